Source: an optimization exercise on an open RTL-to-GDS flow (aim: small area, a short achievable clock period and few clock cycles per item). Production flows keep margins and buffers that such runs may drop.
Where RTL was checked, it was by simulation tests only, not by an equivalence proof against the original.
The runs stand in the order in which they began. Some may have run side by side, so a run need not build on the results above it, and the first need not be the original design.
Some runs may be left out. An edit can pass the tests and still lose a function that they never use.
Only the layout flow was run in runs 2 to 6, 12, 15, 17, 23, 28, 31, 32, 35, 38, 41 and 46 to 48; the RTL was not checked for function there.
No activity file was given, so power comes from the tool's default toggle rates.

--- flow/config.mk ---
export PLATFORM = sky130hd
export DESIGN_NAME = dot_product
export DESIGN_NICKNAME = dot_product
export VERILOG_FILES = /design/flow/design.v
export SDC_FILE = /design/flow/constraint.sdc
export NUM_CORES = 4
export LEC_CHECK = 0
export CAP_MARGIN = 20
export CORE_MARGIN = 2
export CORE_UTILIZATION = 30
export PLACE_DENSITY = 0.5
export SLEW_MARGIN = 20
--- flow/constraint.sdc ---
create_clock -name core_clock -period 10.0 [get_ports {clk}]
set_input_delay 2.0000 -clock core_clock [delete_from_list [all_inputs] [get_ports {clk}]]
set_output_delay 2.0000 -clock core_clock [all_outputs]
set_load 0.01 [all_outputs]
--- flow/design.v ---
module sram22_64x32m4w8 (
  input clk,
  input we,
  input [3:0] wmask,
  input [5:0] addr,
  input [31:0] din,
  output reg [31:0] dout
);
reg [31:0] mem [0:63];
always @(posedge clk) begin
  if (we) begin
    if (wmask[0]) mem[addr][7:0]   <= din[7:0];
    if (wmask[1]) mem[addr][15:8]  <= din[15:8];
    if (wmask[2]) mem[addr][23:16] <= din[23:16];
    if (wmask[3]) mem[addr][31:24] <= din[31:24];
  end else begin
    dout <= mem[addr];
  end
end
endmodule
module dot_product #(
  parameter ADDR_WIDTH = 5,
  parameter WIDTH = 32
) (
  input clk,
  input rst,
  input [ADDR_WIDTH:0] len,
  input [WIDTH-1:0] a_data,
  input a_valid,
  output reg a_ready,
  input [WIDTH-1:0] b_data,
  input b_valid,
  output reg b_ready,
  output [WIDTH-1:0] c_data,
  output reg c_valid,
  input c_ready
);
reg [WIDTH-1:0] a_r, b_r;
reg a_full, b_full;
reg [ADDR_WIDTH:0] len_r;
reg [ADDR_WIDTH:0] n;
reg [WIDTH-1:0] p_r;
reg p_v, p_last;
reg [WIDTH-1:0] acc;
wire a_fire = a_valid && a_ready;
wire b_fire = b_valid && b_ready;
wire pair = a_full && b_full;
wire last = pair && (n == len_r - 1'b1);
wire a_full_nx = a_fire || (a_full && !pair);
wire b_full_nx = b_fire || (b_full && !pair);
assign c_data = acc;
always @(posedge clk) begin
  len_r <= len;
  if (a_ready) a_r <= a_data;
  if (b_ready) b_r <= b_data;
  p_r <= a_r * b_r;
  if (rst) begin
    a_full <= 1'b0;
    b_full <= 1'b0;
    a_ready <= 1'b1;
    b_ready <= 1'b1;
    n <= 0;
    p_v <= 1'b0;
    p_last <= 1'b0;
    acc <= 0;
    c_valid <= 1'b0;
  end else begin
    a_full <= a_full_nx;
    b_full <= b_full_nx;
    a_ready <= !a_full_nx || b_full_nx;
    b_ready <= !b_full_nx || a_full_nx;
    if (pair) n <= last ? 0 : n + 1'b1;
    p_v <= pair;
    p_last <= last;
    if (c_valid && c_ready) begin
      c_valid <= 1'b0;
      acc <= 0;
    end else begin
      if (p_v) acc <= acc + p_r;
      if (p_last) c_valid <= 1'b1;
    end
  end
end
endmodule
--- flow/run.sh ---
#!/bin/bash
# synth_recipe.tcl (not shown) runs the flow's synth.tcl, then flattens the netlist and writes it again
# the make line also repeats each setting of config.mk as NAME=value (left out here)
make -C /OpenROAD-flow-scripts/flow DESIGN_CONFIG=/design/flow/config.mk WORK_HOME=/design/flow/orfs CLKGATE_MAP_FILE= SYNTH_SCRIPT=/design/flow/synth_recipe.tcl finish
==> results of run 1 <==
-- sequential cells by signal, indices dropped and copies added, names as in the netlist --
| register | flops |
|---|---|
| a_r | 32 |
| acc | 32 |
| b_r | 32 |
| p_r | 32 |
| len_r | 6 |
| n | 6 |
| a_full | 1 |
| a_ready | 1 |
| b_full | 1 |
| b_ready | 1 |
| c_valid | 1 |
| p_last | 1 |
| p_v | 1 |
-- path summary, 6_finish.rpt --
| kind | start | end | depth (start not counted) |
|---|---|---|---|
| max | b_r[5] | p_r[31] | 22 |
| min | p_last | c_valid | 2 |
| max reg2reg | b_r[5] | p_r[31] | 22 |
| min reg2reg | p_last | c_valid | 2 |
-- placed cells by master, fill, tap and decap left out, drive strengths merged, types with 3 or more instances in the layout --
master | Yosys | routed
a211oi | 11 | 11
a21o | 23 | 23
a21oi | 59 | 59
a31oi | 4 | 4
and2 | 288 | 288
and3 | 4 | 4
buf | 1 | 20
clkbuf | 97 | 18
clkdlybuf4s50 | 0 | 109
clkinv | 0 | 4
dfxtp | 83 | 83
edfxtp | 64 | 64
fa | 409 | 409
ha | 156 | 156
inv | 399 | 408
mux2i | 14 | 14
nand2 | 273 | 273
nand2b | 13 | 13
nand3 | 15 | 15
nand4 | 8 | 8
nor2 | 72 | 72
nor2b | 3 | 3
nor3 | 5 | 5
o21a | 15 | 15
o21ai | 35 | 35
o21bai | 7 | 7
o22ai | 3 | 3
xnor2 | 93 | 93
xor2 | 30 | 30
-- area by class of cell --
class / instances / area, um^2 / area share (%)
repair buffers: 129 / 1241 / 5.164
multi-input cells: 1568 / 15930 / 66.28
well taps: 940 / 1176 / 4.894
clock inverters: 14 / 153.9 / 0.6403
clock buffers: 18 / 450.4 / 1.874
inverters: 399 / 1498 / 6.231
flip-flops and latches: 147 / 3586 / 14.92
-- worst max-delay path: cells and delay by family, from the launching register on --
| kind | cells | cell delay, ps |
|---|---|---|
| simple gates | 5 | 870 |
| buf+inv | 4 | 200 |
| flops | 1 | 1000 |
| compound gates | 3 | 1130 |
| xor+xnor | 1 | 110 |
| fa+ha+maj | 9 | 4240 |
-- metrics by stage --
step           hold slack [ps]  utilization [%]
2_1_floorplan            411.4                -
4_1_cts                  454.4            34.20
5_1_grt                  472.2            34.20
6_report                 446.7            34.20
3_3_place_gp             426.7            33.34
3_5_place_dp             431.0            33.34
-- kinds of logic after synthesis --
family                     Yosys count  share of synthesized area, %
AOI/OAI and AO/OA                  177                         5.302
buffers and inverters              497                         8.732
xor gates and xnor gates           123                         5.039
adders and majority gates          565                         47.43
DFF                                147                         16.76
and+or+nand+nor                    688                         16.03
muxes                               15                        0.7081
-- routing by layer --
layer	track usage (%)	up-vias	wire (um)
li1	-	6797	-
met1	20.63	7608	24790
met3	2.388	70	1543
met4	5.176	0	1562
met2	31.25	249	31930
met5	0	-	0
==> impl_metrics.tcl, run 1 <==
set metrics [dict create \
    status "finished clean" \
    crit_required_ps 10370 \
    hpwl_um 48370 \
    rsz0062_at_grt "false" \
    async_flop_share_pct 0 \
    wl_per_cell_um 18.61 \
    worstPathArrival_ps 8060 \
    grt_pass1_wl_um 95320 \
    synthesis.area_um2 21380 \
    cts-buffers-inserted 17 \
    place_congestion 0.8390 \
    grt_usage_pct 17.08 \
    port_buffers 109 \
    clock_latency_ps 500 \
    rows 97 \
    ys_seq_area_share_pct 16.76 \
    ys_ff_latch 147 \
    dp_cells 3183 \
    r2r_slack_ps 2310 \
    fin_worst_skew_ps 25.75 \
    period_minus_slack_ps 7695 \
    crit_slowest_cell "edfxtp_1" \
    cts_htree_levels 4 \
    syn_to_final_growth_pct 12.42 \
    period_share_pct 76.95 \
    drv_slew 0 \
    final_cell_area_um2 24030 \
    ys_warn_count 1 \
    routed_wl_um 59830 \
    drt_first_pass_iters 6 \
    start_kind "flip-flop" \
    cts.repair.resized 0 \
    start_util_pct 30.42 \
    cpMostUsedCell "fa_1" \
    layout-drive-gt1-share_pct 2.813 \
    ctsHoldBuffers 0 \
    synth_edf_count 64 \
    grt_max_degree 34 \
    yosys.area.top_type_share_pct 38.30 \
    vias_per_cell 4.580 \
    cts_setup_buffers 0 \
    drt_iter0_drc 602 \
    dieWidth_um 271.0 \
    antenna_cells 0 \
    ys_types 52 \
    fillers 7228 \
    setup_ws_ps 2305 \
    synth_ff_type "dfxtp_1" \
    antenna_found_initial 0 \
    hold_class "reg2reg" \
    cts_root_buf "clkbuf_16" \
    fp.coreArea_um2 70270 \
    clkTransAtPathRegs_ps 70 \
    fin_setup_tns_ps 0 \
    slowest_delay_ps 1000 \
    dpl_worst_slack_ps 2249 \
    final-setup-viol-count 0 \
    antenna_left 0 \
    synth.most_common_cell "fa_1" \
    end_kind "flip-flop" \
    path_cells "and2_1, fa_1, fa_1, fa_1, inv_1, fa_1, inv_1, fa_1, fa_1, fa_1, inv_1, fa_1, inv_1, ha_1, and3_1, nand4_1, o21ai_0, nand4_1, a41oi_1, o21a_1, nor2_1, xnor2_1" \
    path_class "reg2reg" \
    synth_commonest_cells "fa_1 (409), inv_1 (399), and2_1 (288)" \
    clkSinkCount 147 \
    cp_max_fo 27 \
    synthCells 2212 \
    io_pins 110 \
    worstMarginPinSlew_ps 1073 \
    synth.avg_cell_area_um2 9.665 \
    nets 2902 \
    hold_viol_final 0 \
    max_freq_mhz 130.0 \
    yosysTopAreaCell "fa_1" \
    cap_viol_max_count 0 \
    grt_pass1_vias 16240 \
    cts_buffer_depth 2 \
    layout.cells.non_filler 3215 \
    vias 14720 \
    slew_headroom_pct 28.43 \
    die-area_um2 73420 \
    grt_overflow 0 \
    drcViolationCount 0 \
    die_y_um 271.0 \
    placed_area_um2 23430 \
    cts_tree "yes" \
    syn_nets 2852 \
    synth.area.top_cells "fa_1 (38%), ha_1 (9.1%), edfxtp_1 (9.0%)" \
]
Testbench counts, summed over its fixed seeds: cycles 10,109, items 512.
Power of run 1 is not shown: default switching activity piles up to over one toggle a cycle in this logic, so the estimate is an artifact.
--- run 2: outline of the changes from run 1 ---
flow/design.v: 84 -> 1700 lines; modules unchanged: 1
  dot_product: edited, 64 -> 1680 lines, shown in part
==> module dot_product, changes in run 2, first 21 of 1686 lines <==
@@ -15,34 +15,1653 @@
   output reg c_valid,
   input c_ready
 );
-reg [WIDTH-1:0] a_r, b_r;
+reg [WIDTH-1:0] a_r;
 reg a_full, b_full;
 reg [ADDR_WIDTH:0] len_r;
 reg [ADDR_WIDTH:0] n;
-reg [WIDTH-1:0] p_r;
-reg p_v, p_last;
+reg m_v, m_first, m_last;
 reg [WIDTH-1:0] acc;
 wire a_fire = a_valid && a_ready;
 wire b_fire = b_valid && b_ready;
 wire pair = a_full && b_full;
-wire last = pair && (n == len_r - 1'b1);
+wire last = n == len_r - 1'b1;
 wire a_full_nx = a_fire || (a_full && !pair);
 wire b_full_nx = b_fire || (b_full && !pair);
 assign c_data = acc;
--- a/flow/config.mk
+++ b/flow/config.mk
@@ -7,6 +7,7 @@
 export LEC_CHECK = 0
 export CAP_MARGIN = 20
 export CORE_MARGIN = 2
-export CORE_UTILIZATION = 30
-export PLACE_DENSITY = 0.5
+export CORE_UTILIZATION = 40
+export PLACE_DENSITY = 0.6
+export SETUP_SLACK_MARGIN = 5
 export SLEW_MARGIN = 20
==> run 2 against run 1 <==
Register-to-register slack gained 3100 ps. Count of clock-buffer cells in the layout grew 22. Synthesized cell count grew 58%. Area after synthesis grew 24%. Cell count grew 31%. Sequential share of layout area grew 4.8 points. Maximum frequency grew 66%. Via count grew 53%. Critical path type unchanged. Critical endpoint is now m_31_3.
==> impl_metrics.tcl, run 2 <==
set metrics [dict create \
    antenna_left 0 \
    syn_nets 3848 \
    final_common_cell "nand2_1" \
    synth.area.top_cells "fa_1 (17%), edfxtp_1 (11%), dfxtp_1 (10%)" \
    place_congestion 0.8646 \
    grt_usage_pct 21.27 \
    period_share_pct 46.45 \
    end_kind "flip-flop" \
    ys_warn_count 1 \
    rsz0062_at_grt "false" \
    start_kind "flip-flop" \
    fin_worst_skew_ps 25.24 \
    hold_class "reg2reg" \
    top_regs "a_r: 32 flops, acc: 32 flops, b_r: 32 flops" \
    cts_tree "yes" \
    yosysTopAreaCell "fa_1" \
    cts_root_buf "clkbuf_16" \
    hold_viol_final 0 \
    drcViolationCount 0 \
    clock_latency_ps 600 \
    max_freq_mhz 215.3 \
    antenna_cells 0 \
    wl_per_cell_um 17.34 \
    cts_htree_levels 1 \
    clkTransAtPathRegs_ps 60 \
    async_flop_share_pct 0 \
    synth_commonest_cells "nand2_1 (479), inv_1 (315), o21ai_0 (313)" \
    ys_types 61 \
    routed_wl_um 72800 \
    ys_seq_area_share_pct 21.37 \
    yosys.area.top_type_share_pct 16.54 \
    nets 3671 \
    worstPathArrival_ps 5120 \
    grt_pass1_wl_um 115700 \
    synth.avg_cell_area_um2 7.598 \
    die_y_um 261.4 \
    cts-buffers-inserted 29 \
    min_path_cells 2 \
    drv_slew 0 \
    worstMarginPinSlew_ps 1073 \
    final-setup-viol-count 0 \
    grt_overflow 0 \
    drt_iter0_drc 1884 \
    cap_viol_max_count 0 \
    start_util_pct 40.39 \
    die-area_um2 68350 \
    cp_max_fo 70 \
    grt_max_degree 108 \
    io_pins 110 \
    status "finished clean" \
    rows 94 \
    synth_ff_type "dfxtp_1" \
    clkSinkCount 235 \
    ys_ff_latch 235 \
    layout.cells.non_filler 4198 \
    dp_cells 4143 \
    hpwl_um 51020 \
    fp.coreArea_um2 65630 \
    vias_per_cell 5.381 \
    slew_headroom_pct 28.44 \
    ctsHoldBuffers 0 \
    syn_to_final_growth_pct 8.260 \
    synthesis.area_um2 26510 \
    port_buffers 109 \
    drt_first_pass_iters 5 \
    period_minus_slack_ps 4645 \
    grt_pass1_vias 20190 \
    crit_required_ps 10480 \
    synth_edf_count 96 \
    fillers 6648 \
    r2r_slack_ps 5360 \
    ff2ff_path_depth 14 \
    vias 22590 \
    fin_setup_tns_ps 0 \
    cts_buffer_depth 3 \
    antenna_found_initial 0 \
    layout-drive-gt1-share_pct 3.599 \
    synth.most_common_cell "nand2_1" \
    layout_common_cells "nand2_1 (479), inv_1 (315), o21ai_0 (313)" \
    synthCells 3489 \
    path_class "reg2reg" \
    dieWidth_um 261.4 \
]
==> run 2: cell types whose count changed in the layout (fill, tap and decap cells not counted), moves of 55 or more <==
cell | before | now
a21oi_1 | 58 | 256
and2_1 | 288 | 3
dfxtp_1 | 81 | 136
fa_1 | 409 | 219
ha_1 | 156 | 65
inv_1 | 399 | 315
maj3_1 | 0 | 170
nand2_1 | 273 | 479
nor2_1 | 72 | 298
nor2b_1 | 3 | 93
o211ai_1 | 1 | 70
o21ai_0 | 34 | 313
o22ai_1 | 3 | 106
==> run 2: kinds of logic after synthesis <==
kind of cell             synth area share (%)
AND/OR/NAND/NOR                         16.56
AO/OA/AOI/OAI                           21.39
buffers and inverters                   9.784
XOR/XNOR                                3.833
flip-flops                              21.37
adder cells (fa/ha/maj)                 26.03
multiplexers                            1.043
==> run 2: area by class of cell <==
cell class	instances	area [um^2]	area share, %
clock buffer	40	819.5	2.856
clock inverter	13	156.4	0.5450
inverter	318	1197	4.172
multi-input combinational	2563	18250	63.60
sequential	235	5669	19.75
tap	864	1081	3.767
timing repair buffer	165	1523	5.306
==> run 2: repair_timing <==
item	4_1_cts	5_1_grt
buffers inserted	0	1
resized for setup	1	2
hold endpoints to repair	0	0
endpoints found under the setup margin	1	1
==> run 2: final timing paths <==
kind / end / from
hold reg to reg: n[1] / n[1]
setup reg to reg: m_31_3 / b_r[4]
hold / removal: n[1] / n[1]
setup / recovery: m_31_3 / b_r[4]
==> run 2: critical path, cell delays in order (launching register included) <==
cell and delay [ps]:
edfxtp_1 320, buf_4 430, buf_4 620, xor2_1 210, a31oi_1 230, o21ai_0 150, fa_1 650, fa_1 500
fa_1 460, xnor2_1 150, xnor2_1 210, xnor2_1 160, xnor2_1 150, xnor2_1 160, xnor2_1 100
==> run 2: metrics by stage <==
stage          util [%]  worst slack (ps)  hold slack, ps  cell area, um^2
4_1_cts           43.68              5083           534.9            28670
2_1_floorplan         -              5861           346.2            26510
5_1_grt           43.73              5002           572.1            28700
6_report          43.73              5355           531.6            28700
3_5_place_dp      42.19              4893           526.2            27690
3_3_place_gp      42.19              4949           524.3            27690
==> run 2: layer usage <==
| layer | GRT usage, % | wire, um | part of all wire [%] |
|---|---|---|---|
| met4 | 5.997 | 2148 | 3.0 |
| met2 | 32.38 | 31860 | 44 |
| met5 | 0 | 0 | 0 |
| met3 | 2.884 | 4267 | 5.9 |
| met1 | 31.39 | 34530 | 47 |
Power of run 2 is not shown: the default activity estimate is doubtful for this run.
==> run 3: too many edits to list; what changed since run 2 <==
flow/design.v: 1700 -> 1646 lines; modules unchanged: 1
  dot_product: edited, 1680 -> 1626 lines, not shown
==> run 3 against run 2 <==
Still clean. Utilization is 0.44 points higher. Non-clock buffer count increased by 2. Via count decreased by 10%. Critical path type unchanged.
==> impl_metrics.tcl, run 3 <==
set metrics [dict create \
    synth_ff_type "dfxtp_1" \
    die-area_um2 59580 \
    fillers 5498 \
    synth_top_family_by_area "adder cells" \
    final_common_cell "nand2_1" \
    cts_buffer_depth 3 \
    period_minus_slack_ps 4756 \
    end_kind "flip-flop" \
    placed_area_um2 24300 \
    nets 3092 \
    synth_commonest_cells "nand2_1 (414), clkbuf_1 (280), a21oi_1 (258)" \
    clkPwrFrac_pct 10.3 \
    cts_htree_levels 1 \
    crit_start "b_r[1]" \
    grt_pass1_vias 19280 \
    cap_viol_max_count 0 \
    synth.avg_cell_area_um2 8.073 \
    final_cell_area_um2 25340 \
    clkTransAtPathRegs_ps 60 \
    ys_seq_area_share_pct 22.23 \
    cts_root_buf "clkbuf_16" \
    yosys.area_share.simple_pct 15.76 \
    p_seq_share_pct 16.9 \
    routed_wl_um 70290 \
    max_freq_mhz 210.3 \
    fin_worst_skew_ps 12.42 \
    grt_usage_pct 23.22 \
    reg2reg_to "m_31_2" \
    async_flop_share_pct 0 \
    start_kind "flip-flop" \
    cts_tree "yes" \
    ys_types 61 \
    worstMarginPinSlew_ps 860.2 \
    p_sw_share_pct 47.49 \
    cp_max_fo 51 \
    endpoint "m_31_2" \
    dieWidth_um 244.1 \
    clock_latency_ps 570 \
    antenna_left 0 \
    syn_to_final_growth_pct 9.904 \
    ctsHoldBuffers 0 \
    hold_viol_final 0 \
    fin_setup_tns_ps 0 \
    antenna_found_initial 0 \
    synth.area.top_cells "fa_1 (19%), edfxtp_1 (13%), dfxtp_1 (9.7%)" \
    grt_pass1_wl_um 110200 \
    vias_per_cell 5.748 \
    power_switching_mw 4.364 \
    hold_class "reg2reg" \
    cts-buffers-inserted 25 \
    rows 88 \
    place_congestion 0.8895 \
    drt_first_pass_iters 6 \
    port_buffers 109 \
    grt_overflow 0 \
    die_y_um 244.1 \
    status "finished clean" \
    p_comb_share_pct 72.9 \
    ys_warn_count 1 \
    synth.most_common_cell "nand2_1" \
    clkSinkCount 208 \
    start_util_pct 40.19 \
    post-route-util_pct 44.17 \
    fp.coreArea_um2 57370 \
    worstReg2RegStart "b_r[1]" \
    internal_power_mw 4.826 \
    synth_edf_count 96 \
    synth_fa_ha_area_share_pct 26.75 \
    rsz0062_at_grt "true" \
    synthXorXnorAreaFrac_pct 4.407 \
    hpwl_um 49500 \
    ys_ff_latch 208 \
    final-setup-viol-count 0 \
    io_pins 110 \
    path_class "reg2reg" \
    synth_compound_area_share_pct 22.40 \
    wl_per_cell_um 19.98 \
    layout-drive-gt1-share_pct 4.504 \
    synthCells 2856 \
    ff2ff_path_depth 17 \
    p_leak_nw 9.706 \
    synthesis.area_um2 23060 \
    drcViolationCount 0 \
    r2r_slack_ps 5240 \
    synthMuxAreaShare_pct 0.3690 \
    crit_required_ps 10450 \
    ir_drop_uv 294.4 \
    period_share_pct 47.56 \
    vias 20220 \
    layout_common_cells "nand2_1 (411), a21oi_1 (258), fa_1 (218)" \
    power.density_nw_per_um2 362.7 \
    worstPathArrival_ps 5210 \
    top_regs "a_r: 32 flops, acc: 32 flops, b_r: 32 flops" \
    yosys.area.top_type_share_pct 18.93 \
    antenna_cells 0 \
    grt_max_degree 110 \
    drv_slew 0 \
    drt_iter0_drc 2215 \
    syn_nets 3214 \
    slew_headroom_pct 42.65 \
    yosysTopAreaCell "fa_1" \
]
==> run 3: cell count changes after synthesis, moves of 39 or more <==
cell and delta:
nor2_1 -143, inv_1 -138, o21ai_0 -119, maj3_1 -71
a22oi_1 +69, nand2_1 -65, a221oi_1 +55, o211ai_1 -55
buf_1 -52, o22ai_1 -39
==> run 3: final cells by class <==
cell class | count | area (um^2) | share of cell area [%]
tap | 765 | 957.2 | 3.777
multi-input combinational | 2153 | 16100 | 63.54
inverter | 179 | 671.9 | 2.652
clock inverter | 10 | 97.59 | 0.3851
sequential | 208 | 5126 | 20.23
timing repair buffer | 167 | 1637 | 6.459
clock buffer | 36 | 748.2 | 2.953
==> run 3: how the worst min path moves through the flow <==
| stage | from | endpoint | slack [ps] | cells after the start |
|---|---|---|---|---|
| global placement | a_ready | b_ready | 460 | 2 |
| detailed placement | n[5] | m_first | 480 | 1 |
| finish | n[5] | m_first | 480 | 1 |
| floorplan | b_r[3] | m_2_2 | 350 | 0 |
| CTS | n[5] | m_first | 490 | 1 |
| global route | n[5] | m_first | 520 | 1 |
==> run 3: critical path, cell delays in order (launching register included) <==
cell	delay [ps]
edfxtp_1	420
clkbuf_16	240
and2_1	200
buf_6	180
a21oi_1	160
o22ai_1	90
a21oi_1	200
fa_1	530
fa_1	560
inv_1	50
fa_1	440
fa_1	440
fa_1	390
xnor2_1	180
xnor2_1	150
xnor2_1	150
xnor2_1	150
xnor2_1	90
==> run 3: logic make-up (layout without fill, tap and decap cells) <==
kind of cell | Yosys count | after routing
AOI/OAI and AO/OA | 829 | 829
and+or+nand+nor | 818 | 818
buffers and inverters | 495 | 392
adders and majority gates | 382 | 382
DFF | 208 | 208
xor gates and xnor gates | 116 | 116
muxes | 8 | 8
==> run 3: power groups by stage <==
stage / clock (mW) / sequential [mW] / combinational, mW
detailed placement: 0 / 1.58 / 6.67
finish: 0.943 / 1.55 / 6.70
global placement: 0 / 1.57 / 6.54
floorplan: 0 / 1.54 / 4.91
CTS: 0.970 / 1.56 / 6.72
global route: 1.00 / 1.58 / 7.53
==> run 3: per-layer routing <==
layer / track usage, % / routed length [um]
met1: 30.73 / 29560
met2: 38.20 / 32620
met3: 2.513 / 4668
met5: 0 / 0
met4: 10.63 / 3448
==> run 3: repair_timing <==
action,in CTS,in global routing
buffers inserted,1,5
endpoints found under the setup margin,1,4
resized for setup,6,21
gates cloned,1,2
==> run 3: metrics by stage <==
| stage | hold slack (ps) | instances | setup slack [ps] | power, mW |
|---|---|---|---|---|
| final | 481.6 | 3518 | 5244 | 9.190 |
| after floorplan | 346.2 | 2856 | 5038 | 6.452 |
| after CTS | 488.9 | 3511 | 5006 | 9.248 |
| after global routing | 521.4 | 3518 | 4990 | 10.11 |
| after global placement | 460.9 | 3463 | 4632 | 8.104 |
| after detailed placement | 480.4 | 3463 | 4677 | 8.247 |
--- run 4: outline of the changes from run 3 ---
flow/design.v: 1646 -> 1694 lines; modules unchanged: 1
  dot_product: edited, 1626 -> 1674 lines, not shown
removed: flow/run.sh
==> flow/flow/run.sh (new file) <==
#!/bin/bash
# Own layout flow: the standard layout (standard synthesis, floorplan,
# placement, CTS, routing) with the timing repair steps aiming at a setup
# slack margin below the clock period, so that repair keeps shortening the
# critical paths instead of stopping once the 10 ns clock is met.
# The design's clock and I/O constraints are used unchanged.
set -euo pipefail
cd "$(dirname "$0")/.."
MARGIN=$(cat flow/margin.txt)
bash standard.sh SETUP_SLACK_MARGIN="$MARGIN" finish > flow_make.log 2>&1
==> flow/flow/margin.txt (new file) <==
6.6
==> flow/standard.sh (new file) <==
#!/bin/bash
# synth_recipe.tcl (not shown) runs the flow's synth.tcl, then flattens the netlist and writes it again
# the make line also repeats each setting of config.mk as NAME=value (left out here)
make -C /OpenROAD-flow-scripts/flow DESIGN_CONFIG=/design/flow/config.mk WORK_HOME=/design/flow/orfs CLKGATE_MAP_FILE= SYNTH_SCRIPT=/design/flow/synth_recipe.tcl "${@:-finish}"
--- a/flow/config.mk
+++ b/flow/config.mk
@@ -9,5 +9,4 @@
 export CORE_MARGIN = 2
 export CORE_UTILIZATION = 40
 export PLACE_DENSITY = 0.6
-export SETUP_SLACK_MARGIN = 5
 export SLEW_MARGIN = 20
==> run 4 against run 3 <==
Highest routed layer unchanged. First-iteration DRC count decreased by 46%. Count of clock-buffer cells in the layout increased by 6. Hold slack improved by 49 ps. Global-route usage decreased by 1.5 points. Non-clock buffer count increased by 113. Still clean on timing, DRC and antenna.
==> impl_metrics.tcl, run 4 <==
set metrics [dict create \
    port_buffers 109 \
    grt_max_degree 50 \
    reg2reg_to "acc[29]" \
    die-area_um2 51350 \
    worstMarginPinSlew_ps 701.0 \
    ys_types 57 \
    clkTransAtPathRegs_ps 60 \
    die_y_um 226.6 \
    crit_family "adder cells" \
    vias_per_cell 5.237 \
    cap_viol_max_count 0 \
    synth_ff_type "dfxtp_1" \
    drt_iter0_drc 1186 \
    r2r_slack_ps 6140 \
    syn_to_final_growth_pct 23.54 \
    start_kind "flip-flop" \
    antenna_found_initial 0 \
    fp.coreArea_um2 48950 \
    path_depth 14 \
    antenna_left 0 \
    cts_buffer_depth 3 \
    synthCells 1885 \
    start_util_pct 40.49 \
    crit_buf_inv 2 \
    ys_ff_latch 251 \
    worstPathArrival_ps 4190 \
    dpl_worst_slack_ps 5878 \
    drcViolationCount 0 \
    syn_nets 2244 \
    path_class "reg2reg" \
    io_pins 110 \
    rows 81 \
    max_freq_mhz 259.2 \
    crit_start "m_6_0" \
    final-setup-viol-count 0 \
    cp_max_fo 5 \
    timing.hold.ws_ps 530.5 \
    top_regs "a_r: 32 flops, acc: 32 flops" \
    clkSinkCount 251 \
    grt_usage_pct 21.69 \
    synth.avg_cell_area_um2 10.51 \
    grt_overflow 0 \
    synth_commonest_cells "inv_1 (297), a22oi_1 (256), fa_1 (219)" \
    synth.most_common_cell "inv_1" \
    place_congestion 0.9118 \
    status "finished clean" \
    fin_worst_skew_ps 38.39 \
    async_flop_share_pct 0 \
    layout-drive-gt1-share_pct 17.33 \
    ys_seq_area_share_pct 31.01 \
    dp_cells 2544 \
    grt_pass1_vias 14910 \
    endpoint "acc[29]" \
    synthesis.area_um2 19820 \
    clock_latency_ps 600 \
    cts-buffers-inserted 30 \
    antenna_cells 0 \
    yosys.area.top_type_share_pct 22.12 \
    setup_ws_ps 6142 \
    end_kind "flip-flop" \
    rsz0062_at_grt "true" \
    drt_first_pass_iters 6 \
    ff2ff_path_depth 14 \
    layout.cells.non_filler 2747 \
    dieWidth_um 226.6 \
    ys_warn_count 1 \
    period_minus_slack_ps 3858 \
    grt_pass1_wl_um 85580 \
    cts_root_buf "clkbuf_16" \
    synth_edf_count 112 \
    cts_htree_levels 1 \
    drv_slew 0 \
    cts_tree "yes" \
    synth.area.top_cells "fa_1 (22%), edfxtp_1 (17%), dfxtp_1 (14%)" \
    wl_per_cell_um 20.27 \
    crit_slowest_cell "fa_1" \
    slew_headroom_pct 53.27 \
    slowest_delay_ps 540 \
    layout_common_cells "inv_1 (284), a22oi_1 (252), fa_1 (199)" \
    routed_wl_um 55670 \
    hold_viol_final 0 \
    nets 2418 \
    yosysTopAreaCell "fa_1" \
    vias 14390 \
    crit_required_ps 10330 \
    worstReg2RegStart "m_6_0" \
    fin_setup_tns_ps 0 \
    hpwl_um 38280 \
    hold_class "reg2reg" \
    period_share_pct 38.58 \
    final_common_cell "inv_1" \
    path_cells "inv_2, fa_2, fa_1, inv_2, fa_1, ha_4, o21ai_2, a21oi_2, o21a_1, a221o_1, a221oi_4, or4_1, o211ai_1, xnor2_1" \
]
-- run 4: what timing repair did --
item                       CTS  global route
pin swaps                   29            27
setup endpoints to repair   71            28
buffers inserted            82            62
gates resized for setup    103            68
cloned                       0             3
hold buffers                 0             0
-- run 4: per-layer routing --
layer / share of wire (%) / vias up / GRT usage, %
li1: - / 6517 / -
met1: 43 / 7181 / 28.79
met2: 47 / 557 / 35.69
met3: 5.5 / 132 / 2.488
met4: 4.7 / 0 / 9.826
met5: 0 / - / 0
-- run 4: kinds of logic (layout without fill, tap and decap cells) --
family                     Yosys count  in the layout  synth area share [%]
buffers and inverters              437            635                 8.289
AOI/OAI and AO/OA                  372            372                 13.51
xor gates and xnor gates           359            359                 15.86
adders and majority gates          284            284                 26.22
DFF                                251            251                 31.01
and+or+nand+nor                    177            177                 4.836
muxes                                5              5                0.2714
-- run 4: per-stage QoR --
step / instance area, um^2 / utilization (%)
2_1_floorplan: 20250 / -
3_3_place_gp: 21800 / 44.53
3_5_place_dp: 21800 / 44.53
4_1_cts: 23700 / 48.41
5_1_grt: 24490 / 50.02
6_report: 24490 / 50.02
-- run 4: worst min-delay path, stage by stage, from the launching register on --
cell,delay (ps)
dfxtp_1,360
nand2_1,80
a21oi_1,50
-- run 4: how the worst min path moves through the flow --
stage / start / endpoint / cells after the start / slack [ps]
2_1_floorplan: b_neg[0] / m_0_1 / 0 / 350
3_3_place_gp: n[1] / n[1] / 2 / 510
3_5_place_dp: n[1] / n[1] / 2 / 520
4_1_cts: n[1] / n[1] / 2 / 530
5_1_grt: n[1] / n[1] / 2 / 570
6_report: n[1] / n[1] / 2 / 530
-- run 4: area by class of cell --
cell class	instances	area [um^2]
Clock buffer	42	883.3
Inverter	299	1125
Multi-Input combinational cell	1197	12740
Timing Repair Buffer	280	2626
Fill cell	4376	24460
Sequential cell	251	6160
Clock inverter	14	122.6
Tap cell	664	830.8
Power of run 4 is not shown: default switching activity piles up to over one toggle a cycle in this logic, so the estimate is an artifact.
## Run 5: large edit since run 4, in outline
flow/design.v: 1694 -> 1640 lines; modules unchanged: 1
  dot_product: edited, 1674 -> 1620 lines, not shown
==> run 5 against run 4 <==
Still clean. Design area is 2.6% lower. Critical path depth is 1 higher. Routed wire length is 2.9% lower. Worst setup slack better by 210 ps. Global-route usage is 0.45 points lower. Count of clock-buffer cells in the layout is 6 lower.
==> impl_metrics.tcl, run 5 <==
set metrics [dict create \
    worstReg2RegStart "b_one[2]" \
    fp.coreArea_um2 46560 \
    cts-buffers-inserted 27 \
    io_pins 110 \
    routed_wl_um 54050 \
    cts_buffer_depth 3 \
    vias_per_cell 5.493 \
    fillers 4065 \
    grt_pass1_wl_um 82200 \
    final-setup-viol-count 0 \
    grt_pass1_vias 14430 \
    antenna_left 0 \
    period_minus_slack_ps 3645 \
    drcViolationCount 0 \
    synthesis.area_um2 18880 \
    cts_tree "yes" \
    max_freq_mhz 274.3 \
    placed_area_um2 20520 \
    ys_warn_count 1 \
    rows 79 \
    nets 2306 \
    grt_usage_pct 21.24 \
    synth_edf_count 112 \
    async_flop_share_pct 0 \
    crit_required_ps 10460 \
    synth.avg_cell_area_um2 10.75 \
    antenna_cells 0 \
    worstMarginPinSlew_ps 622.1 \
    holdCritStartpoint "n[5]" \
    slowest_delay_ps 570 \
    antenna_found_initial 0 \
    start_util_pct 40.56 \
    hpwl_um 36100 \
    status "finished clean" \
    path_cells "buf_12, a22oi_2, xor2_1, fa_1, inv_2, fa_1, fa_2, inv_2, fa_2, xnor2_2, xnor2_1, xnor2_1, xnor2_1, xnor2_1, xnor2_1" \
    top_regs "a_r: 32 flops, acc: 32 flops" \
    die_y_um 221.3 \
    cap_viol_max_count 0 \
    wl_per_cell_um 20.98 \
    final_cell_area_um2 23850 \
    cts_root_buf "clkbuf_16" \
    final_common_cell "a22oi_1" \
    ys_seq_area_share_pct 29.69 \
    hold_viol_final 0 \
    grt_max_degree 49 \
    ys_types 58 \
    cp_max_fo 5 \
    path_class "reg2reg" \
    crit_buf_inv 3 \
    vias 14150 \
    ys_ff_latch 224 \
    layout-drive-gt1-share_pct 22.04 \
    clkTransAtPathRegs_ps 70 \
    cts_htree_levels 1 \
    synth.area.top_cells "fa_1 (23%), edfxtp_1 (18%), dfxtp_1 (12%)" \
    clock_latency_ps 570 \
    crit_slowest_cell "fa_1" \
    place_congestion 0.8893 \
    yosysTopAreaCell "fa_1" \
    drt_first_pass_iters 6 \
    period_share_pct 36.45 \
    fin_worst_skew_ps 12.99 \
    timing.hold.ws_ps 462.2 \
    synthCells 1756 \
    dieWidth_um 221.3 \
    end_kind "flip-flop" \
    rsz0062_at_grt "true" \
    yosys.area.top_type_share_pct 23.11 \
    start_kind "flip-flop" \
    layout_common_cells "a22oi_1 (206), xnor2_1 (202), fa_1 (173)" \
    worstPathArrival_ps 4110 \
    drv_slew 0 \
    hold_class "reg2reg" \
    syn_nets 2113 \
    syn_to_final_growth_pct 26.33 \
    clkSinkCount 224 \
    fin_setup_tns_ps 0 \
    crit_start "b_one[2]" \
    synth_ff_type "edfxtp_1" \
    die-area_um2 48960 \
    crit_family "adder cells" \
    ctsHoldBuffers 0 \
    slew_headroom_pct 58.53 \
    cpMostUsedCell "xnor2_1" \
    port_buffers 109 \
    synth.most_common_cell "a22oi_1" \
    drt_iter0_drc 1176 \
    synth_commonest_cells "a22oi_1 (256), fa_1 (218), xnor2_1 (209)" \
    grt_overflow 0 \
]
run 5: kinds of logic (layout without fill, tap and decap cells):
kind of cell / count (synthesis) / count (layout) / share of synthesized area, %
compound gates: 382 / 382 / 14.43
xor+xnor: 356 / 356 / 16.51
fa+ha+maj: 282 / 282 / 27.35
buf+inv: 322 / 535 / 6.467
flops: 224 / 224 / 29.69
mux: 6 / 6 / 0.3446
simple gates: 184 / 184 / 5.202
run 5: worst paths after layout:
path | cells after the start | slack [ps] | end
worst max register to register | 15 | 6350 | m_31_0
worst min-delay path | 1 | 460 | m_first
worst min register to register | 1 | 460 | m_first
worst max-delay path | 15 | 6350 | m_31_0
run 5: final cells by class:
type | count | area [um^2] | area share, %
Multi-Input combinational cell | 1210 | 12920 | 54.17
Tap cell | 607 | 759.5 | 3.184
Inverter | 179 | 680.7 | 2.853
Clock buffer | 36 | 752.0 | 3.152
Timing Repair Buffer | 307 | 2985 | 12.52
Sequential cell | 224 | 5610 | 23.52
Clock inverter | 13 | 145.1 | 0.6084
run 5: routing by layer:
layer | wire length [um] | GRT usage, % | part of all wire, %
met1 | 22940 | 28.43 | 42
met2 | 25270 | 34.43 | 47
met3 | 3513 | 2.589 | 6.5
met4 | 2326 | 9.829 | 4.3
met5 | 0 | 0 | 0
run 5: timing repair:
| action | 4_1_cts | 5_1_grt |
|---|---|---|
| pin swaps | 19 | 59 |
| setup endpoints to repair | 107 | 42 |
| gates resized for setup | 86 | 162 |
| buffers inserted | 117 | 51 |
| cloned | 2 | 3 |
run 5: per-stage QoR:
stage          util (%)  std cells  setup slack (ps)
6_report          51.24       2576              6355
3_5_place_dp      44.07       2354              5488
4_1_cts           48.73       2522              6345
2_1_floorplan         -       1756              6506
3_3_place_gp      44.07       2354              5616
5_1_grt           51.24       2576              6194
Power of run 5 is not shown: the default activity estimate is doubtful for this run.
==> run 6: too many edits to list; what changed since run 5 <==
flow/design.v: 1640 -> 1714 lines; modules unchanged: 1
  dot_product: edited, 1620 -> 1694 lines, not shown
==> run 6 against run 5 <==
Clock skew grew 2.0 ps. Maximum frequency grew 1.2%. Count of clock-buffer cells in the layout is the same.
==> impl_metrics.tcl, run 6 <==
set metrics [dict create \
    status "finished clean" \
    final-setup-viol-count 0 \
    dieWidth_um 227.8 \
    yosys.area.top_type_share_pct 21.89 \
    final_common_cell "inv_1" \
    drcViolationCount 0 \
    syn_nets 2252 \
    layout_common_cells "inv_1 (280), a22oi_1 (255), fa_1 (197)" \
    fillers 4453 \
    synth_ff_type "dfxtp_1" \
    hold_viol_final 0 \
    io_pins 110 \
    max_freq_mhz 277.6 \
    grt_overflow 0 \
    place_congestion 0.9084 \
    layout-drive-gt1-share_pct 14.12 \
    drt_iter0_drc 1199 \
    die_y_um 227.8 \
    rsz0062_at_grt "true" \
    multi_input_area_um2 12680 \
    cts_htree_levels 1 \
    port_buffers 109 \
    ys_seq_area_share_pct 31.69 \
    cts_buffer_depth 3 \
    synth.most_common_cell "inv_1" \
    fin_setup_tns_ps 0 \
    clock_latency_ps 590 \
    ys_ff_latch 261 \
    grt_max_degree 50 \
    start_util_pct 40.74 \
    synth.avg_cell_area_um2 10.58 \
    routed_wl_um 55190 \
    hpwl_um 38080 \
    fp.coreArea_um2 49150 \
    slew_headroom_pct 39.80 \
    synth.area.top_cells "fa_1 (22%), edfxtp_1 (17%), dfxtp_1 (15%)" \
    period_share_pct 36.02 \
    ys_warn_count 1 \
    async_flop_share_pct 0 \
    antenna_left 0 \
    cp_max_fo 5 \
    cap_viol_max_count 0 \
    seq_area_um2 6357 \
    syn_to_final_growth_pct 19.61 \
    clkTransAtPathRegs_ps 60 \
    clkSinkCount 261 \
    path_class "reg2reg" \
    hold_class "reg2reg" \
    grt_pass1_wl_um 86480 \
    nets 2362 \
    ys_types 64 \
    grt_pass1_vias 14880 \
    vias 14140 \
    crit_required_ps 10350 \
    drv_slew 0 \
    vias_per_cell 5.260 \
    cts_root_buf "clkbuf_16" \
    wl_per_cell_um 20.52 \
    yosysTopAreaCell "fa_1" \
    synthesis.area_um2 20030 \
    worstMarginPinSlew_ps 903.0 \
    rows 81 \
    cts_tree "yes" \
    worstPathArrival_ps 3950 \
    period_minus_slack_ps 3602 \
    top_regs "a_r: 32 flops, acc: 32 flops" \
    cts-buffers-inserted 29 \
    fin_worst_skew_ps 14.98 \
    drt_first_pass_iters 6 \
    synth_commonest_cells "inv_1 (289), a22oi_1 (256), fa_1 (219)" \
    synthCells 1893 \
    antenna_cells 0 \
    synth_edf_count 112 \
    grt_usage_pct 21.04 \
    antenna_found_initial 0 \
    start_kind "flip-flop" \
    die-area_um2 51870 \
    end_kind "flip-flop" \
]
-- run 6: path summary, 6_finish.rpt --
| kind | start | to | slack [ps] | cells past startpoint |
|---|---|---|---|---|
| max | m_7_2 | acc[27] | 6400 | 13 |
| min | m_last | c_valid | 540 | 3 |
| max reg2reg | m_7_2 | acc[27] | 6400 | 13 |
| min reg2reg | m_last | c_valid | 540 | 3 |
-- run 6: worst max-delay path, stage by stage, from the launching register on --
cell and delay, ps:
dfxtp_2 320, inv_2 30, fa_2 390, fa_1 490
inv_1 50, fa_1 480, ha_4 340, nand2_2 70
o21ai_2 190, a31oi_4 150, o211ai_4 290, a31oi_4 160
o31a_1 280, xnor2_1 120
-- run 6: cell families (layout without fill, tap and decap cells) --
family          Yosys count  after routing  synth area share [%]
xor+xnor                360            360                 15.74
buf+inv                 429            561                 8.209
compound gates          364            364                 13.06
fa+ha+maj               284            284                 25.95
mux                       6              6                0.3186
simple gates            189            189                 5.030
flops                   261            261                 31.69
-- run 6: through the flow --
stage	util [%]	worst slack [ps]	std cells	hold slack [ps]	instance area, um^2
global placement	44.18	5909	2553	523.4	21710
global route	48.73	6305	2689	581.6	23950
CTS	47.87	6441	2655	548.3	23530
floorplan	-	6584	1893	342.7	20150
finish	48.73	6398	2689	544.2	23950
detailed placement	44.26	5742	2555	540.2	21760
-- run 6: what timing repair did --
item                       in CTS  in global routing
hold buffers                    0                  0
resized for setup             150                 18
pin swaps                      69                 13
setup endpoints to repair      92                 33
buffers inserted               47                 34
-- run 6: final cells by class --
class,count,share of cell area (%)
Clock buffer,36,3.317
Sequential cell,261,26.54
Inverter,290,4.565
Timing Repair Buffer,218,8.561
Multi-Input combinational cell,1203,52.95
Tap cell,664,3.468
Clock inverter,17,0.5955
-- run 6: per-layer routing --
layer	routed length, um	track usage (%)	vias to the layer above
met5	0	0	-
met4	2351	8.512	0
met3	3824	3.209	131
met2	24880	33.55	633
met1	24130	28.73	6977
li1	-	-	6402
Power of run 6 is not shown: default switching activity piles up to over one toggle a cycle in this logic, so the estimate is an artifact.
==> run 7: too many edits to list; what changed since run 6 <==
flow/design.v: 1714 -> 1664 lines; modules unchanged: 1
  dot_product: edited, 1694 -> 1644 lines, not shown
==> run 7 against run 6 <==
Maximum frequency increased by 3.0%. Synthesized cell count down 5.4%. Highest routed layer unchanged. Still clean. Design area up 1.9%.
==> impl_metrics.tcl, run 7 <==
set metrics [dict create \
    status "finished clean" \
    start_util_pct 40.42 \
    crit_buf_inv 4 \
    vias_per_cell 5.495 \
    syn_to_final_growth_pct 26.98 \
    layout_common_cells "a22oi_1 (210), xnor2_1 (206), inv_1 (175)" \
    vias 14570 \
    syn_nets 2147 \
    cts_buffer_depth 3 \
    synth.most_common_cell "a22oi_1" \
    rows 80 \
    rsz0062_at_grt "true" \
    grt_pass1_vias 15110 \
    clkSinkCount 236 \
    post-route-util_pct 51.33 \
    synthesis.area_um2 19220 \
    grt_pass1_wl_um 88450 \
    drt_iter0_drc 1215 \
    synth_edf_count 112 \
    synthXorXnorAreaFrac_pct 16.18 \
    worstPathArrival_ps 3940 \
    nets 2372 \
    place_congestion 0.8721 \
    drcViolationCount 0 \
    final-setup-viol-count 0 \
    final_cell_area_um2 24400 \
    ff2ff_path_depth 11 \
    io_pins 110 \
    crit_required_ps 10440 \
    path_depth 11 \
    crit_start "a_r[26]" \
    worstMarginPinSlew_ps 903.6 \
    hpwl_um 37740 \
    fin_setup_tns_ps 0 \
    async_flop_share_pct 0 \
    die_y_um 223.2 \
    path_cells "buf_4, buf_6, a22oi_2, xnor2_2, fa_2, fa_1, inv_2, fa_2, fa_2, inv_2, fa_1" \
    cts_root_buf "clkbuf_16" \
    grt_overflow 0 \
    placed_area_um2 20780 \
    clock_latency_ps 580 \
    dieWidth_um 223.2 \
    drv_slew 0 \
    synth_ff_type "dfxtp_1" \
    path_class "reg2reg" \
    synthCells 1790 \
    synthMuxAreaShare_pct 0.2865 \
    fp.coreArea_um2 47550 \
    drt_first_pass_iters 5 \
    ys_types 58 \
    synth.avg_cell_area_um2 10.74 \
    slew_headroom_pct 38.21 \
    antenna_found_initial 0 \
    cap_viol_max_count 0 \
    holdCritStartpoint "b_neg[15]" \
    crit_family "adder cells" \
    ctsHoldBuffers 0 \
    layout-drive-gt1-share_pct 22.26 \
    cts-buffers-inserted 27 \
    worstReg2RegStart "a_r[26]" \
    synth_commonest_cells "a22oi_1 (256), fa_1 (218), xnor2_1 (213)" \
    min_path_cells 2 \
    cpMostUsedCell "fa_2" \
    hold_class "reg2reg" \
    synth.area.top_cells "fa_1 (23%), edfxtp_1 (18%), dfxtp_1 (13%)" \
    port_buffers 109 \
    yosysTopAreaCell "fa_1" \
    die-area_um2 49820 \
    end_kind "flip-flop" \
    ys_warn_count 1 \
    synth_fa_ha_area_share_pct 26.88 \
    fin_worst_skew_ps 20.41 \
    cts_htree_levels 1 \
    routed_wl_um 56940 \
    setup_ws_ps 6501 \
    grt_usage_pct 22.94 \
    synth_compound_area_share_pct 14.32 \
    period_minus_slack_ps 3499 \
    dpl_worst_slack_ps 5723 \
    antenna_left 0 \
    ys_ff_latch 236 \
    crit_slowest_cell "fa_1" \
    hold_viol_final 0 \
    yosys.area.top_type_share_pct 22.71 \
    cts_tree "yes" \
    cp_max_fo 3 \
    yosys.area_share.simple_pct 5.495 \
    synth_top_family_by_area "adder cells" \
    ys_seq_area_share_pct 30.42 \
    wl_per_cell_um 21.48 \
    max_freq_mhz 285.8 \
    final_common_cell "a22oi_1" \
    top_regs "a_r: 32 flops, acc: 32 flops" \
    start_kind "flip-flop" \
    period_share_pct 34.99 \
    grt_max_degree 49 \
    slowest_delay_ps 540 \
    clkTransAtPathRegs_ps 60 \
]
[run 7: cells by family after synthesis]
family                   Yosys count
AO/OA/AOI/OAI                    383
XOR/XNOR                         355
adder cells (fa/ha/maj)          282
buffers and inverters            328
flip-flops                       236
multiplexers                       5
AND/OR/NAND/NOR                  201
[run 7: area by class of cell]
type	instances	area, um^2
Antenna cell	1	2.502
Sequential cell	236	5853
Fill cell	4094	23140
Clock inverter	9	96.34
Timing Repair Buffer	337	3241
Tap cell	615	769.5
Multi-Input combinational cell	1226	12900
Inverter	187	718.2
Clock buffer	40	823.3
[run 7: stage by stage]
stage | instances | hold WS, ps
after floorplan | 1790 | 346.2
after global placement | 2398 | 497.9
after detailed placement | 2398 | 503.7
after CTS | 2617 | 518.4
after global routing | 2650 | 562.3
final | 2651 | 518.3
[run 7: metal layers]
metal,GRT usage [%],share of wire [%],wire length (um)
met1,30.15,42,23750
met2,36.94,45,25710
met3,4.293,7.9,4518
met4,10.26,5.2,2951
met5,0,0,0
[run 7: worst paths after layout]
path             to  slack (ps)
max          m_30_1        6500
min          m_31_6         520
min reg2reg  m_31_6         520
max reg2reg  m_30_1        6500
[run 7: worst reg2reg max path: cells and delay by family (launching register included)]
kind | cells | cell delay [ps]
compound gates | 1 | 210
xor+xnor | 1 | 150
fa+ha+maj | 5 | 2190
flops | 1 | 450
buf+inv | 4 | 380
[run 7: repair_timing]
action	CTS	global route
setup endpoints to repair	94	39
gates resized for setup	134	117
pin swaps	48	87
cloned	6	0
setup buffers	164	32
Testbench counts for the RTL of run 7, summed over its fixed seeds: cycles 10,109, items 512.
Power of run 7 is not shown: the default activity estimate is doubtful for this run.
==> run 8, diff against run 7 <==
==> flow/flow/margin.txt (replaced) <==
7.0
--- a/flow/config.mk
+++ b/flow/config.mk
@@ -8,5 +8,7 @@
 export CAP_MARGIN = 20
 export CORE_MARGIN = 2
 export CORE_UTILIZATION = 40
+export CTS_CLUSTER_DIAMETER = 100
+export CTS_CLUSTER_SIZE = 30
 export PLACE_DENSITY = 0.6
 export SLEW_MARGIN = 20
==> run 8 against run 7 <==
Register-to-register slack gained 30 ps. Sequential share of layout area shrank 0.80 points. Worst setup slack gained 27 ps. Global-route usage grew 0.49 points. Count of clock-buffer cells in the layout shrank 24. Area after synthesis is the same. Hold slack gained 18 ps. Critical path type unchanged. Maximum frequency grew 0.78%. Routed wire length grew 3.6%. Die area is the same. Clock skew grew 9.3 ps.
==> impl_metrics.tcl, run 8 <==
set metrics [dict create \
    synthMuxAreaShare_pct 0.2865 \
    max_freq_mhz 288.0 \
    crit_family "adder cells" \
    fp.coreArea_um2 47550 \
    slew_headroom_pct 53.48 \
    clkTransAtPathRegs_ps 120 \
    routed_wl_um 58970 \
    r2r_slack_ps 6530 \
    period_share_pct 34.72 \
    vias_per_cell 5.525 \
    ys_warn_count 1 \
    period_minus_slack_ps 3472 \
    yosys.area.top_type_share_pct 22.71 \
    grt_usage_pct 23.43 \
    antenna_found_initial 1 \
    clkSinkCount 236 \
    reg2reg_to "acc[19]" \
    synthesis.area_um2 19220 \
    ys_types 58 \
    io_pins 110 \
    crit_slowest_cell "fa_1" \
    start_util_pct 40.42 \
    syn_to_final_growth_pct 31.51 \
    grt_pass1_wl_um 89670 \
    path_cells "fa_1, fa_1, ha_4, a21oi_2, and2b_2, nor3_2, a221o_2, o31ai_4, buf_6, a2111oi_4, a311o_1" \
    synth_ff_type "dfxtp_1" \
    layout-drive-gt1-share_pct 32.50 \
    worstMarginPinSlew_ps 696.1 \
    cts_buffer_depth 3 \
    cts_root_buf "clkbuf_16" \
    antenna_left 0 \
    synth_commonest_cells "a22oi_1 (256), fa_1 (218), xnor2_1 (213)" \
    hold_class "reg2reg" \
    synth.area.top_cells "fa_1 (23%), edfxtp_1 (18%), dfxtp_1 (13%)" \
    ys_ff_latch 236 \
    grt_pass1_vias 15210 \
    worstPathArrival_ps 3740 \
    grt_max_degree 49 \
    rows 80 \
    clock_latency_ps 520 \
    async_flop_share_pct 0 \
    die_y_um 223.2 \
    final-setup-viol-count 0 \
    synthXorXnorAreaFrac_pct 16.18 \
    synth_compound_area_share_pct 14.32 \
    rsz0062_at_grt "true" \
    fin_setup_tns_ps 0 \
    ys_seq_area_share_pct 30.42 \
    cts-buffers-inserted 13 \
    crit_required_ps 10260 \
    synthCells 1790 \
    cpMostUsedCell "fa_1" \
    crit_start "m_6_1" \
    endpoint "acc[19]" \
    layout_common_cells "xnor2_1 (190), a22oi_1 (180), buf_4 (159)" \
    ff2ff_path_depth 11 \
    start_kind "flip-flop" \
    crit_buf_inv 1 \
    cts_htree_levels 1 \
    synth.most_common_cell "a22oi_1" \
    path_depth 11 \
    nets 2403 \
    cts_tree "yes" \
    drt_iter0_drc 1225 \
    slowest_delay_ps 560 \
    cp_max_fo 4 \
    antenna_cells 0 \
    drcViolationCount 0 \
    synth_top_family_by_area "adder cells" \
    top_regs "a_r: 32 flops, acc: 32 flops" \
    drt_first_pass_iters 5 \
    die-area_um2 49820 \
    end_kind "flip-flop" \
    syn_nets 2147 \
    synth.avg_cell_area_um2 10.74 \
    path_class "reg2reg" \
    wl_per_cell_um 22.11 \
    status "finished clean" \
    place_congestion 0.8709 \
    cap_viol_max_count 0 \
    port_buffers 109 \
    yosys.area_share.simple_pct 5.495 \
    dieWidth_um 223.2 \
    synth_fa_ha_area_share_pct 26.88 \
    synth_edf_count 112 \
    yosysTopAreaCell "fa_1" \
    grt_overflow 0 \
    fin_worst_skew_ps 29.74 \
    worstReg2RegStart "m_6_1" \
    drv_slew 0 \
    final_common_cell "xnor2_1" \
    hold_viol_final 0 \
    post-route-util_pct 53.16 \
    ctsHoldBuffers 0 \
    hpwl_um 37860 \
    vias 14740 \
]
-- run 8: changes by cell type in the layout (fill, tap and decap cells not counted), sizes merged --
cell	previous run	this run
clkbuf	40	16
diode	1	0
clkinv	4	3
bufinv	1	0
buf	222	302
dlygate4sd2	34	0
inv	190	188
clkdlybuf4s15	1	0
-- run 8: metal layers --
layer | track usage [%] | wire (um)
met1 | 31.25 | 24050
met2 | 38.57 | 27570
met3 | 3.227 | 4421
met4 | 9.461 | 2917
met5 | 0 | 17
-- run 8: repair_timing --
action	4_1_cts	5_1_grt
pin swaps	115	93
setup buffers	210	29
endpoints found under the setup margin	119	103
gates cloned	9	0
resized for setup	397	138
-- run 8: worst min-delay path: cells and delay by family (launching register included) --
family | cells | cell delay [ps]
AOI/OAI and AO/OA | 1 | 90
and+or+nand+nor | 1 | 50
DFF | 1 | 370
-- run 8: metrics by stage --
step / hold slack [ps] / area [um^2] / std cells / setup WS (ps)
floorplan: 346.2 / 19960 / 1790 / 6714
global placement: 513.4 / 21080 / 2398 / 5904
detailed placement: 522.5 / 21080 / 2398 / 5852
CTS: 541.3 / 24460 / 2638 / 6407
global route: 567.7 / 25270 / 2667 / 6389
finish: 536.0 / 25270 / 2667 / 6528
-- run 8: cell type report --
class                           count  area, um^2
Fill cell                        4026       22270
Multi-Input combinational cell   1226       13550
Sequential cell                   236        5859
Timing Repair Buffer              382        3958
Tap cell                          615       769.5
Inverter                          187       710.7
Clock buffer                       16       357.8
Clock inverter                      5       70.07
-- run 8: cells by family (layout without fill, tap and decap cells) --
group / after synthesis / count (layout)
XOR/XNOR: 355 / 355
buffers and inverters: 328 / 590
AO/OA/AOI/OAI: 383 / 383
AND/OR/NAND/NOR: 201 / 201
adder cells (fa/ha/maj): 282 / 282
multiplexers: 5 / 5
flip-flops: 236 / 236
-- run 8: worst min path at each step --
stage	from	end	slack [ps]	depth (start not counted)
floorplan	b_neg[0]	m_0_1	350	0
finish	a_full	b_ready	540	2
CTS	n[0]	n[0]	540	2
global route	b_neg[15]	m_31_6	570	2
global placement	b_neg[15]	m_31_6	510	2
detailed placement	a_full	b_ready	520	2
Power of run 8 is not shown: the default activity estimate is doubtful for this run.
==> run 9, diff against run 8 <==
--- a/flow/config.mk
+++ b/flow/config.mk
@@ -8,7 +8,5 @@
 export CAP_MARGIN = 20
 export CORE_MARGIN = 2
 export CORE_UTILIZATION = 40
-export CTS_CLUSTER_DIAMETER = 100
-export CTS_CLUSTER_SIZE = 30
 export PLACE_DENSITY = 0.6
 export SLEW_MARGIN = 20
==> run 9 against run 8 <==
Still clean. Maximum frequency fell by 0.65%. Critical path depth unchanged. Area after synthesis unchanged. Design area rose by 1.7%. Clock skew is 7.4 ps lower. Register-to-register slack worse by 20 ps. Sequential share of layout area decreased by 0.40 points. Die area did not move. Worst setup slack got worse by 23 ps. Routed wire length increased by 0.11%. Cell count rose by 1.0%. Hold slack got worse by 8.3 ps. Critical endpoint is now acc[28].
==> impl_metrics.tcl, run 9 <==
set metrics [dict create \
    hpwl_um 37860 \
    wl_per_cell_um 21.91 \
    synth_commonest_cells "a22oi_1 (256), fa_1 (218), xnor2_1 (213)" \
    die_y_um 223.2 \
    syn_to_final_growth_pct 33.76 \
    crit_buf_inv 1 \
    clkTransAtPathRegs_ps 60 \
    async_flop_share_pct 0 \
    cp_max_fo 4 \
    grt_usage_pct 23.37 \
    slowest_delay_ps 590 \
    cts_tree "yes" \
    max_freq_mhz 286.2 \
    antenna_found_initial 1 \
    synth.most_common_cell "a22oi_1" \
    synthCells 1790 \
    place_congestion 0.8709 \
    start_util_pct 40.42 \
    hold_class "reg2reg" \
    clock_latency_ps 580 \
    yosys.area_share.simple_pct 5.495 \
    grt_overflow 0 \
    rows 80 \
    worstMarginPinSlew_ps 697.0 \
    synth_fa_ha_area_share_pct 26.88 \
    drt_iter0_drc 1348 \
    antenna_cells 0 \
    dieWidth_um 223.2 \
    vias 14830 \
    fin_worst_skew_ps 22.35 \
    synthXorXnorAreaFrac_pct 16.18 \
    synth_compound_area_share_pct 14.32 \
    path_cells "fa_2, fa_1, ha_4, nand3_4, buf_4, or4_4, nand3_4, o41ai_4, o31ai_4, a21oi_2, xnor2_1" \
    grt_pass1_vias 15240 \
    yosysTopAreaCell "fa_1" \
    final_common_cell "xnor2_1" \
    dr_wl_met2_um 27680 \
    crit_slowest_cell "fa_2" \
    period_minus_slack_ps 3494 \
    cts-buffers-inserted 28 \
    cts_root_buf "clkbuf_16" \
    synth.area.top_cells "fa_1 (23%), edfxtp_1 (18%), dfxtp_1 (13%)" \
    synth.avg_cell_area_um2 10.74 \
    layout-drive-gt1-share_pct 33.32 \
    rsz0062_at_grt "true" \
    status "finished clean" \
    clkSinkCount 236 \
    die-area_um2 49820 \
    ys_seq_area_share_pct 30.42 \
    cts_htree_levels 1 \
    synthesis.area_um2 19220 \
    end_kind "flip-flop" \
    crit_required_ps 10320 \
    start_kind "flip-flop" \
    crit_family "adder cells" \
    nets 2416 \
    routed_wl_um 59040 \
    final-setup-viol-count 0 \
    grt_max_degree 49 \
    synth_top_family_by_area "adder cells" \
    fin_setup_tns_ps 0 \
    cap_viol_max_count 0 \
    cpMostUsedCell "nand3_4" \
    vias_per_cell 5.504 \
    yosys.area.top_type_share_pct 22.71 \
    syn_nets 2147 \
    synth_edf_count 112 \
    drt_first_pass_iters 5 \
    ys_warn_count 1 \
    antenna_left 0 \
    ys_types 58 \
    period_share_pct 34.94 \
    hold_viol_final 0 \
    drv_slew 0 \
    fp.coreArea_um2 47550 \
    grt_pass1_wl_um 89610 \
    worstPathArrival_ps 3810 \
    wirelength_met1_um 23970 \
    port_buffers 109 \
    slew_headroom_pct 53.41 \
    cts_buffer_depth 3 \
    dr.max_layer_used "met5" \
    drcViolationCount 0 \
    ctsHoldBuffers 0 \
    synth_ff_type "dfxtp_1" \
    path_class "reg2reg" \
    layout_common_cells "xnor2_1 (186), buf_4 (173), a22oi_1 (168)" \
    top_regs "a_r: 32 flops, acc: 32 flops" \
    ys_ff_latch 236 \
    wl_met3_um 4220 \
    synthMuxAreaShare_pct 0.2865 \
    io_pins 110 \
]
-- run 9: cell counts after synthesis --
Identical to the previous run, type by type.
-- run 9: worst register-to-register path, stage by stage (launching register included) --
cell	delay (ps)
dfxtp_2	320
fa_2	590
fa_1	470
ha_4	320
nand3_4	70
buf_4	150
or4_4	500
nand3_4	100
o41ai_4	80
o31ai_4	390
a21oi_2	110
xnor2_1	140
-- run 9: worst paths after layout --
check,startpoint,end,slack [ps],cells after the start
worst max-delay path,m_5_0,acc[28],6510,11
worst min-delay path,a_full,b_ready,530,2
worst max register to register,m_5_0,acc[28],6510,11
worst min register to register,a_full,b_ready,530,2
-- run 9: kinds of logic (layout without fill, tap and decap cells) --
| family | Yosys count | in the layout |
|---|---|---|
| AO/OA/AOI/OAI | 383 | 383 |
| buffers and inverters | 328 | 618 |
| flip-flops | 236 | 236 |
| XOR/XNOR | 355 | 355 |
| multiplexers | 5 | 5 |
| adder cells (fa/ha/maj) | 282 | 282 |
| AND/OR/NAND/NOR | 201 | 201 |
-- run 9: area by class of cell --
cell class                      instances  area (um^2)
Sequential cell                       236         5857
Tap cell                              615        769.5
Multi-Input combinational cell       1226        13560
Fill cell                            3994        21840
Inverter                              187        710.7
Clock buffer                           32        715.7
Clock inverter                         19        221.5
Timing Repair Buffer                  380         3872
-- run 9: routing by layer --
metal	up-vias	global-route usage, %
met5	-	0
met4	2	10.37
met3	166	3.358
met2	679	38.00
met1	7409	31.11
li1	6577	-
-- run 9: stage by stage --
| step | utilization, % | area [um^2] | std cells | hold slack [ps] | worst slack, ps |
|---|---|---|---|---|---|
| 6_report | 54.07 | 25710 | 2695 | 527.6 | 6506 |
| 5_1_grt | 54.07 | 25710 | 2695 | 549.9 | 6392 |
| 3_3_place_gp | 44.34 | 21080 | 2398 | 513.4 | 5904 |
| 4_1_cts | 52.33 | 24880 | 2667 | 533.2 | 6430 |
| 2_1_floorplan | - | 19960 | 1790 | 346.2 | 6714 |
| 3_5_place_dp | 44.34 | 21080 | 2398 | 522.5 | 5852 |
-- run 9: repair_timing --
item | CTS | global route
gates resized for setup | 368 | 142
endpoints found under the setup margin | 119 | 102
endpoints found under the hold margin | 0 | 0
cloned | 8 | 0
pin swaps | 104 | 135
buffers inserted | 210 | 28
Power of run 9 is not shown: the default activity estimate is doubtful for this run.
==> run 10, diff against run 9 <==
==> flow/flow/run.sh (replaced) <==
#!/bin/bash
# Own layout flow: the standard layout (standard synthesis, floorplan,
# placement, CTS, routing) run through standard.sh, with extra make settings
# read from flow/make_args.txt (one VAR=value per line). They set how hard
# timing repair works (a setup slack margin, so that repair keeps shortening
# the critical paths after the 10 ns clock is met) and which buffer cell
# buffers the ports. The design's clock and I/O constraints are unchanged.
# make's full output goes to flow_make.log here; each ORFS step also keeps
# its own log under orfs/logs/.
set -euo pipefail
cd "$(dirname "$0")/.."
args=()
while IFS= read -r line || [[ -n "$line" ]]; do
  [[ -z "$line" || "$line" == \#* ]] && continue
  args+=("$line")
done < flow/make_args.txt
bash standard.sh "${args[@]}" finish > flow_make.log 2>&1
==> flow/flow/make_args.txt (new file) <==
SETUP_SLACK_MARGIN=6.8
BUFFER_PORTS_ARGS=-buffer_cell sky130_fd_sc_hd__buf_2
removed: flow/flow/margin.txt
==> run 10 against run 9 <==
Still clean. Area after synthesis did not move. Critical path depth stayed put. Utilization decreased by 2.3 points. Design area shrank 4.3%. Synthesized cell count did not move. Non-clock buffer count shrank 44. Sequential share of layout area grew 1.0 points. Hold slack got worse by 4.8 ps. Worst setup slack gained 14 ps. Die area unchanged.
==> impl_metrics.tcl, run 10 <==
set metrics [dict create \
    wirelength_met1_um 23910 \
    slowest_delay_ps 610 \
    synthesis.area_um2 19220 \
    crit_required_ps 10310 \
    ys_warn_count 1 \
    ctsHoldBuffers 0 \
    layout-drive-gt1-share_pct 33.78 \
    drt_first_pass_iters 5 \
    wl_met3_um 4072 \
    syn_nets 2147 \
    dieWidth_um 223.2 \
    place_congestion 0.8856 \
    grt_overflow 0 \
    syn_to_final_growth_pct 27.99 \
    hold_end "m_31_6" \
    path_depth 11 \
    dr.max_layer_used "met4" \
    yosys.area.top_type_share_pct 22.71 \
    status "finished clean" \
    crit_family "adder cells" \
    synth.avg_cell_area_um2 10.74 \
    antenna_found_initial 0 \
    cts-buffers-inserted 28 \
    start_util_pct 40.42 \
    clock_latency_ps 570 \
    hold_class "reg2reg" \
    drv_slew 0 \
    max_freq_mhz 287.4 \
    clkSinkCount 236 \
    cp_max_fo 4 \
    worstMarginPinSlew_ps 900.6 \
    die-area_um2 49820 \
    slew_headroom_pct 38.40 \
    cts_buffer_depth 3 \
    routed_wl_um 57880 \
    yosysTopAreaCell "fa_1" \
    synth_ff_type "dfxtp_1" \
    ys_seq_area_share_pct 30.42 \
    top_regs "a_r: 32 flops, acc: 32 flops" \
    cpMostUsedCell "fa_2" \
    r2r_slack_ps 6520 \
    synth_commonest_cells "a22oi_1 (256), fa_1 (218), xnor2_1 (213)" \
    fin_setup_tns_ps 0 \
    crit_buf_inv 1 \
    final-setup-viol-count 0 \
    hold_viol_final 0 \
    clkTransAtPathRegs_ps 60 \
    final_common_cell "xnor2_1" \
    rows 80 \
    io_pins 110 \
    fp.coreArea_um2 47550 \
    crit_slowest_cell "fa_2" \
    reg2reg_to "acc[31]" \
    period_minus_slack_ps 3480 \
    worstPathArrival_ps 3790 \
    synth_edf_count 112 \
    drt_iter0_drc 1175 \
    worstReg2RegStart "m_5_1" \
    die_y_um 223.2 \
    cts_htree_levels 1 \
    antenna_cells 0 \
    ff2ff_path_depth 11 \
    holdCritStartpoint "b_neg[15]" \
    cts_tree "yes" \
    hpwl_um 37930 \
    path_class "reg2reg" \
    end_kind "flip-flop" \
    grt_usage_pct 23.04 \
    start_kind "flip-flop" \
    path_cells "fa_2, fa_2, ha_4, nand3_4, nor2_4, o31ai_2, a221o_2, buf_4, a311oi_4, nor3_4, xnor2_1" \
    dr_wl_met2_um 26750 \
    antenna_left 0 \
    port_buffers 109 \
    period_share_pct 34.80 \
    fin_worst_skew_ps 14.30 \
    synth.most_common_cell "a22oi_1" \
    vias 14460 \
    grt_pass1_wl_um 88840 \
    ys_ff_latch 236 \
    rsz0062_at_grt "true" \
    layout_common_cells "xnor2_1 (193), a22oi_1 (181), buf_4 (147)" \
    synthCells 1790 \
    async_flop_share_pct 0 \
    cap_viol_max_count 0 \
    min_path_cells 2 \
    grt_max_degree 49 \
    vias_per_cell 5.452 \
    grt_pass1_vias 15240 \
    wl_per_cell_um 21.82 \
    synth.area.top_cells "fa_1 (23%), edfxtp_1 (18%), dfxtp_1 (13%)" \
    drcViolationCount 0 \
    cts_root_buf "clkbuf_16" \
    nets 2372 \
    ys_types 58 \
]
run 10: cell count changes in the layout (fill, tap and decap cells not counted), sizes merged:
cell	previous run	this run
clkbuf	32	35
bufinv	4	2
buf	301	329
clkinv	11	8
inv	186	191
clkdlybuf4s50	74	0
bufbuf	5	7
clkinvlp	5	3
run 10: how the worst max path moves through the flow:
stage,endpoint,slack [ps],start
floorplan,acc[28],6710,m_first
finish,acc[31],6520,m_5_1
CTS,acc[19],6480,m_7_2
detailed placement,acc[31],5960,m_first
global route,acc[19],6440,m_5_1
global placement,acc[25],6000,m_first
run 10: timing repair:
item / CTS / global route
hold endpoints to repair: 0 / 0
endpoints found under the setup margin: 73 / 60
pin swaps: 69 / 103
buffers inserted: 160 / 33
cloned: 7 / 0
resized for setup: 141 / 197
run 10: cell type report:
class / instances / area [um^2]
inverter: 187 / 713.2
multi-input combinational: 1226 / 13380
clock inverter: 17 / 168.9
sequential: 236 / 5857
clock buffer: 35 / 790.8
fill: 4076 / 22950
tap: 615 / 769.5
timing repair buffer: 336 / 2918
run 10: per-stage QoR:
step / area [um^2] / setup WS, ps / std cells / util, % / hold WS (ps)
3_5_place_dp: 20440 / 5962 / 2400 / 43.00 / 526.5
4_1_cts: 23580 / 6479 / 2619 / 49.58 / 538.5
6_report: 24600 / 6520 / 2652 / 51.73 / 522.9
5_1_grt: 24600 / 6440 / 2652 / 51.73 / 561.0
3_3_place_gp: 20440 / 6000 / 2400 / 43.00 / 520.3
2_1_floorplan: 19770 / 6714 / 1790 / - / 346.2
run 10: worst reg2reg max path: stages, from the launching register on:
cell and delay, ps:
dfxtp_2 320, fa_2 610, fa_2 470, ha_4 310, nand3_4 90, nor2_4 110, o31ai_2 90, a221o_2 510
buf_4 180, a311oi_4 280, nor3_4 90, xnor2_1 150
run 10: layer usage:
layer  GRT usage [%]  vias to the layer above
met5               0                        -
li1                -                     6475
met2           36.73                      596
met4           11.43                        0
met3           3.819                      157
met1           30.48                     7230
run 10: cells by family (layout without fill, tap and decap cells):
family | count (synthesis) | after routing | share of synthesized area (%)
fa+ha+maj | 282 | 282 | 26.88
compound gates | 383 | 383 | 14.32
simple gates | 201 | 201 | 5.495
buf+inv | 328 | 575 | 6.426
flops | 236 | 236 | 30.42
mux | 5 | 5 | 0.2864
xor+xnor | 355 | 355 | 16.18
Power of run 10 is not shown: default switching activity piles up to over one toggle a cycle in this logic, so the estimate is an artifact.
==> run 11, diff against run 10 <==
==> flow/flow/make_args.txt (replaced) <==
SETUP_SLACK_MARGIN=6.6
BUFFER_PORTS_ARGS=-buffer_cell sky130_fd_sc_hd__buf_2
==> run 11 against run 10 <==
Die area unchanged. Largest cell class unchanged. Routed wire length decreased by 3.8%. Cell count decreased by 0.83%. Clock skew increased by 22 ps. Critical path depth decreased by 1. Hold slack got worse by 4.2 ps. Synthesized cell count unchanged. Via count decreased by 0.29%. Sequential cell count unchanged.
==> impl_metrics.tcl, run 11 <==
set metrics [dict create \
    status "finished clean" \
    port_buffers 109 \
    cts_root_buf "clkbuf_16" \
    r2r_slack_ps 6470 \
    clkSinkCount 236 \
    ys_warn_count 1 \
    worstPathArrival_ps 3850 \
    clkTransAtPathRegs_ps 70 \
    holdCritStartpoint "b_neg[15]" \
    wl_per_cell_um 21.17 \
    drcViolationCount 0 \
    min_path_cells 2 \
    hpwl_um 37710 \
    ff2ff_path_depth 10 \
    ys_types 58 \
    drt_first_pass_iters 6 \
    grt_usage_pct 22.28 \
    vias 14420 \
    async_flop_share_pct 0 \
    ys_ff_latch 236 \
    period_share_pct 35.34 \
    top_regs "a_r: 32 flops, acc: 32 flops" \
    worstReg2RegStart "m_6_2" \
    setup_ws_ps 6466 \
    end_kind "flip-flop" \
    fp.coreArea_um2 47550 \
    die-area_um2 49820 \
    slew_headroom_pct 32.49 \
    synth.area.top_cells "fa_1 (23%), edfxtp_1 (18%), dfxtp_1 (13%)" \
    start_util_pct 40.42 \
    cts_tree "yes" \
    final-setup-viol-count 0 \
    die_y_um 223.2 \
    crit_required_ps 10320 \
    start_kind "flip-flop" \
    grt_pass1_wl_um 86440 \
    final_common_cell "a22oi_1" \
    synthesis.area_um2 19220 \
    dpl_worst_slack_ps 5747 \
    syn_nets 2147 \
    cts_buffer_depth 3 \
    drt_iter0_drc 1282 \
    period_minus_slack_ps 3534 \
    grt_pass1_vias 14920 \
    synth.avg_cell_area_um2 10.74 \
    reg2reg_to "acc[19]" \
    io_pins 110 \
    routed_wl_um 55680 \
    fin_worst_skew_ps 36.71 \
    antenna_cells 0 \
    synth_commonest_cells "a22oi_1 (256), fa_1 (218), xnor2_1 (213)" \
    rsz0062_at_grt "true" \
    path_class "reg2reg" \
    synth.most_common_cell "a22oi_1" \
    yosysTopAreaCell "fa_1" \
    hold_end "m_31_6" \
    antenna_found_initial 0 \
    rows 80 \
    synth_ff_type "dfxtp_1" \
    path_cells "fa_2, fa_1, ha_4, a21oi_2, and2b_2, nor3_2, a221o_2, o31ai_4, a2111oi_2, a311o_1" \
    ys_seq_area_share_pct 30.42 \
    syn_to_final_growth_pct 22.04 \
    yosys.area.top_type_share_pct 22.71 \
    crit_slowest_cell "fa_2" \
    grt_max_degree 49 \
    layout_common_cells "a22oi_1 (223), xnor2_1 (205), fa_1 (172)" \
    cp_max_fo 7 \
    cts_htree_levels 1 \
    vias_per_cell 5.481 \
    fin_setup_tns_ps 0 \
    slowest_delay_ps 600 \
    hold_class "reg2reg" \
    synth_edf_count 112 \
    grt_overflow 0 \
    fillers 4144 \
    cts-buffers-inserted 26 \
    synthCells 1790 \
    nets 2352 \
    cap_viol_max_count 0 \
    dieWidth_um 223.2 \
    clock_latency_ps 580 \
    antenna_left 0 \
    worstMarginPinSlew_ps 987.1 \
    layout-drive-gt1-share_pct 26.05 \
    place_congestion 0.9150 \
    drv_slew 0 \
    hold_viol_final 0 \
    max_freq_mhz 283.0 \
]
run 11: cell counts after synthesis:
Identical to the previous run, type by type.
run 11: worst max-delay path by stage:
stage	to	slack, ps	from	cells past startpoint
finish	acc[19]	6470	m_6_2	10
global route	acc[21]	6370	m_6_2	11
CTS	acc[19]	6460	m_6_1	10
detailed placement	acc[19]	5750	m_first	12
global placement	acc[19]	5820	m_first	12
floorplan	m_30_2	6580	a_r[4]	11
run 11: through the flow:
step	util, %	cells	hold slack (ps)	instance area [um^2]
CTS	47.93	2599	528.6	22790
floorplan	-	1790	346.2	19420
global route	49.33	2630	560.4	23460
finish	49.33	2630	518.7	23460
detailed placement	42.58	2399	501.8	20250
global placement	42.58	2399	507.8	20250
run 11: cell families (layout without fill, tap and decap cells):
kind of cell,count (synthesis),in the layout,share of synthesized area (%)
xor+xnor,355,355,16.18
simple gates,201,201,5.495
fa+ha+maj,282,282,26.88
flops,236,236,30.42
mux,5,5,0.2864
compound gates,383,383,14.32
buf+inv,328,553,6.426
run 11: layout make-up:
| type | count | area [um^2] | share of cell area [%] |
|---|---|---|---|
| Timing Repair Buffer | 318 | 2491 | 10.62 |
| Tap cell | 615 | 769.5 | 3.281 |
| Inverter | 187 | 718.2 | 3.062 |
| Sequential cell | 236 | 5854 | 24.96 |
| Clock buffer | 33 | 686.9 | 2.929 |
| Multi-Input combinational cell | 1226 | 12790 | 54.54 |
| Clock inverter | 15 | 141.4 | 0.6028 |
run 11: routing by layer:
metal / wire length, um / GRT usage [%] / share of wire, %
met1: 23730 / 30.52 / 43
met2: 25480 / 35.45 / 46
met4: 2291 / 8.963 / 4.1
met5: 0 / 0 / 0
met3: 4176 / 3.437 / 7.5
run 11: repair_timing:
action,CTS,global route
hold buffers,0,0
pin swaps,57,68
cloned,4,0
buffers inserted,148,31
endpoints found under the setup margin,52,37
resized for setup,92,106
run 11: critical path, delay by kind of cell, from the launching register on:
family	cells	cell delay [ps]
DFF	1	340
and+or+nand+nor	2	270
adders and majority gates	3	1390
AOI/OAI and AO/OA	5	1260
Power of run 11 is not shown: the default activity estimate is doubtful for this run.
## Run 12: large edit since run 11, in outline
flow/design.v: 1664 -> 1826 lines; modules unchanged: 1
  dot_product: edited, 1644 -> 1806 lines, not shown
==> flow/flow/make_args.txt (replaced) <==
SETUP_SLACK_MARGIN=7.0
BUFFER_PORTS_ARGS=-buffer_cell sky130_fd_sc_hd__buf_2
==> run 12 against run 11 <==
Synthesized cell count rose by 17%. Hold slack got worse by 110 ps. Die area is 19% higher. Non-clock buffer count decreased by 50. Critical path depth unchanged. Highest routed layer unchanged. Sequential share of layout area up 4.3 points. Design area grew 16%. Still clean. Area after synthesis grew 20%. Clock skew down 15 ps. First-iteration DRC count grew 3.4%. Routed wire length grew 8.0%. Via count increased by 9.1%.
==> impl_metrics.tcl, run 12 <==
set metrics [dict create \
    cts-buffers-inserted 39 \
    yosys.area.top_type_share_pct 21.70 \
    final-setup-viol-count 0 \
    layout-drive-gt1-share_pct 20.29 \
    crit_start "b_two[0]" \
    die_y_um 243.6 \
    antenna_found_initial 0 \
    drcViolationCount 0 \
    ctsHoldBuffers 0 \
    vias_per_cell 5.196 \
    synth.most_common_cell "inv_1" \
    syn_to_final_growth_pct 18.82 \
    grt_usage_pct 20.36 \
    cts_buffer_depth 3 \
    fin_setup_tns_ps 0 \
    clkSinkCount 326 \
    fin_worst_skew_ps 21.94 \
    synth.area.top_cells "fa_1 (22%), edfxtp_1 (19%), dfxtp_1 (16%)" \
    period_minus_slack_ps 3017 \
    ys_types 81 \
    dieWidth_um 243.6 \
    drt_first_pass_iters 6 \
    power.density_nw_per_um2 282.3 \
    layout_common_cells "inv_1 (279), fa_1 (229), a22oi_1 (225)" \
    drv_slew 0 \
    fillers 5139 \
    ys_warn_count 1 \
    async_flop_share_pct 0 \
    drt_iter0_drc 1325 \
    routed_wl_um 60120 \
    cap_viol_max_count 0 \
    cts_tree "yes" \
    reg2reg_to "m_29_3" \
    grt_max_degree 65 \
    antenna_left 0 \
    place_congestion 0.8970 \
    finalPower_mw 7.704 \
    grt_pass1_wl_um 94470 \
    synth_commonest_cells "inv_1 (291), a22oi_1 (256), fa_1 (249)" \
    synth_ff_type "dfxtp_1" \
    final_common_cell "inv_1" \
    yosysTopAreaCell "fa_1" \
    vias 15740 \
    setup_ws_ps 6983 \
    synth.avg_cell_area_um2 11.00 \
    end_kind "flip-flop" \
    slew_headroom_pct 42.27 \
    cts_root_buf "clkbuf_16" \
    final_cell_area_um2 27290 \
    endpoint "m_29_3" \
    worstPathArrival_ps 3450 \
    clock_latency_ps 560 \
    period_share_pct 30.17 \
    die-area_um2 59350 \
    fp.coreArea_um2 56600 \
    synthCells 2088 \
    dpl_worst_slack_ps 6333 \
    cp_max_fo 7 \
    start_util_pct 40.58 \
    placed_area_um2 24000 \
    io_pins 110 \
    rsz0062_at_grt "true" \
    clkTransAtPathRegs_ps 60 \
    synthesis.area_um2 22970 \
    grt_pass1_vias 16770 \
    start_kind "flip-flop" \
    ir_drop_uv 163.3 \
    ff2ff_path_depth 10 \
    port_buffers 109 \
    rows 87 \
    hpwl_um 41380 \
    grt_overflow 0 \
    ys_ff_latch 326 \
    wl_per_cell_um 19.85 \
    nets 2625 \
    hold_class "reg2reg" \
    path_class "reg2reg" \
    worstReg2RegStart "b_two[0]" \
    status "finished clean" \
    hold_viol_final 0 \
    syn_nets 2472 \
    r2r_slack_ps 6980 \
    p_leak_nw 11.44 \
    max_freq_mhz 331.4 \
    worstMarginPinSlew_ps 865.9 \
    cts_htree_levels 2 \
    crit_required_ps 10440 \
    antenna_cells 0 \
    ys_seq_area_share_pct 34.69 \
    synth_edf_count 144 \
]
[run 12: cell types whose count changed in the layout (fill, tap and decap cells not counted), moves of 32 or more]
cell / change
edfxtp_1: +32
fa_1: +57
buf_4: -51
dfxtp_1: +44
nand2b_1: +56
inv_1: +113
[run 12: kinds of logic after synthesis]
group	synth area share [%]
buffers and inverters	7.697
AO/OA/AOI/OAI	12.87
adder cells (fa/ha/maj)	24.97
flip-flops	34.69
multiplexers	0.3214
AND/OR/NAND/NOR	5.987
XOR/XNOR	13.46
[run 12: critical path, stage by stage (launching register included)]
cell	delay, ps
edfxtp_1	420
buf_12	170
buf_6	110
a22oi_2	230
xnor2_2	110
fa_2	590
inv_2	60
fa_2	390
fa_2	370
inv_2	60
fa_1	390
[run 12: power breakdown]
| part | leakage [nW] | internal (mW) | switching (mW) |
|---|---|---|---|
| logic | 7.85 | 1.79 | 2.27 |
| clock network | 0.648 | 0.849 | 0.574 |
| registers | 2.94 | 2.03 | 0.188 |
| total | 11.4 | 4.67 | 3.03 |
[run 12: cell type report]
type / count / area, um^2 / area share [%]
Tap cell: 756 / 945.9 / 3.466
Timing Repair Buffer: 268 / 2354 / 8.624
Sequential cell: 326 / 7991 / 29.28
Clock inverter: 17 / 135.1 / 0.4951
Inverter: 292 / 1096 / 4.016
Multi-Input combinational cell: 1314 / 13600 / 49.83
Clock buffer: 55 / 1171 / 4.291
[run 12: how the worst min path moves through the flow]
stage,startpoint,to,slack [ps],cells after the start
2_1_floorplan,b_neg[2],m_4_3,340,0
3_3_place_gp,m_last,s_last,410,2
3_5_place_dp,m_last,s_last,400,2
4_1_cts,m_last,s_last,410,2
5_1_grt,m_last,s_last,470,2
6_report,m_last,s_last,410,2
[run 12: layer usage]
metal	up-vias	global-route usage [%]	routed length [um]
met2	637	32.72	27580
met5	-	0	0
met3	170	3.272	3925
met4	0	9.164	2754
li1	7192	-	-
met1	7736	27.11	25860
[run 12: stage by stage]
stage	util, %	instances	hold WS, ps
5_1_grt	48.21	3028	467.1
6_report	48.21	3028	408.6
3_3_place_gp	42.40	2824	407.8
3_5_place_dp	42.40	2824	404.0
4_1_cts	47.27	3012	413.6
2_1_floorplan	-	2088	342.7
[run 12: repair_timing]
item	in CTS	in global routing
setup buffers	112	15
gates resized for setup	71	91
pin swaps	22	37
gates cloned	4	1
endpoints found under the setup margin	87	56
==> run 13, diff against run 12 <==
==> flow/design.v: back to that of run 7 <==
==> flow/flow/make_args.txt (replaced) <==
SETUP_SLACK_MARGIN=6.3
BUFFER_PORTS_ARGS=-buffer_cell sky130_fd_sc_hd__buf_2
==> run 13 against run 12 <==
Still clean. Utilization decreased by 1.6 points. Sequential cell count decreased by 90. Sequential share of layout area decreased by 2.9 points. Clock skew decreased by 7.4 ps. Cell count decreased by 16%. Global-route usage increased by 0.68 points. Count of clock-buffer cells in the layout decreased by 20. Routed wire length decreased by 12%. First-iteration DRC count decreased by 17%. Design area decreased by 19%. Largest cell class unchanged.
==> impl_metrics.tcl, run 13 <==
set metrics [dict create \
    crit_family "adder cells" \
    antenna_left 0 \
    crit_buf_inv 1 \
    vias 13920 \
    multi_input_area_um2 12310 \
    grt_overflow 0 \
    cap_viol_max_count 0 \
    async_flop_share_pct 0 \
    syn_nets 2147 \
    start_kind "flip-flop" \
    setup_ws_ps 6326 \
    drv_slew 0 \
    layout_common_cells "a22oi_1 (247), xnor2_1 (212), fa_1 (212)" \
    start_util_pct 40.42 \
    slowest_delay_ps 610 \
    synth.area.top_cells "fa_1 (23%), edfxtp_1 (18%), dfxtp_1 (13%)" \
    clkTransAtPathRegs_ps 60 \
    slew_headroom_pct 42.86 \
    clkSinkCount 236 \
    status "finished clean" \
    place_congestion 0.9063 \
    min_path_cells 2 \
    path_cells "fa_1, fa_1, ha_4, a21o_1, a21o_2, nor3_1, a221o_2, buf_4, a21oi_1, or4_1, o211ai_1" \
    grt_use_met2_pct 32.63 \
    hold_class "reg2reg" \
    vias_per_cell 5.458 \
    syn_to_final_growth_pct 15.40 \
    nets 2272 \
    fp.coreArea_um2 47550 \
    grt_max_degree 49 \
    antenna_cells 0 \
    ff2ff_path_depth 11 \
    cts_root_buf "clkbuf_16" \
    die-area_um2 49820 \
    cpMostUsedCell "fa_1" \
    cts-buffers-inserted 27 \
    drt_iter0_drc 1100 \
    fin_worst_skew_ps 14.52 \
    synth_commonest_cells "a22oi_1 (256), fa_1 (218), xnor2_1 (213)" \
    io_pins 110 \
    yosysTopAreaCell "fa_1" \
    end_kind "flip-flop" \
    port_buffers 109 \
    period_share_pct 36.74 \
    ys_warn_count 1 \
    met1_usage_pct 29.07 \
    synth.avg_cell_area_um2 10.74 \
    hold_end "m_31_6" \
    max_freq_mhz 272.2 \
    cts_tree "yes" \
    ys_types 58 \
    synth_edf_count 112 \
    ys_ff_latch 236 \
    path_class "reg2reg" \
    synthCells 1790 \
    dp_cells 2403 \
    r2r_slack_ps 6330 \
    layout.cells.non_filler 2551 \
    use_met3_pct 3.121 \
    grt_pass1_wl_um 82100 \
    reg2reg_to "acc[29]" \
    seq_area_um2 5849 \
    ys_seq_area_share_pct 30.42 \
    dpl_worst_slack_ps 5652 \
    yosys.area.top_type_share_pct 22.71 \
    hold_viol_final 0 \
    antenna_found_initial 0 \
    fillers 4357 \
    cp_max_fo 6 \
    hpwl_um 37220 \
    final-setup-viol-count 0 \
    drt_first_pass_iters 5 \
    period_minus_slack_ps 3674 \
    timing.hold.ws_ps 507.3 \
    synth_ff_type "dfxtp_1" \
    worstPathArrival_ps 4070 \
    dieWidth_um 223.2 \
    crit_required_ps 10400 \
    rows 80 \
    fin_setup_tns_ps 0 \
    cts_htree_levels 1 \
    crit_slowest_cell "fa_1" \
    final_common_cell "a22oi_1" \
    cts_buffer_depth 3 \
    grt_usage_pct 21.04 \
    layout-drive-gt1-share_pct 16.94 \
    routed_wl_um 53200 \
    clock_latency_ps 570 \
    busiest_layer "met2" \
    worstReg2RegStart "m_8_0" \
    wl_per_cell_um 20.85 \
    synthesis.area_um2 19220 \
    worstMarginPinSlew_ps 855.0 \
    grt_pass1_vias 14170 \
    synth.most_common_cell "a22oi_1" \
    holdCritStartpoint "b_neg[15]" \
    drcViolationCount 0 \
    top_regs "a_r: 32 flops, acc: 32 flops" \
    rsz0062_at_grt "true" \
    die_y_um 223.2 \
]
==> run 13: changes by cell type after synthesis, sizes merged, moves of 14 or more <==
cell,change
dfxtp,-58
buf,-29
edfxtp,-32
inv,-106
fa,-31
nor2b,+24
nand2b,-57
clkbuf,+14
==> run 13: cell families (layout without fill, tap and decap cells) <==
group | Yosys count | in the layout | share of synthesized area [%]
AOI/OAI and AO/OA | 383 | 383 | 14.32
xor gates and xnor gates | 355 | 355 | 16.18
adders and majority gates | 282 | 282 | 26.88
buffers and inverters | 328 | 474 | 6.426
DFF | 236 | 236 | 30.42
muxes | 5 | 5 | 0.2864
and+or+nand+nor | 201 | 201 | 5.495
==> run 13: how the worst max path moves through the flow <==
stage	start	depth (start not counted)	to
floorplan	a_r[5]	11	m_30_2
global placement	b_neg[5]	9	m_30_2
detailed placement	b_neg[5]	9	m_30_2
CTS	a_r[8]	9	m_30_2
global route	m_7_2	10	acc[19]
finish	m_8_0	11	acc[29]
==> run 13: area by class of cell <==
cell class                      count  area share, %
Clock buffer                       35          3.323
Clock inverter                     15         0.7334
Inverter                          187          3.187
Multi-Input combinational cell   1226          55.52
Sequential cell                   236          26.37
Tap cell                          615          3.469
Timing Repair Buffer              237          7.390
==> run 13: per-stage QoR <==
step / utilization (%) / instance area (um^2)
6_report: 46.65 / 22180
5_1_grt: 46.65 / 22180
4_1_cts: 45.20 / 21490
3_5_place_dp: 42.55 / 20230
3_3_place_gp: 42.54 / 20230
2_1_floorplan: - / 19240
==> run 13: worst register-to-register path, stage by stage (launching register included) <==
cell	delay, ps
dfxtp_1	310
fa_1	520
fa_1	610
ha_4	230
a21o_1	190
a21o_2	240
nor3_1	200
a221o_2	340
buf_4	160
a21oi_1	90
or4_1	510
o211ai_1	110
==> run 13: per-layer routing <==
layer	part of all wire (%)	vias to the layer above
li1	-	6276
met1	44	6905
met2	44	601
met3	6.8	141
met4	4.9	0
met5	0	-
==> run 13: repair_timing <==
action	4_1_cts	5_1_grt
pin swaps	2	13
gates cloned	0	2
hold endpoints to repair	0	0
hold buffers	0	0
gates resized for setup	11	42
setup buffers	40	56
endpoints found under the setup margin	36	17
Testbench counts for the RTL of run 13, summed over its fixed seeds: cycles 10,109, items 512.
Power of run 13 is not shown: the default activity estimate is doubtful for this run.
==> run 14, diff against run 13 <==
==> flow/flow/make_args.txt (replaced) <==
SETUP_SLACK_MARGIN=6.6
BUFFER_PORTS_ARGS=-buffer_cell sky130_fd_sc_hd__buf_2
--- a/flow/config.mk
+++ b/flow/config.mk
@@ -7,6 +7,6 @@
 export LEC_CHECK = 0
 export CAP_MARGIN = 20
 export CORE_MARGIN = 2
-export CORE_UTILIZATION = 40
-export PLACE_DENSITY = 0.6
+export CORE_UTILIZATION = 55
+export PLACE_DENSITY = 0.7
 export SLEW_MARGIN = 20
==> run 14 against run 13 <==
Largest cell class unchanged. Clock skew rose by 15 ps. Non-clock buffer count rose by 108. Still clean on timing, DRC and antenna. Sequential share of layout area fell by 1.6 points. Maximum frequency rose by 4.2%. Hold slack improved by 7.1 ps. Via count rose by 7.7%. Count of clock-buffer cells in the layout rose by 2. Worst setup slack improved by 150 ps. Critical path type unchanged. Global-route usage rose by 10 points. Die area fell by 27%.
==> impl_metrics.tcl, run 14 <==
set metrics [dict create \
    fin_worst_skew_ps 29.09 \
    grt_max_degree 49 \
    rows 68 \
    cts_htree_levels 1 \
    start_kind "flip-flop" \
    die_y_um 190.9 \
    cts_buffer_depth 3 \
    layout-drive-gt1-share_pct 27.13 \
    grt_pass1_vias 15410 \
    fin_setup_tns_ps 0 \
    ctsHoldBuffers 0 \
    clkSinkCount 236 \
    rsz0062_at_grt "true" \
    crit_start "b_one[5]" \
    max_freq_mhz 283.5 \
    crit_slowest_cell "fa_2" \
    place_congestion 0.9404 \
    synth_ff_type "dfxtp_1" \
    slew_headroom_pct 24.42 \
    io_pins 110 \
    cts_root_buf "clkbuf_16" \
    hpwl_um 35450 \
    drcViolationCount 0 \
    final-setup-viol-count 0 \
    crit_required_ps 10460 \
    period_minus_slack_ps 3527 \
    yosysTopAreaCell "fa_1" \
    synthCells 1790 \
    cts_tree "yes" \
    period_share_pct 35.27 \
    drt_iter0_drc 1831 \
    syn_nets 2147 \
    antenna_cells 0 \
    cap_viol_max_count 0 \
    grt_usage_pct 31.17 \
    cts-buffers-inserted 26 \
    drv_slew 0 \
    fp.coreArea_um2 34460 \
    synthesis.area_um2 19220 \
    clock_latency_ps 560 \
    grt_overflow 0 \
    wl_per_cell_um 23.21 \
    reg2reg_to "m_29_2" \
    worstMarginPinSlew_ps 1105 \
    ys_types 58 \
    synth.most_common_cell "a22oi_1" \
    hold_viol_final 0 \
    final_common_cell "a22oi_1" \
    die-area_um2 36450 \
    synth_edf_count 112 \
    routed_wl_um 57950 \
    antenna_left 0 \
    layout_common_cells "a22oi_1 (210), xnor2_1 (207), fa_1 (184)" \
    status "finished clean" \
    synth.avg_cell_area_um2 10.74 \
    vias_per_cell 6.006 \
    drt_first_pass_iters 7 \
    worstReg2RegStart "b_one[5]" \
    async_flop_share_pct 0 \
    ys_seq_area_share_pct 30.42 \
    ff2ff_path_depth 10 \
    end_kind "flip-flop" \
    grt_pass1_wl_um 87180 \
    path_cells "buf_4, a22oi_1, xnor2_1, fa_1, fa_2, fa_2, fa_2, inv_1, ha_2, ha_4" \
    synth_commonest_cells "a22oi_1 (256), fa_1 (218), xnor2_1 (213)" \
    top_regs "a_r: 32 flops, acc: 32 flops" \
    worstPathArrival_ps 3980 \
    syn_to_final_growth_pct 22.84 \
    port_buffers 109 \
    hold_class "reg2reg" \
    dieWidth_um 190.9 \
    path_class "reg2reg" \
    r2r_slack_ps 6470 \
    nets 2379 \
    antenna_found_initial 0 \
    slowest_delay_ps 540 \
    ys_warn_count 1 \
    synth.area.top_cells "fa_1 (23%), edfxtp_1 (18%), dfxtp_1 (13%)" \
    ys_ff_latch 236 \
    start_util_pct 55.77 \
    cp_max_fo 8 \
    clkTransAtPathRegs_ps 60 \
    vias 15000 \
    endpoint "m_29_2" \
    cpMostUsedCell "fa_2" \
    yosys.area.top_type_share_pct 22.71 \
]
## run 14: worst max-delay path, delay by kind of cell, from the launching register on
family	cells	cell delay, ps
adder cells (fa/ha/maj)	6	2200
XOR/XNOR	1	160
AO/OA/AOI/OAI	1	400
buffers and inverters	2	260
flip-flops	1	410
## run 14: cells by family (layout without fill, tap and decap cells)
family | Yosys count | count (layout) | share of synthesized area (%)
AOI/OAI and AO/OA | 383 | 383 | 14.32
adders and majority gates | 282 | 282 | 26.88
DFF | 236 | 236 | 30.42
xor gates and xnor gates | 355 | 355 | 16.18
buffers and inverters | 328 | 580 | 6.426
and+or+nand+nor | 201 | 201 | 5.495
muxes | 5 | 5 | 0.2864
## run 14: routing by layer
layer,up-vias,track usage [%],wire (um)
met4,0,16.64,3654
met3,240,6.224,5628
met2,959,48.20,25920
li1,6488,-,-
met1,7311,41.50,22740
met5,-,0,0
## run 14: area by class of cell
cell class	count	area (um^2)
multi-input cells	1226	12810
fillers	2474	10850
flip-flops and latches	236	5854
repair buffers	345	2806
clock buffers	37	755.7
inverters	187	710.7
well taps	455	569.3
clock inverters	11	96.34
## run 14: worst min path at each step
stage | from | cells past startpoint | endpoint
global placement | b_neg[15] | 2 | m_31_6
detailed placement | b_neg[15] | 2 | m_31_6
floorplan | b_neg[0] | 0 | m_0_1
CTS | b_neg[15] | 2 | m_31_6
finish | b_neg[15] | 2 | m_31_6
global route | b_neg[15] | 2 | m_31_6
## run 14: stage by stage
step | cells | worst slack (ps) | hold WS (ps) | util (%) | cell area [um^2]
2_1_floorplan | 1790 | 6576 | 346.2 | - | 19420
3_3_place_gp | 2234 | 5849 | 506.4 | 58.07 | 20010
3_5_place_dp | 2235 | 5754 | 507.3 | 58.15 | 20040
4_1_cts | 2457 | 6482 | 522.7 | 66.18 | 22800
5_1_grt | 2497 | 6404 | 560.7 | 68.51 | 23610
6_report | 2497 | 6473 | 514.5 | 68.51 | 23610
## run 14: timing repair
item	in CTS	in global routing
cloned	5	1
endpoints found under the setup margin	60	34
resized for setup	89	113
endpoints found under the hold margin	0	0
pin swaps	60	76
buffers inserted	169	39
Power of run 14 is not shown: the default activity estimate is doubtful for this run.
==> run 15: too many edits to list; what changed since run 14 <==
flow/design.v: 1664 -> 1559 lines; modules unchanged: 1
  dot_product: edited, 1644 -> 1539 lines, not shown
--- a/flow/config.mk
+++ b/flow/config.mk
@@ -7,6 +7,6 @@
 export LEC_CHECK = 0
 export CAP_MARGIN = 20
 export CORE_MARGIN = 2
-export CORE_UTILIZATION = 55
-export PLACE_DENSITY = 0.7
+export CORE_UTILIZATION = 40
+export PLACE_DENSITY = 0.6
 export SLEW_MARGIN = 20
==> run 15 against run 14 <==
Sequential cell count is the same. First-iteration DRC count shrank 34%. Count of clock-buffer cells in the layout shrank 7.
==> impl_metrics.tcl, run 15 <==
set metrics [dict create \
    ctsHoldBuffers 0 \
    hold_class "reg2reg" \
    clkTransAtPathRegs_ps 60 \
    grt_max_degree 44 \
    grt_pass1_wl_um 85430 \
    cts-buffers-inserted 28 \
    fillers 4730 \
    layout-drive-gt1-share_pct 18.62 \
    io_pins 110 \
    worstMarginPinSlew_ps 889.5 \
    synth.most_common_cell "xnor2_1" \
    dieWidth_um 228.9 \
    drv_slew 0 \
    hold_viol_final 0 \
    antenna_cells 0 \
    vias_per_cell 5.375 \
    drcViolationCount 0 \
    max_freq_mhz 285.5 \
    antenna_found_initial 0 \
    cts_htree_levels 1 \
    worstPathArrival_ps 3800 \
    cts_root_buf "clkbuf_16" \
    yosys.area.top_type_share_pct 26.75 \
    yosysTopAreaCell "xnor2_1" \
    async_flop_share_pct 0 \
    grt_pass1_vias 15540 \
    rows 82 \
    cp_max_fo 7 \
    layout.cells.non_filler 2928 \
    syn_nets 2243 \
    status "finished clean" \
    fp.coreArea_um2 50070 \
    drt_iter0_drc 1209 \
    dp_cells 2758 \
    ys_ff_latch 236 \
    synth.area.top_cells "xnor2_1 (27%), edfxtp_1 (17%), dfxtp_1 (12%)" \
    antenna_left 0 \
    synth_commonest_cells "xnor2_1 (618), a22oi_1 (254), maj3_1 (133)" \
    cap_viol_max_count 0 \
    port_buffers 109 \
    grt_usage_pct 20.24 \
    slew_headroom_pct 40.70 \
    cts_buffer_depth 3 \
    clock_latency_ps 570 \
    ys_warn_count 1 \
    start_kind "flip-flop" \
    synth_edf_count 112 \
    cts_tree "yes" \
    place_congestion 0.9043 \
    die_y_um 228.9 \
    grt_overflow 0 \
    period_share_pct 35.02 \
    vias 15740 \
    synthCells 2087 \
    synthesis.area_um2 20230 \
    end_kind "flip-flop" \
    fin_worst_skew_ps 10.50 \
    synth_ff_type "dfxtp_1" \
    final_common_cell "xnor2_1" \
    syn_to_final_growth_pct 17.57 \
    period_minus_slack_ps 3502 \
    synth.avg_cell_area_um2 9.694 \
    wl_per_cell_um 18.82 \
    fin_setup_tns_ps 0 \
    die-area_um2 52390 \
    ys_types 57 \
    nets 2390 \
    layout_common_cells "xnor2_1 (604), a22oi_1 (253), xor2_1 (127)" \
    final-setup-viol-count 0 \
    ys_seq_area_share_pct 28.89 \
    path_class "reg2reg" \
    drt_first_pass_iters 6 \
    hpwl_um 37250 \
    start_util_pct 40.41 \
    crit_required_ps 10300 \
    rsz0062_at_grt "true" \
    clkSinkCount 236 \
    top_regs "a_r: 32 flops, acc: 32 flops" \
    routed_wl_um 55100 \
]
-- run 15: changes by cell type after synthesis, moves of 51 or more --
cell / previous run / this run
xnor2_1: 213 / 618
clkbuf_1: 103 / 44
maj3_1: 0 / 133
buf_2: 3 / 54
fa_1: 218 / 15
inv_1: 186 / 21
-- run 15: worst max-delay path, stage by stage (launching register included) --
cell	delay, ps
dfxtp_4	370
buf_12	150
nand2b_4	140
fa_2	360
nor2_2	110
a21oi_1	40
inv_1	100
ha_4	160
o21ai_2	60
nand2b_1	130
nand3_1	160
o21ai_4	230
o21ai_4	100
a31o_4	270
buf_4	140
o211ai_1	240
a31oi_2	170
buf_4	170
xnor2_1	130
-- run 15: final cells by class --
cell class                 count  area (um^2)  area share, %
inverter                      21        78.83         0.3314
multi-input combinational   1692        14150          59.51
tap                          672        840.8          3.535
sequential                   236         5852          24.60
clock inverter                22        190.2         0.7996
timing repair buffer         255         1962          8.248
clock buffer                  30        708.2          2.977
-- run 15: cell families after synthesis --
family	after synthesis	synth area share [%]
mux	15	0.8226
simple gates	282	6.778
xor+xnor	753	33.00
fa+ha+maj	218	12.37
compound gates	424	14.50
buf+inv	159	3.643
flops	236	28.89
-- run 15: path summary, 6_finish.rpt --
path	depth (start not counted)	end	startpoint	slack (ps)
max	18	acc[27]	m_first	6500
min	2	n[0]	n[0]	530
max reg2reg	18	acc[27]	m_first	6500
min reg2reg	2	n[0]	n[0]	530
-- run 15: what timing repair did --
item | CTS | global route
hold endpoints to repair | 0 | 0
setup endpoints to repair | 36 | 31
pin swaps | 23 | 46
resized for setup | 51 | 72
gates cloned | 2 | 0
buffers inserted | 54 | 62
-- run 15: layer usage --
metal | up-vias | GRT usage, % | part of all wire, %
met5 | - | 0 | 0
met4 | 0 | 8.442 | 3.7
met3 | 130 | 1.809 | 5.1
met2 | 483 | 34.32 | 48
met1 | 7566 | 26.45 | 43
li1 | 7559 | - | -
-- run 15: per-stage QoR --
step	hold WS, ps	area, um^2	worst slack, ps	utilization [%]
floorplan	342.7	20270	6617	-
global placement	510.9	21200	5711	42.34
detailed placement	517.1	21200	5687	42.34
CTS	526.0	22910	6522	45.76
global route	553.6	23790	6331	47.51
finish	527.5	23790	6498	47.51
Power of run 15 is not shown: the default activity estimate is doubtful for this run.
==> run 16, diff against run 15 <==
==> flow/design.v: back to that of run 7 <==
==> flow/flow/make_args.txt (replaced) <==
SETUP_SLACK_MARGIN=6.0
BUFFER_PORTS_ARGS=-buffer_cell sky130_fd_sc_hd__buf_2
==> run 16 against run 15 <==
Still clean on timing, DRC and antenna. Critical endpoint is now m_30_2. First-iteration DRC count shrank 5.4%. Sequential share of layout area rose by 2.4 points. Highest routed layer is now met5. Register-to-register slack got worse by 330 ps. Maximum frequency is 8.6% lower. Via count fell by 13%. Hold slack worse by 13 ps. Worst setup slack worse by 330 ps. Non-clock buffer count decreased by 66. Global-route usage up 0.58 points. Critical path depth decreased by 9. Count of clock-buffer cells in the layout up 7. Area after synthesis shrank 5.0%.
==> impl_metrics.tcl, run 16 <==
set metrics [dict create \
    period_minus_slack_ps 3833 \
    clock_latency_ps 580 \
    synth.most_common_cell "a22oi_1" \
    cts_root_buf "clkbuf_16" \
    syn_to_final_growth_pct 12.90 \
    setup_ws_ps 6167 \
    yosysTopAreaCell "fa_1" \
    ff2ff_path_depth 9 \
    hold_viol_final 0 \
    worstPathArrival_ps 4290 \
    reg2reg_to "m_30_2" \
    cts_htree_levels 1 \
    port_buffers 109 \
    fillers 4375 \
    drv_slew 0 \
    cap_viol_max_count 0 \
    cts_tree "yes" \
    ys_ff_latch 236 \
    cts_buffer_depth 3 \
    worstReg2RegStart "b_one[9]" \
    wl_per_cell_um 20.64 \
    ys_types 58 \
    synth_ff_type "dfxtp_1" \
    layout-drive-gt1-share_pct 13.51 \
    ys_seq_area_share_pct 30.42 \
    start_util_pct 40.42 \
    met1_usage_pct 28.31 \
    grt_overflow 0 \
    synth.area.top_cells "fa_1 (23%), edfxtp_1 (18%), dfxtp_1 (13%)" \
    placed_area_um2 20220 \
    worstMarginPinSlew_ps 881.1 \
    cp_max_fo 14 \
    dpl_worst_slack_ps 5635 \
    grt_usage_pct 20.83 \
    path_class "reg2reg" \
    fin_setup_tns_ps 0 \
    die_y_um 223.2 \
    final_cell_area_um2 21700 \
    top_regs "a_r: 32 flops, acc: 32 flops" \
    synth_edf_count 112 \
    synthesis.area_um2 19220 \
    max_freq_mhz 260.9 \
    hold_class "reg2reg" \
    io_pins 110 \
    busiest_layer "met2" \
    synthCells 1790 \
    crit_start "b_one[9]" \
    fin_worst_skew_ps 26.76 \
    syn_nets 2147 \
    crit_required_ps 10450 \
    clkTransAtPathRegs_ps 60 \
    routed_wl_um 51660 \
    die-area_um2 49820 \
    async_flop_share_pct 0 \
    synth.avg_cell_area_um2 10.74 \
    grt_pass1_wl_um 81360 \
    endpoint "m_30_2" \
    ys_warn_count 1 \
    vias 13660 \
    vias_per_cell 5.456 \
    drcViolationCount 0 \
    place_congestion 0.9248 \
    grt_max_degree 49 \
    antenna_cells 0 \
    grt_pass1_vias 14120 \
    yosys.area.top_type_share_pct 22.71 \
    use_met3_pct 2.871 \
    drt_first_pass_iters 6 \
    fp.coreArea_um2 47550 \
    grt_use_met2_pct 33.44 \
    rows 80 \
    nets 2224 \
    antenna_left 0 \
    layout_common_cells "a22oi_1 (255), fa_1 (218), xnor2_1 (213)" \
    final-setup-viol-count 0 \
    period_share_pct 38.33 \
    cts-buffers-inserted 27 \
    synth_commonest_cells "a22oi_1 (256), fa_1 (218), xnor2_1 (213)" \
    final_common_cell "a22oi_1" \
    rsz0062_at_grt "false" \
    status "finished clean" \
    drt_iter0_drc 1144 \
    hpwl_um 37550 \
    end_kind "flip-flop" \
    dieWidth_um 223.2 \
    slew_headroom_pct 41.26 \
    clkSinkCount 236 \
    r2r_slack_ps 6170 \
    antenna_found_initial 1 \
    start_kind "flip-flop" \
]
run 16: cell type report:
cell class / count / area (um^2) / area share (%)
multi-input cells: 1226 / 12160 / 56.05
repair buffers: 189 / 1220 / 5.622
flip-flops and latches: 236 / 5849 / 26.96
clock buffers: 37 / 809.5 / 3.731
well taps: 615 / 769.5 / 3.546
clock inverters: 13 / 180.2 / 0.8304
inverters: 187 / 706.9 / 3.258
run 16: stage by stage:
| step | std cells | util, % | hold WS (ps) |
|---|---|---|---|
| floorplan | 1790 | - | 346.2 |
| global placement | 2402 | 42.53 | 491.9 |
| detailed placement | 2402 | 42.53 | 502.1 |
| CTS | 2459 | 44.75 | 521.1 |
| global route | 2503 | 45.64 | 537.8 |
| finish | 2503 | 45.64 | 514.8 |
run 16: timing repair:
action,CTS,global route
hold buffers,0,0
pin swaps,0,1
cloned,0,0
buffers inserted,7,44
resized for setup,2,5
endpoints found under the setup margin,11,7
run 16: logic make-up after synthesis:
family | after synthesis | share of synthesized area [%]
flip-flops | 236 | 30.42
buffers and inverters | 328 | 6.426
AND/OR/NAND/NOR | 201 | 5.495
XOR/XNOR | 355 | 16.18
adder cells (fa/ha/maj) | 282 | 26.88
AO/OA/AOI/OAI | 383 | 14.32
multiplexers | 5 | 0.2864
run 16: metal layers:
| metal | vias up | part of all wire, % | wire length [um] |
|---|---|---|---|
| met5 | - | 0.017 | 9 |
| met4 | 2 | 4.3 | 2215 |
| met3 | 126 | 6.9 | 3577 |
| met2 | 566 | 46 | 23730 |
| met1 | 6789 | 43 | 22130 |
| li1 | 6173 | - | - |
run 16: how the worst min path moves through the flow:
stage                   start      to  slack (ps)  depth (start not counted)
floorplan            b_neg[0]   m_0_1         350                          0
global placement    b_neg[15]  m_31_6         490                          2
detailed placement  b_neg[15]  m_31_6         500                          2
CTS                 b_neg[15]  m_31_6         520                          2
global route        b_neg[15]  m_31_6         540                          2
finish              b_neg[15]  m_31_6         510                          2
run 16: worst max-delay path, cell delays in order (launching register included):
cell and delay, ps:
edfxtp_1 780, a22oi_1 210, xor2_1 220, fa_1 480
fa_1 430, fa_1 430, fa_1 460, fa_1 430
inv_1 60, ha_1 220
Testbench counts for the RTL of run 16, summed over its fixed seeds: cycles 10,109, items 512.
Power of run 16 is not shown: the default activity estimate is doubtful for this run.
--- run 17: outline of the changes from run 16 ---
flow/design.v: 1664 -> 1520 lines; modules unchanged: 1
  dot_product: edited, 1644 -> 1500 lines, not shown
==> flow/flow/make_args.txt (replaced) <==
SETUP_SLACK_MARGIN=6.6
BUFFER_PORTS_ARGS=-buffer_cell sky130_fd_sc_hd__buf_2
==> run 17 against run 16 <==
Maximum frequency is 0.87% higher. Hold slack worse by 29 ps. Sequential share of layout area is 6.3 points lower. First-iteration DRC count is 4.4% lower. Non-clock buffer count is 149 higher. Count of clock-buffer cells in the layout is 4 higher. Sequential cell count is 28 lower. Via count is 17% higher. Clock skew is 12 ps lower. Critical endpoint is now m_29_1.
==> impl_metrics.tcl, run 17 <==
set metrics [dict create \
    timing.hold.ws_ps 485.6 \
    ys_types 53 \
    start_kind "flip-flop" \
    dieWidth_um 223.1 \
    synth.area.top_cells "xnor2_1 (24%), dfxtp_1 (13%), edfxtp_1 (13%)" \
    fin_worst_skew_ps 14.39 \
    hold_viol_final 0 \
    period_minus_slack_ps 3800 \
    grt_overflow 0 \
    worstMarginPinSlew_ps 993.6 \
    yosysTopAreaCell "xnor2_1" \
    drv_slew 0 \
    max_freq_mhz 263.1 \
    grt_use_met2_pct 36.24 \
    layout-drive-gt1-share_pct 25.71 \
    syn_to_final_growth_pct 25.61 \
    layout_common_cells "xnor2_1 (467), a22oi_1 (224), buf_4 (187)" \
    die-area_um2 49780 \
    final_cell_area_um2 24120 \
    vias 16030 \
    synth.most_common_cell "xnor2_1" \
    status "finished clean" \
    grt_pass1_wl_um 88100 \
    nets 2488 \
    ys_warn_count 1 \
    rows 80 \
    cts_htree_levels 1 \
    worstPathArrival_ps 4240 \
    antenna_left 0 \
    top_regs "a_r: 32 flops, acc: 32 flops" \
    hpwl_um 38670 \
    busiest_layer "met2" \
    antenna_cells 0 \
    cp_max_fo 6 \
    synth_ff_type "dfxtp_1" \
    syn_nets 2262 \
    clkSinkCount 208 \
    grt_pass1_vias 15860 \
    drcViolationCount 0 \
    cap_viol_max_count 0 \
    final-setup-viol-count 0 \
    ys_seq_area_share_pct 25.85 \
    wl_per_cell_um 19.29 \
    die_y_um 223.1 \
    fp.coreArea_um2 47550 \
    async_flop_share_pct 0 \
    routed_wl_um 56510 \
    synth_commonest_cells "xnor2_1 (533), a22oi_1 (256), xor2_1 (140)" \
    synth.avg_cell_area_um2 9.287 \
    io_pins 110 \
    grt_max_degree 49 \
    met1_usage_pct 28.96 \
    yosys.area.top_type_share_pct 24.31 \
    place_congestion 0.8791 \
    synthCells 2068 \
    end_kind "flip-flop" \
    clock_latency_ps 560 \
    rsz0062_at_grt "true" \
    vias_per_cell 5.472 \
    slew_headroom_pct 33.76 \
    path_class "reg2reg" \
    placed_area_um2 20220 \
    start_util_pct 40.39 \
    clkTransAtPathRegs_ps 70 \
    period_share_pct 38.00 \
    cts_buffer_depth 3 \
    antenna_found_initial 0 \
    synth_edf_count 80 \
    ys_ff_latch 208 \
    hold_class "reg2reg" \
    post-route-util_pct 50.74 \
    drt_iter0_drc 1094 \
    crit_required_ps 10440 \
    synthesis.area_um2 19200 \
    grt_usage_pct 22.34 \
    cts_root_buf "clkbuf_16" \
    cts_tree "yes" \
    use_met3_pct 3.582 \
    cts-buffers-inserted 27 \
    final_common_cell "xnor2_1" \
    port_buffers 109 \
    drt_first_pass_iters 7 \
    fin_setup_tns_ps 0 \
]
[run 17: path summary, 6_finish.rpt]
kind | endpoint | start | depth (start not counted) | slack [ps]
max | m_29_1 | b_one[5] | 15 | 6200
min | c_valid | m_last | 2 | 490
max reg2reg | m_29_1 | b_one[5] | 15 | 6200
min reg2reg | c_valid | m_last | 2 | 490
[run 17: kinds of logic after synthesis]
| kind of cell | share of synthesized area [%] |
|---|---|
| compound gates | 16.18 |
| mux | 1.642 |
| flops | 25.85 |
| xor+xnor | 30.82 |
| fa+ha+maj | 14.03 |
| simple gates | 7.408 |
| buf+inv | 4.065 |
[run 17: per-stage QoR]
stage          worst slack, ps  instances
6_report                  6200       2929
5_1_grt                   6051       2929
4_1_cts                   6238       2875
3_5_place_dp              5642       2677
3_3_place_gp              5657       2676
2_1_floorplan             6348       2068
[run 17: worst max-delay path, cell delays in order (launching register included)]
cell	delay [ps]
edfxtp_1	510
buf_4	190
a22oi_1	200
xnor2_1	130
maj3_1	410
ha_4	280
xnor2_4	140
xnor2_2	160
xnor2_2	230
xnor2_2	160
xnor2_2	150
xor2_1	200
xnor2_1	110
fa_1	500
inv_1	50
ha_1	270
[run 17: routing by layer]
layer	wire (um)	vias to the layer above	share of wire, %
li1	-	7618	-
met1	24020	7713	43
met2	25900	572	46
met3	3649	125	6.5
met4	2932	0	5.2
met5	0	-	0
[run 17: repair_timing]
| action | CTS | global route |
|---|---|---|
| pin swaps | 65 | 87 |
| setup endpoints to repair | 49 | 46 |
| cloned | 3 | 1 |
| buffers inserted | 146 | 53 |
| hold buffers | 0 | 0 |
| gates resized for setup | 119 | 124 |
[run 17: layout make-up]
type | count | area, um^2
clock buffers | 41 | 830.8
clock inverters | 8 | 122.6
fillers | 4266 | 23420
inverters | 37 | 138.9
multi-input cells | 1682 | 14700
flip-flops and latches | 208 | 4972
well taps | 615 | 769.5
repair buffers | 338 | 2594
Power of run 17 is not shown: the default activity estimate is doubtful for this run.
## Run 18: large edit since run 17, in outline
flow/design.v: 1520 -> 1560 lines; modules unchanged: 1
  dot_product: edited, 1500 -> 1540 lines, not shown
==> flow/flow/make_args.txt (replaced) <==
SETUP_SLACK_MARGIN=6.9
BUFFER_PORTS_ARGS=-buffer_cell sky130_fd_sc_hd__buf_2
==> run 18 against run 17 <==
Via count grew 3.6%. Non-clock buffer count grew 27. Design area grew 7.0%. Routed wire length grew 4.7%. First-iteration DRC count grew 15%. Die area grew 4.3%. Largest cell class unchanged. Sequential cell count grew 27. Synthesized cell count grew 2.2%. Area after synthesis grew 4.4%.
==> impl_metrics.tcl, run 18 <==
set metrics [dict create \
    vias 16600 \
    place_congestion 0.8309 \
    wirelength_met1_um 24930 \
    yosys.area.top_type_share_pct 27.04 \
    fin_worst_skew_ps 35.35 \
    crit_buf_inv 0 \
    synth.most_common_cell "xnor2_1" \
    period_share_pct 34.21 \
    crit_family "compound AO/OA/AOI/OAI gates" \
    max_freq_mhz 292.3 \
    synth_edf_count 80 \
    drt_iter0_drc 1263 \
    hold_viol_final 0 \
    path_cells "fa_2, xnor2_2, xnor2_1, ha_1, nand2_2, o21ai_4, a311oi_4, o32a_1, o221ai_4, a21o_1, a21oi_2, or4b_4, nand3_2" \
    r2r_slack_ps 6580 \
    async_flop_share_pct 0 \
    grt_pass1_vias 16310 \
    cts-buffers-inserted 27 \
    path_class "reg2reg" \
    crit_slowest_cell "or4b_4" \
    timing.hold.ws_ps 468.1 \
    synth_commonest_cells "xnor2_1 (619), a22oi_1 (255), dfxtp_1 (155)" \
    end_kind "flip-flop" \
    drv_slew 0 \
    synthesis.area_um2 20050 \
    ys_types 59 \
    post-route-util_pct 51.77 \
    antenna_found_initial 0 \
    start_kind "flip-flop" \
    rsz0062_at_grt "true" \
    routed_wl_um 59150 \
    rows 82 \
    wl_met3_um 3100 \
    wl_per_cell_um 19.37 \
    vias_per_cell 5.435 \
    die_y_um 227.9 \
    grt_pass1_wl_um 88880 \
    hold_class "reg2reg" \
    fin_setup_tns_ps 0 \
    cp_max_fo 4 \
    cts_root_buf "clkbuf_16" \
    port_buffers 109 \
    crit_required_ps 10490 \
    worstPathArrival_ps 3910 \
    fillers 4485 \
    drt_first_pass_iters 5 \
    synth.area.top_cells "xnor2_1 (27%), dfxtp_1 (15%), edfxtp_1 (12%)" \
    drcViolationCount 0 \
    dr_wl_met2_um 28380 \
    ys_seq_area_share_pct 27.46 \
    grt_usage_pct 21.19 \
    synthCells 2113 \
    final-setup-viol-count 0 \
    final_common_cell "xnor2_1" \
    hpwl_um 37900 \
    antenna_cells 0 \
    start_util_pct 40.20 \
    clock_latency_ps 570 \
    clkSinkCount 235 \
    period_minus_slack_ps 3421 \
    nets 2518 \
    antenna_left 0 \
    clkTransAtPathRegs_ps 60 \
    syn_to_final_growth_pct 28.78 \
    die-area_um2 51920 \
    cts_tree "yes" \
    grt_max_degree 54 \
    fp.coreArea_um2 49860 \
    io_pins 110 \
    status "finished clean" \
    syn_nets 2270 \
    layout_common_cells "xnor2_1 (541), a22oi_1 (219), buf_4 (183)" \
    top_regs "a_r: 32 flops, acc: 32 flops" \
    cap_viol_max_count 0 \
    ys_warn_count 1 \
    ys_ff_latch 235 \
    cts_buffer_depth 3 \
    grt_overflow 0 \
    cts_htree_levels 1 \
    synth_ff_type "dfxtp_1" \
    yosysTopAreaCell "xnor2_1" \
    ctsHoldBuffers 0 \
    slowest_delay_ps 480 \
    worstMarginPinSlew_ps 1061 \
    dieWidth_um 227.9 \
    slew_headroom_pct 29.28 \
    synth.avg_cell_area_um2 9.487 \
    dr.max_layer_used "met4" \
    layout-drive-gt1-share_pct 29.39 \
]
==> run 18: cell types whose count changed after synthesis, moves of 16 or more <==
| cell | before | now |
|---|---|---|
| clkbuf_1 | 34 | 50 |
| xnor2_1 | 533 | 619 |
| nand2_1 | 109 | 85 |
| nor2_1 | 108 | 82 |
| fa_1 | 44 | 15 |
| a21oi_1 | 88 | 72 |
| dfxtp_1 | 128 | 155 |
| maj3_1 | 83 | 143 |
==> run 18: metal layers <==
layer / track usage, % / vias up
met5: 0 / -
met4: 9.355 / 0
met3: 3.863 / 163
met2: 35.82 / 535
met1: 26.35 / 8036
li1: - / 7865
==> run 18: final timing paths <==
check / to / start / depth (start not counted)
max: acc[23] / acc[3] / 13
min: c_valid / m_last / 2
max reg2reg: acc[23] / acc[3] / 13
min reg2reg: c_valid / m_last / 2
==> run 18: repair_timing <==
action / in CTS / in global routing
setup endpoints to repair: 87 / 68
setup buffers: 145 / 76
pin swaps: 64 / 172
gates cloned: 2 / 5
gates resized for setup: 165 / 203
hold endpoints to repair: 0 / 0
==> run 18: cell type report <==
type / count / area (um^2) / area share (%)
Multi-Input combinational cell: 1710 / 15240 / 59.03
Clock buffer: 41 / 788.3 / 3.053
Clock inverter: 9 / 86.33 / 0.3344
Tap cell: 672 / 840.8 / 3.257
Sequential cell: 235 / 5585 / 21.64
Timing Repair Buffer: 365 / 3193 / 12.37
Inverter: 22 / 82.58 / 0.3199
==> run 18: metrics by stage <==
stage / area (um^2) / setup WS [ps] / cells
floorplan: 20120 / 6878 / 2113
global placement: 21040 / 6157 / 2776
detailed placement: 21040 / 6109 / 2776
CTS: 24020 / 6565 / 2973
global route: 25820 / 6473 / 3054
finish: 25820 / 6579 / 3054
==> run 18: worst reg2reg max path, delay by kind of cell (launching register included) <==
family / cells / cell delay (ps)
XOR/XNOR: 2 / 300
AO/OA/AOI/OAI: 6 / 1240
AND/OR/NAND/NOR: 3 / 640
adder cells (fa/ha/maj): 2 / 820
flip-flops: 1 / 340
==> run 18: logic make-up (layout without fill, tap and decap cells) <==
family          count (synthesis)  in the layout  share of synthesized area (%)
compound gates                429            429                          14.70
flops                         235            235                          27.46
xor+xnor                      749            749                          32.91
simple gates                  273            273                          6.647
buf+inv                       168            437                          3.682
fa+ha+maj                     229            229                          13.04
mux                            30             30                          1.554
Testbench counts for the RTL of run 18, summed over its fixed seeds: cycles 10,109, items 512.
Power of run 18 is not shown: the default activity estimate is doubtful for this run.
==> run 19, diff against run 18 <==
==> flow/flow/make_args.txt (replaced) <==
SETUP_SLACK_MARGIN=7.2
BUFFER_PORTS_ARGS=-buffer_cell sky130_fd_sc_hd__buf_2
==> run 19 against run 18 <==
Still clean on timing, DRC and antenna. Area after synthesis stayed put. Utilization is 2.5 points higher. Non-clock buffer count is 64 higher. Die area stayed put. Sequential cell count stayed put. Maximum frequency is 3.1% higher. First-iteration DRC count is 7.3% lower. Routed wire length is 0.31% higher. Critical path depth stayed put. Hold slack worse by 3.2 ps.
==> impl_metrics.tcl, run 19 <==
set metrics [dict create \
    synth_ff_type "dfxtp_1" \
    yosys.area.top_type_share_pct 27.04 \
    final_common_cell "xnor2_1" \
    crit_required_ps 10490 \
    setup_ws_ps 6680 \
    nets 2582 \
    timing.hold.ws_ps 464.9 \
    synth_commonest_cells "xnor2_1 (619), a22oi_1 (255), dfxtp_1 (155)" \
    synthesis.area_um2 20050 \
    worstPathArrival_ps 3810 \
    vias_per_cell 5.462 \
    start_kind "flip-flop" \
    layout-drive-gt1-share_pct 36.35 \
    fin_setup_tns_ps 0 \
    yosysTopAreaCell "xnor2_1" \
    ys_warn_count 1 \
    clkSinkCount 235 \
    cts-buffers-inserted 27 \
    min_path_cells 2 \
    hold_end "c_valid" \
    synth.most_common_cell "xnor2_1" \
    dpl_worst_slack_ps 6461 \
    cts_buffer_depth 3 \
    hpwl_um 38340 \
    start_util_pct 40.20 \
    hold_viol_final 0 \
    antenna_left 0 \
    grt_max_degree 50 \
    grt_pass1_wl_um 90850 \
    drt_first_pass_iters 6 \
    synth.avg_cell_area_um2 9.487 \
    clkTransAtPathRegs_ps 60 \
    cts_tree "yes" \
    holdCritStartpoint "m_last" \
    slew_headroom_pct 39.11 \
    fin_worst_skew_ps 21.51 \
    status "finished clean" \
    period_share_pct 33.20 \
    final-setup-viol-count 0 \
    cts_htree_levels 1 \
    cp_max_fo 4 \
    die_y_um 227.9 \
    reg2reg_to "acc[23]" \
    fp.coreArea_um2 49860 \
    r2r_slack_ps 6680 \
    antenna_cells 0 \
    ctsHoldBuffers 0 \
    drv_slew 0 \
    clock_latency_ps 570 \
    path_class "reg2reg" \
    synthCells 2113 \
    rsz0062_at_grt "true" \
    routed_wl_um 59330 \
    period_minus_slack_ps 3320 \
    wl_per_cell_um 19.03 \
    drcViolationCount 0 \
    fillers 4321 \
    antenna_found_initial 0 \
    ys_types 59 \
    grt_pass1_vias 16750 \
    ff2ff_path_depth 13 \
    syn_to_final_growth_pct 35.09 \
    hold_class "reg2reg" \
    vias 17030 \
    ys_seq_area_share_pct 27.46 \
    dieWidth_um 227.9 \
    layout_common_cells "xnor2_1 (500), buf_4 (235), a22oi_1 (197)" \
    drt_iter0_drc 1171 \
    worstMarginPinSlew_ps 913.3 \
    rows 82 \
    syn_nets 2270 \
    io_pins 110 \
    grt_usage_pct 21.54 \
    post-route-util_pct 54.31 \
    port_buffers 109 \
    place_congestion 0.8701 \
    cap_viol_max_count 0 \
    die-area_um2 51920 \
    top_regs "a_r: 32 flops, acc: 32 flops" \
    async_flop_share_pct 0 \
    ys_ff_latch 235 \
    end_kind "flip-flop" \
    max_freq_mhz 301.2 \
    cts_root_buf "clkbuf_16" \
    synth.area.top_cells "xnor2_1 (27%), dfxtp_1 (15%), edfxtp_1 (12%)" \
    worstReg2RegStart "m_3_0" \
    grt_overflow 0 \
    synth_edf_count 80 \
]
run 19: cell counts after synthesis:
Identical to the previous run, type by type.
run 19: layer usage:
metal,wire length (um),vias up,GRT usage (%)
met5,0,-,0
met4,2965,0,10.27
met3,3316,170,2.850
met2,28430,599,36.60
met1,24620,8273,27.03
li1,-,7988,-
run 19: how the worst max path moves through the flow:
stage / endpoint / cells past startpoint / from
CTS: acc[23] / 13 / m_3_0
finish: acc[23] / 13 / m_3_0
global placement: acc[31] / 6 / rst
global route: acc[28] / 14 / m_3_0
floorplan: acc[31] / 5 / rst
detailed placement: acc[31] / 6 / rst
run 19: critical path, cell delays in order (launching register included):
cell      delay (ps)
dfxtp_2          320
fa_2             410
xnor2_2          150
xnor2_1          140
ha_1             350
nand2_2           80
o21ai_4          200
a311oi_4         150
o32a_1           390
o221ai_4         250
a21o_1           180
a21oi_2           60
or4b_4           480
nand3_2           80
run 19: layout make-up:
cell class              count  area [um^2]  area share, %
repair buffers            429         3731          13.78
flip-flops and latches    235         5610          20.72
inverters                  22        82.58         0.3049
clock inverters            21        209.0         0.7716
clock buffers              29        683.2          2.523
multi-input cells        1710        15920          58.80
well taps                 672        840.8          3.105
run 19: timing repair:
action | CTS | global route
gates resized for setup | 324 | 193
cloned | 4 | 1
setup endpoints to repair | 108 | 109
buffers inserted | 219 | 63
pin swaps | 178 | 203
run 19: per-stage QoR:
step	cell area, um^2	std cells
2_1_floorplan	20530	2113
3_3_place_gp	21360	2781
3_5_place_dp	21360	2781
4_1_cts	25560	3054
5_1_grt	27080	3118
6_report	27080	3118
run 19: logic make-up after synthesis:
kind of cell	share of synthesized area (%)
AOI/OAI and AO/OA	14.70
xor gates and xnor gates	32.91
adders and majority gates	13.04
buffers and inverters	3.682
DFF	27.46
muxes	1.554
and+or+nand+nor	6.647
Power of run 19 is not shown: the default activity estimate is doubtful for this run.
==> run 20, diff against run 19 <==
==> flow/flow/make_args.txt (replaced) <==
SETUP_SLACK_MARGIN=6.3
BUFFER_PORTS_ARGS=-buffer_cell sky130_fd_sc_hd__buf_2
==> run 20 against run 19 <==
Still clean on timing, DRC and antenna. Cell count is 8.2% lower. Sequential share of layout area is 3.9 points higher. Area after synthesis stayed put. Critical path depth stayed put. Via count is 8.8% lower. Sequential cell count stayed put. Routed wire length is 11% lower. Maximum frequency is 7.0% lower. Die area stayed put. Non-clock buffer count is 257 lower. Design area is 17% lower. Register-to-register slack worse by 250 ps. Largest cell class unchanged.
==> impl_metrics.tcl, run 20 <==
set metrics [dict create \
    status "finished clean" \
    cts_tree "yes" \
    start_kind "flip-flop" \
    fp.coreArea_um2 49860 \
    placed_area_um2 21020 \
    cap_viol_max_count 0 \
    cp_max_fo 4 \
    max_freq_mhz 280.1 \
    grt_pass1_wl_um 83080 \
    synthCells 2113 \
    ys_ff_latch 235 \
    vias 15540 \
    yosysTopAreaCell "xnor2_1" \
    top_regs "a_r: 32 flops, acc: 32 flops" \
    end_kind "flip-flop" \
    syn_nets 2270 \
    r2r_slack_ps 6430 \
    synthesis.area_um2 20050 \
    io_pins 110 \
    timing.hold.ws_ps 477.7 \
    antenna_left 0 \
    die-area_um2 51920 \
    layout-drive-gt1-share_pct 11.79 \
    cts-buffers-inserted 27 \
    grt_usage_pct 19.63 \
    holdCritStartpoint "m_last" \
    clock_latency_ps 590 \
    ys_types 59 \
    die_y_um 227.9 \
    fillers 4758 \
    grt_max_degree 54 \
    cts_root_buf "clkbuf_16" \
    synth_edf_count 80 \
    vias_per_cell 5.430 \
    worstReg2RegStart "acc[3]" \
    routed_wl_um 53010 \
    ff2ff_path_depth 13 \
    hold_viol_final 0 \
    rows 82 \
    synth.avg_cell_area_um2 9.487 \
    nets 2325 \
    async_flop_share_pct 0 \
    worstPathArrival_ps 4090 \
    drv_slew 0 \
    grt_pass1_vias 15150 \
    min_path_cells 2 \
    rsz0062_at_grt "false" \
    synth.most_common_cell "xnor2_1" \
    path_class "reg2reg" \
    fin_worst_skew_ps 25.97 \
    drt_first_pass_iters 7 \
    reg2reg_to "acc[23]" \
    ys_warn_count 1 \
    drt_iter0_drc 1037 \
    syn_to_final_growth_pct 11.81 \
    post-route-util_pct 44.95 \
    slew_headroom_pct 31.53 \
    hold_class "reg2reg" \
    grt_overflow 0 \
    synth_ff_type "dfxtp_1" \
    yosys.area.top_type_share_pct 27.04 \
    synth.area.top_cells "xnor2_1 (27%), dfxtp_1 (15%), edfxtp_1 (12%)" \
    port_buffers 109 \
    drcViolationCount 0 \
    final_cell_area_um2 22410 \
    final-setup-viol-count 0 \
    clkTransAtPathRegs_ps 60 \
    worstMarginPinSlew_ps 1027 \
    antenna_found_initial 0 \
    antenna_cells 0 \
    cts_buffer_depth 3 \
    hpwl_um 37690 \
    place_congestion 0.8658 \
    clkSinkCount 235 \
    fin_setup_tns_ps 0 \
    ys_seq_area_share_pct 27.46 \
    crit_required_ps 10520 \
    synth_commonest_cells "xnor2_1 (619), a22oi_1 (255), dfxtp_1 (155)" \
    hold_end "c_valid" \
    period_share_pct 35.70 \
    final_common_cell "xnor2_1" \
    period_minus_slack_ps 3570 \
    cts_htree_levels 1 \
    wl_per_cell_um 18.53 \
    start_util_pct 40.20 \
    dieWidth_um 227.9 \
    layout_common_cells "xnor2_1 (618), a22oi_1 (255), dfxtp_1 (154)" \
]
## run 20: cell counts after synthesis
Identical to the previous run, type by type.
## run 20: timing repair
action	in CTS	in global routing
gates resized for setup	5	10
endpoints found under the setup margin	8	20
pin swaps	0	9
hold buffers	0	0
setup buffers	0	33
## run 20: cell families (layout without fill, tap and decap cells)
group	count (synthesis)	count (layout)	share of synthesized area, %
flops	235	235	27.46
fa+ha+maj	229	229	13.04
xor+xnor	749	749	32.91
mux	30	30	1.554
simple gates	273	273	6.647
buf+inv	168	244	3.682
compound gates	429	429	14.70
## run 20: worst max-delay path by stage
stage / cells after the start / start / end
2_1_floorplan: 13 / acc[3] / acc[29]
3_3_place_gp: 13 / acc[3] / acc[29]
4_1_cts: 13 / acc[3] / acc[29]
3_5_place_dp: 13 / acc[3] / acc[29]
5_1_grt: 13 / acc[3] / acc[23]
6_report: 13 / acc[3] / acc[23]
## run 20: worst max-delay path, stage by stage, from the launching register on
cell      delay (ps)
dfxtp_1          340
fa_2             420
xnor2_2          150
xnor2_1          130
ha_1             360
nand2_1          110
o21ai_4          180
a311oi_2         160
o32a_1           450
o221ai_4         260
a21o_1           160
a21oi_1           70
or4b_2           630
nand3_1           90
## run 20: metal layers
layer | up-vias | part of all wire (%) | global-route usage [%]
met4 | 0 | 4.1 | 8.435
met2 | 462 | 47 | 32.74
met1 | 7471 | 44 | 25.74
met3 | 122 | 4.9 | 2.188
li1 | 7481 | - | -
met5 | - | 0 | 0
## run 20: area by class of cell
type                            count  area, um^2  area share, %
Multi-Input combinational cell   1710       13880          61.91
Sequential cell                   235        5507          24.57
Timing Repair Buffer              172        1122          5.007
Tap cell                          672       840.8          3.751
Clock buffer                       34       763.2          3.405
Clock inverter                     16       221.5         0.9881
Inverter                           22       82.58         0.3684
## run 20: stage by stage
stage | instances | setup slack (ps)
global placement | 2777 | 6004
finish | 2861 | 6430
floorplan | 2113 | 6615
detailed placement | 2778 | 5962
global route | 2861 | 6284
CTS | 2828 | 6227
Power of run 20 is not shown: the default activity estimate is doubtful for this run.
==> run 21, diff against run 20 <==
==> flow/flow/make_args.txt (replaced) <==
SETUP_SLACK_MARGIN=6.45
BUFFER_PORTS_ARGS=-buffer_cell sky130_fd_sc_hd__buf_2
==> run 21 against run 20 <==
Routed wire length grew 1.0%. Die area is the same. Cell count grew 1.0%. Worst setup slack gained 140 ps. Count of clock-buffer cells in the layout is the same. Critical path type unchanged. Clock skew shrank 6.2 ps. First-iteration DRC count is the same. Via count grew 0.57%. Sequential share of layout area shrank 0.40 points. Register-to-register slack gained 140 ps. Hold slack is essentially flat.
==> impl_metrics.tcl, run 21 <==
set metrics [dict create \
    die_y_um 227.9 \
    fin_setup_tns_ps 0 \
    synth_edf_count 80 \
    syn_to_final_growth_pct 13.64 \
    start_util_pct 40.20 \
    wl_per_cell_um 18.52 \
    drv_slew 0 \
    synthCells 2113 \
    antenna_cells 0 \
    port_buffers 109 \
    yosysTopAreaCell "xnor2_1" \
    cts_htree_levels 1 \
    clock_latency_ps 580 \
    top_regs "a_r: 32 flops, acc: 32 flops" \
    grt_overflow 0 \
    synth_commonest_cells "xnor2_1 (619), a22oi_1 (255), dfxtp_1 (155)" \
    start_kind "flip-flop" \
    cts_root_buf "clkbuf_16" \
    cts_tree "yes" \
    synthesis.area_um2 20050 \
    drt_first_pass_iters 6 \
    layout-drive-gt1-share_pct 13.56 \
    die-area_um2 51920 \
    hpwl_um 37690 \
    place_congestion 0.8658 \
    crit_slowest_cell "fa_2" \
    path_cells "fa_2, maj3_1, ha_1, a21o_1, a21oi_1, nor2b_1, a311oi_2, o32a_1, o221ai_4, a21oi_2, o21ai_1, or3_1, o311ai_1" \
    synth.area.top_cells "xnor2_1 (27%), dfxtp_1 (15%), edfxtp_1 (12%)" \
    final-setup-viol-count 0 \
    period_share_pct 34.31 \
    r2r_slack_ps 6570 \
    synth.avg_cell_area_um2 9.487 \
    rsz0062_at_grt "true" \
    routed_wl_um 53550 \
    grt_usage_pct 20.06 \
    slew_headroom_pct 38.12 \
    vias_per_cell 5.405 \
    antenna_left 0 \
    layout_common_cells "xnor2_1 (614), a22oi_1 (255), dfxtp_1 (154)" \
    drt_iter0_drc 1037 \
    path_class "reg2reg" \
    grt_pass1_vias 15390 \
    grt_max_degree 54 \
    cts_buffer_depth 3 \
    ys_ff_latch 235 \
    hold_class "reg2reg" \
    clkTransAtPathRegs_ps 70 \
    antenna_found_initial 0 \
    status "finished clean" \
    nets 2355 \
    period_minus_slack_ps 3431 \
    max_freq_mhz 291.4 \
    synth.most_common_cell "xnor2_1" \
    synth_ff_type "dfxtp_1" \
    rows 82 \
    hold_viol_final 0 \
    worstMarginPinSlew_ps 928.2 \
    end_kind "flip-flop" \
    yosys.area.top_type_share_pct 27.04 \
    syn_nets 2270 \
    crit_required_ps 10480 \
    dieWidth_um 227.9 \
    ys_warn_count 1 \
    async_flop_share_pct 0 \
    vias 15630 \
    grt_pass1_wl_um 84590 \
    io_pins 110 \
    clkSinkCount 235 \
    drcViolationCount 0 \
    cap_viol_max_count 0 \
    final_common_cell "xnor2_1" \
    cts-buffers-inserted 27 \
    ys_types 59 \
    worstPathArrival_ps 3910 \
    fp.coreArea_um2 49860 \
    slowest_delay_ps 410 \
    cp_max_fo 4 \
    fin_worst_skew_ps 19.76 \
    ys_seq_area_share_pct 27.46 \
]
-- run 21: logic make-up (layout without fill, tap and decap cells) --
family	Yosys count	count (layout)	synth area share, %
buffers and inverters	168	274	3.682
AND/OR/NAND/NOR	273	273	6.647
XOR/XNOR	749	749	32.91
adder cells (fa/ha/maj)	229	229	13.04
flip-flops	235	235	27.46
multiplexers	30	30	1.554
AO/OA/AOI/OAI	429	429	14.70
-- run 21: layout make-up --
class | count | area (um^2)
Sequential cell | 235 | 5507
Timing Repair Buffer | 202 | 1389
Tap cell | 672 | 840.8
Inverter | 22 | 82.58
Multi-Input combinational cell | 1710 | 13980
Clock inverter | 16 | 221.5
Clock buffer | 34 | 763.2
Fill cell | 4727 | 27080
-- run 21: stage by stage --
stage / setup WS (ps) / cells / util, % / instance area [um^2] / hold WS [ps]
after floorplan: 6615 / 2113 / - / 20050 / 342.7
after global placement: 6004 / 2777 / 42.13 / 21010 / 442.0
after detailed placement: 5962 / 2778 / 42.16 / 21020 / 469.5
after CTS: 6424 / 2856 / 44.82 / 22350 / 483.6
after global routing: 6376 / 2891 / 45.69 / 22780 / 489.5
final: 6569 / 2891 / 45.69 / 22780 / 477.8
-- run 21: metal layers --
layer / share of wire, % / wire, um / global-route usage [%]
met2: 47 / 25010 / 33.42
met1: 44 / 23560 / 25.89
met5: 0 / 0 / 0
met4: 4.2 / 2237 / 9.048
met3: 5.1 / 2749 / 2.637
-- run 21: critical path: cells and delay by family (launching register included) --
kind	cells	cell delay, ps
and+or+nand+nor	2	440
DFF	1	320
adders and majority gates	3	1040
AOI/OAI and AO/OA	8	1550
-- run 21: worst paths after layout --
| check | from | to | cells after the start |
|---|---|---|---|
| worst max-delay path | m_3_1 | acc[29] | 13 |
| worst min-delay path | m_last | c_valid | 2 |
| worst min register to register | m_last | c_valid | 2 |
| worst max register to register | m_3_1 | acc[29] | 13 |
-- run 21: what timing repair did --
item | 4_1_cts | 5_1_grt
hold buffers | 0 | 0
buffers inserted | 28 | 35
resized for setup | 11 | 20
endpoints found under the hold margin | 0 | 0
endpoints found under the setup margin | 17 | 25
pin swaps | 7 | 9
Power of run 21 is not shown: the default activity estimate is doubtful for this run.
==> run 22, diff against run 21 <==
==> flow/flow/make_args.txt (replaced) <==
SETUP_SLACK_MARGIN=6.6
BUFFER_PORTS_ARGS=-buffer_cell sky130_fd_sc_hd__buf_2
==> run 22 against run 21 <==
Critical path depth is the same. Count of clock-buffer cells in the layout is the same. Non-clock buffer count grew 39. Maximum frequency grew 2.2%. Die area is the same. First-iteration DRC count grew 6.9%. Routed wire length grew 2.0%. Utilization grew 1.1 points. Sequential cell count is the same. Synthesized cell count is the same. Critical endpoint is now acc[23].
==> impl_metrics.tcl, run 22 <==
set metrics [dict create \
    ctsHoldBuffers 0 \
    routed_wl_um 54620 \
    placed_area_um2 21020 \
    drcViolationCount 0 \
    clkTransAtPathRegs_ps 60 \
    final_common_cell "xnor2_1" \
    io_pins 110 \
    start_kind "flip-flop" \
    ys_types 59 \
    dieWidth_um 227.9 \
    cts_tree "yes" \
    vias 15860 \
    worstMarginPinSlew_ps 937.3 \
    fin_setup_tns_ps 0 \
    top_regs "a_r: 32 flops, acc: 32 flops" \
    fin_worst_skew_ps 22.42 \
    status "finished clean" \
    crit_start "m_3_0" \
    antenna_left 0 \
    grt_max_degree 54 \
    die-area_um2 51920 \
    end_kind "flip-flop" \
    synthCells 2113 \
    hold_viol_final 0 \
    ys_ff_latch 235 \
    cp_max_fo 4 \
    grt_pass1_wl_um 85790 \
    drv_slew 0 \
    hold_class "reg2reg" \
    cts-buffers-inserted 27 \
    drt_iter0_drc 1109 \
    r2r_slack_ps 6640 \
    ys_warn_count 1 \
    ys_seq_area_share_pct 27.46 \
    slew_headroom_pct 37.51 \
    synth_ff_type "dfxtp_1" \
    path_class "reg2reg" \
    port_buffers 109 \
    hold_end "c_valid" \
    cts_root_buf "clkbuf_16" \
    min_path_cells 2 \
    synth.avg_cell_area_um2 9.487 \
    async_flop_share_pct 0 \
    syn_to_final_growth_pct 16.37 \
    synth.area.top_cells "xnor2_1 (27%), dfxtp_1 (15%), edfxtp_1 (12%)" \
    antenna_found_initial 0 \
    layout-drive-gt1-share_pct 16.30 \
    clock_latency_ps 580 \
    synth_commonest_cells "xnor2_1 (619), a22oi_1 (255), dfxtp_1 (155)" \
    worstReg2RegStart "m_3_0" \
    crit_required_ps 10520 \
    place_congestion 0.8658 \
    cts_buffer_depth 3 \
    grt_pass1_vias 15600 \
    layout_common_cells "xnor2_1 (607), a22oi_1 (255), dfxtp_1 (152)" \
    drt_first_pass_iters 7 \
    max_freq_mhz 297.8 \
    grt_usage_pct 20.38 \
    hpwl_um 37690 \
    syn_nets 2270 \
    period_share_pct 33.58 \
    synthesis.area_um2 20050 \
    yosysTopAreaCell "xnor2_1" \
    antenna_cells 0 \
    ff2ff_path_depth 13 \
    grt_overflow 0 \
    yosys.area.top_type_share_pct 27.04 \
    rows 82 \
    rsz0062_at_grt "true" \
    synth.most_common_cell "xnor2_1" \
    period_minus_slack_ps 3358 \
    clkSinkCount 235 \
    die_y_um 227.9 \
    final_cell_area_um2 23330 \
    vias_per_cell 5.411 \
    start_util_pct 40.20 \
    nets 2394 \
    cap_viol_max_count 0 \
    synth_edf_count 80 \
    holdCritStartpoint "m_last" \
    worstPathArrival_ps 3870 \
    wl_per_cell_um 18.64 \
    reg2reg_to "acc[23]" \
    fp.coreArea_um2 49860 \
    final-setup-viol-count 0 \
    cts_htree_levels 1 \
]
==> run 22: timing repair <==
action	CTS	global route
gates resized for setup	25	53
setup buffers	63	39
pin swaps	12	25
endpoints found under the hold margin	0	0
endpoints found under the setup margin	32	26
==> run 22: how the worst max path moves through the flow <==
stage                     endpoint  slack, ps  depth (start not counted)
after detailed placement   acc[29]       5960                         13
after global routing       acc[29]       6520                         14
final                      acc[23]       6640                         13
after global placement     acc[29]       6000                         13
after floorplan            acc[29]       6620                         13
after CTS                  acc[29]       6520                         13
==> run 22: stage by stage <==
| step | hold slack [ps] | worst slack [ps] | instances | util, % |
|---|---|---|---|---|
| 6_report | 477.8 | 6642 | 2930 | 46.78 |
| 5_1_grt | 489.5 | 6523 | 2930 | 46.78 |
| 4_1_cts | 483.6 | 6515 | 2891 | 45.55 |
| 3_5_place_dp | 469.5 | 5962 | 2778 | 42.16 |
| 3_3_place_gp | 442.0 | 6004 | 2777 | 42.13 |
| 2_1_floorplan | 342.7 | 6615 | 2113 | - |
==> run 22: critical path: stages, from the launching register on <==
cell and delay, ps:
dfxtp_2 320, fa_2 410, xnor2_2 160, xnor2_1 120, ha_1 350, nand2_1 90
o21ai_2 180, a311oi_2 160, o32a_1 390, o221ai_4 290, a21o_1 170, a21oi_1 80
or4b_4 500, nand3_2 80
==> run 22: area by class of cell <==
type,count,area (um^2)
Clock buffer,34,763.2
Clock inverter,16,221.5
Fill cell,4675,26540
Inverter,22,82.58
Multi-Input combinational cell,1710,14190
Sequential cell,235,5509
Tap cell,672,840.8
Timing Repair Buffer,241,1724
==> run 22: cells by family after synthesis <==
family | Yosys count | synth area share, %
multiplexers | 30 | 1.554
buffers and inverters | 168 | 3.682
XOR/XNOR | 749 | 32.91
AO/OA/AOI/OAI | 429 | 14.70
adder cells (fa/ha/maj) | 229 | 13.04
flip-flops | 235 | 27.46
AND/OR/NAND/NOR | 273 | 6.647
==> run 22: routing by layer <==
metal | track usage, % | up-vias | share of wire [%]
li1 | - | 7620 | -
met1 | 26.48 | 7628 | 44
met2 | 33.87 | 476 | 47
met3 | 2.450 | 131 | 5.2
met4 | 9.314 | 0 | 4.2
met5 | 0 | - | 0
Power of run 22 is not shown: the default activity estimate is doubtful for this run.
==> run 23, diff against run 22 <==
--- a/flow/design.v
+++ b/flow/design.v
@@ -1070,7 +1070,31 @@
 wire xs562;
 assign xs562 = xs559 ^ xs560;
 wire xs563;
-assign xs563 = xs561 ^ xs562;
+assign xs563 = xo511 ^ xo517;
+wire xs564;
+assign xs564 = xo523 ^ xs561;
+wire xs565;
+assign xs565 = xs562 ^ xc510;
+wire xs566;
+assign xs566 = xc516 ^ xc522;
+wire xs567;
+assign xs567 = xs563 ^ xs564;
+wire xs568;
+assign xs568 = xs565 ^ xs566;
+wire xs569;
+assign xs569 = xo529 ^ xs567;
+wire xs570;
+assign xs570 = xs568 ^ xo535;
+wire xs571;
+assign xs571 = xc528 ^ xs569;
+wire xs572;
+assign xs572 = xs570 ^ xc534;
+wire xs573;
+assign xs573 = xs571 ^ xs572;
+wire xs574;
+assign xs574 = xo541 ^ xs573;
+wire xs575;
+assign xs575 = xc540 ^ xs574;
 reg m_0_0;
 reg m_0_1;
 reg m_1_0;
@@ -1163,18 +1187,6 @@
 reg m_31_0;
 reg m_31_1;
 reg m_31_2;
-reg m_31_3;
-reg m_31_4;
-reg m_31_5;
-reg m_31_6;
-reg m_31_7;
-reg m_31_8;
-reg m_31_9;
-reg m_31_10;
-reg m_31_11;
-reg m_31_12;
-reg m_31_13;
-reg m_31_14;
 always @(posedge clk) begin
   m_0_0 <= pp0_0;
   m_0_1 <= b_neg[0];
@@ -1265,270 +1277,234 @@
   m_30_0 <= xc508;
   m_30_1 <= xs545;
   m_30_2 <= xs547;
-  m_31_0 <= xs563;
-  m_31_1 <= xc510;
-  m_31_2 <= xo511;
-  m_31_3 <= xc516;
-  m_31_4 <= xo517;
-  m_31_5 <= xc522;
-  m_31_6 <= xo523;
-  m_31_7 <= xc528;
-  m_31_8 <= xo529;
-  m_31_9 <= xc534;
-  m_31_10 <= xo535;
-  m_31_11 <= xc540;
-  m_31_12 <= xo541;
-  m_31_13 <= xc546;
-  m_31_14 <= xc548;
+  m_31_0 <= xc546;
+  m_31_1 <= xs575;
+  m_31_2 <= xc548;
 end
 wire [WIDTH-1:0] accg = acc;
-wire ys564;
-wire yc565;
-assign ys564 = m_0_0 ^ m_0_1;
-assign yc565 = m_0_0 & m_0_1;
-wire ys566;
-wire yc567;
-assign ys566 = m_1_0 ^ accg[1];
-assign yc567 = m_1_0 & accg[1];
-wire ys568;
-wire yc569;
-assign ys568 = m_2_0 ^ m_2_1 ^ m_2_2;
-assign yc569 = (m_2_0 & m_2_1) | (m_2_0 & m_2_2) | (m_2_1 & m_2_2);
-wire ys570;
-wire yc571;
-assign ys570 = accg[2] ^ yc567;
-assign yc571 = accg[2] & yc567;
-wire ys572;
-wire yc573;
-assign ys572 = m_3_0 ^ m_3_1 ^ accg[3];
-assign yc573 = (m_3_0 & m_3_1) | (m_3_0 & accg[3]) | (m_3_1 & accg[3]);
-wire ys574;
-wire yc575;
-assign ys574 = yc569 ^ yc571;
-assign yc575 = yc569 & yc571;
-wire ys576, yc577, yo578, yp579, yp580, yt581;
-assign yp579 = m_4_0 ^ m_4_1;
-assign yp580 = m_4_2 ^ accg[4];
-assign yt581 = yp579 ^ yp580;
-assign ys576 = yt581 ^ yc573;
-assign yc577 = yt581 ? yc573 : accg[4];
-assign yo578 = yp579 ? m_4_2 : m_4_0;
-wire ys582, yc583, yo584, yp585, yp586, yt587;
-assign yp585 = m_5_0 ^ m_5_1;
-assign yp586 = m_5_2 ^ accg[5];
-assign yt587 = yp585 ^ yp586;
-assign ys582 = yt587 ^ yo578;
-assign yc583 = yt587 ? yo578 : accg[5];
-assign yo584 = yp585 ? m_5_2 : m_5_0;
+wire ys576;
+wire yc577;
+assign ys576 = m_0_0 ^ m_0_1;
+assign yc577 = m_0_0 & m_0_1;
+wire ys578;
+wire yc579;
+assign ys578 = m_1_0 ^ accg[1];
+assign yc579 = m_1_0 & accg[1];
+wire ys580;
+wire yc581;
+assign ys580 = m_2_0 ^ m_2_1 ^ m_2_2;
+assign yc581 = (m_2_0 & m_2_1) | (m_2_0 & m_2_2) | (m_2_1 & m_2_2);
+wire ys582;
+wire yc583;
+assign ys582 = accg[2] ^ yc579;
+assign yc583 = accg[2] & yc579;
+wire ys584;
+wire yc585;
+assign ys584 = m_3_0 ^ m_3_1 ^ accg[3];
+assign yc585 = (m_3_0 & m_3_1) | (m_3_0 & accg[3]) | (m_3_1 & accg[3]);
+wire ys586;
+wire yc587;
+assign ys586 = yc581 ^ yc583;
+assign yc587 = yc581 & yc583;
 wire ys588, yc589, yo590, yp591, yp592, yt593;
-assign yp591 = m_6_0 ^ m_6_1;
-assign yp592 = m_6_2 ^ accg[6];
+assign yp591 = m_4_0 ^ m_4_1;
+assign yp592 = m_4_2 ^ accg[4];
 assign yt593 = yp591 ^ yp592;
-assign ys588 = yt593 ^ yo584;
-assign yc589 = yt593 ? yo584 : accg[6];
-assign yo590 = yp591 ? m_6_2 : m_6_0;
+assign ys588 = yt593 ^ yc585;
+assign yc589 = yt593 ? yc585 : accg[4];
+assign yo590 = yp591 ? m_4_2 : m_4_0;
 wire ys594, yc595, yo596, yp597, yp598, yt599;
-assign yp597 = m_7_0 ^ m_7_1;
-assign yp598 = m_7_2 ^ accg[7];
+assign yp597 = m_5_0 ^ m_5_1;
+assign yp598 = m_5_2 ^ accg[5];
 assign yt599 = yp597 ^ yp598;
 assign ys594 = yt599 ^ yo590;
-assign yc595 = yt599 ? yo590 : accg[7];
-assign yo596 = yp597 ? m_7_2 : m_7_0;
+assign yc595 = yt599 ? yo590 : accg[5];
+assign yo596 = yp597 ? m_5_2 : m_5_0;
 wire ys600, yc601, yo602, yp603, yp604, yt605;
-assign yp603 = m_8_0 ^ m_8_1;
-assign yp604 = m_8_2 ^ accg[8];
+assign yp603 = m_6_0 ^ m_6_1;
+assign yp604 = m_6_2 ^ accg[6];
 assign yt605 = yp603 ^ yp604;
 assign ys600 = yt605 ^ yo596;
-assign yc601 = yt605 ? yo596 : accg[8];
-assign yo602 = yp603 ? m_8_2 : m_8_0;
+assign yc601 = yt605 ? yo596 : accg[6];
+assign yo602 = yp603 ? m_6_2 : m_6_0;
 wire ys606, yc607, yo608, yp609, yp610, yt611;
-assign yp609 = m_9_0 ^ m_9_1;
-assign yp610 = m_9_2 ^ accg[9];
+assign yp609 = m_7_0 ^ m_7_1;
+assign yp610 = m_7_2 ^ accg[7];
 assign yt611 = yp609 ^ yp610;
 assign ys606 = yt611 ^ yo602;
-assign yc607 = yt611 ? yo602 : accg[9];
-assign yo608 = yp609 ? m_9_2 : m_9_0;
+assign yc607 = yt611 ? yo602 : accg[7];
+assign yo608 = yp609 ? m_7_2 : m_7_0;
 wire ys612, yc613, yo614, yp615, yp616, yt617;
-assign yp615 = m_10_0 ^ m_10_1;
-assign yp616 = m_10_2 ^ accg[10];
+assign yp615 = m_8_0 ^ m_8_1;
+assign yp616 = m_8_2 ^ accg[8];
 assign yt617 = yp615 ^ yp616;
 assign ys612 = yt617 ^ yo608;
-assign yc613 = yt617 ? yo608 : accg[10];
-assign yo614 = yp615 ? m_10_2 : m_10_0;
+assign yc613 = yt617 ? yo608 : accg[8];
+assign yo614 = yp615 ? m_8_2 : m_8_0;
 wire ys618, yc619, yo620, yp621, yp622, yt623;
-assign yp621 = m_11_0 ^ m_11_1;
-assign yp622 = m_11_2 ^ accg[11];
+assign yp621 = m_9_0 ^ m_9_1;
+assign yp622 = m_9_2 ^ accg[9];
 assign yt623 = yp621 ^ yp622;
 assign ys618 = yt623 ^ yo614;
-assign yc619 = yt623 ? yo614 : accg[11];
-assign yo620 = yp621 ? m_11_2 : m_11_0;
+assign yc619 = yt623 ? yo614 : accg[9];
+assign yo620 = yp621 ? m_9_2 : m_9_0;
 wire ys624, yc625, yo626, yp627, yp628, yt629;
-assign yp627 = m_12_0 ^ m_12_1;
-assign yp628 = m_12_2 ^ accg[12];
+assign yp627 = m_10_0 ^ m_10_1;
+assign yp628 = m_10_2 ^ accg[10];
 assign yt629 = yp627 ^ yp628;
 assign ys624 = yt629 ^ yo620;
-assign yc625 = yt629 ? yo620 : accg[12];
-assign yo626 = yp627 ? m_12_2 : m_12_0;
+assign yc625 = yt629 ? yo620 : accg[10];
+assign yo626 = yp627 ? m_10_2 : m_10_0;
 wire ys630, yc631, yo632, yp633, yp634, yt635;
-assign yp633 = m_13_0 ^ m_13_1;
-assign yp634 = m_13_2 ^ accg[13];
+assign yp633 = m_11_0 ^ m_11_1;
+assign yp634 = m_11_2 ^ accg[11];
 assign yt635 = yp633 ^ yp634;
 assign ys630 = yt635 ^ yo626;
-assign yc631 = yt635 ? yo626 : accg[13];
-assign yo632 = yp633 ? m_13_2 : m_13_0;
+assign yc631 = yt635 ? yo626 : accg[11];
+assign yo632 = yp633 ? m_11_2 : m_11_0;
 wire ys636, yc637, yo638, yp639, yp640, yt641;
-assign yp639 = m_14_0 ^ m_14_1;
-assign yp640 = m_14_2 ^ accg[14];
+assign yp639 = m_12_0 ^ m_12_1;
+assign yp640 = m_12_2 ^ accg[12];
 assign yt641 = yp639 ^ yp640;
 assign ys636 = yt641 ^ yo632;
-assign yc637 = yt641 ? yo632 : accg[14];
-assign yo638 = yp639 ? m_14_2 : m_14_0;
+assign yc637 = yt641 ? yo632 : accg[12];
+assign yo638 = yp639 ? m_12_2 : m_12_0;
 wire ys642, yc643, yo644, yp645, yp646, yt647;
-assign yp645 = m_15_0 ^ m_15_1;
-assign yp646 = m_15_2 ^ accg[15];
+assign yp645 = m_13_0 ^ m_13_1;
+assign yp646 = m_13_2 ^ accg[13];
 assign yt647 = yp645 ^ yp646;
 assign ys642 = yt647 ^ yo638;
-assign yc643 = yt647 ? yo638 : accg[15];
-assign yo644 = yp645 ? m_15_2 : m_15_0;
+assign yc643 = yt647 ? yo638 : accg[13];
+assign yo644 = yp645 ? m_13_2 : m_13_0;
 wire ys648, yc649, yo650, yp651, yp652, yt653;
-assign yp651 = m_16_0 ^ m_16_1;
-assign yp652 = m_16_2 ^ accg[16];
+assign yp651 = m_14_0 ^ m_14_1;
+assign yp652 = m_14_2 ^ accg[14];
 assign yt653 = yp651 ^ yp652;
 assign ys648 = yt653 ^ yo644;
-assign yc649 = yt653 ? yo644 : accg[16];
-assign yo650 = yp651 ? m_16_2 : m_16_0;
+assign yc649 = yt653 ? yo644 : accg[14];
+assign yo650 = yp651 ? m_14_2 : m_14_0;
 wire ys654, yc655, yo656, yp657, yp658, yt659;
-assign yp657 = m_17_0 ^ m_17_1;
-assign yp658 = m_17_2 ^ accg[17];
+assign yp657 = m_15_0 ^ m_15_1;
+assign yp658 = m_15_2 ^ accg[15];
 assign yt659 = yp657 ^ yp658;
 assign ys654 = yt659 ^ yo650;
-assign yc655 = yt659 ? yo650 : accg[17];
-assign yo656 = yp657 ? m_17_2 : m_17_0;
+assign yc655 = yt659 ? yo650 : accg[15];
+assign yo656 = yp657 ? m_15_2 : m_15_0;
 wire ys660, yc661, yo662, yp663, yp664, yt665;
-assign yp663 = m_18_0 ^ m_18_1;
-assign yp664 = m_18_2 ^ accg[18];
+assign yp663 = m_16_0 ^ m_16_1;
+assign yp664 = m_16_2 ^ accg[16];
 assign yt665 = yp663 ^ yp664;
 assign ys660 = yt665 ^ yo656;
-assign yc661 = yt665 ? yo656 : accg[18];
-assign yo662 = yp663 ? m_18_2 : m_18_0;
+assign yc661 = yt665 ? yo656 : accg[16];
+assign yo662 = yp663 ? m_16_2 : m_16_0;
 wire ys666, yc667, yo668, yp669, yp670, yt671;
-assign yp669 = m_19_0 ^ m_19_1;
-assign yp670 = m_19_2 ^ accg[19];
+assign yp669 = m_17_0 ^ m_17_1;
+assign yp670 = m_17_2 ^ accg[17];
 assign yt671 = yp669 ^ yp670;
 assign ys666 = yt671 ^ yo662;
-assign yc667 = yt671 ? yo662 : accg[19];
-assign yo668 = yp669 ? m_19_2 : m_19_0;
+assign yc667 = yt671 ? yo662 : accg[17];
+assign yo668 = yp669 ? m_17_2 : m_17_0;
 wire ys672, yc673, yo674, yp675, yp676, yt677;
-assign yp675 = m_20_0 ^ m_20_1;
-assign yp676 = m_20_2 ^ accg[20];
+assign yp675 = m_18_0 ^ m_18_1;
+assign yp676 = m_18_2 ^ accg[18];
 assign yt677 = yp675 ^ yp676;
 assign ys672 = yt677 ^ yo668;
-assign yc673 = yt677 ? yo668 : accg[20];
-assign yo674 = yp675 ? m_20_2 : m_20_0;
+assign yc673 = yt677 ? yo668 : accg[18];
+assign yo674 = yp675 ? m_18_2 : m_18_0;
 wire ys678, yc679, yo680, yp681, yp682, yt683;
-assign yp681 = m_21_0 ^ m_21_1;
-assign yp682 = m_21_2 ^ accg[21];
+assign yp681 = m_19_0 ^ m_19_1;
+assign yp682 = m_19_2 ^ accg[19];
 assign yt683 = yp681 ^ yp682;
 assign ys678 = yt683 ^ yo674;
-assign yc679 = yt683 ? yo674 : accg[21];
-assign yo680 = yp681 ? m_21_2 : m_21_0;
+assign yc679 = yt683 ? yo674 : accg[19];
+assign yo680 = yp681 ? m_19_2 : m_19_0;
 wire ys684, yc685, yo686, yp687, yp688, yt689;
-assign yp687 = m_22_0 ^ m_22_1;
-assign yp688 = m_22_2 ^ accg[22];
+assign yp687 = m_20_0 ^ m_20_1;
+assign yp688 = m_20_2 ^ accg[20];
 assign yt689 = yp687 ^ yp688;
 assign ys684 = yt689 ^ yo680;
-assign yc685 = yt689 ? yo680 : accg[22];
-assign yo686 = yp687 ? m_22_2 : m_22_0;
+assign yc685 = yt689 ? yo680 : accg[20];
+assign yo686 = yp687 ? m_20_2 : m_20_0;
 wire ys690, yc691, yo692, yp693, yp694, yt695;
-assign yp693 = m_23_0 ^ m_23_1;
-assign yp694 = m_23_2 ^ accg[23];
+assign yp693 = m_21_0 ^ m_21_1;
+assign yp694 = m_21_2 ^ accg[21];
 assign yt695 = yp693 ^ yp694;
 assign ys690 = yt695 ^ yo686;
-assign yc691 = yt695 ? yo686 : accg[23];
-assign yo692 = yp693 ? m_23_2 : m_23_0;
+assign yc691 = yt695 ? yo686 : accg[21];
+assign yo692 = yp693 ? m_21_2 : m_21_0;
 wire ys696, yc697, yo698, yp699, yp700, yt701;
-assign yp699 = m_24_0 ^ m_24_1;
-assign yp700 = m_24_2 ^ accg[24];
+assign yp699 = m_22_0 ^ m_22_1;
+assign yp700 = m_22_2 ^ accg[22];
 assign yt701 = yp699 ^ yp700;
 assign ys696 = yt701 ^ yo692;
-assign yc697 = yt701 ? yo692 : accg[24];
-assign yo698 = yp699 ? m_24_2 : m_24_0;
+assign yc697 = yt701 ? yo692 : accg[22];
+assign yo698 = yp699 ? m_22_2 : m_22_0;
 wire ys702, yc703, yo704, yp705, yp706, yt707;
-assign yp705 = m_25_0 ^ m_25_1;
-assign yp706 = m_25_2 ^ accg[25];
+assign yp705 = m_23_0 ^ m_23_1;
+assign yp706 = m_23_2 ^ accg[23];
 assign yt707 = yp705 ^ yp706;
 assign ys702 = yt707 ^ yo698;
-assign yc703 = yt707 ? yo698 : accg[25];
-assign yo704 = yp705 ? m_25_2 : m_25_0;
+assign yc703 = yt707 ? yo698 : accg[23];
+assign yo704 = yp705 ? m_23_2 : m_23_0;
 wire ys708, yc709, yo710, yp711, yp712, yt713;
-assign yp711 = m_26_0 ^ m_26_1;
-assign yp712 = m_26_2 ^ accg[26];
+assign yp711 = m_24_0 ^ m_24_1;
+assign yp712 = m_24_2 ^ accg[24];
 assign yt713 = yp711 ^ yp712;
 assign ys708 = yt713 ^ yo704;
-assign yc709 = yt713 ? yo704 : accg[26];
-assign yo710 = yp711 ? m_26_2 : m_26_0;
+assign yc709 = yt713 ? yo704 : accg[24];
+assign yo710 = yp711 ? m_24_2 : m_24_0;
 wire ys714, yc715, yo716, yp717, yp718, yt719;
-assign yp717 = m_27_0 ^ m_27_1;
-assign yp718 = m_27_2 ^ accg[27];
+assign yp717 = m_25_0 ^ m_25_1;
+assign yp718 = m_25_2 ^ accg[25];
 assign yt719 = yp717 ^ yp718;
 assign ys714 = yt719 ^ yo710;
-assign yc715 = yt719 ? yo710 : accg[27];
-assign yo716 = yp717 ? m_27_2 : m_27_0;
+assign yc715 = yt719 ? yo710 : accg[25];
+assign yo716 = yp717 ? m_25_2 : m_25_0;
 wire ys720, yc721, yo722, yp723, yp724, yt725;
-assign yp723 = m_28_0 ^ m_28_1;
-assign yp724 = m_28_2 ^ accg[28];
+assign yp723 = m_26_0 ^ m_26_1;
+assign yp724 = m_26_2 ^ accg[26];
 assign yt725 = yp723 ^ yp724;
 assign ys720 = yt725 ^ yo716;
-assign yc721 = yt725 ? yo716 : accg[28];
-assign yo722 = yp723 ? m_28_2 : m_28_0;
+assign yc721 = yt725 ? yo716 : accg[26];
+assign yo722 = yp723 ? m_26_2 : m_26_0;
 wire ys726, yc727, yo728, yp729, yp730, yt731;
-assign yp729 = m_29_0 ^ m_29_1;
-assign yp730 = m_29_2 ^ accg[29];
+assign yp729 = m_27_0 ^ m_27_1;
+assign yp730 = m_27_2 ^ accg[27];
 assign yt731 = yp729 ^ yp730;
 assign ys726 = yt731 ^ yo722;
-assign yc727 = yt731 ? yo722 : accg[29];
-assign yo728 = yp729 ? m_29_2 : m_29_0;
+assign yc727 = yt731 ? yo722 : accg[27];
+assign yo728 = yp729 ? m_27_2 : m_27_0;
 wire ys732, yc733, yo734, yp735, yp736, yt737;
-assign yp735 = m_30_0 ^ m_30_1;
-assign yp736 = m_30_2 ^ accg[30];
+assign yp735 = m_28_0 ^ m_28_1;
+assign yp736 = m_28_2 ^ accg[28];
 assign yt737 = yp735 ^ yp736;
 assign ys732 = yt737 ^ yo728;
-assign yc733 = yt737 ? yo728 : accg[30];
-assign yo734 = yp735 ? m_30_2 : m_30_0;
-wire ys738;
-assign ys738 = m_31_0 ^ m_31_1;
-wire ys739;
-assign ys739 = m_31_2 ^ m_31_3;
-wire ys740;
-assign ys740 = m_31_4 ^ m_31_5;
-wire ys741;
-assign ys741 = m_31_6 ^ m_31_7;
-wire ys742;
-assign ys742 = m_31_8 ^ m_31_9;
-wire ys743;
-assign ys743 = m_31_10 ^ m_31_11;
-wire ys744;
-assign ys744 = m_31_12 ^ m_31_13;
-wire ys745;
-assign ys745 = m_31_14 ^ accg[31];
-wire ys746;
-assign ys746 = ys738 ^ ys739;
-wire ys747;
-assign ys747 = ys740 ^ ys741;
-wire ys748;
-assign ys748 = ys742 ^ ys743;
-wire ys749;
-assign ys749 = ys744 ^ ys745;
+assign yc733 = yt737 ? yo728 : accg[28];
+assign yo734 = yp735 ? m_28_2 : m_28_0;
+wire ys738, yc739, yo740, yp741, yp742, yt743;
+assign yp741 = m_29_0 ^ m_29_1;
+assign yp742 = m_29_2 ^ accg[29];
+assign yt743 = yp741 ^ yp742;
+assign ys738 = yt743 ^ yo734;
+assign yc739 = yt743 ? yo734 : accg[29];
+assign yo740 = yp741 ? m_29_2 : m_29_0;
+wire ys744, yc745, yo746, yp747, yp748, yt749;
+assign yp747 = m_30_0 ^ m_30_1;
+assign yp748 = m_30_2 ^ accg[30];
+assign yt749 = yp747 ^ yp748;
+assign ys744 = yt749 ^ yo740;
+assign yc745 = yt749 ? yo740 : accg[30];
+assign yo746 = yp747 ? m_30_2 : m_30_0;
 wire ys750;
-assign ys750 = ys746 ^ ys747;
+assign ys750 = m_31_0 ^ m_31_1;
 wire ys751;
-assign ys751 = ys748 ^ ys749;
+assign ys751 = m_31_2 ^ accg[31];
 wire ys752;
-assign ys752 = yo734 ^ ys750;
+assign ys752 = ys750 ^ ys751;
 wire ys753;
-assign ys753 = ys751 ^ yc733;
-wire [WIDTH-1:0] sx = {ys752, ys732, ys726, ys720, ys714, ys708, ys702, ys696, ys690, ys684, ys678, ys672, ys666, ys660, ys654, ys648, ys642, ys636, ys630, ys624, ys618, ys612, ys606, ys600, ys594, ys588, yc577, ys576, ys572, ys568, yc565, accg[0]};
-wire [WIDTH-1:0] sy = {ys753, yc727, yc721, yc715, yc709, yc703, yc697, yc691, yc685, yc679, yc673, yc667, yc661, yc655, yc649, yc643, yc637, yc631, yc625, yc619, yc613, yc607, yc601, yc595, yc589, yc583, ys582, yc575, ys574, ys570, ys566, ys564};
+assign ys753 = ys752 ^ yo746;
+wire [WIDTH-1:0] sx = {ys753, ys744, ys738, ys732, ys726, ys720, ys714, ys708, ys702, ys696, ys690, ys684, ys678, ys672, ys666, ys660, ys654, ys648, ys642, ys636, ys630, ys624, ys618, ys612, ys606, ys600, yc589, ys588, ys584, ys580, yc577, accg[0]};
+wire [WIDTH-1:0] sy = {yc745, yc739, yc733, yc727, yc721, yc715, yc709, yc703, yc697, yc691, yc685, yc679, yc673, yc667, yc661, yc655, yc649, yc643, yc637, yc631, yc625, yc619, yc613, yc607, yc601, yc595, ys594, yc587, ys586, ys582, ys578, ys576};
 wire [WIDTH-1:0] acc_nx = sx + sy;
 always @(posedge clk) begin
   len_r <= len;
==> run 23 against run 22 <==
Count of clock-buffer cells in the layout is 2 higher. First-iteration DRC count rose by 8.7%. Die area is 0.90% lower. Critical path depth rose by 1. Routed wire length decreased by 0.49%. Register-to-register slack worse by 30 ps. Synthesized cell count shrank 1.2%. Hold slack better by 9.3 ps. Via count fell by 0.73%. Maximum frequency is 1.0% lower. Non-clock buffer count grew 31. Global-route usage grew 0.31 points. Critical endpoint is now acc[30].
==> impl_metrics.tcl, run 23 <==
set metrics [dict create \
    status "finished clean" \
    crit_family "compound AO/OA/AOI/OAI gates" \
    max_freq_mhz 294.7 \
    grt_overflow 0 \
    path_depth 14 \
    layout_common_cells "xnor2_1 (583), a22oi_1 (244), buf_4 (137)" \
    vias_per_cell 5.381 \
    path_class "reg2reg" \
    reg2reg_to "acc[30]" \
    ff2ff_path_depth 14 \
    die-area_um2 51460 \
    crit_slowest_cell "or4b_4" \
    path_cells "fa_2, xnor2_1, xnor2_1, ha_1, inv_1, o21bai_1, a21o_1, a21oi_4, o211ai_1, a21oi_2, o31ai_4, a221oi_2, or4b_4, nand3_2" \
    fp.coreArea_um2 48950 \
    hold_end "c_valid" \
    start_util_pct 40.58 \
    holdCritStartpoint "m_last" \
    hpwl_um 37760 \
    period_minus_slack_ps 3393 \
    syn_nets 2243 \
    slowest_delay_ps 490 \
    ys_seq_area_share_pct 26.51 \
    hold_class "reg2reg" \
    post-route-util_pct 47.89 \
    yosys.area.top_type_share_pct 26.85 \
    seq_area_um2 5278 \
    place_congestion 0.8780 \
    final_common_cell "xnor2_1" \
    grt_max_degree 49 \
    drcViolationCount 0 \
    antenna_cells 0 \
    async_flop_share_pct 0 \
    hold_viol_final 0 \
    layout-drive-gt1-share_pct 20.17 \
    ys_types 55 \
    worstPathArrival_ps 3870 \
    nets 2399 \
    synth.avg_cell_area_um2 9.517 \
    clock_latency_ps 550 \
    clkTransAtPathRegs_ps 60 \
    drt_first_pass_iters 6 \
    cts_htree_levels 1 \
    r2r_slack_ps 6610 \
    rows 81 \
    grt_pass1_vias 15420 \
    top_regs "a_r: 32 flops, acc: 32 flops" \
    synthCells 2087 \
    syn_to_final_growth_pct 18.03 \
    fin_worst_skew_ps 27.83 \
    fin_setup_tns_ps 0 \
    placed_area_um2 20770 \
    synth.most_common_cell "xnor2_1" \
    synth_ff_type "dfxtp_1" \
    slew_headroom_pct 25.06 \
    cts_tree "yes" \
    ys_warn_count 1 \
    cap_viol_max_count 0 \
    layout.cells.non_filler 2925 \
    worstMarginPinSlew_ps 1124 \
    die_y_um 226.8 \
    synth_commonest_cells "xnor2_1 (609), a22oi_1 (248), dfxtp_1 (143)" \
    synth.area.top_cells "xnor2_1 (27%), dfxtp_1 (14%), edfxtp_1 (12%)" \
    fillers 4516 \
    cpMostUsedCell "xnor2_1" \
    min_path_cells 2 \
    crit_buf_inv 1 \
    multi_input_area_um2 14460 \
    antenna_found_initial 2 \
    cts-buffers-inserted 24 \
    cts_buffer_depth 3 \
    synth_edf_count 80 \
    start_kind "flip-flop" \
    synthesis.area_um2 19860 \
    end_kind "flip-flop" \
    ys_ff_latch 223 \
    io_pins 110 \
    period_share_pct 33.93 \
    crit_required_ps 10480 \
    wl_per_cell_um 18.58 \
    port_buffers 109 \
    drt_iter0_drc 1205 \
    vias 15740 \
    yosysTopAreaCell "xnor2_1" \
    routed_wl_um 54360 \
    cts_root_buf "clkbuf_16" \
    final_cell_area_um2 23440 \
    grt_usage_pct 20.69 \
    cp_max_fo 3 \
    dp_cells 2744 \
    drv_slew 0 \
    grt_pass1_wl_um 84490 \
    antenna_left 0 \
    worstReg2RegStart "m_3_0" \
    clkSinkCount 223 \
    dieWidth_um 226.8 \
    rsz0062_at_grt "true" \
    final-setup-viol-count 0 \
]
## run 23: cell families (layout without fill, tap and decap cells)
logic type | after synthesis | count (layout) | synth area share (%)
buffers and inverters | 162 | 336 | 3.767
muxes | 35 | 35 | 1.808
xor gates and xnor gates | 754 | 754 | 33.59
and+or+nand+nor | 260 | 260 | 6.186
adders and majority gates | 227 | 227 | 13.06
AOI/OAI and AO/OA | 426 | 426 | 15.08
DFF | 223 | 223 | 26.51
## run 23: metrics by stage
step	setup slack (ps)	hold slack, ps
6_report	6607	487.1
5_1_grt	6455	545.9
4_1_cts	6601	490.1
3_5_place_dp	6003	474.6
3_3_place_gp	6088	457.5
2_1_floorplan	6601	342.7
## run 23: metal layers
| layer | track usage (%) | vias to the layer above | part of all wire [%] | wire length [um] |
|---|---|---|---|---|
| met5 | 0 | - | 0.024 | 13 |
| met4 | 8.977 | 2 | 3.9 | 2133 |
| met3 | 2.086 | 113 | 5.1 | 2767 |
| met2 | 34.97 | 461 | 48 | 26080 |
| met1 | 26.73 | 7582 | 43 | 23360 |
| li1 | - | 7582 | - | - |
## run 23: how the worst max path moves through the flow
stage | startpoint | to | slack, ps
2_1_floorplan | m_5_1 | acc[30] | 6600
3_3_place_gp | m_2_0 | acc[25] | 6090
3_5_place_dp | m_5_1 | acc[30] | 6000
4_1_cts | m_3_1 | acc[30] | 6600
5_1_grt | m_3_0 | acc[30] | 6450
6_report | m_3_0 | acc[30] | 6610
## run 23: timing repair
item / CTS / global route
setup buffers: 70 / 67
endpoints found under the setup margin: 41 / 28
hold buffers: 0 / 0
pin swaps: 23 / 61
gates cloned: 0 / 0
resized for setup: 59 / 80
## run 23: cell type report
cell class	instances	share of cell area (%)
clock buffers	36	3.122
well taps	664	3.544
clock inverters	8	0.5711
multi-input cells	1702	61.69
flip-flops and latches	223	22.51
repair buffers	272	8.246
inverters	20	0.3202
## run 23: worst min-delay path, delay by kind of cell (launching register included)
family / cells / cell delay [ps]
flip-flops: 1 / 310
AND/OR/NAND/NOR: 1 / 80
AO/OA/AOI/OAI: 1 / 60
Power of run 23 is not shown: the default activity estimate is doubtful for this run.
--- run 24: outline of the changes from run 23 ---
flow/design.v: 1536 -> 1564 lines; modules unchanged: 1
  dot_product: edited, 1516 -> 1544 lines, not shown
==> flow/flow/make_args.txt (replaced) <==
SETUP_SLACK_MARGIN=6.75
BUFFER_PORTS_ARGS=-buffer_cell sky130_fd_sc_hd__buf_2
==> run 24 against run 23 <==
Hold slack improved by 37 ps. Register-to-register slack improved by 140 ps. Maximum frequency rose by 4.1%. Sequential cell count rose by 13. Design area rose by 3.4%. Sequential share of layout area rose by 0.31 points. Clock skew fell by 17 ps. Utilization rose by 0.63 points. Synthesized cell count rose by 1.4%. Critical path depth fell by 3. Area after synthesis rose by 1.5%. Largest cell class unchanged.
==> impl_metrics.tcl, run 24 <==
set metrics [dict create \
    status "finished clean" \
    layout.cells.non_filler 2979 \
    period_share_pct 32.58 \
    nets 2442 \
    yosys.area_share.simple_pct 7.065 \
    grt_max_degree 49 \
    worstMarginPinSlew_ps 620.3 \
    drcViolationCount 0 \
    start_util_pct 40.34 \
    ys_types 54 \
    final_common_cell "xnor2_1" \
    synth_compound_area_share_pct 14.59 \
    grt_pass1_vias 15740 \
    layout_common_cells "xnor2_1 (599), a22oi_1 (235), dfxtp_1 (150)" \
    io_pins 110 \
    vias_per_cell 5.398 \
    clkSinkCount 236 \
    synthCells 2116 \
    synthMuxAreaShare_pct 1.403 \
    synth_ff_type "dfxtp_1" \
    synthXorXnorAreaFrac_pct 33.19 \
    antenna_left 0 \
    fin_setup_tns_ps 0 \
    use_met3_pct 2.545 \
    final-setup-viol-count 0 \
    routed_wl_um 56490 \
    drt_first_pass_iters 6 \
    cp_max_fo 27 \
    syn_nets 2273 \
    slew_headroom_pct 58.55 \
    synth_edf_count 80 \
    drt_iter0_drc 1005 \
    top_regs "a_r: 32 flops, acc: 32 flops" \
    max_freq_mhz 306.9 \
    grt_overflow 0 \
    cts_buffer_depth 3 \
    port_buffers 109 \
    clock_latency_ps 570 \
    async_flop_share_pct 0 \
    dpl_worst_slack_ps 5977 \
    grt_use_met2_pct 34.87 \
    ys_seq_area_share_pct 27.41 \
    cts-buffers-inserted 28 \
    rsz0062_at_grt "true" \
    synth_top_family_by_area "XOR/XNOR gates" \
    cts_root_buf "clkbuf_16" \
    hpwl_um 38910 \
    wl_per_cell_um 18.96 \
    synth_commonest_cells "xnor2_1 (652), a22oi_1 (247), dfxtp_1 (156)" \
    cap_viol_max_count 0 \
    path_class "reg2reg" \
    end_kind "flip-flop" \
    drv_slew 0 \
    antenna_found_initial 0 \
    synth.avg_cell_area_um2 9.525 \
    layout-drive-gt1-share_pct 22.89 \
    crit_required_ps 10460 \
    ys_ff_latch 236 \
    met1_usage_pct 26.11 \
    clkTransAtPathRegs_ps 60 \
    rows 82 \
    post-route-util_pct 48.52 \
    synth_fa_ha_area_share_pct 12.56 \
    setup_ws_ps 6742 \
    place_congestion 0.8870 \
    vias 16080 \
    yosys.area.top_type_share_pct 28.33 \
    hold_class "reg2reg" \
    grt_pass1_wl_um 86530 \
    ys_warn_count 1 \
    yosysTopAreaCell "xnor2_1" \
    dieWidth_um 228.5 \
    hold_viol_final 0 \
    grt_usage_pct 20.52 \
    antenna_cells 0 \
    period_minus_slack_ps 3258 \
    fin_worst_skew_ps 10.76 \
    busiest_layer "met2" \
    die_y_um 228.5 \
    cts_htree_levels 1 \
    die-area_um2 52200 \
    synth.most_common_cell "xnor2_1" \
    dp_cells 2788 \
    synthesis.area_um2 20150 \
    synth.area.top_cells "xnor2_1 (28%), dfxtp_1 (15%), edfxtp_1 (12%)" \
    syn_to_final_growth_pct 20.29 \
    fp.coreArea_um2 49970 \
    start_kind "flip-flop" \
    worstPathArrival_ps 3720 \
    cts_tree "yes" \
]
-- run 24: cells by family (layout without fill, tap and decap cells) --
logic type / after synthesis / after routing
AOI/OAI and AO/OA: 414 / 414
DFF: 236 / 236
xor gates and xnor gates: 757 / 757
muxes: 26 / 26
buffers and inverters: 166 / 357
adders and majority gates: 221 / 221
and+or+nand+nor: 296 / 296
-- run 24: cell type report --
class | instances | area, um^2
Tap cell | 672 | 840.8
Clock buffer | 36 | 814.5
Sequential cell | 236 | 5533
Fill cell | 4603 | 25720
Timing Repair Buffer | 282 | 2088
Inverter | 23 | 86.33
Multi-Input combinational cell | 1714 | 14730
Clock inverter | 16 | 155.1
-- run 24: critical path: stages, from the launching register on --
cell	delay (ps)
edfxtp_1	390
buf_6	210
a22oi_1	220
xnor2_1	180
xor2_1	260
xnor2_2	140
a21oi_2	290
xnor2_1	130
xnor2_1	300
mux2_4	350
fa_1	390
ha_1	280
-- run 24: path summary, 6_finish.rpt --
check                               from  endpoint  slack, ps  cells past startpoint
worst max-delay path            b_two[2]    m_27_2       6740                     11
worst min-delay path                n[1]      n[1]        520                      2
worst max register to register  b_two[2]    m_27_2       6740                     11
worst min register to register      n[1]      n[1]        520                      2
-- run 24: repair_timing --
action | in CTS | in global routing
hold buffers | 0 | 0
resized for setup | 48 | 133
setup endpoints to repair | 38 | 37
gates cloned | 0 | 3
setup buffers | 93 | 43
pin swaps | 23 | 86
-- run 24: layer usage --
| layer | wire length, um | vias to the layer above | part of all wire [%] |
|---|---|---|---|
| li1 | - | 7669 | - |
| met1 | 23850 | 7757 | 42 |
| met2 | 27080 | 519 | 48 |
| met3 | 3149 | 135 | 5.6 |
| met4 | 2412 | 0 | 4.3 |
| met5 | 0 | - | 0 |
-- run 24: metrics by stage --
step	area [um^2]	hold WS [ps]
floorplan	20160	342.7
global placement	21120	492.8
detailed placement	21120	513.5
CTS	23070	520.2
global route	24240	548.2
finish	24240	524.0
Testbench counts for the RTL of run 24, summed over its fixed seeds: cycles 10,109, items 512.
Power of run 24 is not shown: the default activity estimate is doubtful for this run.
==> run 25, diff against run 24 <==
==> flow/flow/make_args.txt (replaced) <==
SETUP_SLACK_MARGIN=6.6
BUFFER_PORTS_ARGS=-buffer_cell sky130_fd_sc_hd__buf_2
--- a/flow/config.mk
+++ b/flow/config.mk
@@ -8,5 +8,7 @@
 export CAP_MARGIN = 20
 export CORE_MARGIN = 2
 export CORE_UTILIZATION = 40
+export CTS_CLUSTER_DIAMETER = 80
+export CTS_CLUSTER_SIZE = 20
 export PLACE_DENSITY = 0.6
 export SLEW_MARGIN = 20
==> run 25 against run 24 <==
Area after synthesis is the same. Die area is the same. Still clean on timing, DRC and antenna. First-iteration DRC count is 2.0% lower. Critical path depth stayed put.
==> impl_metrics.tcl, run 25 <==
set metrics [dict create \
    vias_per_cell 5.388 \
    routed_wl_um 54700 \
    synth.most_common_cell "xnor2_1" \
    clkSinkCount 236 \
    die-area_um2 52200 \
    end_kind "flip-flop" \
    holdCritStartpoint "n[1]" \
    crit_family "XOR/XNOR gates" \
    nets 2381 \
    slew_headroom_pct 51.84 \
    start_kind "flip-flop" \
    synth.avg_cell_area_um2 9.525 \
    hold_viol_final 0 \
    top_regs "a_r: 32 flops, acc: 32 flops" \
    grt_pass1_wl_um 84260 \
    reg2reg_to "m_27_2" \
    cap_viol_max_count 0 \
    yosysTopAreaCell "xnor2_1" \
    hold_class "reg2reg" \
    status "finished clean" \
    rows 82 \
    grt_max_degree 49 \
    dieWidth_um 228.5 \
    clkTransAtPathRegs_ps 80 \
    cp_max_fo 32 \
    cts_buffer_depth 3 \
    period_share_pct 33.42 \
    wl_per_cell_um 18.81 \
    rsz0062_at_grt "true" \
    grt_pass1_vias 15220 \
    ys_warn_count 1 \
    ys_ff_latch 236 \
    fp.coreArea_um2 49970 \
    min_path_cells 2 \
    fin_worst_skew_ps 32.19 \
    synth_commonest_cells "xnor2_1 (652), a22oi_1 (247), dfxtp_1 (156)" \
    worstReg2RegStart "b_one[0]" \
    drcViolationCount 0 \
    yosys.area_share.simple_pct 7.065 \
    max_freq_mhz 299.2 \
    final-setup-viol-count 0 \
    antenna_left 0 \
    drv_slew 0 \
    layout-drive-gt1-share_pct 16.46 \
    io_pins 110 \
    layout_common_cells "xnor2_1 (634), a22oi_1 (247), dfxtp_1 (156)" \
    crit_slowest_cell "fa_1" \
    fin_setup_tns_ps 0 \
    vias 15670 \
    syn_nets 2273 \
    synthXorXnorAreaFrac_pct 33.19 \
    period_minus_slack_ps 3342 \
    crit_buf_inv 1 \
    ff2ff_path_depth 11 \
    drt_iter0_drc 985 \
    worstPathArrival_ps 3750 \
    yosys.area.top_type_share_pct 28.33 \
    r2r_slack_ps 6660 \
    die_y_um 228.5 \
    path_cells "buf_8, a22oi_1, xnor2_1, xor2_1, xnor2_2, a21oi_2, xnor2_1, xnor2_2, mux2_2, fa_1, ha_1" \
    crit_required_ps 10410 \
    grt_overflow 0 \
    ys_types 54 \
    place_congestion 0.8870 \
    synthesis.area_um2 20150 \
    ys_seq_area_share_pct 27.41 \
    grt_usage_pct 20.02 \
    hpwl_um 38910 \
    cts_tree "yes" \
    slowest_delay_ps 390 \
    final_common_cell "xnor2_1" \
    cts-buffers-inserted 18 \
    synth_top_family_by_area "XOR/XNOR gates" \
    cts_root_buf "clkbuf_16" \
    synthCells 2116 \
    antenna_found_initial 0 \
    synthMuxAreaShare_pct 1.403 \
    async_flop_share_pct 0 \
    synth_edf_count 80 \
    antenna_cells 0 \
    start_util_pct 40.34 \
    worstMarginPinSlew_ps 722.4 \
    syn_to_final_growth_pct 13.17 \
    clock_latency_ps 540 \
    hold_end "n[1]" \
    path_class "reg2reg" \
    drt_first_pass_iters 6 \
    synth.area.top_cells "xnor2_1 (28%), dfxtp_1 (15%), edfxtp_1 (12%)" \
    cts_htree_levels 1 \
    post-route-util_pct 45.65 \
    synth_ff_type "dfxtp_1" \
    synth_compound_area_share_pct 14.59 \
    synth_fa_ha_area_share_pct 12.56 \
    port_buffers 109 \
]
[run 25: cells by family after synthesis]
logic type / after synthesis
buffers and inverters: 166
AO/OA/AOI/OAI: 414
adder cells (fa/ha/maj): 221
AND/OR/NAND/NOR: 296
multiplexers: 26
flip-flops: 236
XOR/XNOR: 757
[run 25: repair_timing]
action	CTS	global route
hold endpoints to repair	0	0
endpoints found under the setup margin	31	30
hold buffers	0	0
gates resized for setup	26	49
setup buffers	43	45
pin swaps	4	16
[run 25: final cells by class]
cell class | instances | area (um^2)
Fill cell | 4777 | 27160
Multi-Input combinational cell | 1714 | 14200
Sequential cell | 236 | 5525
Timing Repair Buffer | 231 | 1555
Tap cell | 672 | 840.8
Clock buffer | 22 | 475.5
Clock inverter | 10 | 120.1
Inverter | 23 | 86.33
[run 25: worst max-delay path by stage]
stage | from | endpoint | slack (ps) | depth (start not counted)
5_1_grt | b_two[1] | m_29_2 | 6520 | 12
3_3_place_gp | m_6_1 | acc[27] | 6110 | 12
6_report | b_one[0] | m_27_2 | 6660 | 11
4_1_cts | acc[3] | acc[27] | 6570 | 13
3_5_place_dp | m_6_1 | acc[27] | 5980 | 12
2_1_floorplan | rst | b_neg[0] | 6000 | 2
[run 25: worst reg2reg max path: cells and delay by family (launching register included)]
kind,cells,cell delay (ps)
xor+xnor,5,1130
fa+ha+maj,2,670
compound gates,2,430
mux,1,370
flops,1,360
buf+inv,1,230
[run 25: layer usage]
metal  share of wire, %  global-route usage (%)
met1                 44                   25.96
met4                3.7                   8.088
met2                 48                   34.26
met3                4.6                   1.796
met5                  0                       0
[run 25: per-stage QoR]
step                setup WS, ps  hold slack, ps  cell area, um^2  instances
detailed placement          5977           513.5            21120       2788
CTS                         6571           524.4            22170       2863
global placement            6114           492.8            21120       2788
global route                6523           552.1            22810       2908
finish                      6658           525.8            22810       2908
floorplan                   6002           342.7            20160       2116
Power of run 25 is not shown: the default activity estimate is doubtful for this run.
==> run 26, diff against run 25 <==
--- a/flow/config.mk
+++ b/flow/config.mk
@@ -8,7 +8,5 @@
 export CAP_MARGIN = 20
 export CORE_MARGIN = 2
 export CORE_UTILIZATION = 40
-export CTS_CLUSTER_DIAMETER = 80
-export CTS_CLUSTER_SIZE = 20
 export PLACE_DENSITY = 0.6
 export SLEW_MARGIN = 20
==> run 26 against run 25 <==
Synthesized cell count is the same. Utilization grew 0.54 points. Via count grew 0.75%. Critical endpoint unchanged. Cell count grew 0.52%. Maximum frequency grew 1.4%. Sequential cell count is the same. Worst setup slack gained 47 ps. Register-to-register slack gained 50 ps. Area after synthesis is the same.
==> impl_metrics.tcl, run 26 <==
set metrics [dict create \
    start_util_pct 40.34 \
    crit_family "XOR/XNOR gates" \
    cts_htree_levels 1 \
    path_class "reg2reg" \
    clkSinkCount 236 \
    wl_per_cell_um 18.70 \
    grt_overflow 0 \
    grt_usage_pct 20.11 \
    ys_seq_area_share_pct 27.41 \
    clock_latency_ps 580 \
    worstMarginPinSlew_ps 714.8 \
    rsz0062_at_grt "true" \
    hold_viol_final 0 \
    grt_pass1_wl_um 84750 \
    slowest_delay_ps 390 \
    cap_viol_max_count 0 \
    post-route-util_pct 46.18 \
    cp_max_fo 9 \
    io_pins 110 \
    end_kind "flip-flop" \
    synth_edf_count 80 \
    vias_per_cell 5.400 \
    period_share_pct 32.95 \
    synth_ff_type "dfxtp_1" \
    vias 15780 \
    port_buffers 109 \
    routed_wl_um 54650 \
    drt_first_pass_iters 5 \
    antenna_left 0 \
    cts-buffers-inserted 28 \
    die_y_um 228.5 \
    hold_class "reg2reg" \
    max_freq_mhz 303.5 \
    worstPathArrival_ps 3760 \
    path_cells "buf_4, buf_4, a22oi_1, xnor2_1, xor2_1, xnor2_2, a21oi_2, xnor2_1, xnor2_2, mux2_2, fa_1, ha_1" \
    synth_commonest_cells "xnor2_1 (652), a22oi_1 (247), dfxtp_1 (156)" \
    final-setup-viol-count 0 \
    yosys.area.top_type_share_pct 28.33 \
    crit_slowest_cell "fa_1" \
    fillers 4756 \
    nets 2386 \
    die-area_um2 52200 \
    grt_max_degree 49 \
    synth.area.top_cells "xnor2_1 (28%), dfxtp_1 (15%), edfxtp_1 (12%)" \
    final_common_cell "xnor2_1" \
    dieWidth_um 228.5 \
    slew_headroom_pct 52.35 \
    ys_types 54 \
    layout-drive-gt1-share_pct 16.93 \
    synthesis.area_um2 20150 \
    antenna_cells 0 \
    period_minus_slack_ps 3295 \
    layout_common_cells "xnor2_1 (636), a22oi_1 (247), dfxtp_1 (156)" \
    cts_buffer_depth 3 \
    status "finished clean" \
    clkTransAtPathRegs_ps 60 \
    cts_root_buf "clkbuf_16" \
    place_congestion 0.8870 \
    start_kind "flip-flop" \
    fp.coreArea_um2 49970 \
    crit_buf_inv 2 \
    async_flop_share_pct 0 \
    synth.most_common_cell "xnor2_1" \
    antenna_found_initial 0 \
    synthCells 2116 \
    top_regs "a_r: 32 flops, acc: 32 flops" \
    drv_slew 0 \
    drcViolationCount 0 \
    synth.avg_cell_area_um2 9.525 \
    syn_to_final_growth_pct 14.50 \
    yosysTopAreaCell "xnor2_1" \
    ys_warn_count 1 \
    fin_setup_tns_ps 0 \
    fin_worst_skew_ps 13.15 \
    hpwl_um 38910 \
    rows 82 \
    ys_ff_latch 236 \
    crit_required_ps 10460 \
    grt_pass1_vias 15320 \
    cts_tree "yes" \
    syn_nets 2273 \
    drt_iter0_drc 1037 \
]
## run 26: area by class of cell
type	instances	area (um^2)	area share, %
multi-input cells	1714	14160	61.35
clock inverters	16	155.1	0.6723
flip-flops and latches	236	5525	23.94
repair buffers	226	1498	6.490
inverters	23	86.33	0.3741
well taps	672	840.8	3.644
clock buffers	36	814.5	3.530
## run 26: kinds of logic (layout without fill, tap and decap cells)
group / after synthesis / in the layout / share of synthesized area (%)
buffers and inverters: 166 / 301 / 3.774
muxes: 26 / 26 / 1.403
DFF: 236 / 236 / 27.41
AOI/OAI and AO/OA: 414 / 414 / 14.59
and+or+nand+nor: 296 / 296 / 7.065
adders and majority gates: 221 / 221 / 12.56
xor gates and xnor gates: 757 / 757 / 33.19
## run 26: path summary, 6_finish.rpt
check | from | end | slack, ps | cells after the start
min reg2reg | n[1] | n[1] | 520 | 2
max reg2reg | a_r[23] | m_27_2 | 6700 | 12
max | a_r[23] | m_27_2 | 6700 | 12
min | n[1] | n[1] | 520 | 2
## run 26: tightest hold or removal path, delay by kind of cell, from the launching register on
| family | cells | cell delay, ps |
|---|---|---|
| compound gates | 1 | 50 |
| flops | 1 | 350 |
| simple gates | 1 | 70 |
## run 26: through the flow
stage	cell area [um^2]	worst slack [ps]	instances	hold slack (ps)
after floorplan	20160	6002	2116	342.7
after global placement	21120	6114	2788	492.8
after detailed placement	21120	5977	2788	513.5
after CTS	22570	6605	2886	520.2
after global routing	23080	6540	2923	548.2
final	23080	6705	2923	524.2
## run 26: routing by layer
layer	global-route usage [%]	wire length, um	vias up
met5	0	0	-
met4	7.782	2028	0
met3	2.171	2808	121
met2	34.38	25930	497
met1	26.00	23880	7611
li1	-	-	7555
## run 26: repair_timing
| item | CTS | global route |
|---|---|---|
| hold buffers | 0 | 0 |
| gates cloned | 0 | 0 |
| endpoints found under the setup margin | 31 | 23 |
| setup buffers | 46 | 37 |
| pin swaps | 6 | 11 |
| resized for setup | 28 | 43 |
| endpoints found under the hold margin | 0 | 0 |
Power of run 26 is not shown: the default activity estimate is doubtful for this run.
==> run 27, diff against run 26 <==
==> flow/flow/make_args.txt (replaced) <==
SETUP_SLACK_MARGIN=6.5
BUFFER_PORTS_ARGS=-buffer_cell sky130_fd_sc_hd__buf_2
==> run 27 against run 26 <==
Still clean on timing, DRC and antenna. Sequential cell count unchanged. Non-clock buffer count decreased by 3. Sequential share of layout area increased by 0.14 points. Utilization decreased by 0.28 points. Clock skew increased by 3.2 ps. Cell count decreased by 0.10%. Global-route usage decreased by 0.11 points. Count of clock-buffer cells in the layout unchanged. Register-to-register slack got worse by 50 ps. Highest routed layer unchanged.
==> impl_metrics.tcl, run 27 <==
set metrics [dict create \
    status "finished clean" \
    fin_worst_skew_ps 16.39 \
    port_buffers 109 \
    layout-drive-gt1-share_pct 15.88 \
    ys_seq_area_share_pct 27.41 \
    synth_edf_count 80 \
    hpwl_um 38910 \
    seq_area_um2 5525 \
    end_kind "flip-flop" \
    async_flop_share_pct 0 \
    synthesis.area_um2 20150 \
    drcViolationCount 0 \
    synth_commonest_cells "xnor2_1 (652), a22oi_1 (247), dfxtp_1 (156)" \
    wl_met3_um 2833 \
    max_freq_mhz 298.7 \
    fillers 4768 \
    ys_ff_latch 236 \
    timing.hold.ws_ps 524.1 \
    vias 15660 \
    cp_max_fo 2 \
    grt_overflow 0 \
    start_kind "flip-flop" \
    synth.avg_cell_area_um2 9.525 \
    path_class "reg2reg" \
    final-setup-viol-count 0 \
    rsz0062_at_grt "false" \
    io_pins 110 \
    synth_ff_type "dfxtp_1" \
    hold_viol_final 0 \
    multi_input_area_um2 14030 \
    grt_usage_pct 20.00 \
    cap_viol_max_count 0 \
    ctsHoldBuffers 0 \
    syn_nets 2273 \
    worstMarginPinSlew_ps 720.4 \
    die_y_um 228.5 \
    antenna_left 0 \
    cts_buffer_depth 3 \
    die-area_um2 52200 \
    hold_class "reg2reg" \
    syn_to_final_growth_pct 13.81 \
    grt_pass1_wl_um 84240 \
    yosys.area.top_type_share_pct 28.33 \
    start_util_pct 40.34 \
    fin_setup_tns_ps 0 \
    period_share_pct 33.48 \
    dieWidth_um 228.5 \
    synth.most_common_cell "xnor2_1" \
    cts_htree_levels 1 \
    drt_first_pass_iters 8 \
    clkSinkCount 236 \
    nets 2383 \
    dr_wl_met2_um 25710 \
    grt_pass1_vias 15170 \
    grt_max_degree 49 \
    fp.coreArea_um2 49970 \
    crit_required_ps 10450 \
    routed_wl_um 54270 \
    wirelength_met1_um 23710 \
    antenna_found_initial 0 \
    period_minus_slack_ps 3348 \
    slew_headroom_pct 51.98 \
    final_common_cell "xnor2_1" \
    ys_types 54 \
    yosysTopAreaCell "xnor2_1" \
    top_regs "a_r: 32 flops, acc: 32 flops" \
    antenna_cells 0 \
    worstPathArrival_ps 3790 \
    cts_tree "yes" \
    cts_root_buf "clkbuf_16" \
    place_congestion 0.8870 \
    wl_per_cell_um 18.58 \
    drt_iter0_drc 960 \
    clock_latency_ps 570 \
    synthCells 2116 \
    rows 82 \
    clkTransAtPathRegs_ps 60 \
    cts-buffers-inserted 28 \
    dr.max_layer_used "met4" \
    synth.area.top_cells "xnor2_1 (28%), dfxtp_1 (15%), edfxtp_1 (12%)" \
    layout_common_cells "xnor2_1 (645), a22oi_1 (247), dfxtp_1 (156)" \
    vias_per_cell 5.361 \
    drv_slew 0 \
    ys_warn_count 1 \
]
run 27: cell counts after synthesis:
No cell type changed its count.
run 27: cell families (layout without fill, tap and decap cells):
family,Yosys count,after routing,share of synthesized area [%]
adders and majority gates,221,221,12.56
xor gates and xnor gates,757,757,33.19
buffers and inverters,166,298,3.774
muxes,26,26,1.403
AOI/OAI and AO/OA,414,414,14.59
and+or+nand+nor,296,296,7.065
DFF,236,236,27.41
run 27: routing by layer:
layer | GRT usage [%] | vias up
met3 | 2.158 | 118
met5 | 0 | -
met1 | 25.93 | 7532
met4 | 7.659 | 0
met2 | 34.14 | 460
li1 | - | 7545
run 27: stage by stage:
stage	utilization [%]	area [um^2]	std cells	setup WS, ps
after detailed placement	42.28	21120	2788	5977
after floorplan	-	20160	2116	6002
final	45.91	22940	2920	6652
after global placement	42.28	21120	2788	6114
after CTS	44.73	22350	2867	6476
after global routing	45.91	22940	2920	6487
run 27: worst max-delay path, stage by stage (launching register included):
cell	delay (ps)
dfxtp_1	300
ha_1	290
ha_2	200
fa_2	420
a21o_1	180
a21oi_2	180
o21bai_1	120
a2111o_1	430
buf_4	150
a31o_2	220
a21o_1	200
a21o_1	190
a21oi_1	170
xnor2_1	130
nor2_1	50
run 27: final timing paths:
check             slack [ps]  endpoint  startpoint  depth (start not counted)
hold reg to reg          520      n[1]        n[1]                          2
setup reg to reg        6650   acc[14]       m_0_0                         14
setup / recovery        6650   acc[14]       m_0_0                         14
hold / removal           520      n[1]        n[1]                          2
run 27: final cells by class:
class,count,area share [%]
flip-flops and latches,236,24.09
well taps,672,3.666
clock inverters,16,0.6764
repair buffers,223,6.464
inverters,23,0.3764
clock buffers,36,3.551
multi-input cells,1714,61.18
run 27: repair_timing:
item,4_1_cts,5_1_grt
pin swaps,1,8
buffers inserted,27,53
endpoints found under the setup margin,22,22
gates resized for setup,10,34
Power of run 27 is not shown: the default activity estimate is doubtful for this run.
## Run 28: large edit since run 27, in outline
flow/design.v: 1564 -> 1545 lines; modules unchanged: 1
  dot_product: edited, 1544 -> 1525 lines, not shown
==> flow/flow/make_args.txt (replaced) <==
SETUP_SLACK_MARGIN=6.6
BUFFER_PORTS_ARGS=-buffer_cell sky130_fd_sc_hd__buf_2
==> run 28 against run 27 <==
Global-route usage grew 0.67 points. Area after synthesis about the same. Routed wire length increased by 2.5%. Die area is essentially flat. Hold slack got worse by 16 ps. Utilization increased by 0.63 points. Still clean on timing, DRC and antenna. Critical endpoint is now m_30_2. Non-clock buffer count rose by 33. Sequential share of layout area fell by 1.4 points. Sequential cell count fell by 13.
==> impl_metrics.tcl, run 28 <==
set metrics [dict create \
    drt_first_pass_iters 5 \
    ir_drop_uv 159.8 \
    final_common_cell "xnor2_1" \
    fp.coreArea_um2 49970 \
    routed_wl_um 55610 \
    rsz0062_at_grt "true" \
    antenna_found_initial 0 \
    grt_max_degree 49 \
    hpwl_um 38710 \
    seq_area_um2 5266 \
    period_share_pct 33.33 \
    drv_slew 0 \
    top_regs "a_r: 32 flops, acc: 32 flops" \
    worstMarginPinSlew_ps 648.3 \
    ys_warn_count 1 \
    syn_to_final_growth_pct 15.43 \
    place_congestion 0.8331 \
    grt_overflow 0 \
    r2r_slack_ps 6670 \
    ys_types 68 \
    p_seq_share_pct 17.7 \
    nets 2437 \
    synth_edf_count 80 \
    synthesis.area_um2 20140 \
    slew_headroom_pct 56.78 \
    drcViolationCount 0 \
    clkPwrFrac_pct 12.0 \
    cts-buffers-inserted 25 \
    die_y_um 228.4 \
    reg2reg_to "m_30_2" \
    synth_ff_type "dfxtp_1" \
    wl_per_cell_um 18.84 \
    worstReg2RegStart "b_one[1]" \
    hold_viol_final 0 \
    syn_nets 2301 \
    layout-drive-gt1-share_pct 17.95 \
    status "finished clean" \
    cts_htree_levels 1 \
    die-area_um2 52170 \
    crit_required_ps 10440 \
    start_util_pct 40.31 \
    holdCritStartpoint "n[1]" \
    synth.area.top_cells "xnor2_1 (25%), dfxtp_1 (14%), edfxtp_1 (12%)" \
    cts_buffer_depth 3 \
    timing.hold.ws_ps 508.2 \
    ctsHoldBuffers 0 \
    clkTransAtPathRegs_ps 60 \
    synth.most_common_cell "xnor2_1" \
    clock_latency_ps 560 \
    drt_iter0_drc 1116 \
    ff2ff_path_depth 11 \
    fillers 4722 \
    fin_setup_tns_ps 0 \
    start_kind "flip-flop" \
    grt_usage_pct 20.67 \
    vias_per_cell 5.451 \
    yosysTopAreaCell "xnor2_1" \
    internal_power_mw 4.383 \
    clkSinkCount 223 \
    dieWidth_um 228.4 \
    cp_max_fo 15 \
    antenna_left 0 \
    antenna_cells 0 \
    final-setup-viol-count 0 \
    fin_worst_skew_ps 15.31 \
    cts_root_buf "clkbuf_16" \
    ys_seq_area_share_pct 26.14 \
    end_kind "flip-flop" \
    period_minus_slack_ps 3333 \
    power_switching_mw 3.539 \
    yosys.area.top_type_share_pct 25.05 \
    grt_pass1_vias 16000 \
    post-route-util_pct 46.53 \
    path_class "reg2reg" \
    hold_end "n[1]" \
    vias 16090 \
    layout.cells.non_filler 2951 \
    hold_class "reg2reg" \
    power.density_nw_per_um2 340.7 \
    ys_ff_latch 223 \
    cts_tree "yes" \
    p_leak_nw 8.478 \
    max_freq_mhz 300.0 \
    multi_input_area_um2 14340 \
    cap_viol_max_count 0 \
    dp_cells 2794 \
    rows 82 \
    port_buffers 109 \
    p_comb_share_pct 70.3 \
    synth_commonest_cells "xnor2_1 (576), a22oi_1 (244), dfxtp_1 (143)" \
    synth.avg_cell_area_um2 9.479 \
    worstPathArrival_ps 3770 \
    min_path_cells 2 \
    io_pins 110 \
    grt_pass1_wl_um 87100 \
    p_sw_share_pct 44.68 \
    layout_common_cells "xnor2_1 (564), a22oi_1 (238), dfxtp_1 (142)" \
    async_flop_share_pct 0 \
    synthCells 2125 \
]
run 28: cell count changes in the layout (fill, tap and decap cells not counted), moves of 8 or more:
| cell | delta |
|---|---|
| mux2_2 | -11 |
| xnor2_1 | -81 |
| a22oi_2 | +10 |
| o21ai_0 | +8 |
| fa_1 | +15 |
| xnor2_2 | +15 |
| nand2_1 | +14 |
| maj3_1 | -26 |
| a22oi_1 | -9 |
| dfxtp_1 | -14 |
| nor3_1 | +9 |
| buf_4 | +25 |
run 28: cell type report:
| type | count | area share, % |
|---|---|---|
| multi-input cells | 1727 | 61.69 |
| flip-flops and latches | 223 | 22.65 |
| repair buffers | 256 | 7.927 |
| well taps | 672 | 3.616 |
| clock buffers | 34 | 3.116 |
| clock inverters | 11 | 0.5489 |
| inverters | 28 | 0.4520 |
run 28: power groups by stage:
stage / clock, mW / sequential [mW] / combinational (mW)
detailed placement: 0 / 1.46 / 5.10
global route: 1.01 / 1.43 / 6.18
finish: 0.949 / 1.40 / 5.57
CTS: 0.977 / 1.41 / 5.35
global placement: 0 / 1.46 / 5.00
floorplan: 0 / 1.39 / 4.10
run 28: per-layer routing:
metal | vias up | part of all wire (%) | global-route usage, %
met3 | 132 | 5.7 | 2.670
met2 | 552 | 47 | 34.57
met4 | 0 | 4.6 | 9.477
met5 | - | 0 | 0
met1 | 7746 | 43 | 26.55
li1 | 7655 | - | -
run 28: cells by family after synthesis:
logic type                 share of synthesized area [%]
muxes                                              1.168
AOI/OAI and AO/OA                                  15.20
buffers and inverters                              4.199
xor gates and xnor gates                           31.62
adders and majority gates                          13.23
DFF                                                26.14
and+or+nand+nor                                    8.448
run 28: critical path, cell delays in order, from the launching register on:
cell      delay (ps)
edfxtp_1         440
buf_12           190
a22oi_2          230
xnor2_2          130
xnor2_2          180
xnor2_2          230
mux2_4           350
maj3_2           330
ha_4             260
xor2_2           190
maj3_1           370
ha_1             300
run 28: what timing repair did:
| item | CTS | global route |
|---|---|---|
| hold endpoints to repair | 0 | 0 |
| buffers inserted | 81 | 30 |
| cloned | 0 | 1 |
| pin swaps | 9 | 25 |
| gates resized for setup | 23 | 60 |
| endpoints found under the setup margin | 42 | 24 |
run 28: worst max path at each step:
stage              from        to  slack, ps  cells after the start
2_1_floorplan       rst  b_neg[0]       6000                      2
3_3_place_gp   b_two[0]    m_30_2       6050                     10
3_5_place_dp   b_two[0]    m_30_2       5990                     10
4_1_cts        b_one[2]    m_30_2       6550                     11
5_1_grt          m_19_1   acc[31]       6520                     13
6_report       b_one[1]    m_30_2       6670                     11
run 28: through the flow:
stage	power, mW	setup WS, ps	cell area, um^2
2_1_floorplan	5.485	6002	20150
3_3_place_gp	6.452	6047	21060
3_5_place_dp	6.568	5989	21060
4_1_cts	7.743	6554	22680
5_1_grt	8.626	6521	23250
6_report	7.922	6667	23250
==> run 29, diff against run 28 <==
==> flow/design.v: back to that of run 24 <==
==> flow/flow/make_args.txt (replaced) <==
SETUP_SLACK_MARGIN=6.6
BUFFER_PORTS_ARGS=-buffer_cell sky130_fd_sc_hd__buf_2
DONT_USE_CELLS=sky130_fd_sc_hd__probe_p_8 sky130_fd_sc_hd__probec_p_8 sky130_fd_sc_hd__lpflow_bleeder_1 sky130_fd_sc_hd__lpflow_clkbufkapwr_1 sky130_fd_sc_hd__lpflow_clkbufkapwr_16 sky130_fd_sc_hd__lpflow_clkbufkapwr_2 sky130_fd_sc_hd__lpflow_clkbufkapwr_4 sky130_fd_sc_hd__lpflow_clkbufkapwr_8 sky130_fd_sc_hd__lpflow_clkinvkapwr_1 sky130_fd_sc_hd__lpflow_clkinvkapwr_16 sky130_fd_sc_hd__lpflow_clkinvkapwr_2 sky130_fd_sc_hd__lpflow_clkinvkapwr_4 sky130_fd_sc_hd__lpflow_clkinvkapwr_8 sky130_fd_sc_hd__lpflow_decapkapwr_12 sky130_fd_sc_hd__lpflow_decapkapwr_3 sky130_fd_sc_hd__lpflow_decapkapwr_4 sky130_fd_sc_hd__lpflow_decapkapwr_6 sky130_fd_sc_hd__lpflow_decapkapwr_8 sky130_fd_sc_hd__lpflow_inputiso0n_1 sky130_fd_sc_hd__lpflow_inputiso0p_1 sky130_fd_sc_hd__lpflow_inputiso1n_1 sky130_fd_sc_hd__lpflow_inputiso1p_1 sky130_fd_sc_hd__lpflow_inputisolatch_1 sky130_fd_sc_hd__lpflow_isobufsrc_1 sky130_fd_sc_hd__lpflow_isobufsrc_16 sky130_fd_sc_hd__lpflow_isobufsrc_2 sky130_fd_sc_hd__lpflow_isobufsrc_4 sky130_fd_sc_hd__lpflow_isobufsrc_8 sky130_fd_sc_hd__lpflow_isobufsrckapwr_16 sky130_fd_sc_hd__lpflow_lsbuf_lh_hl_isowell_tap_1 sky130_fd_sc_hd__lpflow_lsbuf_lh_hl_isowell_tap_2 sky130_fd_sc_hd__lpflow_lsbuf_lh_hl_isowell_tap_4 sky130_fd_sc_hd__lpflow_lsbuf_lh_isowell_4 sky130_fd_sc_hd__lpflow_lsbuf_lh_isowell_tap_1 sky130_fd_sc_hd__lpflow_lsbuf_lh_isowell_tap_2 sky130_fd_sc_hd__lpflow_lsbuf_lh_isowell_tap_4 sky130_fd_sc_hd__fa_1 sky130_fd_sc_hd__fa_2 sky130_fd_sc_hd__fa_4 sky130_fd_sc_hd__ha_1 sky130_fd_sc_hd__ha_2 sky130_fd_sc_hd__ha_4
==> run 29 against run 28 <==
Die area increased by 7.6%. Clock skew down 2.1 ps. Design area increased by 8.0%. Sequential cell count grew 13. Area after synthesis grew 7.7%. Still clean on timing, DRC and antenna. Routed wire length grew 10%. Synthesized cell count up 19%. Count of clock-buffer cells in the layout stayed put. Maximum frequency decreased by 4.0%. Utilization up 0.22 points. Register-to-register slack worse by 140 ps. Via count increased by 15%.
==> impl_metrics.tcl, run 29 <==
set metrics [dict create \
    ctsHoldBuffers 0 \
    worstReg2RegStart "m_8_2" \
    clkSinkCount 236 \
    fp.coreArea_um2 53710 \
    die-area_um2 56110 \
    cts_tree "yes" \
    cp_max_fo 8 \
    grt_pass1_wl_um 95440 \
    synth_edf_count 80 \
    cts_buffer_depth 3 \
    dieWidth_um 236.9 \
    end_kind "flip-flop" \
    cap_viol_max_count 0 \
    drcViolationCount 0 \
    ys_seq_area_share_pct 25.47 \
    vias_per_cell 5.525 \
    dp_cells 3201 \
    async_flop_share_pct 0 \
    worstPathArrival_ps 3900 \
    ys_warn_count 1 \
    synth_commonest_cells "xnor2_1 (648), a22oi_1 (260), nor2_1 (198)" \
    vias 18570 \
    synth.most_common_cell "xnor2_1" \
    rsz0062_at_grt "true" \
    drt_iter0_drc 1285 \
    synth.area.top_cells "xnor2_1 (26%), dfxtp_1 (14%), edfxtp_1 (11%)" \
    start_kind "flip-flop" \
    period_minus_slack_ps 3472 \
    crit_required_ps 10430 \
    synthCells 2528 \
    final_common_cell "xnor2_1" \
    layout.cells.non_filler 3362 \
    nets 2721 \
    rows 85 \
    ys_types 82 \
    die_y_um 236.9 \
    place_congestion 0.8924 \
    port_buffers 109 \
    io_pins 110 \
    cts_htree_levels 1 \
    wl_per_cell_um 18.20 \
    fillers 5071 \
    hold_viol_final 0 \
    synth.avg_cell_area_um2 8.581 \
    layout-drive-gt1-share_pct 15.90 \
    grt_max_degree 49 \
    slew_headroom_pct 50.40 \
    fin_worst_skew_ps 13.26 \
    antenna_cells 0 \
    start_util_pct 40.39 \
    drv_slew 0 \
    holdCritStartpoint "m_0_1" \
    worstMarginPinSlew_ps 738.8 \
    period_share_pct 34.72 \
    top_regs "a_r: 32 flops, acc: 32 flops" \
    yosysTopAreaCell "xnor2_1" \
    synth_ff_type "dfxtp_1" \
    cts-buffers-inserted 27 \
    status "finished clean" \
    syn_nets 2603 \
    grt_pass1_vias 17870 \
    hpwl_um 42130 \
    clkTransAtPathRegs_ps 60 \
    yosys.area.top_type_share_pct 26.16 \
    hold_class "reg2reg" \
    syn_to_final_growth_pct 15.76 \
    fin_setup_tns_ps 0 \
    crit_start "m_8_2" \
    synthesis.area_um2 21690 \
    ys_ff_latch 236 \
    routed_wl_um 61190 \
    grt_usage_pct 21.00 \
    cts_root_buf "clkbuf_16" \
    grt_overflow 0 \
    antenna_found_initial 0 \
    final-setup-viol-count 0 \
    antenna_left 0 \
    layout_common_cells "xnor2_1 (629), a22oi_1 (259), nor2_1 (195)" \
    path_class "reg2reg" \
    drt_first_pass_iters 6 \
    clock_latency_ps 570 \
    max_freq_mhz 288.0 \
]
==> run 29: cell types whose count changed after synthesis, sizes merged, moves of 18 or more <==
cell    change
nor2       +84
a21oi      +32
o21ai      +29
xnor2      +57
buf        -62
xor2       +54
a21o       -19
maj3       +20
fa         -30
ha         -71
clkbuf     +78
and2       +18
nand2      +62
==> run 29: per-stage QoR <==
stage               util, %  hold slack, ps  instance area (um^2)  worst slack (ps)
floorplan                 -           342.7                 21700              6002
global placement      42.26           492.6                 22700              6044
detailed placement    42.26           506.8                 22700              5932
CTS                   45.28           515.7                 24320              6531
global route          46.76           558.5                 25110              6418
finish                46.76           513.5                 25110              6528
==> run 29: cell type report <==
class                      count  area [um^2]  share of cell area, %
tap                          696        870.8                  3.468
timing repair buffer         251         1775                  7.070
sequential                   236         5572                  22.19
inverter                      43        161.4                 0.6428
clock inverter                15        148.9                 0.5929
clock buffer                  34        721.9                  2.875
multi-input combinational   2087        15860                  63.16
==> run 29: layer usage <==
metal  part of all wire, %  up-vias  GRT usage, %
met4                   4.6        0         9.379
met3                   6.2      171         2.250
met2                    48      640         37.05
met1                    41     8775         25.75
met5                     0        -             0
li1                      -     8988             -
==> run 29: cell families (layout without fill, tap and decap cells) <==
kind of cell,after synthesis,in the layout,share of synthesized area (%)
XOR/XNOR,816,817,33.39
AO/OA/AOI/OAI,554,554,17.61
AND/OR/NAND/NOR,545,545,11.84
flip-flops,236,236,25.47
buffers and inverters,206,343,3.726
adder cells (fa/ha/maj),137,137,6.373
multiplexers,34,34,1.598
==> run 29: what timing repair did <==
item / in CTS / in global routing
endpoints found under the setup margin: 37 / 31
pin swaps: 27 / 27
resized for setup: 68 / 49
endpoints found under the hold margin: 0 / 0
setup buffers: 51 / 60
gates cloned: 0 / 1
==> run 29: path summary, 6_finish.rpt <==
kind | endpoint | slack [ps] | cells after the start
setup / recovery | acc[31] | 6530 | 13
hold / removal | acc[0] | 510 | 2
setup reg to reg | acc[31] | 6530 | 13
hold reg to reg | acc[0] | 510 | 2
==> run 29: worst max-delay path: stages, from the launching register on <==
cell and delay, ps:
dfxtp_1 340, maj3_2 420, or2_4 280, o311a_1 300, nand3_2 100, xnor2_2 130
a311o_1 410, a32oi_4 230, and2_4 220, o41ai_4 80, a311o_1 430, a31oi_2 200
xnor2_1 140, nor2_1 50
Testbench counts for the RTL of run 29, summed over its fixed seeds: cycles 10,109, items 512.
Power of run 29 is not shown: the default activity estimate is doubtful for this run.
==> run 30, diff against run 29 <==
==> flow/flow/make_args.txt (replaced) <==
SETUP_SLACK_MARGIN=6.6
BUFFER_PORTS_ARGS=-buffer_cell sky130_fd_sc_hd__buf_2
--- a/flow/config.mk
+++ b/flow/config.mk
@@ -10,3 +10,4 @@
 export CORE_UTILIZATION = 40
 export PLACE_DENSITY = 0.6
 export SLEW_MARGIN = 20
+export TNS_END_PERCENT = 30
==> run 30 against run 29 <==
Non-clock buffer count down 25. Largest cell class unchanged. Register-to-register slack better by 180 ps. Design area down 8.2%. Critical path type unchanged. Still clean on timing, DRC and antenna. Sequential cell count unchanged.
==> impl_metrics.tcl, run 30 <==
set metrics [dict create \
    hold_class "reg2reg" \
    layout_common_cells "xnor2_1 (638), a22oi_1 (247), dfxtp_1 (156)" \
    clkSinkCount 236 \
    hold_viol_final 0 \
    period_share_pct 32.96 \
    synth_commonest_cells "xnor2_1 (652), a22oi_1 (247), dfxtp_1 (156)" \
    antenna_left 0 \
    ff2ff_path_depth 12 \
    layout-drive-gt1-share_pct 16.75 \
    io_pins 110 \
    grt_pass1_vias 15310 \
    cts_buffer_depth 3 \
    synth_ff_type "dfxtp_1" \
    cts_htree_levels 1 \
    timing.hold.ws_ps 524.0 \
    cap_viol_max_count 0 \
    synth.avg_cell_area_um2 9.525 \
    cpMostUsedCell "xnor2_1" \
    crit_slowest_cell "xnor2_1" \
    dieWidth_um 228.5 \
    rsz0062_at_grt "true" \
    cp_max_fo 9 \
    yosys.area.top_type_share_pct 28.33 \
    final_common_cell "xnor2_1" \
    worstReg2RegStart "a_r[23]" \
    vias_per_cell 5.388 \
    final-setup-viol-count 0 \
    min_path_cells 2 \
    die_y_um 228.5 \
    hold_end "n[1]" \
    path_class "reg2reg" \
    grt_max_degree 49 \
    grt_overflow 0 \
    ys_seq_area_share_pct 27.41 \
    yosysTopAreaCell "xnor2_1" \
    nets 2386 \
    path_cells "buf_4, buf_4, a22oi_1, xnor2_1, xor2_1, xnor2_2, xnor2_1, xnor2_1, xnor2_1, maj3_2, maj3_1, ha_1" \
    routed_wl_um 54530 \
    fin_setup_tns_ps 0 \
    synthesis.area_um2 20150 \
    grt_usage_pct 20.11 \
    port_buffers 109 \
    dr_wl_met2_um 25980 \
    crit_family "XOR/XNOR gates" \
    reg2reg_to "m_26_2" \
    syn_nets 2273 \
    synth.most_common_cell "xnor2_1" \
    top_regs "a_r: 32 flops, acc: 32 flops" \
    end_kind "flip-flop" \
    synth_edf_count 80 \
    r2r_slack_ps 6700 \
    rows 82 \
    wl_met3_um 2873 \
    max_freq_mhz 303.4 \
    ys_types 54 \
    hpwl_um 38910 \
    worstPathArrival_ps 3750 \
    clkTransAtPathRegs_ps 60 \
    multi_input_area_um2 14130 \
    crit_required_ps 10450 \
    dr.max_layer_used "met4" \
    ys_ff_latch 236 \
    fillers 4760 \
    post-route-util_pct 46.13 \
    async_flop_share_pct 0 \
    cts_tree "yes" \
    place_congestion 0.8870 \
    crit_buf_inv 2 \
    start_kind "flip-flop" \
    slowest_delay_ps 430 \
    vias 15750 \
    wl_per_cell_um 18.66 \
    antenna_cells 0 \
    drt_iter0_drc 1150 \
    holdCritStartpoint "n[1]" \
    drt_first_pass_iters 5 \
    drcViolationCount 0 \
    synth.area.top_cells "xnor2_1 (28%), dfxtp_1 (15%), edfxtp_1 (12%)" \
    synthCells 2116 \
    dp_cells 2788 \
    syn_to_final_growth_pct 14.37 \
    start_util_pct 40.34 \
    die-area_um2 52200 \
    fp.coreArea_um2 49970 \
    wirelength_met1_um 23720 \
    fin_worst_skew_ps 14.88 \
    cts-buffers-inserted 28 \
    clock_latency_ps 570 \
    layout.cells.non_filler 2923 \
    ys_warn_count 1 \
    period_minus_slack_ps 3296 \
    seq_area_um2 5525 \
    status "finished clean" \
    cts_root_buf "clkbuf_16" \
    drv_slew 0 \
    antenna_found_initial 0 \
    grt_pass1_wl_um 84730 \
    path_depth 12 \
    slew_headroom_pct 52.22 \
    worstMarginPinSlew_ps 716.8 \
]
[run 30: changes by cell type after synthesis, moves of 15 or more]
cell | before | now
clkbuf_1 | 114 | 44
a21o_1 | 6 | 22
and2_1 | 57 | 37
nand2_1 | 152 | 76
mux2i_1 | 29 | 8
buf_2 | 13 | 59
xor2_1 | 159 | 97
o21ai_0 | 57 | 22
fa_1 | 0 | 15
nor2_1 | 198 | 110
inv_1 | 43 | 23
a21oi_1 | 103 | 72
ha_1 | 0 | 67
o211ai_1 | 19 | 3
[run 30: how the worst max path moves through the flow]
stage | from | endpoint | slack, ps
6_report | a_r[23] | m_26_2 | 6700
4_1_cts | b_one[0] | m_29_2 | 6580
3_3_place_gp | m_6_1 | acc[27] | 6110
2_1_floorplan | rst | b_neg[0] | 6000
3_5_place_dp | m_6_1 | acc[27] | 5980
5_1_grt | b_two[1] | m_29_2 | 6540
[run 30: logic make-up (layout without fill, tap and decap cells)]
logic type               after synthesis  in the layout  synth area share [%]
XOR/XNOR                             757            757                 33.19
AO/OA/AOI/OAI                        414            414                 14.59
AND/OR/NAND/NOR                      296            296                 7.065
flip-flops                           236            236                 27.41
adder cells (fa/ha/maj)              221            221                 12.56
buffers and inverters                166            301                 3.774
multiplexers                          26             26                 1.403
[run 30: metal layers]
layer | up-vias | global-route usage (%)
met1 | 7578 | 26.01
li1 | 7562 | -
met3 | 118 | 2.171
met2 | 490 | 34.37
met5 | - | 0
met4 | 0 | 7.782
[run 30: area by class of cell]
| class | instances | share of cell area [%] |
|---|---|---|
| Multi-Input combinational cell | 1714 | 61.30 |
| Inverter | 23 | 0.3746 |
| Clock inverter | 16 | 0.6731 |
| Timing Repair Buffer | 226 | 6.498 |
| Sequential cell | 236 | 23.97 |
| Tap cell | 672 | 3.648 |
| Clock buffer | 36 | 3.534 |
[run 30: repair_timing]
item / 4_1_cts / 5_1_grt
hold buffers: 0 / 0
endpoints found under the setup margin: 31 / 23
gates resized for setup: 26 / 41
buffers inserted: 46 / 37
hold endpoints to repair: 0 / 0
pin swaps: 6 / 10
[run 30: tightest hold or removal path, delay by kind of cell (launching register included)]
kind / cells / cell delay [ps]
flops: 1 / 350
simple gates: 1 / 70
compound gates: 1 / 50
[run 30: through the flow]
stage / cell area, um^2 / setup WS (ps)
finish: 23050 / 6704
global route: 23050 / 6540
CTS: 22560 / 6584
detailed placement: 21120 / 5977
global placement: 21120 / 6114
floorplan: 20160 / 6002
Power of run 30 is not shown: the default activity estimate is doubtful for this run.
--- run 31: outline of the changes from run 30 ---
flow/design.v: 1564 -> 1564 lines; modules unchanged: 1
  dot_product: edited, 1544 -> 1544 lines, not shown
--- a/flow/config.mk
+++ b/flow/config.mk
@@ -10,4 +10,3 @@
 export CORE_UTILIZATION = 40
 export PLACE_DENSITY = 0.6
 export SLEW_MARGIN = 20
-export TNS_END_PERCENT = 30
==> run 31 against run 30 <==
Synthesized cell count grew 0.71%. Non-clock buffer count is 2 higher. Critical path depth shrank 3. Area after synthesis grew 0.66%. Critical path type unchanged.
==> impl_metrics.tcl, run 31 <==
set metrics [dict create \
    clock_latency_ps 580 \
    worstMarginPinSlew_ps 686.5 \
    met1_usage_pct 26.29 \
    drt_iter0_drc 1321 \
    ys_seq_area_share_pct 27.24 \
    crit_slowest_cell "edfxtp_1" \
    dieWidth_um 229.2 \
    grt_pass1_wl_um 86530 \
    io_pins 110 \
    layout-drive-gt1-share_pct 16.56 \
    nets 2402 \
    final_common_cell "xnor2_1" \
    synth.avg_cell_area_um2 9.520 \
    rows 82 \
    fin_setup_tns_ps 0 \
    grt_use_met2_pct 35.06 \
    grt_max_degree 49 \
    grt_overflow 0 \
    ys_warn_count 1 \
    ys_types 57 \
    fp.coreArea_um2 50070 \
    clkSinkCount 236 \
    endpoint "m_30_1" \
    busiest_layer "met2" \
    worstPathArrival_ps 3770 \
    setup_ws_ps 6672 \
    path_class "reg2reg" \
    cap_viol_max_count 0 \
    synth_commonest_cells "xnor2_1 (661), a22oi_1 (255), dfxtp_1 (156)" \
    synth.area.top_cells "xnor2_1 (29%), dfxtp_1 (15%), edfxtp_1 (12%)" \
    layout_common_cells "xnor2_1 (642), a22oi_1 (248), dfxtp_1 (156)" \
    end_kind "flip-flop" \
    crit_start "b_one[10]" \
    synthesis.area_um2 20290 \
    yosys.area.top_type_share_pct 28.54 \
    antenna_left 0 \
    cts_buffer_depth 3 \
    antenna_found_initial 0 \
    start_kind "flip-flop" \
    period_share_pct 33.28 \
    ys_ff_latch 236 \
    hold_viol_final 0 \
    final-setup-viol-count 0 \
    hpwl_um 38350 \
    r2r_slack_ps 6670 \
    cts_root_buf "clkbuf_16" \
    cts-buffers-inserted 27 \
    period_minus_slack_ps 3328 \
    grt_pass1_vias 15590 \
    async_flop_share_pct 0 \
    slowest_delay_ps 770 \
    fin_worst_skew_ps 24.04 \
    drt_first_pass_iters 5 \
    top_regs "a_r: 32 flops, acc: 32 flops" \
    place_congestion 0.8879 \
    grt_usage_pct 20.58 \
    vias_per_cell 5.466 \
    cts_htree_levels 1 \
    syn_nets 2290 \
    max_freq_mhz 300.5 \
    drcViolationCount 0 \
    synth_edf_count 80 \
    synth.most_common_cell "xnor2_1" \
    ff2ff_path_depth 9 \
    slew_headroom_pct 54.23 \
    synthCells 2131 \
    synth_ff_type "dfxtp_1" \
    status "finished clean" \
    timing.hold.ws_ps 512.9 \
    reg2reg_to "m_30_1" \
    use_met3_pct 3.000 \
    cpMostUsedCell "xnor2_1" \
    die_y_um 229.2 \
    crit_required_ps 10440 \
    clkTransAtPathRegs_ps 60 \
    antenna_cells 0 \
    worstReg2RegStart "b_one[10]" \
    port_buffers 109 \
    wl_per_cell_um 19.18 \
    start_util_pct 40.52 \
    path_cells "a22oi_1, xnor2_1, xnor2_1, xnor2_1, xnor2_1, xor2_1, xnor2_1, xnor2_1, fa_1" \
    syn_to_final_growth_pct 14.92 \
    hold_class "reg2reg" \
    yosysTopAreaCell "xnor2_1" \
    die-area_um2 52530 \
    cp_max_fo 12 \
    rsz0062_at_grt "true" \
    vias 16050 \
    routed_wl_um 56310 \
    cts_tree "yes" \
    fillers 4835 \
    dpl_worst_slack_ps 6174 \
    drv_slew 0 \
]
[run 31: cell types whose count changed in the layout (fill, tap and decap cells not counted), sizes merged, moves of 6 or more]
cell,before,now
xnor2,659,669
clkbuf,37,31
maj3,139,146
nor2,110,103
nor2b,2,8
xor2,98,91
[run 31: cell families (layout without fill, tap and decap cells)]
logic type / after synthesis / in the layout / synth area share (%)
xor+xnor: 763 / 763 / 33.45
compound gates: 411 / 411 / 14.19
simple gates: 297 / 297 / 7.087
flops: 236 / 236 / 27.24
fa+ha+maj: 230 / 230 / 13.00
buf+inv: 174 / 307 / 3.978
mux: 20 / 20 / 1.067
[run 31: how the worst min path moves through the flow]
stage	from	end	slack (ps)	cells past startpoint
finish	n[1]	n[1]	510	2
global route	n[1]	n[1]	550	2
CTS	n[1]	n[1]	520	2
detailed placement	n[1]	n[1]	510	2
global placement	n[1]	n[1]	500	2
floorplan	b_neg[0]	m_0_0	340	0
[run 31: final cells by class]
| type | instances | area (um^2) | share of cell area [%] |
|---|---|---|---|
| timing repair buffer | 228 | 1640 | 7.036 |
| multi-input combinational | 1721 | 14320 | 61.43 |
| inverter | 29 | 108.9 | 0.4669 |
| clock inverter | 20 | 190.2 | 0.8158 |
| sequential | 236 | 5525 | 23.70 |
| tap | 672 | 840.8 | 3.607 |
| clock buffer | 30 | 686.9 | 2.946 |
[run 31: per-layer routing]
layer / vias to the layer above / part of all wire, %
li1: 7597 / -
met1: 7754 / 42
met2: 580 / 48
met3: 116 / 6.8
met4: 0 / 3.2
met5: - / 0
[run 31: per-stage QoR]
stage	util [%]	std cells	area, um^2
after floorplan	-	2131	20300
after global placement	42.44	2803	21250
after detailed placement	42.44	2803	21250
after CTS	45.11	2899	22590
after global routing	46.56	2936	23310
final	46.56	2936	23310
[run 31: what timing repair did]
| item | CTS | global route |
|---|---|---|
| setup buffers | 46 | 36 |
| pin swaps | 5 | 26 |
| endpoints found under the setup margin | 33 | 26 |
| resized for setup | 22 | 62 |
| gates cloned | 0 | 1 |
| hold buffers | 0 | 0 |
[run 31: worst max-delay path: cells and delay by family (launching register included)]
kind | cells | cell delay (ps)
AOI/OAI and AO/OA | 1 | 170
xor gates and xnor gates | 7 | 1750
adders and majority gates | 1 | 490
DFF | 1 | 770
Power of run 31 is not shown: the default activity estimate is doubtful for this run.
--- run 32: outline of the changes from run 31 ---
flow/design.v: 1564 -> 1582 lines; modules unchanged: 1
  dot_product: edited, 1544 -> 1562 lines, not shown
--- a/flow/config.mk
+++ b/flow/config.mk
@@ -5,8 +5,8 @@
 export SDC_FILE = /design/flow/constraint.sdc
 export NUM_CORES = 4
 export LEC_CHECK = 0
-export CAP_MARGIN = 20
+export CAP_MARGIN = 5
 export CORE_MARGIN = 2
 export CORE_UTILIZATION = 40
 export PLACE_DENSITY = 0.6
-export SLEW_MARGIN = 20
+export SLEW_MARGIN = 5
==> run 32 against run 31 <==
Cell count is 1.4% higher. Utilization is 0.75 points higher. Non-clock buffer count is 24 higher.
==> impl_metrics.tcl, run 32 <==
set metrics [dict create \
    ys_types 61 \
    clock_latency_ps 570 \
    die-area_um2 52610 \
    dieWidth_um 229.4 \
    start_kind "flip-flop" \
    synth.avg_cell_area_um2 9.450 \
    grt_max_degree 49 \
    drt_first_pass_iters 6 \
    final-setup-viol-count 0 \
    ys_warn_count 1 \
    status "finished clean" \
    min_path_cells 2 \
    start_util_pct 40.50 \
    synth_ff_type "dfxtp_1" \
    r2r_slack_ps 6370 \
    synthMuxAreaShare_pct 0.8930 \
    grt_pass1_vias 16040 \
    fin_worst_skew_ps 15.99 \
    synth.most_common_cell "xnor2_1" \
    fin_setup_tns_ps 0 \
    cp_max_fo 5 \
    grt_usage_pct 20.74 \
    synth_compound_area_share_pct 14.80 \
    drt_iter0_drc 1124 \
    synthesis.area_um2 20320 \
    ff2ff_path_depth 17 \
    synth.area.top_cells "xnor2_1 (24%), dfxtp_1 (15%), edfxtp_1 (12%)" \
    routed_wl_um 56050 \
    nets 2473 \
    yosys.area_share.simple_pct 7.846 \
    ctsHoldBuffers 0 \
    cts_tree "yes" \
    crit_slowest_cell "fa_1" \
    period_share_pct 36.27 \
    hold_viol_final 0 \
    slowest_delay_ps 510 \
    synthXorXnorAreaFrac_pct 29.81 \
    synthCells 2150 \
    worstPathArrival_ps 4070 \
    antenna_left 0 \
    path_cells "inv_1, fa_1, fa_1, inv_1, ha_4, a21o_1, a21oi_1, nor2b_1, o21ai_2, o31ai_4, buf_6, buf_6, a21bo_4, a21o_1, a21oi_2, xor2_1, nor2_1" \
    top_regs "a_r: 32 flops, acc: 32 flops" \
    port_buffers 109 \
    hold_class "reg2reg" \
    grt_pass1_wl_um 87620 \
    slew_headroom_pct 31.24 \
    wl_per_cell_um 18.82 \
    yosysTopAreaCell "xnor2_1" \
    clkTransAtPathRegs_ps 60 \
    fp.coreArea_um2 50170 \
    rsz0062_at_grt "true" \
    async_flop_share_pct 0 \
    syn_to_final_growth_pct 16.84 \
    vias_per_cell 5.382 \
    yosys.area.top_type_share_pct 23.62 \
    place_congestion 0.8645 \
    rows 82 \
    ys_ff_latch 236 \
    crit_required_ps 10440 \
    fillers 4666 \
    end_kind "flip-flop" \
    io_pins 110 \
    antenna_cells 0 \
    cts_htree_levels 1 \
    layout-drive-gt1-share_pct 18.52 \
    cts-buffers-inserted 27 \
    drcViolationCount 0 \
    cap_viol_max_count 0 \
    layout_common_cells "xnor2_1 (544), a22oi_1 (244), dfxtp_1 (150)" \
    worstMarginPinSlew_ps 1030 \
    cts_root_buf "clkbuf_16" \
    ys_seq_area_share_pct 27.20 \
    grt_overflow 0 \
    period_minus_slack_ps 3627 \
    die_y_um 229.4 \
    synth_fa_ha_area_share_pct 14.28 \
    cts_buffer_depth 3 \
    synth_edf_count 80 \
    hpwl_um 38720 \
    syn_nets 2338 \
    synth_commonest_cells "xnor2_1 (548), a22oi_1 (245), dfxtp_1 (156)" \
    drv_slew 0 \
    max_freq_mhz 275.7 \
    synth_top_family_by_area "XOR/XNOR gates" \
    path_class "reg2reg" \
    antenna_found_initial 0 \
    final_common_cell "xnor2_1" \
    vias 16030 \
    clkSinkCount 236 \
]
run 32: changes by cell type in the layout (fill, tap and decap cells not counted), moves of 10 or more:
cell / before / now
inv_2: 0 / 13
buf_4: 92 / 110
xor2_1: 86 / 114
maj3_1: 141 / 102
ha_1: 65 / 54
inv_1: 29 / 84
xnor2_1: 642 / 544
xnor2_2: 27 / 17
fa_1: 15 / 49
buf_12: 9 / 19
a21oi_1: 63 / 81
run 32: worst paths after layout:
path              to  startpoint
max reg2reg  acc[20]      m_11_0
min reg2reg     n[1]        n[1]
max          acc[20]      m_11_0
min             n[1]        n[1]
run 32: layer usage:
metal,GRT usage (%),vias up,wire length [um]
li1,-,7613,-
met1,26.08,7768,23530
met2,36.11,530,27440
met3,1.917,118,2815
met4,9.131,0,2256
met5,0,-,0
run 32: layout make-up:
class | instances | area, um^2 | share of cell area (%)
clock buffer | 36 | 824.5 | 3.473
clock inverter | 14 | 141.4 | 0.5956
timing repair buffer | 252 | 1921 | 8.090
sequential | 236 | 5533 | 23.31
inverter | 97 | 364.1 | 1.534
multi-input combinational | 1671 | 14110 | 59.46
tap | 672 | 840.8 | 3.542
run 32: metrics by stage:
stage	hold WS [ps]	util (%)	area (um^2)	setup slack [ps]	std cells
after floorplan	342.7	-	20380	6002	2150
after global placement	496.9	42.36	21250	6124	2808
after detailed placement	502.2	42.36	21250	6083	2808
after CTS	506.5	46.00	23080	6380	2929
after global routing	546.5	47.32	23740	6277	2978
final	508.0	47.32	23740	6373	2978
run 32: worst max-delay path: cells and delay by family, from the launching register on:
family	cells	cell delay, ps
and+or+nand+nor	2	160
adders and majority gates	3	1270
buffers and inverters	4	380
xor gates and xnor gates	1	150
DFF	1	300
AOI/OAI and AO/OA	7	1250
run 32: repair_timing:
| action | CTS | global route |
|---|---|---|
| setup buffers | 71 | 49 |
| gates cloned | 0 | 0 |
| gates resized for setup | 42 | 41 |
| endpoints found under the setup margin | 39 | 38 |
| pin swaps | 25 | 32 |
run 32: cells by family after synthesis:
| group | after synthesis |
|---|---|
| flip-flops | 236 |
| adder cells (fa/ha/maj) | 223 |
| XOR/XNOR | 677 |
| AND/OR/NAND/NOR | 325 |
| AO/OA/AOI/OAI | 429 |
| multiplexers | 17 |
| buffers and inverters | 243 |
Power of run 32 is not shown: the default activity estimate is doubtful for this run.
==> run 33, diff against run 32 <==
==> flow/design.v: back to that of run 24 <==
--- a/flow/config.mk
+++ b/flow/config.mk
@@ -8,5 +8,5 @@
 export CAP_MARGIN = 5
 export CORE_MARGIN = 2
 export CORE_UTILIZATION = 40
-export PLACE_DENSITY = 0.6
+export PLACE_DENSITY = 0.65
 export SLEW_MARGIN = 5
==> run 33 against run 32 <==
Cell count fell by 1.6%. Via count fell by 0.66%. Synthesized cell count fell by 1.6%. Register-to-register slack improved by 310 ps. Global-route usage fell by 0.54 points. First-iteration DRC count rose by 10%. Still clean. Sequential cell count did not move. Utilization fell by 0.86 points. Critical path depth fell by 5. Sequential share of layout area rose by 0.50 points.
==> impl_metrics.tcl, run 33 <==
set metrics [dict create \
    status "finished clean" \
    path_class "reg2reg" \
    setup_ws_ps 6687 \
    synth_ff_type "dfxtp_1" \
    yosys.area.top_type_share_pct 28.33 \
    cts_root_buf "clkbuf_16" \
    cts_buffer_depth 3 \
    hold_viol_final 0 \
    synthesis.area_um2 20150 \
    routed_wl_um 54990 \
    grt_pass1_wl_um 84810 \
    vias 15920 \
    fin_worst_skew_ps 15.69 \
    worstPathArrival_ps 3760 \
    layout_common_cells "xnor2_1 (635), a22oi_1 (246), dfxtp_1 (156)" \
    io_pins 110 \
    cts-buffers-inserted 26 \
    drv_slew 0 \
    crit_slowest_cell "maj3_1" \
    cpMostUsedCell "xnor2_1" \
    start_kind "flip-flop" \
    async_flop_share_pct 0 \
    clkSinkCount 236 \
    antenna_left 0 \
    slew_headroom_pct 32.89 \
    fin_setup_tns_ps 0 \
    cp_max_fo 30 \
    place_congestion 0.9153 \
    die-area_um2 52200 \
    min_path_cells 2 \
    synth.most_common_cell "xnor2_1" \
    worstReg2RegStart "b_one[1]" \
    drt_iter0_drc 1239 \
    grt_max_degree 49 \
    rows 82 \
    hold_end "n[1]" \
    ys_types 54 \
    ctsHoldBuffers 0 \
    port_buffers 109 \
    path_cells "buf_6, a22oi_1, xnor2_1, maj3_1, xor2_1, xnor2_1, o21ai_0, ha_1, xor2_2, xor2_1, xnor2_1, ha_1" \
    fp.coreArea_um2 49970 \
    synth_edf_count 80 \
    drcViolationCount 0 \
    top_regs "a_r: 32 flops, acc: 32 flops" \
    ff2ff_path_depth 12 \
    drt_first_pass_iters 6 \
    grt_pass1_vias 15490 \
    synth.area.top_cells "xnor2_1 (28%), dfxtp_1 (15%), edfxtp_1 (12%)" \
    syn_to_final_growth_pct 15.17 \
    cap_viol_max_count 0 \
    yosysTopAreaCell "xnor2_1" \
    antenna_cells 0 \
    clkTransAtPathRegs_ps 70 \
    ys_ff_latch 236 \
    hold_class "reg2reg" \
    syn_nets 2273 \
    crit_required_ps 10450 \
    start_util_pct 40.34 \
    grt_overflow 0 \
    ys_seq_area_share_pct 27.41 \
    reg2reg_to "m_29_2" \
    period_share_pct 33.13 \
    antenna_found_initial 0 \
    ys_warn_count 1 \
    wl_per_cell_um 18.77 \
    clock_latency_ps 570 \
    r2r_slack_ps 6690 \
    final_common_cell "xnor2_1" \
    synth.avg_cell_area_um2 9.525 \
    dpl_worst_slack_ps 6028 \
    vias_per_cell 5.436 \
    synth_commonest_cells "xnor2_1 (652), a22oi_1 (247), dfxtp_1 (156)" \
    dieWidth_um 228.5 \
    die_y_um 228.5 \
    final-setup-viol-count 0 \
    cts_tree "yes" \
    nets 2394 \
    worstMarginPinSlew_ps 1006 \
    hpwl_um 38770 \
    rsz0062_at_grt "true" \
    period_minus_slack_ps 3313 \
    layout-drive-gt1-share_pct 17.10 \
    end_kind "flip-flop" \
    cts_htree_levels 1 \
    synthCells 2116 \
    holdCritStartpoint "n[1]" \
    slowest_delay_ps 470 \
    grt_usage_pct 20.20 \
    max_freq_mhz 301.9 \
]
==> run 33: final cells by class <==
class	instances	area (um^2)
fillers	4688	26750
multi-input cells	1714	14210
flip-flops and latches	236	5525
repair buffers	236	1683
well taps	672	840.8
clock buffers	30	665.6
clock inverters	18	198.9
inverters	23	86.33
==> run 33: cell families (layout without fill, tap and decap cells) <==
kind of cell / Yosys count / in the layout / synth area share (%)
muxes: 26 / 26 / 1.403
adders and majority gates: 221 / 221 / 12.56
and+or+nand+nor: 296 / 296 / 7.065
xor gates and xnor gates: 757 / 757 / 33.19
buffers and inverters: 166 / 307 / 3.774
DFF: 236 / 236 / 27.41
AOI/OAI and AO/OA: 414 / 414 / 14.59
==> run 33: per-layer routing <==
layer / track usage [%] / vias to the layer above / wire length (um)
li1: - / 7568 / -
met3: 2.670 / 132 / 3320
met1: 25.23 / 7650 / 23010
met2: 34.86 / 573 / 26510
met5: 0 / - / 0
met4: 8.599 / 0 / 2150
==> run 33: what timing repair did <==
action                     4_1_cts  5_1_grt
cloned                           0        0
pin swaps                        7       19
resized for setup               31       42
setup endpoints to repair       31       31
setup buffers                   61       34
==> run 33: stage by stage <==
step | cells | utilization (%) | hold WS, ps | cell area (um^2)
3_3_place_gp | 2786 | 42.25 | 493.7 | 21110
4_1_cts | 2895 | 45.33 | 530.8 | 22650
5_1_grt | 2929 | 46.45 | 549.9 | 23210
2_1_floorplan | 2116 | - | 342.7 | 20160
6_report | 2929 | 46.45 | 525.4 | 23210
3_5_place_dp | 2786 | 42.25 | 521.3 | 21110
==> run 33: worst max-delay path, delay by kind of cell, from the launching register on <==
family          cells  cell delay, ps
xor+xnor            6            1110
compound gates      2             410
fa+ha+maj           3            1040
buf+inv             1             270
flops               1             340
==> run 33: how the worst max path moves through the flow <==
stage	start	endpoint	slack (ps)	depth (start not counted)
final	b_one[1]	m_29_2	6690	12
after global routing	b_one[1]	m_29_2	6550	12
after CTS	acc[3]	acc[27]	6580	13
after detailed placement	m_6_1	acc[27]	6030	12
after global placement	m_6_1	acc[27]	6120	12
after floorplan	rst	b_neg[0]	6000	2
Testbench counts for the RTL of run 33, summed over its fixed seeds: cycles 10,109, items 512.
Power of run 33 is not shown: the default activity estimate is doubtful for this run.
==> run 34, diff against run 33 <==
==> flow/config.mk (replaced) <==
export PLATFORM = sky130hd
export DESIGN_NAME = dot_product
export DESIGN_NICKNAME = dot_product
export VERILOG_FILES = /design/flow/design.v
export SDC_FILE = /design/flow/constraint.sdc
export NUM_CORES = 4
export LEC_CHECK = 0
export CAP_MARGIN = 0
export CORE_MARGIN = 2
export CORE_UTILIZATION = 40
export PLACE_DENSITY = 0.6
export SLEW_MARGIN = 0
==> run 34 against run 33 <==
Die area is the same. Design area shrank 0.60%. Utilization is 0.28 points lower. Maximum frequency rose by 0.78%. Sequential share of layout area is 0.14 points higher. Routed wire length down 0.62%. Clock skew decreased by 0.60 ps. Area after synthesis stayed put. First-iteration DRC count decreased by 17%. Register-to-register slack better by 30 ps.
==> impl_metrics.tcl, run 34 <==
set metrics [dict create \
    syn_nets 2273 \
    synth.most_common_cell "xnor2_1" \
    path_class "reg2reg" \
    place_congestion 0.8870 \
    r2r_slack_ps 6710 \
    synth_ff_type "dfxtp_1" \
    dieWidth_um 228.5 \
    die_y_um 228.5 \
    ys_warn_count 1 \
    synthCells 2116 \
    grt_overflow 0 \
    worstMarginPinSlew_ps 1080 \
    vias_per_cell 5.377 \
    layout-drive-gt1-share_pct 16.93 \
    rows 82 \
    crit_start "a_r[23]" \
    start_kind "flip-flop" \
    worstPathArrival_ps 3750 \
    yosys.area.top_type_share_pct 28.33 \
    fin_worst_skew_ps 15.08 \
    ys_ff_latch 236 \
    cts-buffers-inserted 28 \
    rsz0062_at_grt "true" \
    dp_cells 2788 \
    cts_tree "yes" \
    yosysTopAreaCell "xnor2_1" \
    antenna_cells 0 \
    layout.cells.non_filler 2923 \
    clkSinkCount 236 \
    synth_commonest_cells "xnor2_1 (652), a22oi_1 (247), dfxtp_1 (156)" \
    synth.area.top_cells "xnor2_1 (28%), dfxtp_1 (15%), edfxtp_1 (12%)" \
    setup_ws_ps 6713 \
    cts_htree_levels 1 \
    dpl_worst_slack_ps 5977 \
    start_util_pct 40.34 \
    drcViolationCount 0 \
    fp.coreArea_um2 49970 \
    drt_first_pass_iters 8 \
    status "finished clean" \
    synth_edf_count 80 \
    final-setup-viol-count 0 \
    hpwl_um 38910 \
    wl_per_cell_um 18.70 \
    grt_usage_pct 20.11 \
    drt_iter0_drc 1034 \
    async_flop_share_pct 0 \
    grt_max_degree 49 \
    ctsHoldBuffers 0 \
    top_regs "a_r: 32 flops, acc: 32 flops" \
    antenna_found_initial 0 \
    hold_viol_final 0 \
    antenna_left 0 \
    cap_viol_max_count 0 \
    end_kind "flip-flop" \
    clock_latency_ps 580 \
    endpoint "m_27_2" \
    crit_required_ps 10460 \
    final_common_cell "xnor2_1" \
    nets 2386 \
    routed_wl_um 54650 \
    cts_buffer_depth 3 \
    ys_seq_area_share_pct 27.41 \
    grt_pass1_vias 15320 \
    syn_to_final_growth_pct 14.47 \
    period_minus_slack_ps 3287 \
    slew_headroom_pct 27.89 \
    port_buffers 109 \
    die-area_um2 52200 \
    hold_class "reg2reg" \
    timing.hold.ws_ps 524.2 \
    vias 15720 \
    cts_root_buf "clkbuf_16" \
    grt_pass1_wl_um 84750 \
    period_share_pct 32.87 \
    ys_types 54 \
    fin_setup_tns_ps 0 \
    synth.avg_cell_area_um2 9.525 \
    synthesis.area_um2 20150 \
    fillers 4757 \
    max_freq_mhz 304.2 \
    drv_slew 0 \
    io_pins 110 \
    layout_common_cells "xnor2_1 (636), a22oi_1 (247), dfxtp_1 (156)" \
    ff2ff_path_depth 12 \
    reg2reg_to "m_27_2" \
    worstReg2RegStart "a_r[23]" \
    clkTransAtPathRegs_ps 60 \
    cp_max_fo 9 \
]
[run 34: worst min path at each step]
stage | depth (start not counted) | end | slack, ps | startpoint
detailed placement | 2 | n[1] | 510 | n[1]
CTS | 2 | n[1] | 520 | n[1]
global placement | 2 | n[1] | 490 | n[1]
global route | 2 | n[1] | 550 | n[1]
floorplan | 0 | m_4_1 | 340 | b_neg[2]
finish | 2 | n[1] | 520 | n[1]
[run 34: final cells by class]
class                   instances  area [um^2]  share of cell area [%]
multi-input cells            1714        14150                   61.34
clock buffers                  36        814.5                   3.531
inverters                      23        86.33                  0.3742
flip-flops and latches        236         5525                   23.95
repair buffers                226         1498                   6.492
clock inverters                16        155.1                  0.6725
well taps                     672        840.8                   3.644
[run 34: per-stage QoR]
stage               util, %  area, um^2
floorplan                 -       20160
global placement      42.28       21120
detailed placement    42.28       21120
CTS                   45.16       22570
global route          46.17       23070
finish                46.17       23070
[run 34: cell families after synthesis]
group	Yosys count	synth area share [%]
XOR/XNOR	757	33.19
adder cells (fa/ha/maj)	221	12.56
AND/OR/NAND/NOR	296	7.065
AO/OA/AOI/OAI	414	14.59
flip-flops	236	27.41
buffers and inverters	166	3.774
multiplexers	26	1.403
[run 34: routing by layer]
| metal | track usage, % | routed length, um | vias up |
|---|---|---|---|
| met5 | 0 | 0 | - |
| met4 | 7.782 | 1993 | 0 |
| met3 | 2.171 | 2820 | 114 |
| met2 | 34.38 | 25900 | 481 |
| met1 | 26.00 | 23930 | 7566 |
| li1 | - | - | 7555 |
[run 34: timing repair]
| item | in CTS | in global routing |
|---|---|---|
| gates resized for setup | 28 | 43 |
| cloned | 0 | 0 |
| endpoints found under the setup margin | 31 | 23 |
| pin swaps | 6 | 11 |
| endpoints found under the hold margin | 0 | 0 |
| buffers inserted | 46 | 37 |
[run 34: worst max-delay path: stages (launching register included)]
cell and delay [ps]:
edfxtp_1 360, buf_4 190, buf_4 140, a22oi_1 170
xnor2_1 210, xor2_1 270, xnor2_2 150, a21oi_2 280
xnor2_1 200, xnor2_2 170, mux2_2 370, fa_1 390
ha_1 280
Power of run 34 is not shown: the default activity estimate is doubtful for this run.
--- run 35: outline of the changes from run 34 ---
flow/design.v: 1564 -> 1564 lines; modules unchanged: 1
  dot_product: edited, 1544 -> 1544 lines, shown in part
==> module dot_product as of run 35, first 26 of 1544 lines <==
module dot_product #(
  parameter ADDR_WIDTH = 5,
  parameter WIDTH = 32
) (
  input clk,
  input rst,
  input [ADDR_WIDTH:0] len,
  input [WIDTH-1:0] a_data,
  input a_valid,
  output reg a_ready,
  input [WIDTH-1:0] b_data,
  input b_valid,
  output reg b_ready,
  output [WIDTH-1:0] c_data,
  output reg c_valid,
  input c_ready
);
reg [WIDTH-1:0] a_r;
reg a_full, b_full;
reg [ADDR_WIDTH:0] len_r;
reg [ADDR_WIDTH:0] n;
reg m_v, m_first, m_last;
reg [WIDTH-1:0] acc;
reg rst_d;
wire a_en = !a_full || b_full;
wire b_en = !b_full || a_full;
--- a/flow/config.mk
+++ b/flow/config.mk
@@ -5,8 +5,8 @@
 export SDC_FILE = /design/flow/constraint.sdc
 export NUM_CORES = 4
 export LEC_CHECK = 0
-export CAP_MARGIN = 0
+export CAP_MARGIN = 5
 export CORE_MARGIN = 2
 export CORE_UTILIZATION = 40
 export PLACE_DENSITY = 0.6
-export SLEW_MARGIN = 0
+export SLEW_MARGIN = 5
==> run 35 against run 34 <==
Still clean on timing, DRC and antenna. Critical path depth is 4 higher. Worst setup slack worse by 460 ps. Global-route usage is 0.060 points higher. Routed wire length is 0.86% higher. Maximum frequency is 12% lower. Sequential cell count stayed put. Clock skew is 3.1 ps lower. Via count is 3.0% higher. Non-clock buffer count is 3 lower. Area after synthesis is 1.8% higher. Count of clock-buffer cells in the layout is 5 lower. Largest cell class unchanged.
==> impl_metrics.tcl, run 35 <==
set metrics [dict create \
    cts_htree_levels 1 \
    timing.hold.ws_ps 535.0 \
    cts_tree "yes" \
    top_regs "a_r: 32 flops, acc: 32 flops" \
    rsz0062_at_grt "true" \
    final-setup-viol-count 0 \
    drcViolationCount 0 \
    rows 82 \
    io_pins 110 \
    period_minus_slack_ps 3746 \
    synth.avg_cell_area_um2 9.310 \
    synth_edf_count 80 \
    synthCells 2203 \
    antenna_left 0 \
    ys_warn_count 1 \
    syn_nets 2362 \
    status "finished clean" \
    hold_viol_final 0 \
    ys_seq_area_share_pct 26.94 \
    worstMarginPinSlew_ps 1077 \
    cp_max_fo 2 \
    period_share_pct 37.46 \
    synth.most_common_cell "xnor2_1" \
    syn_to_final_growth_pct 16.28 \
    drt_iter0_drc 992 \
    layout-drive-gt1-share_pct 19.32 \
    start_util_pct 40.71 \
    max_freq_mhz 267.0 \
    grt_overflow 0 \
    clkSinkCount 236 \
    port_buffers 109 \
    cts-buffers-inserted 28 \
    antenna_cells 0 \
    vias_per_cell 5.385 \
    routed_wl_um 55120 \
    end_kind "flip-flop" \
    wl_per_cell_um 18.34 \
    synth_ff_type "dfxtp_1" \
    yosysTopAreaCell "xnor2_1" \
    synth_commonest_cells "xnor2_1 (613), a22oi_1 (244), dfxtp_1 (156)" \
    hpwl_um 38800 \
    nets 2471 \
    drv_slew 0 \
    cts_root_buf "clkbuf_16" \
    min_path_cells 2 \
    vias 16190 \
    fin_worst_skew_ps 12.02 \
    cts_buffer_depth 3 \
    fillers 4724 \
    layout_common_cells "xnor2_1 (591), a22oi_1 (244), dfxtp_1 (143)" \
    antenna_found_initial 0 \
    dieWidth_um 230.4 \
    cap_viol_max_count 0 \
    die_y_um 230.4 \
    synth.area.top_cells "xnor2_1 (26%), dfxtp_1 (15%), edfxtp_1 (12%)" \
    drt_first_pass_iters 5 \
    grt_max_degree 49 \
    ys_types 64 \
    ff2ff_path_depth 16 \
    ys_ff_latch 236 \
    worstPathArrival_ps 4190 \
    async_flop_share_pct 0 \
    die-area_um2 53100 \
    yosys.area.top_type_share_pct 26.18 \
    slew_headroom_pct 28.15 \
    clock_latency_ps 570 \
    dpl_worst_slack_ps 5668 \
    grt_usage_pct 20.17 \
    crit_required_ps 10440 \
    setup_ws_ps 6254 \
    grt_pass1_vias 16100 \
    path_class "reg2reg" \
    synthesis.area_um2 20510 \
    fp.coreArea_um2 50380 \
    clkTransAtPathRegs_ps 60 \
    place_congestion 0.8420 \
    grt_pass1_wl_um 86820 \
    start_kind "flip-flop" \
    post-route-util_pct 47.34 \
    final_common_cell "xnor2_1" \
    hold_class "reg2reg" \
    fin_setup_tns_ps 0 \
]
[run 35: cell count changes in the layout (fill, tap and decap cells not counted), sizes merged, moves of 11 or more]
cell,before,now
inv,26,54
nand2,76,104
nor2,110,133
xor2,98,133
maj3,139,119
o21a,8,29
xnor2,659,622
clkinv,7,18
a21oi,72,83
[run 35: logic make-up after synthesis]
logic type	Yosys count	synth area share (%)
and+or+nand+nor	345	7.851
buffers and inverters	197	4.392
AOI/OAI and AO/OA	448	15.66
DFF	236	26.94
muxes	19	1.013
adders and majority gates	203	11.54
xor gates and xnor gates	755	32.61
[run 35: worst paths after layout]
check                             from       to  slack (ps)
worst min register to register  a_full      m_v         530
worst max register to register  m_12_0  acc[29]        6250
worst max-delay path            m_12_0  acc[29]        6250
worst min-delay path            a_full      m_v         530
[run 35: critical path, cell delays in order, from the launching register on]
cell      delay (ps)
dfxtp_1          340
maj3_2           350
xnor2_2          150
xnor2_1          130
ha_1             310
ha_2             200
a21o_1           180
a21o_1           170
a221oi_2         320
o31ai_1          120
a21o_1           180
a21oi_2          160
o41ai_4          120
a311o_1          370
a221oi_2         290
xor2_1           180
nor2_1            60
[run 35: through the flow]
stage	cells	instance area, um^2
6_report	3006	23850
5_1_grt	3006	23850
4_1_cts	2957	23030
3_5_place_dp	2868	21540
3_3_place_gp	2868	21540
2_1_floorplan	2203	20650
[run 35: layout make-up]
type | count | area (um^2) | share of cell area (%)
multi-input combinational | 1770 | 14790 | 62.03
sequential | 236 | 5542 | 23.24
timing repair buffer | 223 | 1551 | 6.506
tap | 672 | 840.8 | 3.526
clock buffer | 31 | 743.2 | 3.116
inverter | 53 | 201.4 | 0.8447
clock inverter | 21 | 176.4 | 0.7398
[run 35: timing repair]
action | CTS | global route
hold buffers | 0 | 0
endpoints found under the hold margin | 0 | 0
cloned | 0 | 0
setup buffers | 37 | 49
gates resized for setup | 49 | 73
pin swaps | 21 | 38
setup endpoints to repair | 27 | 26
[run 35: routing by layer]
metal	part of all wire (%)	wire, um	global-route usage [%]	vias up
met1	43	23510	25.50	7841
met2	49	26850	34.94	439
met4	3.4	1858	7.762	0
met3	5.3	2907	2.557	111
met5	0	0	0	-
li1	-	-	-	7796
Power of run 35 is not shown: the default activity estimate is doubtful for this run.
==> run 36, diff against run 35 <==
==> flow/design.v: back to that of run 24 <==
--- a/flow/config.mk
+++ b/flow/config.mk
@@ -8,5 +8,6 @@
 export CAP_MARGIN = 5
 export CORE_MARGIN = 2
 export CORE_UTILIZATION = 40
+export CTS_BUF_LIST = sky130_fd_sc_hd__clkbuf_4 sky130_fd_sc_hd__clkbuf_8
 export PLACE_DENSITY = 0.6
 export SLEW_MARGIN = 5
==> run 36 against run 35 <==
Via count decreased by 2.3%. Routed wire length decreased by 0.27%. Critical path depth decreased by 3. Still clean on timing, DRC and antenna. Hold slack got worse by 12 ps. Design area decreased by 2.9%. Worst setup slack improved by 450 ps. Register-to-register slack improved by 450 ps. Area after synthesis decreased by 1.7%. First-iteration DRC count decreased by 4.2%. Count of clock-buffer cells in the layout increased by 31. Non-clock buffer count unchanged. Cell count decreased by 2.0%.
==> impl_metrics.tcl, run 36 <==
set metrics [dict create \
    status "finished clean" \
    async_flop_share_pct 0 \
    worstMarginPinSlew_ps 1095 \
    die_y_um 228.5 \
    vias 15810 \
    slew_headroom_pct 26.94 \
    start_util_pct 40.34 \
    yosys.area.top_type_share_pct 28.33 \
    grt_pass1_vias 15510 \
    synthesis.area_um2 20150 \
    hpwl_um 38910 \
    fin_setup_tns_ps 0 \
    place_congestion 0.8870 \
    layout-drive-gt1-share_pct 17.99 \
    die-area_um2 52200 \
    clkTransAtPathRegs_ps 60 \
    synth_commonest_cells "xnor2_1 (652), a22oi_1 (247), dfxtp_1 (156)" \
    grt_max_degree 49 \
    ys_seq_area_share_pct 27.41 \
    post-route-util_pct 46.32 \
    crit_slowest_cell "a2111o_1" \
    clock_latency_ps 620 \
    crit_start "m_0_0" \
    antenna_left 0 \
    path_class "reg2reg" \
    setup_ws_ps 6705 \
    drcViolationCount 0 \
    synth.most_common_cell "xnor2_1" \
    grt_use_met2_pct 34.93 \
    cpMostUsedCell "a21o_1" \
    ys_warn_count 1 \
    synth.area.top_cells "xnor2_1 (28%), dfxtp_1 (15%), edfxtp_1 (12%)" \
    cap_viol_max_count 0 \
    met1_usage_pct 25.56 \
    ff2ff_path_depth 13 \
    cts-buffers-inserted 43 \
    path_cells "ha_1, ha_1, fa_2, a21o_1, a21oi_2, o21bai_2, a2111o_1, a31o_2, a21o_1, a21o_1, a21oi_1, xnor2_1, nor2_1" \
    grt_overflow 0 \
    holdCritStartpoint "n[1]" \
    cts_buffer_depth 3 \
    layout_common_cells "xnor2_1 (633), a22oi_1 (247), dfxtp_1 (155)" \
    io_pins 110 \
    period_share_pct 32.95 \
    rows 82 \
    min_path_cells 2 \
    dpl_worst_slack_ps 5977 \
    syn_nets 2273 \
    hold_end "n[1]" \
    cts_root_buf "clkbuf_8" \
    drt_iter0_drc 950 \
    routed_wl_um 54970 \
    end_kind "flip-flop" \
    r2r_slack_ps 6710 \
    cts_htree_levels 2 \
    reg2reg_to "acc[14]" \
    top_regs "a_r: 32 flops, acc: 32 flops" \
    port_buffers 109 \
    yosysTopAreaCell "xnor2_1" \
    hold_viol_final 0 \
    rsz0062_at_grt "true" \
    grt_usage_pct 20.38 \
    period_minus_slack_ps 3295 \
    dieWidth_um 228.5 \
    hold_class "reg2reg" \
    ys_ff_latch 236 \
    ys_types 54 \
    fin_worst_skew_ps 26.17 \
    use_met3_pct 2.520 \
    synth.avg_cell_area_um2 9.525 \
    drt_first_pass_iters 7 \
    fp.coreArea_um2 49970 \
    cts_tree "yes" \
    wl_per_cell_um 18.65 \
    busiest_layer "met2" \
    syn_to_final_growth_pct 14.84 \
    synth_edf_count 80 \
    drv_slew 0 \
    final-setup-viol-count 0 \
    start_kind "flip-flop" \
    slowest_delay_ps 440 \
    nets 2398 \
    max_freq_mhz 303.5 \
    antenna_found_initial 0 \
    grt_pass1_wl_um 85150 \
    cp_max_fo 2 \
    worstPathArrival_ps 3770 \
    vias_per_cell 5.365 \
    synth_ff_type "dfxtp_1" \
    final_common_cell "xnor2_1" \
    worstReg2RegStart "m_0_0" \
    synthCells 2116 \
    crit_required_ps 10470 \
    clkSinkCount 236 \
]
run 36: cell type report:
type / instances / area [um^2]
diodes: 1 / 2.502
clock buffers: 62 / 797.0
clock inverters: 16 / 187.7
fillers: 4780 / 26820
inverters: 23 / 86.33
multi-input cells: 1714 / 14190
flip-flops and latches: 236 / 5527
well taps: 672 / 840.8
repair buffers: 223 / 1513
run 36: per-stage QoR:
step | instance area, um^2 | hold slack (ps) | instances
floorplan | 20160 | 342.7 | 2116
global placement | 21120 | 492.8 | 2788
detailed placement | 21120 | 513.5 | 2788
CTS | 22590 | 520.4 | 2910
global route | 23140 | 548.5 | 2946
finish | 23140 | 523.4 | 2947
run 36: what timing repair did:
item / in CTS / in global routing
setup buffers: 44 / 36
pin swaps: 4 / 17
setup endpoints to repair: 34 / 28
resized for setup: 27 / 50
hold buffers: 0 / 0
gates cloned: 0 / 0
run 36: worst max-delay path by stage:
stage,slack [ps],end,cells past startpoint
6_report,6710,acc[14],13
5_1_grt,6540,m_29_2,13
4_1_cts,6570,acc[27],13
3_5_place_dp,5980,acc[27],12
3_3_place_gp,6110,acc[27],12
2_1_floorplan,6000,b_neg[0],2
run 36: per-layer routing:
metal  share of wire (%)  vias to the layer above
met1                  43                     7612
li1                    -                     7595
met2                  48                      477
met5                   0                        -
met4                 4.2                        0
met3                 4.9                      128
run 36: critical path: cells and delay by family (launching register included):
| family | cells | cell delay [ps] |
|---|---|---|
| xor+xnor | 1 | 130 |
| compound gates | 8 | 1740 |
| flops | 1 | 300 |
| fa+ha+maj | 3 | 940 |
| simple gates | 1 | 50 |
run 36: cells by family (layout without fill, tap and decap cells):
kind of cell	Yosys count	after routing	share of synthesized area (%)
xor gates and xnor gates	757	757	33.19
AOI/OAI and AO/OA	414	414	14.59
and+or+nand+nor	296	296	7.065
DFF	236	236	27.41
adders and majority gates	221	221	12.56
buffers and inverters	166	324	3.774
muxes	26	26	1.403
other	0	1	0
Testbench counts for the RTL of run 36, summed over its fixed seeds: cycles 10,109, items 512.
Power of run 36 is not shown: the default activity estimate is doubtful for this run.
==> run 37, diff against run 36 <==
==> flow/flow/make_args.txt (replaced) <==
SETUP_SLACK_MARGIN=6.65
BUFFER_PORTS_ARGS=-buffer_cell sky130_fd_sc_hd__buf_2
--- a/flow/config.mk
+++ b/flow/config.mk
@@ -8,6 +8,5 @@
 export CAP_MARGIN = 5
 export CORE_MARGIN = 2
 export CORE_UTILIZATION = 40
-export CTS_BUF_LIST = sky130_fd_sc_hd__clkbuf_4 sky130_fd_sc_hd__clkbuf_8
 export PLACE_DENSITY = 0.6
 export SLEW_MARGIN = 5
==> run 37 against run 36 <==
Design area grew 0.57%. Sequential cell count unchanged. Synthesized cell count stayed put. Largest cell class unchanged. Area after synthesis did not move.
==> impl_metrics.tcl, run 37 <==
set metrics [dict create \
    antenna_found_initial 0 \
    grt_pass1_vias 15510 \
    yosys.area.top_type_share_pct 28.33 \
    cts-buffers-inserted 28 \
    synth.area.top_cells "xnor2_1 (28%), dfxtp_1 (15%), edfxtp_1 (12%)" \
    worstReg2RegStart "b_one[0]" \
    start_kind "flip-flop" \
    hold_viol_final 0 \
    ys_warn_count 1 \
    hold_end "n[1]" \
    cts_buffer_depth 3 \
    antenna_cells 0 \
    die_y_um 228.5 \
    synth_ff_type "dfxtp_1" \
    holdCritStartpoint "n[1]" \
    dr.max_layer_used "met4" \
    final-setup-viol-count 0 \
    period_share_pct 32.74 \
    nets 2396 \
    r2r_slack_ps 6730 \
    fp.coreArea_um2 49970 \
    synth.most_common_cell "xnor2_1" \
    syn_to_final_growth_pct 15.49 \
    ys_types 54 \
    async_flop_share_pct 0 \
    ctsHoldBuffers 0 \
    vias_per_cell 5.367 \
    io_pins 110 \
    cts_tree "yes" \
    dr_wl_met2_um 25760 \
    drt_iter0_drc 993 \
    synth_edf_count 80 \
    antenna_left 0 \
    yosysTopAreaCell "xnor2_1" \
    min_path_cells 2 \
    cp_max_fo 32 \
    synthCells 2116 \
    clock_latency_ps 580 \
    wl_met3_um 2775 \
    slew_headroom_pct 27.93 \
    final_common_cell "xnor2_1" \
    drcViolationCount 0 \
    synthesis.area_um2 20150 \
    layout-drive-gt1-share_pct 18.00 \
    status "finished clean" \
    cts_htree_levels 1 \
    cts_root_buf "clkbuf_16" \
    ys_seq_area_share_pct 27.41 \
    place_congestion 0.8870 \
    end_kind "flip-flop" \
    port_buffers 109 \
    crit_required_ps 10460 \
    synth.avg_cell_area_um2 9.525 \
    path_class "reg2reg" \
    top_regs "a_r: 32 flops, acc: 32 flops" \
    cap_viol_max_count 0 \
    hpwl_um 38910 \
    reg2reg_to "m_27_2" \
    dieWidth_um 228.5 \
    clkSinkCount 236 \
    layout_common_cells "xnor2_1 (632), a22oi_1 (245), dfxtp_1 (155)" \
    grt_overflow 0 \
    die-area_um2 52200 \
    rows 82 \
    wirelength_met1_um 24100 \
    hold_class "reg2reg" \
    grt_usage_pct 20.28 \
    max_freq_mhz 305.5 \
    clkTransAtPathRegs_ps 60 \
    ff2ff_path_depth 11 \
    routed_wl_um 54970 \
    drt_first_pass_iters 6 \
    worstPathArrival_ps 3740 \
    grt_max_degree 49 \
    rsz0062_at_grt "true" \
    fin_setup_tns_ps 0 \
    fin_worst_skew_ps 14.15 \
    ys_ff_latch 236 \
    period_minus_slack_ps 3274 \
    wl_per_cell_um 18.74 \
    syn_nets 2273 \
    drv_slew 0 \
    start_util_pct 40.34 \
    synth_commonest_cells "xnor2_1 (652), a22oi_1 (247), dfxtp_1 (156)" \
    worstMarginPinSlew_ps 1080 \
    vias 15740 \
    grt_pass1_wl_um 85450 \
]
run 37: cell counts after synthesis:
Identical to the previous run, type by type.
run 37: layout make-up:
type / count / area, um^2
Multi-Input combinational cell: 1714 / 14260
Clock inverter: 16 / 155.1
Clock buffer: 36 / 814.5
Fill cell: 4722 / 26690
Timing Repair Buffer: 236 / 1593
Sequential cell: 236 / 5527
Tap cell: 672 / 840.8
Inverter: 23 / 86.33
run 37: logic make-up after synthesis:
family	share of synthesized area [%]
muxes	1.403
DFF	27.41
AOI/OAI and AO/OA	14.59
adders and majority gates	12.56
and+or+nand+nor	7.065
xor gates and xnor gates	33.19
buffers and inverters	3.774
run 37: metrics by stage:
| stage | worst slack, ps | utilization (%) | cell area (um^2) | hold WS, ps | std cells |
|---|---|---|---|---|---|
| global placement | 6114 | 42.28 | 21120 | 492.8 | 2788 |
| detailed placement | 5977 | 42.28 | 21120 | 513.5 | 2788 |
| floorplan | 6002 | - | 20160 | 342.7 | 2116 |
| CTS | 6623 | 45.45 | 22710 | 520.2 | 2901 |
| finish | 6727 | 46.58 | 23280 | 533.0 | 2933 |
| global route | 6578 | 46.58 | 23280 | 548.2 | 2933 |
run 37: worst max path at each step:
stage / from / to / slack (ps) / cells after the start
after global placement: m_6_1 / acc[27] / 6110 / 12
after detailed placement: m_6_1 / acc[27] / 5980 / 12
after floorplan: rst / b_neg[0] / 6000 / 2
after global routing: b_one[5] / m_29_2 / 6580 / 12
after CTS: m_6_1 / acc[27] / 6620 / 12
final: b_one[0] / m_27_2 / 6730 / 11
run 37: timing repair:
action                                  CTS  global route
cloned                                    0             0
endpoints found under the setup margin   36            29
setup buffers                            61            32
resized for setup                        37            54
pin swaps                                 6            26
run 37: worst max-delay path, cell delays in order, from the launching register on:
cell      delay (ps)
edfxtp_1         360
buf_8            240
a22oi_1          140
xnor2_1          320
xor2_1           270
xnor2_2          140
a21oi_2          280
xnor2_1          200
xnor2_2          170
mux2_2           370
fa_1             390
ha_1             270
run 37: layer usage:
layer	vias to the layer above	track usage (%)
li1	7583	-
met1	7555	26.02
met2	481	34.38
met3	121	2.433
met4	0	8.619
met5	-	0
Power of run 37 is not shown: the default activity estimate is doubtful for this run.
==> run 38: too many edits to list; what changed since run 37 <==
flow/design.v: 1564 -> 1523 lines; modules unchanged: 1
  dot_product: edited, 1544 -> 1503 lines, not shown
==> flow/flow/make_args.txt (replaced) <==
SETUP_SLACK_MARGIN=6.6
BUFFER_PORTS_ARGS=-buffer_cell sky130_fd_sc_hd__buf_2
==> run 38 against run 37 <==
Critical path depth is 3 higher. Global-route usage is 0.75 points higher. Highest routed layer unchanged. First-iteration DRC count is 30% higher. Still clean. Maximum frequency is 3.1% lower. Sequential share of layout area is 2.3 points lower. Routed wire length is 8.1% higher.
==> impl_metrics.tcl, run 38 <==
set metrics [dict create \
    synthesis.area_um2 21050 \
    syn_to_final_growth_pct 16.64 \
    slew_headroom_pct 50.42 \
    cts_buffer_depth 3 \
    grt_pass1_vias 16760 \
    rsz0062_at_grt "true" \
    rows 84 \
    start_kind "flip-flop" \
    synth_commonest_cells "xnor2_1 (596), a22oi_1 (252), dfxtp_1 (143)" \
    drcViolationCount 0 \
    max_freq_mhz 295.9 \
    synth_edf_count 80 \
    wl_per_cell_um 19.04 \
    end_kind "flip-flop" \
    vias_per_cell 5.528 \
    cp_max_fo 6 \
    slowest_delay_ps 360 \
    period_share_pct 33.80 \
    yosys.area.top_type_share_pct 24.80 \
    final_common_cell "xnor2_1" \
    crit_slowest_cell "dfxtp_4" \
    die_y_um 233.4 \
    ys_warn_count 1 \
    cap_viol_max_count 0 \
    grt_max_degree 49 \
    layout-drive-gt1-share_pct 18.58 \
    p_leak_nw 8.861 \
    min_path_cells 2 \
    synth.most_common_cell "xnor2_1" \
    ff2ff_path_depth 14 \
    finalPower_mw 8.812 \
    antenna_cells 0 \
    synthCells 2269 \
    path_class "reg2reg" \
    hold_class "reg2reg" \
    drv_slew 0 \
    port_buffers 109 \
    dieWidth_um 233.4 \
    period_minus_slack_ps 3380 \
    grt_pass1_wl_um 91310 \
    holdCritStartpoint "n[1]" \
    path_cells "xor2_2, xnor2_2, mux2i_4, buf_6, nand3_2, o221a_4, ha_4, and3_4, nand3_2, nand3b_1, a31o_4, a221oi_4, mux2i_1, a311o_1" \
    reg2reg_to "acc[28]" \
    vias 17250 \
    die-area_um2 54480 \
    worstMarginPinSlew_ps 738.4 \
    clkTransAtPathRegs_ps 60 \
    final-setup-viol-count 0 \
    routed_wl_um 59420 \
    async_flop_share_pct 0 \
    clock_latency_ps 580 \
    hold_end "n[1]" \
    worstReg2RegStart "acc[5]" \
    status "finished clean" \
    cts_htree_levels 1 \
    ys_seq_area_share_pct 25.01 \
    syn_nets 2380 \
    ys_types 84 \
    synth.avg_cell_area_um2 9.278 \
    drt_first_pass_iters 6 \
    r2r_slack_ps 6620 \
    drt_iter0_drc 1287 \
    io_pins 110 \
    fin_setup_tns_ps 0 \
    cts_root_buf "clkbuf_16" \
    clkSinkCount 223 \
    grt_overflow 0 \
    place_congestion 0.8680 \
    fin_worst_skew_ps 24.73 \
    cts_tree "yes" \
    ir_drop_uv 182.5 \
    antenna_left 0 \
    ys_ff_latch 223 \
    fp.coreArea_um2 52340 \
    hpwl_um 40540 \
    yosysTopAreaCell "xnor2_1" \
    grt_usage_pct 21.04 \
    crit_start "acc[5]" \
    synth_ff_type "dfxtp_1" \
    top_regs "a_r: 32 flops, acc: 32 flops" \
    cpMostUsedCell "nand3_2" \
    crit_required_ps 10470 \
    synth.area.top_cells "xnor2_1 (25%), dfxtp_1 (14%), edfxtp_1 (11%)" \
    nets 2524 \
    cts-buffers-inserted 27 \
    start_util_pct 40.22 \
    power.density_nw_per_um2 358.9 \
    worstPathArrival_ps 3850 \
    layout_common_cells "xnor2_1 (581), a22oi_1 (250), dfxtp_1 (139)" \
    hold_viol_final 0 \
    antenna_found_initial 0 \
]
-- run 38: worst max path at each step --
| stage | endpoint | slack, ps | depth (start not counted) |
|---|---|---|---|
| 6_report | acc[28] | 6620 | 14 |
| 5_1_grt | acc[28] | 6450 | 14 |
| 4_1_cts | m_29_2 | 6550 | 10 |
| 3_5_place_dp | m_29_2 | 6110 | 9 |
| 3_3_place_gp | acc[27] | 6190 | 13 |
| 2_1_floorplan | b_neg[0] | 6000 | 2 |
-- run 38: repair_timing --
action | in CTS | in global routing
buffers inserted | 82 | 48
hold buffers | 0 | 0
pin swaps | 15 | 44
endpoints found under the setup margin | 44 | 34
gates resized for setup | 22 | 77
-- run 38: power by group --
group / switching [mW] / total (mW) / internal (mW)
sequential: 0.236 / 1.46 / 1.22
clock: 0.406 / 0.996 / 0.589
combinational: 3.30 / 6.36 / 3.05
total: 3.95 / 8.81 / 4.87
-- run 38: critical path: cells and delay by family (launching register included) --
family,cells,cell delay (ps)
buf+inv,1,140
xor+xnor,2,440
fa+ha+maj,1,300
mux,2,460
simple gates,4,560
flops,1,360
compound gates,4,1030
-- run 38: final cells by class --
cell class / count / area (um^2)
fillers: 4949 / 27790
multi-input cells: 1859 / 15300
clock inverters: 14 / 147.6
well taps: 688 / 860.8
flip-flops and latches: 223 / 5275
inverters: 33 / 123.9
clock buffers: 35 / 758.2
repair buffers: 269 / 2085
-- run 38: kinds of logic after synthesis --
kind of cell	after synthesis	share of synthesized area, %
compound gates	469	15.98
xor+xnor	770	34.86
fa+ha+maj	183	9.254
buf+inv	187	4.321
flops	223	25.01
mux	23	1.171
simple gates	414	9.397
-- run 38: per-layer routing --
layer  GRT usage (%)  vias to the layer above  wire length, um
met2           36.83                      543            29050
met5               0                        -                0
met3           2.441                      141             3339
li1                -                     8258                -
met1           26.16                     8311            24630
met4           8.604                        0             2395
-- run 38: metrics by stage --
| step | hold WS, ps | util [%] | instances | instance area (um^2) | setup WS (ps) |
|---|---|---|---|---|---|
| global placement | 495.7 | 41.88 | 2942 | 21920 | 6192 |
| floorplan | 342.7 | - | 2269 | 21100 | 6002 |
| finish | 527.2 | 46.91 | 3121 | 24550 | 6620 |
| detailed placement | 509.3 | 41.88 | 2942 | 21920 | 6112 |
| CTS | 526.4 | 45.32 | 3073 | 23720 | 6548 |
| global route | 552.3 | 46.91 | 3121 | 24550 | 6447 |
==> run 39, diff against run 38 <==
==> flow/design.v: back to that of run 24 <==
==> run 39 against run 38 <==
Still clean on timing, DRC and antenna. Sequential share of layout area grew 2.5 points. Cell count is 6.3% lower. First-iteration DRC count decreased by 20%. Area after synthesis down 4.3%. Register-to-register slack gained 90 ps. Worst setup slack better by 93 ps. Global-route usage down 0.93 points. Design area fell by 6.0%. Via count shrank 8.9%. Die area shrank 4.2%. Non-clock buffer count decreased by 43. Maximum frequency rose by 2.8%. Critical path type unchanged.
==> impl_metrics.tcl, run 39 <==
set metrics [dict create \
    status "finished clean" \
    layout.cells.non_filler 2923 \
    worstMarginPinSlew_ps 1080 \
    reg2reg_to "m_27_2" \
    wl_per_cell_um 18.70 \
    path_class "reg2reg" \
    ff2ff_path_depth 12 \
    syn_nets 2273 \
    holdCritStartpoint "n[1]" \
    routed_wl_um 54650 \
    nets 2386 \
    synthXorXnorAreaFrac_pct 33.19 \
    clkSinkCount 236 \
    met1_usage_pct 26.00 \
    synth.avg_cell_area_um2 9.525 \
    fillers 4757 \
    fp.coreArea_um2 49970 \
    path_cells "buf_4, buf_4, a22oi_1, xnor2_1, xor2_1, xnor2_2, a21oi_2, xnor2_1, xnor2_2, mux2_2, fa_1, ha_1" \
    max_freq_mhz 304.2 \
    synthesis.area_um2 20150 \
    synth_commonest_cells "xnor2_1 (652), a22oi_1 (247), dfxtp_1 (156)" \
    drt_iter0_drc 1034 \
    grt_use_met2_pct 34.38 \
    cts_buffer_depth 3 \
    dieWidth_um 228.5 \
    drt_first_pass_iters 8 \
    hpwl_um 38910 \
    cts-buffers-inserted 28 \
    dpl_worst_slack_ps 5977 \
    synth_ff_type "dfxtp_1" \
    synth_top_family_by_area "XOR/XNOR gates" \
    cp_max_fo 9 \
    use_met3_pct 2.171 \
    final-setup-viol-count 0 \
    clock_latency_ps 580 \
    synthMuxAreaShare_pct 1.403 \
    drcViolationCount 0 \
    vias 15720 \
    hold_class "reg2reg" \
    worstPathArrival_ps 3750 \
    slew_headroom_pct 27.89 \
    synth_fa_ha_area_share_pct 12.56 \
    io_pins 110 \
    setup_ws_ps 6713 \
    async_flop_share_pct 0 \
    fin_worst_skew_ps 15.08 \
    final_common_cell "xnor2_1" \
    slowest_delay_ps 390 \
    yosys.area_share.simple_pct 7.065 \
    period_minus_slack_ps 3287 \
    busiest_layer "met2" \
    cts_tree "yes" \
    dp_cells 2788 \
    synth_edf_count 80 \
    cts_root_buf "clkbuf_16" \
    fin_setup_tns_ps 0 \
    crit_required_ps 10460 \
    synth.area.top_cells "xnor2_1 (28%), dfxtp_1 (15%), edfxtp_1 (12%)" \
    ys_warn_count 1 \
    yosys.area.top_type_share_pct 28.33 \
    layout_common_cells "xnor2_1 (636), a22oi_1 (247), dfxtp_1 (156)" \
    ys_types 54 \
    grt_pass1_vias 15320 \
    grt_pass1_wl_um 84750 \
    antenna_cells 0 \
    cap_viol_max_count 0 \
    crit_buf_inv 2 \
    clkTransAtPathRegs_ps 60 \
    crit_slowest_cell "fa_1" \
    layout-drive-gt1-share_pct 16.93 \
    drv_slew 0 \
    place_congestion 0.8870 \
    rsz0062_at_grt "true" \
    cts_htree_levels 1 \
    timing.hold.ws_ps 524.2 \
    period_share_pct 32.87 \
    antenna_found_initial 0 \
    grt_usage_pct 20.11 \
    die_y_um 228.5 \
    hold_end "n[1]" \
    antenna_left 0 \
    yosysTopAreaCell "xnor2_1" \
    syn_to_final_growth_pct 14.47 \
    end_kind "flip-flop" \
    grt_overflow 0 \
    synth.most_common_cell "xnor2_1" \
    die-area_um2 52200 \
    synthCells 2116 \
    port_buffers 109 \
    start_kind "flip-flop" \
    grt_max_degree 49 \
    r2r_slack_ps 6710 \
    worstReg2RegStart "a_r[23]" \
    top_regs "a_r: 32 flops, acc: 32 flops" \
    vias_per_cell 5.377 \
    hold_viol_final 0 \
    ctsHoldBuffers 0 \
    crit_family "XOR/XNOR gates" \
    min_path_cells 2 \
    ys_seq_area_share_pct 27.41 \
    start_util_pct 40.34 \
    rows 82 \
    ys_ff_latch 236 \
    synth_compound_area_share_pct 14.59 \
]
run 39: cell count changes after synthesis, sizes merged, moves of 13 or more:
cell	previous run	this run
ha	35	67
xnor2	603	659
nor3	22	6
fa	1	15
xor2	129	98
dfxtp	143	156
xnor3	23	0
xor3	15	0
buf	114	99
nor2	143	110
nand2	112	76
a21o	9	22
run 39: layout make-up:
class | instances | area (um^2) | share of cell area [%]
Inverter | 23 | 86.33 | 0.3742
Clock inverter | 16 | 155.1 | 0.6725
Sequential cell | 236 | 5525 | 23.95
Tap cell | 672 | 840.8 | 3.644
Clock buffer | 36 | 814.5 | 3.531
Timing Repair Buffer | 226 | 1498 | 6.492
Multi-Input combinational cell | 1714 | 14150 | 61.34
run 39: kinds of logic after synthesis:
family,Yosys count
AOI/OAI and AO/OA,414
muxes,26
and+or+nand+nor,296
DFF,236
xor gates and xnor gates,757
adders and majority gates,221
buffers and inverters,166
run 39: per-stage QoR:
step,area [um^2],util (%)
after floorplan,20160,-
after global placement,21120,42.28
after detailed placement,21120,42.28
after CTS,22570,45.16
after global routing,23070,46.17
final,23070,46.17
run 39: tightest hold or removal path: stages (launching register included):
cell and delay (ps):
dfxtp_1 350, nand2_1 70, a21oi_1 50
run 39: repair_timing:
item / in CTS / in global routing
buffers inserted: 46 / 37
endpoints found under the hold margin: 0 / 0
gates resized for setup: 28 / 43
setup endpoints to repair: 31 / 23
pin swaps: 6 / 11
run 39: per-layer routing:
layer / wire, um / part of all wire, %
met1: 23930 / 44
met2: 25900 / 47
met3: 2820 / 5.2
met4: 1993 / 3.6
met5: 0 / 0
run 39: worst max-delay path by stage:
stage	startpoint	endpoint	slack, ps	cells past startpoint
after floorplan	rst	b_neg[0]	6000	2
after global placement	m_6_1	acc[27]	6110	12
after detailed placement	m_6_1	acc[27]	5980	12
after CTS	b_one[2]	m_29_2	6600	12
after global routing	b_two[1]	m_29_2	6540	12
final	a_r[23]	m_27_2	6710	12
Testbench counts for the RTL of run 39, summed over its fixed seeds: cycles 10,109, items 512.
Power of run 39 is not shown: the default activity estimate is doubtful for this run.
==> run 40, diff against run 39 <==
==> flow/flow/make_args.txt (replaced) <==
SETUP_SLACK_MARGIN=6.8
BUFFER_PORTS_ARGS=-buffer_cell sky130_fd_sc_hd__buf_2
--- a/flow/config.mk
+++ b/flow/config.mk
@@ -10,3 +10,4 @@
 export CORE_UTILIZATION = 40
 export PLACE_DENSITY = 0.6
 export SLEW_MARGIN = 5
+export TNS_END_PERCENT = 10
==> run 40 against run 39 <==
Non-clock buffer count rose by 56. Count of clock-buffer cells in the layout did not move. Routed wire length rose by 2.9%. Hold slack barely moved. Critical path type unchanged. Critical endpoint is now acc[26].
==> impl_metrics.tcl, run 40 <==
set metrics [dict create \
    drt_first_pass_iters 6 \
    syn_to_final_growth_pct 20.47 \
    nets 2442 \
    drt_iter0_drc 1177 \
    grt_overflow 0 \
    ys_warn_count 1 \
    hold_class "reg2reg" \
    die_y_um 228.5 \
    worstMarginPinSlew_ps 1077 \
    end_kind "flip-flop" \
    antenna_left 0 \
    grt_pass1_vias 15640 \
    fin_worst_skew_ps 13.54 \
    fp.coreArea_um2 49970 \
    grt_max_degree 49 \
    crit_required_ps 10450 \
    dieWidth_um 228.5 \
    reg2reg_to "acc[26]" \
    synthesis.area_um2 20150 \
    drcViolationCount 0 \
    antenna_found_initial 0 \
    clkTransAtPathRegs_ps 60 \
    met1_usage_pct 26.20 \
    synth_commonest_cells "xnor2_1 (652), a22oi_1 (247), dfxtp_1 (156)" \
    final-setup-viol-count 0 \
    crit_start "m_0_1" \
    period_minus_slack_ps 3265 \
    die-area_um2 52200 \
    fillers 4588 \
    cts_htree_levels 1 \
    yosys.area.top_type_share_pct 28.33 \
    synth_top_family_by_area "XOR/XNOR gates" \
    vias 16080 \
    place_congestion 0.8870 \
    io_pins 110 \
    rows 82 \
    start_util_pct 40.34 \
    ctsHoldBuffers 0 \
    fin_setup_tns_ps 0 \
    busiest_layer "met2" \
    dpl_worst_slack_ps 5977 \
    endpoint "acc[26]" \
    ys_ff_latch 236 \
    r2r_slack_ps 6740 \
    setup_ws_ps 6735 \
    synth.most_common_cell "xnor2_1" \
    async_flop_share_pct 0 \
    synth_fa_ha_area_share_pct 12.56 \
    clock_latency_ps 570 \
    slew_headroom_pct 28.15 \
    hpwl_um 38910 \
    cts_buffer_depth 3 \
    syn_nets 2273 \
    synthCells 2116 \
    rsz0062_at_grt "true" \
    cts-buffers-inserted 28 \
    cp_max_fo 4 \
    cap_viol_max_count 0 \
    final_common_cell "xnor2_1" \
    yosysTopAreaCell "xnor2_1" \
    port_buffers 109 \
    routed_wl_um 56210 \
    synth.area.top_cells "xnor2_1 (28%), dfxtp_1 (15%), edfxtp_1 (12%)" \
    cts_tree "yes" \
    grt_pass1_wl_um 86200 \
    synth_edf_count 80 \
    ff2ff_path_depth 13 \
    worstPathArrival_ps 3710 \
    worstReg2RegStart "m_0_1" \
    yosys.area_share.simple_pct 7.065 \
    synth.avg_cell_area_um2 9.525 \
    top_regs "a_r: 32 flops, acc: 32 flops" \
    layout_common_cells "xnor2_1 (595), a22oi_1 (233), dfxtp_1 (152)" \
    period_share_pct 32.65 \
    vias_per_cell 5.398 \
    start_kind "flip-flop" \
    synthMuxAreaShare_pct 1.403 \
    max_freq_mhz 306.3 \
    ys_types 54 \
    ys_seq_area_share_pct 27.41 \
    grt_usage_pct 20.45 \
    clkSinkCount 236 \
    synth_ff_type "dfxtp_1" \
    use_met3_pct 2.370 \
    cts_root_buf "clkbuf_16" \
    status "finished clean" \
    grt_use_met2_pct 34.62 \
    layout-drive-gt1-share_pct 23.28 \
    wl_per_cell_um 18.87 \
    synthXorXnorAreaFrac_pct 33.19 \
    drv_slew 0 \
    synth_compound_area_share_pct 14.59 \
    antenna_cells 0 \
    hold_viol_final 0 \
    path_class "reg2reg" \
]
[run 40: how the worst min path moves through the flow]
stage | from | depth (start not counted) | slack [ps] | to
2_1_floorplan | b_neg[2] | 0 | 340 | m_4_1
3_3_place_gp | n[1] | 2 | 490 | n[1]
3_5_place_dp | n[1] | 2 | 510 | n[1]
4_1_cts | n[1] | 2 | 520 | n[1]
5_1_grt | n[1] | 2 | 550 | n[1]
6_report | n[1] | 2 | 520 | n[1]
[run 40: final cells by class]
cell class | count | area, um^2 | share of cell area, %
multi-input cells | 1714 | 14810 | 60.98
flip-flops and latches | 236 | 5530 | 22.78
repair buffers | 282 | 2047 | 8.431
well taps | 672 | 840.8 | 3.463
clock buffers | 36 | 814.5 | 3.355
clock inverters | 16 | 155.1 | 0.6390
inverters | 23 | 86.33 | 0.3556
[run 40: metal layers]
layer	wire (um)	vias up
met5	0	-
met4	2775	0
met3	2910	157
met2	26620	523
met1	23910	7732
li1	-	7670
[run 40: cells by family (layout without fill, tap and decap cells)]
group | after synthesis | count (layout)
muxes | 26 | 26
adders and majority gates | 221 | 221
buffers and inverters | 166 | 357
and+or+nand+nor | 296 | 296
AOI/OAI and AO/OA | 414 | 414
xor gates and xnor gates | 757 | 757
DFF | 236 | 236
[run 40: stage by stage]
| step | std cells | hold slack (ps) | instance area [um^2] | utilization [%] |
|---|---|---|---|---|
| final | 2979 | 524.1 | 24280 | 48.59 |
| after floorplan | 2116 | 342.7 | 20160 | - |
| after global routing | 2979 | 548.2 | 24280 | 48.59 |
| after CTS | 2923 | 520.2 | 23030 | 46.09 |
| after detailed placement | 2788 | 513.5 | 21120 | 42.28 |
| after global placement | 2788 | 492.8 | 21120 | 42.28 |
[run 40: repair_timing]
item / in CTS / in global routing
pin swaps: 19 / 92
setup endpoints to repair: 43 / 44
resized for setup: 54 / 141
hold endpoints to repair: 0 / 0
setup buffers: 83 / 56
[run 40: critical path: stages (launching register included)]
cell and delay [ps]:
dfxtp_2 330, ha_4 240, ha_4 160, fa_2 380
a21o_1 210, a21oi_2 210, o21bai_2 120, a2111o_1 480
and2_4 190, a21oi_4 250, o21ai_2 110, a31oi_1 230
xor2_1 170, nor2_1 60
Power of run 40 is not shown: the default activity estimate is doubtful for this run.
## Run 41: large edit since run 40, in outline
flow/design.v: 1564 -> 1626 lines; modules unchanged: 1
  dot_product: edited, 1544 -> 1606 lines, not shown
==> flow/flow/make_args.txt (replaced) <==
SETUP_SLACK_MARGIN=6.6
BUFFER_PORTS_ARGS=-buffer_cell sky130_fd_sc_hd__buf_2
--- a/flow/config.mk
+++ b/flow/config.mk
@@ -10,4 +10,3 @@
 export CORE_UTILIZATION = 40
 export PLACE_DENSITY = 0.6
 export SLEW_MARGIN = 5
-export TNS_END_PERCENT = 10
==> run 41 against run 40 <==
Worst setup slack got worse by 410 ps. Maximum frequency is 11% lower. Cell count increased by 0.40%. Die area rose by 3.0%. Routed wire length increased by 1.5%. Area after synthesis grew 3.0%. Count of clock-buffer cells in the layout up 3. Via count increased by 1.3%. Sequential cell count increased by 25. Clock skew grew 4.6 ps. Register-to-register slack got worse by 410 ps. Global-route usage about the same. Highest routed layer unchanged.
==> impl_metrics.tcl, run 41 <==
set metrics [dict create \
    grt_overflow 0 \
    routed_wl_um 57050 \
    cts_tree "yes" \
    top_regs "a_r: 32 flops, acc: 32 flops" \
    yosys.area.top_type_share_pct 25.18 \
    die-area_um2 53750 \
    period_minus_slack_ps 3673 \
    cts_root_buf "clkbuf_16" \
    grt_pass1_wl_um 87950 \
    synth_ff_type "dfxtp_1" \
    cts_buffer_depth 3 \
    drcViolationCount 0 \
    wl_per_cell_um 19.07 \
    synthesis.area_um2 20760 \
    period_share_pct 36.73 \
    antenna_found_initial 0 \
    cts-buffers-inserted 29 \
    cap_viol_max_count 0 \
    drt_first_pass_iters 6 \
    io_pins 110 \
    cp_max_fo 4 \
    vias_per_cell 5.446 \
    clkSinkCount 261 \
    rsz0062_at_grt "true" \
    synthCells 2198 \
    grt_usage_pct 20.48 \
    layout_common_cells "xnor2_1 (590), a22oi_1 (251), dfxtp_1 (149)" \
    syn_nets 2375 \
    antenna_cells 0 \
    ctsHoldBuffers 0 \
    final-setup-viol-count 0 \
    ys_ff_latch 261 \
    synth.avg_cell_area_um2 9.447 \
    start_util_pct 40.48 \
    ys_seq_area_share_pct 29.02 \
    worstPathArrival_ps 4150 \
    port_buffers 109 \
    status "finished clean" \
    drt_iter0_drc 1228 \
    clock_latency_ps 590 \
    synth_edf_count 80 \
    cpMostUsedCell "a21o_1" \
    die_y_um 231.8 \
    yosysTopAreaCell "xnor2_1" \
    drv_slew 0 \
    rows 83 \
    crit_buf_inv 1 \
    hold_viol_final 0 \
    final_common_cell "xnor2_1" \
    path_class "reg2reg" \
    start_kind "flip-flop" \
    slowest_delay_ps 540 \
    synth.area.top_cells "xnor2_1 (25%), dfxtp_1 (17%), edfxtp_1 (12%)" \
    crit_required_ps 10480 \
    fillers 4886 \
    r2r_slack_ps 6330 \
    dieWidth_um 231.8 \
    max_freq_mhz 272.2 \
    place_congestion 0.8732 \
    crit_family "compound AO/OA/AOI/OAI gates" \
    synth_commonest_cells "xnor2_1 (597), a22oi_1 (252), dfxtp_1 (181)" \
    fp.coreArea_um2 51300 \
    vias 16290 \
    path_cells "xor2_2, xnor2_2, nand2_1, o21ai_2, fa_1, inv_1, ha_4, a21o_1, a21o_1, a21oi_4, o221ai_4, a31oi_4, a21boi_4, a221o_1, a311o_1, and3_1" \
    hold_class "reg2reg" \
    cts_htree_levels 1 \
    antenna_left 0 \
    ys_warn_count 1 \
    grt_pass1_vias 15980 \
    async_flop_share_pct 0 \
    ys_types 52 \
    hpwl_um 39510 \
    clkTransAtPathRegs_ps 60 \
    fin_setup_tns_ps 0 \
    synth.most_common_cell "xnor2_1" \
    end_kind "flip-flop" \
    syn_to_final_growth_pct 14.27 \
    fin_worst_skew_ps 18.19 \
    worstMarginPinSlew_ps 1121 \
    layout-drive-gt1-share_pct 17.22 \
    nets 2465 \
    crit_slowest_cell "fa_1" \
    slew_headroom_pct 25.27 \
    grt_max_degree 49 \
]
==> run 41: cell count changes after synthesis, sizes merged, moves of 24 or more <==
cell and change:
xnor2 -59, inv +55, maj3 -55, o21ai +42, nand2 +29, a21o +25, dfxtp +25, fa +24
==> run 41: tightest hold or removal path: stages, from the launching register on <==
cell and delay (ps):
dfxtp_1 350, nand2_1 70, a21oi_1 50
==> run 41: area by class of cell <==
class,instances,area [um^2],area share (%)
Clock buffer,39,825.8,3.480
Clock inverter,15,133.9,0.5642
Inverter,78,292.8,1.234
Multi-Input combinational cell,1715,14210,59.91
Sequential cell,261,6068,25.57
Tap cell,680,850.8,3.586
Timing Repair Buffer,203,1343,5.658
==> run 41: metal layers <==
layer,wire (um),vias up,track usage (%)
li1,-,7723,-
met1,24510,7811,26.42
met2,26630,604,34.80
met3,3413,152,2.358
met4,2503,0,8.193
met5,0,-,0
==> run 41: path summary, 6_finish.rpt <==
path                             from  endpoint  cells after the start
worst max register to register  m_6_2   acc[28]                     16
worst max-delay path            m_6_2   acc[28]                     16
worst min-delay path             n[1]      n[1]                      2
worst min register to register   n[1]      n[1]                      2
==> run 41: cells by family (layout without fill, tap and decap cells) <==
kind of cell	after synthesis	in the layout	synth area share, %
adders and majority gates	186	186	11.64
xor gates and xnor gates	705	705	29.84
buffers and inverters	222	335	4.784
muxes	26	26	1.356
and+or+nand+nor	320	320	7.448
AOI/OAI and AO/OA	478	478	15.91
DFF	261	261	29.02
==> run 41: through the flow <==
stage                     hold slack (ps)  utilization (%)  worst slack [ps]  area (um^2)  instances
after global placement              503.9            42.28              6071        21690       2867
after floorplan                     342.7                -              6002        20830       2198
after detailed placement            526.2            42.28              5921        21690       2867
after global routing                571.2            46.25              6182        23730       2991
final                               525.0            46.25              6327        23730       2991
after CTS                           534.1            45.23              6361        23200       2950
==> run 41: what timing repair did <==
item                                   CTS  global route
setup endpoints to repair               21            28
endpoints found under the hold margin    0             0
gates resized for setup                 79            40
buffers inserted                        29            41
pin swaps                               50            40
Power of run 41 is not shown: the default activity estimate is doubtful for this run.
==> run 42, diff against run 41 <==
==> flow/design.v: back to that of run 24 <==
==> flow/flow/make_args.txt (replaced) <==
SETUP_SLACK_MARGIN=6.55
BUFFER_PORTS_ARGS=-buffer_cell sky130_fd_sc_hd__buf_2
==> run 42 against run 41 <==
Sequential share of layout area fell by 1.6 points. Count of clock-buffer cells in the layout fell by 3. Critical path depth fell by 6. Routed wire length fell by 4.4%. Area after synthesis fell by 2.9%. Sequential cell count fell by 25. Clock skew fell by 2.8 ps. Via count fell by 3.7%. Register-to-register slack improved by 350 ps. Largest cell class unchanged. Worst setup slack improved by 350 ps. First-iteration DRC count fell by 21%.
==> impl_metrics.tcl, run 42 <==
set metrics [dict create \
    status "finished clean" \
    cts_tree "yes" \
    fp.coreArea_um2 49970 \
    worstReg2RegStart "b_one[0]" \
    drcViolationCount 0 \
    synth_top_family_by_area "XOR/XNOR gates" \
    place_congestion 0.8870 \
    vias_per_cell 5.368 \
    antenna_cells 0 \
    drt_iter0_drc 975 \
    synth_edf_count 80 \
    ys_types 54 \
    layout_common_cells "xnor2_1 (642), a22oi_1 (247), dfxtp_1 (156)" \
    drt_first_pass_iters 6 \
    grt_max_degree 49 \
    rsz0062_at_grt "true" \
    synth_compound_area_share_pct 14.59 \
    wl_per_cell_um 18.66 \
    vias 15700 \
    grt_usage_pct 20.08 \
    crit_slowest_cell "maj3_1" \
    path_class "reg2reg" \
    fin_worst_skew_ps 15.36 \
    cts-buffers-inserted 28 \
    syn_nets 2273 \
    cts_buffer_depth 3 \
    start_kind "flip-flop" \
    final-setup-viol-count 0 \
    antenna_left 0 \
    die-area_um2 52200 \
    end_kind "flip-flop" \
    fin_setup_tns_ps 0 \
    synth_commonest_cells "xnor2_1 (652), a22oi_1 (247), dfxtp_1 (156)" \
    post-route-util_pct 46.03 \
    crit_required_ps 10460 \
    cts_root_buf "clkbuf_16" \
    ys_ff_latch 236 \
    synth_ff_type "dfxtp_1" \
    slew_headroom_pct 27.78 \
    die_y_um 228.5 \
    synthesis.area_um2 20150 \
    cp_max_fo 32 \
    hold_end "n[1]" \
    ys_warn_count 1 \
    final_common_cell "xnor2_1" \
    grt_pass1_wl_um 84550 \
    synth.area.top_cells "xnor2_1 (28%), dfxtp_1 (15%), edfxtp_1 (12%)" \
    synthXorXnorAreaFrac_pct 33.19 \
    synthMuxAreaShare_pct 1.403 \
    hold_viol_final 0 \
    ff2ff_path_depth 10 \
    routed_wl_um 54570 \
    reg2reg_to "m_27_2" \
    hpwl_um 38910 \
    period_minus_slack_ps 3326 \
    clock_latency_ps 570 \
    cap_viol_max_count 0 \
    yosys.area_share.simple_pct 7.065 \
    nets 2387 \
    yosysTopAreaCell "xnor2_1" \
    holdCritStartpoint "n[1]" \
    slowest_delay_ps 430 \
    synth_fa_ha_area_share_pct 12.56 \
    drv_slew 0 \
    cts_htree_levels 1 \
    layout-drive-gt1-share_pct 16.47 \
    path_cells "buf_6, a22oi_1, xnor2_1, xor2_1, xnor2_1, xnor2_1, maj3_1, maj3_1, fa_1, ha_1" \
    grt_overflow 0 \
    synth.avg_cell_area_um2 9.525 \
    hold_class "reg2reg" \
    synthCells 2116 \
    worstMarginPinSlew_ps 1082 \
    min_path_cells 2 \
    synth.most_common_cell "xnor2_1" \
    clkSinkCount 236 \
    grt_pass1_vias 15270 \
    yosys.area.top_type_share_pct 28.33 \
    ctsHoldBuffers 0 \
    async_flop_share_pct 0 \
    start_util_pct 40.34 \
    io_pins 110 \
    antenna_found_initial 0 \
    rows 82 \
    period_share_pct 33.26 \
    max_freq_mhz 300.7 \
    syn_to_final_growth_pct 14.12 \
    worstPathArrival_ps 3790 \
    r2r_slack_ps 6670 \
    top_regs "a_r: 32 flops, acc: 32 flops" \
    cpMostUsedCell "xnor2_1" \
    dieWidth_um 228.5 \
    ys_seq_area_share_pct 27.41 \
    clkTransAtPathRegs_ps 60 \
    port_buffers 109 \
]
run 42: changes by cell type after synthesis, moves of 7 or more:
cell | previous run | this run
a21o_1 | 47 | 22
a21oi_1 | 63 | 72
and3_1 | 10 | 3
dfxtp_1 | 181 | 156
fa_1 | 39 | 15
inv_1 | 78 | 23
maj3_1 | 78 | 138
nand2_1 | 105 | 76
nor2_1 | 94 | 110
o21ai_0 | 64 | 22
xnor2_1 | 597 | 652
xor2_1 | 105 | 97
run 42: kinds of logic (layout without fill, tap and decap cells):
group           after synthesis  after routing
xor+xnor                    757            757
compound gates              414            414
simple gates                296            296
flops                       236            236
fa+ha+maj                   221            221
buf+inv                     166            302
mux                          26             26
run 42: metrics by stage:
step / area [um^2] / hold WS, ps / setup slack, ps / instances
detailed placement: 21120 / 513.5 / 5977 / 2788
finish: 23000 / 524.0 / 6674 / 2924
floorplan: 20160 / 342.7 / 6002 / 2116
CTS: 22480 / 520.2 / 6556 / 2879
global placement: 21120 / 492.8 / 6114 / 2788
global route: 23000 / 548.2 / 6524 / 2924
run 42: final cells by class:
type,instances,area (um^2)
Clock buffer,36,814.5
Tap cell,672,840.8
Fill cell,4779,26960
Inverter,23,86.33
Clock inverter,16,155.1
Timing Repair Buffer,227,1504
Sequential cell,236,5525
Multi-Input combinational cell,1714,14070
run 42: repair_timing:
item,4_1_cts,5_1_grt
setup buffers,39,45
setup endpoints to repair,26,20
pin swaps,5,11
cloned,0,0
resized for setup,18,37
run 42: per-layer routing:
| layer | vias up | GRT usage, % | part of all wire (%) |
|---|---|---|---|
| li1 | 7555 | - | - |
| met1 | 7542 | 25.88 | 44 |
| met2 | 479 | 34.31 | 47 |
| met3 | 119 | 2.345 | 5.4 |
| met4 | 0 | 7.700 | 3.7 |
| met5 | - | 0 | 0 |
run 42: worst max-delay path by stage:
stage / startpoint / end / slack, ps / depth (start not counted)
floorplan: rst / b_neg[0] / 6000 / 2
global placement: m_6_1 / acc[27] / 6110 / 12
global route: b_two[3] / m_29_2 / 6520 / 13
detailed placement: m_6_1 / acc[27] / 5980 / 12
finish: b_one[0] / m_27_2 / 6670 / 10
CTS: m_10_1 / acc[31] / 6560 / 12
run 42: worst max-delay path: cells and delay by family, from the launching register on:
kind	cells	cell delay (ps)
compound gates	1	150
flops	1	340
buf+inv	1	250
xor+xnor	4	1000
fa+ha+maj	4	1460
Testbench counts for the RTL of run 42, summed over its fixed seeds: cycles 10,109, items 512.
Power of run 42 is not shown: the default activity estimate is doubtful for this run.
==> run 43, diff against run 42 <==
==> flow/flow/make_args.txt (replaced) <==
SETUP_SLACK_MARGIN=6.62
BUFFER_PORTS_ARGS=-buffer_cell sky130_fd_sc_hd__buf_2
==> run 43 against run 42 <==
Clock skew decreased by 0.91 ps. Maximum frequency increased by 0.71%. Global-route usage about the same. Worst setup slack improved by 23 ps. Cell count increased by 0.24%. Largest cell class unchanged. Highest routed layer unchanged.
==> impl_metrics.tcl, run 43 <==
set metrics [dict create \
    status "finished clean" \
    crit_required_ps 10460 \
    synthXorXnorAreaFrac_pct 33.19 \
    cp_max_fo 9 \
    die_y_um 228.5 \
    period_minus_slack_ps 3303 \
    die-area_um2 52200 \
    drcViolationCount 0 \
    yosys.area_share.simple_pct 7.065 \
    synth_fa_ha_area_share_pct 12.56 \
    hold_class "reg2reg" \
    synth_ff_type "dfxtp_1" \
    worstMarginPinSlew_ps 1078 \
    fp.coreArea_um2 49970 \
    nets 2394 \
    synth_commonest_cells "xnor2_1 (652), a22oi_1 (247), dfxtp_1 (156)" \
    clock_latency_ps 570 \
    layout_common_cells "xnor2_1 (632), a22oi_1 (247), dfxtp_1 (156)" \
    ys_seq_area_share_pct 27.41 \
    final-setup-viol-count 0 \
    fin_setup_tns_ps 0 \
    start_kind "flip-flop" \
    worstReg2RegStart "a_r[23]" \
    min_path_cells 2 \
    synthCells 2116 \
    dieWidth_um 228.5 \
    antenna_cells 0 \
    cts_buffer_depth 3 \
    cap_viol_max_count 0 \
    final_common_cell "xnor2_1" \
    port_buffers 109 \
    rsz0062_at_grt "true" \
    max_freq_mhz 302.8 \
    synth_compound_area_share_pct 14.59 \
    crit_start "a_r[23]" \
    clkSinkCount 236 \
    r2r_slack_ps 6700 \
    place_congestion 0.8870 \
    grt_overflow 0 \
    antenna_found_initial 0 \
    yosysTopAreaCell "xnor2_1" \
    layout-drive-gt1-share_pct 17.66 \
    grt_usage_pct 20.12 \
    grt_pass1_wl_um 84790 \
    synthMuxAreaShare_pct 1.403 \
    synth_top_family_by_area "XOR/XNOR gates" \
    hold_viol_final 0 \
    cts_root_buf "clkbuf_16" \
    ys_warn_count 1 \
    holdCritStartpoint "n[1]" \
    ys_types 54 \
    vias_per_cell 5.400 \
    end_kind "flip-flop" \
    slew_headroom_pct 28.03 \
    reg2reg_to "m_27_2" \
    rows 82 \
    routed_wl_um 54730 \
    wl_per_cell_um 18.67 \
    worstPathArrival_ps 3760 \
    hold_end "n[1]" \
    path_class "reg2reg" \
    drt_first_pass_iters 6 \
    drt_iter0_drc 1037 \
    cts_htree_levels 1 \
    grt_max_degree 49 \
    hpwl_um 38910 \
    syn_to_final_growth_pct 15.14 \
    synth.avg_cell_area_um2 9.525 \
    start_util_pct 40.34 \
    top_regs "a_r: 32 flops, acc: 32 flops" \
    synth_edf_count 80 \
    synth.most_common_cell "xnor2_1" \
    antenna_left 0 \
    async_flop_share_pct 0 \
    synth.area.top_cells "xnor2_1 (28%), dfxtp_1 (15%), edfxtp_1 (12%)" \
    period_share_pct 33.03 \
    cts_tree "yes" \
    clkTransAtPathRegs_ps 60 \
    fin_worst_skew_ps 14.45 \
    synthesis.area_um2 20150 \
    ctsHoldBuffers 0 \
    syn_nets 2273 \
    yosys.area.top_type_share_pct 28.33 \
    grt_pass1_vias 15340 \
    io_pins 110 \
    drv_slew 0 \
    ys_ff_latch 236 \
    vias 15830 \
    cts-buffers-inserted 28 \
    ff2ff_path_depth 12 \
]
==> run 43: cell counts after synthesis <==
No cell type changed its count.
==> run 43: cell families after synthesis <==
| family | Yosys count |
|---|---|
| XOR/XNOR | 757 |
| AO/OA/AOI/OAI | 414 |
| AND/OR/NAND/NOR | 296 |
| flip-flops | 236 |
| adder cells (fa/ha/maj) | 221 |
| buffers and inverters | 166 |
| multiplexers | 26 |
==> run 43: area by class of cell <==
class / count / area (um^2)
timing repair buffer: 234 / 1565
multi-input combinational: 1714 / 14220
clock inverter: 16 / 155.1
tap: 672 / 840.8
sequential: 236 / 5525
inverter: 23 / 86.33
fill: 4733 / 26760
clock buffer: 36 / 814.5
==> run 43: how the worst max path moves through the flow <==
stage	slack, ps	depth (start not counted)	to
2_1_floorplan	6000	2	b_neg[0]
3_3_place_gp	6110	12	acc[27]
3_5_place_dp	5980	12	acc[27]
4_1_cts	6620	13	acc[27]
5_1_grt	6590	12	acc[24]
6_report	6700	12	m_27_2
==> run 43: through the flow <==
| step | area [um^2] | setup slack (ps) | hold slack [ps] | cells | util (%) |
|---|---|---|---|---|---|
| finish | 23210 | 6697 | 524.1 | 2931 | 46.44 |
| global route | 23210 | 6589 | 548.2 | 2931 | 46.44 |
| CTS | 22570 | 6620 | 520.2 | 2886 | 45.17 |
| detailed placement | 21120 | 5977 | 513.5 | 2788 | 42.28 |
| global placement | 21120 | 6114 | 492.8 | 2788 | 42.28 |
| floorplan | 20160 | 6002 | 342.7 | 2116 | - |
==> run 43: layer usage <==
layer  up-vias  GRT usage [%]  routed length, um
met5         -              0                  0
met4         0          7.802               2028
met3       124          2.171               2948
met2       508          34.38              26040
met1      7622          26.01              23710
li1       7573              -                  -
==> run 43: repair_timing <==
action / in CTS / in global routing
gates resized for setup: 30 / 53
setup buffers: 46 / 45
pin swaps: 6 / 17
endpoints found under the setup margin: 33 / 25
==> run 43: critical path, stage by stage (launching register included) <==
cell,delay (ps)
edfxtp_1,360
buf_4,190
buf_4,140
a22oi_1,170
xnor2_1,210
xor2_1,270
xnor2_2,150
a21oi_2,280
xnor2_1,210
xnor2_2,180
mux2_2,370
fa_1,390
ha_1,280
Power of run 43 is not shown: the default activity estimate is doubtful for this run.
==> run 44, diff against run 43 <==
==> flow/flow/make_args.txt (replaced) <==
SETUP_SLACK_MARGIN=6.6
BUFFER_PORTS_ARGS=-buffer_cell sky130_fd_sc_hd__buf_2
--- a/flow/config.mk
+++ b/flow/config.mk
@@ -7,6 +7,6 @@
 export LEC_CHECK = 0
 export CAP_MARGIN = 5
 export CORE_MARGIN = 2
-export CORE_UTILIZATION = 40
-export PLACE_DENSITY = 0.6
+export CORE_UTILIZATION = 45
+export PLACE_DENSITY = 0.55
 export SLEW_MARGIN = 5
==> run 44 against run 43 <==
First-iteration DRC count rose by 14%. Routed wire length decreased by 1.7%. Non-clock buffer count fell by 8. Utilization is 5.5 points higher. Synthesized cell count stayed put. Maximum frequency fell by 1.1%. Hold slack lost 16 ps. Clock skew is 5.7 ps lower. Global-route usage increased by 2.4 points. Critical path depth unchanged. Sequential cell count unchanged. Still clean.
==> impl_metrics.tcl, run 44 <==
set metrics [dict create \
    status "finished clean" \
    dieWidth_um 215.6 \
    dp_cells 2706 \
    period_minus_slack_ps 3338 \
    final_cell_area_um2 22960 \
    seq_area_um2 5525 \
    yosys.area.top_type_share_pct 28.33 \
    grt_max_degree 49 \
    drt_first_pass_iters 6 \
    drv_slew 0 \
    final-setup-viol-count 0 \
    layout.cells.non_filler 2841 \
    period_share_pct 33.38 \
    io_pins 110 \
    layout_common_cells "xnor2_1 (640), a22oi_1 (247), dfxtp_1 (156)" \
    max_freq_mhz 299.6 \
    clock_latency_ps 580 \
    fp.coreArea_um2 44220 \
    cts_root_buf "clkbuf_16" \
    synth.most_common_cell "xnor2_1" \
    end_kind "flip-flop" \
    vias_per_cell 5.478 \
    start_util_pct 45.58 \
    syn_nets 2273 \
    die-area_um2 46500 \
    cp_max_fo 4 \
    crit_start "m_2_0" \
    final_common_cell "xnor2_1" \
    ys_ff_latch 236 \
    top_regs "a_r: 32 flops, acc: 32 flops" \
    syn_to_final_growth_pct 13.90 \
    grt_usage_pct 22.55 \
    clkTransAtPathRegs_ps 60 \
    synthCells 2116 \
    cts_buffer_depth 3 \
    synthesis.area_um2 20150 \
    vias 15560 \
    die_y_um 215.6 \
    drcViolationCount 0 \
    hold_class "reg2reg" \
    fin_worst_skew_ps 8.716 \
    ys_seq_area_share_pct 27.41 \
    hpwl_um 38370 \
    grt_pass1_wl_um 83610 \
    post-route-util_pct 51.91 \
    crit_required_ps 10460 \
    grt_overflow 0 \
    clkSinkCount 236 \
    worstReg2RegStart "m_2_0" \
    cts-buffers-inserted 27 \
    slew_headroom_pct 53.75 \
    wl_per_cell_um 18.94 \
    antenna_cells 0 \
    worstMarginPinSlew_ps 693.7 \
    synth_edf_count 80 \
    port_buffers 109 \
    antenna_found_initial 0 \
    synth.area.top_cells "xnor2_1 (28%), dfxtp_1 (15%), edfxtp_1 (12%)" \
    worstPathArrival_ps 3790 \
    synth_commonest_cells "xnor2_1 (652), a22oi_1 (247), dfxtp_1 (156)" \
    placed_area_um2 21010 \
    async_flop_share_pct 0 \
    synth.avg_cell_area_um2 9.525 \
    cts_htree_levels 1 \
    cts_tree "yes" \
    holdCritStartpoint "n[1]" \
    yosysTopAreaCell "xnor2_1" \
    ys_warn_count 1 \
    synth_ff_type "dfxtp_1" \
    place_congestion 0.8270 \
    fin_setup_tns_ps 0 \
    hold_viol_final 0 \
    fillers 4087 \
    routed_wl_um 53820 \
    ys_types 54 \
    rows 77 \
    start_kind "flip-flop" \
    nets 2385 \
    ctsHoldBuffers 0 \
    multi_input_area_um2 14180 \
    path_class "reg2reg" \
    rsz0062_at_grt "true" \
    layout-drive-gt1-share_pct 16.59 \
    grt_pass1_vias 14940 \
    cap_viol_max_count 0 \
    antenna_left 0 \
    drt_iter0_drc 1182 \
]
run 44: cell types whose count changed in the layout (fill, tap and decap cells not counted), sizes merged:
| cell | delta |
|---|---|
| inv | -1 |
| clkinv | +2 |
| clkbuf | -7 |
| buf | -8 |
| clkinvlp | +4 |
run 44: through the flow:
stage,worst slack [ps],hold slack (ps)
after global routing,6559,554.0
after floorplan,6002,342.7
after CTS,6586,510.7
final,6662,508.2
after global placement,6016,495.1
after detailed placement,5949,502.1
run 44: worst max-delay path, cell delays in order, from the launching register on:
cell,delay (ps)
dfxtp_1,320
fa_1,430
ha_1,300
ha_1,330
a21oi_2,180
o21bai_1,110
a2111o_1,510
and2_4,210
a21oi_4,220
o21bai_1,170
o31ai_2,220
xor2_1,160
nor2_1,50
run 44: per-layer routing:
| metal | global-route usage [%] | wire (um) |
|---|---|---|
| met1 | 29.99 | 24140 |
| met2 | 38.74 | 25660 |
| met3 | 2.382 | 2630 |
| met4 | 6.299 | 1387 |
| met5 | 0 | 0 |
run 44: final timing paths:
check	end	slack, ps	depth (start not counted)
setup / recovery	acc[24]	6660	12
hold / removal	n[1]	510	2
setup reg to reg	acc[24]	6660	12
hold reg to reg	n[1]	510	2
run 44: cell type report:
cell class | count | share of cell area [%]
sequential | 236 | 24.07
timing repair buffer | 226 | 6.759
multi-input combinational | 1714 | 61.79
clock buffer | 29 | 2.976
clock inverter | 21 | 0.8012
tap | 592 | 3.227
inverter | 23 | 0.3761
run 44: logic make-up after synthesis:
group | count (synthesis) | synth area share, %
multiplexers | 26 | 1.403
AND/OR/NAND/NOR | 296 | 7.065
AO/OA/AOI/OAI | 414 | 14.59
XOR/XNOR | 757 | 33.19
flip-flops | 236 | 27.41
adder cells (fa/ha/maj) | 221 | 12.56
buffers and inverters | 166 | 3.774
run 44: what timing repair did:
| item | 4_1_cts | 5_1_grt |
|---|---|---|
| buffers inserted | 46 | 39 |
| resized for setup | 20 | 46 |
| setup endpoints to repair | 30 | 28 |
| pin swaps | 4 | 16 |
Power of run 44 is not shown: the default activity estimate is doubtful for this run.
==> run 45, diff against run 44 <==
--- a/flow/config.mk
+++ b/flow/config.mk
@@ -7,6 +7,7 @@
 export LEC_CHECK = 0
 export CAP_MARGIN = 5
 export CORE_MARGIN = 2
-export CORE_UTILIZATION = 45
-export PLACE_DENSITY = 0.55
+export CORE_UTILIZATION = 40
+export GPL_ROUTABILITY_DRIVEN = 0
+export PLACE_DENSITY = 0.6
 export SLEW_MARGIN = 5
==> run 45 against run 44 <==
Routed wire length grew 1.8%. Area after synthesis unchanged. Count of clock-buffer cells in the layout is 9 higher. Maximum frequency grew 0.35%. Global-route usage decreased by 2.3 points. Cell count rose by 3.2%. First-iteration DRC count decreased by 11%. Sequential share of layout area down 0.30 points. Critical path depth unchanged. Non-clock buffer count grew 8. Worst setup slack better by 12 ps.
==> impl_metrics.tcl, run 45 <==
set metrics [dict create \
    status "finished clean" \
    rows 82 \
    end_kind "flip-flop" \
    drt_iter0_drc 1054 \
    rsz0062_at_grt "true" \
    antenna_cells 0 \
    ys_seq_area_share_pct 27.41 \
    cap_viol_max_count 0 \
    timing.hold.ws_ps 519.3 \
    grt_usage_pct 20.29 \
    layout.cells.non_filler 2931 \
    syn_to_final_growth_pct 15.35 \
    vias_per_cell 5.404 \
    final_common_cell "xnor2_1" \
    async_flop_share_pct 0 \
    dieWidth_um 228.5 \
    port_buffers 109 \
    fillers 4742 \
    synth_ff_type "dfxtp_1" \
    syn_nets 2273 \
    fin_setup_tns_ps 0 \
    start_util_pct 40.34 \
    grt_overflow 0 \
    synthesis.area_um2 20150 \
    vias 15840 \
    post-route-util_pct 46.53 \
    start_kind "flip-flop" \
    cts_tree "yes" \
    grt_pass1_wl_um 85170 \
    routed_wl_um 54780 \
    io_pins 110 \
    layout-drive-gt1-share_pct 17.26 \
    period_minus_slack_ps 3326 \
    ys_ff_latch 236 \
    drcViolationCount 0 \
    synth.area.top_cells "xnor2_1 (28%), dfxtp_1 (15%), edfxtp_1 (12%)" \
    layout_common_cells "xnor2_1 (633), a22oi_1 (247), dfxtp_1 (156)" \
    clkTransAtPathRegs_ps 60 \
    antenna_left 0 \
    synth_commonest_cells "xnor2_1 (652), a22oi_1 (247), dfxtp_1 (156)" \
    clock_latency_ps 580 \
    max_freq_mhz 300.6 \
    cts_buffer_depth 3 \
    yosys.area.top_type_share_pct 28.33 \
    grt_max_degree 49 \
    ys_warn_count 1 \
    synthCells 2116 \
    grt_pass1_vias 15420 \
    ys_types 54 \
    slew_headroom_pct 29.78 \
    die_y_um 228.5 \
    synth.avg_cell_area_um2 9.525 \
    drt_first_pass_iters 7 \
    antenna_found_initial 0 \
    synth.most_common_cell "xnor2_1" \
    cts-buffers-inserted 28 \
    fin_worst_skew_ps 17.10 \
    worstPathArrival_ps 3790 \
    dp_cells 2785 \
    drv_slew 0 \
    worstMarginPinSlew_ps 1052 \
    final-setup-viol-count 0 \
    path_class "reg2reg" \
    synth_edf_count 80 \
    crit_required_ps 10470 \
    cts_root_buf "clkbuf_16" \
    die-area_um2 52200 \
    cp_max_fo 32 \
    hold_viol_final 0 \
    clkSinkCount 236 \
    ctsHoldBuffers 0 \
    nets 2394 \
    fp.coreArea_um2 49970 \
    top_regs "a_r: 32 flops, acc: 32 flops" \
    cts_htree_levels 1 \
    yosysTopAreaCell "xnor2_1" \
    wl_per_cell_um 18.69 \
    hold_class "reg2reg" \
    hpwl_um 38930 \
    period_share_pct 33.26 \
]
-- run 45: cell counts after synthesis --
No cell type changed its count.
-- run 45: layer usage --
metal | vias up | share of wire [%] | routed length [um] | track usage (%)
met2 | 503 | 47 | 25720 | 34.41
li1 | 7573 | - | - | -
met5 | - | 0 | 0 | 0
met1 | 7632 | 44 | 23950 | 26.05
met3 | 131 | 4.7 | 2567 | 1.959
met4 | 0 | 4.6 | 2546 | 9.314
-- run 45: cell type report --
cell class	count	area, um^2	area share, %
Timing Repair Buffer	234	1600	6.884
Clock inverter	14	185.2	0.7966
Tap cell	672	840.8	3.617
Clock buffer	38	815.8	3.509
Inverter	23	86.33	0.3714
Sequential cell	236	5525	23.77
Multi-Input combinational cell	1714	14190	61.05
-- run 45: worst max-delay path, cell delays in order (launching register included) --
cell and delay [ps]:
edfxtp_1 410, buf_12 190, a22oi_1 230, xnor2_1 150
maj3_1 480, xor2_1 200, xnor2_1 260, o21ai_0 160
ha_1 340, xor2_2 220, xor2_1 190, xnor2_1 130
ha_1 250
-- run 45: per-stage QoR --
stage	setup WS, ps	instance area, um^2
floorplan	6002	20160
global placement	6111	21100
detailed placement	6084	21100
CTS	6580	22620
global route	6530	23250
finish	6674	23250
-- run 45: logic make-up after synthesis --
family | after synthesis | synth area share, %
xor+xnor | 757 | 33.19
compound gates | 414 | 14.59
simple gates | 296 | 7.065
flops | 236 | 27.41
fa+ha+maj | 221 | 12.56
buf+inv | 166 | 3.774
mux | 26 | 1.403
-- run 45: repair_timing --
item                       4_1_cts  5_1_grt
cloned                           0        0
pin swaps                        4       18
buffers inserted                51       43
setup endpoints to repair       32       26
gates resized for setup         24       51
-- run 45: worst paths after layout --
check	startpoint	to	slack, ps	cells past startpoint
hold / removal	n[1]	n[1]	520	2
setup / recovery	b_one[0]	m_29_2	6670	12
hold reg to reg	n[1]	n[1]	520	2
setup reg to reg	b_one[0]	m_29_2	6670	12
Power of run 45 is not shown: the default activity estimate is doubtful for this run.
==> run 46, diff against run 45 <==
--- a/flow/design.v
+++ b/flow/design.v
@@ -1309,229 +1309,256 @@
 wire yc575;
 assign ys574 = yc569 ^ yc571;
 assign yc575 = yc569 & yc571;
-wire ys576, yc577, yo578, yp579, yp580, yt581;
-assign yp579 = m_4_0 ^ m_4_1;
-assign yp580 = m_4_2 ^ accg[4];
-assign yt581 = yp579 ^ yp580;
-assign ys576 = yt581 ^ yc573;
-assign yc577 = yt581 ? yc573 : accg[4];
-assign yo578 = yp579 ? m_4_2 : m_4_0;
-wire ys582, yc583, yo584, yp585, yp586, yt587;
-assign yp585 = m_5_0 ^ m_5_1;
-assign yp586 = m_5_2 ^ accg[5];
-assign yt587 = yp585 ^ yp586;
-assign ys582 = yt587 ^ yo578;
-assign yc583 = yt587 ? yo578 : accg[5];
-assign yo584 = yp585 ? m_5_2 : m_5_0;
-wire ys588, yc589, yo590, yp591, yp592, yt593;
-assign yp591 = m_6_0 ^ m_6_1;
-assign yp592 = m_6_2 ^ accg[6];
-assign yt593 = yp591 ^ yp592;
-assign ys588 = yt593 ^ yo584;
-assign yc589 = yt593 ? yo584 : accg[6];
-assign yo590 = yp591 ? m_6_2 : m_6_0;
-wire ys594, yc595, yo596, yp597, yp598, yt599;
-assign yp597 = m_7_0 ^ m_7_1;
-assign yp598 = m_7_2 ^ accg[7];
-assign yt599 = yp597 ^ yp598;
-assign ys594 = yt599 ^ yo590;
-assign yc595 = yt599 ? yo590 : accg[7];
-assign yo596 = yp597 ? m_7_2 : m_7_0;
-wire ys600, yc601, yo602, yp603, yp604, yt605;
-assign yp603 = m_8_0 ^ m_8_1;
-assign yp604 = m_8_2 ^ accg[8];
-assign yt605 = yp603 ^ yp604;
-assign ys600 = yt605 ^ yo596;
-assign yc601 = yt605 ? yo596 : accg[8];
-assign yo602 = yp603 ? m_8_2 : m_8_0;
-wire ys606, yc607, yo608, yp609, yp610, yt611;
-assign yp609 = m_9_0 ^ m_9_1;
-assign yp610 = m_9_2 ^ accg[9];
-assign yt611 = yp609 ^ yp610;
-assign ys606 = yt611 ^ yo602;
-assign yc607 = yt611 ? yo602 : accg[9];
-assign yo608 = yp609 ? m_9_2 : m_9_0;
-wire ys612, yc613, yo614, yp615, yp616, yt617;
-assign yp615 = m_10_0 ^ m_10_1;
-assign yp616 = m_10_2 ^ accg[10];
-assign yt617 = yp615 ^ yp616;
-assign ys612 = yt617 ^ yo608;
-assign yc613 = yt617 ? yo608 : accg[10];
-assign yo614 = yp615 ? m_10_2 : m_10_0;
-wire ys618, yc619, yo620, yp621, yp622, yt623;
-assign yp621 = m_11_0 ^ m_11_1;
-assign yp622 = m_11_2 ^ accg[11];
-assign yt623 = yp621 ^ yp622;
-assign ys618 = yt623 ^ yo614;
-assign yc619 = yt623 ? yo614 : accg[11];
-assign yo620 = yp621 ? m_11_2 : m_11_0;
-wire ys624, yc625, yo626, yp627, yp628, yt629;
-assign yp627 = m_12_0 ^ m_12_1;
-assign yp628 = m_12_2 ^ accg[12];
-assign yt629 = yp627 ^ yp628;
-assign ys624 = yt629 ^ yo620;
-assign yc625 = yt629 ? yo620 : accg[12];
-assign yo626 = yp627 ? m_12_2 : m_12_0;
-wire ys630, yc631, yo632, yp633, yp634, yt635;
-assign yp633 = m_13_0 ^ m_13_1;
-assign yp634 = m_13_2 ^ accg[13];
-assign yt635 = yp633 ^ yp634;
-assign ys630 = yt635 ^ yo626;
-assign yc631 = yt635 ? yo626 : accg[13];
-assign yo632 = yp633 ? m_13_2 : m_13_0;
-wire ys636, yc637, yo638, yp639, yp640, yt641;
-assign yp639 = m_14_0 ^ m_14_1;
-assign yp640 = m_14_2 ^ accg[14];
-assign yt641 = yp639 ^ yp640;
-assign ys636 = yt641 ^ yo632;
-assign yc637 = yt641 ? yo632 : accg[14];
-assign yo638 = yp639 ? m_14_2 : m_14_0;
-wire ys642, yc643, yo644, yp645, yp646, yt647;
-assign yp645 = m_15_0 ^ m_15_1;
-assign yp646 = m_15_2 ^ accg[15];
-assign yt647 = yp645 ^ yp646;
-assign ys642 = yt647 ^ yo638;
-assign yc643 = yt647 ? yo638 : accg[15];
-assign yo644 = yp645 ? m_15_2 : m_15_0;
-wire ys648, yc649, yo650, yp651, yp652, yt653;
-assign yp651 = m_16_0 ^ m_16_1;
-assign yp652 = m_16_2 ^ accg[16];
-assign yt653 = yp651 ^ yp652;
-assign ys648 = yt653 ^ yo644;
-assign yc649 = yt653 ? yo644 : accg[16];
-assign yo650 = yp651 ? m_16_2 : m_16_0;
-wire ys654, yc655, yo656, yp657, yp658, yt659;
-assign yp657 = m_17_0 ^ m_17_1;
-assign yp658 = m_17_2 ^ accg[17];
-assign yt659 = yp657 ^ yp658;
-assign ys654 = yt659 ^ yo650;
-assign yc655 = yt659 ? yo650 : accg[17];
-assign yo656 = yp657 ? m_17_2 : m_17_0;
-wire ys660, yc661, yo662, yp663, yp664, yt665;
-assign yp663 = m_18_0 ^ m_18_1;
-assign yp664 = m_18_2 ^ accg[18];
-assign yt665 = yp663 ^ yp664;
-assign ys660 = yt665 ^ yo656;
-assign yc661 = yt665 ? yo656 : accg[18];
-assign yo662 = yp663 ? m_18_2 : m_18_0;
-wire ys666, yc667, yo668, yp669, yp670, yt671;
-assign yp669 = m_19_0 ^ m_19_1;
-assign yp670 = m_19_2 ^ accg[19];
-assign yt671 = yp669 ^ yp670;
-assign ys666 = yt671 ^ yo662;
-assign yc667 = yt671 ? yo662 : accg[19];
-assign yo668 = yp669 ? m_19_2 : m_19_0;
-wire ys672, yc673, yo674, yp675, yp676, yt677;
-assign yp675 = m_20_0 ^ m_20_1;
-assign yp676 = m_20_2 ^ accg[20];
-assign yt677 = yp675 ^ yp676;
-assign ys672 = yt677 ^ yo668;
-assign yc673 = yt677 ? yo668 : accg[20];
-assign yo674 = yp675 ? m_20_2 : m_20_0;
-wire ys678, yc679, yo680, yp681, yp682, yt683;
-assign yp681 = m_21_0 ^ m_21_1;
-assign yp682 = m_21_2 ^ accg[21];
-assign yt683 = yp681 ^ yp682;
-assign ys678 = yt683 ^ yo674;
-assign yc679 = yt683 ? yo674 : accg[21];
-assign yo680 = yp681 ? m_21_2 : m_21_0;
-wire ys684, yc685, yo686, yp687, yp688, yt689;
-assign yp687 = m_22_0 ^ m_22_1;
-assign yp688 = m_22_2 ^ accg[22];
-assign yt689 = yp687 ^ yp688;
-assign ys684 = yt689 ^ yo680;
-assign yc685 = yt689 ? yo680 : accg[22];
-assign yo686 = yp687 ? m_22_2 : m_22_0;
-wire ys690, yc691, yo692, yp693, yp694, yt695;
-assign yp693 = m_23_0 ^ m_23_1;
-assign yp694 = m_23_2 ^ accg[23];
-assign yt695 = yp693 ^ yp694;
-assign ys690 = yt695 ^ yo686;
-assign yc691 = yt695 ? yo686 : accg[23];
-assign yo692 = yp693 ? m_23_2 : m_23_0;
-wire ys696, yc697, yo698, yp699, yp700, yt701;
-assign yp699 = m_24_0 ^ m_24_1;
-assign yp700 = m_24_2 ^ accg[24];
-assign yt701 = yp699 ^ yp700;
-assign ys696 = yt701 ^ yo692;
-assign yc697 = yt701 ? yo692 : accg[24];
-assign yo698 = yp699 ? m_24_2 : m_24_0;
-wire ys702, yc703, yo704, yp705, yp706, yt707;
-assign yp705 = m_25_0 ^ m_25_1;
-assign yp706 = m_25_2 ^ accg[25];
-assign yt707 = yp705 ^ yp706;
-assign ys702 = yt707 ^ yo698;
-assign yc703 = yt707 ? yo698 : accg[25];
-assign yo704 = yp705 ? m_25_2 : m_25_0;
-wire ys708, yc709, yo710, yp711, yp712, yt713;
-assign yp711 = m_26_0 ^ m_26_1;
-assign yp712 = m_26_2 ^ accg[26];
-assign yt713 = yp711 ^ yp712;
-assign ys708 = yt713 ^ yo704;
-assign yc709 = yt713 ? yo704 : accg[26];
-assign yo710 = yp711 ? m_26_2 : m_26_0;
-wire ys714, yc715, yo716, yp717, yp718, yt719;
-assign yp717 = m_27_0 ^ m_27_1;
-assign yp718 = m_27_2 ^ accg[27];
-assign yt719 = yp717 ^ yp718;
-assign ys714 = yt719 ^ yo710;
-assign yc715 = yt719 ? yo710 : accg[27];
-assign yo716 = yp717 ? m_27_2 : m_27_0;
-wire ys720, yc721, yo722, yp723, yp724, yt725;
-assign yp723 = m_28_0 ^ m_28_1;
-assign yp724 = m_28_2 ^ accg[28];
-assign yt725 = yp723 ^ yp724;
-assign ys720 = yt725 ^ yo716;
-assign yc721 = yt725 ? yo716 : accg[28];
-assign yo722 = yp723 ? m_28_2 : m_28_0;
-wire ys726, yc727, yo728, yp729, yp730, yt731;
-assign yp729 = m_29_0 ^ m_29_1;
-assign yp730 = m_29_2 ^ accg[29];
-assign yt731 = yp729 ^ yp730;
-assign ys726 = yt731 ^ yo722;
-assign yc727 = yt731 ? yo722 : accg[29];
-assign yo728 = yp729 ? m_29_2 : m_29_0;
-wire ys732, yc733, yo734, yp735, yp736, yt737;
-assign yp735 = m_30_0 ^ m_30_1;
-assign yp736 = m_30_2 ^ accg[30];
-assign yt737 = yp735 ^ yp736;
-assign ys732 = yt737 ^ yo728;
-assign yc733 = yt737 ? yo728 : accg[30];
-assign yo734 = yp735 ? m_30_2 : m_30_0;
-wire ys738;
-assign ys738 = m_31_0 ^ m_31_1;
-wire ys739;
-assign ys739 = m_31_2 ^ m_31_3;
-wire ys740;
-assign ys740 = m_31_4 ^ m_31_5;
-wire ys741;
-assign ys741 = m_31_6 ^ m_31_7;
-wire ys742;
-assign ys742 = m_31_8 ^ m_31_9;
-wire ys743;
-assign ys743 = m_31_10 ^ m_31_11;
-wire ys744;
-assign ys744 = m_31_12 ^ m_31_13;
-wire ys745;
-assign ys745 = m_31_14 ^ accg[31];
-wire ys746;
-assign ys746 = ys738 ^ ys739;
-wire ys747;
-assign ys747 = ys740 ^ ys741;
-wire ys748;
-assign ys748 = ys742 ^ ys743;
-wire ys749;
-assign ys749 = ys744 ^ ys745;
-wire ys750;
-assign ys750 = ys746 ^ ys747;
-wire ys751;
-assign ys751 = ys748 ^ ys749;
-wire ys752;
-assign ys752 = yo734 ^ ys750;
-wire ys753;
-assign ys753 = ys751 ^ yc733;
-wire [WIDTH-1:0] sx = {ys752, ys732, ys726, ys720, ys714, ys708, ys702, ys696, ys690, ys684, ys678, ys672, ys666, ys660, ys654, ys648, ys642, ys636, ys630, ys624, ys618, ys612, ys606, ys600, ys594, ys588, yc577, ys576, ys572, ys568, yc565, accg[0]};
-wire [WIDTH-1:0] sy = {ys753, yc727, yc721, yc715, yc709, yc703, yc697, yc691, yc685, yc679, yc673, yc667, yc661, yc655, yc649, yc643, yc637, yc631, yc625, yc619, yc613, yc607, yc601, yc595, yc589, yc583, ys582, yc575, ys574, ys570, ys566, ys564};
+wire ys576;
+wire yc577;
+assign ys576 = m_4_0 ^ m_4_1 ^ m_4_2;
+assign yc577 = (m_4_0 & m_4_1) | (m_4_0 & m_4_2) | (m_4_1 & m_4_2);
+wire ys578;
+wire yc579;
+assign ys578 = accg[4] ^ yc573 ^ ys576;
+assign yc579 = (accg[4] & yc573) | (accg[4] & ys576) | (yc573 & ys576);
+wire ys580;
+wire yc581;
+assign ys580 = m_5_0 ^ m_5_1 ^ m_5_2;
+assign yc581 = (m_5_0 & m_5_1) | (m_5_0 & m_5_2) | (m_5_1 & m_5_2);
+wire ys582;
+wire yc583;
+assign ys582 = accg[5] ^ yc577 ^ ys580;
+assign yc583 = (accg[5] & yc577) | (accg[5] & ys580) | (yc577 & ys580);
+wire ys584;
+wire yc585;
+assign ys584 = m_6_0 ^ m_6_1 ^ m_6_2;
+assign yc585 = (m_6_0 & m_6_1) | (m_6_0 & m_6_2) | (m_6_1 & m_6_2);
+wire ys586;
+wire yc587;
+assign ys586 = accg[6] ^ yc581 ^ ys584;
+assign yc587 = (accg[6] & yc581) | (accg[6] & ys584) | (yc581 & ys584);
+wire ys588;
+wire yc589;
+assign ys588 = m_7_0 ^ m_7_1 ^ m_7_2;
+assign yc589 = (m_7_0 & m_7_1) | (m_7_0 & m_7_2) | (m_7_1 & m_7_2);
+wire ys590;
+wire yc591;
+assign ys590 = accg[7] ^ yc585 ^ ys588;
+assign yc591 = (accg[7] & yc585) | (accg[7] & ys588) | (yc585 & ys588);
+wire ys592;
+wire yc593;
+assign ys592 = m_8_0 ^ m_8_1 ^ m_8_2;
+assign yc593 = (m_8_0 & m_8_1) | (m_8_0 & m_8_2) | (m_8_1 & m_8_2);
+wire ys594;
+wire yc595;
+assign ys594 = accg[8] ^ yc589 ^ ys592;
+assign yc595 = (accg[8] & yc589) | (accg[8] & ys592) | (yc589 & ys592);
+wire ys596;
+wire yc597;
+assign ys596 = m_9_0 ^ m_9_1 ^ m_9_2;
+assign yc597 = (m_9_0 & m_9_1) | (m_9_0 & m_9_2) | (m_9_1 & m_9_2);
+wire ys598;
+wire yc599;
+assign ys598 = accg[9] ^ yc593 ^ ys596;
+assign yc599 = (accg[9] & yc593) | (accg[9] & ys596) | (yc593 & ys596);
+wire ys600;
+wire yc601;
+assign ys600 = m_10_0 ^ m_10_1 ^ m_10_2;
+assign yc601 = (m_10_0 & m_10_1) | (m_10_0 & m_10_2) | (m_10_1 & m_10_2);
+wire ys602;
+wire yc603;
+assign ys602 = accg[10] ^ yc597 ^ ys600;
+assign yc603 = (accg[10] & yc597) | (accg[10] & ys600) | (yc597 & ys600);
+wire ys604;
+wire yc605;
+assign ys604 = m_11_0 ^ m_11_1 ^ m_11_2;
+assign yc605 = (m_11_0 & m_11_1) | (m_11_0 & m_11_2) | (m_11_1 & m_11_2);
+wire ys606;
+wire yc607;
+assign ys606 = accg[11] ^ yc601 ^ ys604;
+assign yc607 = (accg[11] & yc601) | (accg[11] & ys604) | (yc601 & ys604);
+wire ys608;
+wire yc609;
+assign ys608 = m_12_0 ^ m_12_1 ^ m_12_2;
+assign yc609 = (m_12_0 & m_12_1) | (m_12_0 & m_12_2) | (m_12_1 & m_12_2);
+wire ys610;
+wire yc611;
+assign ys610 = accg[12] ^ yc605 ^ ys608;
+assign yc611 = (accg[12] & yc605) | (accg[12] & ys608) | (yc605 & ys608);
+wire ys612;
+wire yc613;
+assign ys612 = m_13_0 ^ m_13_1 ^ m_13_2;
+assign yc613 = (m_13_0 & m_13_1) | (m_13_0 & m_13_2) | (m_13_1 & m_13_2);
+wire ys614;
+wire yc615;
+assign ys614 = accg[13] ^ yc609 ^ ys612;
+assign yc615 = (accg[13] & yc609) | (accg[13] & ys612) | (yc609 & ys612);
+wire ys616;
+wire yc617;
+assign ys616 = m_14_0 ^ m_14_1 ^ m_14_2;
+assign yc617 = (m_14_0 & m_14_1) | (m_14_0 & m_14_2) | (m_14_1 & m_14_2);
+wire ys618;
+wire yc619;
+assign ys618 = accg[14] ^ yc613 ^ ys616;
+assign yc619 = (accg[14] & yc613) | (accg[14] & ys616) | (yc613 & ys616);
+wire ys620;
+wire yc621;
+assign ys620 = m_15_0 ^ m_15_1 ^ m_15_2;
+assign yc621 = (m_15_0 & m_15_1) | (m_15_0 & m_15_2) | (m_15_1 & m_15_2);
+wire ys622;
+wire yc623;
+assign ys622 = accg[15] ^ yc617 ^ ys620;
+assign yc623 = (accg[15] & yc617) | (accg[15] & ys620) | (yc617 & ys620);
+wire ys624;
+wire yc625;
+assign ys624 = m_16_0 ^ m_16_1 ^ m_16_2;
+assign yc625 = (m_16_0 & m_16_1) | (m_16_0 & m_16_2) | (m_16_1 & m_16_2);
+wire ys626;
+wire yc627;
+assign ys626 = accg[16] ^ yc621 ^ ys624;
+assign yc627 = (accg[16] & yc621) | (accg[16] & ys624) | (yc621 & ys624);
+wire ys628;
+wire yc629;
+assign ys628 = m_17_0 ^ m_17_1 ^ m_17_2;
+assign yc629 = (m_17_0 & m_17_1) | (m_17_0 & m_17_2) | (m_17_1 & m_17_2);
+wire ys630;
+wire yc631;
+assign ys630 = accg[17] ^ yc625 ^ ys628;
+assign yc631 = (accg[17] & yc625) | (accg[17] & ys628) | (yc625 & ys628);
+wire ys632;
+wire yc633;
+assign ys632 = m_18_0 ^ m_18_1 ^ m_18_2;
+assign yc633 = (m_18_0 & m_18_1) | (m_18_0 & m_18_2) | (m_18_1 & m_18_2);
+wire ys634;
+wire yc635;
+assign ys634 = accg[18] ^ yc629 ^ ys632;
+assign yc635 = (accg[18] & yc629) | (accg[18] & ys632) | (yc629 & ys632);
+wire ys636;
+wire yc637;
+assign ys636 = m_19_0 ^ m_19_1 ^ m_19_2;
+assign yc637 = (m_19_0 & m_19_1) | (m_19_0 & m_19_2) | (m_19_1 & m_19_2);
+wire ys638;
+wire yc639;
+assign ys638 = accg[19] ^ yc633 ^ ys636;
+assign yc639 = (accg[19] & yc633) | (accg[19] & ys636) | (yc633 & ys636);
+wire ys640;
+wire yc641;
+assign ys640 = m_20_0 ^ m_20_1 ^ m_20_2;
+assign yc641 = (m_20_0 & m_20_1) | (m_20_0 & m_20_2) | (m_20_1 & m_20_2);
+wire ys642;
+wire yc643;
+assign ys642 = accg[20] ^ yc637 ^ ys640;
+assign yc643 = (accg[20] & yc637) | (accg[20] & ys640) | (yc637 & ys640);
+wire ys644;
+wire yc645;
+assign ys644 = m_21_0 ^ m_21_1 ^ m_21_2;
+assign yc645 = (m_21_0 & m_21_1) | (m_21_0 & m_21_2) | (m_21_1 & m_21_2);
+wire ys646;
+wire yc647;
+assign ys646 = accg[21] ^ yc641 ^ ys644;
+assign yc647 = (accg[21] & yc641) | (accg[21] & ys644) | (yc641 & ys644);
+wire ys648;
+wire yc649;
+assign ys648 = m_22_0 ^ m_22_1 ^ m_22_2;
+assign yc649 = (m_22_0 & m_22_1) | (m_22_0 & m_22_2) | (m_22_1 & m_22_2);
+wire ys650;
+wire yc651;
+assign ys650 = accg[22] ^ yc645 ^ ys648;
+assign yc651 = (accg[22] & yc645) | (accg[22] & ys648) | (yc645 & ys648);
+wire ys652;
+wire yc653;
+assign ys652 = m_23_0 ^ m_23_1 ^ m_23_2;
+assign yc653 = (m_23_0 & m_23_1) | (m_23_0 & m_23_2) | (m_23_1 & m_23_2);
+wire ys654;
+wire yc655;
+assign ys654 = accg[23] ^ yc649 ^ ys652;
+assign yc655 = (accg[23] & yc649) | (accg[23] & ys652) | (yc649 & ys652);
+wire ys656;
+wire yc657;
+assign ys656 = m_24_0 ^ m_24_1 ^ m_24_2;
+assign yc657 = (m_24_0 & m_24_1) | (m_24_0 & m_24_2) | (m_24_1 & m_24_2);
+wire ys658;
+wire yc659;
+assign ys658 = accg[24] ^ yc653 ^ ys656;
+assign yc659 = (accg[24] & yc653) | (accg[24] & ys656) | (yc653 & ys656);
+wire ys660;
+wire yc661;
+assign ys660 = m_25_0 ^ m_25_1 ^ m_25_2;
+assign yc661 = (m_25_0 & m_25_1) | (m_25_0 & m_25_2) | (m_25_1 & m_25_2);
+wire ys662;
+wire yc663;
+assign ys662 = accg[25] ^ yc657 ^ ys660;
+assign yc663 = (accg[25] & yc657) | (accg[25] & ys660) | (yc657 & ys660);
+wire ys664;
+wire yc665;
+assign ys664 = m_26_0 ^ m_26_1 ^ m_26_2;
+assign yc665 = (m_26_0 & m_26_1) | (m_26_0 & m_26_2) | (m_26_1 & m_26_2);
+wire ys666;
+wire yc667;
+assign ys666 = accg[26] ^ yc661 ^ ys664;
+assign yc667 = (accg[26] & yc661) | (accg[26] & ys664) | (yc661 & ys664);
+wire ys668;
+wire yc669;
+assign ys668 = m_27_0 ^ m_27_1 ^ m_27_2;
+assign yc669 = (m_27_0 & m_27_1) | (m_27_0 & m_27_2) | (m_27_1 & m_27_2);
+wire ys670;
+wire yc671;
+assign ys670 = accg[27] ^ yc665 ^ ys668;
+assign yc671 = (accg[27] & yc665) | (accg[27] & ys668) | (yc665 & ys668);
+wire ys672;
+wire yc673;
+assign ys672 = m_28_0 ^ m_28_1 ^ m_28_2;
+assign yc673 = (m_28_0 & m_28_1) | (m_28_0 & m_28_2) | (m_28_1 & m_28_2);
+wire ys674;
+wire yc675;
+assign ys674 = accg[28] ^ yc669 ^ ys672;
+assign yc675 = (accg[28] & yc669) | (accg[28] & ys672) | (yc669 & ys672);
+wire ys676;
+wire yc677;
+assign ys676 = m_29_0 ^ m_29_1 ^ m_29_2;
+assign yc677 = (m_29_0 & m_29_1) | (m_29_0 & m_29_2) | (m_29_1 & m_29_2);
+wire ys678;
+wire yc679;
+assign ys678 = accg[29] ^ yc673 ^ ys676;
+assign yc679 = (accg[29] & yc673) | (accg[29] & ys676) | (yc673 & ys676);
+wire ys680;
+wire yc681;
+assign ys680 = m_30_0 ^ m_30_1 ^ m_30_2;
+assign yc681 = (m_30_0 & m_30_1) | (m_30_0 & m_30_2) | (m_30_1 & m_30_2);
+wire ys682;
+wire yc683;
+assign ys682 = accg[30] ^ yc677 ^ ys680;
+assign yc683 = (accg[30] & yc677) | (accg[30] & ys680) | (yc677 & ys680);
+wire ys684;
+assign ys684 = m_31_0 ^ m_31_1;
+wire ys685;
+assign ys685 = m_31_2 ^ m_31_3;
+wire ys686;
+assign ys686 = m_31_4 ^ m_31_5;
+wire ys687;
+assign ys687 = m_31_6 ^ m_31_7;
+wire ys688;
+assign ys688 = m_31_8 ^ m_31_9;
+wire ys689;
+assign ys689 = m_31_10 ^ m_31_11;
+wire ys690;
+assign ys690 = m_31_12 ^ m_31_13;
+wire ys691;
+assign ys691 = m_31_14 ^ accg[31];
+wire ys692;
+assign ys692 = ys684 ^ ys685;
+wire ys693;
+assign ys693 = ys686 ^ ys687;
+wire ys694;
+assign ys694 = ys688 ^ ys689;
+wire ys695;
+assign ys695 = ys690 ^ ys691;
+wire ys696;
+assign ys696 = yc681 ^ ys692;
+wire ys697;
+assign ys697 = ys693 ^ ys694;
+wire ys698;
+assign ys698 = ys695 ^ ys696;
+wire ys699;
+assign ys699 = ys697 ^ ys698;
+wire [WIDTH-1:0] sx = {yc683, yc679, yc675, yc671, yc667, yc663, yc659, yc655, yc651, yc647, yc643, yc639, yc635, yc631, yc627, yc623, yc619, yc615, yc611, yc607, yc603, yc599, yc595, yc591, yc587, yc583, yc579, yc575, ys572, ys568, yc565, accg[0]};
+wire [WIDTH-1:0] sy = {ys699, ys682, ys678, ys674, ys670, ys666, ys662, ys658, ys654, ys650, ys646, ys642, ys638, ys634, ys630, ys626, ys622, ys618, ys614, ys610, ys606, ys602, ys598, ys594, ys590, ys586, ys582, ys578, ys574, ys570, ys566, ys564};
 wire [WIDTH-1:0] acc_nx = sx + sy;
 always @(posedge clk) begin
   len_r <= len;
--- a/flow/config.mk
+++ b/flow/config.mk
@@ -8,6 +8,5 @@
 export CAP_MARGIN = 5
 export CORE_MARGIN = 2
 export CORE_UTILIZATION = 40
-export GPL_ROUTABILITY_DRIVEN = 0
 export PLACE_DENSITY = 0.6
 export SLEW_MARGIN = 5
==> run 46 against run 45 <==
Utilization decreased by 0.13 points. Area after synthesis grew 1.0%. Sequential cell count is the same. Worst setup slack worse by 190 ps. Register-to-register slack worse by 190 ps. Count of clock-buffer cells in the layout unchanged. Highest routed layer unchanged. Maximum frequency down 5.3%. Largest cell class unchanged. Critical path depth rose by 2.
==> impl_metrics.tcl, run 46 <==
set metrics [dict create \
    ys_warn_count 1 \
    fp.coreArea_um2 50170 \
    fin_worst_skew_ps 27.95 \
    synth_ff_type "dfxtp_1" \
    syn_nets 2399 \
    final-setup-viol-count 0 \
    cts_tree "yes" \
    status "finished clean" \
    antenna_cells 0 \
    top_regs "a_r: 32 flops, acc: 32 flops" \
    rsz0062_at_grt "true" \
    final_common_cell "xnor2_1" \
    async_flop_share_pct 0 \
    hpwl_um 37950 \
    period_share_pct 35.13 \
    io_pins 110 \
    yosys.area_share.simple_pct 7.800 \
    cp_max_fo 4 \
    synth_top_family_by_area "XOR/XNOR gates" \
    cts-buffers-inserted 28 \
    synthesis.area_um2 20360 \
    clkSinkCount 236 \
    fin_setup_tns_ps 0 \
    period_minus_slack_ps 3513 \
    nets 2508 \
    hold_class "reg2reg" \
    use_met3_pct 2.328 \
    clkTransAtPathRegs_ps 60 \
    grt_use_met2_pct 34.78 \
    dieWidth_um 229.6 \
    synthXorXnorAreaFrac_pct 27.84 \
    cts_htree_levels 1 \
    max_freq_mhz 284.7 \
    worstMarginPinSlew_ps 1271 \
    routed_wl_um 53930 \
    port_buffers 109 \
    start_kind "flip-flop" \
    die_y_um 229.6 \
    synthMuxAreaShare_pct 1.709 \
    hold_viol_final 0 \
    synthCells 2192 \
    path_class "reg2reg" \
    grt_max_degree 49 \
    reg2reg_to "acc[25]" \
    start_util_pct 40.57 \
    antenna_left 0 \
    cap_viol_max_count 0 \
    drt_first_pass_iters 5 \
    ys_ff_latch 236 \
    fillers 4768 \
    met1_usage_pct 25.97 \
    grt_pass1_wl_um 85830 \
    vias 15870 \
    syn_to_final_growth_pct 14.36 \
    wl_per_cell_um 18.01 \
    die-area_um2 52710 \
    yosys.area.top_type_share_pct 22.93 \
    drv_slew 0 \
    synth.most_common_cell "xnor2_1" \
    busiest_layer "met2" \
    rows 82 \
    crit_required_ps 10500 \
    grt_overflow 0 \
    worstPathArrival_ps 4010 \
    synth.avg_cell_area_um2 9.286 \
    clock_latency_ps 570 \
    synth_edf_count 80 \
    cts_buffer_depth 3 \
    worstReg2RegStart "m_8_0" \
    place_congestion 0.8550 \
    ff2ff_path_depth 14 \
    synth.area.top_cells "xnor2_1 (23%), dfxtp_1 (15%), edfxtp_1 (12%)" \
    layout_common_cells "xnor2_1 (527), a22oi_1 (253), inv_1 (170)" \
    slew_headroom_pct 14.99 \
    yosysTopAreaCell "xnor2_1" \
    drt_iter0_drc 1055 \
    grt_pass1_vias 15800 \
    vias_per_cell 5.298 \
    endpoint "acc[25]" \
    grt_usage_pct 20.15 \
    synth_fa_ha_area_share_pct 14.46 \
    cts_root_buf "clkbuf_16" \
    synth_compound_area_share_pct 14.46 \
    ctsHoldBuffers 0 \
    end_kind "flip-flop" \
    synth_commonest_cells "xnor2_1 (533), a22oi_1 (254), inv_1 (176)" \
    crit_start "m_8_0" \
    drcViolationCount 0 \
    ys_types 55 \
    antenna_found_initial 0 \
    ys_seq_area_share_pct 27.14 \
    r2r_slack_ps 6490 \
    layout-drive-gt1-share_pct 15.54 \
    holdCritStartpoint "n[1]" \
]
run 46: cell count changes after synthesis, moves of 5 or more:
cell,change
inv_1,+153
xnor2_1,-119
maj3_1,-63
fa_1,+54
a21oi_1,+17
mux2i_1,+11
nand2_1,+11
nand2b_1,+10
a22oi_1,+7
a22oi_2,-6
nor2b_1,+5
o21ai_0,+5
xor2_1,+5
run 46: per-layer routing:
layer | vias to the layer above | share of wire (%)
li1 | 7583 | -
met1 | 7705 | 43
met2 | 463 | 48
met3 | 118 | 5.1
met4 | 0 | 3.4
met5 | - | 0
run 46: how the worst min path moves through the flow:
| stage | slack (ps) | cells past startpoint | to |
|---|---|---|---|
| 4_1_cts | 520 | 2 | n[1] |
| 3_5_place_dp | 510 | 2 | n[1] |
| 2_1_floorplan | 340 | 0 | m_0_1 |
| 6_report | 520 | 2 | n[1] |
| 5_1_grt | 550 | 2 | n[1] |
| 3_3_place_gp | 500 | 2 | n[1] |
run 46: worst max-delay path, cell delays in order, from the launching register on:
cell,delay (ps)
dfxtp_2,320
inv_2,30
fa_1,500
fa_1,530
inv_2,50
ha_4,210
a21o_1,150
a21o_1,180
a21oi_2,110
o21ai_1,70
a221o_2,460
a31o_4,290
a21o_1,200
a21oi_2,150
mux2i_1,200
run 46: cell families after synthesis:
family,after synthesis
AND/OR/NAND/NOR,322
multiplexers,33
AO/OA/AOI/OAI,429
flip-flops,236
buffers and inverters,322
XOR/XNOR,641
adder cells (fa/ha/maj),209
run 46: stage by stage:
stage	area (um^2)	worst slack [ps]	std cells	hold slack [ps]	util [%]
final	23280	6487	2995	517.6	46.40
after global routing	23280	6334	2995	551.5	46.40
after CTS	22720	6455	2957	517.4	45.28
after detailed placement	21330	5967	2859	509.5	42.52
after global placement	21330	6045	2859	501.7	42.52
after floorplan	20390	6002	2192	342.7	-
run 46: area by class of cell:
cell class              instances  area, um^2  share of cell area (%)
clock buffers                  38       809.5                   3.477
repair buffers                225        1550                   6.659
clock inverters                14       106.4                  0.4568
multi-input cells            1634       13780                   59.20
flip-flops and latches        236        5528                   23.75
inverters                     176       663.1                   2.849
well taps                     672       840.8                   3.612
run 46: repair_timing:
| action | 4_1_cts | 5_1_grt |
|---|---|---|
| pin swaps | 23 | 30 |
| resized for setup | 24 | 55 |
| cloned | 0 | 0 |
| setup buffers | 46 | 38 |
| endpoints found under the setup margin | 28 | 31 |
Power of run 46 is not shown: the default activity estimate is doubtful for this run.
## Run 47: large edit since run 46, in outline
flow/design.v: 1591 -> 1562 lines; modules unchanged: 1
  dot_product: edited, 1571 -> 1542 lines, not shown
==> run 47 against run 46 <==
Non-clock buffer count rose by 61. Register-to-register slack improved by 140 ps. Worst setup slack improved by 140 ps. Critical path type unchanged. Highest routed layer unchanged.
==> impl_metrics.tcl, run 47 <==
set metrics [dict create \
    start_util_pct 40.31 \
    ys_types 57 \
    grt_pass1_vias 15720 \
    final-setup-viol-count 0 \
    ys_ff_latch 236 \
    synth.avg_cell_area_um2 9.408 \
    cp_max_fo 5 \
    cts_htree_levels 1 \
    cts-buffers-inserted 28 \
    place_congestion 0.8597 \
    status "finished clean" \
    hold_class "reg2reg" \
    fin_setup_tns_ps 0 \
    synth_ff_type "dfxtp_1" \
    max_freq_mhz 296.4 \
    clkTransAtPathRegs_ps 70 \
    drt_iter0_drc 1215 \
    clkSinkCount 236 \
    cap_viol_max_count 0 \
    hold_viol_final 0 \
    end_kind "flip-flop" \
    worstMarginPinSlew_ps 907.8 \
    dieWidth_um 228.4 \
    routed_wl_um 55640 \
    hold_end "n[1]" \
    drcViolationCount 0 \
    fp.coreArea_um2 49970 \
    layout-drive-gt1-share_pct 19.46 \
    die_y_um 228.4 \
    wl_per_cell_um 18.52 \
    grt_max_degree 49 \
    async_flop_share_pct 0 \
    vias 16180 \
    yosysTopAreaCell "xnor2_1" \
    holdCritStartpoint "n[1]" \
    rows 82 \
    port_buffers 109 \
    antenna_found_initial 0 \
    drv_slew 0 \
    ctsHoldBuffers 0 \
    vias_per_cell 5.386 \
    yosys.area.top_type_share_pct 27.31 \
    nets 2460 \
    ff2ff_path_depth 14 \
    worstReg2RegStart "m_13_1" \
    die-area_um2 52170 \
    io_pins 110 \
    antenna_left 0 \
    slew_headroom_pct 39.04 \
    synth.area.top_cells "xnor2_1 (27%), dfxtp_1 (16%), edfxtp_1 (12%)" \
    syn_to_final_growth_pct 18.70 \
    synth.most_common_cell "xnor2_1" \
    r2r_slack_ps 6630 \
    synth_commonest_cells "xnor2_1 (628), a22oi_1 (256), dfxtp_1 (156)" \
    synthesis.area_um2 20140 \
    ys_seq_area_share_pct 27.43 \
    grt_pass1_wl_um 86220 \
    worstPathArrival_ps 3810 \
    synthCells 2141 \
    top_regs "a_r: 32 flops, acc: 32 flops" \
    clock_latency_ps 580 \
    grt_overflow 0 \
    min_path_cells 2 \
    synth_edf_count 80 \
    period_minus_slack_ps 3373 \
    layout_common_cells "xnor2_1 (607), a22oi_1 (246), dfxtp_1 (153)" \
    cts_tree "yes" \
    drt_first_pass_iters 6 \
    path_class "reg2reg" \
    ys_warn_count 1 \
    start_kind "flip-flop" \
    antenna_cells 0 \
    grt_usage_pct 20.40 \
    crit_required_ps 10440 \
    rsz0062_at_grt "true" \
    fin_worst_skew_ps 25.97 \
    reg2reg_to "acc[31]" \
    period_share_pct 33.73 \
    cts_root_buf "clkbuf_16" \
    cts_buffer_depth 3 \
    syn_nets 2290 \
    hpwl_um 38730 \
    final_common_cell "xnor2_1" \
]
[run 47: cells by family (layout without fill, tap and decap cells)]
| kind of cell | Yosys count | in the layout | synth area share, % |
|---|---|---|---|
| AND/OR/NAND/NOR | 327 | 327 | 7.994 |
| flip-flops | 236 | 236 | 27.43 |
| buffers and inverters | 166 | 358 | 3.398 |
| AO/OA/AOI/OAI | 411 | 411 | 14.37 |
| multiplexers | 23 | 23 | 1.217 |
| XOR/XNOR | 758 | 758 | 33.24 |
| adder cells (fa/ha/maj) | 220 | 220 | 12.35 |
[run 47: final cells by class]
class,instances,area [um^2]
fill,4621,26060
timing repair buffer,286,2043
tap,672,840.8
clock buffer,40,797.0
clock inverter,12,176.4
multi-input combinational,1739,14440
inverter,20,78.83
sequential,236,5529
[run 47: worst max path at each step]
stage / startpoint / endpoint / slack [ps] / cells after the start
4_1_cts: m_6_0 / acc[26] / 6600 / 13
2_1_floorplan: rst / b_neg[0] / 6000 / 2
3_3_place_gp: m_3_1 / acc[31] / 6240 / 11
6_report: m_13_1 / acc[31] / 6630 / 14
3_5_place_dp: m_3_1 / acc[31] / 6160 / 11
5_1_grt: m_4_1 / acc[31] / 6490 / 12
[run 47: critical path, cell delays in order (launching register included)]
cell and delay, ps:
dfxtp_2 330, maj3_2 340, xnor2_2 210, xnor2_2 150, ha_4 230, a21o_1 160
a21o_1 160, a21o_1 170, a21o_1 170, a21o_1 170, a21o_1 170, a221o_2 430
a31oi_4 220, mux2i_1 210, nand3_1 90
[run 47: layer usage]
layer / share of wire, % / GRT usage, %
met1: 43 / 26.01
met2: 47 / 35.15
met3: 5.3 / 1.784
met4: 4.4 / 9.028
met5: 0 / 0
[run 47: stage by stage]
stage | area, um^2 | setup slack, ps | utilization, % | hold WS, ps | instances
after floorplan | 20150 | 6002 | - | 342.7 | 2141
after global placement | 21120 | 6244 | 42.27 | 499.2 | 2802
after detailed placement | 21120 | 6163 | 42.27 | 512.8 | 2802
after CTS | 22810 | 6603 | 45.65 | 529.8 | 2916
after global routing | 23910 | 6493 | 47.85 | 570.7 | 3005
final | 23910 | 6627 | 47.85 | 534.3 | 3005
[run 47: what timing repair did]
action,in CTS,in global routing
gates cloned,0,2
resized for setup,45,66
pin swaps,14,38
buffers inserted,62,87
setup endpoints to repair,35,25
Power of run 47 is not shown: the default activity estimate is doubtful for this run.
--- run 48: outline of the changes from run 47 ---
flow/design.v: 1562 -> 1538 lines; modules unchanged: 1
  dot_product: edited, 1542 -> 1518 lines, not shown
==> run 48 against run 47 <==
Sequential share of layout area is 1.5 points lower. Largest cell class unchanged. Utilization grew 0.58 points. First-iteration DRC count shrank 20%. Area after synthesis increased by 1.4%. Non-clock buffer count up 10. Still clean. Via count barely moved. Sequential cell count fell by 13. Register-to-register slack lost 120 ps. Clock skew is essentially flat. Routed wire length increased by 1.2%. Maximum frequency shrank 3.4%.
==> impl_metrics.tcl, run 48 <==
set metrics [dict create \
    multi_input_area_um2 14910 \
    vias_per_cell 5.294 \
    setup_ws_ps 6507 \
    drcViolationCount 0 \
    drt_first_pass_iters 5 \
    grt_usage_pct 20.64 \
    cts_tree "yes" \
    crit_required_ps 10470 \
    cts_htree_levels 1 \
    final-setup-viol-count 0 \
    fin_setup_tns_ps 0 \
    start_kind "flip-flop" \
    layout_common_cells "xnor2_1 (526), a22oi_1 (229), buf_4 (153)" \
    timing.hold.ws_ps 515.1 \
    dieWidth_um 229.9 \
    fin_worst_skew_ps 26.19 \
    synth_commonest_cells "xnor2_1 (560), a22oi_1 (243), dfxtp_1 (143)" \
    ys_warn_count 1 \
    slew_headroom_pct 26.35 \
    synth.most_common_cell "xnor2_1" \
    slowest_delay_ps 410 \
    worstMarginPinSlew_ps 1105 \
    period_minus_slack_ps 3493 \
    ys_seq_area_share_pct 25.79 \
    ctsHoldBuffers 0 \
    end_kind "flip-flop" \
    dpl_worst_slack_ps 5943 \
    path_class "reg2reg" \
    yosysTopAreaCell "xnor2_1" \
    wl_per_cell_um 18.44 \
    max_freq_mhz 286.3 \
    layout.cells.non_filler 3055 \
    crit_slowest_cell "fa_2" \
    rows 82 \
    final_cell_area_um2 24350 \
    fillers 4677 \
    clkTransAtPathRegs_ps 60 \
    synthesis.area_um2 20420 \
    die-area_um2 52870 \
    top_regs "a_r: 32 flops, acc: 32 flops" \
    layout-drive-gt1-share_pct 23.63 \
    antenna_left 0 \
    antenna_cells 0 \
    seq_area_um2 5269 \
    ys_types 58 \
    grt_pass1_vias 15990 \
    period_share_pct 34.93 \
    async_flop_share_pct 0 \
    cts-buffers-inserted 26 \
    worstPathArrival_ps 3960 \
    io_pins 110 \
    syn_nets 2345 \
    yosys.area.top_type_share_pct 24.02 \
    hold_class "reg2reg" \
    synth_edf_count 80 \
    status "finished clean" \
    grt_max_degree 49 \
    finalPower_mw 8.830 \
    synth_ff_type "dfxtp_1" \
    port_buffers 109 \
    dp_cells 2849 \
    nets 2526 \
    antenna_found_initial 0 \
    path_cells "fa_2, ha_4, ha_4, inv_2, o21bai_1, a21oi_2, o21bai_1, a21oi_2, o31a_1, buf_4, o21a_4, o31a_1, or3_4, a21oi_2" \
    placed_area_um2 21290 \
    cap_viol_max_count 0 \
    power.density_nw_per_um2 362.7 \
    routed_wl_um 56330 \
    drt_iter0_drc 967 \
    cts_root_buf "clkbuf_16" \
    place_congestion 0.8703 \
    p_leak_nw 9.105 \
    cpMostUsedCell "a21oi_2" \
    cts_buffer_depth 3 \
    cp_max_fo 3 \
    vias 16170 \
    synth.area.top_cells "xnor2_1 (24%), dfxtp_1 (14%), edfxtp_1 (12%)" \
    final_common_cell "xnor2_1" \
    ir_drop_uv 174.8 \
    hpwl_um 39000 \
    start_util_pct 40.61 \
    rsz0062_at_grt "true" \
    clock_latency_ps 570 \
    ys_ff_latch 223 \
    syn_to_final_growth_pct 19.26 \
    clkSinkCount 223 \
    grt_overflow 0 \
    fp.coreArea_um2 50270 \
    post-route-util_pct 48.43 \
    grt_pass1_wl_um 87570 \
    drv_slew 0 \
    synthCells 2182 \
    die_y_um 229.9 \
    hold_viol_final 0 \
    synth.avg_cell_area_um2 9.357 \
]
==> run 48: path summary, 6_finish.rpt <==
| path | from | cells after the start | to | slack, ps |
|---|---|---|---|---|
| min | n[1] | 2 | n[1] | 520 |
| max | m_2_2 | 14 | acc[27] | 6510 |
| max reg2reg | m_2_2 | 14 | acc[27] | 6510 |
| min reg2reg | n[1] | 2 | n[1] | 520 |
==> run 48: critical path, delay by kind of cell (launching register included) <==
family	cells	cell delay (ps)
compound gates	8	1570
fa+ha+maj	3	920
simple gates	1	400
flops	1	320
buf+inv	2	190
==> run 48: power breakdown <==
group	internal (mW)	switching (mW)	leakage, nW
Combinational	3.08	3.41	6.58
Clock	0.574	0.398	0.422
Sequential	1.22	0.143	2.10
==> run 48: final cells by class <==
cell class	instances	area share [%]
flip-flops and latches	223	21.64
clock buffers	31	2.852
multi-input cells	1754	61.25
inverters	62	0.9558
clock inverters	17	0.7451
well taps	672	3.453
repair buffers	296	9.106
==> run 48: kinds of logic after synthesis <==
kind of cell	share of synthesized area (%)
simple gates	8.059
mux	0.8273
compound gates	15.28
fa+ha+maj	11.90
flops	25.79
xor+xnor	33.35
buf+inv	4.798
==> run 48: repair_timing <==
| item | CTS | global route |
|---|---|---|
| pin swaps | 27 | 48 |
| buffers inserted | 85 | 73 |
| cloned | 0 | 0 |
| setup endpoints to repair | 40 | 26 |
| gates resized for setup | 41 | 119 |
==> run 48: metal layers <==
| metal | vias to the layer above | wire (um) | GRT usage [%] |
|---|---|---|---|
| li1 | 7829 | - | - |
| met5 | - | 0 | 0 |
| met4 | 0 | 2058 | 8.004 |
| met2 | 425 | 27950 | 36.58 |
| met1 | 7796 | 23680 | 25.21 |
| met3 | 124 | 2644 | 2.840 |

## port drivers added, routing unchanged
The flow's constraints put no driver on any port. The routed layouts listed below were extracted and timed again, unchanged, in two steps.
Step 1 (the two cells are an assumption about what drives the block):
set clk [get_ports {clk}]
set_driving_cell -lib_cell sky130_fd_sc_hd__clkbuf_16 $clk
set_driving_cell -lib_cell sky130_fd_sc_hd__buf_2 [delete_from_list [all_inputs] $clk]
Step 2 adds t to the input delays and takes it off the output delays; t is the mean of the earliest and latest rising clock arrival at the registers after step 1. Input paths then give back, and output paths get back, about the clock's delay inside the block.
Slacks: no drivers / after step 1 / after step 2; pairs: no drivers / after step 1.
run | shift t [ns] | setup slack, ns | slew at the worst register clock pin (ns) | pins driven straight from the clock port
run 1 | 0.553 | 2.305 / 2.305 / 2.305 | 0.09 / 0.09 | 1
run 2 | 0.643 | 5.355 / 5.355 / 5.355 | 0.07 / 0.07 | 1
run 3 | 0.625 | 5.244 / 5.244 / 5.244 | 0.07 / 0.07 | 1
run 4 | 0.638 | 6.142 / 6.142 / 6.142 | 0.07 / 0.07 | 1
run 5 | 0.621 | 6.355 / 6.355 / 6.355 | 0.07 / 0.07 | 1
run 6 | 0.639 | 6.398 / 6.398 / 6.398 | 0.07 / 0.07 | 1
run 7 | 0.625 | 6.501 / 6.501 / 6.501 | 0.07 / 0.07 | 1
run 8 | 0.554 | 6.528 / 6.528 / 6.528 | 0.12 / 0.12 | 1
run 9 | 0.619 | 6.506 / 6.506 / 6.506 | 0.07 / 0.07 | 1
run 10 | 0.617 | 6.520 / 6.520 / 6.520 | 0.07 / 0.07 | 1
run 11 | 0.621 | 6.466 / 6.466 / 6.466 | 0.07 / 0.07 | 1
run 12 | 0.609 | 6.983 / 6.952 / 6.983 | 0.06 / 0.06 | 1
run 13 | 0.609 | 6.326 / 6.326 / 6.326 | 0.07 / 0.07 | 1
run 14 | 0.604 | 6.473 / 6.473 / 6.473 | 0.07 / 0.07 | 1
run 15 | 0.615 | 6.498 / 6.498 / 6.498 | 0.07 / 0.07 | 1
run 16 | 0.621 | 6.167 / 6.167 / 6.167 | 0.07 / 0.07 | 1
run 17 | 0.617 | 6.200 / 6.200 / 6.200 | 0.07 / 0.07 | 1
run 18 | 0.611 | 6.579 / 6.579 / 6.334 | 0.07 / 0.07 | 1
run 19 | 0.617 | 6.680 / 6.680 / 6.421 | 0.06 / 0.06 | 1
run 20 | 0.627 | 6.430 / 6.430 / 6.272 | 0.07 / 0.07 | 1
run 21 | 0.620 | 6.569 / 6.569 / 6.268 | 0.07 / 0.07 | 1
run 22 | 0.622 | 6.642 / 6.642 / 6.261 | 0.07 / 0.07 | 1
run 23 | 0.592 | 6.607 / 6.607 / 6.309 | 0.07 / 0.07 | 1
run 24 | 0.619 | 6.742 / 6.742 / 6.582 | 0.06 / 0.06 | 1
run 25 | 0.585 | 6.658 / 6.658 / 6.564 | 0.09 / 0.09 | 1
run 26 | 0.623 | 6.705 / 6.685 / 6.577 | 0.06 / 0.06 | 1
run 27 | 0.617 | 6.652 / 6.652 / 6.584 | 0.06 / 0.06 | 1
run 28 | 0.615 | 6.667 / 6.667 / 6.481 | 0.07 / 0.07 | 1
run 29 | 0.617 | 6.528 / 6.528 / 6.528 | 0.07 / 0.07 | 1
run 30 | 0.621 | 6.704 / 6.685 / 6.582 | 0.06 / 0.06 | 1
run 31 | 0.619 | 6.672 / 6.672 / 6.560 | 0.07 / 0.07 | 1
run 32 | 0.611 | 6.373 / 6.373 / 6.373 | 0.07 / 0.07 | 1
run 33 | 0.615 | 6.687 / 6.650 / 6.470 | 0.07 / 0.07 | 1
run 34 | 0.623 | 6.713 / 6.684 / 6.490 | 0.06 / 0.06 | 1
run 35 | 0.621 | 6.254 / 6.254 / 6.254 | 0.06 / 0.06 | 1
run 36 | 0.657 | 6.705 / 6.705 / 6.475 | 0.07 / 0.07 | 1
run 37 | 0.622 | 6.726 / 6.726 / 6.486 | 0.06 / 0.06 | 1
run 38 | 0.623 | 6.620 / 6.617 / 6.519 | 0.06 / 0.06 | 1
run 39 | 0.623 | 6.713 / 6.684 / 6.490 | 0.06 / 0.06 | 1
run 40 | 0.618 | 6.735 / 6.735 / 6.490 | 0.06 / 0.06 | 1
run 41 | 0.637 | 6.327 / 6.327 / 6.327 | 0.07 / 0.07 | 1
run 42 | 0.617 | 6.674 / 6.674 / 6.493 | 0.06 / 0.06 | 1
run 43 | 0.621 | 6.697 / 6.685 / 6.491 | 0.06 / 0.06 | 1
run 44 | 0.627 | 6.662 / 6.662 / 6.636 | 0.06 / 0.06 | 1
run 45 | 0.625 | 6.674 / 6.630 / 6.403 | 0.06 / 0.06 | 1
run 46 | 0.615 | 6.487 / 6.487 / 6.176 | 0.06 / 0.06 | 1
run 47 | 0.625 | 6.627 / 6.627 / 6.558 | 0.07 / 0.07 | 1
run 48 | 0.615 | 6.507 / 6.507 / 6.507 | 0.07 / 0.07 | 1
After both steps setup and hold are still met in every run listed. The setup slack of run 22, which loses most, moves by 0.000 ns with the drivers and by -0.381 ns with both steps.
